Source: an optimization exercise on an open RTL-to-GDS flow (aim: small area). Production flows keep margins and buffers that such runs may drop. RTL that was checked went through simulation tests only; none was proved equivalent to the original. The runs stand in the order in which they began. Some may have run side by side, so a run need not build on the results above it, and the first need not be the original design. Some runs may be left out. An edit can pass the tests and still lose a function that they never use. Only the layout flow was run in runs 3, 4, 8 to 10, 13, 14, 18, 20 and 21; the RTL was not checked for function there. Power and IR drop assume default switching activity.

**flow/design.v**
```verilog
module vending_machine(pclk,prst,pvalid,pready,paddr,pwdata,prdata,wr_rd,coin,coin_valid,num_of_tea_reqd,num_of_milk_reqd,num_of_coffee_reqd,num_of_tea_served,num_of_coffee_served,num_of_milk_served,machine_ready);
input pclk, prst, coin_valid;
input [2:0] coin;
input pvalid, wr_rd;
input [15:0] paddr;
input [15:0] pwdata;
output reg pready;
output reg [7:0] prdata;
output reg machine_ready;
output reg [3:0] num_of_tea_served;
output reg [3:0] num_of_coffee_served;
output reg [3:0] num_of_milk_served;
input [3:0] num_of_tea_reqd;
input [3:0] num_of_coffee_reqd;
input [3:0] num_of_milk_reqd;
reg [15:0] tea_cost;
reg [15:0] milk_cost;
reg [15:0] coffee_cost;
reg [31:0] credit;
wire base_hit = ~(|paddr[15:4]) & ~(|paddr[1:0]);
wire hit_t = base_hit & (paddr[3:2] == 2'b00);
wire hit_c = base_hit & (paddr[3:2] == 2'b01);
wire hit_m = base_hit & (paddr[3:2] == 2'b10);
wire wr = pvalid & wr_rd;
wire rd = pvalid & ~wr_rd;
wire [15:0] wdata = pwdata & {16{~prst}};
wire we_t = prst | (wr & hit_t);
wire we_c = prst | (wr & hit_c);
wire we_m = prst | (wr & hit_m);
wire re = prst | (rd & (hit_t | hit_c | hit_m));
wire [7:0] rsel = hit_t ? tea_cost[7:0] : hit_c ? coffee_cost[7:0] : milk_cost[7:0];
always @(posedge pclk) begin
	if (we_t) tea_cost <= wdata;
	if (we_c) coffee_cost <= wdata;
	if (we_m) milk_cost <= wdata;
	if (re) prdata <= rsel & {8{~prst}};
	pready <= pvalid & ~prst;
end
reg [9:0] cv;
always @(*) begin
	case (coin)
		3'd0: cv = 10'd25;
		3'd1: cv = 10'd50;
		3'd2: cv = 10'd100;
		3'd3: cv = 10'd200;
		3'd4: cv = 10'd500;
		3'd5: cv = 10'd1000;
		default: cv = 10'd0;
	endcase
	if (!coin_valid) cv = 10'd0;
end
wire [31:0] c;
wire cc10, cc22;
wire [31:10] pre;
wire [22:0] low;
wire [31:0] credit_d;
wire [31:22] zz;
wire tkp, kpp, tb;
  wire n1, n2;
  g_ha u3 (.a(credit[0]), .b(cv[0]), .s(n1), .co(n2));
  assign c[0] = n1;
  wire n4, n5;
  g_fa u6 (.a(credit[1]), .b(cv[1]), .ci(n2), .s(n4), .co(n5));
  assign c[1] = n4;
  wire n7, n8;
  g_fa u9 (.a(credit[2]), .b(cv[2]), .ci(n5), .s(n7), .co(n8));
  assign c[2] = n7;
  wire n10, n11;
  g_fa u12 (.a(credit[3]), .b(cv[3]), .ci(n8), .s(n10), .co(n11));
  assign c[3] = n10;
  wire n13, n14;
  g_fa u15 (.a(credit[4]), .b(cv[4]), .ci(n11), .s(n13), .co(n14));
  assign c[4] = n13;
  wire n16, n17;
  g_fa u18 (.a(credit[5]), .b(cv[5]), .ci(n14), .s(n16), .co(n17));
  assign c[5] = n16;
  wire n19, n20;
  g_fa u21 (.a(credit[6]), .b(cv[6]), .ci(n17), .s(n19), .co(n20));
  assign c[6] = n19;
  wire n22, n23;
  g_fa u24 (.a(credit[7]), .b(cv[7]), .ci(n20), .s(n22), .co(n23));
  assign c[7] = n22;
  wire n25, n26;
  g_fa u27 (.a(credit[8]), .b(cv[8]), .ci(n23), .s(n25), .co(n26));
  assign c[8] = n25;
  wire n28, n29;
  g_fa u30 (.a(credit[9]), .b(cv[9]), .ci(n26), .s(n28), .co(n29));
  assign c[9] = n28;
  assign cc10 = n29;
  assign pre[10] = 1'b1;
  wire n31;
  g_and2 u32 (.a(pre[10]), .b(credit[10]), .y(n31));
  assign pre[11] = n31;
  wire n33;
  g_and2 u34 (.a(pre[11]), .b(credit[11]), .y(n33));
  assign pre[12] = n33;
  wire n35;
  g_and2 u36 (.a(pre[12]), .b(credit[12]), .y(n35));
  assign pre[13] = n35;
  wire n37;
  g_and2 u38 (.a(pre[13]), .b(credit[13]), .y(n37));
  assign pre[14] = n37;
  wire n39;
  g_and2 u40 (.a(pre[14]), .b(credit[14]), .y(n39));
  assign pre[15] = n39;
  wire n41;
  g_and2 u42 (.a(pre[15]), .b(credit[15]), .y(n41));
  assign pre[16] = n41;
  wire n43;
  g_and2 u44 (.a(pre[16]), .b(credit[16]), .y(n43));
  assign pre[17] = n43;
  wire n45;
  g_and2 u46 (.a(pre[17]), .b(credit[17]), .y(n45));
  assign pre[18] = n45;
  wire n47;
  g_and2 u48 (.a(pre[18]), .b(credit[18]), .y(n47));
  assign pre[19] = n47;
  wire n49;
  g_and2 u50 (.a(pre[19]), .b(credit[19]), .y(n49));
  assign pre[20] = n49;
  wire n51;
  g_and2 u52 (.a(pre[20]), .b(credit[20]), .y(n51));
  assign pre[21] = n51;
  wire n53;
  g_and2 u54 (.a(pre[21]), .b(credit[21]), .y(n53));
  assign pre[22] = n53;
  wire n55;
  g_and2 u56 (.a(pre[22]), .b(credit[22]), .y(n55));
  assign pre[23] = n55;
  wire n57;
  g_and2 u58 (.a(pre[23]), .b(credit[23]), .y(n57));
  assign pre[24] = n57;
  wire n59;
  g_and2 u60 (.a(pre[24]), .b(credit[24]), .y(n59));
  assign pre[25] = n59;
  wire n61;
  g_and2 u62 (.a(pre[25]), .b(credit[25]), .y(n61));
  assign pre[26] = n61;
  wire n63;
  g_and2 u64 (.a(pre[26]), .b(credit[26]), .y(n63));
  assign pre[27] = n63;
  wire n65;
  g_and2 u66 (.a(pre[27]), .b(credit[27]), .y(n65));
  assign pre[28] = n65;
  wire n67;
  g_and2 u68 (.a(pre[28]), .b(credit[28]), .y(n67));
  assign pre[29] = n67;
  wire n69;
  g_and2 u70 (.a(pre[29]), .b(credit[29]), .y(n69));
  assign pre[30] = n69;
  wire n71;
  g_and2 u72 (.a(pre[30]), .b(credit[30]), .y(n71));
  assign pre[31] = n71;
  wire n73;
  g_xor2 u74 (.a(credit[10]), .b(cc10), .y(n73));
  assign c[10] = n73;
  wire n75;
  g_nand2 u76 (.a(cc10), .b(pre[11]), .y(n75));
  wire n77;
  g_xnor2 u78 (.a(credit[11]), .b(n75), .y(n77));
  assign c[11] = n77;
  wire n79;
  g_nand2 u80 (.a(cc10), .b(pre[12]), .y(n79));
  wire n81;
  g_xnor2 u82 (.a(credit[12]), .b(n79), .y(n81));
  assign c[12] = n81;
  wire n83;
  g_nand2 u84 (.a(cc10), .b(pre[13]), .y(n83));
  wire n85;
  g_xnor2 u86 (.a(credit[13]), .b(n83), .y(n85));
  assign c[13] = n85;
  wire n87;
  g_nand2 u88 (.a(cc10), .b(pre[14]), .y(n87));
  wire n89;
  g_xnor2 u90 (.a(credit[14]), .b(n87), .y(n89));
  assign c[14] = n89;
  wire n91;
  g_nand2 u92 (.a(cc10), .b(pre[15]), .y(n91));
  wire n93;
  g_xnor2 u94 (.a(credit[15]), .b(n91), .y(n93));
  assign c[15] = n93;
  wire n95;
  g_nand2 u96 (.a(cc10), .b(pre[16]), .y(n95));
  wire n97;
  g_xnor2 u98 (.a(credit[16]), .b(n95), .y(n97));
  assign c[16] = n97;
  wire n99;
  g_nand2 u100 (.a(cc10), .b(pre[17]), .y(n99));
  wire n101;
  g_xnor2 u102 (.a(credit[17]), .b(n99), .y(n101));
  assign c[17] = n101;
  wire n103;
  g_nand2 u104 (.a(cc10), .b(pre[18]), .y(n103));
  wire n105;
  g_xnor2 u106 (.a(credit[18]), .b(n103), .y(n105));
  assign c[18] = n105;
  wire n107;
  g_nand2 u108 (.a(cc10), .b(pre[19]), .y(n107));
  wire n109;
  g_xnor2 u110 (.a(credit[19]), .b(n107), .y(n109));
  assign c[19] = n109;
  wire n111;
  g_nand2 u112 (.a(cc10), .b(pre[20]), .y(n111));
  wire n113;
  g_xnor2 u114 (.a(credit[20]), .b(n111), .y(n113));
  assign c[20] = n113;
  wire n115;
  g_nand2 u116 (.a(cc10), .b(pre[21]), .y(n115));
  wire n117;
  g_xnor2 u118 (.a(credit[21]), .b(n115), .y(n117));
  assign c[21] = n117;
  wire n119;
  g_nand2 u120 (.a(tea_cost[0]), .b(num_of_tea_reqd[0]), .y(n119));
  wire n121;
  g_nand2 u122 (.a(tea_cost[1]), .b(num_of_tea_reqd[0]), .y(n121));
  wire n123;
  g_nand2 u124 (.a(tea_cost[2]), .b(num_of_tea_reqd[0]), .y(n123));
  wire n125;
  g_nand2 u126 (.a(tea_cost[3]), .b(num_of_tea_reqd[0]), .y(n125));
  wire n127;
  g_nand2 u128 (.a(tea_cost[4]), .b(num_of_tea_reqd[0]), .y(n127));
  wire n129;
  g_nand2 u130 (.a(tea_cost[5]), .b(num_of_tea_reqd[0]), .y(n129));
  wire n131;
  g_nand2 u132 (.a(tea_cost[6]), .b(num_of_tea_reqd[0]), .y(n131));
  wire n133;
  g_nand2 u134 (.a(tea_cost[7]), .b(num_of_tea_reqd[0]), .y(n133));
  wire n135;
  g_nand2 u136 (.a(tea_cost[8]), .b(num_of_tea_reqd[0]), .y(n135));
  wire n137;
  g_nand2 u138 (.a(tea_cost[9]), .b(num_of_tea_reqd[0]), .y(n137));
  wire n139;
  g_nand2 u140 (.a(tea_cost[10]), .b(num_of_tea_reqd[0]), .y(n139));
  wire n141;
  g_nand2 u142 (.a(tea_cost[11]), .b(num_of_tea_reqd[0]), .y(n141));
  wire n143;
  g_nand2 u144 (.a(tea_cost[12]), .b(num_of_tea_reqd[0]), .y(n143));
  wire n145;
  g_nand2 u146 (.a(tea_cost[13]), .b(num_of_tea_reqd[0]), .y(n145));
  wire n147;
  g_nand2 u148 (.a(tea_cost[14]), .b(num_of_tea_reqd[0]), .y(n147));
  wire n149;
  g_nand2 u150 (.a(tea_cost[15]), .b(num_of_tea_reqd[0]), .y(n149));
  wire n151;
  g_nand2 u152 (.a(tea_cost[0]), .b(num_of_tea_reqd[1]), .y(n151));
  wire n153;
  g_nand2 u154 (.a(tea_cost[1]), .b(num_of_tea_reqd[1]), .y(n153));
  wire n155;
  g_nand2 u156 (.a(tea_cost[2]), .b(num_of_tea_reqd[1]), .y(n155));
  wire n157;
  g_nand2 u158 (.a(tea_cost[3]), .b(num_of_tea_reqd[1]), .y(n157));
  wire n159;
  g_nand2 u160 (.a(tea_cost[4]), .b(num_of_tea_reqd[1]), .y(n159));
  wire n161;
  g_nand2 u162 (.a(tea_cost[5]), .b(num_of_tea_reqd[1]), .y(n161));
  wire n163;
  g_nand2 u164 (.a(tea_cost[6]), .b(num_of_tea_reqd[1]), .y(n163));
  wire n165;
  g_nand2 u166 (.a(tea_cost[7]), .b(num_of_tea_reqd[1]), .y(n165));
  wire n167;
  g_nand2 u168 (.a(tea_cost[8]), .b(num_of_tea_reqd[1]), .y(n167));
  wire n169;
  g_nand2 u170 (.a(tea_cost[9]), .b(num_of_tea_reqd[1]), .y(n169));
  wire n171;
  g_nand2 u172 (.a(tea_cost[10]), .b(num_of_tea_reqd[1]), .y(n171));
  wire n173;
  g_nand2 u174 (.a(tea_cost[11]), .b(num_of_tea_reqd[1]), .y(n173));
  wire n175;
  g_nand2 u176 (.a(tea_cost[12]), .b(num_of_tea_reqd[1]), .y(n175));
  wire n177;
  g_nand2 u178 (.a(tea_cost[13]), .b(num_of_tea_reqd[1]), .y(n177));
  wire n179;
  g_nand2 u180 (.a(tea_cost[14]), .b(num_of_tea_reqd[1]), .y(n179));
  wire n181;
  g_nand2 u182 (.a(tea_cost[15]), .b(num_of_tea_reqd[1]), .y(n181));
  wire n183;
  g_nand2 u184 (.a(tea_cost[0]), .b(num_of_tea_reqd[2]), .y(n183));
  wire n185;
  g_nand2 u186 (.a(tea_cost[1]), .b(num_of_tea_reqd[2]), .y(n185));
  wire n187;
  g_nand2 u188 (.a(tea_cost[2]), .b(num_of_tea_reqd[2]), .y(n187));
  wire n189;
  g_nand2 u190 (.a(tea_cost[3]), .b(num_of_tea_reqd[2]), .y(n189));
  wire n191;
  g_nand2 u192 (.a(tea_cost[4]), .b(num_of_tea_reqd[2]), .y(n191));
  wire n193;
  g_nand2 u194 (.a(tea_cost[5]), .b(num_of_tea_reqd[2]), .y(n193));
  wire n195;
  g_nand2 u196 (.a(tea_cost[6]), .b(num_of_tea_reqd[2]), .y(n195));
  wire n197;
  g_nand2 u198 (.a(tea_cost[7]), .b(num_of_tea_reqd[2]), .y(n197));
  wire n199;
  g_nand2 u200 (.a(tea_cost[8]), .b(num_of_tea_reqd[2]), .y(n199));
  wire n201;
  g_nand2 u202 (.a(tea_cost[9]), .b(num_of_tea_reqd[2]), .y(n201));
  wire n203;
  g_nand2 u204 (.a(tea_cost[10]), .b(num_of_tea_reqd[2]), .y(n203));
  wire n205;
  g_nand2 u206 (.a(tea_cost[11]), .b(num_of_tea_reqd[2]), .y(n205));
  wire n207;
  g_nand2 u208 (.a(tea_cost[12]), .b(num_of_tea_reqd[2]), .y(n207));
  wire n209;
  g_nand2 u210 (.a(tea_cost[13]), .b(num_of_tea_reqd[2]), .y(n209));
  wire n211;
  g_nand2 u212 (.a(tea_cost[14]), .b(num_of_tea_reqd[2]), .y(n211));
  wire n213;
  g_nand2 u214 (.a(tea_cost[15]), .b(num_of_tea_reqd[2]), .y(n213));
  wire n215;
  g_nand2 u216 (.a(tea_cost[0]), .b(num_of_tea_reqd[3]), .y(n215));
  wire n217;
  g_nand2 u218 (.a(tea_cost[1]), .b(num_of_tea_reqd[3]), .y(n217));
  wire n219;
  g_nand2 u220 (.a(tea_cost[2]), .b(num_of_tea_reqd[3]), .y(n219));
  wire n221;
  g_nand2 u222 (.a(tea_cost[3]), .b(num_of_tea_reqd[3]), .y(n221));
  wire n223;
  g_nand2 u224 (.a(tea_cost[4]), .b(num_of_tea_reqd[3]), .y(n223));
  wire n225;
  g_nand2 u226 (.a(tea_cost[5]), .b(num_of_tea_reqd[3]), .y(n225));
  wire n227;
  g_nand2 u228 (.a(tea_cost[6]), .b(num_of_tea_reqd[3]), .y(n227));
  wire n229;
  g_nand2 u230 (.a(tea_cost[7]), .b(num_of_tea_reqd[3]), .y(n229));
  wire n231;
  g_nand2 u232 (.a(tea_cost[8]), .b(num_of_tea_reqd[3]), .y(n231));
  wire n233;
  g_nand2 u234 (.a(tea_cost[9]), .b(num_of_tea_reqd[3]), .y(n233));
  wire n235;
  g_nand2 u236 (.a(tea_cost[10]), .b(num_of_tea_reqd[3]), .y(n235));
  wire n237;
  g_nand2 u238 (.a(tea_cost[11]), .b(num_of_tea_reqd[3]), .y(n237));
  wire n239;
  g_nand2 u240 (.a(tea_cost[12]), .b(num_of_tea_reqd[3]), .y(n239));
  wire n241;
  g_nand2 u242 (.a(tea_cost[13]), .b(num_of_tea_reqd[3]), .y(n241));
  wire n243;
  g_nand2 u244 (.a(tea_cost[14]), .b(num_of_tea_reqd[3]), .y(n243));
  wire n245;
  g_nand2 u246 (.a(tea_cost[15]), .b(num_of_tea_reqd[3]), .y(n245));
  wire n247;
  g_nand2 u248 (.a(coffee_cost[0]), .b(num_of_coffee_reqd[0]), .y(n247));
  wire n249;
  g_nand2 u250 (.a(coffee_cost[1]), .b(num_of_coffee_reqd[0]), .y(n249));
  wire n251;
  g_nand2 u252 (.a(coffee_cost[2]), .b(num_of_coffee_reqd[0]), .y(n251));
  wire n253;
  g_nand2 u254 (.a(coffee_cost[3]), .b(num_of_coffee_reqd[0]), .y(n253));
  wire n255;
  g_nand2 u256 (.a(coffee_cost[4]), .b(num_of_coffee_reqd[0]), .y(n255));
  wire n257;
  g_nand2 u258 (.a(coffee_cost[5]), .b(num_of_coffee_reqd[0]), .y(n257));
  wire n259;
  g_nand2 u260 (.a(coffee_cost[6]), .b(num_of_coffee_reqd[0]), .y(n259));
  wire n261;
  g_nand2 u262 (.a(coffee_cost[7]), .b(num_of_coffee_reqd[0]), .y(n261));
  wire n263;
  g_nand2 u264 (.a(coffee_cost[8]), .b(num_of_coffee_reqd[0]), .y(n263));
  wire n265;
  g_nand2 u266 (.a(coffee_cost[9]), .b(num_of_coffee_reqd[0]), .y(n265));
  wire n267;
  g_nand2 u268 (.a(coffee_cost[10]), .b(num_of_coffee_reqd[0]), .y(n267));
  wire n269;
  g_nand2 u270 (.a(coffee_cost[11]), .b(num_of_coffee_reqd[0]), .y(n269));
  wire n271;
  g_nand2 u272 (.a(coffee_cost[12]), .b(num_of_coffee_reqd[0]), .y(n271));
  wire n273;
  g_nand2 u274 (.a(coffee_cost[13]), .b(num_of_coffee_reqd[0]), .y(n273));
  wire n275;
  g_nand2 u276 (.a(coffee_cost[14]), .b(num_of_coffee_reqd[0]), .y(n275));
  wire n277;
  g_nand2 u278 (.a(coffee_cost[15]), .b(num_of_coffee_reqd[0]), .y(n277));
  wire n279;
  g_nand2 u280 (.a(coffee_cost[0]), .b(num_of_coffee_reqd[1]), .y(n279));
  wire n281;
  g_nand2 u282 (.a(coffee_cost[1]), .b(num_of_coffee_reqd[1]), .y(n281));
  wire n283;
  g_nand2 u284 (.a(coffee_cost[2]), .b(num_of_coffee_reqd[1]), .y(n283));
  wire n285;
  g_nand2 u286 (.a(coffee_cost[3]), .b(num_of_coffee_reqd[1]), .y(n285));
  wire n287;
  g_nand2 u288 (.a(coffee_cost[4]), .b(num_of_coffee_reqd[1]), .y(n287));
  wire n289;
  g_nand2 u290 (.a(coffee_cost[5]), .b(num_of_coffee_reqd[1]), .y(n289));
  wire n291;
  g_nand2 u292 (.a(coffee_cost[6]), .b(num_of_coffee_reqd[1]), .y(n291));
  wire n293;
  g_nand2 u294 (.a(coffee_cost[7]), .b(num_of_coffee_reqd[1]), .y(n293));
  wire n295;
  g_nand2 u296 (.a(coffee_cost[8]), .b(num_of_coffee_reqd[1]), .y(n295));
  wire n297;
  g_nand2 u298 (.a(coffee_cost[9]), .b(num_of_coffee_reqd[1]), .y(n297));
  wire n299;
  g_nand2 u300 (.a(coffee_cost[10]), .b(num_of_coffee_reqd[1]), .y(n299));
  wire n301;
  g_nand2 u302 (.a(coffee_cost[11]), .b(num_of_coffee_reqd[1]), .y(n301));
  wire n303;
  g_nand2 u304 (.a(coffee_cost[12]), .b(num_of_coffee_reqd[1]), .y(n303));
  wire n305;
  g_nand2 u306 (.a(coffee_cost[13]), .b(num_of_coffee_reqd[1]), .y(n305));
  wire n307;
  g_nand2 u308 (.a(coffee_cost[14]), .b(num_of_coffee_reqd[1]), .y(n307));
  wire n309;
  g_nand2 u310 (.a(coffee_cost[15]), .b(num_of_coffee_reqd[1]), .y(n309));
  wire n311;
  g_nand2 u312 (.a(coffee_cost[0]), .b(num_of_coffee_reqd[2]), .y(n311));
  wire n313;
  g_nand2 u314 (.a(coffee_cost[1]), .b(num_of_coffee_reqd[2]), .y(n313));
  wire n315;
  g_nand2 u316 (.a(coffee_cost[2]), .b(num_of_coffee_reqd[2]), .y(n315));
  wire n317;
  g_nand2 u318 (.a(coffee_cost[3]), .b(num_of_coffee_reqd[2]), .y(n317));
  wire n319;
  g_nand2 u320 (.a(coffee_cost[4]), .b(num_of_coffee_reqd[2]), .y(n319));
  wire n321;
  g_nand2 u322 (.a(coffee_cost[5]), .b(num_of_coffee_reqd[2]), .y(n321));
  wire n323;
  g_nand2 u324 (.a(coffee_cost[6]), .b(num_of_coffee_reqd[2]), .y(n323));
  wire n325;
  g_nand2 u326 (.a(coffee_cost[7]), .b(num_of_coffee_reqd[2]), .y(n325));
  wire n327;
  g_nand2 u328 (.a(coffee_cost[8]), .b(num_of_coffee_reqd[2]), .y(n327));
  wire n329;
  g_nand2 u330 (.a(coffee_cost[9]), .b(num_of_coffee_reqd[2]), .y(n329));
  wire n331;
  g_nand2 u332 (.a(coffee_cost[10]), .b(num_of_coffee_reqd[2]), .y(n331));
  wire n333;
  g_nand2 u334 (.a(coffee_cost[11]), .b(num_of_coffee_reqd[2]), .y(n333));
  wire n335;
  g_nand2 u336 (.a(coffee_cost[12]), .b(num_of_coffee_reqd[2]), .y(n335));
  wire n337;
  g_nand2 u338 (.a(coffee_cost[13]), .b(num_of_coffee_reqd[2]), .y(n337));
  wire n339;
  g_nand2 u340 (.a(coffee_cost[14]), .b(num_of_coffee_reqd[2]), .y(n339));
  wire n341;
  g_nand2 u342 (.a(coffee_cost[15]), .b(num_of_coffee_reqd[2]), .y(n341));
  wire n343;
  g_nand2 u344 (.a(coffee_cost[0]), .b(num_of_coffee_reqd[3]), .y(n343));
  wire n345;
  g_nand2 u346 (.a(coffee_cost[1]), .b(num_of_coffee_reqd[3]), .y(n345));
  wire n347;
  g_nand2 u348 (.a(coffee_cost[2]), .b(num_of_coffee_reqd[3]), .y(n347));
  wire n349;
  g_nand2 u350 (.a(coffee_cost[3]), .b(num_of_coffee_reqd[3]), .y(n349));
  wire n351;
  g_nand2 u352 (.a(coffee_cost[4]), .b(num_of_coffee_reqd[3]), .y(n351));
  wire n353;
  g_nand2 u354 (.a(coffee_cost[5]), .b(num_of_coffee_reqd[3]), .y(n353));
  wire n355;
  g_nand2 u356 (.a(coffee_cost[6]), .b(num_of_coffee_reqd[3]), .y(n355));
  wire n357;
  g_nand2 u358 (.a(coffee_cost[7]), .b(num_of_coffee_reqd[3]), .y(n357));
  wire n359;
  g_nand2 u360 (.a(coffee_cost[8]), .b(num_of_coffee_reqd[3]), .y(n359));
  wire n361;
  g_nand2 u362 (.a(coffee_cost[9]), .b(num_of_coffee_reqd[3]), .y(n361));
  wire n363;
  g_nand2 u364 (.a(coffee_cost[10]), .b(num_of_coffee_reqd[3]), .y(n363));
  wire n365;
  g_nand2 u366 (.a(coffee_cost[11]), .b(num_of_coffee_reqd[3]), .y(n365));
  wire n367;
  g_nand2 u368 (.a(coffee_cost[12]), .b(num_of_coffee_reqd[3]), .y(n367));
  wire n369;
  g_nand2 u370 (.a(coffee_cost[13]), .b(num_of_coffee_reqd[3]), .y(n369));
  wire n371;
  g_nand2 u372 (.a(coffee_cost[14]), .b(num_of_coffee_reqd[3]), .y(n371));
  wire n373;
  g_nand2 u374 (.a(coffee_cost[15]), .b(num_of_coffee_reqd[3]), .y(n373));
  wire n375;
  g_nand2 u376 (.a(milk_cost[0]), .b(num_of_milk_reqd[0]), .y(n375));
  wire n377;
  g_nand2 u378 (.a(milk_cost[1]), .b(num_of_milk_reqd[0]), .y(n377));
  wire n379;
  g_nand2 u380 (.a(milk_cost[2]), .b(num_of_milk_reqd[0]), .y(n379));
  wire n381;
  g_nand2 u382 (.a(milk_cost[3]), .b(num_of_milk_reqd[0]), .y(n381));
  wire n383;
  g_nand2 u384 (.a(milk_cost[4]), .b(num_of_milk_reqd[0]), .y(n383));
  wire n385;
  g_nand2 u386 (.a(milk_cost[5]), .b(num_of_milk_reqd[0]), .y(n385));
  wire n387;
  g_nand2 u388 (.a(milk_cost[6]), .b(num_of_milk_reqd[0]), .y(n387));
  wire n389;
  g_nand2 u390 (.a(milk_cost[7]), .b(num_of_milk_reqd[0]), .y(n389));
  wire n391;
  g_nand2 u392 (.a(milk_cost[8]), .b(num_of_milk_reqd[0]), .y(n391));
  wire n393;
  g_nand2 u394 (.a(milk_cost[9]), .b(num_of_milk_reqd[0]), .y(n393));
  wire n395;
  g_nand2 u396 (.a(milk_cost[10]), .b(num_of_milk_reqd[0]), .y(n395));
  wire n397;
  g_nand2 u398 (.a(milk_cost[11]), .b(num_of_milk_reqd[0]), .y(n397));
  wire n399;
  g_nand2 u400 (.a(milk_cost[12]), .b(num_of_milk_reqd[0]), .y(n399));
  wire n401;
  g_nand2 u402 (.a(milk_cost[13]), .b(num_of_milk_reqd[0]), .y(n401));
  wire n403;
  g_nand2 u404 (.a(milk_cost[14]), .b(num_of_milk_reqd[0]), .y(n403));
  wire n405;
  g_nand2 u406 (.a(milk_cost[15]), .b(num_of_milk_reqd[0]), .y(n405));
  wire n407;
  g_nand2 u408 (.a(milk_cost[0]), .b(num_of_milk_reqd[1]), .y(n407));
  wire n409;
  g_nand2 u410 (.a(milk_cost[1]), .b(num_of_milk_reqd[1]), .y(n409));
  wire n411;
  g_nand2 u412 (.a(milk_cost[2]), .b(num_of_milk_reqd[1]), .y(n411));
  wire n413;
  g_nand2 u414 (.a(milk_cost[3]), .b(num_of_milk_reqd[1]), .y(n413));
  wire n415;
  g_nand2 u416 (.a(milk_cost[4]), .b(num_of_milk_reqd[1]), .y(n415));
  wire n417;
  g_nand2 u418 (.a(milk_cost[5]), .b(num_of_milk_reqd[1]), .y(n417));
  wire n419;
  g_nand2 u420 (.a(milk_cost[6]), .b(num_of_milk_reqd[1]), .y(n419));
  wire n421;
  g_nand2 u422 (.a(milk_cost[7]), .b(num_of_milk_reqd[1]), .y(n421));
  wire n423;
  g_nand2 u424 (.a(milk_cost[8]), .b(num_of_milk_reqd[1]), .y(n423));
  wire n425;
  g_nand2 u426 (.a(milk_cost[9]), .b(num_of_milk_reqd[1]), .y(n425));
  wire n427;
  g_nand2 u428 (.a(milk_cost[10]), .b(num_of_milk_reqd[1]), .y(n427));
  wire n429;
  g_nand2 u430 (.a(milk_cost[11]), .b(num_of_milk_reqd[1]), .y(n429));
  wire n431;
  g_nand2 u432 (.a(milk_cost[12]), .b(num_of_milk_reqd[1]), .y(n431));
  wire n433;
  g_nand2 u434 (.a(milk_cost[13]), .b(num_of_milk_reqd[1]), .y(n433));
  wire n435;
  g_nand2 u436 (.a(milk_cost[14]), .b(num_of_milk_reqd[1]), .y(n435));
  wire n437;
  g_nand2 u438 (.a(milk_cost[15]), .b(num_of_milk_reqd[1]), .y(n437));
  wire n439;
  g_nand2 u440 (.a(milk_cost[0]), .b(num_of_milk_reqd[2]), .y(n439));
  wire n441;
  g_nand2 u442 (.a(milk_cost[1]), .b(num_of_milk_reqd[2]), .y(n441));
  wire n443;
  g_nand2 u444 (.a(milk_cost[2]), .b(num_of_milk_reqd[2]), .y(n443));
  wire n445;
  g_nand2 u446 (.a(milk_cost[3]), .b(num_of_milk_reqd[2]), .y(n445));
  wire n447;
  g_nand2 u448 (.a(milk_cost[4]), .b(num_of_milk_reqd[2]), .y(n447));
  wire n449;
  g_nand2 u450 (.a(milk_cost[5]), .b(num_of_milk_reqd[2]), .y(n449));
  wire n451;
  g_nand2 u452 (.a(milk_cost[6]), .b(num_of_milk_reqd[2]), .y(n451));
  wire n453;
  g_nand2 u454 (.a(milk_cost[7]), .b(num_of_milk_reqd[2]), .y(n453));
  wire n455;
  g_nand2 u456 (.a(milk_cost[8]), .b(num_of_milk_reqd[2]), .y(n455));
  wire n457;
  g_nand2 u458 (.a(milk_cost[9]), .b(num_of_milk_reqd[2]), .y(n457));
  wire n459;
  g_nand2 u460 (.a(milk_cost[10]), .b(num_of_milk_reqd[2]), .y(n459));
  wire n461;
  g_nand2 u462 (.a(milk_cost[11]), .b(num_of_milk_reqd[2]), .y(n461));
  wire n463;
  g_nand2 u464 (.a(milk_cost[12]), .b(num_of_milk_reqd[2]), .y(n463));
  wire n465;
  g_nand2 u466 (.a(milk_cost[13]), .b(num_of_milk_reqd[2]), .y(n465));
  wire n467;
  g_nand2 u468 (.a(milk_cost[14]), .b(num_of_milk_reqd[2]), .y(n467));
  wire n469;
  g_nand2 u470 (.a(milk_cost[15]), .b(num_of_milk_reqd[2]), .y(n469));
  wire n471;
  g_nand2 u472 (.a(milk_cost[0]), .b(num_of_milk_reqd[3]), .y(n471));
  wire n473;
  g_nand2 u474 (.a(milk_cost[1]), .b(num_of_milk_reqd[3]), .y(n473));
  wire n475;
  g_nand2 u476 (.a(milk_cost[2]), .b(num_of_milk_reqd[3]), .y(n475));
  wire n477;
  g_nand2 u478 (.a(milk_cost[3]), .b(num_of_milk_reqd[3]), .y(n477));
  wire n479;
  g_nand2 u480 (.a(milk_cost[4]), .b(num_of_milk_reqd[3]), .y(n479));
  wire n481;
  g_nand2 u482 (.a(milk_cost[5]), .b(num_of_milk_reqd[3]), .y(n481));
  wire n483;
  g_nand2 u484 (.a(milk_cost[6]), .b(num_of_milk_reqd[3]), .y(n483));
  wire n485;
  g_nand2 u486 (.a(milk_cost[7]), .b(num_of_milk_reqd[3]), .y(n485));
  wire n487;
  g_nand2 u488 (.a(milk_cost[8]), .b(num_of_milk_reqd[3]), .y(n487));
  wire n489;
  g_nand2 u490 (.a(milk_cost[9]), .b(num_of_milk_reqd[3]), .y(n489));
  wire n491;
  g_nand2 u492 (.a(milk_cost[10]), .b(num_of_milk_reqd[3]), .y(n491));
  wire n493;
  g_nand2 u494 (.a(milk_cost[11]), .b(num_of_milk_reqd[3]), .y(n493));
  wire n495;
  g_nand2 u496 (.a(milk_cost[12]), .b(num_of_milk_reqd[3]), .y(n495));
  wire n497;
  g_nand2 u498 (.a(milk_cost[13]), .b(num_of_milk_reqd[3]), .y(n497));
  wire n499;
  g_nand2 u500 (.a(milk_cost[14]), .b(num_of_milk_reqd[3]), .y(n499));
  wire n501;
  g_nand2 u502 (.a(milk_cost[15]), .b(num_of_milk_reqd[3]), .y(n501));
  wire n503, n504;
  g_fa u505 (.a(n119), .b(n247), .ci(n375), .s(n503), .co(n504));
  wire n506, n507;
  g_fa u508 (.a(n121), .b(n151), .ci(n249), .s(n506), .co(n507));
  wire n509, n510;
  g_fa u511 (.a(n279), .b(n377), .ci(n407), .s(n509), .co(n510));
  wire n512, n513;
  g_fa u514 (.a(n504), .b(n506), .ci(n509), .s(n512), .co(n513));
  wire n515, n516;
  g_fa u517 (.a(n123), .b(n153), .ci(n183), .s(n515), .co(n516));
  wire n518, n519;
  g_fa u520 (.a(n251), .b(n281), .ci(n311), .s(n518), .co(n519));
  wire n521, n522;
  g_fa u523 (.a(n379), .b(n409), .ci(n439), .s(n521), .co(n522));
  wire n524, n525;
  g_fa u526 (.a(n507), .b(n510), .ci(n515), .s(n524), .co(n525));
  wire n527, n528;
  g_fa u529 (.a(n518), .b(n521), .ci(n513), .s(n527), .co(n528));
  wire n530, n531;
  g_fa u532 (.a(n524), .b(c[2]), .ci(n527), .s(n530), .co(n531));
  wire n533, n534;
  g_fa u535 (.a(n125), .b(n155), .ci(n185), .s(n533), .co(n534));
  wire n536, n537;
  g_fa u538 (.a(n215), .b(n253), .ci(n283), .s(n536), .co(n537));
  wire n539, n540;
  g_fa u541 (.a(n313), .b(n343), .ci(n381), .s(n539), .co(n540));
  wire n542, n543;
  g_fa u544 (.a(n411), .b(n441), .ci(n471), .s(n542), .co(n543));
  wire n545, n546;
  g_fa u547 (.a(n516), .b(n519), .ci(n522), .s(n545), .co(n546));
  wire n548, n549;
  g_fa u550 (.a(n533), .b(n536), .ci(n539), .s(n548), .co(n549));
  wire n551, n552;
  g_fa u553 (.a(n542), .b(n525), .ci(n545), .s(n551), .co(n552));
  wire n554, n555;
  g_fa u556 (.a(n548), .b(n528), .ci(n551), .s(n554), .co(n555));
  wire n557, n558;
  g_fa u559 (.a(c[3]), .b(n531), .ci(n554), .s(n557), .co(n558));
  wire n560, n561;
  g_fa u562 (.a(n127), .b(n157), .ci(n187), .s(n560), .co(n561));
  wire n563, n564;
  g_fa u565 (.a(n217), .b(n255), .ci(n285), .s(n563), .co(n564));
  wire n566, n567;
  g_fa u568 (.a(n315), .b(n345), .ci(n383), .s(n566), .co(n567));
  wire n569, n570;
  g_fa u571 (.a(n413), .b(n443), .ci(n473), .s(n569), .co(n570));
  wire n572, n573;
  g_fa u574 (.a(n534), .b(n537), .ci(n540), .s(n572), .co(n573));
  wire n575, n576;
  g_fa u577 (.a(n543), .b(n560), .ci(n563), .s(n575), .co(n576));
  wire n578, n579;
  g_fa u580 (.a(n566), .b(n569), .ci(n546), .s(n578), .co(n579));
  wire n581, n582;
  g_fa u583 (.a(n549), .b(n572), .ci(n575), .s(n581), .co(n582));
  wire n584, n585;
  g_fa u586 (.a(n552), .b(n578), .ci(n581), .s(n584), .co(n585));
  wire n587, n588;
  g_fa u589 (.a(n555), .b(c[4]), .ci(n584), .s(n587), .co(n588));
  wire n590, n591;
  g_fa u592 (.a(n129), .b(n159), .ci(n189), .s(n590), .co(n591));
  wire n593, n594;
  g_fa u595 (.a(n219), .b(n257), .ci(n287), .s(n593), .co(n594));
  wire n596, n597;
  g_fa u598 (.a(n317), .b(n347), .ci(n385), .s(n596), .co(n597));
  wire n599, n600;
  g_fa u601 (.a(n415), .b(n445), .ci(n475), .s(n599), .co(n600));
  wire n602, n603;
  g_fa u604 (.a(n561), .b(n564), .ci(n567), .s(n602), .co(n603));
  wire n605, n606;
  g_fa u607 (.a(n570), .b(n590), .ci(n593), .s(n605), .co(n606));
  wire n608, n609;
  g_fa u610 (.a(n596), .b(n599), .ci(n573), .s(n608), .co(n609));
  wire n611, n612;
  g_fa u613 (.a(n576), .b(n602), .ci(n605), .s(n611), .co(n612));
  wire n614, n615;
  g_fa u616 (.a(n579), .b(n608), .ci(n582), .s(n614), .co(n615));
  wire n617, n618;
  g_fa u619 (.a(n611), .b(n585), .ci(n614), .s(n617), .co(n618));
  wire n620, n621;
  g_fa u622 (.a(c[5]), .b(n588), .ci(n617), .s(n620), .co(n621));
  wire n623, n624;
  g_fa u625 (.a(n131), .b(n161), .ci(n191), .s(n623), .co(n624));
  wire n626, n627;
  g_fa u628 (.a(n221), .b(n259), .ci(n289), .s(n626), .co(n627));
  wire n629, n630;
  g_fa u631 (.a(n319), .b(n349), .ci(n387), .s(n629), .co(n630));
  wire n632, n633;
  g_fa u634 (.a(n417), .b(n447), .ci(n477), .s(n632), .co(n633));
  wire n635, n636;
  g_fa u637 (.a(n591), .b(n594), .ci(n597), .s(n635), .co(n636));
  wire n638, n639;
  g_fa u640 (.a(n600), .b(n623), .ci(n626), .s(n638), .co(n639));
  wire n641, n642;
  g_fa u643 (.a(n629), .b(n632), .ci(n603), .s(n641), .co(n642));
  wire n644, n645;
  g_fa u646 (.a(n606), .b(n635), .ci(n638), .s(n644), .co(n645));
  wire n647, n648;
  g_fa u649 (.a(n609), .b(n641), .ci(n612), .s(n647), .co(n648));
  wire n650, n651;
  g_fa u652 (.a(n644), .b(n615), .ci(n647), .s(n650), .co(n651));
  wire n653, n654;
  g_fa u655 (.a(n618), .b(n650), .ci(c[6]), .s(n653), .co(n654));
  wire n656, n657;
  g_fa u658 (.a(n133), .b(n163), .ci(n193), .s(n656), .co(n657));
  wire n659, n660;
  g_fa u661 (.a(n223), .b(n261), .ci(n291), .s(n659), .co(n660));
  wire n662, n663;
  g_fa u664 (.a(n321), .b(n351), .ci(n389), .s(n662), .co(n663));
  wire n665, n666;
  g_fa u667 (.a(n419), .b(n449), .ci(n479), .s(n665), .co(n666));
  wire n668, n669;
  g_fa u670 (.a(n624), .b(n627), .ci(n630), .s(n668), .co(n669));
  wire n671, n672;
  g_fa u673 (.a(n633), .b(n656), .ci(n659), .s(n671), .co(n672));
  wire n674, n675;
  g_fa u676 (.a(n662), .b(n665), .ci(n636), .s(n674), .co(n675));
  wire n677, n678;
  g_fa u679 (.a(n639), .b(n668), .ci(n671), .s(n677), .co(n678));
  wire n680, n681;
  g_fa u682 (.a(n642), .b(n674), .ci(n645), .s(n680), .co(n681));
  wire n683, n684;
  g_fa u685 (.a(n677), .b(n648), .ci(n680), .s(n683), .co(n684));
  wire n686, n687;
  g_fa u688 (.a(n651), .b(n683), .ci(c[7]), .s(n686), .co(n687));
  wire n689, n690;
  g_fa u691 (.a(n135), .b(n165), .ci(n195), .s(n689), .co(n690));
  wire n692, n693;
  g_fa u694 (.a(n225), .b(n263), .ci(n293), .s(n692), .co(n693));
  wire n695, n696;
  g_fa u697 (.a(n323), .b(n353), .ci(n391), .s(n695), .co(n696));
  wire n698, n699;
  g_fa u700 (.a(n421), .b(n451), .ci(n481), .s(n698), .co(n699));
  wire n701, n702;
  g_fa u703 (.a(n657), .b(n660), .ci(n663), .s(n701), .co(n702));
  wire n704, n705;
  g_fa u706 (.a(n666), .b(n689), .ci(n692), .s(n704), .co(n705));
  wire n707, n708;
  g_fa u709 (.a(n695), .b(n698), .ci(n669), .s(n707), .co(n708));
  wire n710, n711;
  g_fa u712 (.a(n672), .b(n701), .ci(n704), .s(n710), .co(n711));
  wire n713, n714;
  g_fa u715 (.a(n675), .b(n707), .ci(n678), .s(n713), .co(n714));
  wire n716, n717;
  g_fa u718 (.a(n710), .b(n681), .ci(n713), .s(n716), .co(n717));
  wire n719, n720;
  g_fa u721 (.a(n684), .b(n716), .ci(c[8]), .s(n719), .co(n720));
  wire n722, n723;
  g_fa u724 (.a(n137), .b(n167), .ci(n197), .s(n722), .co(n723));
  wire n725, n726;
  g_fa u727 (.a(n227), .b(n265), .ci(n295), .s(n725), .co(n726));
  wire n728, n729;
  g_fa u730 (.a(n325), .b(n355), .ci(n393), .s(n728), .co(n729));
  wire n731, n732;
  g_fa u733 (.a(n423), .b(n453), .ci(n483), .s(n731), .co(n732));
  wire n734, n735;
  g_fa u736 (.a(n690), .b(n693), .ci(n696), .s(n734), .co(n735));
  wire n737, n738;
  g_fa u739 (.a(n699), .b(n722), .ci(n725), .s(n737), .co(n738));
  wire n740, n741;
  g_fa u742 (.a(n728), .b(n731), .ci(n702), .s(n740), .co(n741));
  wire n743, n744;
  g_fa u745 (.a(n705), .b(n734), .ci(n737), .s(n743), .co(n744));
  wire n746, n747;
  g_fa u748 (.a(n708), .b(n740), .ci(n711), .s(n746), .co(n747));
  wire n749, n750;
  g_fa u751 (.a(n743), .b(n714), .ci(n746), .s(n749), .co(n750));
  wire n752, n753;
  g_fa u754 (.a(n717), .b(n749), .ci(c[9]), .s(n752), .co(n753));
  wire n755, n756;
  g_fa u757 (.a(n139), .b(n169), .ci(n199), .s(n755), .co(n756));
  wire n758, n759;
  g_fa u760 (.a(n229), .b(n267), .ci(n297), .s(n758), .co(n759));
  wire n761, n762;
  g_fa u763 (.a(n327), .b(n357), .ci(n395), .s(n761), .co(n762));
  wire n764, n765;
  g_fa u766 (.a(n425), .b(n455), .ci(n485), .s(n764), .co(n765));
  wire n767, n768;
  g_fa u769 (.a(n723), .b(n726), .ci(n729), .s(n767), .co(n768));
  wire n770, n771;
  g_fa u772 (.a(n732), .b(n755), .ci(n758), .s(n770), .co(n771));
  wire n773, n774;
  g_fa u775 (.a(n761), .b(n764), .ci(n735), .s(n773), .co(n774));
  wire n776, n777;
  g_fa u778 (.a(n738), .b(n767), .ci(n770), .s(n776), .co(n777));
  wire n779, n780;
  g_fa u781 (.a(n741), .b(n773), .ci(n744), .s(n779), .co(n780));
  wire n782, n783;
  g_fa u784 (.a(n776), .b(n747), .ci(n779), .s(n782), .co(n783));
  wire n785, n786;
  g_fa u787 (.a(n750), .b(n782), .ci(n753), .s(n785), .co(n786));
  wire n788, n789;
  g_fa u790 (.a(n141), .b(n171), .ci(n201), .s(n788), .co(n789));
  wire n791, n792;
  g_fa u793 (.a(n231), .b(n269), .ci(n299), .s(n791), .co(n792));
  wire n794, n795;
  g_fa u796 (.a(n329), .b(n359), .ci(n397), .s(n794), .co(n795));
  wire n797, n798;
  g_fa u799 (.a(n427), .b(n457), .ci(n487), .s(n797), .co(n798));
  wire n800, n801;
  g_fa u802 (.a(n756), .b(n759), .ci(n762), .s(n800), .co(n801));
  wire n803, n804;
  g_fa u805 (.a(n765), .b(n788), .ci(n791), .s(n803), .co(n804));
  wire n806, n807;
  g_fa u808 (.a(n794), .b(n797), .ci(n768), .s(n806), .co(n807));
  wire n809, n810;
  g_fa u811 (.a(n771), .b(n800), .ci(n803), .s(n809), .co(n810));
  wire n812, n813;
  g_fa u814 (.a(n774), .b(n806), .ci(n777), .s(n812), .co(n813));
  wire n815, n816;
  g_fa u817 (.a(n809), .b(n780), .ci(n812), .s(n815), .co(n816));
  wire n818, n819;
  g_fa u820 (.a(n783), .b(n815), .ci(c[11]), .s(n818), .co(n819));
  wire n821, n822;
  g_fa u823 (.a(n143), .b(n173), .ci(n203), .s(n821), .co(n822));
  wire n824, n825;
  g_fa u826 (.a(n233), .b(n271), .ci(n301), .s(n824), .co(n825));
  wire n827, n828;
  g_fa u829 (.a(n331), .b(n361), .ci(n399), .s(n827), .co(n828));
  wire n830, n831;
  g_fa u832 (.a(n429), .b(n459), .ci(n489), .s(n830), .co(n831));
  wire n833, n834;
  g_fa u835 (.a(n789), .b(n792), .ci(n795), .s(n833), .co(n834));
  wire n836, n837;
  g_fa u838 (.a(n798), .b(n821), .ci(n824), .s(n836), .co(n837));
  wire n839, n840;
  g_fa u841 (.a(n827), .b(n830), .ci(n801), .s(n839), .co(n840));
  wire n842, n843;
  g_fa u844 (.a(n804), .b(n833), .ci(n836), .s(n842), .co(n843));
  wire n845, n846;
  g_fa u847 (.a(n807), .b(n839), .ci(n810), .s(n845), .co(n846));
  wire n848, n849;
  g_fa u850 (.a(n842), .b(n813), .ci(n845), .s(n848), .co(n849));
  wire n851, n852;
  g_fa u853 (.a(n816), .b(n848), .ci(c[12]), .s(n851), .co(n852));
  wire n854, n855;
  g_fa u856 (.a(n145), .b(n175), .ci(n205), .s(n854), .co(n855));
  wire n857, n858;
  g_fa u859 (.a(n235), .b(n273), .ci(n303), .s(n857), .co(n858));
  wire n860, n861;
  g_fa u862 (.a(n333), .b(n363), .ci(n401), .s(n860), .co(n861));
  wire n863, n864;
  g_fa u865 (.a(n431), .b(n461), .ci(n491), .s(n863), .co(n864));
  wire n866, n867;
  g_fa u868 (.a(n822), .b(n825), .ci(n828), .s(n866), .co(n867));
  wire n869, n870;
  g_fa u871 (.a(n831), .b(n854), .ci(n857), .s(n869), .co(n870));
  wire n872, n873;
  g_fa u874 (.a(n860), .b(n863), .ci(n834), .s(n872), .co(n873));
  wire n875, n876;
  g_fa u877 (.a(n837), .b(n866), .ci(n869), .s(n875), .co(n876));
  wire n878, n879;
  g_fa u880 (.a(n840), .b(n872), .ci(n843), .s(n878), .co(n879));
  wire n881, n882;
  g_fa u883 (.a(n875), .b(n846), .ci(n878), .s(n881), .co(n882));
  wire n884, n885;
  g_fa u886 (.a(n849), .b(n881), .ci(c[13]), .s(n884), .co(n885));
  wire n887, n888;
  g_fa u889 (.a(n147), .b(n177), .ci(n207), .s(n887), .co(n888));
  wire n890, n891;
  g_fa u892 (.a(n237), .b(n275), .ci(n305), .s(n890), .co(n891));
  wire n893, n894;
  g_fa u895 (.a(n335), .b(n365), .ci(n403), .s(n893), .co(n894));
  wire n896, n897;
  g_fa u898 (.a(n433), .b(n463), .ci(n493), .s(n896), .co(n897));
  wire n899, n900;
  g_fa u901 (.a(n855), .b(n858), .ci(n861), .s(n899), .co(n900));
  wire n902, n903;
  g_fa u904 (.a(n864), .b(n887), .ci(n890), .s(n902), .co(n903));
  wire n905, n906;
  g_fa u907 (.a(n893), .b(n896), .ci(n867), .s(n905), .co(n906));
  wire n908, n909;
  g_fa u910 (.a(n870), .b(n899), .ci(n902), .s(n908), .co(n909));
  wire n911, n912;
  g_fa u913 (.a(n873), .b(n905), .ci(n876), .s(n911), .co(n912));
  wire n914, n915;
  g_fa u916 (.a(n908), .b(n879), .ci(n911), .s(n914), .co(n915));
  wire n917, n918;
  g_fa u919 (.a(n882), .b(n914), .ci(c[14]), .s(n917), .co(n918));
  wire n920, n921;
  g_fa u922 (.a(n149), .b(n179), .ci(n209), .s(n920), .co(n921));
  wire n923, n924;
  g_fa u925 (.a(n239), .b(n277), .ci(n307), .s(n923), .co(n924));
  wire n926, n927;
  g_fa u928 (.a(n337), .b(n367), .ci(n405), .s(n926), .co(n927));
  wire n929, n930;
  g_fa u931 (.a(n435), .b(n465), .ci(n495), .s(n929), .co(n930));
  wire n932, n933;
  g_fa u934 (.a(n888), .b(n891), .ci(n894), .s(n932), .co(n933));
  wire n935, n936;
  g_fa u937 (.a(n897), .b(n920), .ci(n923), .s(n935), .co(n936));
  wire n938, n939;
  g_fa u940 (.a(n926), .b(n929), .ci(n900), .s(n938), .co(n939));
  wire n941, n942;
  g_fa u943 (.a(n903), .b(n932), .ci(n935), .s(n941), .co(n942));
  wire n944, n945;
  g_fa u946 (.a(n906), .b(n938), .ci(n909), .s(n944), .co(n945));
  wire n947, n948;
  g_fa u949 (.a(n941), .b(n912), .ci(n944), .s(n947), .co(n948));
  wire n950, n951;
  g_fa u952 (.a(n915), .b(n947), .ci(c[15]), .s(n950), .co(n951));
  wire n953, n954;
  g_fa u955 (.a(n181), .b(n211), .ci(n241), .s(n953), .co(n954));
  wire n956, n957;
  g_fa u958 (.a(n309), .b(n339), .ci(n369), .s(n956), .co(n957));
  wire n959, n960;
  g_fa u961 (.a(n437), .b(n467), .ci(n497), .s(n959), .co(n960));
  wire n962, n963;
  g_fa u964 (.a(n921), .b(n924), .ci(n927), .s(n962), .co(n963));
  wire n965, n966;
  g_fa u967 (.a(n930), .b(n953), .ci(n956), .s(n965), .co(n966));
  wire n968, n969;
  g_fa u970 (.a(n959), .b(n933), .ci(n936), .s(n968), .co(n969));
  wire n971, n972;
  g_fa u973 (.a(n962), .b(n965), .ci(n939), .s(n971), .co(n972));
  wire n974, n975;
  g_fa u976 (.a(n968), .b(n942), .ci(n971), .s(n974), .co(n975));
  wire n977, n978;
  g_fa u979 (.a(n945), .b(n974), .ci(n948), .s(n977), .co(n978));
  wire n980, n981;
  g_fa u982 (.a(n977), .b(c[16]), .ci(n951), .s(n980), .co(n981));
  wire n983, n984;
  g_fa u985 (.a(n213), .b(n243), .ci(n341), .s(n983), .co(n984));
  wire n986, n987;
  g_fa u988 (.a(n371), .b(n469), .ci(n499), .s(n986), .co(n987));
  wire n989, n990;
  g_fa u991 (.a(n954), .b(n957), .ci(n960), .s(n989), .co(n990));
  wire n992, n993;
  g_fa u994 (.a(n983), .b(n986), .ci(n963), .s(n992), .co(n993));
  wire n995, n996;
  g_fa u997 (.a(n966), .b(n989), .ci(n969), .s(n995), .co(n996));
  wire n998, n999;
  g_fa u1000 (.a(n992), .b(n972), .ci(n995), .s(n998), .co(n999));
  wire n1001, n1002;
  g_fa u1003 (.a(n975), .b(n998), .ci(n978), .s(n1001), .co(n1002));
  wire n1004, n1005;
  g_fa u1006 (.a(n1001), .b(c[17]), .ci(n981), .s(n1004), .co(n1005));
  wire n1007, n1008;
  g_fa u1009 (.a(n245), .b(n373), .ci(n501), .s(n1007), .co(n1008));
  wire n1010, n1011;
  g_fa u1012 (.a(n984), .b(n987), .ci(n1007), .s(n1010), .co(n1011));
  wire n1013, n1014;
  g_fa u1015 (.a(n990), .b(n1010), .ci(n993), .s(n1013), .co(n1014));
  wire n1016, n1017;
  g_fa u1018 (.a(n1013), .b(n996), .ci(n999), .s(n1016), .co(n1017));
  wire n1019, n1020;
  g_fa u1021 (.a(n1016), .b(n1002), .ci(c[18]), .s(n1019), .co(n1020));
  wire n1022, n1023;
  g_fa u1024 (.a(n1008), .b(n1011), .ci(n1014), .s(n1022), .co(n1023));
  wire n1025, n1026;
  g_fa u1027 (.a(n1022), .b(n1017), .ci(c[19]), .s(n1025), .co(n1026));
  wire n1028, n1029;
  g_fa u1030 (.a(n1023), .b(c[20]), .ci(n1026), .s(n1028), .co(n1029));
  wire n1031;
  g_xnor2 u1032 (.a(c[0]), .b(n503), .y(n1031));
  wire n1033;
  g_or2 u1034 (.a(c[0]), .b(n503), .y(n1033));
  wire n1035, n1036;
  g_fa u1037 (.a(c[1]), .b(n512), .ci(n1033), .s(n1035), .co(n1036));
  wire n1038;
  g_xnor2 u1039 (.a(n530), .b(n1036), .y(n1038));
  wire n1040;
  g_or2 u1041 (.a(n530), .b(n1036), .y(n1040));
  wire n1042;
  g_xnor2 u1043 (.a(n557), .b(n1040), .y(n1042));
  wire n1044;
  g_or2 u1045 (.a(n557), .b(n1040), .y(n1044));
  wire n1046;
  g_xor2 u1047 (.a(n558), .b(n587), .y(n1046));
  wire n1048;
  g_xor2 u1049 (.a(n1046), .b(n1044), .y(n1048));
  wire n1050;
  g_and2 u1051 (.a(n558), .b(n587), .y(n1050));
  wire n1052;
  g_or2 u1053 (.a(n558), .b(n587), .y(n1052));
  wire n1054;
  g_o21ai u1055 (.a1(n1044), .a2(n1050), .b1(n1052), .y(n1054));
  wire n1056;
  g_xor2 u1057 (.a(n620), .b(n1054), .y(n1056));
  wire n1058;
  g_inv u1059 (.a(n1054), .y(n1058));
  wire n1060;
  g_nor2 u1061 (.a(n620), .b(n1058), .y(n1060));
  wire n1062;
  g_xor2 u1063 (.a(n621), .b(n653), .y(n1062));
  wire n1064;
  g_xnor2 u1065 (.a(n1062), .b(n1060), .y(n1064));
  wire n1066;
  g_nand2 u1067 (.a(n621), .b(n653), .y(n1066));
  wire n1068;
  g_nor2 u1069 (.a(n621), .b(n653), .y(n1068));
  wire n1070;
  g_a21oi u1071 (.a1(n1066), .a2(n1060), .b1(n1068), .y(n1070));
  wire n1072;
  g_xor2 u1073 (.a(n654), .b(n686), .y(n1072));
  wire n1074;
  g_xor2 u1075 (.a(n1072), .b(n1070), .y(n1074));
  wire n1076;
  g_and2 u1077 (.a(n654), .b(n686), .y(n1076));
  wire n1078;
  g_or2 u1079 (.a(n654), .b(n686), .y(n1078));
  wire n1080;
  g_o21ai u1081 (.a1(n1070), .a2(n1076), .b1(n1078), .y(n1080));
  wire n1082;
  g_xor2 u1083 (.a(n687), .b(n719), .y(n1082));
  wire n1084;
  g_xnor2 u1085 (.a(n1082), .b(n1080), .y(n1084));
  wire n1086;
  g_nand2 u1087 (.a(n687), .b(n719), .y(n1086));
  wire n1088;
  g_nor2 u1089 (.a(n687), .b(n719), .y(n1088));
  wire n1090;
  g_a21oi u1091 (.a1(n1086), .a2(n1080), .b1(n1088), .y(n1090));
  wire n1092;
  g_xor2 u1093 (.a(n720), .b(n752), .y(n1092));
  wire n1094;
  g_xor2 u1095 (.a(n1092), .b(n1090), .y(n1094));
  wire n1096;
  g_and2 u1097 (.a(n720), .b(n752), .y(n1096));
  wire n1098;
  g_or2 u1099 (.a(n720), .b(n752), .y(n1098));
  wire n1100;
  g_o21ai u1101 (.a1(n1090), .a2(n1096), .b1(n1098), .y(n1100));
  wire n1102;
  g_xor2 u1103 (.a(c[10]), .b(n785), .y(n1102));
  wire n1104;
  g_xnor2 u1105 (.a(n1102), .b(n1100), .y(n1104));
  wire n1106;
  g_nand2 u1107 (.a(c[10]), .b(n785), .y(n1106));
  wire n1108;
  g_nor2 u1109 (.a(c[10]), .b(n785), .y(n1108));
  wire n1110;
  g_a21oi u1111 (.a1(n1106), .a2(n1100), .b1(n1108), .y(n1110));
  wire n1112;
  g_xor2 u1113 (.a(n786), .b(n818), .y(n1112));
  wire n1114;
  g_xor2 u1115 (.a(n1112), .b(n1110), .y(n1114));
  wire n1116;
  g_and2 u1117 (.a(n786), .b(n818), .y(n1116));
  wire n1118;
  g_or2 u1119 (.a(n786), .b(n818), .y(n1118));
  wire n1120;
  g_o21ai u1121 (.a1(n1110), .a2(n1116), .b1(n1118), .y(n1120));
  wire n1122;
  g_xor2 u1123 (.a(n819), .b(n851), .y(n1122));
  wire n1124;
  g_xnor2 u1125 (.a(n1122), .b(n1120), .y(n1124));
  wire n1126;
  g_nand2 u1127 (.a(n819), .b(n851), .y(n1126));
  wire n1128;
  g_nor2 u1129 (.a(n819), .b(n851), .y(n1128));
  wire n1130;
  g_a21oi u1131 (.a1(n1126), .a2(n1120), .b1(n1128), .y(n1130));
  wire n1132;
  g_xor2 u1133 (.a(n852), .b(n884), .y(n1132));
  wire n1134;
  g_xor2 u1135 (.a(n1132), .b(n1130), .y(n1134));
  wire n1136;
  g_and2 u1137 (.a(n852), .b(n884), .y(n1136));
  wire n1138;
  g_or2 u1139 (.a(n852), .b(n884), .y(n1138));
  wire n1140;
  g_o21ai u1141 (.a1(n1130), .a2(n1136), .b1(n1138), .y(n1140));
  wire n1142;
  g_xor2 u1143 (.a(n885), .b(n917), .y(n1142));
  wire n1144;
  g_xnor2 u1145 (.a(n1142), .b(n1140), .y(n1144));
  wire n1146;
  g_nand2 u1147 (.a(n885), .b(n917), .y(n1146));
  wire n1148;
  g_nor2 u1149 (.a(n885), .b(n917), .y(n1148));
  wire n1150;
  g_a21oi u1151 (.a1(n1146), .a2(n1140), .b1(n1148), .y(n1150));
  wire n1152;
  g_xor2 u1153 (.a(n918), .b(n950), .y(n1152));
  wire n1154;
  g_xor2 u1155 (.a(n1152), .b(n1150), .y(n1154));
  wire n1156;
  g_and2 u1157 (.a(n918), .b(n950), .y(n1156));
  wire n1158;
  g_or2 u1159 (.a(n918), .b(n950), .y(n1158));
  wire n1160;
  g_o21ai u1161 (.a1(n1150), .a2(n1156), .b1(n1158), .y(n1160));
  wire n1162;
  g_xor2 u1163 (.a(n980), .b(n1160), .y(n1162));
  wire n1164;
  g_inv u1165 (.a(n1160), .y(n1164));
  wire n1166;
  g_nor2 u1167 (.a(n980), .b(n1164), .y(n1166));
  wire n1168;
  g_xor2 u1169 (.a(n1004), .b(n1166), .y(n1168));
  wire n1170;
  g_inv u1171 (.a(n1166), .y(n1170));
  wire n1172;
  g_nor2 u1173 (.a(n1004), .b(n1170), .y(n1172));
  wire n1174;
  g_xor2 u1175 (.a(n1019), .b(n1005), .y(n1174));
  wire n1176;
  g_xnor2 u1177 (.a(n1174), .b(n1172), .y(n1176));
  wire n1178;
  g_nand2 u1179 (.a(n1019), .b(n1005), .y(n1178));
  wire n1180;
  g_nor2 u1181 (.a(n1019), .b(n1005), .y(n1180));
  wire n1182;
  g_a21oi u1183 (.a1(n1178), .a2(n1172), .b1(n1180), .y(n1182));
  wire n1184;
  g_xor2 u1185 (.a(n1020), .b(n1025), .y(n1184));
  wire n1186;
  g_xor2 u1187 (.a(n1184), .b(n1182), .y(n1186));
  wire n1188;
  g_and2 u1189 (.a(n1020), .b(n1025), .y(n1188));
  wire n1190;
  g_or2 u1191 (.a(n1020), .b(n1025), .y(n1190));
  wire n1192;
  g_o21ai u1193 (.a1(n1182), .a2(n1188), .b1(n1190), .y(n1192));
  wire n1194;
  g_xor2 u1195 (.a(n1028), .b(n1192), .y(n1194));
  wire n1196;
  g_inv u1197 (.a(n1192), .y(n1196));
  wire n1198;
  g_nor2 u1199 (.a(n1028), .b(n1196), .y(n1198));
  wire n1200;
  g_xor2 u1201 (.a(c[21]), .b(n1029), .y(n1200));
  wire n1202;
  g_xnor2 u1203 (.a(n1200), .b(n1198), .y(n1202));
  wire n1204;
  g_nand2 u1205 (.a(c[21]), .b(n1029), .y(n1204));
  wire n1206;
  g_nor2 u1207 (.a(c[21]), .b(n1029), .y(n1206));
  wire n1208;
  g_a21oi u1209 (.a1(n1204), .a2(n1198), .b1(n1206), .y(n1208));
  assign low = {n1208, n1202, n1194, n1186, n1176, n1168, n1162, n1154, n1144, n1134, n1124, n1114, n1104, n1094, n1084, n1074, n1064, n1056, n1048, n1042, n1038, n1035, n1031};
  wire n1210;
  g_a22o u1211 (.a1(tkp), .a2(low[0]), .b1(kpp), .b2(c[0]), .y(n1210));
  assign credit_d[0] = n1210;
  wire n1212;
  g_a22o u1213 (.a1(tkp), .a2(low[1]), .b1(kpp), .b2(c[1]), .y(n1212));
  assign credit_d[1] = n1212;
  wire n1214;
  g_a22o u1215 (.a1(tkp), .a2(low[2]), .b1(kpp), .b2(c[2]), .y(n1214));
  assign credit_d[2] = n1214;
  wire n1216;
  g_a22o u1217 (.a1(tkp), .a2(low[3]), .b1(kpp), .b2(c[3]), .y(n1216));
  assign credit_d[3] = n1216;
  wire n1218;
  g_a22o u1219 (.a1(tkp), .a2(low[4]), .b1(kpp), .b2(c[4]), .y(n1218));
  assign credit_d[4] = n1218;
  wire n1220;
  g_a22o u1221 (.a1(tkp), .a2(low[5]), .b1(kpp), .b2(c[5]), .y(n1220));
  assign credit_d[5] = n1220;
  wire n1222;
  g_a22o u1223 (.a1(tkp), .a2(low[6]), .b1(kpp), .b2(c[6]), .y(n1222));
  assign credit_d[6] = n1222;
  wire n1224;
  g_a22o u1225 (.a1(tkp), .a2(low[7]), .b1(kpp), .b2(c[7]), .y(n1224));
  assign credit_d[7] = n1224;
  wire n1226;
  g_a22o u1227 (.a1(tkp), .a2(low[8]), .b1(kpp), .b2(c[8]), .y(n1226));
  assign credit_d[8] = n1226;
  wire n1228;
  g_a22o u1229 (.a1(tkp), .a2(low[9]), .b1(kpp), .b2(c[9]), .y(n1228));
  assign credit_d[9] = n1228;
  wire n1230;
  g_a22o u1231 (.a1(tkp), .a2(low[10]), .b1(kpp), .b2(c[10]), .y(n1230));
  assign credit_d[10] = n1230;
  wire n1232;
  g_a22o u1233 (.a1(tkp), .a2(low[11]), .b1(kpp), .b2(c[11]), .y(n1232));
  assign credit_d[11] = n1232;
  wire n1234;
  g_a22o u1235 (.a1(tkp), .a2(low[12]), .b1(kpp), .b2(c[12]), .y(n1234));
  assign credit_d[12] = n1234;
  wire n1236;
  g_a22o u1237 (.a1(tkp), .a2(low[13]), .b1(kpp), .b2(c[13]), .y(n1236));
  assign credit_d[13] = n1236;
  wire n1238;
  g_a22o u1239 (.a1(tkp), .a2(low[14]), .b1(kpp), .b2(c[14]), .y(n1238));
  assign credit_d[14] = n1238;
  wire n1240;
  g_a22o u1241 (.a1(tkp), .a2(low[15]), .b1(kpp), .b2(c[15]), .y(n1240));
  assign credit_d[15] = n1240;
  wire n1242;
  g_a22o u1243 (.a1(tkp), .a2(low[16]), .b1(kpp), .b2(c[16]), .y(n1242));
  assign credit_d[16] = n1242;
  wire n1244;
  g_a22o u1245 (.a1(tkp), .a2(low[17]), .b1(kpp), .b2(c[17]), .y(n1244));
  assign credit_d[17] = n1244;
  wire n1246;
  g_a22o u1247 (.a1(tkp), .a2(low[18]), .b1(kpp), .b2(c[18]), .y(n1246));
  assign credit_d[18] = n1246;
  wire n1248;
  g_a22o u1249 (.a1(tkp), .a2(low[19]), .b1(kpp), .b2(c[19]), .y(n1248));
  assign credit_d[19] = n1248;
  wire n1250;
  g_a22o u1251 (.a1(tkp), .a2(low[20]), .b1(kpp), .b2(c[20]), .y(n1250));
  assign credit_d[20] = n1250;
  wire n1252;
  g_a22o u1253 (.a1(tkp), .a2(low[21]), .b1(kpp), .b2(c[21]), .y(n1252));
  assign credit_d[21] = n1252;
  wire n1254;
  g_and2 u1255 (.a(cc10), .b(pre[22]), .y(n1254));
  assign cc22 = n1254;
  wire n1256, n1257;
  g_ha u1258 (.a(credit[22]), .b(n1254), .s(n1256), .co(n1257));
  assign c[22] = n1256;
  wire n1259, n1260;
  g_ha u1261 (.a(credit[23]), .b(n1257), .s(n1259), .co(n1260));
  assign c[23] = n1259;
  wire n1262, n1263;
  g_ha u1264 (.a(credit[24]), .b(n1260), .s(n1262), .co(n1263));
  assign c[24] = n1262;
  wire n1265, n1266;
  g_ha u1267 (.a(credit[25]), .b(n1263), .s(n1265), .co(n1266));
  assign c[25] = n1265;
  wire n1268, n1269;
  g_ha u1270 (.a(credit[26]), .b(n1266), .s(n1268), .co(n1269));
  assign c[26] = n1268;
  wire n1271, n1272;
  g_ha u1273 (.a(credit[27]), .b(n1269), .s(n1271), .co(n1272));
  assign c[27] = n1271;
  wire n1274, n1275;
  g_ha u1276 (.a(credit[28]), .b(n1272), .s(n1274), .co(n1275));
  assign c[28] = n1274;
  wire n1277, n1278;
  g_ha u1279 (.a(credit[29]), .b(n1275), .s(n1277), .co(n1278));
  assign c[29] = n1277;
  wire n1280, n1281;
  g_ha u1282 (.a(credit[30]), .b(n1278), .s(n1280), .co(n1281));
  assign c[30] = n1280;
  wire n1283, n1284;
  g_ha u1285 (.a(credit[31]), .b(n1281), .s(n1283), .co(n1284));
  assign c[31] = n1283;
  assign zz[22] = 1'b1;
  wire n1286;
  g_nor2b u1287 (.a(c[22]), .bn(zz[22]), .y(n1286));
  assign zz[23] = n1286;
  wire n1288;
  g_nor2b u1289 (.a(c[23]), .bn(zz[23]), .y(n1288));
  assign zz[24] = n1288;
  wire n1290;
  g_nor2b u1291 (.a(c[24]), .bn(zz[24]), .y(n1290));
  assign zz[25] = n1290;
  wire n1292;
  g_nor2b u1293 (.a(c[25]), .bn(zz[25]), .y(n1292));
  assign zz[26] = n1292;
  wire n1294;
  g_nor2b u1295 (.a(c[26]), .bn(zz[26]), .y(n1294));
  assign zz[27] = n1294;
  wire n1296;
  g_nor2b u1297 (.a(c[27]), .bn(zz[27]), .y(n1296));
  assign zz[28] = n1296;
  wire n1298;
  g_nor2b u1299 (.a(c[28]), .bn(zz[28]), .y(n1298));
  assign zz[29] = n1298;
  wire n1300;
  g_nor2b u1301 (.a(c[29]), .bn(zz[29]), .y(n1300));
  assign zz[30] = n1300;
  wire n1302;
  g_nor2b u1303 (.a(c[30]), .bn(zz[30]), .y(n1302));
  assign zz[31] = n1302;
  wire n1304;
  g_nand2 u1305 (.a(tb), .b(zz[22]), .y(n1304));
  wire n1306;
  g_xor2 u1307 (.a(c[22]), .b(n1304), .y(n1306));
  wire n1308;
  g_nor2 u1309 (.a(prst), .b(n1306), .y(n1308));
  assign credit_d[22] = n1308;
  wire n1310;
  g_nand2 u1311 (.a(tb), .b(zz[23]), .y(n1310));
  wire n1312;
  g_xor2 u1313 (.a(c[23]), .b(n1310), .y(n1312));
  wire n1314;
  g_nor2 u1315 (.a(prst), .b(n1312), .y(n1314));
  assign credit_d[23] = n1314;
  wire n1316;
  g_nand2 u1317 (.a(tb), .b(zz[24]), .y(n1316));
  wire n1318;
  g_xor2 u1319 (.a(c[24]), .b(n1316), .y(n1318));
  wire n1320;
  g_nor2 u1321 (.a(prst), .b(n1318), .y(n1320));
  assign credit_d[24] = n1320;
  wire n1322;
  g_nand2 u1323 (.a(tb), .b(zz[25]), .y(n1322));
  wire n1324;
  g_xor2 u1325 (.a(c[25]), .b(n1322), .y(n1324));
  wire n1326;
  g_nor2 u1327 (.a(prst), .b(n1324), .y(n1326));
  assign credit_d[25] = n1326;
  wire n1328;
  g_nand2 u1329 (.a(tb), .b(zz[26]), .y(n1328));
  wire n1330;
  g_xor2 u1331 (.a(c[26]), .b(n1328), .y(n1330));
  wire n1332;
  g_nor2 u1333 (.a(prst), .b(n1330), .y(n1332));
  assign credit_d[26] = n1332;
  wire n1334;
  g_nand2 u1335 (.a(tb), .b(zz[27]), .y(n1334));
  wire n1336;
  g_xor2 u1337 (.a(c[27]), .b(n1334), .y(n1336));
  wire n1338;
  g_nor2 u1339 (.a(prst), .b(n1336), .y(n1338));
  assign credit_d[27] = n1338;
  wire n1340;
  g_nand2 u1341 (.a(tb), .b(zz[28]), .y(n1340));
  wire n1342;
  g_xor2 u1343 (.a(c[28]), .b(n1340), .y(n1342));
  wire n1344;
  g_nor2 u1345 (.a(prst), .b(n1342), .y(n1344));
  assign credit_d[28] = n1344;
  wire n1346;
  g_nand2 u1347 (.a(tb), .b(zz[29]), .y(n1346));
  wire n1348;
  g_xor2 u1349 (.a(c[29]), .b(n1346), .y(n1348));
  wire n1350;
  g_nor2 u1351 (.a(prst), .b(n1348), .y(n1350));
  assign credit_d[29] = n1350;
  wire n1352;
  g_nand2 u1353 (.a(tb), .b(zz[30]), .y(n1352));
  wire n1354;
  g_xor2 u1355 (.a(c[30]), .b(n1352), .y(n1354));
  wire n1356;
  g_nor2 u1357 (.a(prst), .b(n1354), .y(n1356));
  assign credit_d[30] = n1356;
  wire n1358;
  g_nand2 u1359 (.a(tb), .b(zz[31]), .y(n1358));
  wire n1360;
  g_xor2 u1361 (.a(c[31]), .b(n1358), .y(n1360));
  wire n1362;
  g_nor2 u1363 (.a(prst), .b(n1360), .y(n1362));
  assign credit_d[31] = n1362;
wire all1 = &credit[30:22];
wire c31 = credit[31] ^ (cc22 & all1);
wire chi_zero = cc22 ? (all1 & credit[31]) : ~(|credit[31:22]);
wire serve = ~c31 & (low[22] | ~chi_zero);
wire take = coin_valid & serve;
assign tkp = take & ~prst;
assign kpp = ~take & ~prst;
assign tb = take & ~low[22];
always @(posedge pclk) begin
	credit <= credit_d;
	if (prst | coin_valid) begin
		num_of_tea_served <= num_of_tea_reqd & {4{serve & ~prst}};
		num_of_coffee_served <= num_of_coffee_reqd & {4{serve & ~prst}};
		num_of_milk_served <= num_of_milk_reqd & {4{serve & ~prst}};
		machine_ready <= ~prst;
	end
end
endmodule
module g_fa(a, b, ci, s, co);
input a, b, ci;
output s, co;
assign s = a ^ b ^ ci;
assign co = (a & b) | (a & ci) | (b & ci);
endmodule
module g_ha(a, b, s, co);
input a, b;
output s, co;
assign s = a ^ b;
assign co = a & b;
endmodule
module g_nand2(a, b, y);
input a, b;
output y;
assign y = ~(a & b);
endmodule
module g_nor2(a, b, y);
input a, b;
output y;
assign y = ~(a | b);
endmodule
module g_nor2b(a, bn, y);
input a, bn;
output y;
assign y = ~a & bn;
endmodule
module g_and2(a, b, y);
input a, b;
output y;
assign y = a & b;
endmodule
module g_or2(a, b, y);
input a, b;
output y;
assign y = a | b;
endmodule
module g_inv(a, y);
input a;
output y;
assign y = ~a;
endmodule
module g_xor2(a, b, y);
input a, b;
output y;
assign y = a ^ b;
endmodule
module g_xnor2(a, b, y);
input a, b;
output y;
assign y = ~(a ^ b);
endmodule
module g_a21oi(a1, a2, b1, y);
input a1, a2, b1;
output y;
assign y = ~((a1 & a2) | b1);
endmodule
module g_o21ai(a1, a2, b1, y);
input a1, a2, b1;
output y;
assign y = ~((a1 | a2) & b1);
endmodule
module g_a22o(a1, a2, b1, b2, y);
input a1, a2, b1, b2;
output y;
assign y = (a1 & a2) | (b1 & b2);
endmodule
```
**flow/flow/run.sh**
```bash
#!/bin/bash
# Own layout flow: the standard synthesis, every logic cell set to its smallest
# drive strength (the flow's timing repair sizes up what needs it), port buffers
# of the smallest buffer then the
# standard layout steps.
set -euo pipefail
bash standard.sh synth > synth.log 2>&1
R=orfs/results/$FLOW_PLATFORM/vending_machine/base
openroad -no_init -exit -threads "${NUM_CORES:-4}" \
  -log downsize.log flow/downsize.tcl > downsize.out 2>&1
bash standard.sh "BUFFER_PORTS_ARGS=-buffer_cell sky130_fd_sc_hd__buf_1" \
  "CTS_ARGS=-sink_clustering_enable -repair_clock_nets -dont_use_dummy_load -buf_list {sky130_fd_sc_hd__clkbuf_4 sky130_fd_sc_hd__clkbuf_8} -sink_clustering_size 12 -sink_clustering_max_diameter 60" \
  finish > layout.log 2>&1
```
**flow/flow/downsize.tcl**
```tcl
# Swap each combinational cell of the synthesized netlist to the smallest-area
# cell of the same family (same name but the drive-strength suffix).
set res orfs/results/$::env(FLOW_PLATFORM)/vending_machine/base
read_db $res/1_synth.odb
set db [ord::get_db]
set lib_masters {}
foreach lib [$db getLibs] {
  foreach m [$lib getMasters] {
    set n [$m getName]
    if {[regexp {^(.*)_([0-9]+)$} $n -> base drive]} {
      dict lappend lib_masters $base $m
    }
  }
}
set dont_use {}
if {[info exists ::env(DONT_USE_CELLS)]} { set dont_use [split $::env(DONT_USE_CELLS)] }
set swapped 0
foreach inst [[[$db getChip] getBlock] getInsts] {
  set m [$inst getMaster]
  set n [$m getName]
  if {![regexp {^(.*)_([0-9]+)$} $n -> base drive]} { continue }
  if {[regexp {df|dl|sdf|edf|conb|tap|fill|decap|clk} $base]} { continue }
  set best $m
  set ba [expr {[$m getWidth] * [$m getHeight]}]
  foreach c [dict get $lib_masters $base] {
    if {[lsearch -exact $dont_use [$c getName]] >= 0} { continue }
    set a [expr {[$c getWidth] * [$c getHeight]}]
    if {$a < $ba} { set best $c; set ba $a }
  }
  if {$best ne $m} {
    $inst swapMaster $best
    incr swapped
  }
}
puts "downsized $swapped instances"
write_db $res/1_synth.odb
```
**flow/standard.sh**
```bash
#!/bin/bash
# synth_recipe.tcl (not shown) runs the flow's synth.tcl, then flattens the netlist and writes it again
# the make line also repeats each setting of config.mk as NAME=value (left out here)
make -C /OpenROAD-flow-scripts/flow DESIGN_CONFIG=/design/flow/config.mk WORK_HOME=/design/flow/orfs CLKGATE_MAP_FILE= SYNTH_SCRIPT=/design/flow/synth_recipe.tcl "${@:-finish}"
```
**flow/config.mk**
```make
export PLATFORM = sky130hd
export DESIGN_NAME = vending_machine
export DESIGN_NICKNAME = vending_machine
export VERILOG_FILES = /design/flow/design.v
export SDC_FILE = /design/flow/constraint.sdc
export NUM_CORES = 4
export LEC_CHECK = 0
export CAP_MARGIN = 20
export CORE_MARGIN = 2
export CORE_UTILIZATION = 55
export SLEW_MARGIN = 20
export SYNTH_HIERARCHICAL = 1
```
**flow/constraint.sdc**
```tcl
create_clock -name core_clock -period 12.0 [get_ports {pclk}]
set_input_delay 2.4000 -clock core_clock [delete_from_list [all_inputs] [get_ports {pclk}]]
set_output_delay 2.4000 -clock core_clock [all_outputs]
set_load 0.01 [all_outputs]
```
==> impl_metrics.tcl, run 1 <==
set metrics [dict create \
    run_status "finished clean" \
    worst_pin_slew_ns 1.11 \
    period_share_pct 92.7 \
    area.growth.synth_to_final_pct 7.96 \
    cpPeakStageDelay_ns 0.68 \
    io_buffer_count 73 \
    postCtsSetupBuffers 0 \
    synthesis.instances 790 \
    die_w_um 133 \
    initial_cell_density_of_the_core_pct 55.9 \
    grt_pass1_wl_mm 35.2 \
    unrepaired_setup_endpoints_after_global_routing "no" \
    cts_hold_repair.buffers 0 \
    critPathMaxFanout 22 \
    drt_iter0_drc 332 \
    final_design_area_no_fill_sq_mm 0.00994 \
    cap_viol_max_count 0 \
    crit_slowest_cell "and2_1" \
    insertion_delay_of_the_later_clocked_pin_in_the_worst_skew_pair_ns 0.39 \
    grt.overflow.total 0 \
    finalHoldViolCount 0 \
    dr.pass1.iters 5 \
    maximum_number_of_pins_on_one_net_before_global_route_repair 32 \
    coreArea_sq_mm 0.0165 \
    mappedNetlistArea_sq_mm 0.00921 \
    maxClockFrequency_mhz 89.9 \
    timing.setup.tns_ns 0 \
    globalplace.congestion 0.874 \
    layout-drive-gt1-share_pct 2.63 \
    hpwl_mm 17.0 \
    clk_root_buffer_cell "clkbuf_8" \
    antenna_found_initial 1 \
    top_level_i_o_count 74 \
    clk_path_buf_depth 2 \
    critPathCaptureType "flip-flop" \
    final.min_clock_period_ns 11.13 \
    die_height_um 133 \
    vias_per_cell 5.64 \
    aggregate_global_route_resource_usage_pct 25.6 \
    finish.net_count 1126 \
    n_antenna_cell 0 \
    cp_data_arrival_time_ns 11.44 \
    critical_path_startpoint_category "input port" \
    critical_path_class "input port to flip-flop" \
    drt-wirelength-per-cell_um 19.2 \
    tritoncts "yes" \
    drcViolationCount 0 \
    crit_required_ns 12.31 \
    maxSlewHeadroom_pct 25.9 \
    row_count 47 \
    htree_levels 3 \
    grt_pass1_vias 7001 \
    placedInstanceArea_sq_mm 0.00982 \
    postRouteAntennaNets 0 \
    r2r_setup_slk_ns 3.06 \
    detailroute.via_count 6171 \
    clk_pin_slew_ns 0.09 \
    hold_path.class "flip-flop to flip-flop" \
    setup_viol 0 \
    layout.filler_cells 1372 \
    cts_sinks 102 \
    design.die.area_sq_mm 0.0178 \
    ctsResizeCount 0 \
    synth-warning-count 7 \
    cts_buffers 9 \
    route.final.wire_length_mm 21.1 \
    finClkSkew_ns 0.0269 \
    synth_area_per_cell_sq_um 11.7 \
    finalMaxSlewViolations 0 \
    critical-path-top-cell-by-count "fa_1" \
]
[sequential cells by signal (all words and copies together), names as in the netlist]
| name | flops |
|---|---|
| machine_ready | 1 |
| prdata | 8 |
| coffee_cost | 16 |
| milk_cost | 16 |
| num_of_tea_served | 4 |
| credit | 32 |
| tea_cost | 16 |
| num_of_milk_served | 4 |
| pready | 1 |
| num_of_coffee_served | 4 |
[cell type report]
| type | instances | area [sq um] | area share [%] |
|---|---|---|---|
| multi-input cells | 672 | 6430 | 64.7 |
| inverters | 10 | 37.5 | 0.378 |
| flip-flops and latches | 102 | 2730 | 27.5 |
| clock buffers | 9 | 124 | 1.25 |
| well taps | 220 | 275 | 2.77 |
| repair buffers | 82 | 342 | 3.44 |
[routing by layer]
metal,part of all wire [%],global-route usage [%],routed length (um)
met2,47,41.3,9830
met5,0.062,0,13
met3,7.0,6.13,1480
met1,45,35.7,9450
met4,1.4,6.50,289
[worst max-delay path: cells and delay by family]
| kind | cells | cell delay, ns |
|---|---|---|
| buf+inv | 6 | 0.62 |
| fa+ha+maj | 12 | 4.77 |
| simple gates | 8 | 1.37 |
| compound gates | 11 | 2.23 |
[placed cells by master (no fill, tap or decap)]
| master | instances |
|---|---|
| nand2_1 | 224 |
| fa_1 | 186 |
| buf_1 | 73 |
| edfxtp_1 | 69 |
| xor2_1 | 37 |
| and2_1 | 36 |
| dfxtp_1 | 33 |
| nor2_1 | 29 |
| nor2b_1 | 25 |
| xnor2_1 | 22 |
| a22o_1 | 22 |
| a21oi_1 | 17 |
| ha_1 | 11 |
| inv_1 | 10 |
| or2_1 | 10 |
| clkbuf_8 | 9 |
| buf_4 | 9 |
| mux2i_1 | 8 |
| o31ai_1 | 8 |
| nor4_1 | 7 |
| o21ai_1 | 7 |
| nand4_1 | 4 |
| nor3_1 | 3 |
| conb_1 | 3 |
| or2_2 | 2 |
| o21ai_2 | 2 |
| nand2b_1 | 1 |
| a21o_1 | 1 |
| nor3b_1 | 1 |
| and4_1 | 1 |
| o41a_1 | 1 |
| or2_0 | 1 |
| nor4b_1 | 1 |
| o41ai_2 | 1 |
| o41ai_1 | 1 |
[per-stage QoR]
step	instances	setup WS (ns)	utilization (%)	hold slack, ns
finish	1095	0.873	60.4	0.664
global route	1095	0.257	60.4	0.714
detailed placement	1086	0.430	59.6	0.650
global placement	1086	0.755	59.6	0.642
floorplan	792	1.34	-	0.597
CTS	1095	0.856	60.4	0.675
[worst paths after layout]
path / from / to / depth (start not counted)
worst min-delay path: credit[12] / credit[12] / 2
worst min register to register: credit[12] / credit[12] / 2
worst max-delay path: coin[1] / credit[2] / 37
worst max register to register: credit[0] / credit[2] / 34
Power of run 1 is not shown: the default activity estimate is doubtful for this run.
==> run 2: changes to the inputs <==
==> flow/flow/run.sh (replaced) <==
#!/bin/bash
# Own layout flow: the standard synthesis, every logic cell set to its smallest
# drive strength (the flow's timing repair sizes up what needs it), port buffers
# of the smallest buffer then the
# standard layout steps.
set -euo pipefail
bash standard.sh synth > synth.log 2>&1
R=orfs/results/$FLOW_PLATFORM/vending_machine/base
openroad -no_init -exit -threads "${NUM_CORES:-4}" \
  -log downsize.log flow/downsize.tcl > downsize.out 2>&1
bash standard.sh "BUFFER_PORTS_ARGS=-buffer_cell sky130_fd_sc_hd__buf_1" finish > layout.log 2>&1
--- a/flow/config.mk
+++ b/flow/config.mk
@@ -7,6 +7,6 @@
 export LEC_CHECK = 0
 export CAP_MARGIN = 20
 export CORE_MARGIN = 2
-export CORE_UTILIZATION = 55
+export CORE_UTILIZATION = 40
 export SLEW_MARGIN = 20
 export SYNTH_HIERARCHICAL = 1
==> run 2 against run 1 <==
Count of clock-buffer cells in the layout stayed put. Non-clock buffer count is 1 lower. Core utilization is 15 points lower. Critical path depth stayed put. Worst setup slack better by 0.074 ns. Synthesized cell count stayed put. Worst hold slack worse by 0.015 ns. Still clean on timing, DRC and antenna.
==> impl_metrics.tcl, run 2 <==
set metrics [dict create \
    initial_cell_density_of_the_core_pct 40.7 \
    maximum_number_of_pins_on_one_net_before_global_route_repair 32 \
    final-seq-area_sq_mm 0.00273 \
    aggregate_global_route_resource_usage_pct 18.1 \
    most-common-layout-cells "224 x nand2_1, 186 x fa_1, 73 x buf_1" \
    hpwl_mm 16.5 \
    drt_iter0_drc 344 \
    grt.overflow.total 0 \
    vias_per_cell 5.19 \
    cp_data_arrival_time_ns 11.35 \
    timing.setup.tns_ns 0 \
    period_share_pct 92.1 \
    synthesis.instances 790 \
    final.min_clock_period_ns 11.05 \
    drcViolationCount 0 \
    io_buffer_count 73 \
    drt-wirelength-per-cell_um 17.3 \
    finalHoldViolCount 0 \
    finClkSkew_ns 0.00616 \
    top_level_i_o_count 74 \
    row_count 55 \
    layout-drive-gt1-share_pct 3.06 \
    coreArea_sq_mm 0.0226 \
    area.growth.synth_to_final_pct 10.6 \
    critical-path-top-cell-by-count "fa_1" \
    multi_input_comb_area_sq_mm 0.00645 \
    synth_area_per_cell_sq_um 11.7 \
    globalplace.congestion 0.834 \
    mostFrequentLayoutCell "nand2_1" \
    route.final.wire_length_mm 20.2 \
    regMostFlops "credit" \
    finish.net_count 1125 \
    synth-warning-count 7 \
    postCtsSetupBuffers 0 \
    setup_viol 0 \
    number_of_flip_flops_in_the_largest_register 32 \
    critPathCaptureType "flip-flop" \
    n_antenna_cell 0 \
    layout.filler_cells 2089 \
    die_height_um 156 \
    grt_pass1_wl_mm 34.0 \
    critical_path_class "input port to flip-flop" \
    postRouteAntennaNets 0 \
    clk_pin_slew_ns 0.07 \
    cts_buffers 9 \
    crit_slowest_cell "and2_1" \
    antenna_found_initial 0 \
    worst_pin_slew_ns 1.03 \
    htree_levels 3 \
    clk_root_buffer_cell "clkbuf_16" \
    insertion_delay_of_the_later_clocked_pin_in_the_worst_skew_pair_ns 0.36 \
    cts_sinks 102 \
    design.die.area_sq_mm 0.0243 \
    critical_path_startpoint_category "input port" \
    crit_required_ns 12.30 \
    cap_viol_max_count 0 \
    run_status "finished clean" \
    cts_hold_repair.buffers 0 \
    die_w_um 156 \
    tritoncts "yes" \
    path_delay_family "adder cells" \
    cpPeakStageDelay_ns 0.68 \
    mappedNetlistArea_sq_mm 0.00921 \
    finalMaxSlewViolations 0 \
    hold_path.class "flip-flop to flip-flop" \
    critPathMaxFanout 22 \
    maxClockFrequency_mhz 90.5 \
    critPathBufInv 6 \
    grt_pass1_vias 6667 \
    dr.pass1.iters 5 \
    unrepaired_setup_endpoints_after_global_routing "no" \
    clk_path_buf_depth 2 \
    ctsResizeCount 0 \
    detailroute.via_count 6053 \
    maxSlewHeadroom_pct 31.3 \
]
run 2: cell types whose count changed in the layout (fill, tap and decap cells not counted), sizes merged:
cell    change
buf         -1
clkinv      +3
inv         +4
run 2: area by class of cell:
type                       count  share of cell area, %
multi-input combinational    672                   63.3
inverter                      10                  0.368
tap                          285                   3.50
clock inverter                 7                  0.528
timing repair buffer          81                   3.28
sequential                   102                   26.8
clock buffer                   9                   2.21
run 2: path summary, 6_finish.rpt:
kind / slack, ns / endpoint / depth (start not counted) / startpoint
setup / recovery: 0.95 / credit[3] / 37 / coin_valid
hold / removal: 0.65 / credit[0] / 2 / credit[0]
setup reg to reg: 3.13 / credit[3] / 34 / credit[0]
hold reg to reg: 0.65 / credit[0] / 2 / credit[0]
run 2: per-layer routing:
metal / up-vias / track usage (%) / share of wire [%]
li1: 2749 / - / -
met5: - / 0 / 0
met2: 155 / 29.8 / 47
met1: 3128 / 24.7 / 46
met3: 21 / 3.28 / 5.2
met4: 0 / 5.02 / 1.4
run 2: worst min-delay path, cell delays in order (launching register included):
cell     delay [ns]
dfxtp_1        0.31
ha_1           0.18
a22o_1         0.13
run 2: stage by stage:
stage / util [%] / std cells / area (sq um) / hold slack, ns / setup WS, ns
after global placement: 43.7 / 1150 / 9890 / 0.649 / 0.699
final: 45.0 / 1166 / 10200 / 0.649 / 0.947
after floorplan: - / 792 / 9220 / 0.597 / 1.34
after detailed placement: 43.7 / 1150 / 9890 / 0.640 / 0.482
after global routing: 45.0 / 1166 / 10200 / 0.696 / 0.0883
after CTS: 44.9 / 1166 / 10200 / 0.659 / 0.904
Power of run 2 is not shown: the default activity estimate is doubtful for this run.
==> run 3: changes to the inputs <==
--- a/flow/design.v
+++ b/flow/design.v
@@ -28,12 +28,15 @@
 wire we_c = prst | (wr & hit_c);
 wire we_m = prst | (wr & hit_m);
 wire re = prst | (rd & (hit_t | hit_c | hit_m));
-wire [7:0] rsel = hit_t ? tea_cost[7:0] : hit_c ? coffee_cost[7:0] : milk_cost[7:0];
+wire st = hit_t & ~prst;
+wire sc = hit_c & ~prst;
+wire sm = hit_m & ~prst;
+wire [7:0] rsel;   
 always @(posedge pclk) begin
 	if (we_t) tea_cost <= wdata;
 	if (we_c) coffee_cost <= wdata;
 	if (we_m) milk_cost <= wdata;
-	if (re) prdata <= rsel & {8{~prst}};
+	if (re) prdata <= rsel;
 	pready <= pvalid & ~prst;
 end
 reg [9:0] cv;
@@ -54,8 +57,8 @@
 wire [31:10] pre;
 wire [22:0] low;
 wire [31:0] credit_d;
-wire [31:22] zz;
-wire tkp, kpp, tb;
+wire [32:22] O, Z;
+wire tkp, kpp, up, dn;
   wire n1, n2;
   g_ha u3 (.a(credit[0]), .b(cv[0]), .s(n1), .co(n2));
   assign c[0] = n1;
@@ -964,371 +967,385 @@
   wire n1048;
   g_xor2 u1049 (.a(n1046), .b(n1044), .y(n1048));
   wire n1050;
-  g_and2 u1051 (.a(n558), .b(n587), .y(n1050));
+  g_mux2i u1051 (.a0(n558), .a1(n1044), .sel(n1046), .y(n1050));
   wire n1052;
-  g_or2 u1053 (.a(n558), .b(n587), .y(n1052));
+  g_xor2 u1053 (.a(n620), .b(n1050), .y(n1052));
   wire n1054;
-  g_o21ai u1055 (.a1(n1044), .a2(n1050), .b1(n1052), .y(n1054));
+  g_inv u1055 (.a(n1050), .y(n1054));
   wire n1056;
-  g_xor2 u1057 (.a(n620), .b(n1054), .y(n1056));
+  g_nor2 u1057 (.a(n620), .b(n1054), .y(n1056));
   wire n1058;
-  g_inv u1059 (.a(n1054), .y(n1058));
+  g_xor2 u1059 (.a(n621), .b(n653), .y(n1058));
   wire n1060;
-  g_nor2 u1061 (.a(n620), .b(n1058), .y(n1060));
+  g_xnor2 u1061 (.a(n1058), .b(n1056), .y(n1060));
   wire n1062;
-  g_xor2 u1063 (.a(n621), .b(n653), .y(n1062));
+  g_nand2 u1063 (.a(n621), .b(n653), .y(n1062));
   wire n1064;
-  g_xnor2 u1065 (.a(n1062), .b(n1060), .y(n1064));
+  g_nor2 u1065 (.a(n621), .b(n653), .y(n1064));
   wire n1066;
-  g_nand2 u1067 (.a(n621), .b(n653), .y(n1066));
+  g_a21oi u1067 (.a1(n1062), .a2(n1056), .b1(n1064), .y(n1066));
   wire n1068;
-  g_nor2 u1069 (.a(n621), .b(n653), .y(n1068));
+  g_xor2 u1069 (.a(n654), .b(n686), .y(n1068));
   wire n1070;
-  g_a21oi u1071 (.a1(n1066), .a2(n1060), .b1(n1068), .y(n1070));
+  g_xor2 u1071 (.a(n1068), .b(n1066), .y(n1070));
   wire n1072;
-  g_xor2 u1073 (.a(n654), .b(n686), .y(n1072));
+  g_mux2i u1073 (.a0(n654), .a1(n1066), .sel(n1068), .y(n1072));
   wire n1074;
-  g_xor2 u1075 (.a(n1072), .b(n1070), .y(n1074));
+  g_xor2 u1075 (.a(n687), .b(n719), .y(n1074));
   wire n1076;
-  g_and2 u1077 (.a(n654), .b(n686), .y(n1076));
+  g_xnor2 u1077 (.a(n1074), .b(n1072), .y(n1076));
   wire n1078;
-  g_or2 u1079 (.a(n654), .b(n686), .y(n1078));
+  g_nand2 u1079 (.a(n687), .b(n719), .y(n1078));
   wire n1080;
-  g_o21ai u1081 (.a1(n1070), .a2(n1076), .b1(n1078), .y(n1080));
+  g_nor2 u1081 (.a(n687), .b(n719), .y(n1080));
   wire n1082;
-  g_xor2 u1083 (.a(n687), .b(n719), .y(n1082));
+  g_a21oi u1083 (.a1(n1078), .a2(n1072), .b1(n1080), .y(n1082));
   wire n1084;
-  g_xnor2 u1085 (.a(n1082), .b(n1080), .y(n1084));
+  g_xor2 u1085 (.a(n720), .b(n752), .y(n1084));
   wire n1086;
-  g_nand2 u1087 (.a(n687), .b(n719), .y(n1086));
+  g_xor2 u1087 (.a(n1084), .b(n1082), .y(n1086));
   wire n1088;
-  g_nor2 u1089 (.a(n687), .b(n719), .y(n1088));
+  g_mux2i u1089 (.a0(n720), .a1(n1082), .sel(n1084), .y(n1088));
   wire n1090;
-  g_a21oi u1091 (.a1(n1086), .a2(n1080), .b1(n1088), .y(n1090));
+  g_xor2 u1091 (.a(c[10]), .b(n785), .y(n1090));
   wire n1092;
-  g_xor2 u1093 (.a(n720), .b(n752), .y(n1092));
+  g_xnor2 u1093 (.a(n1090), .b(n1088), .y(n1092));
   wire n1094;
-  g_xor2 u1095 (.a(n1092), .b(n1090), .y(n1094));
+  g_nand2 u1095 (.a(c[10]), .b(n785), .y(n1094));
   wire n1096;
-  g_and2 u1097 (.a(n720), .b(n752), .y(n1096));
+  g_nor2 u1097 (.a(c[10]), .b(n785), .y(n1096));
   wire n1098;
-  g_or2 u1099 (.a(n720), .b(n752), .y(n1098));
+  g_a21oi u1099 (.a1(n1094), .a2(n1088), .b1(n1096), .y(n1098));
   wire n1100;
-  g_o21ai u1101 (.a1(n1090), .a2(n1096), .b1(n1098), .y(n1100));
+  g_xor2 u1101 (.a(n786), .b(n818), .y(n1100));
   wire n1102;
-  g_xor2 u1103 (.a(c[10]), .b(n785), .y(n1102));
+  g_xor2 u1103 (.a(n1100), .b(n1098), .y(n1102));
   wire n1104;
-  g_xnor2 u1105 (.a(n1102), .b(n1100), .y(n1104));
+  g_mux2i u1105 (.a0(n786), .a1(n1098), .sel(n1100), .y(n1104));
   wire n1106;
-  g_nand2 u1107 (.a(c[10]), .b(n785), .y(n1106));
+  g_xor2 u1107 (.a(n819), .b(n851), .y(n1106));
   wire n1108;
-  g_nor2 u1109 (.a(c[10]), .b(n785), .y(n1108));
+  g_xnor2 u1109 (.a(n1106), .b(n1104), .y(n1108));
   wire n1110;
-  g_a21oi u1111 (.a1(n1106), .a2(n1100), .b1(n1108), .y(n1110));
+  g_nand2 u1111 (.a(n819), .b(n851), .y(n1110));
   wire n1112;
-  g_xor2 u1113 (.a(n786), .b(n818), .y(n1112));
+  g_nor2 u1113 (.a(n819), .b(n851), .y(n1112));
   wire n1114;
-  g_xor2 u1115 (.a(n1112), .b(n1110), .y(n1114));
+  g_a21oi u1115 (.a1(n1110), .a2(n1104), .b1(n1112), .y(n1114));
   wire n1116;
-  g_and2 u1117 (.a(n786), .b(n818), .y(n1116));
+  g_xor2 u1117 (.a(n852), .b(n884), .y(n1116));
   wire n1118;
-  g_or2 u1119 (.a(n786), .b(n818), .y(n1118));
+  g_xor2 u1119 (.a(n1116), .b(n1114), .y(n1118));
   wire n1120;
-  g_o21ai u1121 (.a1(n1110), .a2(n1116), .b1(n1118), .y(n1120));
+  g_mux2i u1121 (.a0(n852), .a1(n1114), .sel(n1116), .y(n1120));
   wire n1122;
-  g_xor2 u1123 (.a(n819), .b(n851), .y(n1122));
+  g_xor2 u1123 (.a(n885), .b(n917), .y(n1122));
   wire n1124;
   g_xnor2 u1125 (.a(n1122), .b(n1120), .y(n1124));
   wire n1126;
-  g_nand2 u1127 (.a(n819), .b(n851), .y(n1126));
+  g_nand2 u1127 (.a(n885), .b(n917), .y(n1126));
   wire n1128;
-  g_nor2 u1129 (.a(n819), .b(n851), .y(n1128));
+  g_nor2 u1129 (.a(n885), .b(n917), .y(n1128));
   wire n1130;
   g_a21oi u1131 (.a1(n1126), .a2(n1120), .b1(n1128), .y(n1130));
   wire n1132;
-  g_xor2 u1133 (.a(n852), .b(n884), .y(n1132));
+  g_xor2 u1133 (.a(n918), .b(n950), .y(n1132));
   wire n1134;
   g_xor2 u1135 (.a(n1132), .b(n1130), .y(n1134));
   wire n1136;
-  g_and2 u1137 (.a(n852), .b(n884), .y(n1136));
+  g_mux2i u1137 (.a0(n918), .a1(n1130), .sel(n1132), .y(n1136));
   wire n1138;
-  g_or2 u1139 (.a(n852), .b(n884), .y(n1138));
+  g_xor2 u1139 (.a(n980), .b(n1136), .y(n1138));
   wire n1140;
-  g_o21ai u1141 (.a1(n1130), .a2(n1136), .b1(n1138), .y(n1140));
+  g_inv u1141 (.a(n1136), .y(n1140));
   wire n1142;
-  g_xor2 u1143 (.a(n885), .b(n917), .y(n1142));
+  g_nor2 u1143 (.a(n980), .b(n1140), .y(n1142));
   wire n1144;
-  g_xnor2 u1145 (.a(n1142), .b(n1140), .y(n1144));
+  g_xor2 u1145 (.a(n1004), .b(n1142), .y(n1144));
   wire n1146;
-  g_nand2 u1147 (.a(n885), .b(n917), .y(n1146));
+  g_inv u1147 (.a(n1142), .y(n1146));
   wire n1148;
-  g_nor2 u1149 (.a(n885), .b(n917), .y(n1148));
+  g_nor2 u1149 (.a(n1004), .b(n1146), .y(n1148));
   wire n1150;
-  g_a21oi u1151 (.a1(n1146), .a2(n1140), .b1(n1148), .y(n1150));
+  g_xor2 u1151 (.a(n1019), .b(n1005), .y(n1150));
   wire n1152;
-  g_xor2 u1153 (.a(n918), .b(n950), .y(n1152));
+  g_xnor2 u1153 (.a(n1150), .b(n1148), .y(n1152));
   wire n1154;
-  g_xor2 u1155 (.a(n1152), .b(n1150), .y(n1154));
+  g_nand2 u1155 (.a(n1019), .b(n1005), .y(n1154));
   wire n1156;
-  g_and2 u1157 (.a(n918), .b(n950), .y(n1156));
+  g_nor2 u1157 (.a(n1019), .b(n1005), .y(n1156));
   wire n1158;
-  g_or2 u1159 (.a(n918), .b(n950), .y(n1158));
+  g_a21oi u1159 (.a1(n1154), .a2(n1148), .b1(n1156), .y(n1158));
   wire n1160;
-  g_o21ai u1161 (.a1(n1150), .a2(n1156), .b1(n1158), .y(n1160));
+  g_xor2 u1161 (.a(n1020), .b(n1025), .y(n1160));
   wire n1162;
-  g_xor2 u1163 (.a(n980), .b(n1160), .y(n1162));
+  g_xor2 u1163 (.a(n1160), .b(n1158), .y(n1162));
   wire n1164;
-  g_inv u1165 (.a(n1160), .y(n1164));
+  g_mux2i u1165 (.a0(n1020), .a1(n1158), .sel(n1160), .y(n1164));
   wire n1166;
-  g_nor2 u1167 (.a(n980), .b(n1164), .y(n1166));
+  g_xor2 u1167 (.a(n1028), .b(n1164), .y(n1166));
   wire n1168;
-  g_xor2 u1169 (.a(n1004), .b(n1166), .y(n1168));
+  g_inv u1169 (.a(n1164), .y(n1168));
   wire n1170;
-  g_inv u1171 (.a(n1166), .y(n1170));
+  g_nor2 u1171 (.a(n1028), .b(n1168), .y(n1170));
   wire n1172;
-  g_nor2 u1173 (.a(n1004), .b(n1170), .y(n1172));
+  g_xor2 u1173 (.a(c[21]), .b(n1029), .y(n1172));
   wire n1174;
-  g_xor2 u1175 (.a(n1019), .b(n1005), .y(n1174));
+  g_xnor2 u1175 (.a(n1172), .b(n1170), .y(n1174));
   wire n1176;
-  g_xnor2 u1177 (.a(n1174), .b(n1172), .y(n1176));
+  g_nand2 u1177 (.a(c[21]), .b(n1029), .y(n1176));
   wire n1178;
-  g_nand2 u1179 (.a(n1019), .b(n1005), .y(n1178));
+  g_nor2 u1179 (.a(c[21]), .b(n1029), .y(n1178));
   wire n1180;
-  g_nor2 u1181 (.a(n1019), .b(n1005), .y(n1180));
+  g_a21oi u1181 (.a1(n1176), .a2(n1170), .b1(n1178), .y(n1180));
+  assign low = {n1180, n1174, n1166, n1162, n1152, n1144, n1138, n1134, n1124, n1118, n1108, n1102, n1092, n1086, n1076, n1070, n1060, n1052, n1048, n1042, n1038, n1035, n1031};
   wire n1182;
-  g_a21oi u1183 (.a1(n1178), .a2(n1172), .b1(n1180), .y(n1182));
+  g_a222oi u1183 (.a1(st), .a2(tea_cost[0]), .b1(sc), .b2(coffee_cost[0]), .c1(sm), .c2(milk_cost[0]), .y(n1182));
   wire n1184;
-  g_xor2 u1185 (.a(n1020), .b(n1025), .y(n1184));
+  g_inv u1185 (.a(n1182), .y(n1184));
+  assign rsel[0] = n1184;
   wire n1186;
-  g_xor2 u1187 (.a(n1184), .b(n1182), .y(n1186));
+  g_a222oi u1187 (.a1(st), .a2(tea_cost[1]), .b1(sc), .b2(coffee_cost[1]), .c1(sm), .c2(milk_cost[1]), .y(n1186));
   wire n1188;
-  g_and2 u1189 (.a(n1020), .b(n1025), .y(n1188));
+  g_inv u1189 (.a(n1186), .y(n1188));
+  assign rsel[1] = n1188;
   wire n1190;
-  g_or2 u1191 (.a(n1020), .b(n1025), .y(n1190));
+  g_a222oi u1191 (.a1(st), .a2(tea_cost[2]), .b1(sc), .b2(coffee_cost[2]), .c1(sm), .c2(milk_cost[2]), .y(n1190));
   wire n1192;
-  g_o21ai u1193 (.a1(n1182), .a2(n1188), .b1(n1190), .y(n1192));
+  g_inv u1193 (.a(n1190), .y(n1192));
+  assign rsel[2] = n1192;
   wire n1194;
-  g_xor2 u1195 (.a(n1028), .b(n1192), .y(n1194));
+  g_a222oi u1195 (.a1(st), .a2(tea_cost[3]), .b1(sc), .b2(coffee_cost[3]), .c1(sm), .c2(milk_cost[3]), .y(n1194));
   wire n1196;
-  g_inv u1197 (.a(n1192), .y(n1196));
+  g_inv u1197 (.a(n1194), .y(n1196));
+  assign rsel[3] = n1196;
   wire n1198;
-  g_nor2 u1199 (.a(n1028), .b(n1196), .y(n1198));
+  g_a222oi u1199 (.a1(st), .a2(tea_cost[4]), .b1(sc), .b2(coffee_cost[4]), .c1(sm), .c2(milk_cost[4]), .y(n1198));
   wire n1200;
-  g_xor2 u1201 (.a(c[21]), .b(n1029), .y(n1200));
+  g_inv u1201 (.a(n1198), .y(n1200));
+  assign rsel[4] = n1200;
   wire n1202;
-  g_xnor2 u1203 (.a(n1200), .b(n1198), .y(n1202));
+  g_a222oi u1203 (.a1(st), .a2(tea_cost[5]), .b1(sc), .b2(coffee_cost[5]), .c1(sm), .c2(milk_cost[5]), .y(n1202));
   wire n1204;
-  g_nand2 u1205 (.a(c[21]), .b(n1029), .y(n1204));
+  g_inv u1205 (.a(n1202), .y(n1204));
+  assign rsel[5] = n1204;
   wire n1206;
-  g_nor2 u1207 (.a(c[21]), .b(n1029), .y(n1206));
+  g_a222oi u1207 (.a1(st), .a2(tea_cost[6]), .b1(sc), .b2(coffee_cost[6]), .c1(sm), .c2(milk_cost[6]), .y(n1206));
   wire n1208;
-  g_a21oi u1209 (.a1(n1204), .a2(n1198), .b1(n1206), .y(n1208));
-  assign low = {n1208, n1202, n1194, n1186, n1176, n1168, n1162, n1154, n1144, n1134, n1124, n1114, n1104, n1094, n1084, n1074, n1064, n1056, n1048, n1042, n1038, n1035, n1031};
+  g_inv u1209 (.a(n1206), .y(n1208));
+  assign rsel[6] = n1208;
   wire n1210;
-  g_a22o u1211 (.a1(tkp), .a2(low[0]), .b1(kpp), .b2(c[0]), .y(n1210));
-  assign credit_d[0] = n1210;
+  g_a222oi u1211 (.a1(st), .a2(tea_cost[7]), .b1(sc), .b2(coffee_cost[7]), .c1(sm), .c2(milk_cost[7]), .y(n1210));
   wire n1212;
-  g_a22o u1213 (.a1(tkp), .a2(low[1]), .b1(kpp), .b2(c[1]), .y(n1212));
-  assign credit_d[1] = n1212;
+  g_inv u1213 (.a(n1210), .y(n1212));
+  assign rsel[7] = n1212;
   wire n1214;
-  g_a22o u1215 (.a1(tkp), .a2(low[2]), .b1(kpp), .b2(c[2]), .y(n1214));
-  assign credit_d[2] = n1214;
+  g_a22o u1215 (.a1(tkp), .a2(low[0]), .b1(kpp), .b2(c[0]), .y(n1214));
+  assign credit_d[0] = n1214;
   wire n1216;
-  g_a22o u1217 (.a1(tkp), .a2(low[3]), .b1(kpp), .b2(c[3]), .y(n1216));
-  assign credit_d[3] = n1216;
+  g_a22o u1217 (.a1(tkp), .a2(low[1]), .b1(kpp), .b2(c[1]), .y(n1216));
+  assign credit_d[1] = n1216;
   wire n1218;
-  g_a22o u1219 (.a1(tkp), .a2(low[4]), .b1(kpp), .b2(c[4]), .y(n1218));
-  assign credit_d[4] = n1218;
+  g_a22o u1219 (.a1(tkp), .a2(low[2]), .b1(kpp), .b2(c[2]), .y(n1218));
+  assign credit_d[2] = n1218;
   wire n1220;
-  g_a22o u1221 (.a1(tkp), .a2(low[5]), .b1(kpp), .b2(c[5]), .y(n1220));
-  assign credit_d[5] = n1220;
+  g_a22o u1221 (.a1(tkp), .a2(low[3]), .b1(kpp), .b2(c[3]), .y(n1220));
+  assign credit_d[3] = n1220;
   wire n1222;
-  g_a22o u1223 (.a1(tkp), .a2(low[6]), .b1(kpp), .b2(c[6]), .y(n1222));
-  assign credit_d[6] = n1222;
+  g_a22o u1223 (.a1(tkp), .a2(low[4]), .b1(kpp), .b2(c[4]), .y(n1222));
+  assign credit_d[4] = n1222;
   wire n1224;
-  g_a22o u1225 (.a1(tkp), .a2(low[7]), .b1(kpp), .b2(c[7]), .y(n1224));
-  assign credit_d[7] = n1224;
+  g_a22o u1225 (.a1(tkp), .a2(low[5]), .b1(kpp), .b2(c[5]), .y(n1224));
+  assign credit_d[5] = n1224;
   wire n1226;
-  g_a22o u1227 (.a1(tkp), .a2(low[8]), .b1(kpp), .b2(c[8]), .y(n1226));
-  assign credit_d[8] = n1226;
+  g_a22o u1227 (.a1(tkp), .a2(low[6]), .b1(kpp), .b2(c[6]), .y(n1226));
+  assign credit_d[6] = n1226;
   wire n1228;
-  g_a22o u1229 (.a1(tkp), .a2(low[9]), .b1(kpp), .b2(c[9]), .y(n1228));
-  assign credit_d[9] = n1228;
+  g_a22o u1229 (.a1(tkp), .a2(low[7]), .b1(kpp), .b2(c[7]), .y(n1228));
+  assign credit_d[7] = n1228;
   wire n1230;
-  g_a22o u1231 (.a1(tkp), .a2(low[10]), .b1(kpp), .b2(c[10]), .y(n1230));
-  assign credit_d[10] = n1230;
+  g_a22o u1231 (.a1(tkp), .a2(low[8]), .b1(kpp), .b2(c[8]), .y(n1230));
+  assign credit_d[8] = n1230;
   wire n1232;
-  g_a22o u1233 (.a1(tkp), .a2(low[11]), .b1(kpp), .b2(c[11]), .y(n1232));
-  assign credit_d[11] = n1232;
+  g_a22o u1233 (.a1(tkp), .a2(low[9]), .b1(kpp), .b2(c[9]), .y(n1232));
+  assign credit_d[9] = n1232;
   wire n1234;
-  g_a22o u1235 (.a1(tkp), .a2(low[12]), .b1(kpp), .b2(c[12]), .y(n1234));
-  assign credit_d[12] = n1234;
+  g_a22o u1235 (.a1(tkp), .a2(low[10]), .b1(kpp), .b2(c[10]), .y(n1234));
+  assign credit_d[10] = n1234;
   wire n1236;
-  g_a22o u1237 (.a1(tkp), .a2(low[13]), .b1(kpp), .b2(c[13]), .y(n1236));
-  assign credit_d[13] = n1236;
+  g_a22o u1237 (.a1(tkp), .a2(low[11]), .b1(kpp), .b2(c[11]), .y(n1236));
+  assign credit_d[11] = n1236;
   wire n1238;
-  g_a22o u1239 (.a1(tkp), .a2(low[14]), .b1(kpp), .b2(c[14]), .y(n1238));
-  assign credit_d[14] = n1238;
+  g_a22o u1239 (.a1(tkp), .a2(low[12]), .b1(kpp), .b2(c[12]), .y(n1238));
+  assign credit_d[12] = n1238;
   wire n1240;
-  g_a22o u1241 (.a1(tkp), .a2(low[15]), .b1(kpp), .b2(c[15]), .y(n1240));
-  assign credit_d[15] = n1240;
+  g_a22o u1241 (.a1(tkp), .a2(low[13]), .b1(kpp), .b2(c[13]), .y(n1240));
+  assign credit_d[13] = n1240;
   wire n1242;
-  g_a22o u1243 (.a1(tkp), .a2(low[16]), .b1(kpp), .b2(c[16]), .y(n1242));
-  assign credit_d[16] = n1242;
+  g_a22o u1243 (.a1(tkp), .a2(low[14]), .b1(kpp), .b2(c[14]), .y(n1242));
+  assign credit_d[14] = n1242;
   wire n1244;
-  g_a22o u1245 (.a1(tkp), .a2(low[17]), .b1(kpp), .b2(c[17]), .y(n1244));
-  assign credit_d[17] = n1244;
+  g_a22o u1245 (.a1(tkp), .a2(low[15]), .b1(kpp), .b2(c[15]), .y(n1244));
+  assign credit_d[15] = n1244;
   wire n1246;
-  g_a22o u1247 (.a1(tkp), .a2(low[18]), .b1(kpp), .b2(c[18]), .y(n1246));
-  assign credit_d[18] = n1246;
+  g_a22o u1247 (.a1(tkp), .a2(low[16]), .b1(kpp), .b2(c[16]), .y(n1246));
+  assign credit_d[16] = n1246;
   wire n1248;
-  g_a22o u1249 (.a1(tkp), .a2(low[19]), .b1(kpp), .b2(c[19]), .y(n1248));
-  assign credit_d[19] = n1248;
+  g_a22o u1249 (.a1(tkp), .a2(low[17]), .b1(kpp), .b2(c[17]), .y(n1248));
+  assign credit_d[17] = n1248;
   wire n1250;
-  g_a22o u1251 (.a1(tkp), .a2(low[20]), .b1(kpp), .b2(c[20]), .y(n1250));
-  assign credit_d[20] = n1250;
+  g_a22o u1251 (.a1(tkp), .a2(low[18]), .b1(kpp), .b2(c[18]), .y(n1250));
+  assign credit_d[18] = n1250;
   wire n1252;
-  g_a22o u1253 (.a1(tkp), .a2(low[21]), .b1(kpp), .b2(c[21]), .y(n1252));
-  assign credit_d[21] = n1252;
+  g_a22o u1253 (.a1(tkp), .a2(low[19]), .b1(kpp), .b2(c[19]), .y(n1252));
+  assign credit_d[19] = n1252;
   wire n1254;
-  g_and2 u1255 (.a(cc10), .b(pre[22]), .y(n1254));
-  assign cc22 = n1254;
-  wire n1256, n1257;
-  g_ha u1258 (.a(credit[22]), .b(n1254), .s(n1256), .co(n1257));
-  assign c[22] = n1256;
-  wire n1259, n1260;
-  g_ha u1261 (.a(credit[23]), .b(n1257), .s(n1259), .co(n1260));
-  assign c[23] = n1259;
-  wire n1262, n1263;
-  g_ha u1264 (.a(credit[24]), .b(n1260), .s(n1262), .co(n1263));
-  assign c[24] = n1262;
-  wire n1265, n1266;
-  g_ha u1267 (.a(credit[25]), .b(n1263), .s(n1265), .co(n1266));
-  assign c[25] = n1265;
-  wire n1268, n1269;
-  g_ha u1270 (.a(credit[26]), .b(n1266), .s(n1268), .co(n1269));
-  assign c[26] = n1268;
-  wire n1271, n1272;
-  g_ha u1273 (.a(credit[27]), .b(n1269), .s(n1271), .co(n1272));
-  assign c[27] = n1271;
-  wire n1274, n1275;
-  g_ha u1276 (.a(credit[28]), .b(n1272), .s(n1274), .co(n1275));
-  assign c[28] = n1274;
-  wire n1277, n1278;
-  g_ha u1279 (.a(credit[29]), .b(n1275), .s(n1277), .co(n1278));
-  assign c[29] = n1277;
-  wire n1280, n1281;
-  g_ha u1282 (.a(credit[30]), .b(n1278), .s(n1280), .co(n1281));
-  assign c[30] = n1280;
-  wire n1283, n1284;
-  g_ha u1285 (.a(credit[31]), .b(n1281), .s(n1283), .co(n1284));
-  assign c[31] = n1283;
-  assign zz[22] = 1'b1;
+  g_a22o u1255 (.a1(tkp), .a2(low[20]), .b1(kpp), .b2(c[20]), .y(n1254));
+  assign credit_d[20] = n1254;
+  wire n1256;
+  g_a22o u1257 (.a1(tkp), .a2(low[21]), .b1(kpp), .b2(c[21]), .y(n1256));
+  assign credit_d[21] = n1256;
+  wire n1258;
+  g_and2 u1259 (.a(cc10), .b(pre[22]), .y(n1258));
+  assign cc22 = n1258;
+  assign O[22] = 1'b1;
+  assign Z[22] = 1'b1;
+  assign O[23] = credit[22];
+  assign Z[23] = ~credit[22];
+  wire n1260;
+  g_and2 u1261 (.a(O[23]), .b(credit[23]), .y(n1260));
+  assign O[24] = n1260;
+  wire n1262;
+  g_nor2b u1263 (.a(credit[23]), .bn(Z[23]), .y(n1262));
+  assign Z[24] = n1262;
+  wire n1264;
+  g_and2 u1265 (.a(O[24]), .b(credit[24]), .y(n1264));
+  assign O[25] = n1264;
+  wire n1266;
+  g_nor2b u1267 (.a(credit[24]), .bn(Z[24]), .y(n1266));
+  assign Z[25] = n1266;
+  wire n1268;
+  g_and2 u1269 (.a(O[25]), .b(credit[25]), .y(n1268));
+  assign O[26] = n1268;
+  wire n1270;
+  g_nor2b u1271 (.a(credit[25]), .bn(Z[25]), .y(n1270));
+  assign Z[26] = n1270;
+  wire n1272;
+  g_and2 u1273 (.a(O[26]), .b(credit[26]), .y(n1272));
+  assign O[27] = n1272;
+  wire n1274;
+  g_nor2b u1275 (.a(credit[26]), .bn(Z[26]), .y(n1274));
+  assign Z[27] = n1274;
+  wire n1276;
+  g_and2 u1277 (.a(O[27]), .b(credit[27]), .y(n1276));
+  assign O[28] = n1276;
+  wire n1278;
+  g_nor2b u1279 (.a(credit[27]), .bn(Z[27]), .y(n1278));
+  assign Z[28] = n1278;
+  wire n1280;
+  g_and2 u1281 (.a(O[28]), .b(credit[28]), .y(n1280));
+  assign O[29] = n1280;
+  wire n1282;
+  g_nor2b u1283 (.a(credit[28]), .bn(Z[28]), .y(n1282));
+  assign Z[29] = n1282;
+  wire n1284;
+  g_and2 u1285 (.a(O[29]), .b(credit[29]), .y(n1284));
+  assign O[30] = n1284;
   wire n1286;
-  g_nor2b u1287 (.a(c[22]), .bn(zz[22]), .y(n1286));
-  assign zz[23] = n1286;
+  g_nor2b u1287 (.a(credit[29]), .bn(Z[29]), .y(n1286));
+  assign Z[30] = n1286;
   wire n1288;
-  g_nor2b u1289 (.a(c[23]), .bn(zz[23]), .y(n1288));
-  assign zz[24] = n1288;
+  g_and2 u1289 (.a(O[30]), .b(credit[30]), .y(n1288));
+  assign O[31] = n1288;
   wire n1290;
-  g_nor2b u1291 (.a(c[24]), .bn(zz[24]), .y(n1290));
-  assign zz[25] = n1290;
+  g_nor2b u1291 (.a(credit[30]), .bn(Z[30]), .y(n1290));
+  assign Z[31] = n1290;
   wire n1292;
-  g_nor2b u1293 (.a(c[25]), .bn(zz[25]), .y(n1292));
-  assign zz[26] = n1292;
+  g_and2 u1293 (.a(O[31]), .b(credit[31]), .y(n1292));
+  assign O[32] = n1292;
   wire n1294;
-  g_nor2b u1295 (.a(c[26]), .bn(zz[26]), .y(n1294));
-  assign zz[27] = n1294;
+  g_nor2b u1295 (.a(credit[31]), .bn(Z[31]), .y(n1294));
+  assign Z[32] = n1294;
   wire n1296;
-  g_nor2b u1297 (.a(c[27]), .bn(zz[27]), .y(n1296));
-  assign zz[28] = n1296;
+  g_nor2 u1297 (.a(up), .b(dn), .y(n1296));
   wire n1298;
-  g_nor2b u1299 (.a(c[28]), .bn(zz[28]), .y(n1298));
-  assign zz[29] = n1298;
+  g_xor2 u1299 (.a(credit[22]), .b(n1296), .y(n1298));
   wire n1300;
-  g_nor2b u1301 (.a(c[29]), .bn(zz[29]), .y(n1300));
-  assign zz[30] = n1300;
+  g_nor2 u1301 (.a(prst), .b(n1298), .y(n1300));
+  assign credit_d[22] = n1300;
   wire n1302;
-  g_nor2b u1303 (.a(c[30]), .bn(zz[30]), .y(n1302));
-  assign zz[31] = n1302;
+  g_a22oi u1303 (.a1(up), .a2(O[23]), .b1(dn), .b2(Z[23]), .y(n1302));
   wire n1304;
-  g_nand2 u1305 (.a(tb), .b(zz[22]), .y(n1304));
+  g_xor2 u1305 (.a(credit[23]), .b(n1302), .y(n1304));
   wire n1306;
-  g_xor2 u1307 (.a(c[22]), .b(n1304), .y(n1306));
+  g_nor2 u1307 (.a(prst), .b(n1304), .y(n1306));
+  assign credit_d[23] = n1306;
   wire n1308;
-  g_nor2 u1309 (.a(prst), .b(n1306), .y(n1308));
-  assign credit_d[22] = n1308;
+  g_a22oi u1309 (.a1(up), .a2(O[24]), .b1(dn), .b2(Z[24]), .y(n1308));
   wire n1310;
-  g_nand2 u1311 (.a(tb), .b(zz[23]), .y(n1310));
+  g_xor2 u1311 (.a(credit[24]), .b(n1308), .y(n1310));
   wire n1312;
-  g_xor2 u1313 (.a(c[23]), .b(n1310), .y(n1312));
+  g_nor2 u1313 (.a(prst), .b(n1310), .y(n1312));
+  assign credit_d[24] = n1312;
   wire n1314;
-  g_nor2 u1315 (.a(prst), .b(n1312), .y(n1314));
-  assign credit_d[23] = n1314;
+  g_a22oi u1315 (.a1(up), .a2(O[25]), .b1(dn), .b2(Z[25]), .y(n1314));
   wire n1316;
-  g_nand2 u1317 (.a(tb), .b(zz[24]), .y(n1316));
+  g_xor2 u1317 (.a(credit[25]), .b(n1314), .y(n1316));
   wire n1318;
-  g_xor2 u1319 (.a(c[24]), .b(n1316), .y(n1318));
+  g_nor2 u1319 (.a(prst), .b(n1316), .y(n1318));
+  assign credit_d[25] = n1318;
   wire n1320;
-  g_nor2 u1321 (.a(prst), .b(n1318), .y(n1320));
-  assign credit_d[24] = n1320;
+  g_a22oi u1321 (.a1(up), .a2(O[26]), .b1(dn), .b2(Z[26]), .y(n1320));
   wire n1322;
-  g_nand2 u1323 (.a(tb), .b(zz[25]), .y(n1322));
+  g_xor2 u1323 (.a(credit[26]), .b(n1320), .y(n1322));
   wire n1324;
-  g_xor2 u1325 (.a(c[25]), .b(n1322), .y(n1324));
+  g_nor2 u1325 (.a(prst), .b(n1322), .y(n1324));
+  assign credit_d[26] = n1324;
   wire n1326;
-  g_nor2 u1327 (.a(prst), .b(n1324), .y(n1326));
-  assign credit_d[25] = n1326;
+  g_a22oi u1327 (.a1(up), .a2(O[27]), .b1(dn), .b2(Z[27]), .y(n1326));
   wire n1328;
-  g_nand2 u1329 (.a(tb), .b(zz[26]), .y(n1328));
+  g_xor2 u1329 (.a(credit[27]), .b(n1326), .y(n1328));
   wire n1330;
-  g_xor2 u1331 (.a(c[26]), .b(n1328), .y(n1330));
+  g_nor2 u1331 (.a(prst), .b(n1328), .y(n1330));
+  assign credit_d[27] = n1330;
   wire n1332;
-  g_nor2 u1333 (.a(prst), .b(n1330), .y(n1332));
-  assign credit_d[26] = n1332;
+  g_a22oi u1333 (.a1(up), .a2(O[28]), .b1(dn), .b2(Z[28]), .y(n1332));
   wire n1334;
-  g_nand2 u1335 (.a(tb), .b(zz[27]), .y(n1334));
+  g_xor2 u1335 (.a(credit[28]), .b(n1332), .y(n1334));
   wire n1336;
-  g_xor2 u1337 (.a(c[27]), .b(n1334), .y(n1336));
+  g_nor2 u1337 (.a(prst), .b(n1334), .y(n1336));
+  assign credit_d[28] = n1336;
   wire n1338;
-  g_nor2 u1339 (.a(prst), .b(n1336), .y(n1338));
-  assign credit_d[27] = n1338;
+  g_a22oi u1339 (.a1(up), .a2(O[29]), .b1(dn), .b2(Z[29]), .y(n1338));
   wire n1340;
-  g_nand2 u1341 (.a(tb), .b(zz[28]), .y(n1340));
+  g_xor2 u1341 (.a(credit[29]), .b(n1338), .y(n1340));
   wire n1342;
-  g_xor2 u1343 (.a(c[28]), .b(n1340), .y(n1342));
+  g_nor2 u1343 (.a(prst), .b(n1340), .y(n1342));
+  assign credit_d[29] = n1342;
   wire n1344;
-  g_nor2 u1345 (.a(prst), .b(n1342), .y(n1344));
-  assign credit_d[28] = n1344;
+  g_a22oi u1345 (.a1(up), .a2(O[30]), .b1(dn), .b2(Z[30]), .y(n1344));
   wire n1346;
-  g_nand2 u1347 (.a(tb), .b(zz[29]), .y(n1346));
+  g_xor2 u1347 (.a(credit[30]), .b(n1344), .y(n1346));
   wire n1348;
-  g_xor2 u1349 (.a(c[29]), .b(n1346), .y(n1348));
+  g_nor2 u1349 (.a(prst), .b(n1346), .y(n1348));
+  assign credit_d[30] = n1348;
   wire n1350;
-  g_nor2 u1351 (.a(prst), .b(n1348), .y(n1350));
-  assign credit_d[29] = n1350;
+  g_a22oi u1351 (.a1(up), .a2(O[31]), .b1(dn), .b2(Z[31]), .y(n1350));
   wire n1352;
-  g_nand2 u1353 (.a(tb), .b(zz[30]), .y(n1352));
+  g_xor2 u1353 (.a(credit[31]), .b(n1350), .y(n1352));
   wire n1354;
-  g_xor2 u1355 (.a(c[30]), .b(n1352), .y(n1354));
-  wire n1356;
-  g_nor2 u1357 (.a(prst), .b(n1354), .y(n1356));
-  assign credit_d[30] = n1356;
-  wire n1358;
-  g_nand2 u1359 (.a(tb), .b(zz[31]), .y(n1358));
-  wire n1360;
-  g_xor2 u1361 (.a(c[31]), .b(n1358), .y(n1360));
-  wire n1362;
-  g_nor2 u1363 (.a(prst), .b(n1360), .y(n1362));
-  assign credit_d[31] = n1362;
-wire all1 = &credit[30:22];
-wire c31 = credit[31] ^ (cc22 & all1);
-wire chi_zero = cc22 ? (all1 & credit[31]) : ~(|credit[31:22]);
+  g_nor2 u1355 (.a(prst), .b(n1352), .y(n1354));
+  assign credit_d[31] = n1354;
+wire c31 = credit[31] ^ (cc22 & O[31]);
+wire chi_zero = cc22 ? O[32] : Z[32];
+wire ok = coin_valid & ~c31;
 wire serve = ~c31 & (low[22] | ~chi_zero);
-wire take = coin_valid & serve;
-assign tkp = take & ~prst;
-assign kpp = ~take & ~prst;
-assign tb = take & ~low[22];
+wire take = ok & (low[22] | ~chi_zero);
+wire bw = ok & ~chi_zero & ~low[22];
+assign up = cc22 & ~bw;
+assign dn = bw & ~cc22;
+assign tkp = ~prst & ok & (low[22] | ~chi_zero);
+assign kpp = ~prst & ~(ok & (low[22] | ~chi_zero));
 always @(posedge pclk) begin
 	credit <= credit_d;
 	if (prst | coin_valid) begin
@@ -1396,10 +1413,20 @@
 output y;
 assign y = ~((a1 & a2) | b1);
 endmodule
-module g_o21ai(a1, a2, b1, y);
-input a1, a2, b1;
+module g_mux2i(a0, a1, sel, y);
+input a0, a1, sel;
+output y;
+assign y = ~(sel ? a1 : a0);
+endmodule
+module g_a22oi(a1, a2, b1, b2, y);
+input a1, a2, b1, b2;
+output y;
+assign y = ~((a1 & a2) | (b1 & b2));
+endmodule
+module g_a222oi(a1, a2, b1, b2, c1, c2, y);
+input a1, a2, b1, b2, c1, c2;
 output y;
-assign y = ~((a1 | a2) & b1);
+assign y = ~((a1 & a2) | (b1 & b2) | (c1 & c2));
 endmodule
 module g_a22o(a1, a2, b1, b2, y);
 input a1, a2, b1, b2;
--- a/flow/flow/run.sh
+++ b/flow/flow/run.sh
@@ -8,4 +8,6 @@
 R=orfs/results/$FLOW_PLATFORM/vending_machine/base
 openroad -no_init -exit -threads "${NUM_CORES:-4}" \
   -log downsize.log flow/downsize.tcl > downsize.out 2>&1
-bash standard.sh "BUFFER_PORTS_ARGS=-buffer_cell sky130_fd_sc_hd__buf_1" finish > layout.log 2>&1
+bash standard.sh "BUFFER_PORTS_ARGS=-buffer_cell sky130_fd_sc_hd__buf_1" \
+  "CTS_ARGS=-sink_clustering_enable -repair_clock_nets -dont_use_dummy_load -buf_list {sky130_fd_sc_hd__clkbuf_4 sky130_fd_sc_hd__clkbuf_8} -sink_clustering_size 12 -sink_clustering_max_diameter 60" \
+  finish > layout.log 2>&1
--- a/flow/config.mk
+++ b/flow/config.mk
@@ -7,6 +7,6 @@
 export LEC_CHECK = 0
 export CAP_MARGIN = 20
 export CORE_MARGIN = 2
-export CORE_UTILIZATION = 40
+export CORE_UTILIZATION = 55
 export SLEW_MARGIN = 20
 export SYNTH_HIERARCHICAL = 1
==> run 3 against run 2 <==
Worst setup slack lost 0.030 ns. Worst hold slack lost 0.093 ns. Count of clock-buffer cells in the layout is the same. Maximum frequency shrank 0.27%. Global-route usage grew 7.5 points. Synthesized area shrank 1.4%. Core utilization grew 17 points. Final cell count shrank 7.7%. Critical path depth shrank 1. Critical path type unchanged.
==> impl_metrics.tcl, run 3 <==
set metrics [dict create \
    synthesis.instances 764 \
    drt-wirelength-per-cell_um 19.4 \
    aggregate_global_route_resource_usage_pct 25.5 \
    postCtsSetupBuffers 0 \
    postRouteAntennaNets 0 \
    tritoncts "yes" \
    mappedNetlistArea_sq_mm 0.00908 \
    clk_root_buffer_cell "clkbuf_8" \
    n_antenna_cell 0 \
    unrepaired_setup_endpoints_after_global_routing "no" \
    vias_per_cell 5.69 \
    insertion_delay_of_the_later_clocked_pin_in_the_worst_skew_pair_ns 0.38 \
    fin_hold_ws_ns 0.556 \
    crit_required_ns 12.25 \
    run_status "finished clean" \
    synth-warning-count 7 \
    cap_viol_max_count 0 \
    finClkSkew_ns 0.0352 \
    most-common-layout-cells "214 x nand2_1, 186 x fa_1, 73 x buf_1" \
    cpPeakStageDelay_ns 0.58 \
    io_buffer_count 73 \
    finish.net_count 1101 \
    grt_pass1_wl_mm 34.6 \
    critical-path-top-cell-by-count "fa_1" \
    initial_cell_density_of_the_core_pct 56.7 \
    design.die.area_sq_mm 0.0176 \
    grt.overflow.total 0 \
    mostFrequentLayoutCell "nand2_1" \
    timing.rr.start "credit[0]" \
    coreArea_sq_mm 0.0160 \
    top_level_i_o_count 74 \
    layout-drive-gt1-share_pct 3.72 \
    dr.pass1.iters 7 \
    critical_path.startpoint "coin_valid" \
    clk_pin_slew_ns 0.11 \
    crit_slowest_cell "fa_1" \
    critical_path_startpoint_category "input port" \
    area.growth.synth_to_final_pct 8.76 \
    synth_area_per_cell_sq_um 11.9 \
    cp_data_arrival_time_ns 11.34 \
    number_of_flip_flops_in_the_largest_register 32 \
    cts_hold_repair.buffers 0 \
    cts_buffers 9 \
    maximum_number_of_pins_on_one_net_before_global_route_repair 36 \
    route.final.wire_length_mm 20.9 \
    finalMaxSlewViolations 0 \
    die_w_um 132 \
    setup_viol 0 \
    r2r_setup_slk_ns 3.09 \
    hpwl_mm 17.1 \
    critPathCaptureType "flip-flop" \
    antenna_found_initial 0 \
    cts_sinks 102 \
    row_count 46 \
    hold_wc_startpoint "credit[24]" \
    drt_iter0_drc 372 \
    regMostFlops "credit" \
    finalHoldViolCount 0 \
    timing.setup.tns_ns 0 \
    globalplace.congestion 0.872 \
    critPathMaxFanout 22 \
    clk_path_buf_depth 2 \
    drcViolationCount 0 \
    maxSlewHeadroom_pct 36.2 \
    timing.hold.worst_path_depth 2 \
    critical_path_class "input port to flip-flop" \
    grt_pass1_vias 6692 \
    reg2reg_depth 33 \
    htree_levels 3 \
    detailroute.via_count 6126 \
    hold_path.class "flip-flop to flip-flop" \
    worst_pin_slew_ns 0.950 \
    maxClockFrequency_mhz 90.2 \
    period_share_pct 92.4 \
    die_height_um 132 \
    ctsResizeCount 0 \
    final.min_clock_period_ns 11.08 \
]
## run 3: cell type report
cell class	count	area, sq um
well taps	216	270
flip-flops and latches	102	2730
multi-input cells	640	6270
fillers	1385	6120
repair buffers	92	412
inverters	17	63.8
clock buffers	9	124
## run 3: final timing paths
| kind | to |
|---|---|
| hold reg to reg | credit[24] |
| setup / recovery | credit[13] |
| hold / removal | credit[24] |
| setup reg to reg | credit[13] |
## run 3: per-stage QoR
| step | instance area, sq um | utilization [%] | worst slack (ns) | cells |
|---|---|---|---|---|
| finish | 9880 | 61.7 | 0.917 | 1076 |
| global route | 9880 | 61.7 | 0.252 | 1076 |
| CTS | 9870 | 61.7 | 0.829 | 1074 |
| detailed placement | 9740 | 60.9 | 0.461 | 1065 |
| global placement | 9740 | 60.9 | 0.902 | 1065 |
| floorplan | 9080 | - | 1.02 | 764 |
## run 3: layer usage
metal	global-route usage [%]	share of wire, %	up-vias
met4	6.45	1.2	0
met2	39.6	46	267
met3	5.40	8.1	23
met5	0	0	-
met1	37.5	45	3131
li1	-	-	2705
## run 3: worst max-delay path, delay by kind of cell
family / cells / cell delay [ns]
compound gates: 6 / 1.06
mux: 4 / 0.98
simple gates: 8 / 1.42
fa+ha+maj: 11 / 4.44
xor+xnor: 2 / 0.46
buf+inv: 5 / 0.56
Power of run 3 is not shown: the default activity estimate is doubtful for this run.
--- run 4: outline of the changes from run 3 ---
flow/design.v: 1435 -> 1309 lines; modules unchanged: 15
  vending_machine: edited, 1358 -> 1232 lines, shown in part
==> module vending_machine as of run 4, first 62 of 1232 lines <==
module vending_machine(pclk,prst,pvalid,pready,paddr,pwdata,prdata,wr_rd,coin,coin_valid,num_of_tea_reqd,num_of_milk_reqd,num_of_coffee_reqd,num_of_tea_served,num_of_coffee_served,num_of_milk_served,machine_ready);
input pclk, prst, coin_valid;
input [2:0] coin;
input pvalid, wr_rd;
input [15:0] paddr;
input [15:0] pwdata;
output reg pready;
output reg [7:0] prdata;
output reg machine_ready;
output reg [3:0] num_of_tea_served;
output reg [3:0] num_of_coffee_served;
output reg [3:0] num_of_milk_served;
input [3:0] num_of_tea_reqd;
input [3:0] num_of_coffee_reqd;
input [3:0] num_of_milk_reqd;
reg [15:0] tea_cost;
reg [15:0] milk_cost;
reg [15:0] coffee_cost;
reg [31:0] credit;
wire base_hit = ~(|paddr[15:4]) & ~(|paddr[1:0]);
wire hit_t = base_hit & (paddr[3:2] == 2'b00);
wire hit_c = base_hit & (paddr[3:2] == 2'b01);
wire hit_m = base_hit & (paddr[3:2] == 2'b10);
wire wr = pvalid & wr_rd;
wire rd = pvalid & ~wr_rd;
wire [15:0] wdata = pwdata & {16{~prst}};
wire we_t = prst | (wr & hit_t);
wire we_c = prst | (wr & hit_c);
wire we_m = prst | (wr & hit_m);
wire re = prst | (rd & (hit_t | hit_c | hit_m));
wire st = hit_t & ~prst;
wire sc = hit_c & ~prst;
wire sm = hit_m & ~prst;
wire [7:0] rsel;   
always @(posedge pclk) begin
	if (we_t) tea_cost <= wdata;
	if (we_c) coffee_cost <= wdata;
	if (we_m) milk_cost <= wdata;
	if (re) prdata <= rsel;
	pready <= pvalid & ~prst;
end
reg [9:0] cv;
always @(*) begin
	case (coin)
		3'd0: cv = 10'd25;
		3'd1: cv = 10'd50;
		3'd2: cv = 10'd100;
		3'd3: cv = 10'd200;
		3'd4: cv = 10'd500;
		3'd5: cv = 10'd1000;
		default: cv = 10'd0;
	endcase
	if (!coin_valid) cv = 10'd0;
end
wire [31:0] c;
wire cc10, cc22;
wire [22:10] pre;
wire [22:0] low;
wire [31:0] credit_d;
wire [32:22] O, Z;
wire tkp, kpp, up, dn;
  wire n1, n2;
==> run 4 against run 3 <==
Still clean. Global-route usage is 2.2 points higher. Count of clock-buffer cells in the layout stayed put. Worst setup slack worse by 0.013 ns. Final cell count is 3.9% lower. Die area is 1.4% lower. Sequential share of layout area is 0.33 points higher. Critical path depth is 4 lower. Critical path type unchanged. Critical endpoint unchanged.
==> impl_metrics.tcl, run 4 <==
set metrics [dict create \
    tritoncts "yes" \
    maxSlewHeadroom_pct 19.5 \
    area.growth.synth_to_final_pct 9.09 \
    vias_per_cell 5.86 \
    crit_slowest_cell "and4_1" \
    hold_path.class "flip-flop to flip-flop" \
    antenna_found_initial 1 \
    finClkSkew_ns 0.0426 \
    clk_root_buffer_cell "clkbuf_8" \
    drcViolationCount 0 \
    grt_pass1_vias 6724 \
    crit_required_ns 12.29 \
    finalMaxSlewViolations 0 \
    run_status "finished clean" \
    layout-drive-gt1-share_pct 4.04 \
    period_share_pct 92.5 \
    synth-warning-count 7 \
    clk_path_buf_depth 2 \
    final.min_clock_period_ns 11.10 \
    critical-path-top-cell-by-count "fa_1" \
    die_w_um 132 \
    timing.setup.tns_ns 0 \
    detailroute.via_count 6060 \
    coreArea_sq_mm 0.0159 \
    route.final.wire_length_mm 22.6 \
    mappedNetlistArea_sq_mm 0.00894 \
    hpwl_mm 17.8 \
    top_level_i_o_count 74 \
    maxClockFrequency_mhz 90.1 \
    drt-wirelength-per-cell_um 21.8 \
    globalplace.congestion 0.933 \
    cpPeakStageDelay_ns 0.75 \
    setup_viol 0 \
    dr.pass1.iters 5 \
    clk_pin_slew_ns 0.08 \
    postRouteAntennaNets 0 \
    cts_buffers 9 \
    cts_hold_repair.buffers 0 \
    die_height_um 132 \
    critical_path_startpoint_category "input port" \
    ctsResizeCount 0 \
    unrepaired_setup_endpoints_after_global_routing "no" \
    initial_cell_density_of_the_core_pct 56.3 \
    number_of_flip_flops_in_the_largest_register 32 \
    aggregate_global_route_resource_usage_pct 27.8 \
    design.die.area_sq_mm 0.0173 \
    insertion_delay_of_the_later_clocked_pin_in_the_worst_skew_pair_ns 0.39 \
    critPathCaptureType "flip-flop" \
    htree_levels 3 \
    most-common-layout-cells "200 x nand2_1, 192 x fa_1, 73 x buf_1" \
    cp_data_arrival_time_ns 11.39 \
    cts_sinks 102 \
    regMostFlops "credit" \
    grt_pass1_wl_mm 36.4 \
    cap_viol_max_count 0 \
    drt_iter0_drc 552 \
    io_buffer_count 73 \
    worst_pin_slew_ns 1.20 \
    grt.overflow.total 0 \
    critical_path_class "input port to flip-flop" \
    finish.net_count 1076 \
    postCtsSetupBuffers 0 \
    synthesis.instances 720 \
    critPathMaxFanout 22 \
    maximum_number_of_pins_on_one_net_before_global_route_repair 36 \
    row_count 46 \
    finalHoldViolCount 0 \
    synth_area_per_cell_sq_um 12.4 \
    mostFrequentLayoutCell "nand2_1" \
]
## run 4: cell types whose count changed in the layout (fill, tap and decap cells not counted), moves of 4 or more
cell	previous run	this run
fa_1	186	192
and2_1	24	11
ha_1	1	13
nand2_1	214	200
xor2_1	38	27
xnor2_1	22	9
nor2_1	29	25
## run 4: path summary, 6_finish.rpt
check              start          to  slack, ns  cells past startpoint
max           coin_valid  credit[13]       0.90                     32
min reg2reg   credit[28]  credit[28]       0.56                      2
min           credit[28]  credit[28]       0.56                      2
max reg2reg  tea_cost[1]  credit[13]       2.84                     32
## run 4: routing by layer
metal / vias up / global-route usage (%) / share of wire (%)
met5: - / 0 / 0
met4: 0 / 8.57 / 2.1
met3: 52 / 8.56 / 9.9
met2: 294 / 41.4 / 46
met1: 3120 / 39.6 / 42
li1: 2594 / - / -
## run 4: worst max-delay path: cells and delay by family
family / cells / cell delay (ns)
buffers and inverters: 2 / 0.28
AND/OR/NAND/NOR: 6 / 1.28
AO/OA/AOI/OAI: 4 / 0.99
adder cells (fa/ha/maj): 19 / 6.28
multiplexers: 1 / 0.15
## run 4: stage by stage
step / instance area (sq um) / std cells / hold WS, ns / setup WS (ns) / utilization [%]
floorplan: 8940 / 720 / 0.505 / 0.851 / -
global placement: 9630 / 1024 / 0.516 / 0.681 / 60.6
detailed placement: 9630 / 1024 / 0.534 / 0.539 / 60.6
CTS: 9760 / 1033 / 0.556 / 0.903 / 61.4
global route: 9760 / 1033 / 0.568 / 0.245 / 61.4
finish: 9760 / 1034 / 0.555 / 0.904 / 61.4
## run 4: cell type report
cell class                      count  area (sq um)
Timing Repair Buffer               93           424
Antenna cell                        1          2.50
Fill cell                        1325          6130
Multi-Input combinational cell    597          6140
Sequential cell                   102          2730
Tap cell                          216           270
Clock buffer                        9           124
Inverter                           16          60.1
Power of run 4 is not shown: the default activity estimate is doubtful for this run.
==> run 5: changes to the inputs <==
--- a/flow/design.v
+++ b/flow/design.v
@@ -59,6 +59,8 @@
 wire [31:0] credit_d;
 wire [32:22] O, Z;
 wire tkp, kpp, up, dn;
+wire sv;
+wire [11:0] served_d;
   wire n1, n2;
   g_ha u3 (.a(credit[0]), .b(cv[0]), .s(n1), .co(n2));
   assign c[0] = n1;
@@ -1017,199 +1019,235 @@
   g_inv u1129 (.a(n1126), .y(n1128));
   assign rsel[7] = n1128;
   wire n1130;
-  g_a22o u1131 (.a1(tkp), .a2(low[0]), .b1(kpp), .b2(c[0]), .y(n1130));
-  assign credit_d[0] = n1130;
+  g_and2 u1131 (.a(num_of_tea_reqd[0]), .b(sv), .y(n1130));
+  assign served_d[0] = n1130;
   wire n1132;
-  g_a22o u1133 (.a1(tkp), .a2(low[1]), .b1(kpp), .b2(c[1]), .y(n1132));
-  assign credit_d[1] = n1132;
+  g_and2 u1133 (.a(num_of_tea_reqd[1]), .b(sv), .y(n1132));
+  assign served_d[1] = n1132;
   wire n1134;
-  g_a22o u1135 (.a1(tkp), .a2(low[2]), .b1(kpp), .b2(c[2]), .y(n1134));
-  assign credit_d[2] = n1134;
+  g_and2 u1135 (.a(num_of_tea_reqd[2]), .b(sv), .y(n1134));
+  assign served_d[2] = n1134;
   wire n1136;
-  g_a22o u1137 (.a1(tkp), .a2(low[3]), .b1(kpp), .b2(c[3]), .y(n1136));
-  assign credit_d[3] = n1136;
+  g_and2 u1137 (.a(num_of_tea_reqd[3]), .b(sv), .y(n1136));
+  assign served_d[3] = n1136;
   wire n1138;
-  g_a22o u1139 (.a1(tkp), .a2(low[4]), .b1(kpp), .b2(c[4]), .y(n1138));
-  assign credit_d[4] = n1138;
+  g_and2 u1139 (.a(num_of_coffee_reqd[0]), .b(sv), .y(n1138));
+  assign served_d[4] = n1138;
   wire n1140;
-  g_a22o u1141 (.a1(tkp), .a2(low[5]), .b1(kpp), .b2(c[5]), .y(n1140));
-  assign credit_d[5] = n1140;
+  g_and2 u1141 (.a(num_of_coffee_reqd[1]), .b(sv), .y(n1140));
+  assign served_d[5] = n1140;
   wire n1142;
-  g_a22o u1143 (.a1(tkp), .a2(low[6]), .b1(kpp), .b2(c[6]), .y(n1142));
-  assign credit_d[6] = n1142;
+  g_and2 u1143 (.a(num_of_coffee_reqd[2]), .b(sv), .y(n1142));
+  assign served_d[6] = n1142;
   wire n1144;
-  g_a22o u1145 (.a1(tkp), .a2(low[7]), .b1(kpp), .b2(c[7]), .y(n1144));
-  assign credit_d[7] = n1144;
+  g_and2 u1145 (.a(num_of_coffee_reqd[3]), .b(sv), .y(n1144));
+  assign served_d[7] = n1144;
   wire n1146;
-  g_a22o u1147 (.a1(tkp), .a2(low[8]), .b1(kpp), .b2(c[8]), .y(n1146));
-  assign credit_d[8] = n1146;
+  g_and2 u1147 (.a(num_of_milk_reqd[0]), .b(sv), .y(n1146));
+  assign served_d[8] = n1146;
   wire n1148;
-  g_a22o u1149 (.a1(tkp), .a2(low[9]), .b1(kpp), .b2(c[9]), .y(n1148));
-  assign credit_d[9] = n1148;
+  g_and2 u1149 (.a(num_of_milk_reqd[1]), .b(sv), .y(n1148));
+  assign served_d[9] = n1148;
   wire n1150;
-  g_a22o u1151 (.a1(tkp), .a2(low[10]), .b1(kpp), .b2(c[10]), .y(n1150));
-  assign credit_d[10] = n1150;
+  g_and2 u1151 (.a(num_of_milk_reqd[2]), .b(sv), .y(n1150));
+  assign served_d[10] = n1150;
   wire n1152;
-  g_a22o u1153 (.a1(tkp), .a2(low[11]), .b1(kpp), .b2(c[11]), .y(n1152));
-  assign credit_d[11] = n1152;
+  g_and2 u1153 (.a(num_of_milk_reqd[3]), .b(sv), .y(n1152));
+  assign served_d[11] = n1152;
   wire n1154;
-  g_a22o u1155 (.a1(tkp), .a2(low[12]), .b1(kpp), .b2(c[12]), .y(n1154));
-  assign credit_d[12] = n1154;
+  g_a22o u1155 (.a1(tkp), .a2(low[0]), .b1(kpp), .b2(c[0]), .y(n1154));
+  assign credit_d[0] = n1154;
   wire n1156;
-  g_a22o u1157 (.a1(tkp), .a2(low[13]), .b1(kpp), .b2(c[13]), .y(n1156));
-  assign credit_d[13] = n1156;
+  g_a22o u1157 (.a1(tkp), .a2(low[1]), .b1(kpp), .b2(c[1]), .y(n1156));
+  assign credit_d[1] = n1156;
   wire n1158;
-  g_a22o u1159 (.a1(tkp), .a2(low[14]), .b1(kpp), .b2(c[14]), .y(n1158));
-  assign credit_d[14] = n1158;
+  g_a22o u1159 (.a1(tkp), .a2(low[2]), .b1(kpp), .b2(c[2]), .y(n1158));
+  assign credit_d[2] = n1158;
   wire n1160;
-  g_a22o u1161 (.a1(tkp), .a2(low[15]), .b1(kpp), .b2(c[15]), .y(n1160));
-  assign credit_d[15] = n1160;
+  g_a22o u1161 (.a1(tkp), .a2(low[3]), .b1(kpp), .b2(c[3]), .y(n1160));
+  assign credit_d[3] = n1160;
   wire n1162;
-  g_a22o u1163 (.a1(tkp), .a2(low[16]), .b1(kpp), .b2(c[16]), .y(n1162));
-  assign credit_d[16] = n1162;
+  g_a22o u1163 (.a1(tkp), .a2(low[4]), .b1(kpp), .b2(c[4]), .y(n1162));
+  assign credit_d[4] = n1162;
   wire n1164;
-  g_a22o u1165 (.a1(tkp), .a2(low[17]), .b1(kpp), .b2(c[17]), .y(n1164));
-  assign credit_d[17] = n1164;
+  g_a22o u1165 (.a1(tkp), .a2(low[5]), .b1(kpp), .b2(c[5]), .y(n1164));
+  assign credit_d[5] = n1164;
   wire n1166;
-  g_a22o u1167 (.a1(tkp), .a2(low[18]), .b1(kpp), .b2(c[18]), .y(n1166));
-  assign credit_d[18] = n1166;
+  g_a22o u1167 (.a1(tkp), .a2(low[6]), .b1(kpp), .b2(c[6]), .y(n1166));
+  assign credit_d[6] = n1166;
   wire n1168;
-  g_a22o u1169 (.a1(tkp), .a2(low[19]), .b1(kpp), .b2(c[19]), .y(n1168));
-  assign credit_d[19] = n1168;
+  g_a22o u1169 (.a1(tkp), .a2(low[7]), .b1(kpp), .b2(c[7]), .y(n1168));
+  assign credit_d[7] = n1168;
   wire n1170;
-  g_a22o u1171 (.a1(tkp), .a2(low[20]), .b1(kpp), .b2(c[20]), .y(n1170));
-  assign credit_d[20] = n1170;
+  g_a22o u1171 (.a1(tkp), .a2(low[8]), .b1(kpp), .b2(c[8]), .y(n1170));
+  assign credit_d[8] = n1170;
   wire n1172;
-  g_a22o u1173 (.a1(tkp), .a2(low[21]), .b1(kpp), .b2(c[21]), .y(n1172));
-  assign credit_d[21] = n1172;
-  assign O[22] = 1'b1;
-  assign Z[22] = 1'b1;
-  assign O[23] = credit[22];
-  assign Z[23] = ~credit[22];
+  g_a22o u1173 (.a1(tkp), .a2(low[9]), .b1(kpp), .b2(c[9]), .y(n1172));
+  assign credit_d[9] = n1172;
   wire n1174;
-  g_and2 u1175 (.a(O[23]), .b(credit[23]), .y(n1174));
-  assign O[24] = n1174;
+  g_a22o u1175 (.a1(tkp), .a2(low[10]), .b1(kpp), .b2(c[10]), .y(n1174));
+  assign credit_d[10] = n1174;
   wire n1176;
-  g_nor2b u1177 (.a(credit[23]), .bn(Z[23]), .y(n1176));
-  assign Z[24] = n1176;
+  g_a22o u1177 (.a1(tkp), .a2(low[11]), .b1(kpp), .b2(c[11]), .y(n1176));
+  assign credit_d[11] = n1176;
   wire n1178;
-  g_and2 u1179 (.a(O[24]), .b(credit[24]), .y(n1178));
-  assign O[25] = n1178;
+  g_a22o u1179 (.a1(tkp), .a2(low[12]), .b1(kpp), .b2(c[12]), .y(n1178));
+  assign credit_d[12] = n1178;
   wire n1180;
-  g_nor2b u1181 (.a(credit[24]), .bn(Z[24]), .y(n1180));
-  assign Z[25] = n1180;
+  g_a22o u1181 (.a1(tkp), .a2(low[13]), .b1(kpp), .b2(c[13]), .y(n1180));
+  assign credit_d[13] = n1180;
   wire n1182;
-  g_and2 u1183 (.a(O[25]), .b(credit[25]), .y(n1182));
-  assign O[26] = n1182;
+  g_a22o u1183 (.a1(tkp), .a2(low[14]), .b1(kpp), .b2(c[14]), .y(n1182));
+  assign credit_d[14] = n1182;
   wire n1184;
-  g_nor2b u1185 (.a(credit[25]), .bn(Z[25]), .y(n1184));
-  assign Z[26] = n1184;
+  g_a22o u1185 (.a1(tkp), .a2(low[15]), .b1(kpp), .b2(c[15]), .y(n1184));
+  assign credit_d[15] = n1184;
   wire n1186;
-  g_and2 u1187 (.a(O[26]), .b(credit[26]), .y(n1186));
-  assign O[27] = n1186;
+  g_a22o u1187 (.a1(tkp), .a2(low[16]), .b1(kpp), .b2(c[16]), .y(n1186));
+  assign credit_d[16] = n1186;
   wire n1188;
-  g_nor2b u1189 (.a(credit[26]), .bn(Z[26]), .y(n1188));
-  assign Z[27] = n1188;
+  g_a22o u1189 (.a1(tkp), .a2(low[17]), .b1(kpp), .b2(c[17]), .y(n1188));
+  assign credit_d[17] = n1188;
   wire n1190;
-  g_and2 u1191 (.a(O[27]), .b(credit[27]), .y(n1190));
-  assign O[28] = n1190;
+  g_a22o u1191 (.a1(tkp), .a2(low[18]), .b1(kpp), .b2(c[18]), .y(n1190));
+  assign credit_d[18] = n1190;
   wire n1192;
-  g_nor2b u1193 (.a(credit[27]), .bn(Z[27]), .y(n1192));
-  assign Z[28] = n1192;
+  g_a22o u1193 (.a1(tkp), .a2(low[19]), .b1(kpp), .b2(c[19]), .y(n1192));
+  assign credit_d[19] = n1192;
   wire n1194;
-  g_and2 u1195 (.a(O[28]), .b(credit[28]), .y(n1194));
-  assign O[29] = n1194;
+  g_a22o u1195 (.a1(tkp), .a2(low[20]), .b1(kpp), .b2(c[20]), .y(n1194));
+  assign credit_d[20] = n1194;
   wire n1196;
-  g_nor2b u1197 (.a(credit[28]), .bn(Z[28]), .y(n1196));
-  assign Z[29] = n1196;
+  g_a22o u1197 (.a1(tkp), .a2(low[21]), .b1(kpp), .b2(c[21]), .y(n1196));
+  assign credit_d[21] = n1196;
+  assign O[22] = 1'b1;
+  assign Z[22] = 1'b1;
+  assign O[23] = credit[22];
+  assign Z[23] = ~credit[22];
   wire n1198;
-  g_and2 u1199 (.a(O[29]), .b(credit[29]), .y(n1198));
-  assign O[30] = n1198;
+  g_and2 u1199 (.a(O[23]), .b(credit[23]), .y(n1198));
+  assign O[24] = n1198;
   wire n1200;
-  g_nor2b u1201 (.a(credit[29]), .bn(Z[29]), .y(n1200));
-  assign Z[30] = n1200;
+  g_nor2b u1201 (.a(credit[23]), .bn(Z[23]), .y(n1200));
+  assign Z[24] = n1200;
   wire n1202;
-  g_and2 u1203 (.a(O[30]), .b(credit[30]), .y(n1202));
-  assign O[31] = n1202;
+  g_and2 u1203 (.a(O[24]), .b(credit[24]), .y(n1202));
+  assign O[25] = n1202;
   wire n1204;
-  g_nor2b u1205 (.a(credit[30]), .bn(Z[30]), .y(n1204));
-  assign Z[31] = n1204;
+  g_nor2b u1205 (.a(credit[24]), .bn(Z[24]), .y(n1204));
+  assign Z[25] = n1204;
   wire n1206;
-  g_and2 u1207 (.a(O[31]), .b(credit[31]), .y(n1206));
-  assign O[32] = n1206;
+  g_and2 u1207 (.a(O[25]), .b(credit[25]), .y(n1206));
+  assign O[26] = n1206;
   wire n1208;
-  g_nor2b u1209 (.a(credit[31]), .bn(Z[31]), .y(n1208));
-  assign Z[32] = n1208;
+  g_nor2b u1209 (.a(credit[25]), .bn(Z[25]), .y(n1208));
+  assign Z[26] = n1208;
   wire n1210;
-  g_nor2 u1211 (.a(up), .b(dn), .y(n1210));
+  g_and2 u1211 (.a(O[26]), .b(credit[26]), .y(n1210));
+  assign O[27] = n1210;
   wire n1212;
-  g_xor2 u1213 (.a(credit[22]), .b(n1210), .y(n1212));
+  g_nor2b u1213 (.a(credit[26]), .bn(Z[26]), .y(n1212));
+  assign Z[27] = n1212;
   wire n1214;
-  g_nor2 u1215 (.a(prst), .b(n1212), .y(n1214));
-  assign credit_d[22] = n1214;
+  g_and2 u1215 (.a(O[27]), .b(credit[27]), .y(n1214));
+  assign O[28] = n1214;
   wire n1216;
-  g_a22oi u1217 (.a1(up), .a2(O[23]), .b1(dn), .b2(Z[23]), .y(n1216));
+  g_nor2b u1217 (.a(credit[27]), .bn(Z[27]), .y(n1216));
+  assign Z[28] = n1216;
   wire n1218;
-  g_xor2 u1219 (.a(credit[23]), .b(n1216), .y(n1218));
+  g_and2 u1219 (.a(O[28]), .b(credit[28]), .y(n1218));
+  assign O[29] = n1218;
   wire n1220;
-  g_nor2 u1221 (.a(prst), .b(n1218), .y(n1220));
-  assign credit_d[23] = n1220;
+  g_nor2b u1221 (.a(credit[28]), .bn(Z[28]), .y(n1220));
+  assign Z[29] = n1220;
   wire n1222;
-  g_a22oi u1223 (.a1(up), .a2(O[24]), .b1(dn), .b2(Z[24]), .y(n1222));
+  g_and2 u1223 (.a(O[29]), .b(credit[29]), .y(n1222));
+  assign O[30] = n1222;
   wire n1224;
-  g_xor2 u1225 (.a(credit[24]), .b(n1222), .y(n1224));
+  g_nor2b u1225 (.a(credit[29]), .bn(Z[29]), .y(n1224));
+  assign Z[30] = n1224;
   wire n1226;
-  g_nor2 u1227 (.a(prst), .b(n1224), .y(n1226));
-  assign credit_d[24] = n1226;
+  g_and2 u1227 (.a(O[30]), .b(credit[30]), .y(n1226));
+  assign O[31] = n1226;
   wire n1228;
-  g_a22oi u1229 (.a1(up), .a2(O[25]), .b1(dn), .b2(Z[25]), .y(n1228));
+  g_nor2b u1229 (.a(credit[30]), .bn(Z[30]), .y(n1228));
+  assign Z[31] = n1228;
   wire n1230;
-  g_xor2 u1231 (.a(credit[25]), .b(n1228), .y(n1230));
+  g_and2 u1231 (.a(O[31]), .b(credit[31]), .y(n1230));
+  assign O[32] = n1230;
   wire n1232;
-  g_nor2 u1233 (.a(prst), .b(n1230), .y(n1232));
-  assign credit_d[25] = n1232;
+  g_nor2b u1233 (.a(credit[31]), .bn(Z[31]), .y(n1232));
+  assign Z[32] = n1232;
   wire n1234;
-  g_a22oi u1235 (.a1(up), .a2(O[26]), .b1(dn), .b2(Z[26]), .y(n1234));
+  g_nor2 u1235 (.a(up), .b(dn), .y(n1234));
   wire n1236;
-  g_xor2 u1237 (.a(credit[26]), .b(n1234), .y(n1236));
+  g_xor2 u1237 (.a(credit[22]), .b(n1234), .y(n1236));
   wire n1238;
   g_nor2 u1239 (.a(prst), .b(n1236), .y(n1238));
-  assign credit_d[26] = n1238;
+  assign credit_d[22] = n1238;
   wire n1240;
-  g_a22oi u1241 (.a1(up), .a2(O[27]), .b1(dn), .b2(Z[27]), .y(n1240));
+  g_a22oi u1241 (.a1(up), .a2(O[23]), .b1(dn), .b2(Z[23]), .y(n1240));
   wire n1242;
-  g_xor2 u1243 (.a(credit[27]), .b(n1240), .y(n1242));
+  g_xor2 u1243 (.a(credit[23]), .b(n1240), .y(n1242));
   wire n1244;
   g_nor2 u1245 (.a(prst), .b(n1242), .y(n1244));
-  assign credit_d[27] = n1244;
+  assign credit_d[23] = n1244;
   wire n1246;
-  g_a22oi u1247 (.a1(up), .a2(O[28]), .b1(dn), .b2(Z[28]), .y(n1246));
+  g_a22oi u1247 (.a1(up), .a2(O[24]), .b1(dn), .b2(Z[24]), .y(n1246));
   wire n1248;
-  g_xor2 u1249 (.a(credit[28]), .b(n1246), .y(n1248));
+  g_xor2 u1249 (.a(credit[24]), .b(n1246), .y(n1248));
   wire n1250;
   g_nor2 u1251 (.a(prst), .b(n1248), .y(n1250));
-  assign credit_d[28] = n1250;
+  assign credit_d[24] = n1250;
   wire n1252;
-  g_a22oi u1253 (.a1(up), .a2(O[29]), .b1(dn), .b2(Z[29]), .y(n1252));
+  g_a22oi u1253 (.a1(up), .a2(O[25]), .b1(dn), .b2(Z[25]), .y(n1252));
   wire n1254;
-  g_xor2 u1255 (.a(credit[29]), .b(n1252), .y(n1254));
+  g_xor2 u1255 (.a(credit[25]), .b(n1252), .y(n1254));
   wire n1256;
   g_nor2 u1257 (.a(prst), .b(n1254), .y(n1256));
-  assign credit_d[29] = n1256;
+  assign credit_d[25] = n1256;
   wire n1258;
-  g_a22oi u1259 (.a1(up), .a2(O[30]), .b1(dn), .b2(Z[30]), .y(n1258));
+  g_a22oi u1259 (.a1(up), .a2(O[26]), .b1(dn), .b2(Z[26]), .y(n1258));
   wire n1260;
-  g_xor2 u1261 (.a(credit[30]), .b(n1258), .y(n1260));
+  g_xor2 u1261 (.a(credit[26]), .b(n1258), .y(n1260));
   wire n1262;
   g_nor2 u1263 (.a(prst), .b(n1260), .y(n1262));
-  assign credit_d[30] = n1262;
+  assign credit_d[26] = n1262;
   wire n1264;
-  g_a22oi u1265 (.a1(up), .a2(O[31]), .b1(dn), .b2(Z[31]), .y(n1264));
+  g_a22oi u1265 (.a1(up), .a2(O[27]), .b1(dn), .b2(Z[27]), .y(n1264));
   wire n1266;
-  g_xor2 u1267 (.a(credit[31]), .b(n1264), .y(n1266));
+  g_xor2 u1267 (.a(credit[27]), .b(n1264), .y(n1266));
   wire n1268;
   g_nor2 u1269 (.a(prst), .b(n1266), .y(n1268));
-  assign credit_d[31] = n1268;
+  assign credit_d[27] = n1268;
+  wire n1270;
+  g_a22oi u1271 (.a1(up), .a2(O[28]), .b1(dn), .b2(Z[28]), .y(n1270));
+  wire n1272;
+  g_xor2 u1273 (.a(credit[28]), .b(n1270), .y(n1272));
+  wire n1274;
+  g_nor2 u1275 (.a(prst), .b(n1272), .y(n1274));
+  assign credit_d[28] = n1274;
+  wire n1276;
+  g_a22oi u1277 (.a1(up), .a2(O[29]), .b1(dn), .b2(Z[29]), .y(n1276));
+  wire n1278;
+  g_xor2 u1279 (.a(credit[29]), .b(n1276), .y(n1278));
+  wire n1280;
+  g_nor2 u1281 (.a(prst), .b(n1278), .y(n1280));
+  assign credit_d[29] = n1280;
+  wire n1282;
+  g_a22oi u1283 (.a1(up), .a2(O[30]), .b1(dn), .b2(Z[30]), .y(n1282));
+  wire n1284;
+  g_xor2 u1285 (.a(credit[30]), .b(n1282), .y(n1284));
+  wire n1286;
+  g_nor2 u1287 (.a(prst), .b(n1284), .y(n1286));
+  assign credit_d[30] = n1286;
+  wire n1288;
+  g_a22oi u1289 (.a1(up), .a2(O[31]), .b1(dn), .b2(Z[31]), .y(n1288));
+  wire n1290;
+  g_xor2 u1291 (.a(credit[31]), .b(n1288), .y(n1290));
+  wire n1292;
+  g_nor2 u1293 (.a(prst), .b(n1290), .y(n1292));
+  assign credit_d[31] = n1292;
 wire c31 = credit[31] ^ (cc22 & O[31]);
 wire chi_zero = cc22 ? O[32] : Z[32];
 wire ok = coin_valid & ~c31;
@@ -1218,14 +1256,15 @@
 wire bw = ok & ~chi_zero & ~low[22];
 assign up = cc22 & ~bw;
 assign dn = bw & ~cc22;
+assign sv = serve & ~prst;
 assign tkp = ~prst & ok & (low[22] | ~chi_zero);
 assign kpp = ~prst & ~(ok & (low[22] | ~chi_zero));
 always @(posedge pclk) begin
 	credit <= credit_d;
 	if (prst | coin_valid) begin
-		num_of_tea_served <= num_of_tea_reqd & {4{serve & ~prst}};
-		num_of_coffee_served <= num_of_coffee_reqd & {4{serve & ~prst}};
-		num_of_milk_served <= num_of_milk_reqd & {4{serve & ~prst}};
+		num_of_tea_served <= served_d[3:0];
+		num_of_coffee_served <= served_d[7:4];
+		num_of_milk_served <= served_d[11:8];
 		machine_ready <= ~prst;
 	end
 end
--- a/flow/config.mk
+++ b/flow/config.mk
@@ -7,6 +7,7 @@
 export LEC_CHECK = 0
 export CAP_MARGIN = 20
 export CORE_MARGIN = 2
-export CORE_UTILIZATION = 55
+export CORE_UTILIZATION = 70
+export GPL_TIMING_DRIVEN = 0
 export SLEW_MARGIN = 20
 export SYNTH_HIERARCHICAL = 1
==> run 5 against run 4 <==
Maximum frequency down 2.8%. Synthesized area down 0.36%. Worst hold slack better by 0.0060 ns. Clock skew down 0.010 ns. Core utilization up 16 points. Worst setup slack worse by 0.33 ns. First-iteration DRC count down 21%. Largest cell class unchanged. Highest routed layer unchanged.
==> impl_metrics.tcl, run 5 <==
set metrics [dict create \
    layout-drive-gt1-share_pct 4.70 \
    drt-wirelength-per-cell_um 21.0 \
    cpPeakStageDelay_ns 0.54 \
    grt_pass1_wl_mm 32.5 \
    r2r_setup_slk_ns 2.41 \
    vias_per_cell 6.12 \
    layout.filler_cells 849 \
    finClkSkew_ns 0.0321 \
    aggregate_global_route_resource_usage_pct 32.6 \
    worst_pin_slew_ns 1.10 \
    grt_pass1_vias 6474 \
    path_delay_family "adder cells" \
    critPathBufInv 6 \
    clk_pin_slew_ns 0.09 \
    antenna_found_initial 0 \
    timing.rr.start "tea_cost[0]" \
    regMostFlops "credit" \
    maxSlewHeadroom_pct 26.3 \
    final_design_area_no_fill_sq_mm 0.00969 \
    cp_data_arrival_time_ns 11.69 \
    synth_area_per_cell_sq_um 12.4 \
    globalplace.congestion 0.904 \
    hpwl_mm 15.9 \
    die_w_um 117 \
    io_buffer_count 73 \
    insertion_delay_of_the_later_clocked_pin_in_the_worst_skew_pair_ns 0.40 \
    drcViolationCount 0 \
    crit_path_end "credit[13]" \
    tritoncts "yes" \
    fin_util_pct 77.4 \
    number_of_flip_flops_in_the_largest_register 32 \
    postRouteAntennaNets 0 \
    critical_path_class "input port to flip-flop" \
    area.growth.synth_to_final_pct 8.77 \
    clk_root_buffer_cell "clkbuf_8" \
    crit_slowest_cell "fa_1" \
    critical-path-top-cell-by-count "fa_1" \
    finish.net_count 1068 \
    timing.final.ws_setup_ns 0.579 \
    run_status "finished clean" \
    cp_num_cells 35 \
    design.die.area_sq_mm 0.0137 \
    timing.hold.worst_path_depth 2 \
    coreArea_sq_mm 0.0125 \
    finalMaxSlewViolations 0 \
    critical_path_startpoint_category "input port" \
    cts_sinks 102 \
    row_count 41 \
    critPathMaxFanout 17 \
    maximum_number_of_pins_on_one_net_before_global_route_repair 23 \
    die_height_um 117 \
    mostFrequentLayoutCell "nand2_1" \
    cts_buffers 9 \
    placedInstanceArea_sq_mm 0.00948 \
    period_share_pct 95.2 \
    finalHoldViolCount 0 \
    pre_cts_slack_ns -0.788 \
    crit_required_ns 12.27 \
    hold_path.class "flip-flop to flip-flop" \
    most-common-layout-cells "201 x nand2_1, 192 x fa_1, 69 x edfxtp_1" \
    synthesis.instances 719 \
    reg2reg_depth 34 \
    setup_viol 0 \
    clk_path_buf_depth 2 \
    top_level_i_o_count 74 \
    critical_path.startpoint "num_of_coffee_reqd[2]" \
    n_antenna_cell 0 \
    detailroute.via_count 6000 \
    final.min_clock_period_ns 11.42 \
    critPathCaptureType "flip-flop" \
    maxClockFrequency_mhz 87.6 \
    grt.overflow.total 0 \
    regToRegEndpoint "credit[13]" \
    initial_cell_density_of_the_core_pct 71.2 \
    route.final.wire_length_mm 20.6 \
    mappedNetlistArea_sq_mm 0.00891 \
    cap_viol_max_count 0 \
    htree_levels 3 \
    dr.pass1.iters 5 \
    synth-warning-count 7 \
    drt_iter0_drc 434 \
]
run 5: timing repair:
item,4_1_cts,5_1_grt
gates cloned,0,1
setup buffers,0,2
pin swaps,0,2
endpoints found under the hold margin,0,0
gates resized for setup,5,43
hold buffers,0,0
setup endpoints to repair,32,44
run 5: how the worst min path moves through the flow:
stage | start | end | slack (ns)
2_1_floorplan | credit[23] | credit[23] | 0.51
3_3_place_gp | credit[27] | credit[27] | 0.52
3_5_place_dp | credit[23] | credit[23] | 0.53
4_1_cts | credit[23] | credit[23] | 0.56
5_1_grt | credit[26] | credit[26] | 0.60
6_report | credit[23] | credit[23] | 0.56
run 5: through the flow:
| step | std cells | hold WS (ns) | TNS (ns) |
|---|---|---|---|
| finish | 981 | 0.561 | 0 |
| CTS | 978 | 0.560 | 0 |
| floorplan | 719 | 0.505 | 0 |
| detailed placement | 969 | 0.534 | -23.90 |
| global route | 981 | 0.599 | -0.00952 |
| global placement | 964 | 0.519 | -49.54 |
run 5: cell type report:
type	instances	area, sq um	area share [%]
multi-input combinational	599	6180	63.8
sequential	102	2730	28.2
clock buffer	9	124	1.28
inverter	17	63.8	0.658
buffer	2	7.51	0.0774
timing repair buffer	80	370	3.82
tap	172	215	2.22
run 5: worst register-to-register path, delay by kind of cell, from the launching register on:
family	cells	cell delay, ns
flops	1	0.49
compound gates	6	1.03
simple gates	8	1.46
mux	4	0.99
buf+inv	5	0.62
fa+ha+maj	11	4.87
run 5: per-layer routing:
layer,GRT usage (%),part of all wire [%],up-vias
met5,0,0,-
met4,12.9,2.6,0
met3,7.93,10,45
met2,51.4,49,342
met1,44.7,38,3054
li1,-,-,2559
Power of run 5 is not shown: the default activity estimate is doubtful for this run.
==> run 6: changes to the inputs <==
--- a/flow/flow/run.sh
+++ b/flow/flow/run.sh
@@ -9,5 +9,5 @@
 openroad -no_init -exit -threads "${NUM_CORES:-4}" \
   -log downsize.log flow/downsize.tcl > downsize.out 2>&1
 bash standard.sh "BUFFER_PORTS_ARGS=-buffer_cell sky130_fd_sc_hd__buf_1" \
-  "CTS_ARGS=-sink_clustering_enable -repair_clock_nets -dont_use_dummy_load -buf_list {sky130_fd_sc_hd__clkbuf_4 sky130_fd_sc_hd__clkbuf_8} -sink_clustering_size 12 -sink_clustering_max_diameter 60" \
+  "CTS_ARGS=-sink_clustering_enable -repair_clock_nets -dont_use_dummy_load -buf_list {sky130_fd_sc_hd__clkbuf_4 sky130_fd_sc_hd__clkbuf_8} -sink_clustering_size 20 -sink_clustering_max_diameter 80" \
   finish > layout.log 2>&1
==> run 6 against run 5 <==
Largest cell class unchanged. Critical path depth is the same. Non-clock buffer count unchanged. Flip-flop and latch count unchanged. Die area is the same. First-iteration DRC count is the same.
==> impl_metrics.tcl, run 6 <==
set metrics [dict create \
    placedCellCount 969 \
    setup_viol 0 \
    synth-warning-count 7 \
    pre_cts_slack_ns -0.788 \
    cts_buffers 9 \
    maxSlewHeadroom_pct 26.3 \
    drcViolationCount 0 \
    period_share_pct 95.2 \
    finalMaxSlewViolations 0 \
    crit_required_ns 12.27 \
    hold_path.class "flip-flop to flip-flop" \
    cp_data_arrival_time_ns 11.69 \
    area.growth.synth_to_final_pct 8.77 \
    layout-drive-gt1-share_pct 4.70 \
    clk_path_buf_depth 2 \
    vias_per_cell 6.12 \
    die_w_um 117 \
    die_height_um 117 \
    synth_area_per_cell_sq_um 12.4 \
    aggregate_global_route_resource_usage_pct 32.6 \
    tritoncts "yes" \
    dr.pass1.iters 5 \
    clk_root_buffer_cell "clkbuf_8" \
    final_design_area_no_fill_sq_mm 0.00969 \
    drt_iter0_drc 434 \
    clk_pin_slew_ns 0.09 \
    grt_pass1_vias 6474 \
    htree_levels 3 \
    design.die.area_sq_mm 0.0137 \
    maxClockFrequency_mhz 87.6 \
    placedInstanceArea_sq_mm 0.00948 \
    finalHoldViolCount 0 \
    mappedNetlistArea_sq_mm 0.00891 \
    maximum_number_of_pins_on_one_net_before_global_route_repair 23 \
    number_of_flip_flops_in_the_largest_register 32 \
    critPathMaxFanout 17 \
    finish.net_count 1068 \
    detailroute.via_count 6000 \
    antenna_found_initial 0 \
    drt-wirelength-per-cell_um 21.0 \
    timing.final.ws_setup_ns 0.579 \
    crit_slowest_cell "fa_1" \
    run_status "finished clean" \
    regMostFlops "credit" \
    hpwl_mm 15.9 \
    r2r_setup_slk_ns 2.41 \
    cpPeakStageDelay_ns 0.54 \
    critical-path-top-cell-by-count "fa_1" \
    worst_pin_slew_ns 1.10 \
    io_buffer_count 73 \
    finClkSkew_ns 0.0321 \
    cts_hold_repair.buffers 0 \
    grt.overflow.total 0 \
    fin_util_pct 77.4 \
    instances_no_fill 981 \
    coreArea_sq_mm 0.0125 \
    cts_sinks 102 \
    mostFrequentLayoutCell "nand2_1" \
    insertion_delay_of_the_later_clocked_pin_in_the_worst_skew_pair_ns 0.40 \
    grt_pass1_wl_mm 32.5 \
    row_count 41 \
    final.min_clock_period_ns 11.42 \
    route.final.wire_length_mm 20.6 \
    critical_path_class "input port to flip-flop" \
    postRouteAntennaNets 0 \
    n_antenna_cell 0 \
    critical_path_startpoint_category "input port" \
    critPathCaptureType "flip-flop" \
    synthesis.instances 719 \
    cap_viol_max_count 0 \
    initial_cell_density_of_the_core_pct 71.2 \
    most-common-layout-cells "201 x nand2_1, 192 x fa_1, 69 x edfxtp_1" \
    globalplace.congestion 0.904 \
    top_level_i_o_count 74 \
]
[run 6: cell type report]
cell class                      count  area (sq um)
Buffer                              2          7.51
Clock buffer                        9           124
Fill cell                         849          2820
Inverter                           17          63.8
Multi-Input combinational cell    599          6180
Sequential cell                   102          2730
Tap cell                          172           215
Timing Repair Buffer               80           370
[run 6: per-stage QoR]
stage	TNS [ns]	hold WS (ns)
floorplan	0	0.505
global placement	-49.54	0.519
detailed placement	-23.90	0.534
CTS	0	0.560
global route	-0.00952	0.599
finish	0	0.561
[run 6: path summary, 6_finish.rpt]
check                           cells past startpoint             startpoint         end
worst max-delay path                               35  num_of_coffee_reqd[2]  credit[13]
worst min-delay path                                2             credit[23]  credit[23]
worst max register to register                     34            tea_cost[0]  credit[13]
worst min register to register                      2             credit[23]  credit[23]
[run 6: routing by layer]
metal	track usage (%)	vias up	part of all wire [%]
met2	51.4	342	49
li1	-	2559	-
met4	12.9	0	2.6
met1	44.7	3054	38
met3	7.93	45	10
met5	0	-	0
[run 6: repair_timing]
action	in CTS	in global routing
setup endpoints to repair	32	44
buffers inserted	0	2
gates resized for setup	5	43
pin swaps	0	2
gates cloned	0	1
[run 6: worst max-delay path: cells and delay by family]
family | cells | cell delay (ns)
adders and majority gates | 11 | 4.86
and+or+nand+nor | 8 | 1.50
AOI/OAI and AO/OA | 6 | 1.03
muxes | 4 | 0.99
buffers and inverters | 6 | 0.90
Power of run 6 is not shown: the default activity estimate is doubtful for this run.
==> run 7: changes to the inputs <==
--- a/flow/flow/run.sh
+++ b/flow/flow/run.sh
@@ -9,5 +9,5 @@
 openroad -no_init -exit -threads "${NUM_CORES:-4}" \
   -log downsize.log flow/downsize.tcl > downsize.out 2>&1
 bash standard.sh "BUFFER_PORTS_ARGS=-buffer_cell sky130_fd_sc_hd__buf_1" \
-  "CTS_ARGS=-sink_clustering_enable -repair_clock_nets -dont_use_dummy_load -buf_list {sky130_fd_sc_hd__clkbuf_4 sky130_fd_sc_hd__clkbuf_8} -sink_clustering_size 20 -sink_clustering_max_diameter 80" \
+  "CTS_ARGS=-sink_clustering_enable -repair_clock_nets -dont_use_dummy_load -buf_list {sky130_fd_sc_hd__clkbuf_16} -sink_clustering_size 30 -sink_clustering_max_diameter 120" \
   finish > layout.log 2>&1
==> run 7 against run 6 <==
Still clean. Core utilization up 0.85 points. Worst hold slack got worse by 0.0078 ns. First-iteration DRC count increased by 7.1%. Maximum frequency up 0.14%. Critical path depth is the same. Synthesized area stayed put. Largest cell class unchanged. Highest routed layer unchanged.
==> impl_metrics.tcl, run 7 <==
set metrics [dict create \
    mostFrequentLayoutCell "nand2_1" \
    die_w_um 117 \
    run_status "finished clean" \
    grt_pass1_wl_mm 32.9 \
    synth-warning-count 7 \
    area.growth.synth_to_final_pct 9.97 \
    final_design_area_no_fill_sq_mm 0.00980 \
    placedCellCount 969 \
    pre_cts_slack_ns -0.788 \
    unrepaired_setup_endpoints_after_global_routing "no" \
    reg2reg_depth 34 \
    maximum_number_of_pins_on_one_net_before_global_route_repair 23 \
    insertion_delay_of_the_later_clocked_pin_in_the_worst_skew_pair_ns 0.36 \
    clk_root_buffer_cell "clkbuf_16" \
    cts_buffers 9 \
    drt-wirelength-per-cell_um 21.1 \
    layout-drive-gt1-share_pct 4.94 \
    initial_cell_density_of_the_core_pct 71.2 \
    finish.net_count 1068 \
    drcViolationCount 0 \
    timing.hold.worst_path_depth 2 \
    critical-path-top-cell-by-count "fa_1" \
    placedInstanceArea_sq_mm 0.00948 \
    route.final.wire_length_mm 20.7 \
    r2r_setup_slk_ns 2.47 \
    number_of_flip_flops_in_the_largest_register 32 \
    worst_pin_slew_ns 1.07 \
    cts_hold_repair.buffers 0 \
    row_count 41 \
    cp_data_arrival_time_ns 11.64 \
    timing.final.ws_setup_ns 0.595 \
    clk_path_buf_depth 2 \
    die_height_um 117 \
    hpwl_mm 15.9 \
    hold-path-endpoint "credit[23]" \
    critPathMaxFanout 17 \
    detailroute.via_count 6028 \
    design.die.area_sq_mm 0.0137 \
    crit_required_ns 12.24 \
    final-seq-area_sq_mm 0.00273 \
    instances_no_fill 981 \
    timing.rr.start "tea_cost[1]" \
    n_antenna_cell 0 \
    drt_iter0_drc 465 \
    critPathCaptureType "flip-flop" \
    synthesis.instances 719 \
    cap_viol_max_count 0 \
    layout.filler_cells 821 \
    io_buffer_count 73 \
    finalMaxSlewViolations 0 \
    maxSlewHeadroom_pct 27.9 \
    synth_area_per_cell_sq_um 12.4 \
    clk_pin_slew_ns 0.07 \
    finalHoldViolCount 0 \
    aggregate_global_route_resource_usage_pct 32.9 \
    crit_slowest_cell "fa_1" \
    hold_path.class "flip-flop to flip-flop" \
    vias_per_cell 6.14 \
    dr.pass1.iters 5 \
    setup_viol 0 \
    htree_levels 3 \
    final.min_clock_period_ns 11.41 \
    globalplace.congestion 0.904 \
    tritoncts "yes" \
    most-common-layout-cells "201 x nand2_1, 192 x fa_1, 69 x edfxtp_1" \
    cpPeakStageDelay_ns 0.57 \
    grt.overflow.total 0 \
    critical_path_class "input port to flip-flop" \
    coreArea_sq_mm 0.0125 \
    top_level_i_o_count 74 \
    antenna_found_initial 0 \
    critical_path_startpoint_category "input port" \
    multi_input_comb_area_sq_mm 0.00619 \
    hold_wc_startpoint "credit[23]" \
    postRouteAntennaNets 0 \
    period_share_pct 95.0 \
    finClkSkew_ns 0.0218 \
    maxClockFrequency_mhz 87.7 \
    mappedNetlistArea_sq_mm 0.00891 \
    cts_sinks 102 \
    grt_pass1_vias 6575 \
    regMostFlops "credit" \
    regToRegEndpoint "credit[13]" \
]
-- run 7: changes by cell type in the layout (fill, tap and decap cells not counted) --
cell       delta
clkbuf_8      -9
nor2_1        -1
clkbuf_16     +9
nor2_2        +1
nand2b_2      +1
nand2b_1      -1
-- run 7: through the flow --
stage / utilization [%] / hold slack [ns] / setup TNS (ns)
6_report: 78.3 / 0.553 / 0
5_1_grt: 78.3 / 0.595 / 0
4_1_cts: 77.8 / 0.550 / 0
3_5_place_dp: 75.7 / 0.534 / -23.90
3_3_place_gp: 75.1 / 0.519 / -49.54
2_1_floorplan: - / 0.505 / 0
-- run 7: layout make-up --
| class | count | share of cell area, % |
|---|---|---|
| multi-input cells | 599 | 63.1 |
| flip-flops and latches | 102 | 27.9 |
| repair buffers | 80 | 3.78 |
| clock buffers | 9 | 2.30 |
| well taps | 172 | 2.20 |
| inverters | 17 | 0.651 |
| plain buffers | 2 | 0.0766 |
-- run 7: what timing repair did --
item	4_1_cts	5_1_grt
pin swaps	0	2
resized for setup	8	45
setup buffers	0	2
endpoints found under the setup margin	32	44
gates cloned	0	1
-- run 7: worst max path at each step --
stage	start	endpoint	slack, ns	cells after the start
final	num_of_tea_reqd[1]	credit[13]	0.59	35
after global routing	coin_valid	credit[23]	0.05	35
after CTS	num_of_coffee_reqd[2]	credit[13]	0.003	35
after detailed placement	num_of_tea_reqd[1]	credit[13]	-0.79	33
after global placement	coin_valid	credit[8]	-1.90	32
after floorplan	coin[1]	credit[0]	0.48	31
-- run 7: critical path, delay by kind of cell --
family                     cells  cell delay (ns)
adders and majority gates     11             4.90
and+or+nand+nor                8             1.44
AOI/OAI and AO/OA              6             1.02
muxes                          4             1.00
buffers and inverters          6             0.89
-- run 7: layer usage --
layer	wire length (um)	up-vias	track usage [%]
met5	0	-	0
met4	566	0	13.3
met3	2120	56	8.60
met2	10200	356	52.0
met1	7860	3059	44.6
li1	-	2557	-
Power of run 7 is not shown: the default activity estimate is doubtful for this run.
==> run 8: changes to the inputs <==
--- a/flow/design.v
+++ b/flow/design.v
@@ -895,359 +895,347 @@
   g_fa u1012 (.a(n668), .b(n700), .ci(n1008), .s(n1010), .co(n1011));
   wire n1013, n1014;
   g_fa u1015 (.a(n701), .b(n733), .ci(n1011), .s(n1013), .co(n1014));
-  wire n1016;
-  g_xor2 u1017 (.a(n734), .b(n766), .y(n1016));
-  wire n1018;
-  g_xor2 u1019 (.a(n1016), .b(n1014), .y(n1018));
-  wire n1020;
-  g_mux2i u1021 (.a0(n734), .a1(n1014), .sel(n1016), .y(n1020));
+  wire n1016, n1017;
+  g_fa u1018 (.a(n734), .b(n766), .ci(n1014), .s(n1016), .co(n1017));
+  wire n1019, n1020;
+  g_fa u1021 (.a(n767), .b(n799), .ci(n1017), .s(n1019), .co(n1020));
   wire n1022;
-  g_xor2 u1023 (.a(n767), .b(n799), .y(n1022));
+  g_xor2 u1023 (.a(n800), .b(n832), .y(n1022));
   wire n1024;
-  g_xnor2 u1025 (.a(n1022), .b(n1020), .y(n1024));
+  g_xor2 u1025 (.a(n1022), .b(n1020), .y(n1024));
   wire n1026;
-  g_nand2 u1027 (.a(n767), .b(n799), .y(n1026));
+  g_mux2i u1027 (.a0(n800), .a1(n1020), .sel(n1022), .y(n1026));
   wire n1028;
-  g_nor2 u1029 (.a(n767), .b(n799), .y(n1028));
+  g_xor2 u1029 (.a(n833), .b(n865), .y(n1028));
   wire n1030;
-  g_a21oi u1031 (.a1(n1026), .a2(n1020), .b1(n1028), .y(n1030));
+  g_xnor2 u1031 (.a(n1028), .b(n1026), .y(n1030));
   wire n1032;
-  g_xor2 u1033 (.a(n800), .b(n832), .y(n1032));
+  g_nand2 u1033 (.a(n833), .b(n865), .y(n1032));
   wire n1034;
-  g_xor2 u1035 (.a(n1032), .b(n1030), .y(n1034));
+  g_nor2 u1035 (.a(n833), .b(n865), .y(n1034));
   wire n1036;
-  g_mux2i u1037 (.a0(n800), .a1(n1030), .sel(n1032), .y(n1036));
+  g_a21oi u1037 (.a1(n1032), .a2(n1026), .b1(n1034), .y(n1036));
   wire n1038;
-  g_xor2 u1039 (.a(n833), .b(n865), .y(n1038));
+  g_xor2 u1039 (.a(n866), .b(n898), .y(n1038));
   wire n1040;
-  g_xnor2 u1041 (.a(n1038), .b(n1036), .y(n1040));
+  g_xor2 u1041 (.a(n1038), .b(n1036), .y(n1040));
   wire n1042;
-  g_nand2 u1043 (.a(n833), .b(n865), .y(n1042));
+  g_mux2i u1043 (.a0(n866), .a1(n1036), .sel(n1038), .y(n1042));
   wire n1044;
-  g_nor2 u1045 (.a(n833), .b(n865), .y(n1044));
+  g_xor2 u1045 (.a(n928), .b(n1042), .y(n1044));
   wire n1046;
-  g_a21oi u1047 (.a1(n1042), .a2(n1036), .b1(n1044), .y(n1046));
+  g_inv u1047 (.a(n1042), .y(n1046));
   wire n1048;
-  g_xor2 u1049 (.a(n866), .b(n898), .y(n1048));
+  g_nor2 u1049 (.a(n928), .b(n1046), .y(n1048));
   wire n1050;
-  g_xor2 u1051 (.a(n1048), .b(n1046), .y(n1050));
+  g_xor2 u1051 (.a(n952), .b(n1048), .y(n1050));
   wire n1052;
-  g_mux2i u1053 (.a0(n866), .a1(n1046), .sel(n1048), .y(n1052));
+  g_inv u1053 (.a(n1048), .y(n1052));
   wire n1054;
-  g_xor2 u1055 (.a(n928), .b(n1052), .y(n1054));
+  g_nor2 u1055 (.a(n952), .b(n1052), .y(n1054));
   wire n1056;
-  g_inv u1057 (.a(n1052), .y(n1056));
+  g_xor2 u1057 (.a(n953), .b(n967), .y(n1056));
   wire n1058;
-  g_nor2 u1059 (.a(n928), .b(n1056), .y(n1058));
+  g_xnor2 u1059 (.a(n1056), .b(n1054), .y(n1058));
   wire n1060;
-  g_xor2 u1061 (.a(n952), .b(n1058), .y(n1060));
+  g_nand2 u1061 (.a(n953), .b(n967), .y(n1060));
   wire n1062;
-  g_inv u1063 (.a(n1058), .y(n1062));
+  g_nor2 u1063 (.a(n953), .b(n967), .y(n1062));
   wire n1064;
-  g_nor2 u1065 (.a(n952), .b(n1062), .y(n1064));
+  g_a21oi u1065 (.a1(n1060), .a2(n1054), .b1(n1062), .y(n1064));
   wire n1066;
-  g_xor2 u1067 (.a(n953), .b(n967), .y(n1066));
+  g_xor2 u1067 (.a(n968), .b(n973), .y(n1066));
   wire n1068;
-  g_xnor2 u1069 (.a(n1066), .b(n1064), .y(n1068));
+  g_xor2 u1069 (.a(n1066), .b(n1064), .y(n1068));
   wire n1070;
-  g_nand2 u1071 (.a(n953), .b(n967), .y(n1070));
+  g_mux2i u1071 (.a0(n968), .a1(n1064), .sel(n1066), .y(n1070));
   wire n1072;
-  g_nor2 u1073 (.a(n953), .b(n967), .y(n1072));
+  g_xor2 u1073 (.a(n976), .b(n1070), .y(n1072));
   wire n1074;
-  g_a21oi u1075 (.a1(n1070), .a2(n1064), .b1(n1072), .y(n1074));
+  g_inv u1075 (.a(n1070), .y(n1074));
   wire n1076;
-  g_xor2 u1077 (.a(n968), .b(n973), .y(n1076));
+  g_nor2 u1077 (.a(n976), .b(n1074), .y(n1076));
   wire n1078;
-  g_xor2 u1079 (.a(n1076), .b(n1074), .y(n1078));
+  g_xor2 u1079 (.a(c[21]), .b(n977), .y(n1078));
   wire n1080;
-  g_mux2i u1081 (.a0(n968), .a1(n1074), .sel(n1076), .y(n1080));
+  g_xnor2 u1081 (.a(n1078), .b(n1076), .y(n1080));
   wire n1082;
-  g_xor2 u1083 (.a(n976), .b(n1080), .y(n1082));
+  g_nand2 u1083 (.a(c[21]), .b(n977), .y(n1082));
   wire n1084;
-  g_inv u1085 (.a(n1080), .y(n1084));
+  g_nor2 u1085 (.a(c[21]), .b(n977), .y(n1084));
   wire n1086;
-  g_nor2 u1087 (.a(n976), .b(n1084), .y(n1086));
+  g_a21oi u1087 (.a1(n1082), .a2(n1076), .b1(n1084), .y(n1086));
+  assign low = {n1086, n1080, n1072, n1068, n1058, n1050, n1044, n1040, n1030, n1024, n1019, n1016, n1013, n1010, n1007, n1004, n1001, n997, n994, n990, n986, n983, n979};
   wire n1088;
-  g_xor2 u1089 (.a(c[21]), .b(n977), .y(n1088));
+  g_a222oi u1089 (.a1(st), .a2(tea_cost[0]), .b1(sc), .b2(coffee_cost[0]), .c1(sm), .c2(milk_cost[0]), .y(n1088));
   wire n1090;
-  g_xnor2 u1091 (.a(n1088), .b(n1086), .y(n1090));
+  g_inv u1091 (.a(n1088), .y(n1090));
+  assign rsel[0] = n1090;
   wire n1092;
-  g_nand2 u1093 (.a(c[21]), .b(n977), .y(n1092));
+  g_a222oi u1093 (.a1(st), .a2(tea_cost[1]), .b1(sc), .b2(coffee_cost[1]), .c1(sm), .c2(milk_cost[1]), .y(n1092));
   wire n1094;
-  g_nor2 u1095 (.a(c[21]), .b(n977), .y(n1094));
+  g_inv u1095 (.a(n1092), .y(n1094));
+  assign rsel[1] = n1094;
   wire n1096;
-  g_a21oi u1097 (.a1(n1092), .a2(n1086), .b1(n1094), .y(n1096));
-  assign low = {n1096, n1090, n1082, n1078, n1068, n1060, n1054, n1050, n1040, n1034, n1024, n1018, n1013, n1010, n1007, n1004, n1001, n997, n994, n990, n986, n983, n979};
+  g_a222oi u1097 (.a1(st), .a2(tea_cost[2]), .b1(sc), .b2(coffee_cost[2]), .c1(sm), .c2(milk_cost[2]), .y(n1096));
   wire n1098;
-  g_a222oi u1099 (.a1(st), .a2(tea_cost[0]), .b1(sc), .b2(coffee_cost[0]), .c1(sm), .c2(milk_cost[0]), .y(n1098));
+  g_inv u1099 (.a(n1096), .y(n1098));
+  assign rsel[2] = n1098;
   wire n1100;
-  g_inv u1101 (.a(n1098), .y(n1100));
-  assign rsel[0] = n1100;
+  g_a222oi u1101 (.a1(st), .a2(tea_cost[3]), .b1(sc), .b2(coffee_cost[3]), .c1(sm), .c2(milk_cost[3]), .y(n1100));
   wire n1102;
-  g_a222oi u1103 (.a1(st), .a2(tea_cost[1]), .b1(sc), .b2(coffee_cost[1]), .c1(sm), .c2(milk_cost[1]), .y(n1102));
+  g_inv u1103 (.a(n1100), .y(n1102));
+  assign rsel[3] = n1102;
   wire n1104;
-  g_inv u1105 (.a(n1102), .y(n1104));
-  assign rsel[1] = n1104;
+  g_a222oi u1105 (.a1(st), .a2(tea_cost[4]), .b1(sc), .b2(coffee_cost[4]), .c1(sm), .c2(milk_cost[4]), .y(n1104));
   wire n1106;
-  g_a222oi u1107 (.a1(st), .a2(tea_cost[2]), .b1(sc), .b2(coffee_cost[2]), .c1(sm), .c2(milk_cost[2]), .y(n1106));
+  g_inv u1107 (.a(n1104), .y(n1106));
+  assign rsel[4] = n1106;
   wire n1108;
-  g_inv u1109 (.a(n1106), .y(n1108));
-  assign rsel[2] = n1108;
+  g_a222oi u1109 (.a1(st), .a2(tea_cost[5]), .b1(sc), .b2(coffee_cost[5]), .c1(sm), .c2(milk_cost[5]), .y(n1108));
   wire n1110;
-  g_a222oi u1111 (.a1(st), .a2(tea_cost[3]), .b1(sc), .b2(coffee_cost[3]), .c1(sm), .c2(milk_cost[3]), .y(n1110));
+  g_inv u1111 (.a(n1108), .y(n1110));
+  assign rsel[5] = n1110;
   wire n1112;
-  g_inv u1113 (.a(n1110), .y(n1112));
-  assign rsel[3] = n1112;
+  g_a222oi u1113 (.a1(st), .a2(tea_cost[6]), .b1(sc), .b2(coffee_cost[6]), .c1(sm), .c2(milk_cost[6]), .y(n1112));
   wire n1114;
-  g_a222oi u1115 (.a1(st), .a2(tea_cost[4]), .b1(sc), .b2(coffee_cost[4]), .c1(sm), .c2(milk_cost[4]), .y(n1114));
+  g_inv u1115 (.a(n1112), .y(n1114));
+  assign rsel[6] = n1114;
   wire n1116;
-  g_inv u1117 (.a(n1114), .y(n1116));
-  assign rsel[4] = n1116;
+  g_a222oi u1117 (.a1(st), .a2(tea_cost[7]), .b1(sc), .b2(coffee_cost[7]), .c1(sm), .c2(milk_cost[7]), .y(n1116));
   wire n1118;
-  g_a222oi u1119 (.a1(st), .a2(tea_cost[5]), .b1(sc), .b2(coffee_cost[5]), .c1(sm), .c2(milk_cost[5]), .y(n1118));
+  g_inv u1119 (.a(n1116), .y(n1118));
+  assign rsel[7] = n1118;
   wire n1120;
-  g_inv u1121 (.a(n1118), .y(n1120));
-  assign rsel[5] = n1120;
+  g_and2 u1121 (.a(num_of_tea_reqd[0]), .b(sv), .y(n1120));
+  assign served_d[0] = n1120;
   wire n1122;
-  g_a222oi u1123 (.a1(st), .a2(tea_cost[6]), .b1(sc), .b2(coffee_cost[6]), .c1(sm), .c2(milk_cost[6]), .y(n1122));
+  g_and2 u1123 (.a(num_of_tea_reqd[1]), .b(sv), .y(n1122));
+  assign served_d[1] = n1122;
   wire n1124;
-  g_inv u1125 (.a(n1122), .y(n1124));
-  assign rsel[6] = n1124;
+  g_and2 u1125 (.a(num_of_tea_reqd[2]), .b(sv), .y(n1124));
+  assign served_d[2] = n1124;
   wire n1126;
-  g_a222oi u1127 (.a1(st), .a2(tea_cost[7]), .b1(sc), .b2(coffee_cost[7]), .c1(sm), .c2(milk_cost[7]), .y(n1126));
+  g_and2 u1127 (.a(num_of_tea_reqd[3]), .b(sv), .y(n1126));
+  assign served_d[3] = n1126;
   wire n1128;
-  g_inv u1129 (.a(n1126), .y(n1128));
-  assign rsel[7] = n1128;
+  g_and2 u1129 (.a(num_of_coffee_reqd[0]), .b(sv), .y(n1128));
+  assign served_d[4] = n1128;
   wire n1130;
-  g_and2 u1131 (.a(num_of_tea_reqd[0]), .b(sv), .y(n1130));
-  assign served_d[0] = n1130;
+  g_and2 u1131 (.a(num_of_coffee_reqd[1]), .b(sv), .y(n1130));
+  assign served_d[5] = n1130;
   wire n1132;
-  g_and2 u1133 (.a(num_of_tea_reqd[1]), .b(sv), .y(n1132));
-  assign served_d[1] = n1132;
+  g_and2 u1133 (.a(num_of_coffee_reqd[2]), .b(sv), .y(n1132));
+  assign served_d[6] = n1132;
   wire n1134;
-  g_and2 u1135 (.a(num_of_tea_reqd[2]), .b(sv), .y(n1134));
-  assign served_d[2] = n1134;
+  g_and2 u1135 (.a(num_of_coffee_reqd[3]), .b(sv), .y(n1134));
+  assign served_d[7] = n1134;
   wire n1136;
-  g_and2 u1137 (.a(num_of_tea_reqd[3]), .b(sv), .y(n1136));
-  assign served_d[3] = n1136;
+  g_and2 u1137 (.a(num_of_milk_reqd[0]), .b(sv), .y(n1136));
+  assign served_d[8] = n1136;
   wire n1138;
-  g_and2 u1139 (.a(num_of_coffee_reqd[0]), .b(sv), .y(n1138));
-  assign served_d[4] = n1138;
+  g_and2 u1139 (.a(num_of_milk_reqd[1]), .b(sv), .y(n1138));
+  assign served_d[9] = n1138;
   wire n1140;
-  g_and2 u1141 (.a(num_of_coffee_reqd[1]), .b(sv), .y(n1140));
-  assign served_d[5] = n1140;
+  g_and2 u1141 (.a(num_of_milk_reqd[2]), .b(sv), .y(n1140));
+  assign served_d[10] = n1140;
   wire n1142;
-  g_and2 u1143 (.a(num_of_coffee_reqd[2]), .b(sv), .y(n1142));
-  assign served_d[6] = n1142;
+  g_and2 u1143 (.a(num_of_milk_reqd[3]), .b(sv), .y(n1142));
+  assign served_d[11] = n1142;
   wire n1144;
-  g_and2 u1145 (.a(num_of_coffee_reqd[3]), .b(sv), .y(n1144));
-  assign served_d[7] = n1144;
+  g_a22o u1145 (.a1(tkp), .a2(low[0]), .b1(kpp), .b2(c[0]), .y(n1144));
+  assign credit_d[0] = n1144;
   wire n1146;
-  g_and2 u1147 (.a(num_of_milk_reqd[0]), .b(sv), .y(n1146));
-  assign served_d[8] = n1146;
+  g_a22o u1147 (.a1(tkp), .a2(low[1]), .b1(kpp), .b2(c[1]), .y(n1146));
+  assign credit_d[1] = n1146;
   wire n1148;
-  g_and2 u1149 (.a(num_of_milk_reqd[1]), .b(sv), .y(n1148));
-  assign served_d[9] = n1148;
+  g_a22o u1149 (.a1(tkp), .a2(low[2]), .b1(kpp), .b2(c[2]), .y(n1148));
+  assign credit_d[2] = n1148;
   wire n1150;
-  g_and2 u1151 (.a(num_of_milk_reqd[2]), .b(sv), .y(n1150));
-  assign served_d[10] = n1150;
+  g_a22o u1151 (.a1(tkp), .a2(low[3]), .b1(kpp), .b2(c[3]), .y(n1150));
+  assign credit_d[3] = n1150;
   wire n1152;
-  g_and2 u1153 (.a(num_of_milk_reqd[3]), .b(sv), .y(n1152));
-  assign served_d[11] = n1152;
+  g_a22o u1153 (.a1(tkp), .a2(low[4]), .b1(kpp), .b2(c[4]), .y(n1152));
+  assign credit_d[4] = n1152;
   wire n1154;
-  g_a22o u1155 (.a1(tkp), .a2(low[0]), .b1(kpp), .b2(c[0]), .y(n1154));
-  assign credit_d[0] = n1154;
+  g_a22o u1155 (.a1(tkp), .a2(low[5]), .b1(kpp), .b2(c[5]), .y(n1154));
+  assign credit_d[5] = n1154;
   wire n1156;
-  g_a22o u1157 (.a1(tkp), .a2(low[1]), .b1(kpp), .b2(c[1]), .y(n1156));
-  assign credit_d[1] = n1156;
+  g_a22o u1157 (.a1(tkp), .a2(low[6]), .b1(kpp), .b2(c[6]), .y(n1156));
+  assign credit_d[6] = n1156;
   wire n1158;
-  g_a22o u1159 (.a1(tkp), .a2(low[2]), .b1(kpp), .b2(c[2]), .y(n1158));
-  assign credit_d[2] = n1158;
+  g_a22o u1159 (.a1(tkp), .a2(low[7]), .b1(kpp), .b2(c[7]), .y(n1158));
+  assign credit_d[7] = n1158;
   wire n1160;
-  g_a22o u1161 (.a1(tkp), .a2(low[3]), .b1(kpp), .b2(c[3]), .y(n1160));
-  assign credit_d[3] = n1160;
+  g_a22o u1161 (.a1(tkp), .a2(low[8]), .b1(kpp), .b2(c[8]), .y(n1160));
+  assign credit_d[8] = n1160;
   wire n1162;
-  g_a22o u1163 (.a1(tkp), .a2(low[4]), .b1(kpp), .b2(c[4]), .y(n1162));
-  assign credit_d[4] = n1162;
+  g_a22o u1163 (.a1(tkp), .a2(low[9]), .b1(kpp), .b2(c[9]), .y(n1162));
+  assign credit_d[9] = n1162;
   wire n1164;
-  g_a22o u1165 (.a1(tkp), .a2(low[5]), .b1(kpp), .b2(c[5]), .y(n1164));
-  assign credit_d[5] = n1164;
+  g_a22o u1165 (.a1(tkp), .a2(low[10]), .b1(kpp), .b2(c[10]), .y(n1164));
+  assign credit_d[10] = n1164;
   wire n1166;
-  g_a22o u1167 (.a1(tkp), .a2(low[6]), .b1(kpp), .b2(c[6]), .y(n1166));
-  assign credit_d[6] = n1166;
+  g_a22o u1167 (.a1(tkp), .a2(low[11]), .b1(kpp), .b2(c[11]), .y(n1166));
+  assign credit_d[11] = n1166;
   wire n1168;
-  g_a22o u1169 (.a1(tkp), .a2(low[7]), .b1(kpp), .b2(c[7]), .y(n1168));
-  assign credit_d[7] = n1168;
+  g_a22o u1169 (.a1(tkp), .a2(low[12]), .b1(kpp), .b2(c[12]), .y(n1168));
+  assign credit_d[12] = n1168;
   wire n1170;
-  g_a22o u1171 (.a1(tkp), .a2(low[8]), .b1(kpp), .b2(c[8]), .y(n1170));
-  assign credit_d[8] = n1170;
+  g_a22o u1171 (.a1(tkp), .a2(low[13]), .b1(kpp), .b2(c[13]), .y(n1170));
+  assign credit_d[13] = n1170;
   wire n1172;
-  g_a22o u1173 (.a1(tkp), .a2(low[9]), .b1(kpp), .b2(c[9]), .y(n1172));
-  assign credit_d[9] = n1172;
+  g_a22o u1173 (.a1(tkp), .a2(low[14]), .b1(kpp), .b2(c[14]), .y(n1172));
+  assign credit_d[14] = n1172;
   wire n1174;
-  g_a22o u1175 (.a1(tkp), .a2(low[10]), .b1(kpp), .b2(c[10]), .y(n1174));
-  assign credit_d[10] = n1174;
+  g_a22o u1175 (.a1(tkp), .a2(low[15]), .b1(kpp), .b2(c[15]), .y(n1174));
+  assign credit_d[15] = n1174;
   wire n1176;
-  g_a22o u1177 (.a1(tkp), .a2(low[11]), .b1(kpp), .b2(c[11]), .y(n1176));
-  assign credit_d[11] = n1176;
+  g_a22o u1177 (.a1(tkp), .a2(low[16]), .b1(kpp), .b2(c[16]), .y(n1176));
+  assign credit_d[16] = n1176;
   wire n1178;
-  g_a22o u1179 (.a1(tkp), .a2(low[12]), .b1(kpp), .b2(c[12]), .y(n1178));
-  assign credit_d[12] = n1178;
+  g_a22o u1179 (.a1(tkp), .a2(low[17]), .b1(kpp), .b2(c[17]), .y(n1178));
+  assign credit_d[17] = n1178;
   wire n1180;
-  g_a22o u1181 (.a1(tkp), .a2(low[13]), .b1(kpp), .b2(c[13]), .y(n1180));
-  assign credit_d[13] = n1180;
+  g_a22o u1181 (.a1(tkp), .a2(low[18]), .b1(kpp), .b2(c[18]), .y(n1180));
+  assign credit_d[18] = n1180;
   wire n1182;
-  g_a22o u1183 (.a1(tkp), .a2(low[14]), .b1(kpp), .b2(c[14]), .y(n1182));
-  assign credit_d[14] = n1182;
+  g_a22o u1183 (.a1(tkp), .a2(low[19]), .b1(kpp), .b2(c[19]), .y(n1182));
+  assign credit_d[19] = n1182;
   wire n1184;
-  g_a22o u1185 (.a1(tkp), .a2(low[15]), .b1(kpp), .b2(c[15]), .y(n1184));
-  assign credit_d[15] = n1184;
+  g_a22o u1185 (.a1(tkp), .a2(low[20]), .b1(kpp), .b2(c[20]), .y(n1184));
+  assign credit_d[20] = n1184;
   wire n1186;
-  g_a22o u1187 (.a1(tkp), .a2(low[16]), .b1(kpp), .b2(c[16]), .y(n1186));
-  assign credit_d[16] = n1186;
+  g_a22o u1187 (.a1(tkp), .a2(low[21]), .b1(kpp), .b2(c[21]), .y(n1186));
+  assign credit_d[21] = n1186;
+  assign O[22] = 1'b1;
+  assign Z[22] = 1'b1;
+  assign O[23] = credit[22];
+  assign Z[23] = ~credit[22];
   wire n1188;
-  g_a22o u1189 (.a1(tkp), .a2(low[17]), .b1(kpp), .b2(c[17]), .y(n1188));
-  assign credit_d[17] = n1188;
+  g_and2 u1189 (.a(O[23]), .b(credit[23]), .y(n1188));
+  assign O[24] = n1188;
   wire n1190;
-  g_a22o u1191 (.a1(tkp), .a2(low[18]), .b1(kpp), .b2(c[18]), .y(n1190));
-  assign credit_d[18] = n1190;
+  g_nor2b u1191 (.a(credit[23]), .bn(Z[23]), .y(n1190));
+  assign Z[24] = n1190;
   wire n1192;
-  g_a22o u1193 (.a1(tkp), .a2(low[19]), .b1(kpp), .b2(c[19]), .y(n1192));
-  assign credit_d[19] = n1192;
+  g_and2 u1193 (.a(O[24]), .b(credit[24]), .y(n1192));
+  assign O[25] = n1192;
   wire n1194;
-  g_a22o u1195 (.a1(tkp), .a2(low[20]), .b1(kpp), .b2(c[20]), .y(n1194));
-  assign credit_d[20] = n1194;
+  g_nor2b u1195 (.a(credit[24]), .bn(Z[24]), .y(n1194));
+  assign Z[25] = n1194;
   wire n1196;
-  g_a22o u1197 (.a1(tkp), .a2(low[21]), .b1(kpp), .b2(c[21]), .y(n1196));
-  assign credit_d[21] = n1196;
-  assign O[22] = 1'b1;
-  assign Z[22] = 1'b1;
-  assign O[23] = credit[22];
-  assign Z[23] = ~credit[22];
+  g_and2 u1197 (.a(O[25]), .b(credit[25]), .y(n1196));
+  assign O[26] = n1196;
   wire n1198;
-  g_and2 u1199 (.a(O[23]), .b(credit[23]), .y(n1198));
-  assign O[24] = n1198;
+  g_nor2b u1199 (.a(credit[25]), .bn(Z[25]), .y(n1198));
+  assign Z[26] = n1198;
   wire n1200;
-  g_nor2b u1201 (.a(credit[23]), .bn(Z[23]), .y(n1200));
-  assign Z[24] = n1200;
+  g_and2 u1201 (.a(O[26]), .b(credit[26]), .y(n1200));
+  assign O[27] = n1200;
   wire n1202;
-  g_and2 u1203 (.a(O[24]), .b(credit[24]), .y(n1202));
-  assign O[25] = n1202;
+  g_nor2b u1203 (.a(credit[26]), .bn(Z[26]), .y(n1202));
+  assign Z[27] = n1202;
   wire n1204;
-  g_nor2b u1205 (.a(credit[24]), .bn(Z[24]), .y(n1204));
-  assign Z[25] = n1204;
+  g_and2 u1205 (.a(O[27]), .b(credit[27]), .y(n1204));
+  assign O[28] = n1204;
   wire n1206;
-  g_and2 u1207 (.a(O[25]), .b(credit[25]), .y(n1206));
-  assign O[26] = n1206;
+  g_nor2b u1207 (.a(credit[27]), .bn(Z[27]), .y(n1206));
+  assign Z[28] = n1206;
   wire n1208;
-  g_nor2b u1209 (.a(credit[25]), .bn(Z[25]), .y(n1208));
-  assign Z[26] = n1208;
+  g_and2 u1209 (.a(O[28]), .b(credit[28]), .y(n1208));
+  assign O[29] = n1208;
   wire n1210;
-  g_and2 u1211 (.a(O[26]), .b(credit[26]), .y(n1210));
-  assign O[27] = n1210;
+  g_nor2b u1211 (.a(credit[28]), .bn(Z[28]), .y(n1210));
+  assign Z[29] = n1210;
   wire n1212;
-  g_nor2b u1213 (.a(credit[26]), .bn(Z[26]), .y(n1212));
-  assign Z[27] = n1212;
+  g_and2 u1213 (.a(O[29]), .b(credit[29]), .y(n1212));
+  assign O[30] = n1212;
   wire n1214;
-  g_and2 u1215 (.a(O[27]), .b(credit[27]), .y(n1214));
-  assign O[28] = n1214;
+  g_nor2b u1215 (.a(credit[29]), .bn(Z[29]), .y(n1214));
+  assign Z[30] = n1214;
   wire n1216;
-  g_nor2b u1217 (.a(credit[27]), .bn(Z[27]), .y(n1216));
-  assign Z[28] = n1216;
+  g_and2 u1217 (.a(O[30]), .b(credit[30]), .y(n1216));
+  assign O[31] = n1216;
   wire n1218;
-  g_and2 u1219 (.a(O[28]), .b(credit[28]), .y(n1218));
-  assign O[29] = n1218;
+  g_nor2b u1219 (.a(credit[30]), .bn(Z[30]), .y(n1218));
+  assign Z[31] = n1218;
   wire n1220;
-  g_nor2b u1221 (.a(credit[28]), .bn(Z[28]), .y(n1220));
-  assign Z[29] = n1220;
+  g_and2 u1221 (.a(O[31]), .b(credit[31]), .y(n1220));
+  assign O[32] = n1220;
   wire n1222;
-  g_and2 u1223 (.a(O[29]), .b(credit[29]), .y(n1222));
-  assign O[30] = n1222;
+  g_nor2b u1223 (.a(credit[31]), .bn(Z[31]), .y(n1222));
+  assign Z[32] = n1222;
   wire n1224;
-  g_nor2b u1225 (.a(credit[29]), .bn(Z[29]), .y(n1224));
-  assign Z[30] = n1224;
+  g_nor2 u1225 (.a(up), .b(dn), .y(n1224));
   wire n1226;
-  g_and2 u1227 (.a(O[30]), .b(credit[30]), .y(n1226));
-  assign O[31] = n1226;
+  g_xor2 u1227 (.a(credit[22]), .b(n1224), .y(n1226));
   wire n1228;
-  g_nor2b u1229 (.a(credit[30]), .bn(Z[30]), .y(n1228));
-  assign Z[31] = n1228;
+  g_nor2 u1229 (.a(prst), .b(n1226), .y(n1228));
+  assign credit_d[22] = n1228;
   wire n1230;
-  g_and2 u1231 (.a(O[31]), .b(credit[31]), .y(n1230));
-  assign O[32] = n1230;
+  g_a22oi u1231 (.a1(up), .a2(O[23]), .b1(dn), .b2(Z[23]), .y(n1230));
   wire n1232;
-  g_nor2b u1233 (.a(credit[31]), .bn(Z[31]), .y(n1232));
-  assign Z[32] = n1232;
+  g_xor2 u1233 (.a(credit[23]), .b(n1230), .y(n1232));
   wire n1234;
-  g_nor2 u1235 (.a(up), .b(dn), .y(n1234));
+  g_nor2 u1235 (.a(prst), .b(n1232), .y(n1234));
+  assign credit_d[23] = n1234;
   wire n1236;
-  g_xor2 u1237 (.a(credit[22]), .b(n1234), .y(n1236));
+  g_a22oi u1237 (.a1(up), .a2(O[24]), .b1(dn), .b2(Z[24]), .y(n1236));
   wire n1238;
-  g_nor2 u1239 (.a(prst), .b(n1236), .y(n1238));
-  assign credit_d[22] = n1238;
+  g_xor2 u1239 (.a(credit[24]), .b(n1236), .y(n1238));
   wire n1240;
-  g_a22oi u1241 (.a1(up), .a2(O[23]), .b1(dn), .b2(Z[23]), .y(n1240));
+  g_nor2 u1241 (.a(prst), .b(n1238), .y(n1240));
+  assign credit_d[24] = n1240;
   wire n1242;
-  g_xor2 u1243 (.a(credit[23]), .b(n1240), .y(n1242));
+  g_a22oi u1243 (.a1(up), .a2(O[25]), .b1(dn), .b2(Z[25]), .y(n1242));
   wire n1244;
-  g_nor2 u1245 (.a(prst), .b(n1242), .y(n1244));
-  assign credit_d[23] = n1244;
+  g_xor2 u1245 (.a(credit[25]), .b(n1242), .y(n1244));
   wire n1246;
-  g_a22oi u1247 (.a1(up), .a2(O[24]), .b1(dn), .b2(Z[24]), .y(n1246));
+  g_nor2 u1247 (.a(prst), .b(n1244), .y(n1246));
+  assign credit_d[25] = n1246;
   wire n1248;
-  g_xor2 u1249 (.a(credit[24]), .b(n1246), .y(n1248));
+  g_a22oi u1249 (.a1(up), .a2(O[26]), .b1(dn), .b2(Z[26]), .y(n1248));
   wire n1250;
-  g_nor2 u1251 (.a(prst), .b(n1248), .y(n1250));
-  assign credit_d[24] = n1250;
+  g_xor2 u1251 (.a(credit[26]), .b(n1248), .y(n1250));
   wire n1252;
-  g_a22oi u1253 (.a1(up), .a2(O[25]), .b1(dn), .b2(Z[25]), .y(n1252));
+  g_nor2 u1253 (.a(prst), .b(n1250), .y(n1252));
+  assign credit_d[26] = n1252;
   wire n1254;
-  g_xor2 u1255 (.a(credit[25]), .b(n1252), .y(n1254));
+  g_a22oi u1255 (.a1(up), .a2(O[27]), .b1(dn), .b2(Z[27]), .y(n1254));
   wire n1256;
-  g_nor2 u1257 (.a(prst), .b(n1254), .y(n1256));
-  assign credit_d[25] = n1256;
+  g_xor2 u1257 (.a(credit[27]), .b(n1254), .y(n1256));
   wire n1258;
-  g_a22oi u1259 (.a1(up), .a2(O[26]), .b1(dn), .b2(Z[26]), .y(n1258));
+  g_nor2 u1259 (.a(prst), .b(n1256), .y(n1258));
+  assign credit_d[27] = n1258;
   wire n1260;
-  g_xor2 u1261 (.a(credit[26]), .b(n1258), .y(n1260));
+  g_a22oi u1261 (.a1(up), .a2(O[28]), .b1(dn), .b2(Z[28]), .y(n1260));
   wire n1262;
-  g_nor2 u1263 (.a(prst), .b(n1260), .y(n1262));
-  assign credit_d[26] = n1262;
+  g_xor2 u1263 (.a(credit[28]), .b(n1260), .y(n1262));
   wire n1264;
-  g_a22oi u1265 (.a1(up), .a2(O[27]), .b1(dn), .b2(Z[27]), .y(n1264));
+  g_nor2 u1265 (.a(prst), .b(n1262), .y(n1264));
+  assign credit_d[28] = n1264;
   wire n1266;
-  g_xor2 u1267 (.a(credit[27]), .b(n1264), .y(n1266));
+  g_a22oi u1267 (.a1(up), .a2(O[29]), .b1(dn), .b2(Z[29]), .y(n1266));
   wire n1268;
-  g_nor2 u1269 (.a(prst), .b(n1266), .y(n1268));
-  assign credit_d[27] = n1268;
+  g_xor2 u1269 (.a(credit[29]), .b(n1266), .y(n1268));
   wire n1270;
-  g_a22oi u1271 (.a1(up), .a2(O[28]), .b1(dn), .b2(Z[28]), .y(n1270));
+  g_nor2 u1271 (.a(prst), .b(n1268), .y(n1270));
+  assign credit_d[29] = n1270;
   wire n1272;
-  g_xor2 u1273 (.a(credit[28]), .b(n1270), .y(n1272));
+  g_a22oi u1273 (.a1(up), .a2(O[30]), .b1(dn), .b2(Z[30]), .y(n1272));
   wire n1274;
-  g_nor2 u1275 (.a(prst), .b(n1272), .y(n1274));
-  assign credit_d[28] = n1274;
+  g_xor2 u1275 (.a(credit[30]), .b(n1272), .y(n1274));
   wire n1276;
-  g_a22oi u1277 (.a1(up), .a2(O[29]), .b1(dn), .b2(Z[29]), .y(n1276));
+  g_nor2 u1277 (.a(prst), .b(n1274), .y(n1276));
+  assign credit_d[30] = n1276;
   wire n1278;
-  g_xor2 u1279 (.a(credit[29]), .b(n1276), .y(n1278));
+  g_a22oi u1279 (.a1(up), .a2(O[31]), .b1(dn), .b2(Z[31]), .y(n1278));
   wire n1280;
-  g_nor2 u1281 (.a(prst), .b(n1278), .y(n1280));
-  assign credit_d[29] = n1280;
+  g_xor2 u1281 (.a(credit[31]), .b(n1278), .y(n1280));
   wire n1282;
-  g_a22oi u1283 (.a1(up), .a2(O[30]), .b1(dn), .b2(Z[30]), .y(n1282));
-  wire n1284;
-  g_xor2 u1285 (.a(credit[30]), .b(n1282), .y(n1284));
-  wire n1286;
-  g_nor2 u1287 (.a(prst), .b(n1284), .y(n1286));
-  assign credit_d[30] = n1286;
-  wire n1288;
-  g_a22oi u1289 (.a1(up), .a2(O[31]), .b1(dn), .b2(Z[31]), .y(n1288));
-  wire n1290;
-  g_xor2 u1291 (.a(credit[31]), .b(n1288), .y(n1290));
-  wire n1292;
-  g_nor2 u1293 (.a(prst), .b(n1290), .y(n1292));
-  assign credit_d[31] = n1292;
+  g_nor2 u1283 (.a(prst), .b(n1280), .y(n1282));
+  assign credit_d[31] = n1282;
 wire c31 = credit[31] ^ (cc22 & O[31]);
 wire chi_zero = cc22 ? O[32] : Z[32];
 wire ok = coin_valid & ~c31;
--- a/flow/flow/run.sh
+++ b/flow/flow/run.sh
@@ -9,5 +9,5 @@
 openroad -no_init -exit -threads "${NUM_CORES:-4}" \
   -log downsize.log flow/downsize.tcl > downsize.out 2>&1
 bash standard.sh "BUFFER_PORTS_ARGS=-buffer_cell sky130_fd_sc_hd__buf_1" \
-  "CTS_ARGS=-sink_clustering_enable -repair_clock_nets -dont_use_dummy_load -buf_list {sky130_fd_sc_hd__clkbuf_16} -sink_clustering_size 30 -sink_clustering_max_diameter 120" \
+  "CTS_ARGS=-sink_clustering_enable -repair_clock_nets -dont_use_dummy_load -buf_list {sky130_fd_sc_hd__clkbuf_4 sky130_fd_sc_hd__clkbuf_8} -sink_clustering_size 12 -sink_clustering_max_diameter 60" \
   finish > layout.log 2>&1
--- a/flow/config.mk
+++ b/flow/config.mk
@@ -5,9 +5,9 @@
 export SDC_FILE = /design/flow/constraint.sdc
 export NUM_CORES = 4
 export LEC_CHECK = 0
-export CAP_MARGIN = 20
+export CAP_MARGIN = 5
 export CORE_MARGIN = 2
 export CORE_UTILIZATION = 70
 export GPL_TIMING_DRIVEN = 0
-export SLEW_MARGIN = 20
+export SLEW_MARGIN = 5
 export SYNTH_HIERARCHICAL = 1
==> run 8 against run 7 <==
Clock skew is 0.015 ns higher. Wire length is 0.27% lower. Via count down 1.5%. Critical path depth is 1 lower. Flip-flop and latch count is the same. Still clean on timing, DRC and antenna. Global-route usage is 0.22 points lower. Sequential share of layout area up 0.36 points. Critical endpoint is now credit[23]. Non-clock buffer count did not move. Count of clock-buffer cells in the layout stayed put. Die area down 0.19%. Synthesized area shrank 0.20%. Worst hold slack improved by 0.0072 ns.
==> impl_metrics.tcl, run 8 <==
set metrics [dict create \
    critical_path_class "input port to flip-flop" \
    maxSlewHeadroom_pct 22.8 \
    critical-path-top-cell-by-count "fa_1" \
    clk_path_buf_depth 2 \
    drt-wirelength-per-cell_um 21.2 \
    critPathMaxFanout 17 \
    cts_buffers 9 \
    multi_input_comb_area_sq_mm 0.00616 \
    fin_hold_ws_ns 0.560 \
    detailroute.via_count 5939 \
    crit_path_end "credit[23]" \
    reg2reg_depth 33 \
    route.final.wire_length_mm 20.7 \
    drcViolationCount 0 \
    pre_cts_slack_ns -1.22 \
    antenna_found_initial 0 \
    critical_path.startpoint "num_of_tea_reqd[2]" \
    final-seq-area_sq_mm 0.00273 \
    synth-warning-count 7 \
    top_level_i_o_count 74 \
    timing.rr.start "tea_cost[0]" \
    timing.setup.tns_ns 0 \
    finalMaxSlewViolations 0 \
    cap_viol_max_count 0 \
    hold_path.class "flip-flop to flip-flop" \
    regMostFlops "credit" \
    synthesis.instances 713 \
    maxClockFrequency_mhz 86.6 \
    cp_data_arrival_time_ns 11.78 \
    cts_sinks 102 \
    globalplace.congestion 0.896 \
    dr.pass1.iters 5 \
    layout.filler_cells 843 \
    row_count 41 \
    crit_slowest_cell "fa_1" \
    number_of_flip_flops_in_the_largest_register 32 \
    final.min_clock_period_ns 11.54 \
    finish.net_count 1063 \
    layout-drive-gt1-share_pct 4.99 \
    critical_path_startpoint_category "input port" \
    grt_pass1_vias 6504 \
    crit_required_ns 12.23 \
    period_share_pct 96.2 \
    die_height_um 117 \
    tritoncts "yes" \
    area.growth.synth_to_final_pct 8.76 \
    die_w_um 117 \
    hpwl_mm 15.9 \
    insertion_delay_of_the_later_clocked_pin_in_the_worst_skew_pair_ns 0.39 \
    clk_pin_slew_ns 0.12 \
    finalHoldViolCount 0 \
    aggregate_global_route_resource_usage_pct 32.7 \
    timing.final.ws_setup_ns 0.457 \
    maximum_number_of_pins_on_one_net_before_global_route_repair 23 \
    design.die.area_sq_mm 0.0136 \
    critPathCaptureType "flip-flop" \
    grt.overflow.total 0 \
    synth_area_per_cell_sq_um 12.5 \
    grt_pass1_wl_mm 32.6 \
    clk_root_buffer_cell "clkbuf_8" \
    mostFrequentLayoutCell "nand2_1" \
    io_buffer_count 73 \
    drt_iter0_drc 486 \
    fin_util_pct 77.3 \
    cpPeakStageDelay_ns 0.57 \
    setup_viol 0 \
    r2r_setup_slk_ns 2.33 \
    mappedNetlistArea_sq_mm 0.00889 \
    postRouteAntennaNets 0 \
    run_status "finished clean" \
    htree_levels 3 \
    cts_hold_repair.buffers 0 \
    finClkSkew_ns 0.0363 \
    worst_pin_slew_ns 1.16 \
    coreArea_sq_mm 0.0125 \
    n_antenna_cell 0 \
    initial_cell_density_of_the_core_pct 71.1 \
    most-common-layout-cells "200 x nand2_1, 194 x fa_1, 69 x edfxtp_1" \
    vias_per_cell 6.10 \
    regToRegEndpoint "credit[23]" \
]
-- run 8: metrics by stage --
stage / cells / area, sq um
after floorplan: 713 / 8890
final: 974 / 9670
after CTS: 970 / 9650
after global placement: 958 / 9380
after global routing: 974 / 9670
after detailed placement: 961 / 9440
-- run 8: worst min-delay path by stage --
stage / start / end / depth (start not counted)
6_report: credit[24] / credit[24] / 2
5_1_grt: credit[29] / credit[29] / 2
4_1_cts: credit[24] / credit[24] / 2
3_5_place_dp: credit[28] / credit[28] / 2
3_3_place_gp: credit[25] / credit[25] / 2
2_1_floorplan: credit[23] / credit[23] / 2
-- run 8: area by class of cell --
cell class	instances	share of cell area, %
tap	172	2.22
timing repair buffer	80	3.80
buffer	2	0.0776
sequential	102	28.2
multi-input combinational	592	63.7
clock buffer	9	1.28
inverter	17	0.660
-- run 8: metal layers --
layer	global-route usage, %	wire (um)
met5	0	0
met4	9.80	541
met3	10.2	2150
met2	53.4	10300
met1	43.0	7700
-- run 8: what timing repair did --
action                     CTS  global route
pin swaps                    0             1
gates resized for setup     33            35
setup endpoints to repair   44            44
setup buffers                0             4
-- run 8: critical path, delay by kind of cell --
kind | cells | cell delay, ns
AND/OR/NAND/NOR | 8 | 1.38
multiplexers | 3 | 0.66
AO/OA/AOI/OAI | 5 | 0.99
adder cells (fa/ha/maj) | 13 | 5.62
XOR/XNOR | 1 | 0.20
buffers and inverters | 4 | 0.52
Power of run 8 is not shown: the default activity estimate is doubtful for this run.
==> run 9: changes to the inputs <==
--- a/flow/design.v
+++ b/flow/design.v
@@ -899,343 +899,331 @@
   g_fa u1018 (.a(n734), .b(n766), .ci(n1014), .s(n1016), .co(n1017));
   wire n1019, n1020;
   g_fa u1021 (.a(n767), .b(n799), .ci(n1017), .s(n1019), .co(n1020));
-  wire n1022;
-  g_xor2 u1023 (.a(n800), .b(n832), .y(n1022));
-  wire n1024;
-  g_xor2 u1025 (.a(n1022), .b(n1020), .y(n1024));
-  wire n1026;
-  g_mux2i u1027 (.a0(n800), .a1(n1020), .sel(n1022), .y(n1026));
-  wire n1028;
-  g_xor2 u1029 (.a(n833), .b(n865), .y(n1028));
-  wire n1030;
-  g_xnor2 u1031 (.a(n1028), .b(n1026), .y(n1030));
-  wire n1032;
-  g_nand2 u1033 (.a(n833), .b(n865), .y(n1032));
-  wire n1034;
-  g_nor2 u1035 (.a(n833), .b(n865), .y(n1034));
-  wire n1036;
-  g_a21oi u1037 (.a1(n1032), .a2(n1026), .b1(n1034), .y(n1036));
-  wire n1038;
-  g_xor2 u1039 (.a(n866), .b(n898), .y(n1038));
-  wire n1040;
-  g_xor2 u1041 (.a(n1038), .b(n1036), .y(n1040));
-  wire n1042;
-  g_mux2i u1043 (.a0(n866), .a1(n1036), .sel(n1038), .y(n1042));
-  wire n1044;
-  g_xor2 u1045 (.a(n928), .b(n1042), .y(n1044));
-  wire n1046;
-  g_inv u1047 (.a(n1042), .y(n1046));
-  wire n1048;
-  g_nor2 u1049 (.a(n928), .b(n1046), .y(n1048));
-  wire n1050;
-  g_xor2 u1051 (.a(n952), .b(n1048), .y(n1050));
-  wire n1052;
-  g_inv u1053 (.a(n1048), .y(n1052));
-  wire n1054;
-  g_nor2 u1055 (.a(n952), .b(n1052), .y(n1054));
-  wire n1056;
-  g_xor2 u1057 (.a(n953), .b(n967), .y(n1056));
-  wire n1058;
-  g_xnor2 u1059 (.a(n1056), .b(n1054), .y(n1058));
-  wire n1060;
-  g_nand2 u1061 (.a(n953), .b(n967), .y(n1060));
-  wire n1062;
-  g_nor2 u1063 (.a(n953), .b(n967), .y(n1062));
-  wire n1064;
-  g_a21oi u1065 (.a1(n1060), .a2(n1054), .b1(n1062), .y(n1064));
-  wire n1066;
-  g_xor2 u1067 (.a(n968), .b(n973), .y(n1066));
-  wire n1068;
-  g_xor2 u1069 (.a(n1066), .b(n1064), .y(n1068));
-  wire n1070;
-  g_mux2i u1071 (.a0(n968), .a1(n1064), .sel(n1066), .y(n1070));
-  wire n1072;
-  g_xor2 u1073 (.a(n976), .b(n1070), .y(n1072));
-  wire n1074;
-  g_inv u1075 (.a(n1070), .y(n1074));
-  wire n1076;
-  g_nor2 u1077 (.a(n976), .b(n1074), .y(n1076));
-  wire n1078;
-  g_xor2 u1079 (.a(c[21]), .b(n977), .y(n1078));
-  wire n1080;
-  g_xnor2 u1081 (.a(n1078), .b(n1076), .y(n1080));
-  wire n1082;
-  g_nand2 u1083 (.a(c[21]), .b(n977), .y(n1082));
-  wire n1084;
-  g_nor2 u1085 (.a(c[21]), .b(n977), .y(n1084));
-  wire n1086;
-  g_a21oi u1087 (.a1(n1082), .a2(n1076), .b1(n1084), .y(n1086));
-  assign low = {n1086, n1080, n1072, n1068, n1058, n1050, n1044, n1040, n1030, n1024, n1019, n1016, n1013, n1010, n1007, n1004, n1001, n997, n994, n990, n986, n983, n979};
-  wire n1088;
-  g_a222oi u1089 (.a1(st), .a2(tea_cost[0]), .b1(sc), .b2(coffee_cost[0]), .c1(sm), .c2(milk_cost[0]), .y(n1088));
-  wire n1090;
-  g_inv u1091 (.a(n1088), .y(n1090));
-  assign rsel[0] = n1090;
-  wire n1092;
-  g_a222oi u1093 (.a1(st), .a2(tea_cost[1]), .b1(sc), .b2(coffee_cost[1]), .c1(sm), .c2(milk_cost[1]), .y(n1092));
-  wire n1094;
-  g_inv u1095 (.a(n1092), .y(n1094));
-  assign rsel[1] = n1094;
-  wire n1096;
-  g_a222oi u1097 (.a1(st), .a2(tea_cost[2]), .b1(sc), .b2(coffee_cost[2]), .c1(sm), .c2(milk_cost[2]), .y(n1096));
-  wire n1098;
-  g_inv u1099 (.a(n1096), .y(n1098));
-  assign rsel[2] = n1098;
-  wire n1100;
-  g_a222oi u1101 (.a1(st), .a2(tea_cost[3]), .b1(sc), .b2(coffee_cost[3]), .c1(sm), .c2(milk_cost[3]), .y(n1100));
-  wire n1102;
-  g_inv u1103 (.a(n1100), .y(n1102));
-  assign rsel[3] = n1102;
-  wire n1104;
-  g_a222oi u1105 (.a1(st), .a2(tea_cost[4]), .b1(sc), .b2(coffee_cost[4]), .c1(sm), .c2(milk_cost[4]), .y(n1104));
-  wire n1106;
-  g_inv u1107 (.a(n1104), .y(n1106));
-  assign rsel[4] = n1106;
-  wire n1108;
-  g_a222oi u1109 (.a1(st), .a2(tea_cost[5]), .b1(sc), .b2(coffee_cost[5]), .c1(sm), .c2(milk_cost[5]), .y(n1108));
-  wire n1110;
-  g_inv u1111 (.a(n1108), .y(n1110));
-  assign rsel[5] = n1110;
-  wire n1112;
-  g_a222oi u1113 (.a1(st), .a2(tea_cost[6]), .b1(sc), .b2(coffee_cost[6]), .c1(sm), .c2(milk_cost[6]), .y(n1112));
-  wire n1114;
-  g_inv u1115 (.a(n1112), .y(n1114));
-  assign rsel[6] = n1114;
-  wire n1116;
-  g_a222oi u1117 (.a1(st), .a2(tea_cost[7]), .b1(sc), .b2(coffee_cost[7]), .c1(sm), .c2(milk_cost[7]), .y(n1116));
-  wire n1118;
-  g_inv u1119 (.a(n1116), .y(n1118));
-  assign rsel[7] = n1118;
-  wire n1120;
-  g_and2 u1121 (.a(num_of_tea_reqd[0]), .b(sv), .y(n1120));
-  assign served_d[0] = n1120;
-  wire n1122;
-  g_and2 u1123 (.a(num_of_tea_reqd[1]), .b(sv), .y(n1122));
-  assign served_d[1] = n1122;
-  wire n1124;
-  g_and2 u1125 (.a(num_of_tea_reqd[2]), .b(sv), .y(n1124));
-  assign served_d[2] = n1124;
-  wire n1126;
-  g_and2 u1127 (.a(num_of_tea_reqd[3]), .b(sv), .y(n1126));
-  assign served_d[3] = n1126;
-  wire n1128;
-  g_and2 u1129 (.a(num_of_coffee_reqd[0]), .b(sv), .y(n1128));
-  assign served_d[4] = n1128;
-  wire n1130;
-  g_and2 u1131 (.a(num_of_coffee_reqd[1]), .b(sv), .y(n1130));
-  assign served_d[5] = n1130;
-  wire n1132;
-  g_and2 u1133 (.a(num_of_coffee_reqd[2]), .b(sv), .y(n1132));
-  assign served_d[6] = n1132;
-  wire n1134;
-  g_and2 u1135 (.a(num_of_coffee_reqd[3]), .b(sv), .y(n1134));
-  assign served_d[7] = n1134;
-  wire n1136;
-  g_and2 u1137 (.a(num_of_milk_reqd[0]), .b(sv), .y(n1136));
-  assign served_d[8] = n1136;
-  wire n1138;
-  g_and2 u1139 (.a(num_of_milk_reqd[1]), .b(sv), .y(n1138));
-  assign served_d[9] = n1138;
-  wire n1140;
-  g_and2 u1141 (.a(num_of_milk_reqd[2]), .b(sv), .y(n1140));
-  assign served_d[10] = n1140;
-  wire n1142;
-  g_and2 u1143 (.a(num_of_milk_reqd[3]), .b(sv), .y(n1142));
-  assign served_d[11] = n1142;
-  wire n1144;
-  g_a22o u1145 (.a1(tkp), .a2(low[0]), .b1(kpp), .b2(c[0]), .y(n1144));
-  assign credit_d[0] = n1144;
-  wire n1146;
-  g_a22o u1147 (.a1(tkp), .a2(low[1]), .b1(kpp), .b2(c[1]), .y(n1146));
-  assign credit_d[1] = n1146;
-  wire n1148;
-  g_a22o u1149 (.a1(tkp), .a2(low[2]), .b1(kpp), .b2(c[2]), .y(n1148));
-  assign credit_d[2] = n1148;
-  wire n1150;
-  g_a22o u1151 (.a1(tkp), .a2(low[3]), .b1(kpp), .b2(c[3]), .y(n1150));
-  assign credit_d[3] = n1150;
-  wire n1152;
-  g_a22o u1153 (.a1(tkp), .a2(low[4]), .b1(kpp), .b2(c[4]), .y(n1152));
-  assign credit_d[4] = n1152;
-  wire n1154;
-  g_a22o u1155 (.a1(tkp), .a2(low[5]), .b1(kpp), .b2(c[5]), .y(n1154));
-  assign credit_d[5] = n1154;
-  wire n1156;
-  g_a22o u1157 (.a1(tkp), .a2(low[6]), .b1(kpp), .b2(c[6]), .y(n1156));
-  assign credit_d[6] = n1156;
-  wire n1158;
-  g_a22o u1159 (.a1(tkp), .a2(low[7]), .b1(kpp), .b2(c[7]), .y(n1158));
-  assign credit_d[7] = n1158;
-  wire n1160;
-  g_a22o u1161 (.a1(tkp), .a2(low[8]), .b1(kpp), .b2(c[8]), .y(n1160));
-  assign credit_d[8] = n1160;
-  wire n1162;
-  g_a22o u1163 (.a1(tkp), .a2(low[9]), .b1(kpp), .b2(c[9]), .y(n1162));
-  assign credit_d[9] = n1162;
-  wire n1164;
-  g_a22o u1165 (.a1(tkp), .a2(low[10]), .b1(kpp), .b2(c[10]), .y(n1164));
-  assign credit_d[10] = n1164;
-  wire n1166;
-  g_a22o u1167 (.a1(tkp), .a2(low[11]), .b1(kpp), .b2(c[11]), .y(n1166));
-  assign credit_d[11] = n1166;
-  wire n1168;
-  g_a22o u1169 (.a1(tkp), .a2(low[12]), .b1(kpp), .b2(c[12]), .y(n1168));
-  assign credit_d[12] = n1168;
-  wire n1170;
-  g_a22o u1171 (.a1(tkp), .a2(low[13]), .b1(kpp), .b2(c[13]), .y(n1170));
-  assign credit_d[13] = n1170;
-  wire n1172;
-  g_a22o u1173 (.a1(tkp), .a2(low[14]), .b1(kpp), .b2(c[14]), .y(n1172));
-  assign credit_d[14] = n1172;
-  wire n1174;
-  g_a22o u1175 (.a1(tkp), .a2(low[15]), .b1(kpp), .b2(c[15]), .y(n1174));
-  assign credit_d[15] = n1174;
-  wire n1176;
-  g_a22o u1177 (.a1(tkp), .a2(low[16]), .b1(kpp), .b2(c[16]), .y(n1176));
-  assign credit_d[16] = n1176;
-  wire n1178;
-  g_a22o u1179 (.a1(tkp), .a2(low[17]), .b1(kpp), .b2(c[17]), .y(n1178));
-  assign credit_d[17] = n1178;
-  wire n1180;
-  g_a22o u1181 (.a1(tkp), .a2(low[18]), .b1(kpp), .b2(c[18]), .y(n1180));
-  assign credit_d[18] = n1180;
-  wire n1182;
-  g_a22o u1183 (.a1(tkp), .a2(low[19]), .b1(kpp), .b2(c[19]), .y(n1182));
-  assign credit_d[19] = n1182;
-  wire n1184;
-  g_a22o u1185 (.a1(tkp), .a2(low[20]), .b1(kpp), .b2(c[20]), .y(n1184));
-  assign credit_d[20] = n1184;
-  wire n1186;
-  g_a22o u1187 (.a1(tkp), .a2(low[21]), .b1(kpp), .b2(c[21]), .y(n1186));
-  assign credit_d[21] = n1186;
+  wire n1022, n1023;
+  g_fa u1024 (.a(n800), .b(n832), .ci(n1020), .s(n1022), .co(n1023));
+  wire n1025;
+  g_xor2 u1026 (.a(n833), .b(n865), .y(n1025));
+  wire n1027;
+  g_xor2 u1028 (.a(n1025), .b(n1023), .y(n1027));
+  wire n1029;
+  g_mux2i u1030 (.a0(n833), .a1(n1023), .sel(n1025), .y(n1029));
+  wire n1031;
+  g_xor2 u1032 (.a(n866), .b(n898), .y(n1031));
+  wire n1033;
+  g_xnor2 u1034 (.a(n1031), .b(n1029), .y(n1033));
+  wire n1035;
+  g_nand2 u1036 (.a(n866), .b(n898), .y(n1035));
+  wire n1037;
+  g_nor2 u1038 (.a(n866), .b(n898), .y(n1037));
+  wire n1039;
+  g_a21oi u1040 (.a1(n1035), .a2(n1029), .b1(n1037), .y(n1039));
+  wire n1041;
+  g_xnor2 u1042 (.a(n928), .b(n1039), .y(n1041));
+  wire n1043;
+  g_or2 u1044 (.a(n928), .b(n1039), .y(n1043));
+  wire n1045;
+  g_xnor2 u1046 (.a(n952), .b(n1043), .y(n1045));
+  wire n1047;
+  g_or2 u1048 (.a(n952), .b(n1043), .y(n1047));
+  wire n1049;
+  g_xor2 u1050 (.a(n953), .b(n967), .y(n1049));
+  wire n1051;
+  g_xor2 u1052 (.a(n1049), .b(n1047), .y(n1051));
+  wire n1053;
+  g_mux2i u1054 (.a0(n953), .a1(n1047), .sel(n1049), .y(n1053));
+  wire n1055;
+  g_xor2 u1056 (.a(n968), .b(n973), .y(n1055));
+  wire n1057;
+  g_xnor2 u1058 (.a(n1055), .b(n1053), .y(n1057));
+  wire n1059;
+  g_nand2 u1060 (.a(n968), .b(n973), .y(n1059));
+  wire n1061;
+  g_nor2 u1062 (.a(n968), .b(n973), .y(n1061));
+  wire n1063;
+  g_a21oi u1064 (.a1(n1059), .a2(n1053), .b1(n1061), .y(n1063));
+  wire n1065;
+  g_xnor2 u1066 (.a(n976), .b(n1063), .y(n1065));
+  wire n1067;
+  g_or2 u1068 (.a(n976), .b(n1063), .y(n1067));
+  wire n1069;
+  g_xor2 u1070 (.a(c[21]), .b(n977), .y(n1069));
+  wire n1071;
+  g_xor2 u1072 (.a(n1069), .b(n1067), .y(n1071));
+  wire n1073;
+  g_mux2i u1074 (.a0(c[21]), .a1(n1067), .sel(n1069), .y(n1073));
+  wire n1075;
+  g_inv u1076 (.a(n1073), .y(n1075));
+  assign low = {n1075, n1071, n1065, n1057, n1051, n1045, n1041, n1033, n1027, n1022, n1019, n1016, n1013, n1010, n1007, n1004, n1001, n997, n994, n990, n986, n983, n979};
+  wire n1077;
+  g_a222oi u1078 (.a1(st), .a2(tea_cost[0]), .b1(sc), .b2(coffee_cost[0]), .c1(sm), .c2(milk_cost[0]), .y(n1077));
+  wire n1079;
+  g_inv u1080 (.a(n1077), .y(n1079));
+  assign rsel[0] = n1079;
+  wire n1081;
+  g_a222oi u1082 (.a1(st), .a2(tea_cost[1]), .b1(sc), .b2(coffee_cost[1]), .c1(sm), .c2(milk_cost[1]), .y(n1081));
+  wire n1083;
+  g_inv u1084 (.a(n1081), .y(n1083));
+  assign rsel[1] = n1083;
+  wire n1085;
+  g_a222oi u1086 (.a1(st), .a2(tea_cost[2]), .b1(sc), .b2(coffee_cost[2]), .c1(sm), .c2(milk_cost[2]), .y(n1085));
+  wire n1087;
+  g_inv u1088 (.a(n1085), .y(n1087));
+  assign rsel[2] = n1087;
+  wire n1089;
+  g_a222oi u1090 (.a1(st), .a2(tea_cost[3]), .b1(sc), .b2(coffee_cost[3]), .c1(sm), .c2(milk_cost[3]), .y(n1089));
+  wire n1091;
+  g_inv u1092 (.a(n1089), .y(n1091));
+  assign rsel[3] = n1091;
+  wire n1093;
+  g_a222oi u1094 (.a1(st), .a2(tea_cost[4]), .b1(sc), .b2(coffee_cost[4]), .c1(sm), .c2(milk_cost[4]), .y(n1093));
+  wire n1095;
+  g_inv u1096 (.a(n1093), .y(n1095));
+  assign rsel[4] = n1095;
+  wire n1097;
+  g_a222oi u1098 (.a1(st), .a2(tea_cost[5]), .b1(sc), .b2(coffee_cost[5]), .c1(sm), .c2(milk_cost[5]), .y(n1097));
+  wire n1099;
+  g_inv u1100 (.a(n1097), .y(n1099));
+  assign rsel[5] = n1099;
+  wire n1101;
+  g_a222oi u1102 (.a1(st), .a2(tea_cost[6]), .b1(sc), .b2(coffee_cost[6]), .c1(sm), .c2(milk_cost[6]), .y(n1101));
+  wire n1103;
+  g_inv u1104 (.a(n1101), .y(n1103));
+  assign rsel[6] = n1103;
+  wire n1105;
+  g_a222oi u1106 (.a1(st), .a2(tea_cost[7]), .b1(sc), .b2(coffee_cost[7]), .c1(sm), .c2(milk_cost[7]), .y(n1105));
+  wire n1107;
+  g_inv u1108 (.a(n1105), .y(n1107));
+  assign rsel[7] = n1107;
+  wire n1109;
+  g_and2 u1110 (.a(num_of_tea_reqd[0]), .b(sv), .y(n1109));
+  assign served_d[0] = n1109;
+  wire n1111;
+  g_and2 u1112 (.a(num_of_tea_reqd[1]), .b(sv), .y(n1111));
+  assign served_d[1] = n1111;
+  wire n1113;
+  g_and2 u1114 (.a(num_of_tea_reqd[2]), .b(sv), .y(n1113));
+  assign served_d[2] = n1113;
+  wire n1115;
+  g_and2 u1116 (.a(num_of_tea_reqd[3]), .b(sv), .y(n1115));
+  assign served_d[3] = n1115;
+  wire n1117;
+  g_and2 u1118 (.a(num_of_coffee_reqd[0]), .b(sv), .y(n1117));
+  assign served_d[4] = n1117;
+  wire n1119;
+  g_and2 u1120 (.a(num_of_coffee_reqd[1]), .b(sv), .y(n1119));
+  assign served_d[5] = n1119;
+  wire n1121;
+  g_and2 u1122 (.a(num_of_coffee_reqd[2]), .b(sv), .y(n1121));
+  assign served_d[6] = n1121;
+  wire n1123;
+  g_and2 u1124 (.a(num_of_coffee_reqd[3]), .b(sv), .y(n1123));
+  assign served_d[7] = n1123;
+  wire n1125;
+  g_and2 u1126 (.a(num_of_milk_reqd[0]), .b(sv), .y(n1125));
+  assign served_d[8] = n1125;
+  wire n1127;
+  g_and2 u1128 (.a(num_of_milk_reqd[1]), .b(sv), .y(n1127));
+  assign served_d[9] = n1127;
+  wire n1129;
+  g_and2 u1130 (.a(num_of_milk_reqd[2]), .b(sv), .y(n1129));
+  assign served_d[10] = n1129;
+  wire n1131;
+  g_and2 u1132 (.a(num_of_milk_reqd[3]), .b(sv), .y(n1131));
+  assign served_d[11] = n1131;
+  wire n1133;
+  g_a22o u1134 (.a1(tkp), .a2(low[0]), .b1(kpp), .b2(c[0]), .y(n1133));
+  assign credit_d[0] = n1133;
+  wire n1135;
+  g_a22o u1136 (.a1(tkp), .a2(low[1]), .b1(kpp), .b2(c[1]), .y(n1135));
+  assign credit_d[1] = n1135;
+  wire n1137;
+  g_a22o u1138 (.a1(tkp), .a2(low[2]), .b1(kpp), .b2(c[2]), .y(n1137));
+  assign credit_d[2] = n1137;
+  wire n1139;
+  g_a22o u1140 (.a1(tkp), .a2(low[3]), .b1(kpp), .b2(c[3]), .y(n1139));
+  assign credit_d[3] = n1139;
+  wire n1141;
+  g_a22o u1142 (.a1(tkp), .a2(low[4]), .b1(kpp), .b2(c[4]), .y(n1141));
+  assign credit_d[4] = n1141;
+  wire n1143;
+  g_a22o u1144 (.a1(tkp), .a2(low[5]), .b1(kpp), .b2(c[5]), .y(n1143));
+  assign credit_d[5] = n1143;
+  wire n1145;
+  g_a22o u1146 (.a1(tkp), .a2(low[6]), .b1(kpp), .b2(c[6]), .y(n1145));
+  assign credit_d[6] = n1145;
+  wire n1147;
+  g_a22o u1148 (.a1(tkp), .a2(low[7]), .b1(kpp), .b2(c[7]), .y(n1147));
+  assign credit_d[7] = n1147;
+  wire n1149;
+  g_a22o u1150 (.a1(tkp), .a2(low[8]), .b1(kpp), .b2(c[8]), .y(n1149));
+  assign credit_d[8] = n1149;
+  wire n1151;
+  g_a22o u1152 (.a1(tkp), .a2(low[9]), .b1(kpp), .b2(c[9]), .y(n1151));
+  assign credit_d[9] = n1151;
+  wire n1153;
+  g_a22o u1154 (.a1(tkp), .a2(low[10]), .b1(kpp), .b2(c[10]), .y(n1153));
+  assign credit_d[10] = n1153;
+  wire n1155;
+  g_a22o u1156 (.a1(tkp), .a2(low[11]), .b1(kpp), .b2(c[11]), .y(n1155));
+  assign credit_d[11] = n1155;
+  wire n1157;
+  g_a22o u1158 (.a1(tkp), .a2(low[12]), .b1(kpp), .b2(c[12]), .y(n1157));
+  assign credit_d[12] = n1157;
+  wire n1159;
+  g_a22o u1160 (.a1(tkp), .a2(low[13]), .b1(kpp), .b2(c[13]), .y(n1159));
+  assign credit_d[13] = n1159;
+  wire n1161;
+  g_a22o u1162 (.a1(tkp), .a2(low[14]), .b1(kpp), .b2(c[14]), .y(n1161));
+  assign credit_d[14] = n1161;
+  wire n1163;
+  g_a22o u1164 (.a1(tkp), .a2(low[15]), .b1(kpp), .b2(c[15]), .y(n1163));
+  assign credit_d[15] = n1163;
+  wire n1165;
+  g_a22o u1166 (.a1(tkp), .a2(low[16]), .b1(kpp), .b2(c[16]), .y(n1165));
+  assign credit_d[16] = n1165;
+  wire n1167;
+  g_a22o u1168 (.a1(tkp), .a2(low[17]), .b1(kpp), .b2(c[17]), .y(n1167));
+  assign credit_d[17] = n1167;
+  wire n1169;
+  g_a22o u1170 (.a1(tkp), .a2(low[18]), .b1(kpp), .b2(c[18]), .y(n1169));
+  assign credit_d[18] = n1169;
+  wire n1171;
+  g_a22o u1172 (.a1(tkp), .a2(low[19]), .b1(kpp), .b2(c[19]), .y(n1171));
+  assign credit_d[19] = n1171;
+  wire n1173;
+  g_a22o u1174 (.a1(tkp), .a2(low[20]), .b1(kpp), .b2(c[20]), .y(n1173));
+  assign credit_d[20] = n1173;
+  wire n1175;
+  g_a22o u1176 (.a1(tkp), .a2(low[21]), .b1(kpp), .b2(c[21]), .y(n1175));
+  assign credit_d[21] = n1175;
   assign O[22] = 1'b1;
   assign Z[22] = 1'b1;
   assign O[23] = credit[22];
   assign Z[23] = ~credit[22];
-  wire n1188;
-  g_and2 u1189 (.a(O[23]), .b(credit[23]), .y(n1188));
-  assign O[24] = n1188;
-  wire n1190;
-  g_nor2b u1191 (.a(credit[23]), .bn(Z[23]), .y(n1190));
-  assign Z[24] = n1190;
-  wire n1192;
-  g_and2 u1193 (.a(O[24]), .b(credit[24]), .y(n1192));
-  assign O[25] = n1192;
-  wire n1194;
-  g_nor2b u1195 (.a(credit[24]), .bn(Z[24]), .y(n1194));
-  assign Z[25] = n1194;
-  wire n1196;
-  g_and2 u1197 (.a(O[25]), .b(credit[25]), .y(n1196));
-  assign O[26] = n1196;
-  wire n1198;
-  g_nor2b u1199 (.a(credit[25]), .bn(Z[25]), .y(n1198));
-  assign Z[26] = n1198;
-  wire n1200;
-  g_and2 u1201 (.a(O[26]), .b(credit[26]), .y(n1200));
-  assign O[27] = n1200;
-  wire n1202;
-  g_nor2b u1203 (.a(credit[26]), .bn(Z[26]), .y(n1202));
-  assign Z[27] = n1202;
-  wire n1204;
-  g_and2 u1205 (.a(O[27]), .b(credit[27]), .y(n1204));
-  assign O[28] = n1204;
-  wire n1206;
-  g_nor2b u1207 (.a(credit[27]), .bn(Z[27]), .y(n1206));
-  assign Z[28] = n1206;
-  wire n1208;
-  g_and2 u1209 (.a(O[28]), .b(credit[28]), .y(n1208));
-  assign O[29] = n1208;
-  wire n1210;
-  g_nor2b u1211 (.a(credit[28]), .bn(Z[28]), .y(n1210));
-  assign Z[29] = n1210;
-  wire n1212;
-  g_and2 u1213 (.a(O[29]), .b(credit[29]), .y(n1212));
-  assign O[30] = n1212;
-  wire n1214;
-  g_nor2b u1215 (.a(credit[29]), .bn(Z[29]), .y(n1214));
-  assign Z[30] = n1214;
-  wire n1216;
-  g_and2 u1217 (.a(O[30]), .b(credit[30]), .y(n1216));
-  assign O[31] = n1216;
-  wire n1218;
-  g_nor2b u1219 (.a(credit[30]), .bn(Z[30]), .y(n1218));
-  assign Z[31] = n1218;
-  wire n1220;
-  g_and2 u1221 (.a(O[31]), .b(credit[31]), .y(n1220));
-  assign O[32] = n1220;
-  wire n1222;
-  g_nor2b u1223 (.a(credit[31]), .bn(Z[31]), .y(n1222));
-  assign Z[32] = n1222;
-  wire n1224;
-  g_nor2 u1225 (.a(up), .b(dn), .y(n1224));
-  wire n1226;
-  g_xor2 u1227 (.a(credit[22]), .b(n1224), .y(n1226));
-  wire n1228;
-  g_nor2 u1229 (.a(prst), .b(n1226), .y(n1228));
-  assign credit_d[22] = n1228;
-  wire n1230;
-  g_a22oi u1231 (.a1(up), .a2(O[23]), .b1(dn), .b2(Z[23]), .y(n1230));
-  wire n1232;
-  g_xor2 u1233 (.a(credit[23]), .b(n1230), .y(n1232));
-  wire n1234;
-  g_nor2 u1235 (.a(prst), .b(n1232), .y(n1234));
-  assign credit_d[23] = n1234;
-  wire n1236;
-  g_a22oi u1237 (.a1(up), .a2(O[24]), .b1(dn), .b2(Z[24]), .y(n1236));
-  wire n1238;
-  g_xor2 u1239 (.a(credit[24]), .b(n1236), .y(n1238));
-  wire n1240;
-  g_nor2 u1241 (.a(prst), .b(n1238), .y(n1240));
-  assign credit_d[24] = n1240;
-  wire n1242;
-  g_a22oi u1243 (.a1(up), .a2(O[25]), .b1(dn), .b2(Z[25]), .y(n1242));
-  wire n1244;
-  g_xor2 u1245 (.a(credit[25]), .b(n1242), .y(n1244));
-  wire n1246;
-  g_nor2 u1247 (.a(prst), .b(n1244), .y(n1246));
-  assign credit_d[25] = n1246;
-  wire n1248;
-  g_a22oi u1249 (.a1(up), .a2(O[26]), .b1(dn), .b2(Z[26]), .y(n1248));
-  wire n1250;
-  g_xor2 u1251 (.a(credit[26]), .b(n1248), .y(n1250));
-  wire n1252;
-  g_nor2 u1253 (.a(prst), .b(n1250), .y(n1252));
-  assign credit_d[26] = n1252;
-  wire n1254;
-  g_a22oi u1255 (.a1(up), .a2(O[27]), .b1(dn), .b2(Z[27]), .y(n1254));
-  wire n1256;
-  g_xor2 u1257 (.a(credit[27]), .b(n1254), .y(n1256));
-  wire n1258;
-  g_nor2 u1259 (.a(prst), .b(n1256), .y(n1258));
-  assign credit_d[27] = n1258;
-  wire n1260;
-  g_a22oi u1261 (.a1(up), .a2(O[28]), .b1(dn), .b2(Z[28]), .y(n1260));
-  wire n1262;
-  g_xor2 u1263 (.a(credit[28]), .b(n1260), .y(n1262));
-  wire n1264;
-  g_nor2 u1265 (.a(prst), .b(n1262), .y(n1264));
-  assign credit_d[28] = n1264;
-  wire n1266;
-  g_a22oi u1267 (.a1(up), .a2(O[29]), .b1(dn), .b2(Z[29]), .y(n1266));
-  wire n1268;
-  g_xor2 u1269 (.a(credit[29]), .b(n1266), .y(n1268));
-  wire n1270;
-  g_nor2 u1271 (.a(prst), .b(n1268), .y(n1270));
-  assign credit_d[29] = n1270;
-  wire n1272;
-  g_a22oi u1273 (.a1(up), .a2(O[30]), .b1(dn), .b2(Z[30]), .y(n1272));
-  wire n1274;
-  g_xor2 u1275 (.a(credit[30]), .b(n1272), .y(n1274));
-  wire n1276;
-  g_nor2 u1277 (.a(prst), .b(n1274), .y(n1276));
-  assign credit_d[30] = n1276;
-  wire n1278;
-  g_a22oi u1279 (.a1(up), .a2(O[31]), .b1(dn), .b2(Z[31]), .y(n1278));
-  wire n1280;
-  g_xor2 u1281 (.a(credit[31]), .b(n1278), .y(n1280));
-  wire n1282;
-  g_nor2 u1283 (.a(prst), .b(n1280), .y(n1282));
-  assign credit_d[31] = n1282;
+  wire n1177;
+  g_and2 u1178 (.a(O[23]), .b(credit[23]), .y(n1177));
+  assign O[24] = n1177;
+  wire n1179;
+  g_nor2b u1180 (.a(credit[23]), .bn(Z[23]), .y(n1179));
+  assign Z[24] = n1179;
+  wire n1181;
+  g_and2 u1182 (.a(O[24]), .b(credit[24]), .y(n1181));
+  assign O[25] = n1181;
+  wire n1183;
+  g_nor2b u1184 (.a(credit[24]), .bn(Z[24]), .y(n1183));
+  assign Z[25] = n1183;
+  wire n1185;
+  g_and2 u1186 (.a(O[25]), .b(credit[25]), .y(n1185));
+  assign O[26] = n1185;
+  wire n1187;
+  g_nor2b u1188 (.a(credit[25]), .bn(Z[25]), .y(n1187));
+  assign Z[26] = n1187;
+  wire n1189;
+  g_and2 u1190 (.a(O[26]), .b(credit[26]), .y(n1189));
+  assign O[27] = n1189;
+  wire n1191;
+  g_nor2b u1192 (.a(credit[26]), .bn(Z[26]), .y(n1191));
+  assign Z[27] = n1191;
+  wire n1193;
+  g_and2 u1194 (.a(O[27]), .b(credit[27]), .y(n1193));
+  assign O[28] = n1193;
+  wire n1195;
+  g_nor2b u1196 (.a(credit[27]), .bn(Z[27]), .y(n1195));
+  assign Z[28] = n1195;
+  wire n1197;
+  g_and2 u1198 (.a(O[28]), .b(credit[28]), .y(n1197));
+  assign O[29] = n1197;
+  wire n1199;
+  g_nor2b u1200 (.a(credit[28]), .bn(Z[28]), .y(n1199));
+  assign Z[29] = n1199;
+  wire n1201;
+  g_and2 u1202 (.a(O[29]), .b(credit[29]), .y(n1201));
+  assign O[30] = n1201;
+  wire n1203;
+  g_nor2b u1204 (.a(credit[29]), .bn(Z[29]), .y(n1203));
+  assign Z[30] = n1203;
+  wire n1205;
+  g_and2 u1206 (.a(O[30]), .b(credit[30]), .y(n1205));
+  assign O[31] = n1205;
+  wire n1207;
+  g_nor2b u1208 (.a(credit[30]), .bn(Z[30]), .y(n1207));
+  assign Z[31] = n1207;
+  wire n1209;
+  g_and2 u1210 (.a(O[31]), .b(credit[31]), .y(n1209));
+  assign O[32] = n1209;
+  wire n1211;
+  g_nor2b u1212 (.a(credit[31]), .bn(Z[31]), .y(n1211));
+  assign Z[32] = n1211;
+  wire n1213;
+  g_nor2 u1214 (.a(up), .b(dn), .y(n1213));
+  wire n1215;
+  g_xor2 u1216 (.a(credit[22]), .b(n1213), .y(n1215));
+  wire n1217;
+  g_nor2 u1218 (.a(prst), .b(n1215), .y(n1217));
+  assign credit_d[22] = n1217;
+  wire n1219;
+  g_a22oi u1220 (.a1(up), .a2(O[23]), .b1(dn), .b2(Z[23]), .y(n1219));
+  wire n1221;
+  g_xor2 u1222 (.a(credit[23]), .b(n1219), .y(n1221));
+  wire n1223;
+  g_nor2 u1224 (.a(prst), .b(n1221), .y(n1223));
+  assign credit_d[23] = n1223;
+  wire n1225;
+  g_a22oi u1226 (.a1(up), .a2(O[24]), .b1(dn), .b2(Z[24]), .y(n1225));
+  wire n1227;
+  g_xor2 u1228 (.a(credit[24]), .b(n1225), .y(n1227));
+  wire n1229;
+  g_nor2 u1230 (.a(prst), .b(n1227), .y(n1229));
+  assign credit_d[24] = n1229;
+  wire n1231;
+  g_a22oi u1232 (.a1(up), .a2(O[25]), .b1(dn), .b2(Z[25]), .y(n1231));
+  wire n1233;
+  g_xor2 u1234 (.a(credit[25]), .b(n1231), .y(n1233));
+  wire n1235;
+  g_nor2 u1236 (.a(prst), .b(n1233), .y(n1235));
+  assign credit_d[25] = n1235;
+  wire n1237;
+  g_a22oi u1238 (.a1(up), .a2(O[26]), .b1(dn), .b2(Z[26]), .y(n1237));
+  wire n1239;
+  g_xor2 u1240 (.a(credit[26]), .b(n1237), .y(n1239));
+  wire n1241;
+  g_nor2 u1242 (.a(prst), .b(n1239), .y(n1241));
+  assign credit_d[26] = n1241;
+  wire n1243;
+  g_a22oi u1244 (.a1(up), .a2(O[27]), .b1(dn), .b2(Z[27]), .y(n1243));
+  wire n1245;
+  g_xor2 u1246 (.a(credit[27]), .b(n1243), .y(n1245));
+  wire n1247;
+  g_nor2 u1248 (.a(prst), .b(n1245), .y(n1247));
+  assign credit_d[27] = n1247;
+  wire n1249;
+  g_a22oi u1250 (.a1(up), .a2(O[28]), .b1(dn), .b2(Z[28]), .y(n1249));
+  wire n1251;
+  g_xor2 u1252 (.a(credit[28]), .b(n1249), .y(n1251));
+  wire n1253;
+  g_nor2 u1254 (.a(prst), .b(n1251), .y(n1253));
+  assign credit_d[28] = n1253;
+  wire n1255;
+  g_a22oi u1256 (.a1(up), .a2(O[29]), .b1(dn), .b2(Z[29]), .y(n1255));
+  wire n1257;
+  g_xor2 u1258 (.a(credit[29]), .b(n1255), .y(n1257));
+  wire n1259;
+  g_nor2 u1260 (.a(prst), .b(n1257), .y(n1259));
+  assign credit_d[29] = n1259;
+  wire n1261;
+  g_a22oi u1262 (.a1(up), .a2(O[30]), .b1(dn), .b2(Z[30]), .y(n1261));
+  wire n1263;
+  g_xor2 u1264 (.a(credit[30]), .b(n1261), .y(n1263));
+  wire n1265;
+  g_nor2 u1266 (.a(prst), .b(n1263), .y(n1265));
+  assign credit_d[30] = n1265;
+  wire n1267;
+  g_a22oi u1268 (.a1(up), .a2(O[31]), .b1(dn), .b2(Z[31]), .y(n1267));
+  wire n1269;
+  g_xor2 u1270 (.a(credit[31]), .b(n1267), .y(n1269));
+  wire n1271;
+  g_nor2 u1272 (.a(prst), .b(n1269), .y(n1271));
+  assign credit_d[31] = n1271;
 wire c31 = credit[31] ^ (cc22 & O[31]);
 wire chi_zero = cc22 ? O[32] : Z[32];
 wire ok = coin_valid & ~c31;
==> run 9 against run 8 <==
Flip-flop and latch count is the same. Still clean on timing, DRC and antenna. Wire length grew 1.1%. Via count shrank 0.17%. Highest routed layer unchanged. First-iteration DRC count grew 2.5%.
==> impl_metrics.tcl, run 9 <==
set metrics [dict create \
    final_design_area_no_fill_sq_mm 0.00981 \
    gr-usage-met1_pct 44.1 \
    layout.filler_cells 823 \
    grt.overflow.total 0 \
    clk_path_buf_depth 2 \
    drt-wirelength-per-cell_um 21.5 \
    period_share_pct 97.6 \
    critical-path-top-cell-by-count "fa_1" \
    setup_viol 0 \
    maxClockFrequency_mhz 85.4 \
    die_height_um 117 \
    layout-drive-gt1-share_pct 7.38 \
    grt_pass1_vias 6556 \
    critical_path_class "input port to flip-flop" \
    insertion_delay_of_the_later_clocked_pin_in_the_worst_skew_pair_ns 0.40 \
    synthesis.instances 707 \
    fin_hold_ws_ns 0.559 \
    postRouteAntennaNets 0 \
    antenna_found_initial 0 \
    regToRegEndpoint "credit[12]" \
    dr.pass1.iters 6 \
    aggregate_global_route_resource_usage_pct 33.2 \
    timing.hold.worst_path_depth 2 \
    top_level_i_o_count 74 \
    cpPeakStageDelay_ns 0.57 \
    placedInstanceArea_sq_mm 0.00943 \
    worst_pin_slew_ns 1.18 \
    run_status "finished clean" \
    maxSlewHeadroom_pct 21.1 \
    hold-path-endpoint "credit[24]" \
    finalMaxSlewViolations 0 \
    route.final.wire_length_mm 20.9 \
    pre_cts_slack_ns -1.85 \
    crit_slowest_cell "fa_1" \
    globalplace.congestion 0.886 \
    detailroute.via_count 5929 \
    clk_pin_slew_ns 0.09 \
    coreArea_sq_mm 0.0125 \
    unrepaired_setup_endpoints_after_global_routing "no" \
    htree_levels 3 \
    die_w_um 117 \
    finalHoldViolCount 0 \
    area.growth.synth_to_final_pct 10.4 \
    io_buffer_count 73 \
    cp_data_arrival_time_ns 11.98 \
    critPathMaxFanout 17 \
    design.die.area_sq_mm 0.0136 \
    maximum_number_of_pins_on_one_net_before_global_route_repair 23 \
    synth-warning-count 7 \
    fin_util_pct 78.4 \
    final.min_clock_period_ns 11.71 \
    tritoncts "yes" \
    reg2reg_depth 32 \
    critical_path_startpoint_category "input port" \
    hold_wc_startpoint "credit[24]" \
    mappedNetlistArea_sq_mm 0.00888 \
    clk_root_buffer_cell "clkbuf_8" \
    hold_path.class "flip-flop to flip-flop" \
    cts_buffers 9 \
    initial_cell_density_of_the_core_pct 71.0 \
    cts_sinks 102 \
    synth_area_per_cell_sq_um 12.6 \
    multi_input_comb_area_sq_mm 0.00623 \
    final-seq-area_sq_mm 0.00273 \
    n_antenna_cell 0 \
    vias_per_cell 6.10 \
    number_of_flip_flops_in_the_largest_register 32 \
    timing.rr.start "tea_cost[0]" \
    mostFrequentLayoutCell "nand2_1" \
    drt_iter0_drc 498 \
    drcViolationCount 0 \
    cap_viol_max_count 0 \
    critPathCaptureType "flip-flop" \
    hpwl_mm 16.0 \
    row_count 41 \
    grt-busiest-layer "met2" \
    finish.net_count 1062 \
    met3_global_route_usage_pct 7.63 \
    most-common-layout-cells "199 x nand2_1, 191 x fa_1, 69 x edfxtp_1" \
    crit_required_ns 12.27 \
    grt_pass1_wl_mm 32.7 \
    regMostFlops "credit" \
    r2r_setup_slk_ns 1.97 \
    finClkSkew_ns 0.0411 \
    met2_usage_pct 53.0 \
    timing.final.ws_setup_ns 0.291 \
]
==> run 9: through the flow <==
| step | std cells | TNS [ns] |
|---|---|---|
| after floorplan | 707 | 0 |
| final | 972 | 0 |
| after detailed placement | 955 | -69.14 |
| after global routing | 972 | 0 |
| after global placement | 952 | -76.10 |
| after CTS | 970 | 0 |
==> run 9: worst max path at each step <==
stage	depth (start not counted)	slack (ns)	startpoint	to
2_1_floorplan	32	0.26	coin[1]	credit[23]
3_3_place_gp	32	-2.26	coin_valid	credit[8]
3_5_place_dp	31	-1.85	num_of_tea_reqd[2]	credit[12]
4_1_cts	34	0.01	coin[1]	credit[12]
5_1_grt	33	0.02	num_of_tea_reqd[1]	credit[12]
6_report	33	0.29	num_of_tea_reqd[1]	credit[12]
==> run 9: timing repair <==
| action | CTS | global route |
|---|---|---|
| gates resized for setup | 74 | 24 |
| buffers inserted | 5 | 2 |
| pin swaps | 4 | 8 |
| setup endpoints to repair | 44 | 44 |
| gates cloned | 1 | 0 |
| hold buffers | 0 | 0 |
==> run 9: metal layers <==
layer / vias up / share of wire (%)
met5: - / 0
li1: 2533 / -
met1: 2993 / 37
met2: 344 / 49
met3: 59 / 10
met4: 0 / 3.6
==> run 9: cell type report <==
cell class,count,share of cell area [%]
Buffer,2,0.0765
Inverter,15,0.574
Multi-Input combinational cell,589,63.5
Tap cell,172,2.19
Clock buffer,9,1.26
Timing Repair Buffer,83,4.55
Sequential cell,102,27.9
==> run 9: worst max-delay path, delay by kind of cell <==
family                     cells  cell delay (ns)
AOI/OAI and AO/OA              4             0.63
adders and majority gates     14             5.96
buffers and inverters          4             0.64
muxes                          3             0.69
and+or+nand+nor                8             1.66
Power of run 9 is not shown: the default activity estimate is doubtful for this run.
==> run 10: changes to the inputs <==
--- a/flow/design.v
+++ b/flow/design.v
@@ -901,329 +901,329 @@
   g_fa u1021 (.a(n767), .b(n799), .ci(n1017), .s(n1019), .co(n1020));
   wire n1022, n1023;
   g_fa u1024 (.a(n800), .b(n832), .ci(n1020), .s(n1022), .co(n1023));
-  wire n1025;
-  g_xor2 u1026 (.a(n833), .b(n865), .y(n1025));
-  wire n1027;
-  g_xor2 u1028 (.a(n1025), .b(n1023), .y(n1027));
-  wire n1029;
-  g_mux2i u1030 (.a0(n833), .a1(n1023), .sel(n1025), .y(n1029));
-  wire n1031;
-  g_xor2 u1032 (.a(n866), .b(n898), .y(n1031));
-  wire n1033;
-  g_xnor2 u1034 (.a(n1031), .b(n1029), .y(n1033));
-  wire n1035;
-  g_nand2 u1036 (.a(n866), .b(n898), .y(n1035));
-  wire n1037;
-  g_nor2 u1038 (.a(n866), .b(n898), .y(n1037));
-  wire n1039;
-  g_a21oi u1040 (.a1(n1035), .a2(n1029), .b1(n1037), .y(n1039));
-  wire n1041;
-  g_xnor2 u1042 (.a(n928), .b(n1039), .y(n1041));
-  wire n1043;
-  g_or2 u1044 (.a(n928), .b(n1039), .y(n1043));
-  wire n1045;
-  g_xnor2 u1046 (.a(n952), .b(n1043), .y(n1045));
-  wire n1047;
-  g_or2 u1048 (.a(n952), .b(n1043), .y(n1047));
-  wire n1049;
-  g_xor2 u1050 (.a(n953), .b(n967), .y(n1049));
-  wire n1051;
-  g_xor2 u1052 (.a(n1049), .b(n1047), .y(n1051));
-  wire n1053;
-  g_mux2i u1054 (.a0(n953), .a1(n1047), .sel(n1049), .y(n1053));
-  wire n1055;
-  g_xor2 u1056 (.a(n968), .b(n973), .y(n1055));
-  wire n1057;
-  g_xnor2 u1058 (.a(n1055), .b(n1053), .y(n1057));
-  wire n1059;
-  g_nand2 u1060 (.a(n968), .b(n973), .y(n1059));
-  wire n1061;
-  g_nor2 u1062 (.a(n968), .b(n973), .y(n1061));
-  wire n1063;
-  g_a21oi u1064 (.a1(n1059), .a2(n1053), .b1(n1061), .y(n1063));
-  wire n1065;
-  g_xnor2 u1066 (.a(n976), .b(n1063), .y(n1065));
-  wire n1067;
-  g_or2 u1068 (.a(n976), .b(n1063), .y(n1067));
-  wire n1069;
-  g_xor2 u1070 (.a(c[21]), .b(n977), .y(n1069));
-  wire n1071;
-  g_xor2 u1072 (.a(n1069), .b(n1067), .y(n1071));
-  wire n1073;
-  g_mux2i u1074 (.a0(c[21]), .a1(n1067), .sel(n1069), .y(n1073));
-  wire n1075;
-  g_inv u1076 (.a(n1073), .y(n1075));
-  assign low = {n1075, n1071, n1065, n1057, n1051, n1045, n1041, n1033, n1027, n1022, n1019, n1016, n1013, n1010, n1007, n1004, n1001, n997, n994, n990, n986, n983, n979};
-  wire n1077;
-  g_a222oi u1078 (.a1(st), .a2(tea_cost[0]), .b1(sc), .b2(coffee_cost[0]), .c1(sm), .c2(milk_cost[0]), .y(n1077));
-  wire n1079;
-  g_inv u1080 (.a(n1077), .y(n1079));
-  assign rsel[0] = n1079;
-  wire n1081;
-  g_a222oi u1082 (.a1(st), .a2(tea_cost[1]), .b1(sc), .b2(coffee_cost[1]), .c1(sm), .c2(milk_cost[1]), .y(n1081));
-  wire n1083;
-  g_inv u1084 (.a(n1081), .y(n1083));
-  assign rsel[1] = n1083;
-  wire n1085;
-  g_a222oi u1086 (.a1(st), .a2(tea_cost[2]), .b1(sc), .b2(coffee_cost[2]), .c1(sm), .c2(milk_cost[2]), .y(n1085));
-  wire n1087;
-  g_inv u1088 (.a(n1085), .y(n1087));
-  assign rsel[2] = n1087;
-  wire n1089;
-  g_a222oi u1090 (.a1(st), .a2(tea_cost[3]), .b1(sc), .b2(coffee_cost[3]), .c1(sm), .c2(milk_cost[3]), .y(n1089));
-  wire n1091;
-  g_inv u1092 (.a(n1089), .y(n1091));
-  assign rsel[3] = n1091;
-  wire n1093;
-  g_a222oi u1094 (.a1(st), .a2(tea_cost[4]), .b1(sc), .b2(coffee_cost[4]), .c1(sm), .c2(milk_cost[4]), .y(n1093));
-  wire n1095;
-  g_inv u1096 (.a(n1093), .y(n1095));
-  assign rsel[4] = n1095;
-  wire n1097;
-  g_a222oi u1098 (.a1(st), .a2(tea_cost[5]), .b1(sc), .b2(coffee_cost[5]), .c1(sm), .c2(milk_cost[5]), .y(n1097));
-  wire n1099;
-  g_inv u1100 (.a(n1097), .y(n1099));
-  assign rsel[5] = n1099;
-  wire n1101;
-  g_a222oi u1102 (.a1(st), .a2(tea_cost[6]), .b1(sc), .b2(coffee_cost[6]), .c1(sm), .c2(milk_cost[6]), .y(n1101));
-  wire n1103;
-  g_inv u1104 (.a(n1101), .y(n1103));
-  assign rsel[6] = n1103;
-  wire n1105;
-  g_a222oi u1106 (.a1(st), .a2(tea_cost[7]), .b1(sc), .b2(coffee_cost[7]), .c1(sm), .c2(milk_cost[7]), .y(n1105));
-  wire n1107;
-  g_inv u1108 (.a(n1105), .y(n1107));
-  assign rsel[7] = n1107;
-  wire n1109;
-  g_and2 u1110 (.a(num_of_tea_reqd[0]), .b(sv), .y(n1109));
-  assign served_d[0] = n1109;
-  wire n1111;
-  g_and2 u1112 (.a(num_of_tea_reqd[1]), .b(sv), .y(n1111));
-  assign served_d[1] = n1111;
-  wire n1113;
-  g_and2 u1114 (.a(num_of_tea_reqd[2]), .b(sv), .y(n1113));
-  assign served_d[2] = n1113;
-  wire n1115;
-  g_and2 u1116 (.a(num_of_tea_reqd[3]), .b(sv), .y(n1115));
-  assign served_d[3] = n1115;
-  wire n1117;
-  g_and2 u1118 (.a(num_of_coffee_reqd[0]), .b(sv), .y(n1117));
-  assign served_d[4] = n1117;
-  wire n1119;
-  g_and2 u1120 (.a(num_of_coffee_reqd[1]), .b(sv), .y(n1119));
-  assign served_d[5] = n1119;
-  wire n1121;
-  g_and2 u1122 (.a(num_of_coffee_reqd[2]), .b(sv), .y(n1121));
-  assign served_d[6] = n1121;
-  wire n1123;
-  g_and2 u1124 (.a(num_of_coffee_reqd[3]), .b(sv), .y(n1123));
-  assign served_d[7] = n1123;
-  wire n1125;
-  g_and2 u1126 (.a(num_of_milk_reqd[0]), .b(sv), .y(n1125));
-  assign served_d[8] = n1125;
-  wire n1127;
-  g_and2 u1128 (.a(num_of_milk_reqd[1]), .b(sv), .y(n1127));
-  assign served_d[9] = n1127;
-  wire n1129;
-  g_and2 u1130 (.a(num_of_milk_reqd[2]), .b(sv), .y(n1129));
-  assign served_d[10] = n1129;
-  wire n1131;
-  g_and2 u1132 (.a(num_of_milk_reqd[3]), .b(sv), .y(n1131));
-  assign served_d[11] = n1131;
-  wire n1133;
-  g_a22o u1134 (.a1(tkp), .a2(low[0]), .b1(kpp), .b2(c[0]), .y(n1133));
-  assign credit_d[0] = n1133;
-  wire n1135;
-  g_a22o u1136 (.a1(tkp), .a2(low[1]), .b1(kpp), .b2(c[1]), .y(n1135));
-  assign credit_d[1] = n1135;
-  wire n1137;
-  g_a22o u1138 (.a1(tkp), .a2(low[2]), .b1(kpp), .b2(c[2]), .y(n1137));
-  assign credit_d[2] = n1137;
-  wire n1139;
-  g_a22o u1140 (.a1(tkp), .a2(low[3]), .b1(kpp), .b2(c[3]), .y(n1139));
-  assign credit_d[3] = n1139;
-  wire n1141;
-  g_a22o u1142 (.a1(tkp), .a2(low[4]), .b1(kpp), .b2(c[4]), .y(n1141));
-  assign credit_d[4] = n1141;
-  wire n1143;
-  g_a22o u1144 (.a1(tkp), .a2(low[5]), .b1(kpp), .b2(c[5]), .y(n1143));
-  assign credit_d[5] = n1143;
-  wire n1145;
-  g_a22o u1146 (.a1(tkp), .a2(low[6]), .b1(kpp), .b2(c[6]), .y(n1145));
-  assign credit_d[6] = n1145;
-  wire n1147;
-  g_a22o u1148 (.a1(tkp), .a2(low[7]), .b1(kpp), .b2(c[7]), .y(n1147));
-  assign credit_d[7] = n1147;
-  wire n1149;
-  g_a22o u1150 (.a1(tkp), .a2(low[8]), .b1(kpp), .b2(c[8]), .y(n1149));
-  assign credit_d[8] = n1149;
-  wire n1151;
-  g_a22o u1152 (.a1(tkp), .a2(low[9]), .b1(kpp), .b2(c[9]), .y(n1151));
-  assign credit_d[9] = n1151;
-  wire n1153;
-  g_a22o u1154 (.a1(tkp), .a2(low[10]), .b1(kpp), .b2(c[10]), .y(n1153));
-  assign credit_d[10] = n1153;
-  wire n1155;
-  g_a22o u1156 (.a1(tkp), .a2(low[11]), .b1(kpp), .b2(c[11]), .y(n1155));
-  assign credit_d[11] = n1155;
-  wire n1157;
-  g_a22o u1158 (.a1(tkp), .a2(low[12]), .b1(kpp), .b2(c[12]), .y(n1157));
-  assign credit_d[12] = n1157;
-  wire n1159;
-  g_a22o u1160 (.a1(tkp), .a2(low[13]), .b1(kpp), .b2(c[13]), .y(n1159));
-  assign credit_d[13] = n1159;
-  wire n1161;
-  g_a22o u1162 (.a1(tkp), .a2(low[14]), .b1(kpp), .b2(c[14]), .y(n1161));
-  assign credit_d[14] = n1161;
-  wire n1163;
-  g_a22o u1164 (.a1(tkp), .a2(low[15]), .b1(kpp), .b2(c[15]), .y(n1163));
-  assign credit_d[15] = n1163;
-  wire n1165;
-  g_a22o u1166 (.a1(tkp), .a2(low[16]), .b1(kpp), .b2(c[16]), .y(n1165));
-  assign credit_d[16] = n1165;
-  wire n1167;
-  g_a22o u1168 (.a1(tkp), .a2(low[17]), .b1(kpp), .b2(c[17]), .y(n1167));
-  assign credit_d[17] = n1167;
-  wire n1169;
-  g_a22o u1170 (.a1(tkp), .a2(low[18]), .b1(kpp), .b2(c[18]), .y(n1169));
-  assign credit_d[18] = n1169;
-  wire n1171;
-  g_a22o u1172 (.a1(tkp), .a2(low[19]), .b1(kpp), .b2(c[19]), .y(n1171));
-  assign credit_d[19] = n1171;
-  wire n1173;
-  g_a22o u1174 (.a1(tkp), .a2(low[20]), .b1(kpp), .b2(c[20]), .y(n1173));
-  assign credit_d[20] = n1173;
-  wire n1175;
-  g_a22o u1176 (.a1(tkp), .a2(low[21]), .b1(kpp), .b2(c[21]), .y(n1175));
-  assign credit_d[21] = n1175;
+  wire n1025, n1026;
+  g_fa u1027 (.a(n833), .b(n865), .ci(n1023), .s(n1025), .co(n1026));
+  wire n1028;
+  g_xor2 u1029 (.a(n866), .b(n898), .y(n1028));
+  wire n1030;
+  g_xor2 u1031 (.a(n1028), .b(n1026), .y(n1030));
+  wire n1032;
+  g_mux2i u1033 (.a0(n866), .a1(n1026), .sel(n1028), .y(n1032));
+  wire n1034;
+  g_xor2 u1035 (.a(n928), .b(n1032), .y(n1034));
+  wire n1036;
+  g_inv u1037 (.a(n1032), .y(n1036));
+  wire n1038;
+  g_nor2 u1039 (.a(n928), .b(n1036), .y(n1038));
+  wire n1040;
+  g_xor2 u1041 (.a(n952), .b(n1038), .y(n1040));
+  wire n1042;
+  g_inv u1043 (.a(n1038), .y(n1042));
+  wire n1044;
+  g_nor2 u1045 (.a(n952), .b(n1042), .y(n1044));
+  wire n1046;
+  g_xor2 u1047 (.a(n953), .b(n967), .y(n1046));
+  wire n1048;
+  g_xnor2 u1049 (.a(n1046), .b(n1044), .y(n1048));
+  wire n1050;
+  g_nand2 u1051 (.a(n953), .b(n967), .y(n1050));
+  wire n1052;
+  g_nor2 u1053 (.a(n953), .b(n967), .y(n1052));
+  wire n1054;
+  g_a21oi u1055 (.a1(n1050), .a2(n1044), .b1(n1052), .y(n1054));
+  wire n1056;
+  g_xor2 u1057 (.a(n968), .b(n973), .y(n1056));
+  wire n1058;
+  g_xor2 u1059 (.a(n1056), .b(n1054), .y(n1058));
+  wire n1060;
+  g_mux2i u1061 (.a0(n968), .a1(n1054), .sel(n1056), .y(n1060));
+  wire n1062;
+  g_xor2 u1063 (.a(n976), .b(n1060), .y(n1062));
+  wire n1064;
+  g_inv u1065 (.a(n1060), .y(n1064));
+  wire n1066;
+  g_nor2 u1067 (.a(n976), .b(n1064), .y(n1066));
+  wire n1068;
+  g_xor2 u1069 (.a(c[21]), .b(n977), .y(n1068));
+  wire n1070;
+  g_xnor2 u1071 (.a(n1068), .b(n1066), .y(n1070));
+  wire n1072;
+  g_nand2 u1073 (.a(c[21]), .b(n977), .y(n1072));
+  wire n1074;
+  g_nor2 u1075 (.a(c[21]), .b(n977), .y(n1074));
+  wire n1076;
+  g_a21oi u1077 (.a1(n1072), .a2(n1066), .b1(n1074), .y(n1076));
+  assign low = {n1076, n1070, n1062, n1058, n1048, n1040, n1034, n1030, n1025, n1022, n1019, n1016, n1013, n1010, n1007, n1004, n1001, n997, n994, n990, n986, n983, n979};
+  wire n1078;
+  g_a222oi u1079 (.a1(st), .a2(tea_cost[0]), .b1(sc), .b2(coffee_cost[0]), .c1(sm), .c2(milk_cost[0]), .y(n1078));
+  wire n1080;
+  g_inv u1081 (.a(n1078), .y(n1080));
+  assign rsel[0] = n1080;
+  wire n1082;
+  g_a222oi u1083 (.a1(st), .a2(tea_cost[1]), .b1(sc), .b2(coffee_cost[1]), .c1(sm), .c2(milk_cost[1]), .y(n1082));
+  wire n1084;
+  g_inv u1085 (.a(n1082), .y(n1084));
+  assign rsel[1] = n1084;
+  wire n1086;
+  g_a222oi u1087 (.a1(st), .a2(tea_cost[2]), .b1(sc), .b2(coffee_cost[2]), .c1(sm), .c2(milk_cost[2]), .y(n1086));
+  wire n1088;
+  g_inv u1089 (.a(n1086), .y(n1088));
+  assign rsel[2] = n1088;
+  wire n1090;
+  g_a222oi u1091 (.a1(st), .a2(tea_cost[3]), .b1(sc), .b2(coffee_cost[3]), .c1(sm), .c2(milk_cost[3]), .y(n1090));
+  wire n1092;
+  g_inv u1093 (.a(n1090), .y(n1092));
+  assign rsel[3] = n1092;
+  wire n1094;
+  g_a222oi u1095 (.a1(st), .a2(tea_cost[4]), .b1(sc), .b2(coffee_cost[4]), .c1(sm), .c2(milk_cost[4]), .y(n1094));
+  wire n1096;
+  g_inv u1097 (.a(n1094), .y(n1096));
+  assign rsel[4] = n1096;
+  wire n1098;
+  g_a222oi u1099 (.a1(st), .a2(tea_cost[5]), .b1(sc), .b2(coffee_cost[5]), .c1(sm), .c2(milk_cost[5]), .y(n1098));
+  wire n1100;
+  g_inv u1101 (.a(n1098), .y(n1100));
+  assign rsel[5] = n1100;
+  wire n1102;
+  g_a222oi u1103 (.a1(st), .a2(tea_cost[6]), .b1(sc), .b2(coffee_cost[6]), .c1(sm), .c2(milk_cost[6]), .y(n1102));
+  wire n1104;
+  g_inv u1105 (.a(n1102), .y(n1104));
+  assign rsel[6] = n1104;
+  wire n1106;
+  g_a222oi u1107 (.a1(st), .a2(tea_cost[7]), .b1(sc), .b2(coffee_cost[7]), .c1(sm), .c2(milk_cost[7]), .y(n1106));
+  wire n1108;
+  g_inv u1109 (.a(n1106), .y(n1108));
+  assign rsel[7] = n1108;
+  wire n1110;
+  g_and2 u1111 (.a(num_of_tea_reqd[0]), .b(sv), .y(n1110));
+  assign served_d[0] = n1110;
+  wire n1112;
+  g_and2 u1113 (.a(num_of_tea_reqd[1]), .b(sv), .y(n1112));
+  assign served_d[1] = n1112;
+  wire n1114;
+  g_and2 u1115 (.a(num_of_tea_reqd[2]), .b(sv), .y(n1114));
+  assign served_d[2] = n1114;
+  wire n1116;
+  g_and2 u1117 (.a(num_of_tea_reqd[3]), .b(sv), .y(n1116));
+  assign served_d[3] = n1116;
+  wire n1118;
+  g_and2 u1119 (.a(num_of_coffee_reqd[0]), .b(sv), .y(n1118));
+  assign served_d[4] = n1118;
+  wire n1120;
+  g_and2 u1121 (.a(num_of_coffee_reqd[1]), .b(sv), .y(n1120));
+  assign served_d[5] = n1120;
+  wire n1122;
+  g_and2 u1123 (.a(num_of_coffee_reqd[2]), .b(sv), .y(n1122));
+  assign served_d[6] = n1122;
+  wire n1124;
+  g_and2 u1125 (.a(num_of_coffee_reqd[3]), .b(sv), .y(n1124));
+  assign served_d[7] = n1124;
+  wire n1126;
+  g_and2 u1127 (.a(num_of_milk_reqd[0]), .b(sv), .y(n1126));
+  assign served_d[8] = n1126;
+  wire n1128;
+  g_and2 u1129 (.a(num_of_milk_reqd[1]), .b(sv), .y(n1128));
+  assign served_d[9] = n1128;
+  wire n1130;
+  g_and2 u1131 (.a(num_of_milk_reqd[2]), .b(sv), .y(n1130));
+  assign served_d[10] = n1130;
+  wire n1132;
+  g_and2 u1133 (.a(num_of_milk_reqd[3]), .b(sv), .y(n1132));
+  assign served_d[11] = n1132;
+  wire n1134;
+  g_a22o u1135 (.a1(tkp), .a2(low[0]), .b1(kpp), .b2(c[0]), .y(n1134));
+  assign credit_d[0] = n1134;
+  wire n1136;
+  g_a22o u1137 (.a1(tkp), .a2(low[1]), .b1(kpp), .b2(c[1]), .y(n1136));
+  assign credit_d[1] = n1136;
+  wire n1138;
+  g_a22o u1139 (.a1(tkp), .a2(low[2]), .b1(kpp), .b2(c[2]), .y(n1138));
+  assign credit_d[2] = n1138;
+  wire n1140;
+  g_a22o u1141 (.a1(tkp), .a2(low[3]), .b1(kpp), .b2(c[3]), .y(n1140));
+  assign credit_d[3] = n1140;
+  wire n1142;
+  g_a22o u1143 (.a1(tkp), .a2(low[4]), .b1(kpp), .b2(c[4]), .y(n1142));
+  assign credit_d[4] = n1142;
+  wire n1144;
+  g_a22o u1145 (.a1(tkp), .a2(low[5]), .b1(kpp), .b2(c[5]), .y(n1144));
+  assign credit_d[5] = n1144;
+  wire n1146;
+  g_a22o u1147 (.a1(tkp), .a2(low[6]), .b1(kpp), .b2(c[6]), .y(n1146));
+  assign credit_d[6] = n1146;
+  wire n1148;
+  g_a22o u1149 (.a1(tkp), .a2(low[7]), .b1(kpp), .b2(c[7]), .y(n1148));
+  assign credit_d[7] = n1148;
+  wire n1150;
+  g_a22o u1151 (.a1(tkp), .a2(low[8]), .b1(kpp), .b2(c[8]), .y(n1150));
+  assign credit_d[8] = n1150;
+  wire n1152;
+  g_a22o u1153 (.a1(tkp), .a2(low[9]), .b1(kpp), .b2(c[9]), .y(n1152));
+  assign credit_d[9] = n1152;
+  wire n1154;
+  g_a22o u1155 (.a1(tkp), .a2(low[10]), .b1(kpp), .b2(c[10]), .y(n1154));
+  assign credit_d[10] = n1154;
+  wire n1156;
+  g_a22o u1157 (.a1(tkp), .a2(low[11]), .b1(kpp), .b2(c[11]), .y(n1156));
+  assign credit_d[11] = n1156;
+  wire n1158;
+  g_a22o u1159 (.a1(tkp), .a2(low[12]), .b1(kpp), .b2(c[12]), .y(n1158));
+  assign credit_d[12] = n1158;
+  wire n1160;
+  g_a22o u1161 (.a1(tkp), .a2(low[13]), .b1(kpp), .b2(c[13]), .y(n1160));
+  assign credit_d[13] = n1160;
+  wire n1162;
+  g_a22o u1163 (.a1(tkp), .a2(low[14]), .b1(kpp), .b2(c[14]), .y(n1162));
+  assign credit_d[14] = n1162;
+  wire n1164;
+  g_a22o u1165 (.a1(tkp), .a2(low[15]), .b1(kpp), .b2(c[15]), .y(n1164));
+  assign credit_d[15] = n1164;
+  wire n1166;
+  g_a22o u1167 (.a1(tkp), .a2(low[16]), .b1(kpp), .b2(c[16]), .y(n1166));
+  assign credit_d[16] = n1166;
+  wire n1168;
+  g_a22o u1169 (.a1(tkp), .a2(low[17]), .b1(kpp), .b2(c[17]), .y(n1168));
+  assign credit_d[17] = n1168;
+  wire n1170;
+  g_a22o u1171 (.a1(tkp), .a2(low[18]), .b1(kpp), .b2(c[18]), .y(n1170));
+  assign credit_d[18] = n1170;
+  wire n1172;
+  g_a22o u1173 (.a1(tkp), .a2(low[19]), .b1(kpp), .b2(c[19]), .y(n1172));
+  assign credit_d[19] = n1172;
+  wire n1174;
+  g_a22o u1175 (.a1(tkp), .a2(low[20]), .b1(kpp), .b2(c[20]), .y(n1174));
+  assign credit_d[20] = n1174;
+  wire n1176;
+  g_a22o u1177 (.a1(tkp), .a2(low[21]), .b1(kpp), .b2(c[21]), .y(n1176));
+  assign credit_d[21] = n1176;
   assign O[22] = 1'b1;
   assign Z[22] = 1'b1;
   assign O[23] = credit[22];
   assign Z[23] = ~credit[22];
-  wire n1177;
-  g_and2 u1178 (.a(O[23]), .b(credit[23]), .y(n1177));
-  assign O[24] = n1177;
-  wire n1179;
-  g_nor2b u1180 (.a(credit[23]), .bn(Z[23]), .y(n1179));
-  assign Z[24] = n1179;
-  wire n1181;
-  g_and2 u1182 (.a(O[24]), .b(credit[24]), .y(n1181));
-  assign O[25] = n1181;
-  wire n1183;
-  g_nor2b u1184 (.a(credit[24]), .bn(Z[24]), .y(n1183));
-  assign Z[25] = n1183;
-  wire n1185;
-  g_and2 u1186 (.a(O[25]), .b(credit[25]), .y(n1185));
-  assign O[26] = n1185;
-  wire n1187;
-  g_nor2b u1188 (.a(credit[25]), .bn(Z[25]), .y(n1187));
-  assign Z[26] = n1187;
-  wire n1189;
-  g_and2 u1190 (.a(O[26]), .b(credit[26]), .y(n1189));
-  assign O[27] = n1189;
-  wire n1191;
-  g_nor2b u1192 (.a(credit[26]), .bn(Z[26]), .y(n1191));
-  assign Z[27] = n1191;
-  wire n1193;
-  g_and2 u1194 (.a(O[27]), .b(credit[27]), .y(n1193));
-  assign O[28] = n1193;
-  wire n1195;
-  g_nor2b u1196 (.a(credit[27]), .bn(Z[27]), .y(n1195));
-  assign Z[28] = n1195;
-  wire n1197;
-  g_and2 u1198 (.a(O[28]), .b(credit[28]), .y(n1197));
-  assign O[29] = n1197;
-  wire n1199;
-  g_nor2b u1200 (.a(credit[28]), .bn(Z[28]), .y(n1199));
-  assign Z[29] = n1199;
-  wire n1201;
-  g_and2 u1202 (.a(O[29]), .b(credit[29]), .y(n1201));
-  assign O[30] = n1201;
-  wire n1203;
-  g_nor2b u1204 (.a(credit[29]), .bn(Z[29]), .y(n1203));
-  assign Z[30] = n1203;
-  wire n1205;
-  g_and2 u1206 (.a(O[30]), .b(credit[30]), .y(n1205));
-  assign O[31] = n1205;
-  wire n1207;
-  g_nor2b u1208 (.a(credit[30]), .bn(Z[30]), .y(n1207));
-  assign Z[31] = n1207;
-  wire n1209;
-  g_and2 u1210 (.a(O[31]), .b(credit[31]), .y(n1209));
-  assign O[32] = n1209;
-  wire n1211;
-  g_nor2b u1212 (.a(credit[31]), .bn(Z[31]), .y(n1211));
-  assign Z[32] = n1211;
-  wire n1213;
-  g_nor2 u1214 (.a(up), .b(dn), .y(n1213));
-  wire n1215;
-  g_xor2 u1216 (.a(credit[22]), .b(n1213), .y(n1215));
-  wire n1217;
-  g_nor2 u1218 (.a(prst), .b(n1215), .y(n1217));
-  assign credit_d[22] = n1217;
-  wire n1219;
-  g_a22oi u1220 (.a1(up), .a2(O[23]), .b1(dn), .b2(Z[23]), .y(n1219));
-  wire n1221;
-  g_xor2 u1222 (.a(credit[23]), .b(n1219), .y(n1221));
-  wire n1223;
-  g_nor2 u1224 (.a(prst), .b(n1221), .y(n1223));
-  assign credit_d[23] = n1223;
-  wire n1225;
-  g_a22oi u1226 (.a1(up), .a2(O[24]), .b1(dn), .b2(Z[24]), .y(n1225));
-  wire n1227;
-  g_xor2 u1228 (.a(credit[24]), .b(n1225), .y(n1227));
-  wire n1229;
-  g_nor2 u1230 (.a(prst), .b(n1227), .y(n1229));
-  assign credit_d[24] = n1229;
-  wire n1231;
-  g_a22oi u1232 (.a1(up), .a2(O[25]), .b1(dn), .b2(Z[25]), .y(n1231));
-  wire n1233;
-  g_xor2 u1234 (.a(credit[25]), .b(n1231), .y(n1233));
-  wire n1235;
-  g_nor2 u1236 (.a(prst), .b(n1233), .y(n1235));
-  assign credit_d[25] = n1235;
-  wire n1237;
-  g_a22oi u1238 (.a1(up), .a2(O[26]), .b1(dn), .b2(Z[26]), .y(n1237));
-  wire n1239;
-  g_xor2 u1240 (.a(credit[26]), .b(n1237), .y(n1239));
-  wire n1241;
-  g_nor2 u1242 (.a(prst), .b(n1239), .y(n1241));
-  assign credit_d[26] = n1241;
-  wire n1243;
-  g_a22oi u1244 (.a1(up), .a2(O[27]), .b1(dn), .b2(Z[27]), .y(n1243));
-  wire n1245;
-  g_xor2 u1246 (.a(credit[27]), .b(n1243), .y(n1245));
-  wire n1247;
-  g_nor2 u1248 (.a(prst), .b(n1245), .y(n1247));
-  assign credit_d[27] = n1247;
-  wire n1249;
-  g_a22oi u1250 (.a1(up), .a2(O[28]), .b1(dn), .b2(Z[28]), .y(n1249));
-  wire n1251;
-  g_xor2 u1252 (.a(credit[28]), .b(n1249), .y(n1251));
-  wire n1253;
-  g_nor2 u1254 (.a(prst), .b(n1251), .y(n1253));
-  assign credit_d[28] = n1253;
-  wire n1255;
-  g_a22oi u1256 (.a1(up), .a2(O[29]), .b1(dn), .b2(Z[29]), .y(n1255));
-  wire n1257;
-  g_xor2 u1258 (.a(credit[29]), .b(n1255), .y(n1257));
-  wire n1259;
-  g_nor2 u1260 (.a(prst), .b(n1257), .y(n1259));
-  assign credit_d[29] = n1259;
-  wire n1261;
-  g_a22oi u1262 (.a1(up), .a2(O[30]), .b1(dn), .b2(Z[30]), .y(n1261));
-  wire n1263;
-  g_xor2 u1264 (.a(credit[30]), .b(n1261), .y(n1263));
-  wire n1265;
-  g_nor2 u1266 (.a(prst), .b(n1263), .y(n1265));
-  assign credit_d[30] = n1265;
-  wire n1267;
-  g_a22oi u1268 (.a1(up), .a2(O[31]), .b1(dn), .b2(Z[31]), .y(n1267));
-  wire n1269;
-  g_xor2 u1270 (.a(credit[31]), .b(n1267), .y(n1269));
-  wire n1271;
-  g_nor2 u1272 (.a(prst), .b(n1269), .y(n1271));
-  assign credit_d[31] = n1271;
+  wire n1178;
+  g_and2 u1179 (.a(O[23]), .b(credit[23]), .y(n1178));
+  assign O[24] = n1178;
+  wire n1180;
+  g_nor2b u1181 (.a(credit[23]), .bn(Z[23]), .y(n1180));
+  assign Z[24] = n1180;
+  wire n1182;
+  g_and2 u1183 (.a(O[24]), .b(credit[24]), .y(n1182));
+  assign O[25] = n1182;
+  wire n1184;
+  g_nor2b u1185 (.a(credit[24]), .bn(Z[24]), .y(n1184));
+  assign Z[25] = n1184;
+  wire n1186;
+  g_and2 u1187 (.a(O[25]), .b(credit[25]), .y(n1186));
+  assign O[26] = n1186;
+  wire n1188;
+  g_nor2b u1189 (.a(credit[25]), .bn(Z[25]), .y(n1188));
+  assign Z[26] = n1188;
+  wire n1190;
+  g_and2 u1191 (.a(O[26]), .b(credit[26]), .y(n1190));
+  assign O[27] = n1190;
+  wire n1192;
+  g_nor2b u1193 (.a(credit[26]), .bn(Z[26]), .y(n1192));
+  assign Z[27] = n1192;
+  wire n1194;
+  g_and2 u1195 (.a(O[27]), .b(credit[27]), .y(n1194));
+  assign O[28] = n1194;
+  wire n1196;
+  g_nor2b u1197 (.a(credit[27]), .bn(Z[27]), .y(n1196));
+  assign Z[28] = n1196;
+  wire n1198;
+  g_and2 u1199 (.a(O[28]), .b(credit[28]), .y(n1198));
+  assign O[29] = n1198;
+  wire n1200;
+  g_nor2b u1201 (.a(credit[28]), .bn(Z[28]), .y(n1200));
+  assign Z[29] = n1200;
+  wire n1202;
+  g_and2 u1203 (.a(O[29]), .b(credit[29]), .y(n1202));
+  assign O[30] = n1202;
+  wire n1204;
+  g_nor2b u1205 (.a(credit[29]), .bn(Z[29]), .y(n1204));
+  assign Z[30] = n1204;
+  wire n1206;
+  g_and2 u1207 (.a(O[30]), .b(credit[30]), .y(n1206));
+  assign O[31] = n1206;
+  wire n1208;
+  g_nor2b u1209 (.a(credit[30]), .bn(Z[30]), .y(n1208));
+  assign Z[31] = n1208;
+  wire n1210;
+  g_and2 u1211 (.a(O[31]), .b(credit[31]), .y(n1210));
+  assign O[32] = n1210;
+  wire n1212;
+  g_nor2b u1213 (.a(credit[31]), .bn(Z[31]), .y(n1212));
+  assign Z[32] = n1212;
+  wire n1214;
+  g_nor2 u1215 (.a(up), .b(dn), .y(n1214));
+  wire n1216;
+  g_xor2 u1217 (.a(credit[22]), .b(n1214), .y(n1216));
+  wire n1218;
+  g_nor2 u1219 (.a(prst), .b(n1216), .y(n1218));
+  assign credit_d[22] = n1218;
+  wire n1220;
+  g_a22oi u1221 (.a1(up), .a2(O[23]), .b1(dn), .b2(Z[23]), .y(n1220));
+  wire n1222;
+  g_xor2 u1223 (.a(credit[23]), .b(n1220), .y(n1222));
+  wire n1224;
+  g_nor2 u1225 (.a(prst), .b(n1222), .y(n1224));
+  assign credit_d[23] = n1224;
+  wire n1226;
+  g_a22oi u1227 (.a1(up), .a2(O[24]), .b1(dn), .b2(Z[24]), .y(n1226));
+  wire n1228;
+  g_xor2 u1229 (.a(credit[24]), .b(n1226), .y(n1228));
+  wire n1230;
+  g_nor2 u1231 (.a(prst), .b(n1228), .y(n1230));
+  assign credit_d[24] = n1230;
+  wire n1232;
+  g_a22oi u1233 (.a1(up), .a2(O[25]), .b1(dn), .b2(Z[25]), .y(n1232));
+  wire n1234;
+  g_xor2 u1235 (.a(credit[25]), .b(n1232), .y(n1234));
+  wire n1236;
+  g_nor2 u1237 (.a(prst), .b(n1234), .y(n1236));
+  assign credit_d[25] = n1236;
+  wire n1238;
+  g_a22oi u1239 (.a1(up), .a2(O[26]), .b1(dn), .b2(Z[26]), .y(n1238));
+  wire n1240;
+  g_xor2 u1241 (.a(credit[26]), .b(n1238), .y(n1240));
+  wire n1242;
+  g_nor2 u1243 (.a(prst), .b(n1240), .y(n1242));
+  assign credit_d[26] = n1242;
+  wire n1244;
+  g_a22oi u1245 (.a1(up), .a2(O[27]), .b1(dn), .b2(Z[27]), .y(n1244));
+  wire n1246;
+  g_xor2 u1247 (.a(credit[27]), .b(n1244), .y(n1246));
+  wire n1248;
+  g_nor2 u1249 (.a(prst), .b(n1246), .y(n1248));
+  assign credit_d[27] = n1248;
+  wire n1250;
+  g_a22oi u1251 (.a1(up), .a2(O[28]), .b1(dn), .b2(Z[28]), .y(n1250));
+  wire n1252;
+  g_xor2 u1253 (.a(credit[28]), .b(n1250), .y(n1252));
+  wire n1254;
+  g_nor2 u1255 (.a(prst), .b(n1252), .y(n1254));
+  assign credit_d[28] = n1254;
+  wire n1256;
+  g_a22oi u1257 (.a1(up), .a2(O[29]), .b1(dn), .b2(Z[29]), .y(n1256));
+  wire n1258;
+  g_xor2 u1259 (.a(credit[29]), .b(n1256), .y(n1258));
+  wire n1260;
+  g_nor2 u1261 (.a(prst), .b(n1258), .y(n1260));
+  assign credit_d[29] = n1260;
+  wire n1262;
+  g_a22oi u1263 (.a1(up), .a2(O[30]), .b1(dn), .b2(Z[30]), .y(n1262));
+  wire n1264;
+  g_xor2 u1265 (.a(credit[30]), .b(n1262), .y(n1264));
+  wire n1266;
+  g_nor2 u1267 (.a(prst), .b(n1264), .y(n1266));
+  assign credit_d[30] = n1266;
+  wire n1268;
+  g_a22oi u1269 (.a1(up), .a2(O[31]), .b1(dn), .b2(Z[31]), .y(n1268));
+  wire n1270;
+  g_xor2 u1271 (.a(credit[31]), .b(n1268), .y(n1270));
+  wire n1272;
+  g_nor2 u1273 (.a(prst), .b(n1270), .y(n1272));
+  assign credit_d[31] = n1272;
 wire c31 = credit[31] ^ (cc22 & O[31]);
 wire chi_zero = cc22 ? O[32] : Z[32];
 wire ok = coin_valid & ~c31;
==> run 10 against run 9 <==
Still clean on timing, DRC and antenna. Sequential share of layout area up 0.075 points. Register-to-register slack better by 0.11 ns. Synthesized cell count stayed put. Via count shrank 1.2%. Count of clock-buffer cells in the layout stayed put. Critical path depth rose by 2. Synthesized area about the same. Global-route usage decreased by 0.70 points. Core utilization is 0.21 points lower. Flip-flop and latch count unchanged. Worst hold slack lost 0.0071 ns. Critical endpoint is now credit[8].
==> impl_metrics.tcl, run 10 <==
set metrics [dict create \
    critPathCaptureType "flip-flop" \
    critPathMaxFanout 17 \
    grt-busiest-layer "met2" \
    most-common-layout-cells "199 x nand2_1, 188 x fa_1, 69 x edfxtp_1" \
    postRouteAntennaNets 0 \
    multi_input_comb_area_sq_mm 0.00620 \
    run_status "finished clean" \
    crit_slowest_cell "fa_1" \
    finalHoldViolCount 0 \
    row_count 41 \
    worst_pin_slew_ns 1.18 \
    route.final.wire_length_mm 20.6 \
    cp_data_arrival_time_ns 11.90 \
    r2r_setup_slk_ns 2.08 \
    drt_iter0_drc 451 \
    grt_pass1_wl_mm 32.2 \
    initial_cell_density_of_the_core_pct 70.9 \
    cts_hold_repair.buffers 0 \
    critical-path-top-cell-by-count "fa_1" \
    hpwl_mm 15.6 \
    mostFrequentLayoutCell "nand2_1" \
    layout.filler_cells 863 \
    grt_pass1_vias 6346 \
    timing.hold.worst_path_depth 2 \
    coreArea_sq_mm 0.0125 \
    met3_global_route_usage_pct 8.35 \
    finClkSkew_ns 0.0288 \
    met2_usage_pct 52.4 \
    dr.pass1.iters 5 \
    htree_levels 3 \
    synthesis.instances 707 \
    crit_required_ns 12.25 \
    mappedNetlistArea_sq_mm 0.00888 \
    top_level_i_o_count 74 \
    finalMaxSlewViolations 0 \
    aggregate_global_route_resource_usage_pct 32.5 \
    design.die.area_sq_mm 0.0136 \
    die_w_um 117 \
    layout-drive-gt1-share_pct 7.51 \
    antenna_found_initial 0 \
    maxClockFrequency_mhz 85.9 \
    maximum_number_of_pins_on_one_net_before_global_route_repair 23 \
    reg2reg_depth 34 \
    globalplace.congestion 0.895 \
    cts_sinks 102 \
    period_share_pct 97.0 \
    hold-path-endpoint "credit[25]" \
    timing.rr.start "tea_cost[0]" \
    synth-warning-count 7 \
    insertion_delay_of_the_later_clocked_pin_in_the_worst_skew_pair_ns 0.39 \
    gr-usage-met1_pct 44.5 \
    hold_wc_startpoint "credit[25]" \
    tritoncts "yes" \
    grt.overflow.total 0 \
    finish.net_count 1062 \
    number_of_flip_flops_in_the_largest_register 32 \
    clk_pin_slew_ns 0.09 \
    die_height_um 117 \
    setup_viol 0 \
    clk_path_buf_depth 2 \
    critical_path_startpoint_category "input port" \
    maxSlewHeadroom_pct 20.9 \
    final-seq-area_sq_mm 0.00273 \
    final.min_clock_period_ns 11.64 \
    cap_viol_max_count 0 \
    regToRegEndpoint "credit[8]" \
    hold_path.class "flip-flop to flip-flop" \
    cts_buffers 9 \
    area.growth.synth_to_final_pct 10.2 \
    drcViolationCount 0 \
    clk_root_buffer_cell "clkbuf_8" \
    detailroute.via_count 5855 \
    regMostFlops "credit" \
    io_buffer_count 73 \
    synth_area_per_cell_sq_um 12.6 \
    timing.final.ws_setup_ns 0.355 \
    cpPeakStageDelay_ns 0.57 \
    vias_per_cell 6.03 \
    drt-wirelength-per-cell_um 21.2 \
    n_antenna_cell 0 \
    pre_cts_slack_ns -1.83 \
    critical_path_class "input port to flip-flop" \
]
-- run 10: timing repair --
item	in CTS	in global routing
pin swaps	1	8
gates resized for setup	72	30
endpoints found under the setup margin	44	44
gates cloned	1	0
setup buffers	3	2
-- run 10: cell type report --
cell class	count	share of cell area (%)
timing repair buffer	82	4.48
multi-input combinational	587	63.4
tap	172	2.20
buffer	2	0.0767
sequential	102	27.9
clock buffer	9	1.27
inverter	17	0.652
-- run 10: worst max path at each step --
stage,from,end,slack [ns],cells past startpoint
global placement,coin_valid,credit[8],-1.91,32
detailed placement,num_of_tea_reqd[1],credit[8],-1.83,33
finish,num_of_tea_reqd[2],credit[8],0.36,35
floorplan,coin[1],credit[23],0.23,34
global route,coin_valid,credit[27],-0.02,35
CTS,num_of_coffee_reqd[1],credit[27],0.002,34
-- run 10: worst max-delay path, delay by kind of cell --
family | cells | cell delay, ns
muxes | 2 | 0.42
adders and majority gates | 15 | 6.22
buffers and inverters | 6 | 0.84
and+or+nand+nor | 8 | 1.31
AOI/OAI and AO/OA | 4 | 0.69
-- run 10: metal layers --
metal | vias up | share of wire [%]
li1 | 2526 | -
met1 | 2999 | 38
met2 | 296 | 50
met3 | 34 | 9.4
met4 | 0 | 2.1
met5 | - | 0
-- run 10: per-stage QoR --
step           area, sq um  std cells  hold WS, ns  utilization, %  TNS (ns)
6_report              9780        971        0.552            78.1         0
5_1_grt               9780        971        0.586            78.1    -0.110
4_1_cts               9670        969        0.558            77.2         0
3_5_place_dp          9430        956        0.536            75.3    -69.12
3_3_place_gp          9370        952        0.518            74.8    -66.75
2_1_floorplan         8880        707        0.505               -         0
Power of run 10 is not shown: the default activity estimate is doubtful for this run.
==> run 11: changes to the inputs <==
--- a/flow/design.v
+++ b/flow/design.v
@@ -899,331 +899,337 @@
   g_fa u1018 (.a(n734), .b(n766), .ci(n1014), .s(n1016), .co(n1017));
   wire n1019, n1020;
   g_fa u1021 (.a(n767), .b(n799), .ci(n1017), .s(n1019), .co(n1020));
-  wire n1022, n1023;
-  g_fa u1024 (.a(n800), .b(n832), .ci(n1020), .s(n1022), .co(n1023));
-  wire n1025, n1026;
-  g_fa u1027 (.a(n833), .b(n865), .ci(n1023), .s(n1025), .co(n1026));
+  wire n1022;
+  g_xor2 u1023 (.a(n800), .b(n832), .y(n1022));
+  wire n1024;
+  g_xor2 u1025 (.a(n1022), .b(n1020), .y(n1024));
+  wire n1026;
+  g_mux2i u1027 (.a0(n800), .a1(n1020), .sel(n1022), .y(n1026));
   wire n1028;
-  g_xor2 u1029 (.a(n866), .b(n898), .y(n1028));
+  g_xor2 u1029 (.a(n833), .b(n865), .y(n1028));
   wire n1030;
-  g_xor2 u1031 (.a(n1028), .b(n1026), .y(n1030));
+  g_xnor2 u1031 (.a(n1028), .b(n1026), .y(n1030));
   wire n1032;
-  g_mux2i u1033 (.a0(n866), .a1(n1026), .sel(n1028), .y(n1032));
+  g_nand2 u1033 (.a(n833), .b(n865), .y(n1032));
   wire n1034;
-  g_xor2 u1035 (.a(n928), .b(n1032), .y(n1034));
+  g_nor2 u1035 (.a(n833), .b(n865), .y(n1034));
   wire n1036;
-  g_inv u1037 (.a(n1032), .y(n1036));
+  g_a21oi u1037 (.a1(n1032), .a2(n1026), .b1(n1034), .y(n1036));
   wire n1038;
-  g_nor2 u1039 (.a(n928), .b(n1036), .y(n1038));
+  g_xor2 u1039 (.a(n866), .b(n898), .y(n1038));
   wire n1040;
-  g_xor2 u1041 (.a(n952), .b(n1038), .y(n1040));
+  g_xor2 u1041 (.a(n1038), .b(n1036), .y(n1040));
   wire n1042;
-  g_inv u1043 (.a(n1038), .y(n1042));
+  g_mux2i u1043 (.a0(n866), .a1(n1036), .sel(n1038), .y(n1042));
   wire n1044;
-  g_nor2 u1045 (.a(n952), .b(n1042), .y(n1044));
+  g_xor2 u1045 (.a(n928), .b(n1042), .y(n1044));
   wire n1046;
-  g_xor2 u1047 (.a(n953), .b(n967), .y(n1046));
+  g_nor2b u1047 (.a(n928), .bn(n1042), .y(n1046));
   wire n1048;
-  g_xnor2 u1049 (.a(n1046), .b(n1044), .y(n1048));
+  g_xor2 u1049 (.a(n952), .b(n1046), .y(n1048));
   wire n1050;
-  g_nand2 u1051 (.a(n953), .b(n967), .y(n1050));
+  g_nor2b u1051 (.a(n952), .bn(n1046), .y(n1050));
   wire n1052;
-  g_nor2 u1053 (.a(n953), .b(n967), .y(n1052));
+  g_xor2 u1053 (.a(n953), .b(n967), .y(n1052));
   wire n1054;
-  g_a21oi u1055 (.a1(n1050), .a2(n1044), .b1(n1052), .y(n1054));
+  g_xnor2 u1055 (.a(n1052), .b(n1050), .y(n1054));
   wire n1056;
-  g_xor2 u1057 (.a(n968), .b(n973), .y(n1056));
+  g_nand2 u1057 (.a(n953), .b(n967), .y(n1056));
   wire n1058;
-  g_xor2 u1059 (.a(n1056), .b(n1054), .y(n1058));
+  g_nor2 u1059 (.a(n953), .b(n967), .y(n1058));
   wire n1060;
-  g_mux2i u1061 (.a0(n968), .a1(n1054), .sel(n1056), .y(n1060));
+  g_a21oi u1061 (.a1(n1056), .a2(n1050), .b1(n1058), .y(n1060));
   wire n1062;
-  g_xor2 u1063 (.a(n976), .b(n1060), .y(n1062));
+  g_xor2 u1063 (.a(n968), .b(n973), .y(n1062));
   wire n1064;
-  g_inv u1065 (.a(n1060), .y(n1064));
+  g_xor2 u1065 (.a(n1062), .b(n1060), .y(n1064));
   wire n1066;
-  g_nor2 u1067 (.a(n976), .b(n1064), .y(n1066));
+  g_mux2i u1067 (.a0(n968), .a1(n1060), .sel(n1062), .y(n1066));
   wire n1068;
-  g_xor2 u1069 (.a(c[21]), .b(n977), .y(n1068));
+  g_xor2 u1069 (.a(n976), .b(n1066), .y(n1068));
   wire n1070;
-  g_xnor2 u1071 (.a(n1068), .b(n1066), .y(n1070));
+  g_nor2b u1071 (.a(n976), .bn(n1066), .y(n1070));
   wire n1072;
-  g_nand2 u1073 (.a(c[21]), .b(n977), .y(n1072));
+  g_xor2 u1073 (.a(c[21]), .b(n977), .y(n1072));
   wire n1074;
-  g_nor2 u1075 (.a(c[21]), .b(n977), .y(n1074));
+  g_xnor2 u1075 (.a(n1072), .b(n1070), .y(n1074));
   wire n1076;
-  g_a21oi u1077 (.a1(n1072), .a2(n1066), .b1(n1074), .y(n1076));
-  assign low = {n1076, n1070, n1062, n1058, n1048, n1040, n1034, n1030, n1025, n1022, n1019, n1016, n1013, n1010, n1007, n1004, n1001, n997, n994, n990, n986, n983, n979};
+  g_nand2 u1077 (.a(c[21]), .b(n977), .y(n1076));
   wire n1078;
-  g_a222oi u1079 (.a1(st), .a2(tea_cost[0]), .b1(sc), .b2(coffee_cost[0]), .c1(sm), .c2(milk_cost[0]), .y(n1078));
+  g_nor2 u1079 (.a(c[21]), .b(n977), .y(n1078));
   wire n1080;
-  g_inv u1081 (.a(n1078), .y(n1080));
-  assign rsel[0] = n1080;
+  g_a21oi u1081 (.a1(n1076), .a2(n1070), .b1(n1078), .y(n1080));
+  assign low = {n1080, n1074, n1068, n1064, n1054, n1048, n1044, n1040, n1030, n1024, n1019, n1016, n1013, n1010, n1007, n1004, n1001, n997, n994, n990, n986, n983, n979};
   wire n1082;
-  g_a222oi u1083 (.a1(st), .a2(tea_cost[1]), .b1(sc), .b2(coffee_cost[1]), .c1(sm), .c2(milk_cost[1]), .y(n1082));
+  g_a222oi u1083 (.a1(st), .a2(tea_cost[0]), .b1(sc), .b2(coffee_cost[0]), .c1(sm), .c2(milk_cost[0]), .y(n1082));
   wire n1084;
   g_inv u1085 (.a(n1082), .y(n1084));
-  assign rsel[1] = n1084;
+  assign rsel[0] = n1084;
   wire n1086;
-  g_a222oi u1087 (.a1(st), .a2(tea_cost[2]), .b1(sc), .b2(coffee_cost[2]), .c1(sm), .c2(milk_cost[2]), .y(n1086));
+  g_a222oi u1087 (.a1(st), .a2(tea_cost[1]), .b1(sc), .b2(coffee_cost[1]), .c1(sm), .c2(milk_cost[1]), .y(n1086));
   wire n1088;
   g_inv u1089 (.a(n1086), .y(n1088));
-  assign rsel[2] = n1088;
+  assign rsel[1] = n1088;
   wire n1090;
-  g_a222oi u1091 (.a1(st), .a2(tea_cost[3]), .b1(sc), .b2(coffee_cost[3]), .c1(sm), .c2(milk_cost[3]), .y(n1090));
+  g_a222oi u1091 (.a1(st), .a2(tea_cost[2]), .b1(sc), .b2(coffee_cost[2]), .c1(sm), .c2(milk_cost[2]), .y(n1090));
   wire n1092;
   g_inv u1093 (.a(n1090), .y(n1092));
-  assign rsel[3] = n1092;
+  assign rsel[2] = n1092;
   wire n1094;
-  g_a222oi u1095 (.a1(st), .a2(tea_cost[4]), .b1(sc), .b2(coffee_cost[4]), .c1(sm), .c2(milk_cost[4]), .y(n1094));
+  g_a222oi u1095 (.a1(st), .a2(tea_cost[3]), .b1(sc), .b2(coffee_cost[3]), .c1(sm), .c2(milk_cost[3]), .y(n1094));
   wire n1096;
   g_inv u1097 (.a(n1094), .y(n1096));
-  assign rsel[4] = n1096;
+  assign rsel[3] = n1096;
   wire n1098;
-  g_a222oi u1099 (.a1(st), .a2(tea_cost[5]), .b1(sc), .b2(coffee_cost[5]), .c1(sm), .c2(milk_cost[5]), .y(n1098));
+  g_a222oi u1099 (.a1(st), .a2(tea_cost[4]), .b1(sc), .b2(coffee_cost[4]), .c1(sm), .c2(milk_cost[4]), .y(n1098));
   wire n1100;
   g_inv u1101 (.a(n1098), .y(n1100));
-  assign rsel[5] = n1100;
+  assign rsel[4] = n1100;
   wire n1102;
-  g_a222oi u1103 (.a1(st), .a2(tea_cost[6]), .b1(sc), .b2(coffee_cost[6]), .c1(sm), .c2(milk_cost[6]), .y(n1102));
+  g_a222oi u1103 (.a1(st), .a2(tea_cost[5]), .b1(sc), .b2(coffee_cost[5]), .c1(sm), .c2(milk_cost[5]), .y(n1102));
   wire n1104;
   g_inv u1105 (.a(n1102), .y(n1104));
-  assign rsel[6] = n1104;
+  assign rsel[5] = n1104;
   wire n1106;
-  g_a222oi u1107 (.a1(st), .a2(tea_cost[7]), .b1(sc), .b2(coffee_cost[7]), .c1(sm), .c2(milk_cost[7]), .y(n1106));
+  g_a222oi u1107 (.a1(st), .a2(tea_cost[6]), .b1(sc), .b2(coffee_cost[6]), .c1(sm), .c2(milk_cost[6]), .y(n1106));
   wire n1108;
   g_inv u1109 (.a(n1106), .y(n1108));
-  assign rsel[7] = n1108;
+  assign rsel[6] = n1108;
   wire n1110;
-  g_and2 u1111 (.a(num_of_tea_reqd[0]), .b(sv), .y(n1110));
-  assign served_d[0] = n1110;
+  g_a222oi u1111 (.a1(st), .a2(tea_cost[7]), .b1(sc), .b2(coffee_cost[7]), .c1(sm), .c2(milk_cost[7]), .y(n1110));
   wire n1112;
-  g_and2 u1113 (.a(num_of_tea_reqd[1]), .b(sv), .y(n1112));
-  assign served_d[1] = n1112;
+  g_inv u1113 (.a(n1110), .y(n1112));
+  assign rsel[7] = n1112;
   wire n1114;
-  g_and2 u1115 (.a(num_of_tea_reqd[2]), .b(sv), .y(n1114));
-  assign served_d[2] = n1114;
+  g_and2 u1115 (.a(num_of_tea_reqd[0]), .b(sv), .y(n1114));
+  assign served_d[0] = n1114;
   wire n1116;
-  g_and2 u1117 (.a(num_of_tea_reqd[3]), .b(sv), .y(n1116));
-  assign served_d[3] = n1116;
+  g_and2 u1117 (.a(num_of_tea_reqd[1]), .b(sv), .y(n1116));
+  assign served_d[1] = n1116;
   wire n1118;
-  g_and2 u1119 (.a(num_of_coffee_reqd[0]), .b(sv), .y(n1118));
-  assign served_d[4] = n1118;
+  g_and2 u1119 (.a(num_of_tea_reqd[2]), .b(sv), .y(n1118));
+  assign served_d[2] = n1118;
   wire n1120;
-  g_and2 u1121 (.a(num_of_coffee_reqd[1]), .b(sv), .y(n1120));
-  assign served_d[5] = n1120;
+  g_and2 u1121 (.a(num_of_tea_reqd[3]), .b(sv), .y(n1120));
+  assign served_d[3] = n1120;
   wire n1122;
-  g_and2 u1123 (.a(num_of_coffee_reqd[2]), .b(sv), .y(n1122));
-  assign served_d[6] = n1122;
+  g_and2 u1123 (.a(num_of_coffee_reqd[0]), .b(sv), .y(n1122));
+  assign served_d[4] = n1122;
   wire n1124;
-  g_and2 u1125 (.a(num_of_coffee_reqd[3]), .b(sv), .y(n1124));
-  assign served_d[7] = n1124;
+  g_and2 u1125 (.a(num_of_coffee_reqd[1]), .b(sv), .y(n1124));
+  assign served_d[5] = n1124;
   wire n1126;
-  g_and2 u1127 (.a(num_of_milk_reqd[0]), .b(sv), .y(n1126));
-  assign served_d[8] = n1126;
+  g_and2 u1127 (.a(num_of_coffee_reqd[2]), .b(sv), .y(n1126));
+  assign served_d[6] = n1126;
   wire n1128;
-  g_and2 u1129 (.a(num_of_milk_reqd[1]), .b(sv), .y(n1128));
-  assign served_d[9] = n1128;
+  g_and2 u1129 (.a(num_of_coffee_reqd[3]), .b(sv), .y(n1128));
+  assign served_d[7] = n1128;
   wire n1130;
-  g_and2 u1131 (.a(num_of_milk_reqd[2]), .b(sv), .y(n1130));
-  assign served_d[10] = n1130;
+  g_and2 u1131 (.a(num_of_milk_reqd[0]), .b(sv), .y(n1130));
+  assign served_d[8] = n1130;
   wire n1132;
-  g_and2 u1133 (.a(num_of_milk_reqd[3]), .b(sv), .y(n1132));
-  assign served_d[11] = n1132;
+  g_and2 u1133 (.a(num_of_milk_reqd[1]), .b(sv), .y(n1132));
+  assign served_d[9] = n1132;
   wire n1134;
-  g_a22o u1135 (.a1(tkp), .a2(low[0]), .b1(kpp), .b2(c[0]), .y(n1134));
-  assign credit_d[0] = n1134;
+  g_and2 u1135 (.a(num_of_milk_reqd[2]), .b(sv), .y(n1134));
+  assign served_d[10] = n1134;
   wire n1136;
-  g_a22o u1137 (.a1(tkp), .a2(low[1]), .b1(kpp), .b2(c[1]), .y(n1136));
-  assign credit_d[1] = n1136;
+  g_and2 u1137 (.a(num_of_milk_reqd[3]), .b(sv), .y(n1136));
+  assign served_d[11] = n1136;
   wire n1138;
-  g_a22o u1139 (.a1(tkp), .a2(low[2]), .b1(kpp), .b2(c[2]), .y(n1138));
-  assign credit_d[2] = n1138;
+  g_a22o u1139 (.a1(tkp), .a2(low[0]), .b1(kpp), .b2(c[0]), .y(n1138));
+  assign credit_d[0] = n1138;
   wire n1140;
-  g_a22o u1141 (.a1(tkp), .a2(low[3]), .b1(kpp), .b2(c[3]), .y(n1140));
-  assign credit_d[3] = n1140;
+  g_a22o u1141 (.a1(tkp), .a2(low[1]), .b1(kpp), .b2(c[1]), .y(n1140));
+  assign credit_d[1] = n1140;
   wire n1142;
-  g_a22o u1143 (.a1(tkp), .a2(low[4]), .b1(kpp), .b2(c[4]), .y(n1142));
-  assign credit_d[4] = n1142;
+  g_a22o u1143 (.a1(tkp), .a2(low[2]), .b1(kpp), .b2(c[2]), .y(n1142));
+  assign credit_d[2] = n1142;
   wire n1144;
-  g_a22o u1145 (.a1(tkp), .a2(low[5]), .b1(kpp), .b2(c[5]), .y(n1144));
-  assign credit_d[5] = n1144;
+  g_a22o u1145 (.a1(tkp), .a2(low[3]), .b1(kpp), .b2(c[3]), .y(n1144));
+  assign credit_d[3] = n1144;
   wire n1146;
-  g_a22o u1147 (.a1(tkp), .a2(low[6]), .b1(kpp), .b2(c[6]), .y(n1146));
-  assign credit_d[6] = n1146;
+  g_a22o u1147 (.a1(tkp), .a2(low[4]), .b1(kpp), .b2(c[4]), .y(n1146));
+  assign credit_d[4] = n1146;
   wire n1148;
-  g_a22o u1149 (.a1(tkp), .a2(low[7]), .b1(kpp), .b2(c[7]), .y(n1148));
-  assign credit_d[7] = n1148;
+  g_a22o u1149 (.a1(tkp), .a2(low[5]), .b1(kpp), .b2(c[5]), .y(n1148));
+  assign credit_d[5] = n1148;
   wire n1150;
-  g_a22o u1151 (.a1(tkp), .a2(low[8]), .b1(kpp), .b2(c[8]), .y(n1150));
-  assign credit_d[8] = n1150;
+  g_a22o u1151 (.a1(tkp), .a2(low[6]), .b1(kpp), .b2(c[6]), .y(n1150));
+  assign credit_d[6] = n1150;
   wire n1152;
-  g_a22o u1153 (.a1(tkp), .a2(low[9]), .b1(kpp), .b2(c[9]), .y(n1152));
-  assign credit_d[9] = n1152;
+  g_a22o u1153 (.a1(tkp), .a2(low[7]), .b1(kpp), .b2(c[7]), .y(n1152));
+  assign credit_d[7] = n1152;
   wire n1154;
-  g_a22o u1155 (.a1(tkp), .a2(low[10]), .b1(kpp), .b2(c[10]), .y(n1154));
-  assign credit_d[10] = n1154;
+  g_a22o u1155 (.a1(tkp), .a2(low[8]), .b1(kpp), .b2(c[8]), .y(n1154));
+  assign credit_d[8] = n1154;
   wire n1156;
-  g_a22o u1157 (.a1(tkp), .a2(low[11]), .b1(kpp), .b2(c[11]), .y(n1156));
-  assign credit_d[11] = n1156;
+  g_a22o u1157 (.a1(tkp), .a2(low[9]), .b1(kpp), .b2(c[9]), .y(n1156));
+  assign credit_d[9] = n1156;
   wire n1158;
-  g_a22o u1159 (.a1(tkp), .a2(low[12]), .b1(kpp), .b2(c[12]), .y(n1158));
-  assign credit_d[12] = n1158;
+  g_a22o u1159 (.a1(tkp), .a2(low[10]), .b1(kpp), .b2(c[10]), .y(n1158));
+  assign credit_d[10] = n1158;
   wire n1160;
-  g_a22o u1161 (.a1(tkp), .a2(low[13]), .b1(kpp), .b2(c[13]), .y(n1160));
-  assign credit_d[13] = n1160;
+  g_a22o u1161 (.a1(tkp), .a2(low[11]), .b1(kpp), .b2(c[11]), .y(n1160));
+  assign credit_d[11] = n1160;
   wire n1162;
-  g_a22o u1163 (.a1(tkp), .a2(low[14]), .b1(kpp), .b2(c[14]), .y(n1162));
-  assign credit_d[14] = n1162;
+  g_a22o u1163 (.a1(tkp), .a2(low[12]), .b1(kpp), .b2(c[12]), .y(n1162));
+  assign credit_d[12] = n1162;
   wire n1164;
-  g_a22o u1165 (.a1(tkp), .a2(low[15]), .b1(kpp), .b2(c[15]), .y(n1164));
-  assign credit_d[15] = n1164;
+  g_a22o u1165 (.a1(tkp), .a2(low[13]), .b1(kpp), .b2(c[13]), .y(n1164));
+  assign credit_d[13] = n1164;
   wire n1166;
-  g_a22o u1167 (.a1(tkp), .a2(low[16]), .b1(kpp), .b2(c[16]), .y(n1166));
-  assign credit_d[16] = n1166;
+  g_a22o u1167 (.a1(tkp), .a2(low[14]), .b1(kpp), .b2(c[14]), .y(n1166));
+  assign credit_d[14] = n1166;
   wire n1168;
-  g_a22o u1169 (.a1(tkp), .a2(low[17]), .b1(kpp), .b2(c[17]), .y(n1168));
-  assign credit_d[17] = n1168;
+  g_a22o u1169 (.a1(tkp), .a2(low[15]), .b1(kpp), .b2(c[15]), .y(n1168));
+  assign credit_d[15] = n1168;
   wire n1170;
-  g_a22o u1171 (.a1(tkp), .a2(low[18]), .b1(kpp), .b2(c[18]), .y(n1170));
-  assign credit_d[18] = n1170;
+  g_a22o u1171 (.a1(tkp), .a2(low[16]), .b1(kpp), .b2(c[16]), .y(n1170));
+  assign credit_d[16] = n1170;
   wire n1172;
-  g_a22o u1173 (.a1(tkp), .a2(low[19]), .b1(kpp), .b2(c[19]), .y(n1172));
-  assign credit_d[19] = n1172;
+  g_a22o u1173 (.a1(tkp), .a2(low[17]), .b1(kpp), .b2(c[17]), .y(n1172));
+  assign credit_d[17] = n1172;
   wire n1174;
-  g_a22o u1175 (.a1(tkp), .a2(low[20]), .b1(kpp), .b2(c[20]), .y(n1174));
-  assign credit_d[20] = n1174;
+  g_a22o u1175 (.a1(tkp), .a2(low[18]), .b1(kpp), .b2(c[18]), .y(n1174));
+  assign credit_d[18] = n1174;
   wire n1176;
-  g_a22o u1177 (.a1(tkp), .a2(low[21]), .b1(kpp), .b2(c[21]), .y(n1176));
-  assign credit_d[21] = n1176;
+  g_a22o u1177 (.a1(tkp), .a2(low[19]), .b1(kpp), .b2(c[19]), .y(n1176));
+  assign credit_d[19] = n1176;
+  wire n1178;
+  g_a22o u1179 (.a1(tkp), .a2(low[20]), .b1(kpp), .b2(c[20]), .y(n1178));
+  assign credit_d[20] = n1178;
+  wire n1180;
+  g_a22o u1181 (.a1(tkp), .a2(low[21]), .b1(kpp), .b2(c[21]), .y(n1180));
+  assign credit_d[21] = n1180;
   assign O[22] = 1'b1;
   assign Z[22] = 1'b1;
   assign O[23] = credit[22];
   assign Z[23] = ~credit[22];
-  wire n1178;
-  g_and2 u1179 (.a(O[23]), .b(credit[23]), .y(n1178));
-  assign O[24] = n1178;
-  wire n1180;
-  g_nor2b u1181 (.a(credit[23]), .bn(Z[23]), .y(n1180));
-  assign Z[24] = n1180;
   wire n1182;
-  g_and2 u1183 (.a(O[24]), .b(credit[24]), .y(n1182));
-  assign O[25] = n1182;
+  g_and2 u1183 (.a(O[23]), .b(credit[23]), .y(n1182));
+  assign O[24] = n1182;
   wire n1184;
-  g_nor2b u1185 (.a(credit[24]), .bn(Z[24]), .y(n1184));
-  assign Z[25] = n1184;
+  g_nor2b u1185 (.a(credit[23]), .bn(Z[23]), .y(n1184));
+  assign Z[24] = n1184;
   wire n1186;
-  g_and2 u1187 (.a(O[25]), .b(credit[25]), .y(n1186));
-  assign O[26] = n1186;
+  g_and2 u1187 (.a(O[24]), .b(credit[24]), .y(n1186));
+  assign O[25] = n1186;
   wire n1188;
-  g_nor2b u1189 (.a(credit[25]), .bn(Z[25]), .y(n1188));
-  assign Z[26] = n1188;
+  g_nor2b u1189 (.a(credit[24]), .bn(Z[24]), .y(n1188));
+  assign Z[25] = n1188;
   wire n1190;
-  g_and2 u1191 (.a(O[26]), .b(credit[26]), .y(n1190));
-  assign O[27] = n1190;
+  g_and2 u1191 (.a(O[25]), .b(credit[25]), .y(n1190));
+  assign O[26] = n1190;
   wire n1192;
-  g_nor2b u1193 (.a(credit[26]), .bn(Z[26]), .y(n1192));
-  assign Z[27] = n1192;
+  g_nor2b u1193 (.a(credit[25]), .bn(Z[25]), .y(n1192));
+  assign Z[26] = n1192;
   wire n1194;
-  g_and2 u1195 (.a(O[27]), .b(credit[27]), .y(n1194));
-  assign O[28] = n1194;
+  g_and2 u1195 (.a(O[26]), .b(credit[26]), .y(n1194));
+  assign O[27] = n1194;
   wire n1196;
-  g_nor2b u1197 (.a(credit[27]), .bn(Z[27]), .y(n1196));
-  assign Z[28] = n1196;
+  g_nor2b u1197 (.a(credit[26]), .bn(Z[26]), .y(n1196));
+  assign Z[27] = n1196;
   wire n1198;
-  g_and2 u1199 (.a(O[28]), .b(credit[28]), .y(n1198));
-  assign O[29] = n1198;
+  g_and2 u1199 (.a(O[27]), .b(credit[27]), .y(n1198));
+  assign O[28] = n1198;
   wire n1200;
-  g_nor2b u1201 (.a(credit[28]), .bn(Z[28]), .y(n1200));
-  assign Z[29] = n1200;
+  g_nor2b u1201 (.a(credit[27]), .bn(Z[27]), .y(n1200));
+  assign Z[28] = n1200;
   wire n1202;
-  g_and2 u1203 (.a(O[29]), .b(credit[29]), .y(n1202));
-  assign O[30] = n1202;
+  g_and2 u1203 (.a(O[28]), .b(credit[28]), .y(n1202));
+  assign O[29] = n1202;
   wire n1204;
-  g_nor2b u1205 (.a(credit[29]), .bn(Z[29]), .y(n1204));
-  assign Z[30] = n1204;
+  g_nor2b u1205 (.a(credit[28]), .bn(Z[28]), .y(n1204));
+  assign Z[29] = n1204;
   wire n1206;
-  g_and2 u1207 (.a(O[30]), .b(credit[30]), .y(n1206));
-  assign O[31] = n1206;
+  g_and2 u1207 (.a(O[29]), .b(credit[29]), .y(n1206));
+  assign O[30] = n1206;
   wire n1208;
-  g_nor2b u1209 (.a(credit[30]), .bn(Z[30]), .y(n1208));
-  assign Z[31] = n1208;
+  g_nor2b u1209 (.a(credit[29]), .bn(Z[29]), .y(n1208));
+  assign Z[30] = n1208;
   wire n1210;
-  g_and2 u1211 (.a(O[31]), .b(credit[31]), .y(n1210));
-  assign O[32] = n1210;
+  g_and2 u1211 (.a(O[30]), .b(credit[30]), .y(n1210));
+  assign O[31] = n1210;
   wire n1212;
-  g_nor2b u1213 (.a(credit[31]), .bn(Z[31]), .y(n1212));
-  assign Z[32] = n1212;
+  g_nor2b u1213 (.a(credit[30]), .bn(Z[30]), .y(n1212));
+  assign Z[31] = n1212;
   wire n1214;
-  g_nor2 u1215 (.a(up), .b(dn), .y(n1214));
+  g_and2 u1215 (.a(O[31]), .b(credit[31]), .y(n1214));
+  assign O[32] = n1214;
   wire n1216;
-  g_xor2 u1217 (.a(credit[22]), .b(n1214), .y(n1216));
+  g_nor2b u1217 (.a(credit[31]), .bn(Z[31]), .y(n1216));
+  assign Z[32] = n1216;
   wire n1218;
-  g_nor2 u1219 (.a(prst), .b(n1216), .y(n1218));
-  assign credit_d[22] = n1218;
+  g_nor2 u1219 (.a(up), .b(dn), .y(n1218));
   wire n1220;
-  g_a22oi u1221 (.a1(up), .a2(O[23]), .b1(dn), .b2(Z[23]), .y(n1220));
+  g_xor2 u1221 (.a(credit[22]), .b(n1218), .y(n1220));
   wire n1222;
-  g_xor2 u1223 (.a(credit[23]), .b(n1220), .y(n1222));
+  g_nor2 u1223 (.a(prst), .b(n1220), .y(n1222));
+  assign credit_d[22] = n1222;
   wire n1224;
-  g_nor2 u1225 (.a(prst), .b(n1222), .y(n1224));
-  assign credit_d[23] = n1224;
+  g_a22oi u1225 (.a1(up), .a2(O[23]), .b1(dn), .b2(Z[23]), .y(n1224));
   wire n1226;
-  g_a22oi u1227 (.a1(up), .a2(O[24]), .b1(dn), .b2(Z[24]), .y(n1226));
+  g_xor2 u1227 (.a(credit[23]), .b(n1224), .y(n1226));
   wire n1228;
-  g_xor2 u1229 (.a(credit[24]), .b(n1226), .y(n1228));
+  g_nor2 u1229 (.a(prst), .b(n1226), .y(n1228));
+  assign credit_d[23] = n1228;
   wire n1230;
-  g_nor2 u1231 (.a(prst), .b(n1228), .y(n1230));
-  assign credit_d[24] = n1230;
+  g_a22oi u1231 (.a1(up), .a2(O[24]), .b1(dn), .b2(Z[24]), .y(n1230));
   wire n1232;
-  g_a22oi u1233 (.a1(up), .a2(O[25]), .b1(dn), .b2(Z[25]), .y(n1232));
+  g_xor2 u1233 (.a(credit[24]), .b(n1230), .y(n1232));
   wire n1234;
-  g_xor2 u1235 (.a(credit[25]), .b(n1232), .y(n1234));
+  g_nor2 u1235 (.a(prst), .b(n1232), .y(n1234));
+  assign credit_d[24] = n1234;
   wire n1236;
-  g_nor2 u1237 (.a(prst), .b(n1234), .y(n1236));
-  assign credit_d[25] = n1236;
+  g_a22oi u1237 (.a1(up), .a2(O[25]), .b1(dn), .b2(Z[25]), .y(n1236));
   wire n1238;
-  g_a22oi u1239 (.a1(up), .a2(O[26]), .b1(dn), .b2(Z[26]), .y(n1238));
+  g_xor2 u1239 (.a(credit[25]), .b(n1236), .y(n1238));
   wire n1240;
-  g_xor2 u1241 (.a(credit[26]), .b(n1238), .y(n1240));
+  g_nor2 u1241 (.a(prst), .b(n1238), .y(n1240));
+  assign credit_d[25] = n1240;
   wire n1242;
-  g_nor2 u1243 (.a(prst), .b(n1240), .y(n1242));
-  assign credit_d[26] = n1242;
+  g_a22oi u1243 (.a1(up), .a2(O[26]), .b1(dn), .b2(Z[26]), .y(n1242));
   wire n1244;
-  g_a22oi u1245 (.a1(up), .a2(O[27]), .b1(dn), .b2(Z[27]), .y(n1244));
+  g_xor2 u1245 (.a(credit[26]), .b(n1242), .y(n1244));
   wire n1246;
-  g_xor2 u1247 (.a(credit[27]), .b(n1244), .y(n1246));
+  g_nor2 u1247 (.a(prst), .b(n1244), .y(n1246));
+  assign credit_d[26] = n1246;
   wire n1248;
-  g_nor2 u1249 (.a(prst), .b(n1246), .y(n1248));
-  assign credit_d[27] = n1248;
+  g_a22oi u1249 (.a1(up), .a2(O[27]), .b1(dn), .b2(Z[27]), .y(n1248));
   wire n1250;
-  g_a22oi u1251 (.a1(up), .a2(O[28]), .b1(dn), .b2(Z[28]), .y(n1250));
+  g_xor2 u1251 (.a(credit[27]), .b(n1248), .y(n1250));
   wire n1252;
-  g_xor2 u1253 (.a(credit[28]), .b(n1250), .y(n1252));
+  g_nor2 u1253 (.a(prst), .b(n1250), .y(n1252));
+  assign credit_d[27] = n1252;
   wire n1254;
-  g_nor2 u1255 (.a(prst), .b(n1252), .y(n1254));
-  assign credit_d[28] = n1254;
+  g_a22oi u1255 (.a1(up), .a2(O[28]), .b1(dn), .b2(Z[28]), .y(n1254));
   wire n1256;
-  g_a22oi u1257 (.a1(up), .a2(O[29]), .b1(dn), .b2(Z[29]), .y(n1256));
+  g_xor2 u1257 (.a(credit[28]), .b(n1254), .y(n1256));
   wire n1258;
-  g_xor2 u1259 (.a(credit[29]), .b(n1256), .y(n1258));
+  g_nor2 u1259 (.a(prst), .b(n1256), .y(n1258));
+  assign credit_d[28] = n1258;
   wire n1260;
-  g_nor2 u1261 (.a(prst), .b(n1258), .y(n1260));
-  assign credit_d[29] = n1260;
+  g_a22oi u1261 (.a1(up), .a2(O[29]), .b1(dn), .b2(Z[29]), .y(n1260));
   wire n1262;
-  g_a22oi u1263 (.a1(up), .a2(O[30]), .b1(dn), .b2(Z[30]), .y(n1262));
+  g_xor2 u1263 (.a(credit[29]), .b(n1260), .y(n1262));
   wire n1264;
-  g_xor2 u1265 (.a(credit[30]), .b(n1262), .y(n1264));
+  g_nor2 u1265 (.a(prst), .b(n1262), .y(n1264));
+  assign credit_d[29] = n1264;
   wire n1266;
-  g_nor2 u1267 (.a(prst), .b(n1264), .y(n1266));
-  assign credit_d[30] = n1266;
+  g_a22oi u1267 (.a1(up), .a2(O[30]), .b1(dn), .b2(Z[30]), .y(n1266));
   wire n1268;
-  g_a22oi u1269 (.a1(up), .a2(O[31]), .b1(dn), .b2(Z[31]), .y(n1268));
+  g_xor2 u1269 (.a(credit[30]), .b(n1266), .y(n1268));
   wire n1270;
-  g_xor2 u1271 (.a(credit[31]), .b(n1268), .y(n1270));
+  g_nor2 u1271 (.a(prst), .b(n1268), .y(n1270));
+  assign credit_d[30] = n1270;
   wire n1272;
-  g_nor2 u1273 (.a(prst), .b(n1270), .y(n1272));
-  assign credit_d[31] = n1272;
+  g_a22oi u1273 (.a1(up), .a2(O[31]), .b1(dn), .b2(Z[31]), .y(n1272));
+  wire n1274;
+  g_xor2 u1275 (.a(credit[31]), .b(n1272), .y(n1274));
+  wire n1276;
+  g_nor2 u1277 (.a(prst), .b(n1274), .y(n1276));
+  assign credit_d[31] = n1276;
 wire c31 = credit[31] ^ (cc22 & O[31]);
 wire chi_zero = cc22 ? O[32] : Z[32];
 wire ok = coin_valid & ~c31;
--- a/flow/config.mk
+++ b/flow/config.mk
@@ -7,7 +7,7 @@
 export LEC_CHECK = 0
 export CAP_MARGIN = 5
 export CORE_MARGIN = 2
-export CORE_UTILIZATION = 70
+export CORE_UTILIZATION = 80
 export GPL_TIMING_DRIVEN = 0
 export SLEW_MARGIN = 5
 export SYNTH_HIERARCHICAL = 1
==> run 11 against run 10 <==
Critical endpoint is now credit[26]. Final cell count shrank 3.5%. Die area shrank 12%. Synthesized area grew 0.16%. Core utilization grew 10 points. Wire length grew 15%. Flip-flop and latch count is the same. Non-clock buffer count shrank 4. Maximum frequency shrank 1.2%.
==> impl_metrics.tcl, run 11 <==
set metrics [dict create \
    run_status "finished clean" \
    final.min_clock_period_ns 11.78 \
    die_w_um 109 \
    row_count 38 \
    postRouteAntennaNets 0 \
    drcViolationCount 0 \
    timing.final.ws_setup_ns 0.219 \
    mostFrequentLayoutCell "nand2_1" \
    io_buffer_count 73 \
    layout.filler_cells 477 \
    number_of_flip_flops_in_the_largest_register 32 \
    placedInstanceArea_sq_mm 0.00938 \
    critical-path-top-cell-by-count "fa_1" \
    regMostFlops "credit" \
    critical_path_class "input port to flip-flop" \
    grt.overflow.total 0 \
    initial_cell_density_of_the_core_pct 82.0 \
    area.growth.synth_to_final_pct 8.06 \
    critPathMaxFanout 17 \
    synthesis.instances 710 \
    coreArea_sq_mm 0.0108 \
    aggregate_global_route_resource_usage_pct 41.4 \
    antenna_found_initial 0 \
    design.die.area_sq_mm 0.0120 \
    crit_required_ns 12.25 \
    most-common-layout-cells "200 x nand2_1, 194 x fa_1, 69 x edfxtp_1" \
    cp_data_arrival_time_ns 12.03 \
    critPathCaptureType "flip-flop" \
    placedCellCount 926 \
    worst_pin_slew_ns 1.36 \
    finalMaxSlewViolations 0 \
    grt_pass1_vias 7075 \
    insertion_delay_of_the_later_clocked_pin_in_the_worst_skew_pair_ns 0.39 \
    synth-warning-count 7 \
    finClkSkew_ns 0.0282 \
    critical_path_startpoint_category "input port" \
    maximum_number_of_pins_on_one_net_before_global_route_repair 23 \
    tritoncts "yes" \
    htree_levels 3 \
    route.final.wire_length_mm 23.6 \
    detailroute.via_count 6407 \
    finish.net_count 1058 \
    cts_buffers 9 \
    period_share_pct 98.2 \
    pre_cts_slack_ns -1.33 \
    maxClockFrequency_mhz 84.9 \
    die_height_um 109 \
    clk_root_buffer_cell "clkbuf_8" \
    instances_no_fill 937 \
    grt_pass1_wl_mm 35.1 \
    final_design_area_no_fill_sq_mm 0.00961 \
    cap_viol_max_count 0 \
    clk_pin_slew_ns 0.09 \
    top_level_i_o_count 74 \
    hold_path.class "flip-flop to flip-flop" \
    cts_hold_repair.buffers 0 \
    synth_area_per_cell_sq_um 12.5 \
    mappedNetlistArea_sq_mm 0.00889 \
    layout-drive-gt1-share_pct 4.77 \
    cts_sinks 102 \
    setup_viol 0 \
    vias_per_cell 6.84 \
    n_antenna_cell 0 \
    hpwl_mm 17.2 \
    cpPeakStageDelay_ns 0.53 \
    clk_path_buf_depth 2 \
    drt_iter0_drc 760 \
    finalHoldViolCount 0 \
    globalplace.congestion 0.880 \
    crit_slowest_cell "fa_1" \
    timing.setup.tns_ns 0 \
    dr.pass1.iters 6 \
    drt-wirelength-per-cell_um 25.2 \
    maxSlewHeadroom_pct 9.04 \
]
## run 11: stage by stage
stage / hold slack [ns] / utilization, %
global placement: 0.519 / 86.2
finish: 0.561 / 88.6
detailed placement: 0.540 / 86.6
floorplan: 0.505 / -
CTS: 0.555 / 88.3
global route: 0.596 / 88.6
## run 11: timing repair
| item | CTS | global route |
|---|---|---|
| pin swaps | 0 | 0 |
| endpoints found under the setup margin | 44 | 44 |
| gates resized for setup | 59 | 9 |
| buffers inserted | 0 | 2 |
## run 11: path summary, 6_finish.rpt
| check | startpoint | endpoint | slack, ns | cells after the start |
|---|---|---|---|---|
| setup / recovery | num_of_coffee_reqd[1] | credit[26] | 0.22 | 32 |
| hold / removal | credit[25] | credit[25] | 0.56 | 2 |
| setup reg to reg | coffee_cost[1] | credit[26] | 2.00 | 31 |
| hold reg to reg | credit[25] | credit[25] | 0.56 | 2 |
## run 11: layout make-up
| type | instances | area (sq um) | share of cell area (%) |
|---|---|---|---|
| clock buffer | 9 | 124 | 1.29 |
| inverter | 14 | 52.6 | 0.547 |
| sequential | 102 | 2730 | 28.4 |
| multi-input combinational | 592 | 6170 | 64.2 |
| timing repair buffer | 78 | 350 | 3.65 |
| tap | 140 | 175 | 1.82 |
| buffer | 2 | 7.51 | 0.0781 |
## run 11: critical path, delay by kind of cell
family                   cells  cell delay, ns
AO/OA/AOI/OAI                4            0.56
XOR/XNOR                     1            0.19
multiplexers                 3            0.69
buffers and inverters        2            0.54
AND/OR/NAND/NOR              9            1.96
adder cells (fa/ha/maj)     13            5.67
## run 11: layer usage
metal  vias up  wire (um)  part of all wire, %  GRT usage [%]
met1      3146       7400                   31           51.0
met2       571      11400                   48           65.5
met4         0       1580                  6.7           23.6
li1       2528          -                    -              -
met5         -          0                    0              0
met3       162       3230                   14           13.3
Power of run 11 is not shown: the default activity estimate is doubtful for this run.
==> run 12: changes to the inputs <==
--- a/flow/config.mk
+++ b/flow/config.mk
@@ -7,7 +7,7 @@
 export LEC_CHECK = 0
 export CAP_MARGIN = 5
 export CORE_MARGIN = 2
-export CORE_UTILIZATION = 80
+export CORE_UTILIZATION = 70
 export GPL_TIMING_DRIVEN = 0
 export SLEW_MARGIN = 5
 export SYNTH_HIERARCHICAL = 1
==> run 12 against run 11 <==
Synthesized cell count stayed put. Final cell count is 3.3% higher. Cell area is 0.51% higher. Worst hold slack worse by 0.00066 ns. Critical path depth is 1 lower. Critical path type unchanged.
==> impl_metrics.tcl, run 12 <==
set metrics [dict create \
    finalMaxSlewViolations 0 \
    gr-usage-met1_pct 45.0 \
    crit_required_ns 12.25 \
    hpwl_mm 15.7 \
    drt_iter0_drc 430 \
    timing.final.ws_setup_ns 0.398 \
    finish.net_count 1057 \
    cts_buffers 9 \
    coreArea_sq_mm 0.0125 \
    unrepaired_setup_endpoints_after_global_routing "no" \
    route.final.wire_length_mm 20.7 \
    final.min_clock_period_ns 11.60 \
    tritoncts "yes" \
    maxSlewHeadroom_pct 24.0 \
    vias_per_cell 6.11 \
    setup_viol 0 \
    design.die.area_sq_mm 0.0136 \
    cpPeakStageDelay_ns 0.54 \
    aggregate_global_route_resource_usage_pct 32.7 \
    met3_global_route_usage_pct 8.98 \
    layout-drive-gt1-share_pct 4.52 \
    cp_data_arrival_time_ns 11.85 \
    pre_cts_slack_ns -1.29 \
    synthesis.instances 710 \
    run_status "finished clean" \
    grt_pass1_vias 6273 \
    initial_cell_density_of_the_core_pct 71.0 \
    critPathCaptureType "flip-flop" \
    worst_pin_slew_ns 1.14 \
    met2_usage_pct 51.0 \
    drcViolationCount 0 \
    cts_hold_repair.buffers 0 \
    path_delay_family "adder cells" \
    fin_util_pct 77.1 \
    mostFrequentLayoutCell "nand2_1" \
    critical-path-top-cell-by-count "fa_1" \
    number_of_flip_flops_in_the_largest_register 32 \
    clk_pin_slew_ns 0.09 \
    top_level_i_o_count 74 \
    critPathBufInv 1 \
    crit_slowest_cell "fa_1" \
    n_antenna_cell 0 \
    postRouteAntennaNets 0 \
    most-common-layout-cells "200 x nand2_1, 194 x fa_1, 69 x edfxtp_1" \
    die_w_um 117 \
    critical_path_class "input port to flip-flop" \
    htree_levels 3 \
    die_height_um 117 \
    cap_viol_max_count 0 \
    grt_pass1_wl_mm 32.2 \
    clk_path_buf_depth 2 \
    synth_area_per_cell_sq_um 12.5 \
    regMostFlops "credit" \
    maxClockFrequency_mhz 86.2 \
    finClkSkew_ns 0.0413 \
    drt-wirelength-per-cell_um 21.4 \
    synth-warning-count 7 \
    detailroute.via_count 5915 \
    timing.hold.worst_path_depth 2 \
    grt.overflow.total 0 \
    globalplace.congestion 0.884 \
    dr.pass1.iters 5 \
    finalHoldViolCount 0 \
    cp_num_cells 31 \
    antenna_found_initial 0 \
    critical_path_startpoint_category "input port" \
    period_share_pct 96.7 \
    maximum_number_of_pins_on_one_net_before_global_route_repair 23 \
    hold_path.class "flip-flop to flip-flop" \
    mappedNetlistArea_sq_mm 0.00889 \
    cts_sinks 102 \
    grt-busiest-layer "met2" \
    critPathMaxFanout 17 \
    area.growth.synth_to_final_pct 8.61 \
    insertion_delay_of_the_later_clocked_pin_in_the_worst_skew_pair_ns 0.40 \
    reg2reg_depth 30 \
    row_count 41 \
    layout.filler_cells 836 \
    clk_root_buffer_cell "clkbuf_8" \
    io_buffer_count 73 \
]
run 12: final cells by class:
type / count / area [sq um] / share of cell area [%]
inverter: 14 / 52.6 / 0.544
sequential: 102 / 2730 / 28.3
timing repair buffer: 76 / 345 / 3.58
tap: 172 / 215 / 2.23
clock buffer: 9 / 124 / 1.28
buffer: 2 / 7.51 / 0.0777
multi-input combinational: 593 / 6180 / 64.0
run 12: metrics by stage:
step / setup TNS [ns] / hold slack [ns] / cell area (sq um) / cells
floorplan: 0 / 0.505 / 8890 / 710
global placement: -67.08 / 0.519 / 9380 / 955
detailed placement: -45.45 / 0.543 / 9430 / 957
CTS: 0 / 0.565 / 9620 / 966
global route: 0 / 0.597 / 9660 / 968
finish: 0 / 0.560 / 9660 / 968
run 12: what timing repair did:
item                                    4_1_cts  5_1_grt
endpoints found under the setup margin       44       44
endpoints found under the hold margin         0        0
gates resized for setup                      41       31
pin swaps                                     0        2
buffers inserted                              0        1
gates cloned                                  0        1
run 12: worst register-to-register path, delay by kind of cell (launching register included):
| family | cells | cell delay (ns) |
|---|---|---|
| AO/OA/AOI/OAI | 4 | 0.61 |
| XOR/XNOR | 1 | 0.22 |
| adder cells (fa/ha/maj) | 13 | 5.62 |
| flip-flops | 1 | 0.48 |
| multiplexers | 3 | 0.68 |
| AND/OR/NAND/NOR | 9 | 2.01 |
run 12: worst paths after layout:
path | from | to | slack (ns)
worst min-delay path | credit[23] | credit[23] | 0.56
worst max register to register | tea_cost[0] | credit[25] | 2.20
worst max-delay path | num_of_coffee_reqd[0] | credit[25] | 0.40
worst min register to register | credit[23] | credit[23] | 0.56
run 12: metal layers:
metal	wire (um)	part of all wire [%]
met1	7940	38
met2	9890	48
met3	2220	11
met4	623	3.0
met5	0	0
Power of run 12 is not shown: the default activity estimate is doubtful for this run.
==> run 13: too many edits to list; what changed since run 12 <==
flow/design.v: 1330 -> 1372 lines; modules unchanged: 15
  vending_machine: edited, 1253 -> 1295 lines, shown in part
==> module vending_machine, changes in run 13, first 47 of 735 lines <==
@@ -885,351 +885,393 @@
   g_xnor2 u998 (.a(n568), .b(n995), .y(n997));
   wire n999;
   g_or2 u1000 (.a(n568), .b(n995), .y(n999));
-  wire n1001, n1002;
-  g_fa u1003 (.a(n569), .b(n601), .ci(n999), .s(n1001), .co(n1002));
-  wire n1004, n1005;
-  g_fa u1006 (.a(n602), .b(n634), .ci(n1002), .s(n1004), .co(n1005));
-  wire n1007, n1008;
-  g_fa u1009 (.a(n635), .b(n667), .ci(n1005), .s(n1007), .co(n1008));
-  wire n1010, n1011;
-  g_fa u1012 (.a(n668), .b(n700), .ci(n1008), .s(n1010), .co(n1011));
-  wire n1013, n1014;
-  g_fa u1015 (.a(n701), .b(n733), .ci(n1011), .s(n1013), .co(n1014));
-  wire n1016, n1017;
-  g_fa u1018 (.a(n734), .b(n766), .ci(n1014), .s(n1016), .co(n1017));
-  wire n1019, n1020;
-  g_fa u1021 (.a(n767), .b(n799), .ci(n1017), .s(n1019), .co(n1020));
-  wire n1022;
-  g_xor2 u1023 (.a(n800), .b(n832), .y(n1022));
-  wire n1024;
-  g_xor2 u1025 (.a(n1022), .b(n1020), .y(n1024));
-  wire n1026;
-  g_mux2i u1027 (.a0(n800), .a1(n1020), .sel(n1022), .y(n1026));
-  wire n1028;
-  g_xor2 u1029 (.a(n833), .b(n865), .y(n1028));
-  wire n1030;
-  g_xnor2 u1031 (.a(n1028), .b(n1026), .y(n1030));
-  wire n1032;
-  g_nand2 u1033 (.a(n833), .b(n865), .y(n1032));
-  wire n1034;
-  g_nor2 u1035 (.a(n833), .b(n865), .y(n1034));
-  wire n1036;
-  g_a21oi u1037 (.a1(n1032), .a2(n1026), .b1(n1034), .y(n1036));
-  wire n1038;
-  g_xor2 u1039 (.a(n866), .b(n898), .y(n1038));
-  wire n1040;
-  g_xor2 u1041 (.a(n1038), .b(n1036), .y(n1040));
-  wire n1042;
-  g_mux2i u1043 (.a0(n866), .a1(n1036), .sel(n1038), .y(n1042));
-  wire n1044;
-  g_xor2 u1045 (.a(n928), .b(n1042), .y(n1044));
-  wire n1046;
-  g_nor2b u1047 (.a(n928), .bn(n1042), .y(n1046));
-  wire n1048;
-  g_xor2 u1049 (.a(n952), .b(n1046), .y(n1048));
-  wire n1050;
==> run 13 against run 12 <==
Maximum frequency increased by 0.11%. Critical path depth is 4 higher. Global-route usage about the same. Still clean. Flip-flop and latch count stayed put. First-iteration DRC count up 31%. Synthesized cell count increased by 3.0%. Final cell count rose by 2.2%. Wire length increased by 2.2%. Sequential share of layout area about the same. Worst hold slack improved by 0.00097 ns. Via count grew 3.6%. Count of clock-buffer cells in the layout stayed put.
==> impl_metrics.tcl, run 13 <==
set metrics [dict create \
    run_status "finished clean" \
    critPathCaptureType "flip-flop" \
    crit_slowest_cell "fa_1" \
    clk_pin_slew_ns 0.09 \
    final_design_area_no_fill_sq_mm 0.00967 \
    worst_pin_slew_ns 1.27 \
    critical_path_class "input port to flip-flop" \
    antenna_found_initial 0 \
    most-common-layout-cells "203 x nand2_1, 187 x fa_1, 73 x buf_1" \
    area.growth.synth_to_final_pct 8.02 \
    critical_path_startpoint_category "input port" \
    design.die.area_sq_mm 0.0137 \
    cp_data_arrival_time_ns 11.86 \
    die_w_um 117 \
    insertion_delay_of_the_later_clocked_pin_in_the_worst_skew_pair_ns 0.40 \
    hpwl_mm 16.2 \
    cpPeakStageDelay_ns 0.50 \
    drcViolationCount 0 \
    drt-wirelength-per-cell_um 21.4 \
    placedCellCount 979 \
    timing.rr.start "credit[0]" \
    synthesis.instances 731 \
    final.min_clock_period_ns 11.59 \
    hold_wc_startpoint "credit[28]" \
    number_of_flip_flops_in_the_largest_register 32 \
    die_height_um 117 \
    timing.hold.worst_path_depth 2 \
    maximum_number_of_pins_on_one_net_before_global_route_repair 23 \
    placedInstanceArea_sq_mm 0.00950 \
    globalplace.congestion 0.872 \
    vias_per_cell 6.20 \
    mostFrequentLayoutCell "nand2_1" \
    grt_pass1_vias 6476 \
    clk_root_buffer_cell "clkbuf_8" \
    period_share_pct 96.6 \
    top_level_i_o_count 74 \
    initial_cell_density_of_the_core_pct 71.2 \
    reg2reg_depth 32 \
    regToRegEndpoint "credit[5]" \
    finalMaxSlewViolations 0 \
    cts_hold_repair.buffers 0 \
    htree_levels 3 \
    hold-path-endpoint "credit[28]" \
    cap_viol_max_count 0 \
    maxSlewHeadroom_pct 14.9 \
    synth_area_per_cell_sq_um 12.3 \
    cts_buffers 9 \
    cts_sinks 102 \
    clk_path_buf_depth 2 \
    mappedNetlistArea_sq_mm 0.00895 \
    postRouteAntennaNets 0 \
    critPathMaxFanout 9 \
    unrepaired_setup_endpoints_after_global_routing "no" \
    regMostFlops "credit" \
    instances_no_fill 989 \
    setup_viol 0 \
    synth-warning-count 7 \
    finClkSkew_ns 0.0398 \
    hold_path.class "flip-flop to flip-flop" \
    crit_required_ns 12.27 \
    dr.pass1.iters 5 \
    detailroute.via_count 6127 \
    aggregate_global_route_resource_usage_pct 32.6 \
    drt_iter0_drc 563 \
    route.final.wire_length_mm 21.1 \
    finish.net_count 1071 \
    layout-drive-gt1-share_pct 2.69 \
    finalHoldViolCount 0 \
    grt_pass1_wl_mm 32.2 \
    critical-path-top-cell-by-count "fa_1" \
    grt.overflow.total 0 \
    n_antenna_cell 0 \
    tritoncts "yes" \
    coreArea_sq_mm 0.0126 \
    maxClockFrequency_mhz 86.3 \
    r2r_setup_slk_ns 2.59 \
    row_count 41 \
    io_buffer_count 73 \
]
==> run 13: worst max-delay path, delay by kind of cell <==
family	cells	cell delay, ns
AOI/OAI and AO/OA	5	0.97
xor gates and xnor gates	1	0.27
and+or+nand+nor	7	1.41
adders and majority gates	14	5.01
muxes	4	1.09
buffers and inverters	4	0.70
==> run 13: what timing repair did <==
action | CTS | global route
gates resized for setup | 1 | 6
setup buffers | 0 | 1
setup endpoints to repair | 22 | 32
cloned | 0 | 0
==> run 13: metal layers <==
layer | track usage (%) | vias to the layer above | part of all wire, %
li1 | - | 2588 | -
met1 | 44.3 | 3103 | 38
met2 | 53.5 | 375 | 50
met3 | 7.83 | 61 | 9.9
met4 | 9.96 | 0 | 2.4
met5 | 0 | - | 0
==> run 13: cell type report <==
| cell class | count | area (sq um) |
|---|---|---|
| Buffer | 2 | 7.51 |
| Clock buffer | 9 | 124 |
| Fill cell | 825 | 2900 |
| Inverter | 15 | 56.3 |
| Multi-Input combinational cell | 612 | 6230 |
| Sequential cell | 102 | 2730 |
| Tap cell | 172 | 215 |
| Timing Repair Buffer | 77 | 312 |
==> run 13: worst max path at each step <==
stage,startpoint,end,slack (ns)
finish,coin_valid,credit[5],0.41
global placement,coin_valid,credit[0],-1.87
global route,coin[1],credit[5],0.02
CTS,coin[1],credit[26],0.17
floorplan,coin[1],credit[0],0.42
detailed placement,coin[1],credit[16],-0.58
==> run 13: through the flow <==
stage               util [%]  setup TNS (ns)  setup WS, ns  hold WS, ns
floorplan                  -               0         0.417        0.505
global placement        75.1          -44.04         -1.87        0.517
detailed placement      75.6          -14.39        -0.577        0.535
CTS                     76.6               0         0.171        0.562
global route            77.0               0        0.0164        0.600
finish                  77.0               0         0.411        0.561
Power of run 13 is not shown: the default activity estimate is doubtful for this run.
--- run 14: outline of the changes from run 13 ---
flow/design.v: 1372 -> 1354 lines; modules unchanged: 15
  vending_machine: edited, 1295 -> 1277 lines, shown in part
==> module vending_machine, changes in run 14, first 52 of 759 lines <==
@@ -885,393 +885,375 @@
   g_xnor2 u998 (.a(n568), .b(n995), .y(n997));
   wire n999;
   g_or2 u1000 (.a(n568), .b(n995), .y(n999));
-  wire n1001;
-  g_xor2 u1002 (.a(n569), .b(n601), .y(n1001));
-  wire n1003;
-  g_xor2 u1004 (.a(n1001), .b(n999), .y(n1003));
-  wire n1005;
-  g_mux2i u1006 (.a0(n569), .a1(n999), .sel(n1001), .y(n1005));
-  wire n1007;
-  g_xor2 u1008 (.a(n602), .b(n634), .y(n1007));
-  wire n1009;
-  g_xnor2 u1010 (.a(n1007), .b(n1005), .y(n1009));
-  wire n1011;
-  g_nand2 u1012 (.a(n602), .b(n634), .y(n1011));
-  wire n1013;
-  g_nor2 u1014 (.a(n602), .b(n634), .y(n1013));
-  wire n1015;
-  g_a21oi u1016 (.a1(n1011), .a2(n1005), .b1(n1013), .y(n1015));
-  wire n1017;
-  g_xor2 u1018 (.a(n635), .b(n667), .y(n1017));
-  wire n1019;
-  g_xor2 u1020 (.a(n1017), .b(n1015), .y(n1019));
-  wire n1021;
-  g_mux2i u1022 (.a0(n635), .a1(n1015), .sel(n1017), .y(n1021));
-  wire n1023;
-  g_xor2 u1024 (.a(n668), .b(n700), .y(n1023));
-  wire n1025;
-  g_xnor2 u1026 (.a(n1023), .b(n1021), .y(n1025));
-  wire n1027;
-  g_nand2 u1028 (.a(n668), .b(n700), .y(n1027));
-  wire n1029;
-  g_nor2 u1030 (.a(n668), .b(n700), .y(n1029));
-  wire n1031;
-  g_a21oi u1032 (.a1(n1027), .a2(n1021), .b1(n1029), .y(n1031));
-  wire n1033;
-  g_xor2 u1034 (.a(n701), .b(n733), .y(n1033));
-  wire n1035;
-  g_xor2 u1036 (.a(n1033), .b(n1031), .y(n1035));
-  wire n1037;
-  g_mux2i u1038 (.a0(n701), .a1(n1031), .sel(n1033), .y(n1037));
-  wire n1039;
-  g_xor2 u1040 (.a(n734), .b(n766), .y(n1039));
-  wire n1041;
-  g_xnor2 u1042 (.a(n1039), .b(n1037), .y(n1041));
-  wire n1043;
-  g_nand2 u1044 (.a(n734), .b(n766), .y(n1043));
-  wire n1045;
-  g_nor2 u1046 (.a(n734), .b(n766), .y(n1045));
-  wire n1047;
-  g_a21oi u1048 (.a1(n1043), .a2(n1037), .b1(n1045), .y(n1047));
==> run 14 against run 13 <==
Highest routed layer unchanged. Global-route usage up 0.93 points. Die area down 0.32%. Synthesized area down 0.32%. Largest cell class unchanged.
==> impl_metrics.tcl, run 14 <==
set metrics [dict create \
    grt.overflow.total 0 \
    unrepaired_setup_endpoints_after_global_routing "no" \
    cpPeakStageDelay_ns 0.57 \
    grt_pass1_wl_mm 33.3 \
    critical_path_class "input port to flip-flop" \
    cts_hold_repair.buffers 0 \
    critPathBufInv 1 \
    worst_pin_slew_ns 1.21 \
    initial_cell_density_of_the_core_pct 71.3 \
    cts_sinks 102 \
    area.growth.synth_to_final_pct 8.02 \
    setup_viol 0 \
    cp_data_arrival_time_ns 11.73 \
    cts_buffers 9 \
    grt_pass1_vias 6639 \
    critical_path_startpoint_category "input port" \
    regMostFlops "credit" \
    postCtsSetupBuffers 0 \
    globalplace.congestion 0.891 \
    most-common-layout-cells "202 x nand2_1, 190 x fa_1, 69 x edfxtp_1" \
    synth_area_per_cell_sq_um 12.4 \
    hold_path.class "flip-flop to flip-flop" \
    finalMaxSlewViolations 0 \
    run_status "finished clean" \
    cap_viol_max_count 0 \
    synthesis.instances 722 \
    io_buffer_count 73 \
    maximum_number_of_pins_on_one_net_before_global_route_repair 23 \
    synth-warning-count 7 \
    drt_iter0_drc 479 \
    finalHoldViolCount 0 \
    route.final.wire_length_mm 21.2 \
    critPathCaptureType "flip-flop" \
    critical-path-top-cell-by-count "fa_1" \
    finClkSkew_ns 0.0355 \
    mostFrequentLayoutCell "nand2_1" \
    dr.pass1.iters 6 \
    clk_path_buf_depth 2 \
    die_w_um 117 \
    insertion_delay_of_the_later_clocked_pin_in_the_worst_skew_pair_ns 0.38 \
    drt-wirelength-per-cell_um 21.6 \
    coreArea_sq_mm 0.0125 \
    hold_wc_startpoint "credit[28]" \
    aggregate_global_route_resource_usage_pct 33.6 \
    antenna_found_initial 0 \
    design.die.area_sq_mm 0.0137 \
    finish.net_count 1066 \
    row_count 41 \
    timing.rr.start "tea_cost[1]" \
    hpwl_mm 16.6 \
    vias_per_cell 6.18 \
    n_antenna_cell 0 \
    htree_levels 3 \
    number_of_flip_flops_in_the_largest_register 32 \
    layout-drive-gt1-share_pct 3.96 \
    maxSlewHeadroom_pct 19.2 \
    die_height_um 117 \
    period_share_pct 95.3 \
    drcViolationCount 0 \
    detailroute.via_count 6065 \
    maxClockFrequency_mhz 87.4 \
    crit_required_ns 12.29 \
    mappedNetlistArea_sq_mm 0.00893 \
    clk_pin_slew_ns 0.10 \
    timing.final.ws_setup_ns 0.558 \
    critPathMaxFanout 22 \
    tritoncts "yes" \
    pre_cts_slack_ns -0.624 \
    critical_path.startpoint "coin_valid" \
    top_level_i_o_count 74 \
    postRouteAntennaNets 0 \
    final.min_clock_period_ns 11.44 \
    crit_slowest_cell "o31a_2" \
    clk_root_buffer_cell "clkbuf_8" \
    path_delay_family "adder cells" \
]
## run 14: cell count changes in the layout (fill, tap and decap cells not counted), moves of 2 or more
cell and change:
nor2b_1 +3, fa_1 +3, xor2_1 -2, buf_1 -12, clkbuf_2 +12, or2_1 -3
mux2i_2 -2, xnor2_1 -4
## run 14: metrics by stage
| step | setup TNS (ns) | instances | area (sq um) | utilization, % | hold slack, ns |
|---|---|---|---|---|---|
| finish | 0 | 981 | 9640 | 77.0 | 0.557 |
| global route | 0 | 981 | 9640 | 77.0 | 0.592 |
| CTS | 0 | 981 | 9620 | 76.8 | 0.558 |
| detailed placement | -16.00 | 972 | 9490 | 75.8 | 0.534 |
| global placement | -55.16 | 967 | 9420 | 75.2 | 0.519 |
| floorplan | 0 | 722 | 8930 | - | 0.505 |
## run 14: what timing repair did
action / 4_1_cts / 5_1_grt
endpoints found under the setup margin: 28 / 44
gates resized for setup: 2 / 25
endpoints found under the hold margin: 0 / 0
## run 14: worst paths after layout
kind | end | slack, ns | cells after the start
max | credit[11] | 0.56 | 32
min | credit[28] | 0.56 | 2
max reg2reg | credit[11] | 2.61 | 29
min reg2reg | credit[28] | 0.56 | 2
## run 14: routing by layer
layer  track usage [%]  wire (um)  vias to the layer above
met5                 0          0                        -
met4              12.9        809                        0
met2              55.3      10600                      353
met3              8.14       1940                       81
li1                  -          -                     2558
met1              44.0       7900                     3073
## run 14: worst reg2reg max path: cells and delay by family (launching register included)
kind	cells	cell delay [ns]
simple gates	7	1.53
mux	5	1.33
fa+ha+maj	9	4.11
compound gates	8	1.91
flops	1	0.47
## run 14: area by class of cell
cell class	instances	area [sq um]
Multi-Input combinational cell	604	6170
Fill cell	887	2880
Sequential cell	102	2730
Timing Repair Buffer	78	337
Tap cell	172	215
Clock buffer	9	124
Inverter	14	52.6
Buffer	2	7.51
Power of run 14 is not shown: the default activity estimate is doubtful for this run.
--- run 15: outline of the changes from run 14 ---
flow/design.v: 1354 -> 1163 lines; modules unchanged: 15
  vending_machine: edited, 1277 -> 1086 lines, shown in part
==> module vending_machine as of run 15, first 63 of 1086 lines <==
module vending_machine(pclk,prst,pvalid,pready,paddr,pwdata,prdata,wr_rd,coin,coin_valid,num_of_tea_reqd,num_of_milk_reqd,num_of_coffee_reqd,num_of_tea_served,num_of_coffee_served,num_of_milk_served,machine_ready);
input pclk, prst, coin_valid;
input [2:0] coin;
input pvalid, wr_rd;
input [15:0] paddr;
input [15:0] pwdata;
output reg pready;
output reg [7:0] prdata;
output reg machine_ready;
output reg [3:0] num_of_tea_served;
output reg [3:0] num_of_coffee_served;
output reg [3:0] num_of_milk_served;
input [3:0] num_of_tea_reqd;
input [3:0] num_of_coffee_reqd;
input [3:0] num_of_milk_reqd;
reg [15:0] tea_cost;
reg [15:0] milk_cost;
reg [15:0] coffee_cost;
reg [31:0] credit;
wire base_hit = ~(|paddr[15:4]) & ~(|paddr[1:0]);
wire hit_t = base_hit & (paddr[3:2] == 2'b00);
wire hit_c = base_hit & (paddr[3:2] == 2'b01);
wire hit_m = base_hit & (paddr[3:2] == 2'b10);
wire wr = pvalid & wr_rd;
wire rd = pvalid & ~wr_rd;
wire [15:0] wdata = pwdata & {16{~prst}};
wire we_t = prst | (wr & hit_t);
wire we_c = prst | (wr & hit_c);
wire we_m = prst | (wr & hit_m);
wire re = prst | (rd & (hit_t | hit_c | hit_m));
wire st = hit_t & ~prst;
wire sc = hit_c & ~prst;
wire sm = hit_m & ~prst;
wire [7:0] rsel;   
always @(posedge pclk) begin
	if (we_t) tea_cost <= wdata;
	if (we_c) coffee_cost <= wdata;
	if (we_m) milk_cost <= wdata;
	if (re) prdata <= rsel;
	pready <= pvalid & ~prst;
end
reg [9:0] cv;
always @(*) begin
	case (coin)
		3'd0: cv = 10'd25;
		3'd1: cv = 10'd50;
		3'd2: cv = 10'd100;
		3'd3: cv = 10'd200;
		3'd4: cv = 10'd500;
		3'd5: cv = 10'd1000;
		default: cv = 10'd0;
	endcase
	if (!coin_valid) cv = 10'd0;
end
wire [31:0] c;
wire cc10, cc22;
wire [22:10] pre;
wire [22:0] low;
wire [31:0] credit_d;
wire [32:22] O, Z;
wire tkp, kpp, up, dn;
wire sv;
wire [11:0] served_d;
==> run 15 against run 14 <==
Wire length fell by 9.4%. Global-route usage fell by 3.0 points. Die area fell by 4.2%. Worst setup slack got worse by 0.17 ns. Sequential share of layout area rose by 0.97 points. Synthesized area fell by 4.3%. Via count rose by 2.8%. Final cell count fell by 12%. Count of clock-buffer cells in the layout did not move. First-iteration DRC count rose to 3.2 times the previous value. Maximum frequency fell by 1.4%. Flip-flop and latch count did not move.
==> impl_metrics.tcl, run 15 <==
set metrics [dict create \
    run_status "finished clean" \
    cp_data_arrival_time_ns 11.85 \
    io_buffer_count 73 \
    cpPeakStageDelay_ns 0.54 \
    grt_pass1_vias 6094 \
    postRouteAntennaNets 0 \
    clk_pin_slew_ns 0.10 \
    layout-drive-gt1-share_pct 5.57 \
    maximum_number_of_pins_on_one_net_before_global_route_repair 23 \
    top_level_i_o_count 74 \
    critical_path_startpoint_category "flip-flop" \
    cts_sinks 102 \
    fin_total_pwr_uw 2660 \
    drt-wirelength-per-cell_um 22.2 \
    timing.setup.tns_ns 0 \
    critPathCaptureType "flip-flop" \
    cts_buffers 9 \
    finalHoldViolCount 0 \
    power.ir.vdd_worst_v 0.000162 \
    hold-path-endpoint "credit[29]" \
    die_w_um 114 \
    critical-path-top-cell-by-count "fa_1" \
    total_leakage_power_uw 0.00329 \
    timing.final.ws_setup_ns 0.390 \
    final.min_clock_period_ns 11.61 \
    cts_hold_repair.buffers 0 \
    fin_hold_ws_ns 0.555 \
    synth-warning-count 7 \
    tritoncts "yes" \
    grt_pass1_wl_mm 30.6 \
    area.growth.synth_to_final_pct 9.14 \
    setup_viol 0 \
    finish.net_count 936 \
    globalplace.congestion 0.901 \
    clk_path_buf_depth 2 \
    critPathMaxFanout 10 \
    most-common-layout-cells "144 x fa_1, 98 x a222oi_1, 73 x buf_1" \
    placedCellCount 846 \
    route.final.wire_length_mm 19.2 \
    hold_wc_startpoint "credit[29]" \
    timing.hold.worst_path_depth 2 \
    design.die.area_sq_mm 0.0131 \
    worst_pin_slew_ns 1.22 \
    critical_path_class "flip-flop to flip-flop" \
    clk_root_buffer_cell "clkbuf_8" \
    period_share_pct 96.7 \
    coreArea_sq_mm 0.0120 \
    synthesis.instances 625 \
    crit_slowest_cell "fa_1" \
    maxClockFrequency_mhz 86.1 \
    regToRegEndpoint "credit[24]" \
    initial_cell_density_of_the_core_pct 71.4 \
    synth_area_per_cell_sq_um 13.7 \
    drt_iter0_drc 1550 \
    grt.overflow.total 0 \
    r2r_setup_slk_ns 0.39 \
    row_count 40 \
    layout.filler_cells 747 \
    antenna_found_initial 0 \
    pre_cts_slack_ns -0.498 \
    detailroute.via_count 6237 \
    regMostFlops "credit" \
    dr.pass1.iters 12 \
    instances_no_fill 865 \
    number_of_flip_flops_in_the_largest_register 32 \
    drcViolationCount 0 \
    n_antenna_cell 0 \
    insertion_delay_of_the_later_clocked_pin_in_the_worst_skew_pair_ns 0.38 \
    timing.rr.start "coffee_cost[1]" \
    finClkSkew_ns 0.0306 \
    crit_required_ns 12.24 \
    pwr_density_cell_mw_per_mm2 285 \
    finalMaxSlewViolations 0 \
    die_height_um 114 \
    vias_per_cell 7.21 \
    maxSlewHeadroom_pct 18.5 \
    aggregate_global_route_resource_usage_pct 30.6 \
    hold_path.class "flip-flop to flip-flop" \
    htree_levels 3 \
    mostFrequentLayoutCell "fa_1" \
    reg2reg_depth 31 \
    mappedNetlistArea_sq_mm 0.00854 \
    hpwl_mm 15.3 \
    cap_viol_max_count 0 \
]
run 15: per-stage QoR:
stage,utilization (%),cell area [sq um]
after detailed placement,75.7,9050
final,77.9,9320
after global placement,75.3,9010
after floorplan,-,8550
after global routing,77.9,9320
after CTS,76.8,9190
run 15: how the worst max path moves through the flow:
stage	startpoint	end	slack [ns]	cells past startpoint
after floorplan	num_of_tea_reqd[2]	credit[0]	0.67	24
after global placement	num_of_tea_reqd[2]	credit[3]	-0.72	25
after detailed placement	num_of_tea_reqd[2]	credit[0]	-0.50	25
after CTS	milk_cost[1]	num_of_tea_served[2]	0.15	30
after global routing	milk_cost[1]	credit[31]	-0.01	31
final	coffee_cost[1]	credit[24]	0.39	31
run 15: power breakdown:
group / internal (uW) / switching [uW]
sequential: 433 / 40.7
combinational: 967 / 1040
clock: 67.6 / 108
run 15: final cells by class:
class	count	area, sq um	area share [%]
buffer	2	7.51	0.0805
clock buffer	9	124	1.33
inverter	15	56.3	0.604
multi-input combinational	506	5860	62.8
sequential	102	2730	29.3
tap	147	184	1.97
timing repair buffer	84	360	3.87
run 15: timing repair:
| action | in CTS | in global routing |
|---|---|---|
| gates resized for setup | 3 | 15 |
| pin swaps | 0 | 2 |
| setup endpoints to repair | 32 | 44 |
| hold endpoints to repair | 0 | 0 |
| buffers inserted | 0 | 10 |
run 15: critical path, delay by kind of cell, from the launching register on:
kind / cells / cell delay [ns]
xor+xnor: 1 / 0.19
mux: 2 / 0.38
buf+inv: 1 / 0.08
fa+ha+maj: 20 / 8.90
compound gates: 4 / 0.87
simple gates: 3 / 0.52
flops: 1 / 0.53
run 15: per-layer routing:
layer	vias to the layer above	share of wire, %	global-route usage, %
met5	-	0	0
met4	0	1.6	8.05
met3	33	12	8.26
met2	470	46	47.1
met1	3069	40	43.9
li1	2665	-	-
==> run 16: changes to the inputs <==
--- a/flow/config.mk
+++ b/flow/config.mk
@@ -7,7 +7,7 @@
 export LEC_CHECK = 0
 export CAP_MARGIN = 5
 export CORE_MARGIN = 2
-export CORE_UTILIZATION = 70
+export CORE_UTILIZATION = 55
 export GPL_TIMING_DRIVEN = 0
 export SLEW_MARGIN = 5
 export SYNTH_HIERARCHICAL = 1
==> run 16 against run 15 <==
Still clean on timing, DRC and antenna. Core utilization decreased by 16 points. Wire length rose by 0.85%. Worst setup slack better by 0.043 ns. Die area is 26% higher. Worst hold slack barely moved. Via count shrank 4.2%. Critical endpoint unchanged.
==> impl_metrics.tcl, run 16 <==
set metrics [dict create \
    run_status "finished clean" \
    placedInstanceArea_sq_mm 0.00911 \
    power.ir.vdd_worst_v 0.000155 \
    netSwitchingPower_uw 1130 \
    finalMaxSlewViolations 0 \
    critical_path.startpoint "milk_cost[0]" \
    top_level_i_o_count 74 \
    critical_path_class "flip-flop to flip-flop" \
    p_sw_share_pct 43.9 \
    path_delay_family "adder cells" \
    most-common-layout-cells "145 x fa_1, 98 x a222oi_1, 73 x buf_1" \
    total_leakage_power_uw 0.00332 \
    route.final.wire_length_mm 19.4 \
    synthesis.instances 625 \
    pwr_density_cell_mw_per_mm2 274 \
    final.min_clock_period_ns 11.57 \
    number_of_flip_flops_in_the_largest_register 32 \
    finalHoldViolCount 0 \
    hpwl_mm 15.4 \
    mappedNetlistArea_sq_mm 0.00854 \
    pwr-share-seq_pct 18.4 \
    row_count 45 \
    io_buffer_count 73 \
    grt_pass1_vias 5882 \
    combPwrFrac_pct 74.6 \
    fin_util_pct 61.8 \
    globalplace.congestion 0.858 \
    period_share_pct 96.4 \
    postRouteAntennaNets 0 \
    clk_pin_slew_ns 0.10 \
    aggregate_global_route_resource_usage_pct 24.6 \
    maxClockFrequency_mhz 86.5 \
    crit_slowest_cell "fa_1" \
    die_w_um 129 \
    maxSlewHeadroom_pct 17.8 \
    clk_path_buf_depth 2 \
    grt_pass1_wl_mm 31.2 \
    cp_num_cells 31 \
    critical-path-top-cell-by-count "fa_1" \
    crit_required_ns 12.25 \
    grt.overflow.total 0 \
    timing.rr.start "milk_cost[0]" \
    area.growth.synth_to_final_pct 9.95 \
    layout-drive-gt1-share_pct 5.67 \
    worst_pin_slew_ns 1.23 \
    drcViolationCount 0 \
    cap_viol_max_count 0 \
    crit_path_end "credit[24]" \
    tritoncts "yes" \
    antenna_found_initial 0 \
    drt-wirelength-per-cell_um 21.3 \
    synth-warning-count 7 \
    cp_data_arrival_time_ns 11.82 \
    initial_cell_density_of_the_core_pct 56.2 \
    regMostFlops "credit" \
    clockPowerShare_pct 7.0 \
    die_height_um 129 \
    placedCellCount 888 \
    detailroute.via_count 5975 \
    mostFrequentLayoutCell "fa_1" \
    finish.net_count 941 \
    critPathCaptureType "flip-flop" \
    critPathMaxFanout 10 \
    reg2reg_depth 31 \
    drt_iter0_drc 869 \
    hold_path.class "flip-flop to flip-flop" \
    critical_path_startpoint_category "flip-flop" \
    clk_root_buffer_cell "clkbuf_8" \
    finClkSkew_ns 0.0277 \
    critPathBufInv 1 \
    insertion_delay_of_the_later_clocked_pin_in_the_worst_skew_pair_ns 0.38 \
    layout.filler_cells 1249 \
    maximum_number_of_pins_on_one_net_before_global_route_repair 23 \
    cts_buffers 9 \
    htree_levels 3 \
    dr.pass1.iters 11 \
    timing.hold.worst_path_depth 2 \
    vias_per_cell 6.56 \
    cts_sinks 102 \
    instances_no_fill 911 \
    n_antenna_cell 0 \
    r2r_setup_slk_ns 0.43 \
    internal_power_uw 1440 \
    synth_area_per_cell_sq_um 13.7 \
    setup_viol 0 \
    regToRegEndpoint "credit[24]" \
    final_design_area_no_fill_sq_mm 0.00939 \
    design.die.area_sq_mm 0.0165 \
    cpPeakStageDelay_ns 0.55 \
    fin_total_pwr_uw 2570 \
    coreArea_sq_mm 0.0152 \
    unrepaired_setup_endpoints_after_global_routing "no" \
]
## run 16: cell type report
type                       instances  area, sq um  area share, %
multi-input combinational        506         5830           62.1
sequential                       102         2730           29.1
timing repair buffer              89          402           4.28
tap                              188          235           2.50
clock buffer                       9          124           1.32
inverter                          15         56.3          0.600
buffer                             2         7.51         0.0799
## run 16: worst min path at each step
stage                           from    endpoint  slack, ns
after global routing      credit[25]  credit[25]       0.59
final                     credit[27]  credit[27]       0.55
after detailed placement  credit[27]  credit[27]       0.53
after global placement    credit[30]  credit[30]       0.52
after CTS                 credit[27]  credit[27]       0.56
after floorplan           credit[23]  credit[23]       0.51
## run 16: power groups by stage
stage,combinational [uW],clock [uW],sequential (uW)
after floorplan,1560,0,482
after detailed placement,1890,0,483
after CTS,1890,185,475
after global placement,1830,0,481
final,1920,180,474
after global routing,2170,196,482
## run 16: metrics by stage
| stage | setup TNS, ns | worst slack (ns) | hold slack (ns) |
|---|---|---|---|
| after floorplan | 0 | 0.670 | 0.505 |
| after global placement | -29.56 | -0.893 | 0.517 |
| after detailed placement | -23.71 | -0.654 | 0.532 |
| after CTS | 0 | 0.154 | 0.560 |
| after global routing | 0 | 0.00153 | 0.587 |
| final | 0 | 0.433 | 0.555 |
## run 16: what timing repair did
item | 4_1_cts | 5_1_grt
setup buffers | 0 | 14
hold buffers | 0 | 0
pin swaps | 0 | 2
endpoints found under the setup margin | 32 | 44
gates cloned | 0 | 0
gates resized for setup | 5 | 8
## run 16: worst min-delay path: stages, from the launching register on
cell,delay [ns]
dfxtp_1,0.37
xor2_1,0.07
nor2_1,0.08
## run 16: routing by layer
layer  GRT usage [%]  up-vias  share of wire, %
met4            6.20        0              0.95
met5               0        -                 0
met2            35.8      287                44
met3            4.78       10               7.1
met1            38.4     3004                48
li1                -     2674                 -
==> run 17: changes to the inputs <==
--- a/flow/flow/run.sh
+++ b/flow/flow/run.sh
@@ -9,5 +9,5 @@
 openroad -no_init -exit -threads "${NUM_CORES:-4}" \
   -log downsize.log flow/downsize.tcl > downsize.out 2>&1
 bash standard.sh "BUFFER_PORTS_ARGS=-buffer_cell sky130_fd_sc_hd__buf_1" \
-  "CTS_ARGS=-sink_clustering_enable -repair_clock_nets -dont_use_dummy_load -buf_list {sky130_fd_sc_hd__clkbuf_4 sky130_fd_sc_hd__clkbuf_8} -sink_clustering_size 12 -sink_clustering_max_diameter 60" \
+  "CTS_ARGS=-sink_clustering_enable -repair_clock_nets -dont_use_dummy_load -buf_list {sky130_fd_sc_hd__clkbuf_8} -sink_clustering_buffer sky130_fd_sc_hd__clkbuf_4 -sink_clustering_size 10 -sink_clustering_max_diameter 50" \
   finish > layout.log 2>&1
==> run 17 against run 16 <==
Largest power group unchanged. Total power stayed put. Combinational power about the same. Synthesized cell count is the same. Global-route usage is the same. Die area stayed put. Still clean on timing, DRC and antenna. Sequential share of layout area unchanged. Final cell count unchanged. Via count stayed put. First-iteration DRC count stayed put.
==> impl_metrics.tcl, run 17 <==
set metrics [dict create \
    grt_pass1_vias 5882 \
    io_buffer_count 73 \
    die_height_um 129 \
    run_status "finished clean" \
    cts_sinks 102 \
    fin_util_pct 61.8 \
    area.growth.synth_to_final_pct 9.95 \
    clk_root_buffer_cell "clkbuf_8" \
    design.die.area_sq_mm 0.0165 \
    multi_input_comb_area_sq_mm 0.00583 \
    total_leakage_power_uw 0.00332 \
    layout-drive-gt1-share_pct 5.67 \
    maxClockFrequency_mhz 86.5 \
    layout.filler_cells 1249 \
    synth-warning-count 7 \
    drt_iter0_drc 869 \
    number_of_flip_flops_in_the_largest_register 32 \
    crit_required_ns 12.25 \
    tritoncts "yes" \
    path_delay_family "adder cells" \
    finalMaxSlewViolations 0 \
    critPathBufInv 1 \
    detailroute.via_count 5975 \
    crit_slowest_cell "fa_1" \
    critPathCaptureType "flip-flop" \
    period_share_pct 96.4 \
    grt.overflow.total 0 \
    pre_cts_slack_ns -0.654 \
    hold_path.class "flip-flop to flip-flop" \
    critPathMaxFanout 10 \
    row_count 45 \
    setup_viol 0 \
    finish.net_count 941 \
    insertion_delay_of_the_later_clocked_pin_in_the_worst_skew_pair_ns 0.38 \
    grt_pass1_wl_mm 31.2 \
    cts_buffers 9 \
    finalHoldViolCount 0 \
    die_w_um 129 \
    mappedNetlistArea_sq_mm 0.00854 \
    most-common-layout-cells "145 x fa_1, 98 x a222oi_1, 73 x buf_1" \
    hpwl_mm 15.4 \
    cap_viol_max_count 0 \
    antenna_found_initial 0 \
    critical_path_class "flip-flop to flip-flop" \
    unrepaired_setup_endpoints_after_global_routing "no" \
    cpPeakStageDelay_ns 0.55 \
    route.final.wire_length_mm 19.4 \
    clk_path_buf_depth 2 \
    globalplace.congestion 0.858 \
    postRouteAntennaNets 0 \
    final-seq-area_sq_mm 0.00273 \
    fin_total_pwr_uw 2570 \
    aggregate_global_route_resource_usage_pct 24.6 \
    initial_cell_density_of_the_core_pct 56.2 \
    finClkSkew_ns 0.0277 \
    power.ir.vdd_worst_v 0.000155 \
    cp_data_arrival_time_ns 11.82 \
    mostFrequentLayoutCell "fa_1" \
    clk_pin_slew_ns 0.10 \
    drcViolationCount 0 \
    maximum_number_of_pins_on_one_net_before_global_route_repair 23 \
    maxSlewHeadroom_pct 17.8 \
    regMostFlops "credit" \
    critical-path-top-cell-by-count "fa_1" \
    top_level_i_o_count 74 \
    worst_pin_slew_ns 1.23 \
    htree_levels 3 \
    synth_area_per_cell_sq_um 13.7 \
    final.min_clock_period_ns 11.57 \
    pwr_density_cell_mw_per_mm2 274 \
    timing.final.ws_setup_ns 0.433 \
    vias_per_cell 6.56 \
    coreArea_sq_mm 0.0152 \
    critical_path_startpoint_category "flip-flop" \
    synthesis.instances 625 \
    dr.pass1.iters 11 \
    n_antenna_cell 0 \
    drt-wirelength-per-cell_um 21.3 \
]
==> run 17: repair_timing <==
action                                  CTS  global route
gates resized for setup                   5             8
pin swaps                                 0             2
buffers inserted                          0            14
endpoints found under the setup margin   32            44
hold buffers                              0             0
==> run 17: routing by layer <==
layer | vias to the layer above | GRT usage (%) | part of all wire (%)
li1 | 2674 | - | -
met1 | 3004 | 38.4 | 48
met2 | 287 | 35.8 | 44
met3 | 10 | 4.78 | 7.1
met4 | 0 | 6.20 | 0.95
met5 | - | 0 | 0
==> run 17: final timing paths <==
path	to	cells past startpoint	from	slack, ns
hold / removal	credit[27]	2	credit[27]	0.55
setup reg to reg	credit[24]	31	milk_cost[0]	0.43
setup / recovery	credit[24]	31	milk_cost[0]	0.43
hold reg to reg	credit[27]	2	credit[27]	0.55
==> run 17: cell type report <==
class,count,area share [%]
plain buffers,2,0.0799
clock buffers,9,1.32
inverters,15,0.600
multi-input cells,506,62.1
flip-flops and latches,102,29.1
well taps,188,2.50
repair buffers,89,4.28
==> run 17: worst min-delay path, delay by kind of cell (launching register included) <==
family,cells,cell delay (ns)
DFF,1,0.37
and+or+nand+nor,1,0.08
xor gates and xnor gates,1,0.07
==> run 17: through the flow <==
step | instance area, sq um | cells | TNS, ns | hold slack, ns
global placement | 9060 | 886 | -29.56 | 0.517
global route | 9390 | 911 | 0 | 0.587
CTS | 9250 | 897 | 0 | 0.560
detailed placement | 9110 | 888 | -23.71 | 0.532
floorplan | 8550 | 625 | 0 | 0.505
finish | 9390 | 911 | 0 | 0.555
==> run 17: power by group <==
part	switching, uW	internal [uW]	leakage, uW	total [uW]
Combinational	977	943	0.00229	1920
Clock	112	67.7	0.0000647	180
Sequential	40.6	433	0.000960	474
Total	1130	1440	0.00332	2570
==> run 18: changes to the inputs <==
--- a/flow/design.v
+++ b/flow/design.v
@@ -684,385 +684,367 @@
   g_fa u757 (.a(n527), .b(n541), .ci(n753), .s(n755), .co(n756));
   wire n758, n759;
   g_fa u760 (.a(n542), .b(n556), .ci(n756), .s(n758), .co(n759));
-  wire n761;
-  g_xor2 u762 (.a(n557), .b(n571), .y(n761));
-  wire n763;
-  g_xor2 u764 (.a(n761), .b(n759), .y(n763));
-  wire n765;
-  g_mux2i u766 (.a0(n557), .a1(n759), .sel(n761), .y(n765));
-  wire n767;
-  g_xor2 u768 (.a(n572), .b(n586), .y(n767));
-  wire n769;
-  g_xnor2 u770 (.a(n767), .b(n765), .y(n769));
-  wire n771;
-  g_nand2 u772 (.a(n572), .b(n586), .y(n771));
-  wire n773;
-  g_nor2 u774 (.a(n572), .b(n586), .y(n773));
-  wire n775;
-  g_a21oi u776 (.a1(n771), .a2(n765), .b1(n773), .y(n775));
-  wire n777;
-  g_xor2 u778 (.a(n587), .b(n601), .y(n777));
-  wire n779;
-  g_xor2 u780 (.a(n777), .b(n775), .y(n779));
-  wire n781;
-  g_mux2i u782 (.a0(n587), .a1(n775), .sel(n777), .y(n781));
-  wire n783;
-  g_xor2 u784 (.a(n602), .b(n616), .y(n783));
-  wire n785;
-  g_xnor2 u786 (.a(n783), .b(n781), .y(n785));
-  wire n787;
-  g_nand2 u788 (.a(n602), .b(n616), .y(n787));
-  wire n789;
-  g_nor2 u790 (.a(n602), .b(n616), .y(n789));
-  wire n791;
-  g_a21oi u792 (.a1(n787), .a2(n781), .b1(n789), .y(n791));
-  wire n793;
-  g_xor2 u794 (.a(n617), .b(n631), .y(n793));
-  wire n795;
-  g_xor2 u796 (.a(n793), .b(n791), .y(n795));
-  wire n797;
-  g_mux2i u798 (.a0(n617), .a1(n791), .sel(n793), .y(n797));
-  wire n799;
-  g_xor2 u800 (.a(n632), .b(n646), .y(n799));
-  wire n801;
-  g_xnor2 u802 (.a(n799), .b(n797), .y(n801));
-  wire n803;
-  g_nand2 u804 (.a(n632), .b(n646), .y(n803));
-  wire n805;
-  g_nor2 u806 (.a(n632), .b(n646), .y(n805));
-  wire n807;
-  g_a21oi u808 (.a1(n803), .a2(n797), .b1(n805), .y(n807));
-  wire n809;
-  g_xor2 u810 (.a(n647), .b(n661), .y(n809));
-  wire n811;
-  g_xor2 u812 (.a(n809), .b(n807), .y(n811));
-  wire n813;
-  g_mux2i u814 (.a0(n647), .a1(n807), .sel(n809), .y(n813));
-  wire n815;
-  g_xor2 u816 (.a(n662), .b(n676), .y(n815));
-  wire n817;
-  g_xnor2 u818 (.a(n815), .b(n813), .y(n817));
-  wire n819;
-  g_nand2 u820 (.a(n662), .b(n676), .y(n819));
-  wire n821;
-  g_nor2 u822 (.a(n662), .b(n676), .y(n821));
-  wire n823;
-  g_a21oi u824 (.a1(n819), .a2(n813), .b1(n821), .y(n823));
-  wire n825;
-  g_xor2 u826 (.a(n677), .b(n691), .y(n825));
-  wire n827;
-  g_xor2 u828 (.a(n825), .b(n823), .y(n827));
-  wire n829;
-  g_mux2i u830 (.a0(n677), .a1(n823), .sel(n825), .y(n829));
-  wire n831;
-  g_xor2 u832 (.a(n692), .b(n706), .y(n831));
-  wire n833;
-  g_xnor2 u834 (.a(n831), .b(n829), .y(n833));
-  wire n835;
-  g_nand2 u836 (.a(n692), .b(n706), .y(n835));
-  wire n837;
-  g_nor2 u838 (.a(n692), .b(n706), .y(n837));
-  wire n839;
-  g_a21oi u840 (.a1(n835), .a2(n829), .b1(n837), .y(n839));
-  wire n841;
-  g_xnor2 u842 (.a(n718), .b(n839), .y(n841));
-  wire n843;
-  g_or2 u844 (.a(n718), .b(n839), .y(n843));
-  wire n845;
-  g_xor2 u846 (.a(n719), .b(n727), .y(n845));
-  wire n847;
-  g_xor2 u848 (.a(n845), .b(n843), .y(n847));
-  wire n849;
-  g_mux2i u850 (.a0(n719), .a1(n843), .sel(n845), .y(n849));
-  wire n851;
-  g_xor2 u852 (.a(n728), .b(n730), .y(n851));
-  wire n853;
-  g_xnor2 u854 (.a(n851), .b(n849), .y(n853));
-  wire n855;
-  g_nand2 u856 (.a(n728), .b(n730), .y(n855));
-  wire n857;
-  g_nor2 u858 (.a(n728), .b(n730), .y(n857));
-  wire n859;
-  g_a21oi u860 (.a1(n855), .a2(n849), .b1(n857), .y(n859));
-  wire n861;
-  g_xor2 u862 (.a(c[21]), .b(n731), .y(n861));
-  wire n863;
-  g_xor2 u864 (.a(n861), .b(n859), .y(n863));
-  wire n865;
-  g_mux2i u866 (.a0(c[21]), .a1(n859), .sel(n861), .y(n865));
-  wire n867;
-  g_inv u868 (.a(n865), .y(n867));
-  assign low = {n867, n863, n853, n847, n841, n833, n827, n817, n811, n801, n795, n785, n779, n769, n763, n758, n755, n752, n749, n745, n741, n737, n733};
-  wire n869;
-  g_a222oi u870 (.a1(st), .a2(tea_cost[0]), .b1(sc), .b2(coffee_cost[0]), .c1(sm), .c2(milk_cost[0]), .y(n869));
-  wire n871;
-  g_inv u872 (.a(n869), .y(n871));
-  assign rsel[0] = n871;
-  wire n873;
-  g_a222oi u874 (.a1(st), .a2(tea_cost[1]), .b1(sc), .b2(coffee_cost[1]), .c1(sm), .c2(milk_cost[1]), .y(n873));
-  wire n875;
-  g_inv u876 (.a(n873), .y(n875));
-  assign rsel[1] = n875;
-  wire n877;
-  g_a222oi u878 (.a1(st), .a2(tea_cost[2]), .b1(sc), .b2(coffee_cost[2]), .c1(sm), .c2(milk_cost[2]), .y(n877));
-  wire n879;
-  g_inv u880 (.a(n877), .y(n879));
-  assign rsel[2] = n879;
-  wire n881;
-  g_a222oi u882 (.a1(st), .a2(tea_cost[3]), .b1(sc), .b2(coffee_cost[3]), .c1(sm), .c2(milk_cost[3]), .y(n881));
-  wire n883;
-  g_inv u884 (.a(n881), .y(n883));
-  assign rsel[3] = n883;
-  wire n885;
-  g_a222oi u886 (.a1(st), .a2(tea_cost[4]), .b1(sc), .b2(coffee_cost[4]), .c1(sm), .c2(milk_cost[4]), .y(n885));
-  wire n887;
-  g_inv u888 (.a(n885), .y(n887));
-  assign rsel[4] = n887;
-  wire n889;
-  g_a222oi u890 (.a1(st), .a2(tea_cost[5]), .b1(sc), .b2(coffee_cost[5]), .c1(sm), .c2(milk_cost[5]), .y(n889));
-  wire n891;
-  g_inv u892 (.a(n889), .y(n891));
-  assign rsel[5] = n891;
-  wire n893;
-  g_a222oi u894 (.a1(st), .a2(tea_cost[6]), .b1(sc), .b2(coffee_cost[6]), .c1(sm), .c2(milk_cost[6]), .y(n893));
-  wire n895;
-  g_inv u896 (.a(n893), .y(n895));
-  assign rsel[6] = n895;
-  wire n897;
-  g_a222oi u898 (.a1(st), .a2(tea_cost[7]), .b1(sc), .b2(coffee_cost[7]), .c1(sm), .c2(milk_cost[7]), .y(n897));
-  wire n899;
-  g_inv u900 (.a(n897), .y(n899));
-  assign rsel[7] = n899;
-  wire n901;
-  g_and2 u902 (.a(num_of_tea_reqd[0]), .b(sv), .y(n901));
-  assign served_d[0] = n901;
-  wire n903;
-  g_and2 u904 (.a(num_of_tea_reqd[1]), .b(sv), .y(n903));
-  assign served_d[1] = n903;
-  wire n905;
-  g_and2 u906 (.a(num_of_tea_reqd[2]), .b(sv), .y(n905));
-  assign served_d[2] = n905;
-  wire n907;
-  g_and2 u908 (.a(num_of_tea_reqd[3]), .b(sv), .y(n907));
-  assign served_d[3] = n907;
-  wire n909;
-  g_and2 u910 (.a(num_of_coffee_reqd[0]), .b(sv), .y(n909));
-  assign served_d[4] = n909;
-  wire n911;
-  g_and2 u912 (.a(num_of_coffee_reqd[1]), .b(sv), .y(n911));
-  assign served_d[5] = n911;
-  wire n913;
-  g_and2 u914 (.a(num_of_coffee_reqd[2]), .b(sv), .y(n913));
-  assign served_d[6] = n913;
-  wire n915;
-  g_and2 u916 (.a(num_of_coffee_reqd[3]), .b(sv), .y(n915));
-  assign served_d[7] = n915;
-  wire n917;
-  g_and2 u918 (.a(num_of_milk_reqd[0]), .b(sv), .y(n917));
-  assign served_d[8] = n917;
-  wire n919;
-  g_and2 u920 (.a(num_of_milk_reqd[1]), .b(sv), .y(n919));
-  assign served_d[9] = n919;
-  wire n921;
-  g_and2 u922 (.a(num_of_milk_reqd[2]), .b(sv), .y(n921));
-  assign served_d[10] = n921;
-  wire n923;
-  g_and2 u924 (.a(num_of_milk_reqd[3]), .b(sv), .y(n923));
-  assign served_d[11] = n923;
-  wire n925;
-  g_a22o u926 (.a1(tkp), .a2(low[0]), .b1(kpp), .b2(c[0]), .y(n925));
-  assign credit_d[0] = n925;
-  wire n927;
-  g_a22o u928 (.a1(tkp), .a2(low[1]), .b1(kpp), .b2(c[1]), .y(n927));
-  assign credit_d[1] = n927;
-  wire n929;
-  g_a22o u930 (.a1(tkp), .a2(low[2]), .b1(kpp), .b2(c[2]), .y(n929));
-  assign credit_d[2] = n929;
-  wire n931;
-  g_a22o u932 (.a1(tkp), .a2(low[3]), .b1(kpp), .b2(c[3]), .y(n931));
-  assign credit_d[3] = n931;
-  wire n933;
-  g_a22o u934 (.a1(tkp), .a2(low[4]), .b1(kpp), .b2(c[4]), .y(n933));
-  assign credit_d[4] = n933;
-  wire n935;
-  g_a22o u936 (.a1(tkp), .a2(low[5]), .b1(kpp), .b2(c[5]), .y(n935));
-  assign credit_d[5] = n935;
-  wire n937;
-  g_a22o u938 (.a1(tkp), .a2(low[6]), .b1(kpp), .b2(c[6]), .y(n937));
-  assign credit_d[6] = n937;
-  wire n939;
-  g_a22o u940 (.a1(tkp), .a2(low[7]), .b1(kpp), .b2(c[7]), .y(n939));
-  assign credit_d[7] = n939;
-  wire n941;
-  g_a22o u942 (.a1(tkp), .a2(low[8]), .b1(kpp), .b2(c[8]), .y(n941));
-  assign credit_d[8] = n941;
-  wire n943;
-  g_a22o u944 (.a1(tkp), .a2(low[9]), .b1(kpp), .b2(c[9]), .y(n943));
-  assign credit_d[9] = n943;
-  wire n945;
-  g_a22o u946 (.a1(tkp), .a2(low[10]), .b1(kpp), .b2(c[10]), .y(n945));
-  assign credit_d[10] = n945;
-  wire n947;
-  g_a22o u948 (.a1(tkp), .a2(low[11]), .b1(kpp), .b2(c[11]), .y(n947));
-  assign credit_d[11] = n947;
-  wire n949;
-  g_a22o u950 (.a1(tkp), .a2(low[12]), .b1(kpp), .b2(c[12]), .y(n949));
-  assign credit_d[12] = n949;
-  wire n951;
-  g_a22o u952 (.a1(tkp), .a2(low[13]), .b1(kpp), .b2(c[13]), .y(n951));
-  assign credit_d[13] = n951;
-  wire n953;
-  g_a22o u954 (.a1(tkp), .a2(low[14]), .b1(kpp), .b2(c[14]), .y(n953));
-  assign credit_d[14] = n953;
-  wire n955;
-  g_a22o u956 (.a1(tkp), .a2(low[15]), .b1(kpp), .b2(c[15]), .y(n955));
-  assign credit_d[15] = n955;
-  wire n957;
-  g_a22o u958 (.a1(tkp), .a2(low[16]), .b1(kpp), .b2(c[16]), .y(n957));
-  assign credit_d[16] = n957;
-  wire n959;
-  g_a22o u960 (.a1(tkp), .a2(low[17]), .b1(kpp), .b2(c[17]), .y(n959));
-  assign credit_d[17] = n959;
-  wire n961;
-  g_a22o u962 (.a1(tkp), .a2(low[18]), .b1(kpp), .b2(c[18]), .y(n961));
-  assign credit_d[18] = n961;
-  wire n963;
-  g_a22o u964 (.a1(tkp), .a2(low[19]), .b1(kpp), .b2(c[19]), .y(n963));
-  assign credit_d[19] = n963;
-  wire n965;
-  g_a22o u966 (.a1(tkp), .a2(low[20]), .b1(kpp), .b2(c[20]), .y(n965));
-  assign credit_d[20] = n965;
-  wire n967;
-  g_a22o u968 (.a1(tkp), .a2(low[21]), .b1(kpp), .b2(c[21]), .y(n967));
-  assign credit_d[21] = n967;
+  wire n761, n762;
+  g_fa u763 (.a(n557), .b(n571), .ci(n759), .s(n761), .co(n762));
+  wire n764, n765;
+  g_fa u766 (.a(n572), .b(n586), .ci(n762), .s(n764), .co(n765));
+  wire n767, n768;
+  g_fa u769 (.a(n587), .b(n601), .ci(n765), .s(n767), .co(n768));
+  wire n770;
+  g_xor2 u771 (.a(n602), .b(n616), .y(n770));
+  wire n772;
+  g_xor2 u773 (.a(n770), .b(n768), .y(n772));
+  wire n774;
+  g_mux2i u775 (.a0(n602), .a1(n768), .sel(n770), .y(n774));
+  wire n776;
+  g_xor2 u777 (.a(n617), .b(n631), .y(n776));
+  wire n778;
+  g_xnor2 u779 (.a(n776), .b(n774), .y(n778));
+  wire n780;
+  g_nand2 u781 (.a(n617), .b(n631), .y(n780));
+  wire n782;
+  g_nor2 u783 (.a(n617), .b(n631), .y(n782));
+  wire n784;
+  g_a21oi u785 (.a1(n780), .a2(n774), .b1(n782), .y(n784));
+  wire n786;
+  g_xor2 u787 (.a(n632), .b(n646), .y(n786));
+  wire n788;
+  g_xor2 u789 (.a(n786), .b(n784), .y(n788));
+  wire n790;
+  g_mux2i u791 (.a0(n632), .a1(n784), .sel(n786), .y(n790));
+  wire n792;
+  g_xor2 u793 (.a(n647), .b(n661), .y(n792));
+  wire n794;
+  g_xnor2 u795 (.a(n792), .b(n790), .y(n794));
+  wire n796;
+  g_nand2 u797 (.a(n647), .b(n661), .y(n796));
+  wire n798;
+  g_nor2 u799 (.a(n647), .b(n661), .y(n798));
+  wire n800;
+  g_a21oi u801 (.a1(n796), .a2(n790), .b1(n798), .y(n800));
+  wire n802;
+  g_xor2 u803 (.a(n662), .b(n676), .y(n802));
+  wire n804;
+  g_xor2 u805 (.a(n802), .b(n800), .y(n804));
+  wire n806;
+  g_mux2i u807 (.a0(n662), .a1(n800), .sel(n802), .y(n806));
+  wire n808;
+  g_xor2 u809 (.a(n677), .b(n691), .y(n808));
+  wire n810;
+  g_xnor2 u811 (.a(n808), .b(n806), .y(n810));
+  wire n812;
+  g_nand2 u813 (.a(n677), .b(n691), .y(n812));
+  wire n814;
+  g_nor2 u815 (.a(n677), .b(n691), .y(n814));
+  wire n816;
+  g_a21oi u817 (.a1(n812), .a2(n806), .b1(n814), .y(n816));
+  wire n818;
+  g_xor2 u819 (.a(n692), .b(n706), .y(n818));
+  wire n820;
+  g_xor2 u821 (.a(n818), .b(n816), .y(n820));
+  wire n822;
+  g_mux2i u823 (.a0(n692), .a1(n816), .sel(n818), .y(n822));
+  wire n824;
+  g_xor2 u825 (.a(n718), .b(n822), .y(n824));
+  wire n826;
+  g_nor2b u827 (.a(n718), .bn(n822), .y(n826));
+  wire n828;
+  g_xor2 u829 (.a(n719), .b(n727), .y(n828));
+  wire n830;
+  g_xnor2 u831 (.a(n828), .b(n826), .y(n830));
+  wire n832;
+  g_nand2 u833 (.a(n719), .b(n727), .y(n832));
+  wire n834;
+  g_nor2 u835 (.a(n719), .b(n727), .y(n834));
+  wire n836;
+  g_a21oi u837 (.a1(n832), .a2(n826), .b1(n834), .y(n836));
+  wire n838;
+  g_xor2 u839 (.a(n728), .b(n730), .y(n838));
+  wire n840;
+  g_xor2 u841 (.a(n838), .b(n836), .y(n840));
+  wire n842;
+  g_mux2i u843 (.a0(n728), .a1(n836), .sel(n838), .y(n842));
+  wire n844;
+  g_xor2 u845 (.a(c[21]), .b(n731), .y(n844));
+  wire n846;
+  g_xnor2 u847 (.a(n844), .b(n842), .y(n846));
+  wire n848;
+  g_nand2 u849 (.a(c[21]), .b(n731), .y(n848));
+  wire n850;
+  g_nor2 u851 (.a(c[21]), .b(n731), .y(n850));
+  wire n852;
+  g_a21oi u853 (.a1(n848), .a2(n842), .b1(n850), .y(n852));
+  assign low = {n852, n846, n840, n830, n824, n820, n810, n804, n794, n788, n778, n772, n767, n764, n761, n758, n755, n752, n749, n745, n741, n737, n733};
+  wire n854;
+  g_a222oi u855 (.a1(st), .a2(tea_cost[0]), .b1(sc), .b2(coffee_cost[0]), .c1(sm), .c2(milk_cost[0]), .y(n854));
+  wire n856;
+  g_inv u857 (.a(n854), .y(n856));
+  assign rsel[0] = n856;
+  wire n858;
+  g_a222oi u859 (.a1(st), .a2(tea_cost[1]), .b1(sc), .b2(coffee_cost[1]), .c1(sm), .c2(milk_cost[1]), .y(n858));
+  wire n860;
+  g_inv u861 (.a(n858), .y(n860));
+  assign rsel[1] = n860;
+  wire n862;
+  g_a222oi u863 (.a1(st), .a2(tea_cost[2]), .b1(sc), .b2(coffee_cost[2]), .c1(sm), .c2(milk_cost[2]), .y(n862));
+  wire n864;
+  g_inv u865 (.a(n862), .y(n864));
+  assign rsel[2] = n864;
+  wire n866;
+  g_a222oi u867 (.a1(st), .a2(tea_cost[3]), .b1(sc), .b2(coffee_cost[3]), .c1(sm), .c2(milk_cost[3]), .y(n866));
+  wire n868;
+  g_inv u869 (.a(n866), .y(n868));
+  assign rsel[3] = n868;
+  wire n870;
+  g_a222oi u871 (.a1(st), .a2(tea_cost[4]), .b1(sc), .b2(coffee_cost[4]), .c1(sm), .c2(milk_cost[4]), .y(n870));
+  wire n872;
+  g_inv u873 (.a(n870), .y(n872));
+  assign rsel[4] = n872;
+  wire n874;
+  g_a222oi u875 (.a1(st), .a2(tea_cost[5]), .b1(sc), .b2(coffee_cost[5]), .c1(sm), .c2(milk_cost[5]), .y(n874));
+  wire n876;
+  g_inv u877 (.a(n874), .y(n876));
+  assign rsel[5] = n876;
+  wire n878;
+  g_a222oi u879 (.a1(st), .a2(tea_cost[6]), .b1(sc), .b2(coffee_cost[6]), .c1(sm), .c2(milk_cost[6]), .y(n878));
+  wire n880;
+  g_inv u881 (.a(n878), .y(n880));
+  assign rsel[6] = n880;
+  wire n882;
+  g_a222oi u883 (.a1(st), .a2(tea_cost[7]), .b1(sc), .b2(coffee_cost[7]), .c1(sm), .c2(milk_cost[7]), .y(n882));
+  wire n884;
+  g_inv u885 (.a(n882), .y(n884));
+  assign rsel[7] = n884;
+  wire n886;
+  g_and2 u887 (.a(num_of_tea_reqd[0]), .b(sv), .y(n886));
+  assign served_d[0] = n886;
+  wire n888;
+  g_and2 u889 (.a(num_of_tea_reqd[1]), .b(sv), .y(n888));
+  assign served_d[1] = n888;
+  wire n890;
+  g_and2 u891 (.a(num_of_tea_reqd[2]), .b(sv), .y(n890));
+  assign served_d[2] = n890;
+  wire n892;
+  g_and2 u893 (.a(num_of_tea_reqd[3]), .b(sv), .y(n892));
+  assign served_d[3] = n892;
+  wire n894;
+  g_and2 u895 (.a(num_of_coffee_reqd[0]), .b(sv), .y(n894));
+  assign served_d[4] = n894;
+  wire n896;
+  g_and2 u897 (.a(num_of_coffee_reqd[1]), .b(sv), .y(n896));
+  assign served_d[5] = n896;
+  wire n898;
+  g_and2 u899 (.a(num_of_coffee_reqd[2]), .b(sv), .y(n898));
+  assign served_d[6] = n898;
+  wire n900;
+  g_and2 u901 (.a(num_of_coffee_reqd[3]), .b(sv), .y(n900));
+  assign served_d[7] = n900;
+  wire n902;
+  g_and2 u903 (.a(num_of_milk_reqd[0]), .b(sv), .y(n902));
+  assign served_d[8] = n902;
+  wire n904;
+  g_and2 u905 (.a(num_of_milk_reqd[1]), .b(sv), .y(n904));
+  assign served_d[9] = n904;
+  wire n906;
+  g_and2 u907 (.a(num_of_milk_reqd[2]), .b(sv), .y(n906));
+  assign served_d[10] = n906;
+  wire n908;
+  g_and2 u909 (.a(num_of_milk_reqd[3]), .b(sv), .y(n908));
+  assign served_d[11] = n908;
+  wire n910;
+  g_a22o u911 (.a1(tkp), .a2(low[0]), .b1(kpp), .b2(c[0]), .y(n910));
+  assign credit_d[0] = n910;
+  wire n912;
+  g_a22o u913 (.a1(tkp), .a2(low[1]), .b1(kpp), .b2(c[1]), .y(n912));
+  assign credit_d[1] = n912;
+  wire n914;
+  g_a22o u915 (.a1(tkp), .a2(low[2]), .b1(kpp), .b2(c[2]), .y(n914));
+  assign credit_d[2] = n914;
+  wire n916;
+  g_a22o u917 (.a1(tkp), .a2(low[3]), .b1(kpp), .b2(c[3]), .y(n916));
+  assign credit_d[3] = n916;
+  wire n918;
+  g_a22o u919 (.a1(tkp), .a2(low[4]), .b1(kpp), .b2(c[4]), .y(n918));
+  assign credit_d[4] = n918;
+  wire n920;
+  g_a22o u921 (.a1(tkp), .a2(low[5]), .b1(kpp), .b2(c[5]), .y(n920));
+  assign credit_d[5] = n920;
+  wire n922;
+  g_a22o u923 (.a1(tkp), .a2(low[6]), .b1(kpp), .b2(c[6]), .y(n922));
+  assign credit_d[6] = n922;
+  wire n924;
+  g_a22o u925 (.a1(tkp), .a2(low[7]), .b1(kpp), .b2(c[7]), .y(n924));
+  assign credit_d[7] = n924;
+  wire n926;
+  g_a22o u927 (.a1(tkp), .a2(low[8]), .b1(kpp), .b2(c[8]), .y(n926));
+  assign credit_d[8] = n926;
+  wire n928;
+  g_a22o u929 (.a1(tkp), .a2(low[9]), .b1(kpp), .b2(c[9]), .y(n928));
+  assign credit_d[9] = n928;
+  wire n930;
+  g_a22o u931 (.a1(tkp), .a2(low[10]), .b1(kpp), .b2(c[10]), .y(n930));
+  assign credit_d[10] = n930;
+  wire n932;
+  g_a22o u933 (.a1(tkp), .a2(low[11]), .b1(kpp), .b2(c[11]), .y(n932));
+  assign credit_d[11] = n932;
+  wire n934;
+  g_a22o u935 (.a1(tkp), .a2(low[12]), .b1(kpp), .b2(c[12]), .y(n934));
+  assign credit_d[12] = n934;
+  wire n936;
+  g_a22o u937 (.a1(tkp), .a2(low[13]), .b1(kpp), .b2(c[13]), .y(n936));
+  assign credit_d[13] = n936;
+  wire n938;
+  g_a22o u939 (.a1(tkp), .a2(low[14]), .b1(kpp), .b2(c[14]), .y(n938));
+  assign credit_d[14] = n938;
+  wire n940;
+  g_a22o u941 (.a1(tkp), .a2(low[15]), .b1(kpp), .b2(c[15]), .y(n940));
+  assign credit_d[15] = n940;
+  wire n942;
+  g_a22o u943 (.a1(tkp), .a2(low[16]), .b1(kpp), .b2(c[16]), .y(n942));
+  assign credit_d[16] = n942;
+  wire n944;
+  g_a22o u945 (.a1(tkp), .a2(low[17]), .b1(kpp), .b2(c[17]), .y(n944));
+  assign credit_d[17] = n944;
+  wire n946;
+  g_a22o u947 (.a1(tkp), .a2(low[18]), .b1(kpp), .b2(c[18]), .y(n946));
+  assign credit_d[18] = n946;
+  wire n948;
+  g_a22o u949 (.a1(tkp), .a2(low[19]), .b1(kpp), .b2(c[19]), .y(n948));
+  assign credit_d[19] = n948;
+  wire n950;
+  g_a22o u951 (.a1(tkp), .a2(low[20]), .b1(kpp), .b2(c[20]), .y(n950));
+  assign credit_d[20] = n950;
+  wire n952;
+  g_a22o u953 (.a1(tkp), .a2(low[21]), .b1(kpp), .b2(c[21]), .y(n952));
+  assign credit_d[21] = n952;
   assign O[22] = 1'b1;
   assign Z[22] = 1'b1;
   assign O[23] = credit[22];
   assign Z[23] = ~credit[22];
-  wire n969;
-  g_and2 u970 (.a(O[23]), .b(credit[23]), .y(n969));
-  assign O[24] = n969;
-  wire n971;
-  g_nor2b u972 (.a(credit[23]), .bn(Z[23]), .y(n971));
-  assign Z[24] = n971;
-  wire n973;
-  g_and2 u974 (.a(O[24]), .b(credit[24]), .y(n973));
-  assign O[25] = n973;
-  wire n975;
-  g_nor2b u976 (.a(credit[24]), .bn(Z[24]), .y(n975));
-  assign Z[25] = n975;
-  wire n977;
-  g_and2 u978 (.a(O[25]), .b(credit[25]), .y(n977));
-  assign O[26] = n977;
-  wire n979;
-  g_nor2b u980 (.a(credit[25]), .bn(Z[25]), .y(n979));
-  assign Z[26] = n979;
-  wire n981;
-  g_and2 u982 (.a(O[26]), .b(credit[26]), .y(n981));
-  assign O[27] = n981;
-  wire n983;
-  g_nor2b u984 (.a(credit[26]), .bn(Z[26]), .y(n983));
-  assign Z[27] = n983;
-  wire n985;
-  g_and2 u986 (.a(O[27]), .b(credit[27]), .y(n985));
-  assign O[28] = n985;
-  wire n987;
-  g_nor2b u988 (.a(credit[27]), .bn(Z[27]), .y(n987));
-  assign Z[28] = n987;
-  wire n989;
-  g_and2 u990 (.a(O[28]), .b(credit[28]), .y(n989));
-  assign O[29] = n989;
-  wire n991;
-  g_nor2b u992 (.a(credit[28]), .bn(Z[28]), .y(n991));
-  assign Z[29] = n991;
-  wire n993;
-  g_and2 u994 (.a(O[29]), .b(credit[29]), .y(n993));
-  assign O[30] = n993;
-  wire n995;
-  g_nor2b u996 (.a(credit[29]), .bn(Z[29]), .y(n995));
-  assign Z[30] = n995;
-  wire n997;
-  g_and2 u998 (.a(O[30]), .b(credit[30]), .y(n997));
-  assign O[31] = n997;
-  wire n999;
-  g_nor2b u1000 (.a(credit[30]), .bn(Z[30]), .y(n999));
-  assign Z[31] = n999;
-  wire n1001;
-  g_and2 u1002 (.a(O[31]), .b(credit[31]), .y(n1001));
-  assign O[32] = n1001;
-  wire n1003;
-  g_nor2b u1004 (.a(credit[31]), .bn(Z[31]), .y(n1003));
-  assign Z[32] = n1003;
-  wire n1005;
-  g_nor2 u1006 (.a(up), .b(dn), .y(n1005));
-  wire n1007;
-  g_xor2 u1008 (.a(credit[22]), .b(n1005), .y(n1007));
-  wire n1009;
-  g_nor2 u1010 (.a(prst), .b(n1007), .y(n1009));
-  assign credit_d[22] = n1009;
-  wire n1011;
-  g_a22oi u1012 (.a1(up), .a2(O[23]), .b1(dn), .b2(Z[23]), .y(n1011));
-  wire n1013;
-  g_xor2 u1014 (.a(credit[23]), .b(n1011), .y(n1013));
-  wire n1015;
-  g_nor2 u1016 (.a(prst), .b(n1013), .y(n1015));
-  assign credit_d[23] = n1015;
-  wire n1017;
-  g_a22oi u1018 (.a1(up), .a2(O[24]), .b1(dn), .b2(Z[24]), .y(n1017));
-  wire n1019;
-  g_xor2 u1020 (.a(credit[24]), .b(n1017), .y(n1019));
-  wire n1021;
-  g_nor2 u1022 (.a(prst), .b(n1019), .y(n1021));
-  assign credit_d[24] = n1021;
-  wire n1023;
-  g_a22oi u1024 (.a1(up), .a2(O[25]), .b1(dn), .b2(Z[25]), .y(n1023));
-  wire n1025;
-  g_xor2 u1026 (.a(credit[25]), .b(n1023), .y(n1025));
-  wire n1027;
-  g_nor2 u1028 (.a(prst), .b(n1025), .y(n1027));
-  assign credit_d[25] = n1027;
-  wire n1029;
-  g_a22oi u1030 (.a1(up), .a2(O[26]), .b1(dn), .b2(Z[26]), .y(n1029));
-  wire n1031;
-  g_xor2 u1032 (.a(credit[26]), .b(n1029), .y(n1031));
-  wire n1033;
-  g_nor2 u1034 (.a(prst), .b(n1031), .y(n1033));
-  assign credit_d[26] = n1033;
-  wire n1035;
-  g_a22oi u1036 (.a1(up), .a2(O[27]), .b1(dn), .b2(Z[27]), .y(n1035));
-  wire n1037;
-  g_xor2 u1038 (.a(credit[27]), .b(n1035), .y(n1037));
-  wire n1039;
-  g_nor2 u1040 (.a(prst), .b(n1037), .y(n1039));
-  assign credit_d[27] = n1039;
-  wire n1041;
-  g_a22oi u1042 (.a1(up), .a2(O[28]), .b1(dn), .b2(Z[28]), .y(n1041));
-  wire n1043;
-  g_xor2 u1044 (.a(credit[28]), .b(n1041), .y(n1043));
-  wire n1045;
-  g_nor2 u1046 (.a(prst), .b(n1043), .y(n1045));
-  assign credit_d[28] = n1045;
-  wire n1047;
-  g_a22oi u1048 (.a1(up), .a2(O[29]), .b1(dn), .b2(Z[29]), .y(n1047));
-  wire n1049;
-  g_xor2 u1050 (.a(credit[29]), .b(n1047), .y(n1049));
-  wire n1051;
-  g_nor2 u1052 (.a(prst), .b(n1049), .y(n1051));
-  assign credit_d[29] = n1051;
-  wire n1053;
-  g_a22oi u1054 (.a1(up), .a2(O[30]), .b1(dn), .b2(Z[30]), .y(n1053));
-  wire n1055;
-  g_xor2 u1056 (.a(credit[30]), .b(n1053), .y(n1055));
-  wire n1057;
-  g_nor2 u1058 (.a(prst), .b(n1055), .y(n1057));
-  assign credit_d[30] = n1057;
-  wire n1059;
-  g_a22oi u1060 (.a1(up), .a2(O[31]), .b1(dn), .b2(Z[31]), .y(n1059));
-  wire n1061;
-  g_xor2 u1062 (.a(credit[31]), .b(n1059), .y(n1061));
-  wire n1063;
-  g_nor2 u1064 (.a(prst), .b(n1061), .y(n1063));
-  assign credit_d[31] = n1063;
+  wire n954;
+  g_and2 u955 (.a(O[23]), .b(credit[23]), .y(n954));
+  assign O[24] = n954;
+  wire n956;
+  g_nor2b u957 (.a(credit[23]), .bn(Z[23]), .y(n956));
+  assign Z[24] = n956;
+  wire n958;
+  g_and2 u959 (.a(O[24]), .b(credit[24]), .y(n958));
+  assign O[25] = n958;
+  wire n960;
+  g_nor2b u961 (.a(credit[24]), .bn(Z[24]), .y(n960));
+  assign Z[25] = n960;
+  wire n962;
+  g_and2 u963 (.a(O[25]), .b(credit[25]), .y(n962));
+  assign O[26] = n962;
+  wire n964;
+  g_nor2b u965 (.a(credit[25]), .bn(Z[25]), .y(n964));
+  assign Z[26] = n964;
+  wire n966;
+  g_and2 u967 (.a(O[26]), .b(credit[26]), .y(n966));
+  assign O[27] = n966;
+  wire n968;
+  g_nor2b u969 (.a(credit[26]), .bn(Z[26]), .y(n968));
+  assign Z[27] = n968;
+  wire n970;
+  g_and2 u971 (.a(O[27]), .b(credit[27]), .y(n970));
+  assign O[28] = n970;
+  wire n972;
+  g_nor2b u973 (.a(credit[27]), .bn(Z[27]), .y(n972));
+  assign Z[28] = n972;
+  wire n974;
+  g_and2 u975 (.a(O[28]), .b(credit[28]), .y(n974));
+  assign O[29] = n974;
+  wire n976;
+  g_nor2b u977 (.a(credit[28]), .bn(Z[28]), .y(n976));
+  assign Z[29] = n976;
+  wire n978;
+  g_and2 u979 (.a(O[29]), .b(credit[29]), .y(n978));
+  assign O[30] = n978;
+  wire n980;
+  g_nor2b u981 (.a(credit[29]), .bn(Z[29]), .y(n980));
+  assign Z[30] = n980;
+  wire n982;
+  g_and2 u983 (.a(O[30]), .b(credit[30]), .y(n982));
+  assign O[31] = n982;
+  wire n984;
+  g_nor2b u985 (.a(credit[30]), .bn(Z[30]), .y(n984));
+  assign Z[31] = n984;
+  wire n986;
+  g_and2 u987 (.a(O[31]), .b(credit[31]), .y(n986));
+  assign O[32] = n986;
+  wire n988;
+  g_nor2b u989 (.a(credit[31]), .bn(Z[31]), .y(n988));
+  assign Z[32] = n988;
+  wire n990;
+  g_nor2 u991 (.a(up), .b(dn), .y(n990));
+  wire n992;
+  g_xor2 u993 (.a(credit[22]), .b(n990), .y(n992));
+  wire n994;
+  g_nor2 u995 (.a(prst), .b(n992), .y(n994));
+  assign credit_d[22] = n994;
+  wire n996;
+  g_a22oi u997 (.a1(up), .a2(O[23]), .b1(dn), .b2(Z[23]), .y(n996));
+  wire n998;
+  g_xor2 u999 (.a(credit[23]), .b(n996), .y(n998));
+  wire n1000;
+  g_nor2 u1001 (.a(prst), .b(n998), .y(n1000));
+  assign credit_d[23] = n1000;
+  wire n1002;
+  g_a22oi u1003 (.a1(up), .a2(O[24]), .b1(dn), .b2(Z[24]), .y(n1002));
+  wire n1004;
+  g_xor2 u1005 (.a(credit[24]), .b(n1002), .y(n1004));
+  wire n1006;
+  g_nor2 u1007 (.a(prst), .b(n1004), .y(n1006));
+  assign credit_d[24] = n1006;
+  wire n1008;
+  g_a22oi u1009 (.a1(up), .a2(O[25]), .b1(dn), .b2(Z[25]), .y(n1008));
+  wire n1010;
+  g_xor2 u1011 (.a(credit[25]), .b(n1008), .y(n1010));
+  wire n1012;
+  g_nor2 u1013 (.a(prst), .b(n1010), .y(n1012));
+  assign credit_d[25] = n1012;
+  wire n1014;
+  g_a22oi u1015 (.a1(up), .a2(O[26]), .b1(dn), .b2(Z[26]), .y(n1014));
+  wire n1016;
+  g_xor2 u1017 (.a(credit[26]), .b(n1014), .y(n1016));
+  wire n1018;
+  g_nor2 u1019 (.a(prst), .b(n1016), .y(n1018));
+  assign credit_d[26] = n1018;
+  wire n1020;
+  g_a22oi u1021 (.a1(up), .a2(O[27]), .b1(dn), .b2(Z[27]), .y(n1020));
+  wire n1022;
+  g_xor2 u1023 (.a(credit[27]), .b(n1020), .y(n1022));
+  wire n1024;
+  g_nor2 u1025 (.a(prst), .b(n1022), .y(n1024));
+  assign credit_d[27] = n1024;
+  wire n1026;
+  g_a22oi u1027 (.a1(up), .a2(O[28]), .b1(dn), .b2(Z[28]), .y(n1026));
+  wire n1028;
+  g_xor2 u1029 (.a(credit[28]), .b(n1026), .y(n1028));
+  wire n1030;
+  g_nor2 u1031 (.a(prst), .b(n1028), .y(n1030));
+  assign credit_d[28] = n1030;
+  wire n1032;
+  g_a22oi u1033 (.a1(up), .a2(O[29]), .b1(dn), .b2(Z[29]), .y(n1032));
+  wire n1034;
+  g_xor2 u1035 (.a(credit[29]), .b(n1032), .y(n1034));
+  wire n1036;
+  g_nor2 u1037 (.a(prst), .b(n1034), .y(n1036));
+  assign credit_d[29] = n1036;
+  wire n1038;
+  g_a22oi u1039 (.a1(up), .a2(O[30]), .b1(dn), .b2(Z[30]), .y(n1038));
+  wire n1040;
+  g_xor2 u1041 (.a(credit[30]), .b(n1038), .y(n1040));
+  wire n1042;
+  g_nor2 u1043 (.a(prst), .b(n1040), .y(n1042));
+  assign credit_d[30] = n1042;
+  wire n1044;
+  g_a22oi u1045 (.a1(up), .a2(O[31]), .b1(dn), .b2(Z[31]), .y(n1044));
+  wire n1046;
+  g_xor2 u1047 (.a(credit[31]), .b(n1044), .y(n1046));
+  wire n1048;
+  g_nor2 u1049 (.a(prst), .b(n1046), .y(n1048));
+  assign credit_d[31] = n1048;
 wire c31 = credit[31] ^ (cc22 & O[31]);
 wire chi_zero = cc22 ? O[32] : Z[32];
 wire ok = coin_valid & ~c31;
--- a/flow/flow/run.sh
+++ b/flow/flow/run.sh
@@ -9,5 +9,5 @@
 openroad -no_init -exit -threads "${NUM_CORES:-4}" \
   -log downsize.log flow/downsize.tcl > downsize.out 2>&1
 bash standard.sh "BUFFER_PORTS_ARGS=-buffer_cell sky130_fd_sc_hd__buf_1" \
-  "CTS_ARGS=-sink_clustering_enable -repair_clock_nets -dont_use_dummy_load -buf_list {sky130_fd_sc_hd__clkbuf_8} -sink_clustering_buffer sky130_fd_sc_hd__clkbuf_4 -sink_clustering_size 10 -sink_clustering_max_diameter 50" \
+  "CTS_ARGS=-sink_clustering_enable -repair_clock_nets -dont_use_dummy_load -buf_list {sky130_fd_sc_hd__clkbuf_4 sky130_fd_sc_hd__clkbuf_8} -sink_clustering_size 12 -sink_clustering_max_diameter 60" \
   finish > layout.log 2>&1
--- a/flow/config.mk
+++ b/flow/config.mk
@@ -7,7 +7,7 @@
 export LEC_CHECK = 0
 export CAP_MARGIN = 5
 export CORE_MARGIN = 2
-export CORE_UTILIZATION = 55
+export CORE_UTILIZATION = 62
 export GPL_TIMING_DRIVEN = 0
 export SLEW_MARGIN = 5
 export SYNTH_HIERARCHICAL = 1
==> run 18 against run 17 <==
Combinational power up 2%. Non-clock buffer count down 3. Clock skew up 0.011 ns. Synthesized cell count down 1.4%. Critical path type is now input port to flip-flop. Largest power group unchanged.
==> impl_metrics.tcl, run 18 <==
set metrics [dict create \
    tritoncts "yes" \
    drt-wirelength-per-cell_um 21.9 \
    finClkSkew_ns 0.0388 \
    fin_hold_ws_ns 0.551 \
    n_antenna_cell 0 \
    maxClockFrequency_mhz 86.4 \
    regMostFlops "credit" \
    finalHoldViolCount 0 \
    placedCellCount 866 \
    drcViolationCount 0 \
    timing.rr.start "coffee_cost[0]" \
    postRouteAntennaNets 0 \
    multi_input_comb_area_sq_mm 0.00585 \
    mappedNetlistArea_sq_mm 0.00851 \
    setup_viol 0 \
    instances_no_fill 887 \
    hold_path.class "flip-flop to flip-flop" \
    globalplace.congestion 0.871 \
    finish.net_count 932 \
    detailroute.via_count 6078 \
    crit_required_ns 12.22 \
    total_leakage_power_uw 0.00328 \
    final-seq-area_sq_mm 0.00273 \
    io_buffer_count 73 \
    route.final.wire_length_mm 19.5 \
    pre_cts_slack_ns -0.654 \
    synth-warning-count 7 \
    grt_pass1_wl_mm 31.3 \
    synth_area_per_cell_sq_um 13.8 \
    row_count 42 \
    drt_iter0_drc 1152 \
    worst_pin_slew_ns 1.22 \
    aggregate_global_route_resource_usage_pct 27.9 \
    final.min_clock_period_ns 11.57 \
    cp_data_arrival_time_ns 11.79 \
    placedInstanceArea_sq_mm 0.00906 \
    critical_path.startpoint "num_of_milk_reqd[3]" \
    pwr_density_cell_mw_per_mm2 279 \
    insertion_delay_of_the_later_clocked_pin_in_the_worst_skew_pair_ns 0.38 \
    cts_hold_repair.buffers 0 \
    die_w_um 121 \
    finalMaxSlewViolations 0 \
    hpwl_mm 15.4 \
    maxSlewHeadroom_pct 18.2 \
    reg2reg_depth 32 \
    most-common-layout-cells "148 x fa_1, 98 x a222oi_1, 73 x buf_1" \
    run_status "finished clean" \
    timing.hold.worst_path_depth 2 \
    area.growth.synth_to_final_pct 9.95 \
    hold_wc_startpoint "credit[24]" \
    clk_root_buffer_cell "clkbuf_8" \
    clk_pin_slew_ns 0.09 \
    grt_pass1_vias 5939 \
    cap_viol_max_count 0 \
    power.ir.vdd_worst_v 0.000206 \
    synthesis.instances 616 \
    cts_buffers 9 \
    top_level_i_o_count 74 \
    critPathCaptureType "flip-flop" \
    design.die.area_sq_mm 0.0147 \
    critical_path_class "input port to flip-flop" \
    antenna_found_initial 0 \
    clk_path_buf_depth 2 \
    die_height_um 121 \
    critical_path_startpoint_category "input port" \
    period_share_pct 96.4 \
    vias_per_cell 6.85 \
    number_of_flip_flops_in_the_largest_register 32 \
    layout.filler_cells 973 \
    unrepaired_setup_endpoints_after_global_routing "no" \
    timing.final.ws_setup_ns 0.429 \
    maximum_number_of_pins_on_one_net_before_global_route_repair 23 \
    cts_sinks 102 \
    layout-drive-gt1-share_pct 6.61 \
    dr.pass1.iters 10 \
    critPathMaxFanout 16 \
    coreArea_sq_mm 0.0133 \
    grt.overflow.total 0 \
    htree_levels 3 \
    mostFrequentLayoutCell "fa_1" \
    fin_total_pwr_uw 2620 \
    initial_cell_density_of_the_core_pct 63.8 \
    final_design_area_no_fill_sq_mm 0.00936 \
]
[run 18: through the flow]
stage / setup TNS (ns) / util, %
after CTS: 0 / 68.9
after global routing: 0 / 70.1
after global placement: -23.80 / 67.5
after detailed placement: -23.88 / 67.9
final: 0 / 70.1
after floorplan: 0 / -
[run 18: worst max-delay path, stage by stage]
cell      delay, ns
buf_1          0.18
nor2b_1        0.99
a222oi_1       0.23
fa_1           0.49
fa_1           0.47
fa_1           0.47
fa_1           0.48
fa_1           0.46
fa_1           0.47
fa_1           0.48
fa_1           0.54
fa_1           0.43
fa_1           0.51
fa_1           0.43
fa_1           0.57
xor2_2         0.19
mux2i_1        0.27
nor2b_2        0.22
a21oi_1        0.11
mux2i_2        0.23
a21oi_2        0.10
nand2b_2       0.23
nor4_4         0.29
buf_4          0.22
a22oi_1        0.10
xor2_1         0.17
nor2_1         0.06
[run 18: power breakdown]
group          switching (uW)  leakage, uW  internal [uW]
sequential               42.2     0.000960            444
combinational            1000      0.00225            955
clock                     106    0.0000647           67.6
total                    1150      0.00328           1470
[run 18: layout make-up]
cell class | count | area share, %
buffer | 2 | 0.0802
multi-input combinational | 498 | 62.5
inverter | 14 | 0.561
timing repair buffer | 86 | 4.01
sequential | 102 | 29.2
clock buffer | 9 | 1.32
tap | 176 | 2.35
[run 18: per-layer routing]
layer / vias up / track usage, % / share of wire (%)
li1: 2640 / - / -
met1: 3068 / 42.5 / 44
met2: 353 / 42.8 / 45
met3: 17 / 4.79 / 9.3
met4: 0 / 6.39 / 1.2
met5: - / 0 / 0
[run 18: final timing paths]
kind,to,slack [ns]
worst max-delay path,credit[31],0.43
worst min-delay path,credit[24],0.55
worst max register to register,credit[31],0.45
worst min register to register,credit[24],0.55
[run 18: timing repair]
| action | in CTS | in global routing |
|---|---|---|
| endpoints found under the setup margin | 32 | 44 |
| pin swaps | 0 | 3 |
| buffers inserted | 0 | 12 |
| hold endpoints to repair | 0 | 0 |
| resized for setup | 6 | 18 |
==> run 19: changes to the inputs <==
==> flow/design.v: back to that of run 15 <==
==> run 19 against run 18 <==
First-iteration DRC count shrank 1.5%. Largest cell class unchanged. Combinational power is essentially flat. Non-clock buffer count grew 1. Synthesized cell count grew 1.5%. Total power shrank 0.97%. Maximum frequency shrank 0.32%. Synthesized area grew 0.34%. Critical endpoint is now credit[23]. Via count is essentially flat.
==> impl_metrics.tcl, run 19 <==
set metrics [dict create \
    run_status "finished clean" \
    fin_hold_ws_ns 0.549 \
    netSwitchingPower_uw 1150 \
    critPathBufInv 1 \
    insertion_delay_of_the_later_clocked_pin_in_the_worst_skew_pair_ns 0.38 \
    die_height_um 121 \
    path_delay_family "adder cells" \
    finalHoldViolCount 0 \
    pwr_density_cell_mw_per_mm2 277 \
    setup_viol 0 \
    grt.overflow.total 0 \
    cts_sinks 102 \
    r2r_setup_slk_ns 0.39 \
    drt_iter0_drc 1135 \
    critical_path_class "flip-flop to flip-flop" \
    worst_pin_slew_ns 1.24 \
    finClkSkew_ns 0.0319 \
    critPathMaxFanout 10 \
    final-seq-area_sq_mm 0.00273 \
    drcViolationCount 0 \
    most-common-layout-cells "145 x fa_1, 98 x a222oi_1, 73 x buf_1" \
    pre_cts_slack_ns -0.542 \
    die_w_um 121 \
    maxClockFrequency_mhz 86.1 \
    globalplace.congestion 0.858 \
    layout.filler_cells 976 \
    final_design_area_no_fill_sq_mm 0.00935 \
    cpPeakStageDelay_ns 0.54 \
    antenna_found_initial 0 \
    critical_path_startpoint_category "flip-flop" \
    clk_path_buf_depth 2 \
    hold_path.class "flip-flop to flip-flop" \
    regMostFlops "credit" \
    synthesis.instances 625 \
    multi_input_comb_area_sq_mm 0.00583 \
    crit_required_ns 12.23 \
    combPwrFrac_pct 75.0 \
    internal_power_uw 1440 \
    tritoncts "yes" \
    coreArea_sq_mm 0.0133 \
    area.growth.synth_to_final_pct 9.49 \
    total_leakage_power_uw 0.00331 \
    row_count 42 \
    dr.pass1.iters 9 \
    power.ir.vdd_worst_v 0.000198 \
    io_buffer_count 73 \
    design.die.area_sq_mm 0.0147 \
    clk_root_buffer_cell "clkbuf_8" \
    critical-path-top-cell-by-count "fa_1" \
    finalMaxSlewViolations 0 \
    maximum_number_of_pins_on_one_net_before_global_route_repair 23 \
    route.final.wire_length_mm 19.3 \
    finish.net_count 939 \
    p_sw_share_pct 44.3 \
    cts_buffers 9 \
    hpwl_mm 15.5 \
    critPathCaptureType "flip-flop" \
    timing.final.ws_setup_ns 0.391 \
    clk_pin_slew_ns 0.10 \
    cp_data_arrival_time_ns 11.84 \
    top_level_i_o_count 74 \
    crit_slowest_cell "fa_1" \
    maxSlewHeadroom_pct 17.0 \
    mostFrequentLayoutCell "fa_1" \
    synth_area_per_cell_sq_um 13.7 \
    pwr-share-seq_pct 18.3 \
    grt_pass1_wl_mm 31.4 \
    initial_cell_density_of_the_core_pct 64.0 \
    final.min_clock_period_ns 11.61 \
    postRouteAntennaNets 0 \
    vias_per_cell 6.77 \
    clockPowerShare_pct 6.8 \
    layout-drive-gt1-share_pct 5.41 \
    period_share_pct 96.7 \
    number_of_flip_flops_in_the_largest_register 32 \
    fin_total_pwr_uw 2590 \
    n_antenna_cell 0 \
    placedInstanceArea_sq_mm 0.00909 \
    htree_levels 3 \
    mappedNetlistArea_sq_mm 0.00854 \
    detailroute.via_count 6072 \
    cap_viol_max_count 0 \
    synth-warning-count 7 \
    aggregate_global_route_resource_usage_pct 28.0 \
    grt_pass1_vias 5991 \
    drt-wirelength-per-cell_um 21.6 \
]
[run 19: changes by cell type in the layout (fill, tap and decap cells not counted), sizes merged]
cell / previous run / this run
xor2: 29 / 33
buf: 86 / 87
nor2b: 40 / 39
fa: 148 / 145
nand2: 22 / 23
mux2i: 5 / 7
nor2: 24 / 25
a21oi: 6 / 7
or2: 4 / 5
xnor2: 9 / 11
inv: 14 / 15
[run 19: per-layer routing]
layer,track usage (%),vias to the layer above,share of wire (%)
li1,-,2678,-
met1,42.3,3032,44
met2,41.6,346,45
met3,6.86,16,11
met4,6.11,0,0.99
met5,0,-,0
[run 19: layout make-up]
cell class	count	share of cell area (%)
Multi-Input combinational cell	506	62.3
Sequential cell	102	29.2
Timing Repair Buffer	87	4.09
Tap cell	176	2.35
Clock buffer	9	1.32
Inverter	15	0.602
Buffer	2	0.0803
[run 19: per-stage QoR]
| step | setup TNS [ns] | std cells | utilization [%] |
|---|---|---|---|
| after floorplan | 0 | 625 | - |
| final | 0 | 897 | 70.1 |
| after CTS | 0 | 884 | 69.0 |
| after global placement | -25.37 | 874 | 67.7 |
| after global routing | -0.176 | 897 | 70.1 |
| after detailed placement | -18.56 | 875 | 68.1 |
[run 19: power by group through the flow]
| stage | Combinational, uW | Sequential [uW] | Clock [uW] |
|---|---|---|---|
| floorplan | 1560 | 482 | 0 |
| global placement | 1820 | 480 | 0 |
| detailed placement | 1900 | 483 | 0 |
| CTS | 1910 | 475 | 179 |
| global route | 2190 | 482 | 193 |
| finish | 1940 | 474 | 175 |
[run 19: path summary, 6_finish.rpt]
path | start | end | cells after the start
worst max-delay path | milk_cost[1] | credit[23] | 31
worst min-delay path | credit[27] | credit[27] | 2
worst max register to register | milk_cost[1] | credit[23] | 31
worst min register to register | credit[27] | credit[27] | 2
[run 19: timing repair]
action                                  CTS  global route
hold endpoints to repair                  0             0
endpoints found under the setup margin   26            44
pin swaps                                 0             2
buffers inserted                          0            13
gates resized for setup                   3            10
hold buffers                              0             0
[run 19: tightest hold or removal path, stage by stage (launching register included)]
cell and delay (ns):
dfxtp_1 0.36, xor2_1 0.07, nor2_1 0.08
==> run 20: changes to the inputs <==
--- a/flow/design.v
+++ b/flow/design.v
@@ -58,7 +58,7 @@
 wire [22:0] low;
 wire [31:0] credit_d;
 wire [32:22] O, Z;
-wire tkp, kpp, up, dn;
+wire tkp, kpp, up, dn, updn;
 wire sv;
 wire [11:0] served_d;
   wire n1, n2;
@@ -994,93 +994,74 @@
   g_nor2b u1004 (.a(credit[31]), .bn(Z[31]), .y(n1003));
   assign Z[32] = n1003;
   wire n1005;
-  g_nor2 u1006 (.a(up), .b(dn), .y(n1005));
+  g_a21oi u1006 (.a1(prst), .a2(credit[22]), .b1(updn), .y(n1005));
   wire n1007;
-  g_xor2 u1008 (.a(credit[22]), .b(n1005), .y(n1007));
+  g_xnor2 u1008 (.a(credit[22]), .b(n1005), .y(n1007));
+  assign credit_d[22] = n1007;
   wire n1009;
-  g_nor2 u1010 (.a(prst), .b(n1007), .y(n1009));
-  assign credit_d[22] = n1009;
+  g_a222oi u1010 (.a1(up), .a2(O[23]), .b1(dn), .b2(Z[23]), .c1(prst), .c2(credit[23]), .y(n1009));
   wire n1011;
-  g_a22oi u1012 (.a1(up), .a2(O[23]), .b1(dn), .b2(Z[23]), .y(n1011));
+  g_xnor2 u1012 (.a(credit[23]), .b(n1009), .y(n1011));
+  assign credit_d[23] = n1011;
   wire n1013;
-  g_xor2 u1014 (.a(credit[23]), .b(n1011), .y(n1013));
+  g_a222oi u1014 (.a1(up), .a2(O[24]), .b1(dn), .b2(Z[24]), .c1(prst), .c2(credit[24]), .y(n1013));
   wire n1015;
-  g_nor2 u1016 (.a(prst), .b(n1013), .y(n1015));
-  assign credit_d[23] = n1015;
+  g_xnor2 u1016 (.a(credit[24]), .b(n1013), .y(n1015));
+  assign credit_d[24] = n1015;
   wire n1017;
-  g_a22oi u1018 (.a1(up), .a2(O[24]), .b1(dn), .b2(Z[24]), .y(n1017));
+  g_a222oi u1018 (.a1(up), .a2(O[25]), .b1(dn), .b2(Z[25]), .c1(prst), .c2(credit[25]), .y(n1017));
   wire n1019;
-  g_xor2 u1020 (.a(credit[24]), .b(n1017), .y(n1019));
+  g_xnor2 u1020 (.a(credit[25]), .b(n1017), .y(n1019));
+  assign credit_d[25] = n1019;
   wire n1021;
-  g_nor2 u1022 (.a(prst), .b(n1019), .y(n1021));
-  assign credit_d[24] = n1021;
+  g_a222oi u1022 (.a1(up), .a2(O[26]), .b1(dn), .b2(Z[26]), .c1(prst), .c2(credit[26]), .y(n1021));
   wire n1023;
-  g_a22oi u1024 (.a1(up), .a2(O[25]), .b1(dn), .b2(Z[25]), .y(n1023));
+  g_xnor2 u1024 (.a(credit[26]), .b(n1021), .y(n1023));
+  assign credit_d[26] = n1023;
   wire n1025;
-  g_xor2 u1026 (.a(credit[25]), .b(n1023), .y(n1025));
+  g_a222oi u1026 (.a1(up), .a2(O[27]), .b1(dn), .b2(Z[27]), .c1(prst), .c2(credit[27]), .y(n1025));
   wire n1027;
-  g_nor2 u1028 (.a(prst), .b(n1025), .y(n1027));
-  assign credit_d[25] = n1027;
+  g_xnor2 u1028 (.a(credit[27]), .b(n1025), .y(n1027));
+  assign credit_d[27] = n1027;
   wire n1029;
-  g_a22oi u1030 (.a1(up), .a2(O[26]), .b1(dn), .b2(Z[26]), .y(n1029));
+  g_a222oi u1030 (.a1(up), .a2(O[28]), .b1(dn), .b2(Z[28]), .c1(prst), .c2(credit[28]), .y(n1029));
   wire n1031;
-  g_xor2 u1032 (.a(credit[26]), .b(n1029), .y(n1031));
+  g_xnor2 u1032 (.a(credit[28]), .b(n1029), .y(n1031));
+  assign credit_d[28] = n1031;
   wire n1033;
-  g_nor2 u1034 (.a(prst), .b(n1031), .y(n1033));
-  assign credit_d[26] = n1033;
+  g_a222oi u1034 (.a1(up), .a2(O[29]), .b1(dn), .b2(Z[29]), .c1(prst), .c2(credit[29]), .y(n1033));
   wire n1035;
-  g_a22oi u1036 (.a1(up), .a2(O[27]), .b1(dn), .b2(Z[27]), .y(n1035));
+  g_xnor2 u1036 (.a(credit[29]), .b(n1033), .y(n1035));
+  assign credit_d[29] = n1035;
   wire n1037;
-  g_xor2 u1038 (.a(credit[27]), .b(n1035), .y(n1037));
+  g_a222oi u1038 (.a1(up), .a2(O[30]), .b1(dn), .b2(Z[30]), .c1(prst), .c2(credit[30]), .y(n1037));
   wire n1039;
-  g_nor2 u1040 (.a(prst), .b(n1037), .y(n1039));
-  assign credit_d[27] = n1039;
+  g_xnor2 u1040 (.a(credit[30]), .b(n1037), .y(n1039));
+  assign credit_d[30] = n1039;
   wire n1041;
-  g_a22oi u1042 (.a1(up), .a2(O[28]), .b1(dn), .b2(Z[28]), .y(n1041));
+  g_a222oi u1042 (.a1(up), .a2(O[31]), .b1(dn), .b2(Z[31]), .c1(prst), .c2(credit[31]), .y(n1041));
   wire n1043;
-  g_xor2 u1044 (.a(credit[28]), .b(n1041), .y(n1043));
-  wire n1045;
-  g_nor2 u1046 (.a(prst), .b(n1043), .y(n1045));
-  assign credit_d[28] = n1045;
-  wire n1047;
-  g_a22oi u1048 (.a1(up), .a2(O[29]), .b1(dn), .b2(Z[29]), .y(n1047));
-  wire n1049;
-  g_xor2 u1050 (.a(credit[29]), .b(n1047), .y(n1049));
-  wire n1051;
-  g_nor2 u1052 (.a(prst), .b(n1049), .y(n1051));
-  assign credit_d[29] = n1051;
-  wire n1053;
-  g_a22oi u1054 (.a1(up), .a2(O[30]), .b1(dn), .b2(Z[30]), .y(n1053));
-  wire n1055;
-  g_xor2 u1056 (.a(credit[30]), .b(n1053), .y(n1055));
-  wire n1057;
-  g_nor2 u1058 (.a(prst), .b(n1055), .y(n1057));
-  assign credit_d[30] = n1057;
-  wire n1059;
-  g_a22oi u1060 (.a1(up), .a2(O[31]), .b1(dn), .b2(Z[31]), .y(n1059));
-  wire n1061;
-  g_xor2 u1062 (.a(credit[31]), .b(n1059), .y(n1061));
-  wire n1063;
-  g_nor2 u1064 (.a(prst), .b(n1061), .y(n1063));
-  assign credit_d[31] = n1063;
+  g_xnor2 u1044 (.a(credit[31]), .b(n1041), .y(n1043));
+  assign credit_d[31] = n1043;
 wire c31 = credit[31] ^ (cc22 & O[31]);
 wire chi_zero = cc22 ? O[32] : Z[32];
 wire ok = coin_valid & ~c31;
 wire serve = ~c31 & (low[22] | ~chi_zero);
 wire take = ok & (low[22] | ~chi_zero);
 wire bw = ok & ~chi_zero & ~low[22];
-assign up = cc22 & ~bw;
-assign dn = bw & ~cc22;
+assign up = ~prst & cc22 & ~bw;
+assign dn = ~prst & bw & ~cc22;
+assign updn = up | dn;
 assign sv = serve & ~prst;
 assign tkp = ~prst & ok & (low[22] | ~chi_zero);
 assign kpp = ~prst & ~(ok & (low[22] | ~chi_zero));
 always @(posedge pclk) begin
 	credit <= credit_d;
+	machine_ready <= ~prst & (machine_ready | coin_valid);
 	if (prst | coin_valid) begin
 		num_of_tea_served <= served_d[3:0];
 		num_of_coffee_served <= served_d[7:4];
 		num_of_milk_served <= served_d[11:8];
-		machine_ready <= ~prst;
 	end
 end
 endmodule
==> run 20 against run 19 <==
Count of clock-buffer cells in the layout is the same. Via count grew 0.63%. Clock power about the same. Critical endpoint unchanged. Highest routed layer unchanged.
==> impl_metrics.tcl, run 20 <==
set metrics [dict create \
    finClkSkew_ns 0.0439 \
    met2RoutedLength_mm 9.27 \
    instances_no_fill 895 \
    finalHoldViolCount 0 \
    highest-signal-layer "met4" \
    die_w_um 121 \
    routed-wl-met3_mm 1.61 \
    final.min_clock_period_ns 11.66 \
    grt.overflow.total 0 \
    tritoncts "yes" \
    initial_cell_density_of_the_core_pct 64.1 \
    regMostFlops "credit" \
    critPathBufInv 1 \
    maximum_number_of_pins_on_one_net_before_global_route_repair 24 \
    placedInstanceArea_sq_mm 0.00911 \
    placedCellCount 873 \
    synthesis.instances 622 \
    n_antenna_cell 0 \
    grt_pass1_wl_mm 31.2 \
    run_status "finished clean" \
    finish.net_count 937 \
    hold_path.class "flip-flop to flip-flop" \
    clk_pin_slew_ns 0.12 \
    maxClockFrequency_mhz 85.7 \
    crit_slowest_cell "edfxtp_1" \
    postRouteAntennaNets 0 \
    antenna_found_initial 0 \
    cts_sinks 102 \
    fin_hold_ws_ns 0.482 \
    timing.setup.tns_ns 0 \
    coreArea_sq_mm 0.0133 \
    pre_cts_slack_ns -0.888 \
    critical_path_startpoint_category "flip-flop" \
    synth-warning-count 7 \
    worst_pin_slew_ns 1.17 \
    clk_root_buffer_cell "clkbuf_8" \
    route.final.wire_length_mm 19.6 \
    power.ir.vdd_worst_v 0.000267 \
    cp_data_arrival_time_ns 11.91 \
    io_buffer_count 73 \
    cap_viol_max_count 0 \
    critical_path_class "flip-flop to flip-flop" \
    drt-wirelength-per-cell_um 21.9 \
    drt_iter0_drc 923 \
    hpwl_mm 15.8 \
    layout.filler_cells 967 \
    mostFrequentLayoutCell "fa_1" \
    critical_path.startpoint "milk_cost[1]" \
    pwr_density_cell_mw_per_mm2 293 \
    crit_required_ns 12.25 \
    dr.pass1.iters 12 \
    final_design_area_no_fill_sq_mm 0.00943 \
    route.layer.met1.wl_mm 8.50 \
    grt_pass1_vias 6052 \
    clk_path_buf_depth 2 \
    globalplace.congestion 0.860 \
    number_of_flip_flops_in_the_largest_register 32 \
    row_count 42 \
    critical-path-top-cell-by-count "fa_1" \
    hold_wc_startpoint "machine_ready" \
    cpPeakStageDelay_ns 0.52 \
    finalMaxSlewViolations 0 \
    mappedNetlistArea_sq_mm 0.00855 \
    cts_hold_repair.buffers 0 \
    most-common-layout-cells "140 x fa_1, 107 x a222oi_1, 74 x buf_1" \
    htree_levels 3 \
    design.die.area_sq_mm 0.0148 \
    layout-drive-gt1-share_pct 6.95 \
    vias_per_cell 6.83 \
    total_leakage_power_uw 0.00331 \
    timing.final.ws_setup_ns 0.338 \
    critPathMaxFanout 6 \
    timing.rr.start "milk_cost[1]" \
    synth_area_per_cell_sq_um 13.8 \
    area.growth.synth_to_final_pct 10.3 \
    insertion_delay_of_the_later_clocked_pin_in_the_worst_skew_pair_ns 0.40 \
    maxSlewHeadroom_pct 21.6 \
    aggregate_global_route_resource_usage_pct 27.9 \
    drcViolationCount 0 \
    period_share_pct 97.2 \
    setup_viol 0 \
    path_delay_family "adder cells" \
    detailroute.via_count 6110 \
    die_height_um 121 \
    cts_buffers 9 \
    top_level_i_o_count 74 \
    critPathCaptureType "flip-flop" \
]
-- run 20: layout make-up --
cell class                 count  area [sq um]  area share, %
multi-input combinational    502          5900           62.6
sequential                   102          2720           28.9
timing repair buffer          87           390           4.14
tap                          176           220           2.34
clock buffer                   9           124           1.31
inverter                      16          60.1          0.637
buffer                         3          11.3          0.119
-- run 20: timing repair --
| item | 4_1_cts | 5_1_grt |
|---|---|---|
| endpoints found under the setup margin | 43 | 44 |
| setup buffers | 2 | 10 |
| pin swaps | 1 | 7 |
| gates resized for setup | 6 | 19 |
| cloned | 0 | 1 |
-- run 20: power breakdown --
part	leakage [uW]	switching (uW)	internal (uW)
logic	0.00229	1070	1040
clock network	0.0000647	105	67.5
registers	0.000959	42.8	440
total	0.00331	1220	1550
-- run 20: through the flow --
step	power (uW)	util, %
finish	2770	70.7
detailed placement	2430	68.2
floorplan	2060	-
CTS	2630	69.5
global route	3050	70.7
global placement	2320	67.8
-- run 20: worst min-delay path: cells and delay by family, from the launching register on --
family / cells / cell delay [ns]
simple gates: 2 / 0.12
flops: 1 / 0.33
-- run 20: worst paths after layout --
kind	endpoint	slack, ns	cells past startpoint
max	credit[23]	0.34	31
min	machine_ready	0.48	2
max reg2reg	credit[23]	0.34	31
min reg2reg	machine_ready	0.48	2
-- run 20: routing by layer --
layer  track usage [%]  vias to the layer above
met2              43.8                      317
li1                  -                     2680
met4              6.25                        0
met3              5.12                       20
met5                 0                        -
met1              41.0                     3093
==> run 21: changes to the inputs <==
--- a/flow/config.mk
+++ b/flow/config.mk
@@ -7,7 +7,7 @@
 export LEC_CHECK = 0
 export CAP_MARGIN = 5
 export CORE_MARGIN = 2
-export CORE_UTILIZATION = 62
+export CORE_UTILIZATION = 50
 export GPL_TIMING_DRIVEN = 0
 export SLEW_MARGIN = 5
 export SYNTH_HIERARCHICAL = 1
==> run 21 against run 20 <==
Core utilization decreased by 14 points. Final cell count up 4.7%. Sequential share of layout area is 0.12 points lower. Die area grew 23%. Critical endpoint unchanged. Largest cell class unchanged. Combinational power shrank 4%. Clock power up 4%. Largest power group unchanged. Count of clock-buffer cells in the layout unchanged.
==> impl_metrics.tcl, run 21 <==
set metrics [dict create \
    pwr_density_cell_mw_per_mm2 284 \
    instances_no_fill 937 \
    htree_levels 3 \
    regMostFlops "credit" \
    finish.net_count 935 \
    maxClockFrequency_mhz 86.5 \
    postRouteAntennaNets 0 \
    synth_area_per_cell_sq_um 13.8 \
    antenna_found_initial 0 \
    most-common-layout-cells "143 x fa_1, 107 x a222oi_1, 74 x buf_1" \
    tritoncts "yes" \
    grt_pass1_wl_mm 31.8 \
    cap_viol_max_count 0 \
    n_antenna_cell 0 \
    timing.rr.start "milk_cost[1]" \
    top_level_i_o_count 74 \
    total_leakage_power_uw 0.00330 \
    io_buffer_count 73 \
    mappedNetlistArea_sq_mm 0.00855 \
    grt_pass1_vias 6094 \
    synth-warning-count 7 \
    initial_cell_density_of_the_core_pct 51.4 \
    placedCellCount 917 \
    cp_data_arrival_time_ns 11.84 \
    maxSlewHeadroom_pct 20.6 \
    dr.pass1.iters 10 \
    critical_path_class "flip-flop to flip-flop" \
    aggregate_global_route_resource_usage_pct 22.6 \
    regToRegEndpoint "credit[23]" \
    final.min_clock_period_ns 11.56 \
    vias_per_cell 6.38 \
    crit_required_ns 12.28 \
    finClkSkew_ns 0.0235 \
    unrepaired_setup_endpoints_after_global_routing "no" \
    design.die.area_sq_mm 0.0182 \
    die_height_um 135 \
    drcViolationCount 0 \
    grt.overflow.total 0 \
    clk_path_buf_depth 2 \
    critical_path_startpoint_category "flip-flop" \
    area.growth.synth_to_final_pct 10.7 \
    cts_sinks 102 \
    clk_pin_slew_ns 0.10 \
    reg2reg_depth 31 \
    maximum_number_of_pins_on_one_net_before_global_route_repair 23 \
    coreArea_sq_mm 0.0166 \
    hpwl_mm 15.5 \
    insertion_delay_of_the_later_clocked_pin_in_the_worst_skew_pair_ns 0.39 \
    critical-path-top-cell-by-count "fa_1" \
    cpPeakStageDelay_ns 0.56 \
    drt_iter0_drc 836 \
    route.final.wire_length_mm 19.4 \
    cts_buffers 9 \
    run_status "finished clean" \
    synthesis.instances 622 \
    detailroute.via_count 5978 \
    mostFrequentLayoutCell "fa_1" \
    r2r_setup_slk_ns 0.44 \
    setup_viol 0 \
    critPathCaptureType "flip-flop" \
    layout-drive-gt1-share_pct 6.56 \
    cts_hold_repair.buffers 0 \
    clk_root_buffer_cell "clkbuf_8" \
    die_w_um 135 \
    finalMaxSlewViolations 0 \
    worst_pin_slew_ns 1.19 \
    finalHoldViolCount 0 \
    crit_slowest_cell "fa_1" \
    period_share_pct 96.4 \
    critical_path.startpoint "milk_cost[1]" \
    crit_path_end "credit[23]" \
    power.ir.vdd_worst_v 0.000224 \
    number_of_flip_flops_in_the_largest_register 32 \
    hold_path.class "flip-flop to flip-flop" \
    critPathMaxFanout 9 \
    fin_total_pwr_uw 2690 \
    globalplace.congestion 0.808 \
    drt-wirelength-per-cell_um 20.7 \
    row_count 47 \
]
## run 21: what timing repair did
| item | in CTS | in global routing |
|---|---|---|
| pin swaps | 0 | 8 |
| setup buffers | 0 | 11 |
| resized for setup | 5 | 18 |
| setup endpoints to repair | 31 | 44 |
## run 21: how the worst min path moves through the flow
stage	depth (start not counted)	slack, ns	to	startpoint
floorplan	1	0.45	credit[23]	credit[23]
global placement	2	0.45	machine_ready	machine_ready
detailed placement	2	0.46	machine_ready	machine_ready
CTS	2	0.48	machine_ready	machine_ready
global route	2	0.50	machine_ready	machine_ready
finish	2	0.47	machine_ready	machine_ready
## run 21: metal layers
layer | vias up | global-route usage [%] | part of all wire, %
met4 | 0 | 4.56 | 0.88
met2 | 276 | 35.5 | 47
met5 | - | 0 | 0
li1 | 2682 | - | -
met1 | 3003 | 32.5 | 43
met3 | 17 | 5.59 | 9.0
## run 21: power by group
part | switching, uW | internal [uW] | total [uW]
registers | 43.1 | 440 | 483
clock network | 112 | 67.7 | 180
logic | 1040 | 991 | 2030
total | 1190 | 1500 | 2690
## run 21: layout make-up
class	count	area (sq um)
Buffer	3	11.3
Clock buffer	9	124
Fill cell	1400	7170
Inverter	16	60.1
Multi-Input combinational cell	501	5880
Sequential cell	102	2720
Tap cell	220	275
Timing Repair Buffer	86	395
## run 21: per-stage QoR
stage	setup WS (ns)	hold WS, ns	cell area [sq um]	TNS (ns)	utilization (%)
6_report	0.436	0.473	9470	0	56.9
5_1_grt	0.0504	0.496	9470	0	56.9
4_1_cts	0.00264	0.477	9310	0	55.9
3_5_place_dp	-0.888	0.461	9160	-28.84	55.0
3_3_place_gp	-1.02	0.452	9110	-26.85	54.7
2_1_floorplan	0.658	0.455	8560	0	-
## run 21: worst max-delay path: cells and delay by family (launching register included)
| kind | cells | cell delay, ns |
|---|---|---|
| buf+inv | 1 | 0.11 |
| simple gates | 2 | 0.52 |
| compound gates | 4 | 0.70 |
| fa+ha+maj | 20 | 8.74 |
| flops | 1 | 0.53 |
| mux | 2 | 0.50 |
| xor+xnor | 2 | 0.35 |
## Run 22: large edit since run 21, in outline
flow/design.v: 1144 -> 1162 lines; modules unchanged: 15
  vending_machine: edited, 1067 -> 1085 lines, shown in part
==> module vending_machine, changes in run 22, first 53 of 751 lines <==
@@ -678,371 +678,389 @@
   g_or2 u748 (.a(n496), .b(n743), .y(n747));
   wire n749, n750;
   g_fa u751 (.a(n497), .b(n511), .ci(n747), .s(n749), .co(n750));
-  wire n752, n753;
-  g_fa u754 (.a(n512), .b(n526), .ci(n750), .s(n752), .co(n753));
-  wire n755, n756;
-  g_fa u757 (.a(n527), .b(n541), .ci(n753), .s(n755), .co(n756));
-  wire n758, n759;
-  g_fa u760 (.a(n542), .b(n556), .ci(n756), .s(n758), .co(n759));
-  wire n761;
-  g_xor2 u762 (.a(n557), .b(n571), .y(n761));
-  wire n763;
-  g_xor2 u764 (.a(n761), .b(n759), .y(n763));
-  wire n765;
-  g_mux2i u766 (.a0(n557), .a1(n759), .sel(n761), .y(n765));
-  wire n767;
-  g_xor2 u768 (.a(n572), .b(n586), .y(n767));
-  wire n769;
-  g_xnor2 u770 (.a(n767), .b(n765), .y(n769));
-  wire n771;
-  g_nand2 u772 (.a(n572), .b(n586), .y(n771));
-  wire n773;
-  g_nor2 u774 (.a(n572), .b(n586), .y(n773));
-  wire n775;
-  g_a21oi u776 (.a1(n771), .a2(n765), .b1(n773), .y(n775));
-  wire n777;
-  g_xor2 u778 (.a(n587), .b(n601), .y(n777));
-  wire n779;
-  g_xor2 u780 (.a(n777), .b(n775), .y(n779));
-  wire n781;
-  g_mux2i u782 (.a0(n587), .a1(n775), .sel(n777), .y(n781));
-  wire n783;
-  g_xor2 u784 (.a(n602), .b(n616), .y(n783));
-  wire n785;
-  g_xnor2 u786 (.a(n783), .b(n781), .y(n785));
-  wire n787;
-  g_nand2 u788 (.a(n602), .b(n616), .y(n787));
-  wire n789;
-  g_nor2 u790 (.a(n602), .b(n616), .y(n789));
-  wire n791;
-  g_a21oi u792 (.a1(n787), .a2(n781), .b1(n789), .y(n791));
-  wire n793;
-  g_xor2 u794 (.a(n617), .b(n631), .y(n793));
-  wire n795;
-  g_xor2 u796 (.a(n793), .b(n791), .y(n795));
-  wire n797;
-  g_mux2i u798 (.a0(n617), .a1(n791), .sel(n793), .y(n797));
-  wire n799;
-  g_xor2 u800 (.a(n632), .b(n646), .y(n799));
-  wire n801;
-  g_xnor2 u802 (.a(n799), .b(n797), .y(n801));
-  wire n803;
--- a/flow/config.mk
+++ b/flow/config.mk
@@ -7,7 +7,7 @@
 export LEC_CHECK = 0
 export CAP_MARGIN = 5
 export CORE_MARGIN = 2
-export CORE_UTILIZATION = 50
+export CORE_UTILIZATION = 62
 export GPL_TIMING_DRIVEN = 0
 export SLEW_MARGIN = 5
 export SYNTH_HIERARCHICAL = 1
==> run 22 against run 21 <==
First-iteration DRC count grew 45%. Critical path depth shrank 1. Largest power group unchanged. Critical endpoint is now credit[19]. Global-route usage grew 5.2 points. Synthesized area grew 0.28%. Via count grew 3.0%. Non-clock buffer count shrank 4. Clock power shrank 8%. Combinational power grew 6%. Core utilization grew 13 points. Wire length grew 0.20%. Total power grew 4.1%.
==> impl_metrics.tcl, run 22 <==
set metrics [dict create \
    run_status "finished clean" \
    initial_cell_density_of_the_core_pct 64.0 \
    clk_pin_slew_ns 0.09 \
    mostFrequentLayoutCell "fa_1" \
    period_share_pct 96.5 \
    die_height_um 122 \
    combPwrFrac_pct 76.7 \
    clockPowerShare_pct 5.9 \
    number_of_flip_flops_in_the_largest_register 32 \
    maximum_number_of_pins_on_one_net_before_global_route_repair 23 \
    finalMaxSlewViolations 0 \
    grt.overflow.total 0 \
    top_level_i_o_count 74 \
    fin_total_pwr_uw 2800 \
    crit_required_ns 12.30 \
    design.die.area_sq_mm 0.0148 \
    detailroute.via_count 6157 \
    setup_viol 0 \
    n_antenna_cell 0 \
    tritoncts "yes" \
    cpPeakStageDelay_ns 0.57 \
    grt_pass1_wl_mm 31.4 \
    coreArea_sq_mm 0.0134 \
    netSwitchingPower_uw 1240 \
    hold-path-endpoint "machine_ready" \
    reg2reg_depth 30 \
    drcViolationCount 0 \
    regToRegEndpoint "credit[19]" \
    globalplace.congestion 0.874 \
    synthesis.instances 631 \
    path_delay_family "adder cells" \
    row_count 42 \
    route.final.wire_length_mm 19.4 \
    critPathCaptureType "flip-flop" \
    cts_hold_repair.buffers 0 \
    cp_data_arrival_time_ns 11.89 \
    clk_path_buf_depth 2 \
    htree_levels 3 \
    timing.hold.worst_path_depth 2 \
    layout.filler_cells 995 \
    postRouteAntennaNets 0 \
    synth-warning-count 7 \
    internal_power_uw 1570 \
    synth_area_per_cell_sq_um 13.6 \
    power.ir.vdd_worst_v 0.000223 \
    drt_iter0_drc 1209 \
    io_buffer_count 73 \
    clk_root_buffer_cell "clkbuf_8" \
    timing.setup.tns_ns 0 \
    cts_sinks 102 \
    dr.pass1.iters 10 \
    regMostFlops "credit" \
    fin_hold_ws_ns 0.470 \
    finalHoldViolCount 0 \
    worst_pin_slew_ns 1.21 \
    critPathMaxFanout 22 \
    cap_viol_max_count 0 \
    maxSlewHeadroom_pct 19.0 \
    area.growth.synth_to_final_pct 8.99 \
    die_w_um 122 \
    insertion_delay_of_the_later_clocked_pin_in_the_worst_skew_pair_ns 0.38 \
    critical_path_class "flip-flop to flip-flop" \
    timing.rr.start "milk_cost[1]" \
    pwr_density_cell_mw_per_mm2 300 \
    fin_util_pct 69.8 \
    maxClockFrequency_mhz 86.3 \
    grt_pass1_vias 6218 \
    most-common-layout-cells "141 x fa_1, 107 x a222oi_1, 74 x buf_1" \
    hpwl_mm 15.9 \
    layout-drive-gt1-share_pct 5.12 \
    antenna_found_initial 0 \
    mappedNetlistArea_sq_mm 0.00858 \
    critPathBufInv 0 \
    pwr-share-seq_pct 17.4 \
    finClkSkew_ns 0.0321 \
    drt-wirelength-per-cell_um 21.6 \
    p_sw_share_pct 44.1 \
    timing.final.ws_setup_ns 0.418 \
    critical-path-top-cell-by-count "fa_1" \
    hold_wc_startpoint "machine_ready" \
    final.min_clock_period_ns 11.58 \
    finish.net_count 937 \
    total_leakage_power_uw 0.00328 \
    hold_path.class "flip-flop to flip-flop" \
    vias_per_cell 6.86 \
    critical_path_startpoint_category "flip-flop" \
    r2r_setup_slk_ns 0.42 \
    crit_slowest_cell "fa_1" \
    aggregate_global_route_resource_usage_pct 27.8 \
    cts_buffers 9 \
    pre_cts_slack_ns -0.758 \
]
==> run 22: worst max-delay path by stage <==
stage / start / end / slack [ns] / cells after the start
after floorplan: num_of_tea_reqd[2] / credit[0] / 0.65 / 24
final: milk_cost[1] / credit[19] / 0.42 / 30
after global routing: tea_cost[1] / credit[19] / -0.04 / 30
after detailed placement: num_of_tea_reqd[2] / credit[23] / -0.76 / 25
after CTS: tea_cost[1] / credit[25] / 0.006 / 30
after global placement: num_of_tea_reqd[2] / credit[2] / -0.80 / 25
==> run 22: area by class of cell <==
class	instances	area (sq um)	area share, %
inverters	15	56.3	0.602
repair buffers	82	345	3.69
well taps	176	220	2.36
multi-input cells	511	5870	62.8
plain buffers	3	11.3	0.120
clock buffers	9	124	1.33
flip-flops and latches	102	2720	29.1
==> run 22: routing by layer <==
metal	vias up	track usage (%)	share of wire (%)
met2	371	44.1	48
met5	-	0	0
li1	2696	-	-
met3	22	5.99	9.8
met4	0	7.26	1.2
met1	3068	39.8	41
==> run 22: through the flow <==
| stage | instances | area (sq um) |
|---|---|---|
| after global routing | 898 | 9350 |
| after CTS | 890 | 9260 |
| after floorplan | 631 | 8580 |
| after global placement | 880 | 9080 |
| after detailed placement | 881 | 9110 |
| final | 898 | 9350 |
==> run 22: worst reg2reg max path, delay by kind of cell (launching register included) <==
family,cells,cell delay (ns)
flip-flops,1,0.54
AND/OR/NAND/NOR,2,0.40
adder cells (fa/ha/maj),19,8.50
XOR/XNOR,1,0.19
AO/OA/AOI/OAI,6,1.41
multiplexers,2,0.48
==> run 22: repair_timing <==
action | 4_1_cts | 5_1_grt
pin swaps | 0 | 3
gates resized for setup | 5 | 10
endpoints found under the setup margin | 43 | 44
setup buffers | 0 | 8
gates cloned | 0 | 0
endpoints found under the hold margin | 0 | 0
==> run 22: power by group through the flow <==
stage               registers, uW  logic (uW)  clock network [uW]
floorplan                     494        1720                   0
global placement              493        1990                   0
detailed placement            496        2090                   0
CTS                           488        2090                 174
global route                  494        2400                 186
finish                        487        2150                 166

==> port drivers added, routing unchanged <==
The flow's constraints put no driver on any port. The routed layouts listed below were extracted and timed again, unchanged, in two steps. Step 1 assumes that a clkbuf_16 drives the clock port and a buf_2 every other input. Step 2, shift: input delay + t, output delay - t, t = (earliest + latest rising clock arrival at the registers) / 2. This alone moves slack from input paths to output paths. Three values: no drivers, after step 1, after step 2; two values: the first two.
run | shift t [ns] | slack for setup (ns) | hold WS [ns] | worst slew at a driven data input, ns
run 1 | 0.416 | 0.873 / 0.884 / 0.468 | 0.664 / 0.664 / 0.664 | 0.05
run 2 | 0.402 | 0.947 / 0.972 / 0.570 | 0.649 / 0.649 / 0.649 | 0.04
run 3 | 0.401 | 0.917 / 0.938 / 0.536 | 0.556 / 0.556 / 0.556 | 0.04
run 4 | 0.410 | 0.904 / 0.928 / 0.518 | 0.555 / 0.555 / 0.555 | 0.06
run 5 | 0.426 | 0.579 / 0.592 / 0.166 | 0.561 / 0.561 / 0.561 | 0.05
run 6 | 0.426 | 0.579 / 0.592 / 0.166 | 0.561 / 0.561 / 0.561 | 0.05
run 7 | 0.396 | 0.595 / 0.611 / 0.215 | 0.553 / 0.553 / 0.553 | 0.05
run 8 | 0.405 | 0.457 / 0.469 / 0.063 | 0.560 / 0.560 / 0.560 | 0.06
run 9 | 0.417 | 0.291 / 0.271 / -0.146 | 0.559 / 0.559 / 0.559 | 0.05
run 10 | 0.410 | 0.355 / 0.356 / -0.054 | 0.552 / 0.552 / 0.552 | 0.08
run 11 | 0.417 | 0.219 / 0.226 / -0.191 | 0.561 / 0.561 / 0.561 | 0.08
run 12 | 0.416 | 0.398 / 0.407 / -0.010 | 0.560 / 0.560 / 0.560 | 0.05
run 13 | 0.420 | 0.411 / 0.423 / 0.002 | 0.561 / 0.561 / 0.561 | 0.05
run 14 | 0.403 | 0.558 / 0.575 / 0.172 | 0.557 / 0.557 / 0.557 | 0.06
run 15 | 0.403 | 0.390 / 0.390 / 0.047 | 0.555 / 0.555 / 0.555 | 0.04
run 16 | 0.407 | 0.433 / 0.433 / 0.037 | 0.555 / 0.555 / 0.555 | 0.04
run 17 | 0.407 | 0.433 / 0.433 / 0.037 | 0.555 / 0.555 / 0.555 | 0.04
run 18 | 0.406 | 0.429 / 0.445 / 0.039 | 0.551 / 0.551 / 0.551 | 0.04
run 19 | 0.405 | 0.391 / 0.391 / 0.045 | 0.549 / 0.549 / 0.549 | 0.04
run 20 | 0.412 | 0.338 / 0.338 / -0.006 | 0.482 / 0.482 / 0.482 | 0.04
run 21 | 0.411 | 0.436 / 0.436 / 0.069 | 0.473 / 0.473 / 0.473 | 0.03
run 22 | 0.398 | 0.418 / 0.418 / 0.103 | 0.470 / 0.470 / 0.470 | 0.04
Met with ideal ports but missed after step 2: setup timing in 5 of these runs. The setup slack of run 9, which loses most, moves by -0.020 ns with the drivers and by -0.437 ns with both steps.
